Source: an optimization exercise on an open RTL-to-GDS flow (aim: small area and a short achievable clock period). Production flows keep margins and buffers that such runs may drop. RTL that was checked went through simulation tests only; none was proved equivalent to the original. Order is by start time. A run may have started before the one above it ended, and the first run may already hold edits. The series may have gaps, and a smaller design here may also do less where the tests do not look. No functional check of the RTL was part of runs 8, 9, 14 to 16, 24 and 27. Power and IR drop assume default switching activity.

<file path="design/flow/config.mk">
export PLATFORM = sky130hd
export DESIGN_NAME = conv
export DESIGN_NICKNAME = conv
export VERILOG_FILES = /design/flow/design.v
export SDC_FILE = /design/flow/constraint.sdc
export NUM_CORES = 4
export LEC_CHECK = 0
export CAP_MARGIN = 20
export CORE_MARGIN = 2
export CORE_UTILIZATION = 40
export SLEW_MARGIN = 20
</file>
<file path="design/flow/constraint.sdc">
create_clock -name core_clock -period 11.0 [get_ports {clk}]
set_input_delay 2.2000 -clock core_clock [delete_from_list [all_inputs] [get_ports {clk}]]
set_output_delay 2.2000 -clock core_clock [all_outputs]
set_load 0.01 [all_outputs]
</file>
<file path="design/flow/design.v">
`timescale 1ns / 1ps
module conv (
input [4:0] stride,
input  conv_enable, 
output reg [18:0] address1 , address2, write_address,
output reg end_reach, full_conv_end, dot_sum_end,
input clk,
input reset,
input [9:0] w1 ,h1,w2,h2,
output reg [9:0] width, height
  );
reg [9:0] H1_index_outer , V1_index_outer ;
reg [5:0]	v1_index_inner , h1_index_inner ;
reg dot_sum_start ;
always @ (posedge clk) begin	 
		if (reset) begin
			H1_index_outer = 0;
			V1_index_outer = 0;
			v1_index_inner = 0;
			h1_index_inner = 0;
			address1 = 0;
			address2 = 0;
			write_address = 0;
			end_reach = 0;
			dot_sum_end = 0;
			dot_sum_start = 1;
			full_conv_end = 0;
			width = 0;
			height = 0;
		end
		else if (conv_enable) begin
				if (dot_sum_start) begin
						v1_index_inner = 0;
						h1_index_inner = 0;
						dot_sum_start = 0;
						dot_sum_end =0;
				end	
				if (!full_conv_end) begin
					address1 = address1 + 2'b01;
					h1_index_inner = h1_index_inner + 2'b01 ;
					if (h1_index_inner == w2) begin			 
						v1_index_inner = v1_index_inner + 1;
						h1_index_inner = 6'b0;								
						address1 = (v1_index_inner + V1_index_outer )* w1 + H1_index_outer;
					end	
					if (v1_index_inner == h2) begin			 
						H1_index_outer = H1_index_outer + stride;
						address1 = V1_index_outer * w1 + H1_index_outer ;
						dot_sum_start = 1;
						dot_sum_end =1;
						v1_index_inner = 6'b0;
					end
					if ((H1_index_outer + w2) > w1	) begin		 
						width = H1_index_outer;
						dot_sum_start = 1;
						V1_index_outer = V1_index_outer + stride;
						H1_index_outer = 10'b0000000000;
						address1 = V1_index_outer * w1;
					end
					if (address1 == h1*w1 ) 		full_conv_end = 1;		 
					if ((address1 + 1) == h1*w1 ) 		height = V1_index_outer + 1;
					address2 = v1_index_inner*w2 + h1_index_inner;
					if (dot_sum_start)	write_address	= write_address + 1;
				end
		end
    end
endmodule 
</file>
<file path="design/flow/run.sh">
#!/bin/bash
# synth_recipe.tcl (not shown) runs the flow's synth.tcl, then flattens the netlist and writes it again
# the make line also repeats each setting of config.mk as NAME=value (left out here)
make -C /OpenROAD-flow-scripts/flow DESIGN_CONFIG=/design/flow/config.mk WORK_HOME=/design/flow/orfs CLKGATE_MAP_FILE= SYNTH_SCRIPT=/design/flow/synth_recipe.tcl finish
</file>
==> summary.md, run 1 <==
| Metric | Value |
|---|---|
| Number of nets with antenna violations after routing | 0 |
| Sort of element at the start of the critical path | primary input |
| Number of rows created at floorplan | 90 |
| Sequential element share of the synthesized area | 9.13% |
| 1st-iter DRT viols | between 1,000 and 1,500 |
| Number of synthesized register bits | 110 |
| Maximum clock frequency | 95.7 MHz |
| Max-capacitance violation count | 0 |
| Number of enable-type register cells in the synthesized netlist | 0 |
| Setup TNS after final layout | 0 ns |
| Area growth syn-to-layout | 12.3% |
| Worst R2R Setup Slack | 0.70 ns |
| Signal arrival time at the worst endpoint | 10.72 ns |
| Number of hold-repair buffers added at the cts stage | 0 |
| Depth of the worst register-to-register path | between 40 and 50 |
| Max_slew headroom | around 35% |
| Number of cells produced by synthesis | 2,938 |
| Detailed-route vias per instance | 5.35 |
| Mapped Avg Cell Area | around 8.2 um2 |
| Delay contributed by the slowest stage of the critical path | 0.58 ns |
| Critical path fanouts, max | 10 |
| Leakage component of the power | 12.9 nW |
| Met3 GRT Util | 2.77% |
| CTS H-tree lvls | 3 |
| Grt total ovfl | 0 |
| Clock tree from TritonCTS | yes |
| Pin count of the biggest net entering global routing | 77 |
| Clock Sinks | 110 |
| Maximum VDD drop | 0.129 mV |
| Clock skew | 0.0184 ns |
| Combinational share of power | 75.5% |
| GRT met1 Usage | 32.2% |
| Unrepaired setup endpoints after global routing | no |
| Switch share | about 51% |
| Skew-Pair Late Insertion Delay | 0.41 ns |
| Routed length per placed instance | 19.2 um |
| Net switching power | approximately 1.7 mW |
| Count of final setup violators | 0 |
| Die width | 250 um |
| Async set-reset flop share out of synthesis | 0% |
| Num ports | between 100 and 150 |
| Worst min-delay path category | flop to flop |
| WL final | roughly 74,000 um |
| Post-CTS Repair Setup Buffers | 0 |
| Worst Path Class, Setup | primary input to flop |
| Library cells used by synthesis | 86 |
| Total via count in the routed design | between 20,000 and 25,000 |
| Cell internal power dissipation | around 1.6 mW |
| Port-buffer cells | 124 |
| Clock transition at the register clock pins on the worst setup and hold paths after CTS | 0.09 ns |
| Buffer levels on the longest clock path | 2 |
| Initial core utilization | 40.2% |
| Post-DP HPWL | 60,900 um |
| Most used flip-flop cell after synthesis | sky130_fd_sc_hd__dfxtp_1 |
| Cell with the most instances on the worst path | sky130_fd_sc_hd__fa_1 |
| Global-route wire length before repair | 119,000 um |
| Met2 Usage GRT | 42.1% |
| Number of hold-slack violations in the final timing report | 0 |
| Total instance count after detailed placement | 3,838 |
| Post-route fraction of the period consumed by the critical path | between 90% and 100% |
| Number of global-route vias before repair | 21,200 |
| Clock group share of total power | between 10% and 20% |
| Worst Setup End Kind | flop |
| Status | timing/DRC/antenna clean |
| Count of nets after finishing | 3,724 |
| DRC errors left | 0 |
| Antenna diode count | 0 |
| Required time of the critical path | 11.27 ns |
| Power density over cell area | 120 mW/mm2 |
| Number of max-slew violations in the final report | 0 |
| Final GP Congestion | 0.929 |
| Final min period | about 10 ns |
| Number of antenna violations at the first check in global routing | 3 |
| Number of iterations in the first detailed-routing pass | 5 |
| Share of post-route cells with drive strength above 1 | 5.96% |
| Gr usage total | 24.2% |
| Worst hold stages | 2 |
| Slowest cell on crit path | sky130_fd_sc_hd__fa_1 |
| Floorplan die area | a little over 0.06 mm2 |
| Die H | 250 um |
| Share of power burned in registers | about 14% |
| Number of buffers created by CTS | 9 |
| Global-route layer with the greatest usage | met2 |
| Buffer type at the clock tree root | sky130_fd_sc_hd__clkbuf_16 |
| Area of the mapped netlist | roughly 0.024 mm2 |
| Measured slew at the worst slew-check pin | 0.961 ns |
| Count of non-filler cells in the finished layout | 3,854 |
| Synthesis warning total | 1 |
| Core ar. | 0.0600 mm2 |
## cells by family (layout without fill, tap and decap cells)
family | after synthesis | in the layout | share of synthesized area [%]
AOI/OAI and AO/OA | 391 | 391 | 10.8
xor gates and xnor gates | 217 | 217 | 7.94
adders and majority gates | 609 | 609 | 41.3
buffers and inverters | 561 | 693 | 9.08
DFF | 110 | 110 | 9.13
muxes | 32 | 32 | 1.34
other | 1 | 3 | 0.0156
and+or+nand+nor | 1017 | 1017 | 20.4
## metrics by stage
stage / instance area, um2 / hold slack, ns / setup slack, ns / util (%) / power, mW
after CTS: 27000 / 0.465 / 0.441 / 45.0 / 3.25
after global routing: 27100 / 0.481 / 0.0766 / 45.1 / 3.57
after global placement: 26700 / 0.442 / 0.185 / 44.5 / 2.85
after floorplan: 24100 / 0.476 / 0.922 / - / 2.16
after detailed placement: 26700 / 0.444 / 0.0615 / 44.5 / 2.87
final: 27100 / 0.462 / 0.555 / 45.1 / 3.24
## routing by layer
metal  share of wire (%)  up-vias
li1                    -     9646
met1                  44    10300
met2                  49      545
met3                 4.8       77
met4                 2.0        0
met5                   0        -
## cell usage after synthesis, types with 16 or more instances
cell type,n,area [um2]
sky130_fd_sc_hd__a211oi_1,25,188
sky130_fd_sc_hd__a21o_1,28,210
sky130_fd_sc_hd__a21oi_1,129,646
sky130_fd_sc_hd__a22oi_1,18,135
sky130_fd_sc_hd__and2_1,239,1500
sky130_fd_sc_hd__and3_1,16,100
sky130_fd_sc_hd__clkbuf_1,100,375
sky130_fd_sc_hd__dfxtp_1,110,2200
sky130_fd_sc_hd__fa_1,313,6270
sky130_fd_sc_hd__ha_1,296,3700
sky130_fd_sc_hd__inv_1,437,1640
sky130_fd_sc_hd__mux2i_1,29,290
sky130_fd_sc_hd__nand2_1,358,1340
sky130_fd_sc_hd__nand2b_1,24,150
sky130_fd_sc_hd__nand3_1,41,205
sky130_fd_sc_hd__nand4_1,17,106
sky130_fd_sc_hd__nor2_1,210,788
sky130_fd_sc_hd__nor2b_1,19,119
sky130_fd_sc_hd__nor3_1,40,200
sky130_fd_sc_hd__o21a_1,16,120
sky130_fd_sc_hd__o21ai_0,56,280
sky130_fd_sc_hd__o21bai_1,28,210
sky130_fd_sc_hd__xnor2_1,137,1200
sky130_fd_sc_hd__xor2_1,79,692
## final cells by class
cell class              count  area [um2]
multi-input cells        2269       19800
flip-flops and latches    110        2200
clock buffers               9         225
well taps                 782         978
clock inverters             7        65.1
inverters                 437        1640
repair buffers            240        2160
fillers                  5922       32900
## power by group through the flow
stage,clock [mW],combinational (mW),sequential [mW]
finish,0.350,2.45,0.445
global placement,0,2.39,0.454
detailed placement,0,2.42,0.455
floorplan,0,1.71,0.450
global route,0.373,2.75,0.448
CTS,0.360,2.45,0.445
## worst max-delay path: cells and delay by family
family / cells / cell delay (ns)
adders and majority gates: 7 / 3.13
AOI/OAI and AO/OA: 10 / 1.99
and+or+nand+nor: 7 / 1.30
buffers and inverters: 4 / 0.96
xor gates and xnor gates: 3 / 0.63
muxes: 2 / 0.49
## path summary, 6_finish.rpt
check | startpoint | end
hold reg to reg | address2[9]$_SDFFE_PP0P_ | address2[9]$_SDFFE_PP0P_
setup / recovery | stride[1] | height[6]$_SDFFE_PP0P_
setup reg to reg | v1_index_inner[0]$_SDFFE_PP0P_ | height[6]$_SDFFE_PP0P_
hold / removal | address2[9]$_SDFFE_PP0P_ | address2[9]$_SDFFE_PP0P_
## cells in the final DEF (no fill, tap or decap), drive strengths merged, types with 110 or more instances in the layout
cell type,instances
buf,117
dfxtp,110
nor2,210
a21oi,130
nand2,360
fa,313
ha,296
and2,239
clkdlybuf4s50,123
xnor2,137
inv,440
## flip-flops by register name, summed over array words and instances (netlist names)
name and flops:
address1 19, write_address 19, v1_index_inner 6, address2 17, width 10, V1_index_outer 10, dot_sum_end 1, full_conv_end 1
dot_sum_start 1, height 10, h1_index_inner 6, H1_index_outer 10
## repair_timing
item                                   in CTS  in global routing
setup endpoints to repair                   0                 10
endpoints found under the hold margin       0                  0
gates resized for setup                     0                 10
==> inputs of run 2 (changes only) <==
==> design/flow/design.v (replaced) <==
`timescale 1ns / 1ps
module conv (
input [4:0] stride,
input  conv_enable,
output reg [18:0] address1 , address2, write_address,
output reg end_reach, full_conv_end, dot_sum_end,
input clk,
input reset,
input [9:0] w1 ,h1,w2,h2,
output reg [9:0] width, height
  );
reg [9:0]  H, V;            
reg [5:0]  vi, hi;          
reg [18:0] win_base;        
reg [18:0] nrb;             
wire        hi_wrap = ({4'b0, hi} + 10'd1) == w2;
wire [5:0]  vi1     = vi + 6'd1;
wire        win_end = hi_wrap && ({4'b0, vi1} == h2);
wire [9:0]  Hs      = H + {5'b0, stride};
wire        row_end = win_end && ((Hs + w2) > w1);
wire [5:0]  hi_n    = hi_wrap ? 6'd0 : hi + 6'd1;
wire [5:0]  vi_n    = hi_wrap ? (win_end ? 6'd0 : vi1) : vi;
wire [9:0]  H_n     = row_end ? 10'd0 : (win_end ? Hs : H);
wire [9:0]  V_n     = row_end ? V + {5'b0, stride} : V;
wire [18:0] wrap_val = address1 + {9'b0, w1 - w2 + 10'd1};
wire        cap     = hi_wrap && (H == 10'd0) && ({4'b0, vi1} == {5'b0, stride});
wire [18:0] nrb_cur = cap ? wrap_val : nrb;
wire [18:0] a1_n    = row_end ? nrb_cur :
                      win_end ? win_base + {14'b0, stride} :
                      hi_wrap ? wrap_val : address1 + 19'd1;
wire [9:0]  row_n   = V_n + {4'b0, vi_n};
wire        fce_n   = (row_n == h1) && (H_n == 10'd0) && (hi_n == 6'd0);
wire        hgt_n   = (row_n == h1 - 10'd1) && (H_n + {4'b0, hi_n} == w1 - 10'd1);
always @(posedge clk) begin
  if (reset) begin
    H <= 0; V <= 0; vi <= 0; hi <= 0;
    win_base <= 0; nrb <= 0;
    address1 <= 0; address2 <= 0; write_address <= 0;
    end_reach <= 0; dot_sum_end <= 0; full_conv_end <= 0;
    width <= 0; height <= 0;
  end else if (conv_enable) begin
    dot_sum_end <= 1'b0;
    if (!full_conv_end) begin
      hi <= hi_n; vi <= vi_n; H <= H_n; V <= V_n;
      nrb <= nrb_cur;
      address1 <= a1_n;
      if (win_end) win_base <= a1_n;
      address2 <= win_end ? 19'd0 : address2 + 19'd1;
      if (win_end) write_address <= write_address + 19'd1;
      dot_sum_end <= win_end;
      if (row_end) width <= Hs;
      if (fce_n) full_conv_end <= 1'b1;
      if (hgt_n) height <= V_n + 10'd1;
    end
  end
end
endmodule
==> run 2 against run 1 <==
Against the previous run: clock power is 73% higher; global-route usage is 0.49 points higher; routed wire length is 47% lower; sequential power is 26% higher; critical endpoint is now height[4]$_SDFFE_PP0P_; largest cell class unchanged; critical path type unchanged; highest routed layer unchanged.
==> summary.md, run 2 <==
| Metric | Value |
|---|---|
| Status | timing/DRC/antenna clean |
| Share of post-route cells with drive strength above 1 | 4.95% |
| Delay contributed by the slowest stage of the critical path | 0.64 ns |
| Maximum VDD drop | 0.0993 mV |
| Number of global-route vias before repair | 10,600 |
| Gr usage total | 24.7% |
| Max-capacitance violation count | 0 |
| DRC errors left | 0 |
| Xor/xnor cell area share of the yosys netlist | approximately 13% |
| Total via count in the routed design | 11,600 |
| Number of synthesized register bits | 149 |
| Antenna diode count | 0 |
| Number of nets with antenna violations after routing | 0 |
| Sort of element at the start of the critical path | primary input |
| Combinational family with the most area after synthesis | simple AND/OR/NAND/NOR gates |
| Clock Sinks | 149 |
| Port-buffer cells | 126 |
| Area of the mapped netlist | 0.0120 mm2 |
| Buffer levels on the longest clock path | 2 |
| Final min period | 10.10 ns |
| Number of cells produced by synthesis | 1,578 |
| Buffer type at the clock tree root | sky130_fd_sc_hd__clkbuf_16 |
| Worst min-delay path category | flop to flop |
| List of most frequent post-synthesis cells | sky130_fd_sc_hd__nand2_1 (170), sky130_fd_sc_hd__nor2_1 (163), sky130_fd_sc_hd__dfxtp_1 (149) |
| Library cells used by synthesis | 69 |
| Top area cells in the synthesized netlist | sky130_fd_sc_hd__dfxtp_1 (25%), sky130_fd_sc_hd__ha_1 (8.4%), sky130_fd_sc_hd__xnor2_1 (7.8%), sky130_fd_sc_hd__nand2_1 (5.3%), sky130_fd_sc_hd__a21oi_1 (5.3%) |
| Grt total ovfl | 0 |
| Die H | 177 um |
| Most used flip-flop cell after synthesis | sky130_fd_sc_hd__dfxtp_1 |
| Floorplan die area | between 0.03 and 0.04 mm2 |
| WL final | 38,900 um |
| Detailed-route vias per instance | about 5.6 |
| Synth area leader | sky130_fd_sc_hd__dfxtp_1 |
| Required time of the critical path | approximately 11 ns |
| Setup TNS after final layout | 0 ns |
| Maximum clock frequency | 99.0 MHz |
| Worst Path Class, Setup | primary input to flop |
| Routed length per placed instance | 18.8 um |
| Core ar. | 0.0296 mm2 |
| Mapped Avg Cell Area | roughly 7.6 um2 |
| Number of enable-type register cells in the synthesized netlist | 0 |
| Area growth syn-to-layout | 18.3% |
| Commonest non-fill, non-tap cells in the layout | sky130_fd_sc_hd__nand2_1 (170), sky130_fd_sc_hd__nor2_1 (161), sky130_fd_sc_hd__dfxtp_1 (149), sky130_fd_sc_hd__a21oi_1 (127), sky130_fd_sc_hd__clkdlybuf4s50_1 (125) |
| Power density over cell area | 109 mW/mm2 |
| Sequential element share of the synthesized area | about 25% |
| Clock transition at the register clock pins on the worst setup and hold paths after CTS | 0.07 ns |
| Global-route wire length before repair | roughly 60,000 um |
| Signal arrival time at the worst endpoint | ~10 ns |
| Post-DP HPWL | 28,800 um |
| Number of max-slew violations in the final report | 0 |
| Share of synthesized cell area in and, or, nand and nor gates | 23.7% |
| Cells resized by post-CTS repair | 0 |
| Adder-Cell Fraction of Synth Area | around a tenth |
| Post-route fraction of the period consumed by the critical path | around nine tenths |
| Mux share of post-synthesis cell area | 3.62% |
| Post-CTS Repair Setup Buffers | 0 |
| 1st-iter DRT viols | 837 |
| Count of final setup violators | 0 |
| CTS H-tree lvls | 4 |
| Clock skew | 0.0173 ns |
| Slowest cell on crit path | sky130_fd_sc_hd__clkdlybuf4s50_1 |
| Worst Setup End Kind | flop |
| Top cell type's share of synthesized area | 24.9% |
| Number of hold-slack violations in the final timing report | 0 |
| Measured slew at the worst slew-check pin | 0.915 ns |
| Most common cell after layout, fill and taps aside | sky130_fd_sc_hd__nand2_1 |
| Num ports | 128 |
| Number of iterations in the first detailed-routing pass | 6 |
| Number of rows created at floorplan | 63 |
| Number of antenna violations at the first check in global routing | 0 |
| Unrepaired setup endpoints after global routing | no |
| Synthesis warning total | 1 |
| Number of hold-repair buffers added at the cts stage | 0 |
| Pin count of the biggest net entering global routing | 70 |
| Minimum setup slack in the final design | 0.903 ns |
| Compound-Gate Fraction of Synth Area | between 10% and 20% |
| Most frequent cell after synthesis | sky130_fd_sc_hd__nand2_1 |
| Initial core utilization | 40.5% |
| Number of buffers created by CTS | 17 |
| Leakage component of the power | 5.48 nW |
| Pre-CTS worst setup slack | 0.585 ns |
| Max_slew headroom | 38.7% |
| Count of nets after finishing | 1,799 |
| Skew-Pair Late Insertion Delay | 0.45 ns |
| Async set-reset flop share out of synthesis | 0% |
| Die width | 177 um |
| Clock tree from TritonCTS | yes |
| Critical path fanouts, max | 15 |
| Final GP Congestion | 0.943 |
run 2: cell types whose count changed in the layout (fill, tap and decap cells not counted), moves of 29 or more:
cell                      before  now
sky130_fd_sc_hd__inv_1       437   78
sky130_fd_sc_hd__fa_1        313    8
sky130_fd_sc_hd__and2_1      238    9
sky130_fd_sc_hd__ha_1        296   80
sky130_fd_sc_hd__nand2_1     357  170
sky130_fd_sc_hd__buf_4       113   24
sky130_fd_sc_hd__nor2_1      208  161
sky130_fd_sc_hd__dfxtp_1     110  149
sky130_fd_sc_hd__xnor2_1     135  106
run 2: cell type report:
| cell class | instances | area, um2 |
|---|---|---|
| clock buffer | 19 | 443 |
| inverter | 79 | 297 |
| sequential | 149 | 2980 |
| clock inverter | 13 | 148 |
| multi-input combinational | 1267 | 8380 |
| tap | 390 | 488 |
| timing repair buffer | 149 | 1430 |
| fill | 2921 | 15400 |
run 2: cell families after synthesis:
kind of cell	Yosys count
and+or+nand+nor	592
adders and majority gates	89
muxes	40
other	1
AOI/OAI and AO/OA	366
xor gates and xnor gates	179
buffers and inverters	162
DFF	149
run 2: final timing paths:
path | from | endpoint | slack (ns) | cells past startpoint
worst max-delay path | stride[0] | height[4]$_SDFFE_PP0P_ | 0.90 | 37
worst min-delay path | nrb[4]$_SDFFE_PP0P_ | nrb[4]$_SDFFE_PP0P_ | 0.45 | 2
worst max register to register | H[0]$_SDFFE_PP0P_ | height[4]$_SDFFE_PP0P_ | 2.90 | 36
worst min register to register | nrb[4]$_SDFFE_PP0P_ | nrb[4]$_SDFFE_PP0P_ | 0.45 | 2
run 2: through the flow:
stage / power [mW] / area, um2 / hold slack (ns) / utilization, % / instances
after floorplan: 0.818 / 12000 / 0.429 / - / 1578
after global placement: 0.935 / 13600 / 0.437 / 45.9 / 2034
after detailed placement: 0.941 / 13600 / 0.444 / 45.9 / 2034
after CTS: 1.55 / 14200 / 0.453 / 47.9 / 2066
after global routing: 1.61 / 14200 / 0.473 / 47.9 / 2066
final: 1.54 / 14200 / 0.451 / 47.9 / 2066
run 2: critical path: cells and delay by family:
kind,cells,cell delay [ns]
AOI/OAI and AO/OA,15,2.60
buffers and inverters,6,1.42
xor gates and xnor gates,3,0.51
and+or+nand+nor,6,1.33
adders and majority gates,5,1.71
muxes,2,0.66
run 2: metal layers:
metal  wire length (um)  global-route usage (%)  vias up
met5                  0                       0        -
li1                   -                       -     5745
met1              17800                    33.8     5431
met4                754                    7.13        0
met3               2550                    3.80       54
met2              17800                    40.1      386
run 2: report_power, final:
| part | switching [mW] | total, mW | internal, mW |
|---|---|---|---|
| logic | 0.228 | 0.372 | 0.144 |
| registers | 0.0160 | 0.562 | 0.546 |
| clock network | 0.263 | 0.607 | 0.343 |
==> inputs of run 3 (changes only) <==
==> design/flow/design.v (replaced) <==
`timescale 1ns / 1ps
module conv (
input [4:0] stride,
input  conv_enable,
output reg [18:0] address1 , address2, write_address,
output reg end_reach, full_conv_end, dot_sum_end,
input clk,
input reset,
input [9:0] w1 ,h1,w2,h2,
output reg [9:0] width, height
  );
reg [4:0]  sR;
reg [9:0]  K;        
reg [9:0]  h1m1;     
reg [9:0]  h1ms;     
reg        w2is1;    
always @(posedge clk) begin
  sR    <= stride;
  K     <= w1 - w2 + 10'd1;
  h1m1  <= h1 - 10'd1;
  h1ms  <= h1 - {5'b0, stride};
  w2is1 <= (w2 == 10'd1);
end
reg [5:0]  hc;              
reg [5:0]  vc;              
reg [9:0]  H, V;            
reg        Hz;              
reg [9:0]  R;               
reg [18:0] win_base;        
reg [18:0] nrb;             
wire        step    = conv_enable && !full_conv_end;
wire        wrap    = (hc == 6'd1);
wire        win_end = wrap && (vc == 6'd1);
wire [9:0]  Hs      = H + {5'b0, sR};
wire [9:0]  VS      = V + {5'b0, sR};
wire [9:0]  R1      = R + 10'd1;
wire        LC      = ({1'b0, Hs} >= {1'b0, K});
wire        row_end = win_end && LC;
wire [18:0] wrap_val = address1 + {9'b0, K};
wire        cap     = wrap && Hz && (R1 == VS);
wire [18:0] a1_n    = row_end ? (cap ? wrap_val : nrb) :
                      win_end ? win_base + {14'b0, sR} :
                      wrap    ? wrap_val : address1 + 19'd1;
wire        Hlast   = (H + 10'd1 == K);
wire        fce_n   = (wrap && !win_end && Hz && (R == h1m1)) ||
                      (row_end && (V == h1ms));
wire        hgt_n   = (hc == 6'd2 && Hlast && R == h1m1) ||
                      (wrap && !win_end && w2is1 && Hlast && R1 == h1m1) ||
                      (win_end && !LC && w2is1 && (Hs + 10'd1 == K) && V == h1m1) ||
                      (row_end && w2is1 && K == 10'd1 && V + 10'd1 == h1ms);
wire [9:0]  hgt_v   = (row_end ? VS : V) + 10'd1;
always @(posedge clk) begin
  if (reset) begin
    hc <= w2[5:0]; vc <= h2[5:0];
    H <= 0; V <= 0; R <= 0; Hz <= 1'b1;
    win_base <= 0;
    address1 <= 0; address2 <= 0; write_address <= 0;
    end_reach <= 0; dot_sum_end <= 0; full_conv_end <= 0;
    width <= 0; height <= 0;
  end else if (conv_enable) begin
    dot_sum_end <= step && win_end;
    if (step) begin
      hc <= wrap ? w2[5:0] : hc - 6'd1;
      if (win_end) vc <= h2[5:0];
      else if (wrap) vc <= vc - 6'd1;
      if (row_end) begin
        H <= 0; Hz <= 1'b1; V <= VS; R <= VS;
      end else if (win_end) begin
        H <= Hs; Hz <= 1'b0; R <= V;
      end else if (wrap) begin
        R <= R1;
      end
      address1 <= a1_n;
      if (win_end) win_base <= a1_n;
      address2 <= win_end ? 19'd0 : address2 + 19'd1;
      if (win_end) write_address <= write_address + 19'd1;
      if (row_end) width <= Hs;
      if (fce_n) full_conv_end <= 1'b1;
      if (hgt_n) height <= hgt_v;
    end
  end
end
always @(posedge clk) begin
  if (cap) nrb <= wrap_val;
end
endmodule
==> run 3 against run 2 <==
Against the previous run: flip-flop and latch count grew 47; non-clock buffer count shrank 18; design area grew 5.7%; fmax grew 88%; utilization shrank 0.60 points; clock skew shrank 0.0033 ns; final cell count shrank 1.5%; power grew 16%; sequential share of layout area grew 6.0 points; synthesized area grew 7.6%; critical endpoint is now V[7]$_SDFFE_PP0P_.
==> summary.md, run 3 <==
| Metric | Value |
|---|---|
| Post-route worst hold slack | 0.449 ns |
| Area of the mapped netlist | 0.0129 mm2 |
| List of most frequent post-synthesis cells | sky130_fd_sc_hd__dfxtp_1 (184), sky130_fd_sc_hd__nand2_1 (150), sky130_fd_sc_hd__nor2_1 (148) |
| Final min period | 5.37 ns |
| Power after layout | 1.78 mW |
| Count of nets after finishing | approximately 1,700 |
| Detailed-route vias per instance | between 5 and 6 |
| Number of antenna violations at the first check in global routing | 0 |
| Status | timing/DRC/antenna clean |
| Count of final setup violators | 0 |
| DRC errors left | 0 |
| Setup TNS after final layout | 0 ns |
| Share of post-route cells with drive strength above 1 | 6.18% |
| Global-route layer with the greatest usage | met2 |
| Clock tree from TritonCTS | yes |
| Worst Setup End Kind | flop |
| Clock transition at the register clock pins on the worst setup and hold paths after CTS | 0.08 ns |
| Number of cells produced by synthesis | around 1,500 |
| Most used flip-flop cell after synthesis | sky130_fd_sc_hd__dfxtp_1 |
| Max-capacitance violation count | 0 |
| Number of max-slew violations in the final report | 0 |
| Total via count in the routed design | roughly 11,000 |
| Area growth syn-to-layout | 16.2% |
| Number of synthesized register bits | 196 |
| Sort of element at the start of the critical path | flop |
| GRT met1 Usage | 29.9% |
| Worst Path Class, Setup | flop to flop |
| Buffer levels on the longest clock path | 2 |
| Met3 GRT Util | 3.35% |
| Number of rows created at floorplan | 65 |
| Number of hold-slack violations in the final timing report | 0 |
| Worst min-delay path category | flop to flop |
| Number of enable-type register cells in the synthesized netlist | 12 |
| Maximum VDD drop | around 0.11 mV |
| Skew-Pair Late Insertion Delay | 0.45 ns |
| Signal arrival time at the worst endpoint | 5.75 ns |
| Unrepaired setup endpoints after global routing | no |
| FF/Latch Area | around 0.0040 mm2 |
| Cells resized by post-CTS repair | 0 |
| Library cells used by synthesis | 99 |
| Most common cell after layout, fill and taps aside | sky130_fd_sc_hd__dfxtp_1 |
| Async set-reset flop share out of synthesis | 0% |
| Maximum clock frequency | between 150 and 200 MHz |
| Antenna diode count | 0 |
| Top cell type's share of synthesized area | around 29% |
| Pin count of the biggest net entering global routing | 74 |
| Number of buffers created by CTS | 17 |
| Post-Route Utilization | 47.3% |
| Post-route fraction of the period consumed by the critical path | 48.8% |
| Post-CTS Repair Setup Buffers | 0 |
| Critical path fanouts, max | 23 |
| Max_slew headroom | 27.2% |
| Number of hold-repair buffers added at the cts stage | 0 |
| CTS H-tree lvls | 4 |
| Synth area leader | sky130_fd_sc_hd__dfxtp_1 |
| Multi-input logic area | 0.00828 mm2 |
| Clock skew | 0.0140 ns |
| Sequential element share of the synthesized area | 31.4% |
| Number of iterations in the first detailed-routing pass | 5 |
| Leakage component of the power | 5.75 nW |
| Number of global-route vias before repair | between 10,000 and 15,000 |
| Mapped Avg Cell Area | 8.34 um2 |
| Floorplan die area | 0.0337 mm2 |
| Most frequent cell after synthesis | sky130_fd_sc_hd__dfxtp_1 |
| Met2 Usage GRT | 37.4% |
| 1st-iter DRT viols | 863 |
| Post-DP HPWL | 27,500 um |
| Global-route wire length before repair | 59,000 um |
| Core ar. | between 0.03 and 0.04 mm2 |
| Number of nets with antenna violations after routing | 0 |
| Measured slew at the worst slew-check pin | 1.09 ns |
| Num ports | 128 |
| Final GP Congestion | 0.872 |
| Port-buffer cells | 122 |
| Die width | around 180 um |
| Required time of the critical path | approximately 11 ns |
| Initial core utilization | 40.7% |
| Gr usage total | 22.3% |
| WL final | 37,500 um |
| Commonest non-fill, non-tap cells in the layout | sky130_fd_sc_hd__dfxtp_1 (184), sky130_fd_sc_hd__nand2_1 (150), sky130_fd_sc_hd__nor2_1 (147), sky130_fd_sc_hd__clkdlybuf4s50_1 (121), sky130_fd_sc_hd__xnor2_1 (111) |
| Synthesis warning total | 1 |
| Die H | 183 um |
| Buffer type at the clock tree root | sky130_fd_sc_hd__clkbuf_16 |
| Routed length per placed instance | 18.4 um |
| Clock Sinks | 196 |
| Filler cell count | 3,010 |
| Top area cells in the synthesized netlist | sky130_fd_sc_hd__dfxtp_1 (29%), sky130_fd_sc_hd__xnor2_1 (7.5%), sky130_fd_sc_hd__xor2_1 (7.3%), sky130_fd_sc_hd__ha_1 (6.8%), sky130_fd_sc_hd__nand2_1 (4.4%) |
| Power density over cell area | between 100 and 150 mW/mm2 |
| Grt total ovfl | 0 |
-- run 3: cell count changes after synthesis, moves of 15 or more --
cell	delta
sky130_fd_sc_hd__a211oi_1	-19
sky130_fd_sc_hd__a21o_1	-15
sky130_fd_sc_hd__a21oi_1	-37
sky130_fd_sc_hd__clkbuf_1	-19
sky130_fd_sc_hd__dfxtp_1	+35
sky130_fd_sc_hd__inv_1	-17
sky130_fd_sc_hd__mux2i_1	-24
sky130_fd_sc_hd__nand2_1	-20
sky130_fd_sc_hd__nor2_1	-15
sky130_fd_sc_hd__nor3_1	-15
sky130_fd_sc_hd__o21ai_0	+16
sky130_fd_sc_hd__xor2_1	+37
-- run 3: metal layers --
metal / wire length, um / share of wire (%)
met1: 17500 / 47
met2: 17700 / 47
met3: 1610 / 4.3
met4: 653 / 1.7
met5: 0 / 0
-- run 3: power by group --
| part | leakage [nW] | switching, mW | internal, mW |
|---|---|---|---|
| Combinational | 3.82 | 0.166 | 0.128 |
| Clock | 0.310 | 0.323 | 0.370 |
| Sequential | 1.62 | 0.0487 | 0.748 |
| Total | 5.75 | 0.538 | 1.25 |
-- run 3: cell type report --
| class | count | share of cell area (%) |
|---|---|---|
| clock buffer | 17 | 2.84 |
| clock inverter | 15 | 1.38 |
| inverter | 61 | 1.53 |
| multi-input combinational | 1214 | 55.3 |
| sequential | 196 | 27.0 |
| tap | 402 | 3.36 |
| timing repair buffer | 131 | 8.59 |
-- run 3: cells by family after synthesis --
group | after synthesis | synth area share [%]
compound gates | 331 | 16.9
flops | 196 | 31.4
buf+inv | 136 | 4.52
fa+ha+maj | 76 | 7.73
mux | 17 | 1.45
xor+xnor | 224 | 15.8
simple gates | 565 | 22.2
other cells | 1 | 0.0291
-- run 3: worst paths after layout --
path                                startpoint                end  slack [ns]  cells past startpoint
worst min register to register  nrb[1]$_DFF_P_     nrb[1]$_DFF_P_        0.45                      2
worst max register to register   sR[1]$_DFF_P_  V[7]$_SDFFE_PP0P_        5.63                     14
worst max-delay path             sR[1]$_DFF_P_  V[7]$_SDFFE_PP0P_        5.63                     14
worst min-delay path            nrb[1]$_DFF_P_     nrb[1]$_DFF_P_        0.45                      2
-- run 3: through the flow --
step                      setup WS, ns  cells  area [um2]
final                             5.63   2036       15000
after global placement            5.71   2004       14300
after floorplan                   6.88   1546       12900
after detailed placement          5.71   2004       14300
after CTS                         5.70   2036       15000
after global routing              5.34   2036       15000
-- run 3: worst max-delay path, cell delays in order, from the launching register on --
cell and delay, ns:
sky130_fd_sc_hd__dfxtp_1 0.57, sky130_fd_sc_hd__inv_1 0.22, sky130_fd_sc_hd__fa_1 0.51, sky130_fd_sc_hd__nand2b_1 0.21, sky130_fd_sc_hd__a21oi_1 0.22, sky130_fd_sc_hd__o211ai_1 0.16
sky130_fd_sc_hd__xnor2_1 0.47, sky130_fd_sc_hd__ha_1 0.26, sky130_fd_sc_hd__o21ai_0 0.10, sky130_fd_sc_hd__o21ai_0 0.20, sky130_fd_sc_hd__a21oi_2 0.12, sky130_fd_sc_hd__nor2_1 0.71
sky130_fd_sc_hd__nand2_1 0.82, sky130_fd_sc_hd__or3_1 0.56, sky130_fd_sc_hd__a21oi_1 0.15
==> inputs of run 4 (changes only) <==
--- a/design/flow/config.mk
+++ b/design/flow/config.mk
@@ -5,7 +5,9 @@
 export SDC_FILE = /design/flow/constraint.sdc
 export NUM_CORES = 4
 export LEC_CHECK = 0
+export ABC_CLOCK_PERIOD_IN_PS = 2500
 export CAP_MARGIN = 20
 export CORE_MARGIN = 2
 export CORE_UTILIZATION = 40
+export SETUP_SLACK_MARGIN = 5
 export SLEW_MARGIN = 20
==> run 4 against run 3 <==
Against the previous run: clock-buffer cell count is the same; clock power is essentially flat; utilization is the same; register-to-register slack is essentially flat; setup slack is the same; routed wire length is the same; critical path depth is the same; combinational power is essentially flat; highest routed layer unchanged.
==> summary.md, run 4 <==
| Metric | Value |
|---|---|
| Most frequent cell after synthesis | sky130_fd_sc_hd__dfxtp_1 |
| Async set-reset flop share out of synthesis | 0% |
| Commonest non-fill, non-tap cells in the layout | sky130_fd_sc_hd__dfxtp_1 (184), sky130_fd_sc_hd__nand2_1 (150), sky130_fd_sc_hd__nor2_1 (147), sky130_fd_sc_hd__clkdlybuf4s50_1 (121), sky130_fd_sc_hd__xnor2_1 (111) |
| Final min period | ~5.4 ns |
| Count of nets after finishing | 1,745 |
| Global-route layer with the greatest usage | met2 |
| Final GP Congestion | around 0.87 |
| Pre-CTS worst setup slack | 5.71 ns |
| Required time of the critical path | 11.38 ns |
| Global-route wire length before repair | 59,000 um |
| 1st-iter DRT viols | 863 |
| Synthesis warning total | 1 |
| Post-route fraction of the period consumed by the critical path | about 49% |
| Signal arrival time at the worst endpoint | around 5.8 ns |
| Port-buffer cells | between 100 and 150 |
| Die H | 183 um |
| Routed length per placed instance | 18.4 um |
| List of most frequent post-synthesis cells | sky130_fd_sc_hd__dfxtp_1 (184), sky130_fd_sc_hd__nand2_1 (150), sky130_fd_sc_hd__nor2_1 (148) |
| Top cell type's share of synthesized area | 28.6% |
| Clock tree from TritonCTS | yes |
| Cells resized by post-CTS repair | 0 |
| Number of global-route vias before repair | 10,700 |
| Die width | 183 um |
| GRT met1 Usage | between 20% and 30% |
| Top area cells in the synthesized netlist | sky130_fd_sc_hd__dfxtp_1 (29%), sky130_fd_sc_hd__xnor2_1 (7.5%), sky130_fd_sc_hd__xor2_1 (7.3%), sky130_fd_sc_hd__ha_1 (6.8%), sky130_fd_sc_hd__nand2_1 (4.4%) |
| Post-CTS Repair Setup Buffers | 0 |
| Library cells used by synthesis | slightly below 100 |
| WL final | between 30,000 and 40,000 um |
| Clock skew | between 0.01 and 0.015 ns |
| Gr usage total | 22.3% |
| Setup TNS after final layout | 0 ns |
| FF/Latch Area | a little over 0.004 mm2 |
| Skew-Pair Late Insertion Delay | roughly 0.45 ns |
| Minimum setup slack in the final design | 5.63 ns |
| Maximum VDD drop | roughly 0.11 mV |
| Number of antenna violations at the first check in global routing | 0 |
| Area of the mapped netlist | 0.0129 mm2 |
| Buffer levels on the longest clock path | 2 |
| Met2 Usage GRT | between 30 and 40% |
| Measured slew at the worst slew-check pin | 1.09 ns |
| Worst Path Class, Setup | flop to flop |
| Clock transition at the register clock pins on the worst setup and hold paths after CTS | 0.08 ns |
| Number of hold-slack violations in the final timing report | 0 |
| Most used flip-flop cell after synthesis | sky130_fd_sc_hd__dfxtp_1 |
| CTS H-tree lvls | 4 |
| Worst min-delay path category | flop to flop |
| Maximum clock frequency | 186 MHz |
| Number of buffers created by CTS | 17 |
| Max_slew headroom | 27.2% |
| Core ar. | 0.0316 mm2 |
| Worst Setup End Kind | flop |
| Met3 GRT Util | 3.35% |
| Grt total ovfl | 0 |
| Synth area leader | sky130_fd_sc_hd__dfxtp_1 |
| Power density over cell area | 119 mW/mm2 |
| Number of max-slew violations in the final report | 0 |
| Pin count of the biggest net entering global routing | 74 |
| Mapped Avg Cell Area | between 8 and 9 um2 |
| Sequential element share of the synthesized area | 31.4% |
| Number of synthesized register bits | 196 |
| Area growth syn-to-layout | 16.2% |
| Filler cell count | 3,010 |
| Total via count in the routed design | 11,400 |
| Unrepaired setup endpoints after global routing | no |
| Critical path fanouts, max | 23 |
| Post-Route Utilization | 47.3% |
| Leakage component of the power | approximately 5.7 nW |
| Status | timing/DRC/antenna clean |
| Multi-input logic area | 0.00828 mm2 |
| Antenna diode count | 0 |
| Number of enable-type register cells in the synthesized netlist | 12 |
| Sort of element at the start of the critical path | flop |
| Detailed-route vias per instance | 5.57 |
| Number of hold-repair buffers added at the cts stage | 0 |
| Clock Sinks | 196 |
| Number of nets with antenna violations after routing | 0 |
| Floorplan die area | 0.0337 mm2 |
| Most common cell after layout, fill and taps aside | sky130_fd_sc_hd__dfxtp_1 |
| DRC errors left | 0 |
| Number of rows created at floorplan | between 60 and 70 |
| Count of final setup violators | 0 |
| Max-capacitance violation count | 0 |
| Initial core utilization | 40.7% |
| Share of post-route cells with drive strength above 1 | 6.18% |
| Num ports | between 100 and 150 |
| Buffer type at the clock tree root | sky130_fd_sc_hd__clkbuf_16 |
| Number of iterations in the first detailed-routing pass | 5 |
| Number of cells produced by synthesis | approximately 1,500 |
| Post-DP HPWL | 27,500 um |
-- run 4: cell counts after synthesis --
No cell type changed its count.
-- run 4: area by class of cell --
class                   count  share of cell area [%]
flip-flops and latches    196                    27.0
multi-input cells        1214                    55.3
well taps                 402                    3.36
clock inverters            15                    1.38
clock buffers              17                    2.84
inverters                  61                    1.53
repair buffers            131                    8.59
-- run 4: cells by family after synthesis --
family	after synthesis	share of synthesized area [%]
other	1	0.0291
multiplexers	17	1.45
flip-flops	196	31.4
AO/OA/AOI/OAI	331	16.9
AND/OR/NAND/NOR	565	22.2
adder cells (fa/ha/maj)	76	7.73
XOR/XNOR	224	15.8
buffers and inverters	136	4.52
-- run 4: power breakdown --
part           switching (mW)  internal, mW
clock network           0.323         0.370
logic                   0.166         0.128
registers              0.0487         0.748
total                   0.538          1.25
-- run 4: metrics by stage --
step	power [mW]	instance area (um2)	hold WS, ns	cells
detailed placement	1.10	14300	0.429	2004
finish	1.78	15000	0.449	2036
global route	1.86	15000	0.478	2036
floorplan	1.00	12900	0.410	1546
CTS	1.79	15000	0.449	2036
global placement	1.10	14300	0.420	2004
-- run 4: metal layers --
metal / share of wire (%) / wire, um / up-vias
met3: 4.3 / 1610 / 38
met2: 47 / 17700 / 299
met4: 1.7 / 653 / 0
met5: 0 / 0 / -
met1: 47 / 17500 / 5411
li1: - / - / 5602
-- run 4: critical path: stages (launching register included) --
cell and delay (ns):
sky130_fd_sc_hd__dfxtp_1 0.57, sky130_fd_sc_hd__inv_1 0.22, sky130_fd_sc_hd__fa_1 0.51, sky130_fd_sc_hd__nand2b_1 0.21
sky130_fd_sc_hd__a21oi_1 0.22, sky130_fd_sc_hd__o211ai_1 0.16, sky130_fd_sc_hd__xnor2_1 0.47, sky130_fd_sc_hd__ha_1 0.26
sky130_fd_sc_hd__o21ai_0 0.10, sky130_fd_sc_hd__o21ai_0 0.20, sky130_fd_sc_hd__a21oi_2 0.12, sky130_fd_sc_hd__nor2_1 0.71
sky130_fd_sc_hd__nand2_1 0.82, sky130_fd_sc_hd__or3_1 0.56, sky130_fd_sc_hd__a21oi_1 0.15
-- run 4: final timing paths --
check        depth (start not counted)           start                 to  slack [ns]
min                                  2  nrb[1]$_DFF_P_     nrb[1]$_DFF_P_        0.45
max reg2reg                         14   sR[1]$_DFF_P_  V[7]$_SDFFE_PP0P_        5.63
min reg2reg                          2  nrb[1]$_DFF_P_     nrb[1]$_DFF_P_        0.45
max                                 14   sR[1]$_DFF_P_  V[7]$_SDFFE_PP0P_        5.63
==> inputs of run 5 (changes only) <==
==> design/flow/design.v (replaced) <==
`timescale 1ns / 1ps
module conv (
input [4:0] stride,
input  conv_enable,
output reg [18:0] address1,
output [18:0] address2,
output reg [18:0] write_address,
output end_reach,
output reg full_conv_end, dot_sum_end,
input clk,
input reset,
input [9:0] w1 ,h1,w2,h2,
output reg [9:0] width, height
  );
reg [4:0]  sR;
reg [9:0]  K;         
reg        K1;        
reg        w2is1;     
reg [5:0]  h2m1;      
reg [6:0]  h2m1ms;    
reg [5:0]  CS;        
always @(posedge clk) begin
  sR     <= stride;
  K      <= w1 - w2 + 10'd1;
  K1     <= (w1 == w2);
  w2is1  <= (w2 == 10'd1);
  h2m1   <= h2[5:0] - 6'd1;
  h2m1ms <= {1'b0, h2[5:0]} - 7'd1 - {2'b0, stride};
  CS     <= h2[5:0] + 6'd1 - {1'b0, stride};
end
reg [5:0]  hc;              
reg [5:0]  vc;              
reg [9:0]  P;               
reg        Hz;              
reg        HL;              
reg [9:0]  RL;              
reg [9:0]  Vp1;             
reg [18:0] nxt_win;         
reg [18:0] nrb;             
reg [11:0] a2;              
assign end_reach = 1'b0;
assign address2 = {7'b0, a2};
wire        step    = conv_enable && !full_conv_end;
wire        wrap    = (hc == 6'd1);
wire        win_end = wrap && (vc == 6'd1);
wire        LC      = (P >= K);
wire        row_end = win_end && LC;
wire [18:0] wrap_val = address1 + {9'b0, K};
wire        cap     = wrap && Hz && (vc == CS);
wire [18:0] nrb_cur = cap ? wrap_val : nrb;
wire [18:0] a1_n    = row_end ? nrb_cur :
                      win_end ? nxt_win :
                      address1 + (wrap ? {9'b0, K} : 19'd1);
wire [9:0]  RL_d    = row_end ? {{3{h2m1ms[6]}}, h2m1ms} :
                      win_end ? {4'b0, h2m1} :
                      wrap    ? 10'h3ff : 10'd0;
wire [9:0]  RL_n    = RL + RL_d;
wire        Hz_n    = row_end || (Hz && !win_end);
wire        HL_n    = row_end ? K1 : win_end ? (P + 10'd1 == K) : HL;
wire        fce_n   = (RL_n == 10'd0) && wrap && Hz_n;
wire        hgt_n   = (RL_n == 10'd1) && HL_n && (wrap ? w2is1 : (hc == 6'd2));
wire [9:0]  Vp1_n   = row_end ? Vp1 + {5'b0, sR} : Vp1;
always @(posedge clk) begin
  if (reset) begin
    hc <= w2[5:0]; vc <= h2[5:0];
    P <= {5'b0, stride}; Hz <= 1'b1; HL <= (w1 == w2);
    RL <= h1; Vp1 <= 10'd1;
    nxt_win <= {14'b0, stride};
    address1 <= 0; a2 <= 0; write_address <= 0;
    dot_sum_end <= 0; full_conv_end <= 0;
    width <= 0; height <= 0;
  end else if (conv_enable) begin
    dot_sum_end <= step && win_end;
    if (step) begin
      hc <= wrap ? w2[5:0] : hc - 6'd1;
      if (win_end) vc <= h2[5:0];
      else if (wrap) vc <= vc - 6'd1;
      if (row_end) P <= {5'b0, sR};
      else if (win_end) P <= P + {5'b0, sR};
      Hz <= Hz_n; HL <= HL_n;
      RL <= RL_n; Vp1 <= Vp1_n;
      address1 <= a1_n;
      if (win_end) nxt_win <= a1_n + {14'b0, sR};
      a2 <= win_end ? 12'd0 : a2 + 12'd1;
      if (win_end) write_address <= write_address + 19'd1;
      if (row_end) width <= P;
      if (fce_n) full_conv_end <= 1'b1;
      if (hgt_n) height <= Vp1_n;
    end
  end
end
always @(posedge clk) begin
  if (cap) nrb <= wrap_val;
end
endmodule
==> design/flow/config.mk (replaced) <==
export PLATFORM = sky130hd
export DESIGN_NAME = conv
export DESIGN_NICKNAME = conv
export VERILOG_FILES = /design/flow/design.v
export SDC_FILE = /design/flow/constraint.sdc
export NUM_CORES = 4
export LEC_CHECK = 0
export CAP_MARGIN = 20
export CORE_MARGIN = 2
export CORE_UTILIZATION = 40
export SLEW_MARGIN = 20
==> run 5 against run 4 <==
Against the previous run: still clean; first-iteration DRC count shrank 14%; power shrank 1.4%; critical path depth grew 5; clock-buffer cell count grew 3; register-to-register slack lost 1.4 ns; clock power shrank 14%; hold slack gained 0.0046 ns; sequential power shrank 0.6%; sequential share of layout area grew 2.8 points; critical endpoint is now height[0]$_SDFFE_PP0P_; highest routed layer unchanged.
==> summary.md, run 5 <==
| Metric | Value |
|---|---|
| Status | timing/DRC/antenna clean |
| Worst hold stages | 2 |
| Commonest non-fill, non-tap cells in the layout | sky130_fd_sc_hd__dfxtp_1 (156), sky130_fd_sc_hd__nor2_1 (154), sky130_fd_sc_hd__nand2_1 (150), sky130_fd_sc_hd__clkdlybuf4s50_1 (114), sky130_fd_sc_hd__a21oi_1 (100) |
| Slowest cell on crit path | sky130_fd_sc_hd__nand4_1 |
| Detailed-route vias per instance | around 5.3 |
| Worst Setup End Kind | flop |
| Number of buffers created by CTS | 17 |
| DRC errors left | 0 |
| Max-capacitance violation count | 0 |
| Async set-reset flop share out of synthesis | 0% |
| Number of rows created at floorplan | 62 |
| Die H | 175 um |
| Cells resized by post-CTS repair | 0 |
| Post-CTS Repair Setup Buffers | 0 |
| Number of synthesized register bits | roughly 190 |
| Number of hold-repair buffers added at the cts stage | 0 |
| Floorplan die area | 0.0308 mm2 |
| Number of cells produced by synthesis | approximately 1,400 |
| Delay contributed by the slowest stage of the critical path | 0.86 ns |
| Final min period | 6.73 ns |
| Routed length per placed instance | roughly 16 um |
| Post-route worst hold slack | between 0.4 and 0.5 ns |
| Filler cell count | 2,825 |
| Top cell type's share of synthesized area | 26.5% |
| Post-DP HPWL | 23,100 um |
| Maximum clock frequency | 149 MHz |
| Cell with the most instances on the worst path | sky130_fd_sc_hd__a21oi_1 |
| Signal arrival time at the worst endpoint | 7.09 ns |
| Critical path fanouts, max | 22 |
| Synth area leader | sky130_fd_sc_hd__dfxtp_1 |
| Setup TNS after final layout | 0 ns |
| Die width | 175 um |
| Leakage component of the power | 5.46 nW |
| Skew-Pair Late Insertion Delay | between 0.4 and 0.5 ns |
| Cell-by-cell trace of the critical path | inv_1 > ha_1 > nand2b_1 > a211oi_1 > o211a_1 > buf_4 > mux2i_1 > a21oi_1 > ha_1 > a21o_1 > a21oi_1 > o21ai_0 > a2111oi_0 > o41ai_1 > or3_1 > a2111oi_0 > nand4_1 > or3_1 > a21oi_1 |
| Buffer type at the clock tree root | sky130_fd_sc_hd__clkbuf_16 |
| List of most frequent post-synthesis cells | sky130_fd_sc_hd__dfxtp_1 (156), sky130_fd_sc_hd__nor2_1 (155), sky130_fd_sc_hd__nand2_1 (150) |
| Port-buffer cells | 115 |
| Top area cells in the synthesized netlist | sky130_fd_sc_hd__dfxtp_1 (27%), sky130_fd_sc_hd__ha_1 (9.7%), sky130_fd_sc_hd__edfxtp_1 (8.4%), sky130_fd_sc_hd__nor2_1 (4.9%), sky130_fd_sc_hd__nand2_1 (4.8%) |
| Depth of the worst register-to-register path | 19 |
| Unrepaired setup endpoints after global routing | no |
| Number of nets with antenna violations after routing | 0 |
| Pin count of the biggest net entering global routing | 74 |
| Share of post-route cells with drive strength above 1 | under 10% |
| FF/Latch Area | between 0.004 and 0.005 mm2 |
| Multi-input logic area | 0.00709 mm2 |
| Post-route fraction of the period consumed by the critical path | 61.2% |
| Launch instance of the worst min-delay path | nrb[3]$_DFF_P_ |
| Count of final setup violators | 0 |
| Power density over cell area | 128 mW/mm2 |
| Library cells used by synthesis | 76 |
| Required time of the critical path | 11.36 ns |
| Synthesis warning total | 1 |
| Initial core utilization | ~41% |
| Number of max-slew violations in the final report | 0 |
| Measured slew at the worst slew-check pin | 0.975 ns |
| Final GP Congestion | between 0.8 and 0.9 |
| Count of nets after finishing | 1,636 |
| Number of iterations in the first detailed-routing pass | 5 |
| Area growth syn-to-layout | 17.2% |
| Number of hold-slack violations in the final timing report | 0 |
| Clock tree from TritonCTS | yes |
| Mapped Avg Cell Area | 8.42 um2 |
| Total via count in the routed design | 10,100 |
| Worst min-delay path category | flop to flop |
| Worst hold path endpoint | nrb[3]$_DFF_P_ |
| Launch instance of the worst register-to-register path | P[0]$_DFFE_PP_ |
| Grt total ovfl | 0 |
| Maximum VDD drop | around 0.071 mV |
| Clock transition at the register clock pins on the worst setup and hold paths after CTS | 0.07 ns |
| Number of antenna violations at the first check in global routing | 0 |
| Clock skew | 0.0125 ns |
| Most used flip-flop cell after synthesis | sky130_fd_sc_hd__dfxtp_1 |
| CTS H-tree lvls | 4 |
| Worst Path Class, Setup | flop to flop |
| WL final | slightly above 30,000 um |
| Sort of element at the start of the critical path | flop |
| Gr usage total | between 20 and 25% |
| 1st-iter DRT viols | 746 |
| Area of the mapped netlist | 0.0118 mm2 |
| Worst R2R Setup Slack | 4.27 ns |
| Clock Sinks | 189 |
| Number of global-route vias before repair | 9,780 |
| Buffer levels on the longest clock path | 2 |
| Most common cell after layout, fill and taps aside | sky130_fd_sc_hd__dfxtp_1 |
| Critical R2R Capture | height[0]$_SDFFE_PP0P_ |
| Num ports | approximately 130 |
| Most frequent cell after synthesis | sky130_fd_sc_hd__dfxtp_1 |
| Post-Route Utilization | 47.8% |
| Sequential element share of the synthesized area | 35.0% |
| Antenna diode count | 0 |
| Core ar. | between 0.02 and 0.03 mm2 |
| Max_slew headroom | 34.9% |
| Number of enable-type register cells in the synthesized netlist | 33 |
| Global-route wire length before repair | 50,500 um |
==> run 5: cell types whose count changed after synthesis, sizes merged, moves of 17 or more <==
cell    change
inv        +24
xnor2      -52
dfxtp      -28
o21ai      -17
xor2       -45
edfxtp     +21
ha         +21
nand3      -21
==> run 5: worst max-delay path: cells and delay by family (launching register included) <==
kind | cells | cell delay, ns
AO/OA/AOI/OAI | 10 | 2.89
multiplexers | 1 | 0.23
buffers and inverters | 2 | 0.41
flip-flops | 1 | 0.49
AND/OR/NAND/NOR | 4 | 2.03
adder cells (fa/ha/maj) | 2 | 0.59
==> run 5: worst max-delay path by stage <==
| stage | slack (ns) | startpoint | cells after the start | end |
|---|---|---|---|---|
| 2_1_floorplan | 5.59 | P[0]$_DFFE_PP_ | 21 | height[5]$_SDFFE_PP0P_ |
| 5_1_grt | 3.67 | P[0]$_DFFE_PP_ | 19 | height[0]$_SDFFE_PP0P_ |
| 3_3_place_gp | 4.31 | P[0]$_DFFE_PP_ | 19 | height[0]$_SDFFE_PP0P_ |
| 3_5_place_dp | 4.26 | P[0]$_DFFE_PP_ | 19 | height[0]$_SDFFE_PP0P_ |
| 6_report | 4.27 | P[0]$_DFFE_PP_ | 19 | height[0]$_SDFFE_PP0P_ |
| 4_1_cts | 4.18 | P[0]$_DFFE_PP_ | 19 | height[0]$_SDFFE_PP0P_ |
==> run 5: report_power, final <==
group	internal (mW)	leakage [nW]	switching, mW
logic	0.158	3.59	0.213
registers	0.752	1.60	0.0390
clock network	0.316	0.265	0.281
==> run 5: logic make-up after synthesis <==
kind of cell / count (synthesis) / share of synthesized area (%)
AND/OR/NAND/NOR: 497 / 20.0
buffers and inverters: 148 / 5.03
multiplexers: 25 / 2.25
flip-flops: 189 / 35.0
XOR/XNOR: 124 / 9.23
adder cells (fa/ha/maj): 102 / 11.6
AO/OA/AOI/OAI: 311 / 16.9
other: 1 / 0.0319
==> run 5: per-layer routing <==
metal	up-vias	GRT usage, %	routed length [um]
met5	-	0	0
met3	46	3.12	1280
met1	4782	27.5	14700
li1	5032	-	-
met4	0	6.23	643
met2	203	34.0	14300
==> run 5: final cells by class <==
cell class | instances | share of cell area, %
repair buffers | 126 | 8.93
multi-input cells | 1067 | 51.5
flip-flops and latches | 189 | 29.8
inverters | 85 | 2.31
clock buffers | 20 | 3.17
clock inverters | 11 | 0.799
well taps | 384 | 3.49
==> run 5: through the flow <==
stage	cells	total power, mW	cell area, um2	worst slack [ns]
after CTS	1882	1.77	13800	4.18
after detailed placement	1851	1.17	13200	4.26
after global placement	1851	1.17	13200	4.31
after global routing	1882	1.85	13800	3.67
final	1882	1.76	13800	4.27
after floorplan	1404	1.06	11800	5.59
==> inputs of run 6 (changes only) <==
--- a/design/flow/config.mk
+++ b/design/flow/config.mk
@@ -8,4 +8,5 @@
 export CAP_MARGIN = 20
 export CORE_MARGIN = 2
 export CORE_UTILIZATION = 40
+export SETUP_SLACK_MARGIN = 5
 export SLEW_MARGIN = 20
==> run 6 against run 5 <==
Against the previous run: sequential share of layout area shrank 0.087 points; fmax up 21%; routed wire length rose by 0.46%; non-clock buffer count rose by 3; utilization rose by 0.14 points; first-iteration DRC count down 8.3%; global-route usage is essentially flat; critical path type unchanged.
==> summary.md, run 6 <==
| Metric | Value |
|---|---|
| Maximum VDD drop | 0.0711 mV |
| Initial core utilization | between 40% and 50% |
| Final min period | 5.57 ns |
| Signal arrival time at the worst endpoint | 5.93 ns |
| DRC errors left | 0 |
| Number of buffers created by CTS | 17 |
| Area of the mapped netlist | 0.0118 mm2 |
| Most common cell after layout, fill and taps aside | sky130_fd_sc_hd__dfxtp_1 |
| Final GP Congestion | 0.861 |
| Die width | 175 um |
| Number of global-route vias before repair | 9,794 |
| Unrepaired setup endpoints after global routing | no |
| Top cell type's share of synthesized area | 26.5% |
| Buffer type at the clock tree root | sky130_fd_sc_hd__clkbuf_16 |
| Buffer levels on the longest clock path | 2 |
| Die H | 175 um |
| Delay contributed by the slowest stage of the critical path | between 0.6 and 0.7 ns |
| GRT met1 Usage | 27.4% |
| WL final | 31,100 um |
| Power after layout | 1.76 mW |
| Clock skew | 0.0132 ns |
| Share of post-route cells with drive strength above 1 | 5.26% |
| Grt total ovfl | 0 |
| Count of nets after finishing | 1,639 |
| Post-route fraction of the period consumed by the critical path | between 50% and 60% |
| Synthesis warning total | 1 |
| Post-DP HPWL | 23,100 um |
| Sequential element share of the synthesized area | 35.0% |
| Sort of element at the start of the critical path | flop |
| Clock transition at the register clock pins on the worst setup and hold paths after CTS | 0.08 ns |
| Num ports | 128 |
| Top area cells in the synthesized netlist | sky130_fd_sc_hd__dfxtp_1 (27%), sky130_fd_sc_hd__ha_1 (9.7%), sky130_fd_sc_hd__edfxtp_1 (8.4%), sky130_fd_sc_hd__nor2_1 (4.9%), sky130_fd_sc_hd__nand2_1 (4.8%) |
| Number of hold-repair buffers added at the cts stage | 0 |
| Launch instance of the worst register-to-register path | hc[2]$_DFFE_PP_ |
| Max_slew headroom | 34.4% |
| Timing endpoint of the critical path | nxt_win[18]$_SDFFE_PP0P_ |
| Worst Path Class, Setup | flop to flop |
| Floorplan die area | 0.0308 mm2 |
| Critical path fanouts, max | 16 |
| Measured slew at the worst slew-check pin | a little under 1 ns |
| Number of max-slew violations in the final report | 0 |
| Routed length per placed instance | approximately 16 um |
| Cell-by-cell trace of the critical path | or4_4 > or2_0 > buf_4 > nor2_1 > ha_1 > a21o_1 > a311oi_1 > o211ai_1 > a21oi_1 > mux2_2 > a211oi_1 > nand4b_1 > or3_4 > or4_1 > a31oi_1 |
| Async set-reset flop share out of synthesis | 0% |
| Maximum clock frequency | about 180 MHz |
| Area growth syn-to-layout | 17.5% |
| Number of antenna violations at the first check in global routing | 0 |
| Pin count of the biggest net entering global routing | 74 |
| Core ar. | 0.0289 mm2 |
| Mapped Avg Cell Area | 8.42 um2 |
| Most frequent cell after synthesis | sky130_fd_sc_hd__dfxtp_1 |
| Met3 GRT Util | 3.14% |
| Commonest non-fill, non-tap cells in the layout | sky130_fd_sc_hd__dfxtp_1 (156), sky130_fd_sc_hd__nor2_1 (154), sky130_fd_sc_hd__nand2_1 (150), sky130_fd_sc_hd__clkdlybuf4s50_1 (114), sky130_fd_sc_hd__a21oi_1 (100) |
| Worst min-delay path category | flop to flop |
| Worst Setup End Kind | flop |
| Skew-Pair Late Insertion Delay | 0.44 ns |
| Number of rows created at floorplan | 62 |
| Library cells used by synthesis | 76 |
| CTS H-tree lvls | 4 |
| Port-buffer cells | approximately 120 |
| Synth area leader | sky130_fd_sc_hd__dfxtp_1 |
| Number of enable-type register cells in the synthesized netlist | 33 |
| List of most frequent post-synthesis cells | sky130_fd_sc_hd__dfxtp_1 (156), sky130_fd_sc_hd__nor2_1 (155), sky130_fd_sc_hd__nand2_1 (150) |
| Global-route wire length before repair | ~51,000 um |
| Status | timing/DRC/antenna clean |
| Max-capacitance violation count | 0 |
| Leakage component of the power | 5.48 nW |
| Number of hold-slack violations in the final timing report | 0 |
| Clock Sinks | 189 |
| Number of iterations in the first detailed-routing pass | 7 |
| Power density over cell area | 128 mW/mm2 |
| Antenna diode count | 0 |
| Global-route layer with the greatest usage | met2 |
| Slowest cell on crit path | sky130_fd_sc_hd__or4_4 |
| Most used flip-flop cell after synthesis | sky130_fd_sc_hd__dfxtp_1 |
| Critical R2R Capture | nxt_win[18]$_SDFFE_PP0P_ |
| Number of synthesized register bits | 189 |
| Count of final setup violators | 0 |
| Worst R2R Setup Slack | 5.43 ns |
| Number of nets with antenna violations after routing | 0 |
| Gr usage total | 20.5% |
| Critical Path Start | hc[2]$_DFFE_PP_ |
| 1st-iter DRT viols | around 700 |
| Number of cells produced by synthesis | 1,397 |
| Detailed-route vias per instance | 5.35 |
| Total via count in the routed design | 10,100 |
| Setup TNS after final layout | 0 ns |
| Clock tree from TritonCTS | yes |
| Met2 Usage GRT | 34.1% |
| Required time of the critical path | 11.36 ns |
| Depth of the worst register-to-register path | 15 |
## run 6: worst min path at each step
stage | startpoint | endpoint | depth (start not counted)
2_1_floorplan | nrb[9]$_DFF_P_ | nrb[9]$_DFF_P_ | 2
3_3_place_gp | nrb[9]$_DFF_P_ | nrb[9]$_DFF_P_ | 2
3_5_place_dp | nrb[9]$_DFF_P_ | nrb[9]$_DFF_P_ | 2
4_1_cts | nrb[3]$_DFF_P_ | nrb[3]$_DFF_P_ | 2
5_1_grt | nxt_win[9]$_SDFFE_PP0P_ | nxt_win[9]$_SDFFE_PP0P_ | 2
6_report | nrb[9]$_DFF_P_ | nrb[9]$_DFF_P_ | 2
## run 6: cells by family (layout without fill, tap and decap cells)
family,Yosys count,in the layout,synth area share (%)
other cells,1,8,0.0319
mux,25,25,2.25
fa+ha+maj,102,102,11.6
buf+inv,148,245,5.03
xor+xnor,124,124,9.23
flops,189,189,35.0
compound gates,311,311,16.9
simple gates,497,497,20.0
## run 6: layout make-up
cell class                 count  area, um2
fill                        2819      15000
multi-input combinational   1067       7110
sequential                   189       4110
timing repair buffer         129       1250
tap                          384        480
clock buffer                  20        437
inverter                      85        319
clock inverter                11        110
## run 6: routing by layer
| layer | up-vias | share of wire (%) | wire (um) |
|---|---|---|---|
| met5 | - | 0 | 0 |
| met4 | 0 | 2.0 | 637 |
| met3 | 46 | 4.3 | 1330 |
| met2 | 221 | 46 | 14400 |
| met1 | 4782 | 47 | 14700 |
| li1 | 5041 | - | - |
## run 6: through the flow
step                      hold WS (ns)  worst slack [ns]  instance area [um2]  std cells  util (%)
after floorplan                  0.414              5.59                11800       1404         -
after global placement           0.428              4.31                13200       1851      45.9
after detailed placement         0.435              4.26                13200       1851      45.9
after CTS                        0.451              5.00                13800       1885      47.8
after global routing             0.471              5.03                13800       1885      47.9
final                            0.455              5.43                13800       1885      47.9
## run 6: worst max-delay path, delay by kind of cell (launching register included)
kind	cells	cell delay, ns
DFF	1	0.44
muxes	1	0.38
and+or+nand+nor	6	2.19
buffers and inverters	1	0.28
adders and majority gates	1	0.31
AOI/OAI and AO/OA	6	1.87
## run 6: power breakdown
part,switching (mW),internal (mW),total (mW),leakage [nW]
Sequential,0.0389,0.752,0.791,1.60
Combinational,0.215,0.159,0.374,3.61
Clock,0.283,0.316,0.599,0.265
## run 6: repair_timing
action,in CTS,in global routing
gates resized for setup,0,5
gates cloned,0,0
pin swaps,1,0
buffers inserted,3,0
setup endpoints to repair,10,10
==> inputs of run 7 (changes only) <==
==> design/flow/flow/run.sh (new file) <==
#!/bin/bash
set -euo pipefail
cd "$(dirname "$0")/.."
bash standard.sh SETUP_SLACK_MARGIN=8 finish > flow_make.log 2>&1
==> design/flow/standard.sh (new file) <==
#!/bin/bash
# synth_recipe.tcl (not shown) runs the flow's synth.tcl, then flattens the netlist and writes it again
# the make line also repeats each setting of config.mk as NAME=value (left out here)
make -C /OpenROAD-flow-scripts/flow DESIGN_CONFIG=/design/flow/config.mk WORK_HOME=/design/flow/orfs CLKGATE_MAP_FILE= SYNTH_SCRIPT=/design/flow/synth_recipe.tcl "${@:-finish}"
--- a/design/flow/config.mk
+++ b/design/flow/config.mk
@@ -8,5 +8,4 @@
 export CAP_MARGIN = 20
 export CORE_MARGIN = 2
 export CORE_UTILIZATION = 40
-export SETUP_SLACK_MARGIN = 5
 export SLEW_MARGIN = 20
removed: design/flow/run.sh
==> run 7 against run 6 <==
Against the previous run: hold slack got worse by 0.0012 ns; sequential power fell by 0.5%; routed wire length rose by 25%; critical path depth rose by 5; first-iteration DRC count rose by 21%; combinational power rose by 52%; clock skew barely moved; setup slack improved by 0.98 ns; final cell count rose by 13%; register-to-register slack improved by 0.98 ns; utilization rose by 14 points; design area rose by 29%; largest cell class unchanged.
==> summary.md, run 7 <==
| Metric | Value |
|---|---|
| Placement-stage cell area | 0.0139 mm2 |
| Delay contributed by the slowest stage of the critical path | 0.47 ns |
| Total via count in the routed design | roughly 11,000 |
| Share of post-route cells with drive strength above 1 | 42.1% |
| Buffer levels on the longest clock path | 2 |
| Initial core utilization | between 40% and 50% |
| Post-DP HPWL | between 20,000 and 25,000 um |
| Clock transition at the register clock pins on the worst setup and hold paths after CTS | 0.07 ns |
| Final GP Congestion | 0.849 |
| Antenna diode count | 0 |
| Synthesis warning total | 1 |
| Area growth syn-to-layout | 51.5% |
| Routed length on met3 | roughly 2100 um |
| Most used flip-flop cell after synthesis | sky130_fd_sc_hd__dfxtp_1 |
| Cell with the most instances on the worst path | sky130_fd_sc_hd__buf_4 |
| Number of nets with antenna violations after routing | 0 |
| Clock skew | ~0.013 ns |
| Signal arrival time at the worst endpoint | 4.95 ns |
| Largest delay share family, worst path | compound AO/OA/AOI/OAI gates |
| Clock tree from TritonCTS | yes |
| Minimum setup slack in the final design | 6.42 ns |
| Post-route fraction of the period consumed by the critical path | 41.7% |
| Top area cells in the synthesized netlist | sky130_fd_sc_hd__dfxtp_1 (27%), sky130_fd_sc_hd__ha_1 (9.7%), sky130_fd_sc_hd__edfxtp_1 (8.4%), sky130_fd_sc_hd__nor2_1 (4.9%), sky130_fd_sc_hd__nand2_1 (4.8%) |
| Number of cells produced by synthesis | 1,397 |
| WL final | around 39,000 um |
| Cell-by-cell trace of the critical path | ha_4 > buf_4 > a41o_1 > nand2_2 > o211ai_1 > buf_4 > buf_4 > nand2_1 > a31oi_1 > ha_1 > inv_1 > o21ai_2 > a2111oi_4 > o41ai_2 > or3_4 > a2111oi_4 > nand4_1 > buf_6 > or3_1 > a21oi_1 |
| Post-route worst hold slack | 0.454 ns |
| Highest signal layer in the routed design | met4 |
| Die H | 175 um |
| Top cell type's share of synthesized area | 26.5% |
| Number of rows created at floorplan | 62 |
| Routed metal-1 wire length | 17,000 um |
| DRC errors left | 0 |
| Floorplan die area | 0.0308 mm2 |
| Max_slew headroom | 46.9% |
| Critical path fanouts, max | 9 |
| Slowest cell on crit path | sky130_fd_sc_hd__edfxtp_1 |
| Pin count of the biggest net entering global routing | 44 |
| Pre-CTS worst setup slack | 5.36 ns |
| Commonest non-fill, non-tap cells in the layout | sky130_fd_sc_hd__buf_4 (193), sky130_fd_sc_hd__nand2_1 (139), sky130_fd_sc_hd__nor2_1 (130), sky130_fd_sc_hd__buf_6 (122) |
| Number of global-route vias before repair | 11,000 |
| Number of synthesized register bits | 189 |
| Routed length per placed instance | 18.3 um |
| Worst Setup End Kind | flop |
| Worst Path Class, Setup | flop to flop |
| Die width | 175 um |
| Number of buffers created by CTS | 17 |
| Number of antenna violations at the first check in global routing | 0 |
| Number of max-slew violations in the final report | 0 |
| Skew-Pair Late Insertion Delay | ~0.44 ns |
| Count of final setup violators | 0 |
| Maximum clock frequency | approximately 220 MHz |
| Sort of element at the start of the critical path | flop |
| Core ar. | 0.0289 mm2 |
| Grt total ovfl | 0 |
| Final min period | 4.58 ns |
| Num ports | about 130 |
| CTS H-tree lvls | 4 |
| Async set-reset flop share out of synthesis | 0% |
| Area of all placed cells without fillers | 0.0178 mm2 |
| Number of iterations in the first detailed-routing pass | 7 |
| Sequential element share of the synthesized area | 35.0% |
| Detailed-route vias per instance | 5.38 |
| Mapped Avg Cell Area | 8.42 um2 |
| Most common cell after layout, fill and taps aside | sky130_fd_sc_hd__buf_4 |
| Setup TNS after final layout | 0 ns |
| Port-buffer cells | 115 |
| Clock Sinks | 189 |
| Number of enable-type register cells in the synthesized netlist | 33 |
| List of most frequent post-synthesis cells | sky130_fd_sc_hd__dfxtp_1 (156), sky130_fd_sc_hd__nor2_1 (155), sky130_fd_sc_hd__nand2_1 (150) |
| Gr usage total | 24.5% |
| Measured slew at the worst slew-check pin | 0.788 ns |
| 1st-iter DRT viols | 830 |
| Number of hold-slack violations in the final timing report | 0 |
| Max-capacitance violation count | 0 |
| Required time of the critical path | 11.37 ns |
| Leakage component of the power | approximately 7.3 nW |
| Library cells used by synthesis | 76 |
| Global-route wire length before repair | 59,000 um |
| Met2 WL | 18,700 um |
| Power density over cell area | 111 mW/mm2 |
| Count of nets after finishing | 1,879 |
| Unrepaired setup endpoints after global routing | yes |
| Worst min-delay path category | flop to flop |
| Power after layout | 1.98 mW |
| Most frequent cell after synthesis | sky130_fd_sc_hd__dfxtp_1 |
| Area of the mapped netlist | between 0.01 and 0.015 mm2 |
| Buffer type at the clock tree root | sky130_fd_sc_hd__clkbuf_16 |
| Bufs and invs on worst path | 5 |
| Synth area leader | sky130_fd_sc_hd__dfxtp_1 |
| Status | timing/DRC/antenna clean |
| Maximum VDD drop | 0.105 mV |
-- run 7: worst paths after layout --
path / startpoint / endpoint / slack [ns] / cells past startpoint
max: P[3]$_DFFE_PP_ / height[0]$_SDFFE_PP0P_ / 6.42 / 20
min: nrb[9]$_DFF_P_ / nrb[9]$_DFF_P_ / 0.45 / 2
max reg2reg: P[3]$_DFFE_PP_ / height[0]$_SDFFE_PP0P_ / 6.42 / 20
min reg2reg: nrb[9]$_DFF_P_ / nrb[9]$_DFF_P_ / 0.45 / 2
-- run 7: final cells by class --
cell class,instances,area (um2)
inverters,85,377
multi-input cells,1069,8600
clock inverters,12,129
repair buffers,367,3500
well taps,384,480
fillers,2426,11000
flip-flops and latches,189,4290
clock buffers,20,437
-- run 7: logic make-up (layout without fill, tap and decap cells) --
kind of cell,Yosys count,after routing,synth area share (%)
mux,25,25,2.25
fa+ha+maj,102,102,11.6
buf+inv,148,484,5.03
xor+xnor,124,124,9.23
simple gates,497,499,20.0
other cells,1,8,0.0319
flops,189,189,35.0
compound gates,311,311,16.9
-- run 7: what timing repair did --
action,4_1_cts,5_1_grt
endpoints found under the setup margin,263,176
buffers inserted,184,55
resized for setup,762,103
gates cloned,4,1
hold buffers,0,0
pin swaps,101,80
-- run 7: report_power, final --
group          internal (mW)  total, mW  switching (mW)
combinational          0.274      0.570           0.296
sequential             0.750      0.787          0.0367
clock                  0.320      0.620           0.300
-- run 7: worst min-delay path, delay by kind of cell, from the launching register on --
family          cells  cell delay, ns
compound gates      1            0.06
flops               1            0.31
simple gates        1            0.05
-- run 7: through the flow --
step,utilization [%],cells
2_1_floorplan,-,1404
3_3_place_gp,48.2,1850
3_5_place_dp,48.2,1850
4_1_cts,58.8,2070
5_1_grt,61.8,2126
6_report,61.8,2126
-- run 7: routing by layer --
| layer | up-vias | track usage [%] |
|---|---|---|
| met4 | 0 | 8.68 |
| li1 | 5527 | - |
| met2 | 358 | 40.8 |
| met5 | - | 0 |
| met1 | 5478 | 31.7 |
| met3 | 71 | 4.72 |
==> inputs of run 8 (changes only) <==
==> design/flow/design.v (replaced) <==
`timescale 1ns / 1ps
module conv (
input [4:0] stride,
input  conv_enable,
output reg [18:0] address1,
output [18:0] address2,
output reg [18:0] write_address,
output end_reach,
output reg full_conv_end, dot_sum_end,
input clk,
input reset,
input [9:0] w1 ,h1,w2,h2,
output reg [9:0] width, height
  );
reg [4:0]  sR;
reg [9:0]  Km;        
reg        K1;        
reg        w2is1;     
reg        h2is1;     
reg        sis1;      
reg [5:0]  h2m1;      
reg [6:0]  h2m1ms;    
reg [6:0]  CS1;       
always @(posedge clk) begin
  sR     <= stride;
  Km     <= w1 - w2;
  K1     <= (w1 == w2);
  w2is1  <= (w2 == 10'd1);
  h2is1  <= (h2 == 10'd1);
  sis1   <= (stride == 5'd1);
  h2m1   <= h2[5:0] - 6'd1;
  h2m1ms <= {1'b0, h2[5:0]} - 7'd1 - {2'b0, stride};
  CS1    <= {1'b0, h2[5:0]} + 7'd2 - {2'b0, stride};
end
reg [5:0]  hc;              
reg        wrapF;           
reg [5:0]  vc;              
reg        vclF;            
reg        capF;            
reg [9:0]  P;               
reg        LC;              
reg        Hz;              
reg        HL;              
reg [9:0]  RL;              
reg [9:0]  Vp1;             
reg [18:0] win_base;        
reg [18:0] nrb;             
reg [11:0] a2;              
assign end_reach = 1'b0;
assign address2 = {7'b0, a2};
wire        go      = conv_enable && !full_conv_end;
wire        wrap    = wrapF;
wire        win_end = wrapF && vclF;
wire        row_end = win_end && LC;
wire        cap     = wrapF && Hz && capF;
wire [18:0] a1_inc  = address1 + 19'd1;
wire [18:0] a1_wv   = address1 + {9'b0, Km} + 19'd1;
wire [18:0] a1_bs   = win_base + {14'b0, sR};
wire [18:0] nrb_cur = cap ? a1_wv : nrb;
wire [18:0] a1_n    = row_end ? nrb_cur :
                      win_end ? a1_bs :
                      wrap    ? a1_wv : a1_inc;
wire [9:0]  P_s     = P + {5'b0, sR};
wire [9:0]  P_n     = row_end ? {5'b0, sR} : P_s;
wire [9:0]  RL_d    = row_end ? {{3{h2m1ms[6]}}, h2m1ms} :
                      win_end ? {4'b0, h2m1} :
                      wrap    ? 10'h3ff : 10'd0;
wire [9:0]  RL_n    = RL + RL_d;
wire        Hz_n    = row_end || (Hz && !win_end);
wire        HL_n    = row_end ? K1 : win_end ? (P == Km) : HL;
wire        fce_n   = (RL_n == 10'd0) && wrap && Hz_n;
wire        hgt_n   = (RL_n == 10'd1) && HL_n && (wrap ? w2is1 : (hc == 6'd2));
wire [9:0]  Vp1_n   = row_end ? Vp1 + {5'b0, sR} : Vp1;
always @(posedge clk) begin
  if (reset) begin
    hc <= w2[5:0]; wrapF <= (w2 == 10'd1);
    vc <= h2[5:0]; vclF <= (h2 == 10'd1);
    capF <= (stride == 5'd1);
    P <= {5'b0, stride};
    Hz <= 1'b1; HL <= (w1 == w2);
    RL <= h1; Vp1 <= 10'd1;
    win_base <= 0;
    address1 <= 0; a2 <= 0; write_address <= 0;
    dot_sum_end <= 0; full_conv_end <= 0;
    width <= 0; height <= 0;
  end else if (conv_enable) begin
    dot_sum_end <= go && win_end;
    if (go) begin
      hc <= wrap ? w2[5:0] : hc - 6'd1;
      wrapF <= wrap ? w2is1 : (hc == 6'd2);
      if (win_end) begin
        vc <= h2[5:0]; vclF <= h2is1; capF <= sis1;
      end else if (wrap) begin
        vc <= vc - 6'd1; vclF <= (vc == 6'd2); capF <= ({1'b0, vc} == CS1);
      end
      if (win_end) P <= P_n;
      Hz <= Hz_n; HL <= HL_n;
      RL <= RL_n; Vp1 <= Vp1_n;
      address1 <= a1_n;
      if (win_end) win_base <= a1_n;
      a2 <= win_end ? 12'd0 : a2 + 12'd1;
      if (win_end) write_address <= write_address + 19'd1;
      if (row_end) width <= P;
      if (fce_n) full_conv_end <= 1'b1;
      if (hgt_n) height <= Vp1_n;
    end
  end
end
always @(posedge clk) begin
  if (cap) nrb <= a1_wv;
end
wire LC_n = P_n > Km;
wire LC_h = P > Km;
always @(posedge clk) begin
  if (reset) LC <= (w1 == 10'd1);
  else LC <= (go && win_end) ? LC_n : LC_h;
end
endmodule
==> design/flow/flow/run.sh (replaced) <==
#!/bin/bash
set -euo pipefail
cd "$(dirname "$0")/.."
bash standard.sh SETUP_SLACK_MARGIN=7.8 finish > flow_make.log 2>&1
==> run 8 against run 7 <==
Against the previous run: still clean on timing, DRC and antenna; combinational power decreased by about 20%; final cell count down 6.5%; clock skew grew 0.0053 ns; hold slack lost 0.017 ns; design area is 15% lower; first-iteration DRC count shrank 5.1%; via count decreased by 6.1%; utilization fell by 9.0 points; sequential share of layout area is 4.8 points higher; setup slack gained 1.1 ns; largest cell class unchanged; largest power group unchanged.
==> summary.md, run 8 <==
| Metric | Value |
|---|---|
| Sequential element share of the synthesized area | 36.2% |
| Maximum VDD drop | 0.112 mV |
| Launch instance of the worst register-to-register path | wrapF$_DFFE_PP_ |
| CTS H-tree lvls | 4 |
| Worst Path Class, Setup | primary input to flop |
| Pre-CTS worst setup slack | about 5.8 ns |
| Minimum setup slack in the final design | around 7.5 ns |
| Share of post-route cells with drive strength above 1 | about a quarter |
| Die H | 175 um |
| Filler cell count | between 2,000 and 3,000 |
| Post-DP HPWL | 24,500 um |
| Worst min-delay path category | flop to flop |
| Gr usage total | 23.3% |
| Number of rows created at floorplan | 62 |
| Top cell type's share of synthesized area | 28.3% |
| Clock skew | between 0.015 and 0.02 ns |
| Maximum clock frequency | 284 MHz |
| Sort of element at the start of the critical path | primary input |
| Synth area leader | sky130_fd_sc_hd__dfxtp_1 |
| Worst hold stages | 2 |
| Number of hold-slack violations in the final timing report | 0 |
| Signal arrival time at the worst endpoint | 3.91 ns |
| DRC errors left | 0 |
| Number of buffers created by CTS | 17 |
| Leakage component of the power | 6.41 nW |
| Clock group share of total power | 32.5% |
| Number of synthesized register bits | ~200 |
| Num ports | 128 |
| Detailed-route vias per instance | 5.40 |
| Switch share | between 30% and 40% |
| Clock tree from TritonCTS | yes |
| Setup TNS after final layout | 0 ns |
| Placement-stage cell area | between 0.01 and 0.015 mm2 |
| Power after layout | between 1.5 and 2 mW |
| Initial core utilization | 40.8% |
| Number of enable-type register cells in the synthesized netlist | 31 |
| Net switching power | between 0.6 and 0.7 mW |
| Area of the mapped netlist | 0.0118 mm2 |
| Post-route fraction of the period consumed by the critical path | 32.0% |
| List of most frequent post-synthesis cells | sky130_fd_sc_hd__dfxtp_1 (166), sky130_fd_sc_hd__nand2_1 (166), sky130_fd_sc_hd__nor2_1 (139) |
| Critical R2R Capture | height[2]$_SDFFE_PP0P_ |
| Clock transition at the register clock pins on the worst setup and hold paths after CTS | approximately 0.07 ns |
| Routed length per placed instance | between 15 and 20 um |
| Launch instance of the worst min-delay path | nrb[11]$_DFF_P_ |
| Area of all placed cells without fillers | ~0.015 mm2 |
| Buffer type at the clock tree root | sky130_fd_sc_hd__clkbuf_16 |
| 1st-iter DRT viols | slightly below 800 |
| Worst Setup End Kind | flop |
| Worst hold path endpoint | nrb[11]$_DFF_P_ |
| Pin count of the biggest net entering global routing | 73 |
| Total via count in the routed design | 10,700 |
| Multi-input logic area | 0.00751 mm2 |
| Final GP Congestion | 0.871 |
| Combinational share of power | 23.9% |
| WL final | 36,000 um |
| Number of max-slew violations in the final report | 0 |
| Status | timing/DRC/antenna clean |
| Number of iterations in the first detailed-routing pass | 6 |
| Synthesis warning total | 1 |
| Max-capacitance violation count | 0 |
| Global-route wire length before repair | 56,400 um |
| Antenna diode count | 0 |
| Port-buffer cells | 119 |
| Library cells used by synthesis | 77 |
| Count of nets after finishing | about 1,700 |
| Mapped Avg Cell Area | 8.46 um2 |
| Number of global-route vias before repair | 10,300 |
| Required time of the critical path | 11.39 ns |
| Unrepaired setup endpoints after global routing | yes |
| Commonest non-fill, non-tap cells in the layout | sky130_fd_sc_hd__nand2_1 (162), sky130_fd_sc_hd__nor2_1 (128), sky130_fd_sc_hd__dfxtp_1 (105), sky130_fd_sc_hd__buf_4 (99), sky130_fd_sc_hd__a21oi_1 (89) |
| Most common cell after layout, fill and taps aside | sky130_fd_sc_hd__nand2_1 |
| Grt total ovfl | 0 |
| Critical path fanouts, max | 5 |
| Worst R2R Setup Slack | around 7.6 ns |
| Share of power burned in registers | 43.6% |
| Number of cells produced by synthesis | roughly 1,400 |
| Area growth syn-to-layout | 29.5% |
| Number of nets with antenna violations after routing | 0 |
| FF/Latch Area | 0.00439 mm2 |
| Cell internal power dissipation | between 1 and 1.5 mW |
| Number of hold-repair buffers added at the cts stage | 0 |
| Buffer levels on the longest clock path | 2 |
| Total instance count after detailed placement | 1,851 |
| Max_slew headroom | 53.0% |
| Power density over cell area | ~120 mW/mm2 |
| Post-route worst hold slack | 0.437 ns |
| Count of non-filler cells in the finished layout | 1,988 |
| Floorplan die area | 0.0308 mm2 |
| Measured slew at the worst slew-check pin | between 0.7 and 0.8 ns |
| Async set-reset flop share out of synthesis | 0% |
| Skew-Pair Late Insertion Delay | 0.45 ns |
| Final min period | 3.52 ns |
| Post-Route Utilization | 52.8% |
| Depth of the worst register-to-register path | 15 |
| Top area cells in the synthesized netlist | sky130_fd_sc_hd__dfxtp_1 (28%), sky130_fd_sc_hd__ha_1 (9.0%), sky130_fd_sc_hd__edfxtp_1 (7.9%), sky130_fd_sc_hd__nand2_1 (5.3%), sky130_fd_sc_hd__xor2_1 (4.8%) |
| Core ar. | slightly below 0.03 mm2 |
| Count of final setup violators | 0 |
| Die width | 175 um |
| Most used flip-flop cell after synthesis | sky130_fd_sc_hd__dfxtp_1 |
| Clock Sinks | 197 |
| Number of antenna violations at the first check in global routing | 0 |
-- run 8: cell types whose count changed in the layout (fill, tap and decap cells not counted), sizes merged, moves of 7 or more --
| cell | previous run | this run |
|---|---|---|
| dfxtp | 156 | 166 |
| buf | 345 | 198 |
| a211oi | 30 | 19 |
| mux2i | 16 | 23 |
| or3 | 22 | 13 |
| a32o | 0 | 9 |
| o21ai | 69 | 79 |
| nor2 | 158 | 140 |
| xnor2 | 62 | 53 |
| dlygate4sd2 | 3 | 10 |
| nand2 | 150 | 166 |
-- run 8: area by class of cell --
cell class | instances | area share, %
multi-input combinational | 1055 | 49.3
sequential | 197 | 28.8
timing repair buffer | 234 | 12.4
tap | 384 | 3.15
clock buffer | 19 | 2.84
inverter | 85 | 2.51
clock inverter | 13 | 0.862
timing repair inverter | 1 | 0.0575
-- run 8: how the worst max path moves through the flow --
stage / depth (start not counted) / from / to
2_1_floorplan: 8 / conv_enable / height[2]$_SDFFE_PP0P_
3_3_place_gp: 9 / conv_enable / height[2]$_SDFFE_PP0P_
3_5_place_dp: 9 / conv_enable / height[1]$_SDFFE_PP0P_
4_1_cts: 11 / conv_enable / height[2]$_SDFFE_PP0P_
5_1_grt: 11 / conv_enable / height[2]$_SDFFE_PP0P_
6_report: 11 / conv_enable / height[2]$_SDFFE_PP0P_
-- run 8: power by group through the flow --
stage	Combinational [mW]	Sequential, mW	Clock (mW)
finish	0.454	0.829	0.619
global route	0.502	0.836	0.658
CTS	0.428	0.829	0.630
detailed placement	0.390	0.856	0
global placement	0.382	0.855	0
floorplan	0.281	0.840	0
-- run 8: kinds of logic after synthesis --
kind of cell	synth area share (%)
and+or+nand+nor	19.3
AOI/OAI and AO/OA	17.2
DFF	36.2
buffers and inverters	5.00
xor gates and xnor gates	8.79
adders and majority gates	10.7
muxes	2.85
other	0.0319
-- run 8: metal layers --
layer | global-route usage [%] | wire [um]
met5 | 0 | 0
met4 | 7.58 | 822
met3 | 3.42 | 2270
met2 | 37.9 | 16800
met1 | 31.7 | 16100
-- run 8: timing repair --
| item | 4_1_cts | 5_1_grt |
|---|---|---|
| endpoints found under the setup margin | 229 | 97 |
| cloned | 4 | 1 |
| gates resized for setup | 520 | 83 |
| endpoints found under the hold margin | 0 | 0 |
| pin swaps | 33 | 41 |
| buffers inserted | 84 | 16 |
-- run 8: critical path, stage by stage --
cell and delay, ns:
sky130_fd_sc_hd__buf_8 0.08, sky130_fd_sc_hd__nor2b_4 0.16, sky130_fd_sc_hd__buf_12 0.12, sky130_fd_sc_hd__o2111ai_4 0.10, sky130_fd_sc_hd__a211oi_2 0.19, sky130_fd_sc_hd__o2111ai_2 0.18
sky130_fd_sc_hd__nor4_4 0.19, sky130_fd_sc_hd__buf_6 0.18, sky130_fd_sc_hd__buf_12 0.14, sky130_fd_sc_hd__mux2_4 0.30, sky130_fd_sc_hd__nor2_2 0.07
==> inputs of run 9 (changes only) <==
==> design/flow/run.sh (new file) <==
#!/bin/bash
# synth_recipe.tcl (not shown) runs the flow's synth.tcl, then flattens the netlist and writes it again
# the make line also repeats each setting of config.mk as NAME=value (left out here)
make -C /OpenROAD-flow-scripts/flow DESIGN_CONFIG=/design/flow/config.mk WORK_HOME=/design/flow/orfs CLKGATE_MAP_FILE= SYNTH_SCRIPT=/design/flow/synth_recipe.tcl finish
--- a/design/flow/config.mk
+++ b/design/flow/config.mk
@@ -8,4 +8,5 @@
 export CAP_MARGIN = 20
 export CORE_MARGIN = 2
 export CORE_UTILIZATION = 40
+export SETUP_SLACK_MARGIN = 5
 export SLEW_MARGIN = 20
removed: design/flow/flow/run.sh
removed: design/flow/standard.sh
==> run 9 against run 8 <==
Against the previous run: still clean on timing, DRC and antenna; register-to-register slack lost 0.69 ns; final cell count fell by 5.2%; combinational power is 16% lower; via count fell by 5.3%; die area did not move; fmax is 25% lower; power decreased by 3.2%; global-route usage decreased by 1.8 points; clock power hardly changed; setup slack lost 1.1 ns; synthesized area did not move; synthesized cell count is the same; critical path type unchanged; largest power group unchanged; highest routed layer unchanged.
==> summary.md, run 9 <==
| Metric | Value |
|---|---|
| Routed length per placed instance | roughly 18 um |
| Net switching power | 0.582 mW |
| Required time of the critical path | 11.38 ns |
| Combinational share of power | 20.8% |
| Global-route layer with the greatest usage | met2 |
| Global-route wire length before repair | 52,000 um |
| Clock skew | ~0.026 ns |
| List of most frequent post-synthesis cells | sky130_fd_sc_hd__dfxtp_1 (166), sky130_fd_sc_hd__nand2_1 (166), sky130_fd_sc_hd__nor2_1 (139) |
| Clock transition at the register clock pins on the worst setup and hold paths after CTS | about 0.080 ns |
| Port-buffer cells | 119 |
| Library cells used by synthesis | between 70 and 80 |
| Async set-reset flop share out of synthesis | 0% |
| Number of hold-slack violations in the final timing report | 0 |
| CTS H-tree lvls | 4 |
| Share of post-route cells with drive strength above 1 | 4.67% |
| 1st-iter DRT viols | 757 |
| Number of global-route vias before repair | 9,506 |
| Number of max-slew violations in the final report | 0 |
| WL final | 33,000 um |
| Clock Sinks | 197 |
| Number of antenna violations at the first check in global routing | 0 |
| Leakage component of the power | about 5.5 nW |
| Unrepaired setup endpoints after global routing | no |
| Synth area leader | sky130_fd_sc_hd__dfxtp_1 |
| Count of final setup violators | 0 |
| Worst Setup End Kind | flop |
| Count of nets after finishing | between 1,500 and 2,000 |
| Core ar. | just under 0.03 mm2 |
| Post-DP HPWL | 24,300 um |
| Max_slew headroom | 28.4% |
| Floorplan die area | 0.0308 mm2 |
| Skew-Pair Late Insertion Delay | about 0.45 ns |
| Number of cells produced by synthesis | 1,391 |
| Die width | 175 um |
| Number of nets with antenna violations after routing | 0 |
| Most used flip-flop cell after synthesis | sky130_fd_sc_hd__dfxtp_1 |
| Num ports | ~130 |
| Synthesis warning total | 1 |
| Number of hold-repair buffers added at the cts stage | 0 |
| Signal arrival time at the worst endpoint | 5.05 ns |
| Buffer type at the clock tree root | sky130_fd_sc_hd__clkbuf_16 |
| Total via count in the routed design | approximately 10,000 |
| Final GP Congestion | 0.884 |
| Setup TNS after final layout | 0 ns |
| Number of buffers created by CTS | 17 |
| Met3 GRT Util | 2.94% |
| Cells resized by post-CTS repair | 0 |
| Detailed-route vias per instance | 5.40 |
| Placement-stage cell area | around 0.013 mm2 |
| Top cell type's share of synthesized area | approximately 28% |
| Worst Path Class, Setup | primary input to flop |
| Number of rows created at floorplan | 62 |
| Antenna diode count | 0 |
| Maximum VDD drop | 0.111 mV |
| Clock group share of total power | 33.6% |
| Gr usage total | 21.5% |
| Buffer levels on the longest clock path | 2 |
| Final min period | 4.67 ns |
| Top area cells in the synthesized netlist | sky130_fd_sc_hd__dfxtp_1 (28%), sky130_fd_sc_hd__ha_1 (9.0%), sky130_fd_sc_hd__edfxtp_1 (7.9%), sky130_fd_sc_hd__nand2_1 (5.3%), sky130_fd_sc_hd__xor2_1 (4.8%) |
| Cell internal power dissipation | about 1.3 mW |
| Power density over cell area | between 100 and 150 mW/mm2 |
| Delay contributed by the slowest stage of the critical path | ~0.83 ns |
| Maximum clock frequency | 214 MHz |
| Number of synthesized register bits | 197 |
| Post-CTS Repair Setup Buffers | 0 |
| Critical path fanouts, max | 29 |
| Mapped Avg Cell Area | 8.46 um2 |
| Area of all placed cells without fillers | 0.0139 mm2 |
| Commonest non-fill, non-tap cells in the layout | sky130_fd_sc_hd__dfxtp_1 (166), sky130_fd_sc_hd__nand2_1 (166), sky130_fd_sc_hd__nor2_1 (139), sky130_fd_sc_hd__clkdlybuf4s50_1 (118), sky130_fd_sc_hd__a21oi_1 (97) |
| Filler cell count | between 2,000 and 3,000 |
| Die H | 175 um |
| Status | timing/DRC/antenna clean |
| Sort of element at the start of the critical path | primary input |
| Max-capacitance violation count | 0 |
| GRT met1 Usage | between 30% and 40% |
| Area growth syn-to-layout | 17.8% |
| DRC errors left | 0 |
| Worst min-delay path category | flop to flop |
| Number of enable-type register cells in the synthesized netlist | 31 |
| Sequential element share of the synthesized area | a little over a third |
| Measured slew at the worst slew-check pin | 1.07 ns |
| Pin count of the biggest net entering global routing | 67 |
| Met2 Usage GRT | 34.6% |
| Slowest cell on crit path | sky130_fd_sc_hd__nor4_4 |
| Clock tree from TritonCTS | yes |
| Post-route fraction of the period consumed by the critical path | 42.5% |
| Cell-by-cell trace of the critical path | clkdlybuf4s50_1 > nor2b_2 > buf_4 > o2111ai_1 > a211oi_1 > o2111ai_2 > nor4_4 > mux2_4 > nor2_2 |
| Number of iterations in the first detailed-routing pass | 6 |
| Initial core utilization | 40.8% |
| Share of power burned in registers | a little under half |
| Area of the mapped netlist | approximately 0.012 mm2 |
| Switch share | 31.6% |
| Grt total ovfl | 0 |
## run 9: path summary, 6_finish.rpt
path / startpoint / end / slack (ns) / depth (start not counted)
worst min-delay path: nrb[11]$_DFF_P_ / nrb[11]$_DFF_P_ / 0.44 / 2
worst max register to register: wrapF$_DFFE_PP_ / height[2]$_SDFFE_PP0P_ / 6.94 / 13
worst min register to register: nrb[11]$_DFF_P_ / nrb[11]$_DFF_P_ / 0.44 / 2
worst max-delay path: conv_enable / height[2]$_SDFFE_PP0P_ / 6.33 / 9
## run 9: area by class of cell
type	instances	area, um2	area share [%]
timing repair buffer	131	1280	9.23
tap	384	480	3.47
multi-input combinational	1055	6960	50.2
inverter	85	319	2.30
clock buffer	19	433	3.12
clock inverter	13	131	0.948
sequential	197	4250	30.7
## run 9: power by group through the flow
stage	clock network [mW]	registers, mW	logic [mW]
finish	0.618	0.841	0.383
global route	0.656	0.848	0.431
CTS	0.630	0.841	0.380
detailed placement	0	0.858	0.378
global placement	0	0.856	0.372
floorplan	0	0.840	0.271
## run 9: worst max-delay path, delay by kind of cell
kind	cells	cell delay, ns
buffers and inverters	2	0.85
muxes	1	0.36
AOI/OAI and AO/OA	3	0.58
and+or+nand+nor	3	1.04
## run 9: cell families (layout without fill, tap and decap cells)
group / count (synthesis) / in the layout / synth area share (%)
and+or+nand+nor: 488 / 488 / 19.3
AOI/OAI and AO/OA: 314 / 314 / 17.2
DFF: 197 / 197 / 36.2
buffers and inverters: 146 / 248 / 5.00
xor gates and xnor gates: 118 / 118 / 8.79
adders and majority gates: 95 / 95 / 10.7
muxes: 32 / 32 / 2.85
other: 1 / 8 / 0.0319
## run 9: metal layers
metal	wire, um	part of all wire (%)
met5	0	0
met1	15500	47
met3	1780	5.4
met2	15200	46
met4	503	1.5
## run 9: through the flow
step	hold slack (ns)	power [mW]	utilization [%]	instances	worst slack, ns
after floorplan	0.412	1.11	-	1398	7.10
after global placement	0.427	1.23	46.1	1852	5.85
after detailed placement	0.431	1.24	46.1	1852	5.83
after CTS	0.443	1.85	48.0	1884	6.30
after global routing	0.457	1.94	48.0	1884	6.12
final	0.442	1.84	48.0	1884	6.33
==> inputs of run 10 (changes only) <==
--- a/design/flow/design.v
+++ b/design/flow/design.v
@@ -18,8 +18,6 @@
 reg        w2is1;     
 reg        h2is1;     
 reg        sis1;      
-reg [5:0]  h2m1;      
-reg [6:0]  h2m1ms;    
 reg [6:0]  CS1;       
 always @(posedge clk) begin
   sR     <= stride;
@@ -28,8 +26,6 @@
   w2is1  <= (w2 == 10'd1);
   h2is1  <= (h2 == 10'd1);
   sis1   <= (stride == 5'd1);
-  h2m1   <= h2[5:0] - 6'd1;
-  h2m1ms <= {1'b0, h2[5:0]} - 7'd1 - {2'b0, stride};
   CS1    <= {1'b0, h2[5:0]} + 7'd2 - {2'b0, stride};
 end
 reg [5:0]  hc;              
@@ -42,6 +38,7 @@
 reg        Hz;              
 reg        HL;              
 reg [9:0]  RL;              
+reg [9:0]  VL;              
 reg [9:0]  Vp1;             
 reg [18:0] win_base;        
 reg [18:0] nrb;             
@@ -62,14 +59,19 @@
                       wrap    ? a1_wv : a1_inc;
 wire [9:0]  P_s     = P + {5'b0, sR};
 wire [9:0]  P_n     = row_end ? {5'b0, sR} : P_s;
-wire [9:0]  RL_d    = row_end ? {{3{h2m1ms[6]}}, h2m1ms} :
-                      win_end ? {4'b0, h2m1} :
-                      wrap    ? 10'h3ff : 10'd0;
-wire [9:0]  RL_n    = RL + RL_d;
+wire [9:0]  VLs     = VL - {5'b0, sR};
+wire [9:0]  RL_n    = row_end ? VLs :
+                      win_end ? VL :
+                      wrap    ? RL - 10'd1 : RL;
+wire        RL1     = (RL == 10'd1);
 wire        Hz_n    = row_end || (Hz && !win_end);
 wire        HL_n    = row_end ? K1 : win_end ? (P == Km) : HL;
-wire        fce_n   = (RL_n == 10'd0) && wrap && Hz_n;
-wire        hgt_n   = (RL_n == 10'd1) && HL_n && (wrap ? w2is1 : (hc == 6'd2));
+wire        fce_n   = (wrap && !win_end && Hz && RL1) ||
+                      (row_end && VL == {5'b0, sR});
+wire        hgt_n   = (!wrap && hc == 6'd2 && HL && RL1) ||
+                      (wrap && !win_end && w2is1 && HL && RL == 10'd2) ||
+                      (win_end && !LC && w2is1 && P == Km && VL == 10'd1) ||
+                      (row_end && w2is1 && K1 && VLs == 10'd1);
 wire [9:0]  Vp1_n   = row_end ? Vp1 + {5'b0, sR} : Vp1;
 always @(posedge clk) begin
   if (reset) begin
@@ -78,7 +80,7 @@
     capF <= (stride == 5'd1);
     P <= {5'b0, stride};
     Hz <= 1'b1; HL <= (w1 == w2);
-    RL <= h1; Vp1 <= 10'd1;
+    RL <= h1; VL <= h1; Vp1 <= 10'd1;
     win_base <= 0;
     address1 <= 0; a2 <= 0; write_address <= 0;
     dot_sum_end <= 0; full_conv_end <= 0;
@@ -96,6 +98,7 @@
       if (win_end) P <= P_n;
       Hz <= Hz_n; HL <= HL_n;
       RL <= RL_n; Vp1 <= Vp1_n;
+      if (row_end) VL <= VLs;
       address1 <= a1_n;
       if (win_end) win_base <= a1_n;
       a2 <= win_end ? 12'd0 : a2 + 12'd1;
==> design/flow/flow/run.sh (new file) <==
#!/bin/bash
set -euo pipefail
cd "$(dirname "$0")/.."
bash standard.sh SETUP_SLACK_MARGIN=7.8 finish > flow_make.log 2>&1
==> design/flow/standard.sh (new file) <==
#!/bin/bash
# synth_recipe.tcl (not shown) runs the flow's synth.tcl, then flattens the netlist and writes it again
# the make line also repeats each setting of config.mk as NAME=value (left out here)
make -C /OpenROAD-flow-scripts/flow DESIGN_CONFIG=/design/flow/config.mk WORK_HOME=/design/flow/orfs CLKGATE_MAP_FILE= SYNTH_SCRIPT=/design/flow/synth_recipe.tcl "${@:-finish}"
--- a/design/flow/config.mk
+++ b/design/flow/config.mk
@@ -8,5 +8,4 @@
 export CAP_MARGIN = 20
 export CORE_MARGIN = 2
 export CORE_UTILIZATION = 40
-export SETUP_SLACK_MARGIN = 5
 export SLEW_MARGIN = 20
removed: design/flow/run.sh
==> run 10 against run 9 <==
Against the previous run: still clean on timing, DRC and antenna; first-iteration DRC count fell by 2.1%; largest power group unchanged; combinational power rose by 14%; die area rose by 2.2%; critical endpoint is now height[1]$_SDFFE_PP0P_; utilization rose by 4.0 points; non-clock buffer count rose by 106; global-route usage rose by 1.9 points.
==> summary.md, run 10 <==
| Metric | Value |
|---|---|
| Detailed-route vias per instance | 5.54 |
| List of most frequent post-synthesis cells | sky130_fd_sc_hd__dfxtp_1 (153), sky130_fd_sc_hd__nand2_1 (151), sky130_fd_sc_hd__nor2_1 (139) |
| Number of hold-slack violations in the final timing report | 0 |
| Number of max-slew violations in the final report | 0 |
| Synthesis warning total | 1 |
| Delay contributed by the slowest stage of the critical path | 0.34 ns |
| Maximum VDD drop | 0.126 mV |
| Setup TNS after final layout | 0 ns |
| Die H | between 150 and 200 um |
| Port-buffer cells | 119 |
| Unrepaired setup endpoints after global routing | yes |
| Buffer levels on the longest clock path | 2 |
| Antenna diode count | 0 |
| Clock tree from TritonCTS | yes |
| Floorplan die area | 0.0315 mm2 |
| Slowest cell on crit path | sky130_fd_sc_hd__o41ai_4 |
| Number of rows created at floorplan | 63 |
| Critical path fanouts, max | 5 |
| Number of nets with antenna violations after routing | 0 |
| Post-route fraction of the period consumed by the critical path | 32.4% |
| Num ports | 128 |
| Cell-by-cell trace of the critical path | buf_8 > nor2b_4 > buf_12 > nand2_8 > nor4_4 > o221ai_2 > o41ai_4 > buf_6 > buf_12 > mux2i_1 > nor2_1 |
| Pin count of the biggest net entering global routing | 60 |
| Final min period | 3.56 ns |
| Power after layout | 1.89 mW |
| DRC errors left | 0 |
| Number of global-route vias before repair | 10,900 |
| Buffer type at the clock tree root | sky130_fd_sc_hd__clkbuf_16 |
| Most used flip-flop cell after synthesis | sky130_fd_sc_hd__dfxtp_1 |
| Met3 GRT Util | 3.04% |
| Most frequent cell after synthesis | sky130_fd_sc_hd__dfxtp_1 |
| Maximum clock frequency | around 280 MHz |
| Max_slew headroom | 37.9% |
| Total via count in the routed design | 11,200 |
| Share of post-route cells with drive strength above 1 | 25.2% |
| Clock Sinks | 194 |
| Number of buffers created by CTS | 17 |
| Top area cells in the synthesized netlist | sky130_fd_sc_hd__dfxtp_1 (25%), sky130_fd_sc_hd__edfxtp_1 (10%), sky130_fd_sc_hd__ha_1 (8.2%), sky130_fd_sc_hd__nand2_1 (4.7%), sky130_fd_sc_hd__xnor2_1 (4.4%) |
| Leakage component of the power | 6.39 nW |
| GRT met1 Usage | 29.5% |
| Number of hold-repair buffers added at the cts stage | 0 |
| Clock transition at the register clock pins on the worst setup and hold paths after CTS | about 0.080 ns |
| Synth area leader | sky130_fd_sc_hd__dfxtp_1 |
| Die width | 177 um |
| Required time of the critical path | 11.32 ns |
| Area growth syn-to-layout | 28.2% |
| Met2 Usage GRT | 40.1% |
| Count of final setup violators | 0 |
| Number of enable-type register cells in the synthesized netlist | between 40 and 50 |
| Async set-reset flop share out of synthesis | 0% |
| Cell with the most instances on the worst path | sky130_fd_sc_hd__buf_12 |
| Max-capacitance violation count | 0 |
| Library cells used by synthesis | 81 |
| Area of the mapped netlist | between 0.01 and 0.015 mm2 |
| Clock skew | 0.0210 ns |
| Number of cells produced by synthesis | 1,436 |
| Worst min-delay path category | flop to flop |
| Measured slew at the worst slew-check pin | a little over 0.9 ns |
| Global-route layer with the greatest usage | met2 |
| Routed length per placed instance | about 18 um |
| Initial core utilization | 40.6% |
| Worst Setup End Kind | flop |
| Mapped Avg Cell Area | ~8.4 um2 |
| Largest delay share family, worst path | buffers and inverters |
| Sort of element at the start of the critical path | primary input |
| Most common cell after layout, fill and taps aside | sky130_fd_sc_hd__nand2_1 |
| Count of nets after finishing | 1,759 |
| Skew-Pair Late Insertion Delay | 0.45 ns |
| Number of synthesized register bits | 194 |
| Sequential element share of the synthesized area | 35.7% |
| Commonest non-fill, non-tap cells in the layout | sky130_fd_sc_hd__nand2_1 (146), sky130_fd_sc_hd__nor2_1 (136), sky130_fd_sc_hd__buf_4 (104), sky130_fd_sc_hd__dfxtp_1 (91), sky130_fd_sc_hd__o21ai_0 (86) |
| Number of iterations in the first detailed-routing pass | 7 |
| 1st-iter DRT viols | 741 |
| CTS H-tree lvls | 4 |
| Status | timing/DRC/antenna clean |
| Core ar. | 0.0296 mm2 |
| Worst Path Class, Setup | primary input to flop |
| Filler cell count | ~2,800 |
| Top cell type's share of synthesized area | 25.5% |
| Grt total ovfl | 0 |
| WL final | ~37,000 um |
| Final GP Congestion | 0.892 |
| Post-DP HPWL | 25,000 um |
| Signal arrival time at the worst endpoint | 3.88 ns |
| Placement-stage cell area | 0.0138 mm2 |
| Area of all placed cells without fillers | 0.0154 mm2 |
| Bufs and invs on worst path | 4 |
| Global-route wire length before repair | 57,500 um |
| Number of antenna violations at the first check in global routing | 0 |
| Power density over cell area | 123 mW/mm2 |
| Gr usage total | 23.3% |
-- run 10: cell count changes after synthesis, sizes merged, moves of 10 or more --
| cell | before | now |
|---|---|---|
| edfxtp | 31 | 41 |
| clkbuf | 43 | 53 |
| nand4 | 16 | 26 |
| nand2 | 166 | 152 |
| nand3 | 41 | 53 |
| o21ai | 79 | 94 |
| dfxtp | 166 | 153 |
-- run 10: tightest hold or removal path: stages, from the launching register on --
cell	delay [ns]
sky130_fd_sc_hd__dfxtp_1	0.31
sky130_fd_sc_hd__nand2_1	0.05
sky130_fd_sc_hd__nand2_1	0.05
-- run 10: final timing paths --
check | slack (ns) | cells past startpoint | to | startpoint
hold / removal | 0.45 | 2 | nrb[14]$_DFF_P_ | nrb[14]$_DFF_P_
setup reg to reg | 7.84 | 11 | height[1]$_SDFFE_PP0P_ | wrapF$_DFFE_PP_
hold reg to reg | 0.45 | 2 | nrb[14]$_DFF_P_ | nrb[14]$_DFF_P_
setup / recovery | 7.44 | 11 | height[1]$_SDFFE_PP0P_ | conv_enable
-- run 10: stage by stage --
step	instances	hold slack (ns)	setup WS [ns]	util (%)
2_1_floorplan	1443	0.416	7.32	-
3_3_place_gp	1889	0.429	5.53	46.5
3_5_place_dp	1889	0.434	5.36	46.5
4_1_cts	2001	0.445	7.48	51.2
5_1_grt	2028	0.475	7.36	52.0
6_report	2028	0.452	7.44	52.0
-- run 10: cell type report --
class	instances	area [um2]	area share (%)
Multi-Input combinational cell	1094	7710	50.0
Sequential cell	194	4430	28.7
Timing Repair Buffer	237	1830	11.9
Tap cell	390	488	3.16
Clock buffer	18	450	2.92
Inverter	81	379	2.46
Clock inverter	14	133	0.860
-- run 10: cells by family after synthesis --
logic type | Yosys count | share of synthesized area (%)
compound gates | 340 | 18.2
xor+xnor | 118 | 8.59
fa+ha+maj | 86 | 9.38
buf+inv | 157 | 5.33
flops | 194 | 35.7
mux | 25 | 2.12
other cells | 1 | 0.0312
simple gates | 515 | 20.7
-- run 10: layer usage --
layer  vias to the layer above  share of wire [%]
met5                         -                  0
met4                         0                3.4
met3                        66                4.8
met2                       342                 48
met1                      5355                 44
li1                       5482                  -
-- run 10: repair_timing --
item	in CTS	in global routing
setup endpoints to repair	256	82
pin swaps	27	34
gates resized for setup	493	85
cloned	4	1
hold endpoints to repair	0	0
buffers inserted	76	26
-- run 10: report_power, final --
part | internal [mW] | leakage (nW) | switching (mW)
Sequential | 0.783 | 1.69 | 0.0401
Combinational | 0.190 | 4.42 | 0.248
Clock | 0.315 | 0.283 | 0.317
Total | 1.29 | 6.39 | 0.605
==> inputs of run 11 (changes only) <==
==> design/flow/flow/run.sh (replaced) <==
#!/bin/bash
set -euo pipefail
cd "$(dirname "$0")/.."
bash standard.sh SETUP_SLACK_MARGIN=8.2 finish > flow_make.log 2>&1
==> run 11 against run 10 <==
Against the previous run: global-route usage grew 2.0 points; utilization grew 7.7 points; clock skew shrank 0.0066 ns; sequential share of layout area shrank 3.5 points; sequential power is essentially flat; hold slack gained 0.0054 ns; synthesized cell count is the same; clock-buffer cell count is the same; non-clock buffer count grew 79; synthesized area is the same.
==> summary.md, run 11 <==
| Metric | Value |
|---|---|
| Most frequent cell after synthesis | sky130_fd_sc_hd__dfxtp_1 |
| Measured slew at the worst slew-check pin | around 0.95 ns |
| Synthesis warning total | 1 |
| Number of enable-type register cells in the synthesized netlist | 41 |
| Final min period | around 3.5 ns |
| Setup TNS after final layout | 0 ns |
| DRC errors left | 0 |
| Buffer type at the clock tree root | sky130_fd_sc_hd__clkbuf_16 |
| Post-route worst hold slack | 0.457 ns |
| Launch instance of the worst register-to-register path | wrapF$_DFFE_PP_ |
| Total via count in the routed design | between 10,000 and 15,000 |
| Grt total ovfl | 0 |
| Power density over cell area | 113 mW/mm2 |
| Required time of the critical path | 11.37 ns |
| Max-capacitance violation count | 0 |
| Power after layout | 2.00 mW |
| Library cells used by synthesis | 81 |
| Launch instance of the worst min-delay path | nrb[9]$_DFF_P_ |
| Count of final setup violators | 0 |
| Async set-reset flop share out of synthesis | 0% |
| Final GP Congestion | about 0.84 |
| Number of iterations in the first detailed-routing pass | 7 |
| Most common cell after layout, fill and taps aside | sky130_fd_sc_hd__buf_4 |
| Port-buffer cells | 119 |
| Placement-stage cell area | 0.0140 mm2 |
| Antenna diode count | 0 |
| Filler cell count | 2,530 |
| Detailed-route vias per instance | 5.64 |
| Mapped Avg Cell Area | 8.38 um2 |
| Initial core utilization | 40.6% |
| Commonest non-fill, non-tap cells in the layout | sky130_fd_sc_hd__buf_4 (126), sky130_fd_sc_hd__nor2_1 (122), sky130_fd_sc_hd__buf_6 (118), sky130_fd_sc_hd__nand2_1 (117), sky130_fd_sc_hd__dfxtp_1 (79) |
| 1st-iter DRT viols | between 800 and 900 |
| Synth area leader | sky130_fd_sc_hd__dfxtp_1 |
| CTS H-tree lvls | 4 |
| Die width | roughly 180 um |
| Number of buffers created by CTS | 17 |
| Buffer levels on the longest clock path | 2 |
| Maximum clock frequency | 282 MHz |
| Number of cells produced by synthesis | 1,436 |
| Number of synthesized register bits | 194 |
| Number of max-slew violations in the final report | 0 |
| Sequential element share of the synthesized area | 35.7% |
| Number of nets with antenna violations after routing | 0 |
| Number of rows created at floorplan | 63 |
| Number of hold-slack violations in the final timing report | 0 |
| Worst hold stages | 2 |
| Maximum VDD drop | 0.0982 mV |
| Critical R2R Capture | LC$_DFF_P_ |
| Clock skew | 0.0144 ns |
| Share of post-route cells with drive strength above 1 | a little over a third |
| Worst R2R Setup Slack | 7.96 ns |
| Core ar. | 0.0296 mm2 |
| Clock transition at the register clock pins on the worst setup and hold paths after CTS | 0.08 ns |
| List of most frequent post-synthesis cells | sky130_fd_sc_hd__dfxtp_1 (153), sky130_fd_sc_hd__nand2_1 (151), sky130_fd_sc_hd__nor2_1 (139) |
| Leakage component of the power | 7.16 nW |
| Max_slew headroom | 36.2% |
| Top cell type's share of synthesized area | 25.5% |
| Worst hold path endpoint | nrb[9]$_DFF_P_ |
| Floorplan die area | 0.0315 mm2 |
| Top area cells in the synthesized netlist | sky130_fd_sc_hd__dfxtp_1 (25%), sky130_fd_sc_hd__edfxtp_1 (10%), sky130_fd_sc_hd__ha_1 (8.2%), sky130_fd_sc_hd__nand2_1 (4.7%), sky130_fd_sc_hd__xnor2_1 (4.4%) |
| Post-route fraction of the period consumed by the critical path | 32.2% |
| Die H | between 150 and 200 um |
| Num ports | roughly 130 |
| Clock tree from TritonCTS | yes |
| Skew-Pair Late Insertion Delay | 0.45 ns |
| Worst Path Class, Setup | primary input to flop |
| Gr usage total | between 20% and 30% |
| Worst Setup End Kind | flop |
| Area of the mapped netlist | approximately 0.012 mm2 |
| Sort of element at the start of the critical path | primary input |
| Critical path fanouts, max | 5 |
| Area of all placed cells without fillers | ~0.018 mm2 |
| Count of nets after finishing | about 1,800 |
| Post-DP HPWL | 25,000 um |
| Most used flip-flop cell after synthesis | sky130_fd_sc_hd__dfxtp_1 |
| Number of antenna violations at the first check in global routing | 0 |
| Worst min-delay path category | flop to flop |
| Depth of the worst register-to-register path | 12 |
| Pin count of the biggest net entering global routing | between 80 and 90 |
| Unrepaired setup endpoints after global routing | yes |
| WL final | 40,800 um |
| Signal arrival time at the worst endpoint | 3.92 ns |
| Clock Sinks | 194 |
| Area growth syn-to-layout | 47.1% |
| Global-route wire length before repair | around 62,000 um |
| Number of global-route vias before repair | 11,500 |
| Status | timing/DRC/antenna clean |
| Routed length per placed instance | 19.3 um |
==> run 11: worst max path at each step <==
stage / startpoint / slack [ns] / to
after floorplan: conv_enable / 7.33 / height[0]$_SDFFE_PP0P_
after global placement: conv_enable / 5.93 / height[5]$_SDFFE_PP0P_
after detailed placement: conv_enable / 5.87 / height[6]$_SDFFE_PP0P_
after CTS: conv_enable / 7.60 / height[6]$_SDFFE_PP0P_
after global routing: conv_enable / 7.42 / write_address[16]$_SDFFE_PP0P_
final: conv_enable / 7.45 / write_address[16]$_SDFFE_PP0P_
==> run 11: area by class of cell <==
type	instances	area, um2	area share (%)
Multi-Input combinational cell	1096	8340	47.2
Sequential cell	194	4460	25.2
Timing Repair Buffer	316	3360	19.0
Tap cell	390	488	2.76
Clock buffer	18	450	2.55
Inverter	81	410	2.32
Clock inverter	14	165	0.934
Timing Repair inverter	1	16.3	0.0919
==> run 11: repair_timing <==
| item | CTS | global route |
|---|---|---|
| cloned | 11 | 4 |
| pin swaps | 104 | 76 |
| endpoints found under the setup margin | 267 | 235 |
| buffers inserted | 138 | 37 |
| hold endpoints to repair | 0 | 0 |
| hold buffers | 0 | 0 |
| gates resized for setup | 774 | 106 |
==> run 11: cells by family (layout without fill, tap and decap cells) <==
logic type	Yosys count	count (layout)	share of synthesized area, %
buffers and inverters	157	430	5.33
XOR/XNOR	118	118	8.59
multiplexers	25	25	2.12
flip-flops	194	194	35.7
adder cells (fa/ha/maj)	86	86	9.38
other	1	8	0.0312
AO/OA/AOI/OAI	340	340	18.2
AND/OR/NAND/NOR	515	519	20.7
==> run 11: metal layers <==
layer | GRT usage (%) | part of all wire, % | up-vias
met2 | 42.9 | 48 | 422
met5 | 0 | 0 | -
li1 | - | - | 5661
met3 | 3.83 | 5.7 | 93
met1 | 32.0 | 42 | 5717
met4 | 11.2 | 3.6 | 0
==> run 11: where the power goes <==
part           leakage (nW)  total [mW]  switching [mW]  internal, mW
clock                 0.297       0.667           0.310         0.356
combinational          5.16       0.510           0.277         0.233
sequential             1.70       0.822          0.0403         0.782
total                  7.16        2.00           0.628          1.37
==> run 11: stage by stage <==
step | instances | util, % | setup slack [ns]
after floorplan | 1443 | - | 7.33
after global placement | 1888 | 47.3 | 5.93
after detailed placement | 1888 | 47.3 | 5.87
after CTS | 2069 | 57.4 | 7.60
after global routing | 2110 | 59.7 | 7.42
final | 2110 | 59.7 | 7.45
==> run 11: critical path, cell delays in order <==
cell,delay (ns)
sky130_fd_sc_hd__buf_8,0.07
sky130_fd_sc_hd__buf_4,0.10
sky130_fd_sc_hd__buf_6,0.09
sky130_fd_sc_hd__buf_6,0.09
sky130_fd_sc_hd__and4b_2,0.28
sky130_fd_sc_hd__buf_12,0.11
sky130_fd_sc_hd__and3_4,0.17
sky130_fd_sc_hd__and2b_2,0.18
sky130_fd_sc_hd__nand3_4,0.09
sky130_fd_sc_hd__or3_4,0.40
sky130_fd_sc_hd__a21oi_2,0.14
==> inputs of run 12 (changes only) <==
==> design/flow/design.v (replaced) <==
`timescale 1ns / 1ps
module conv (
input [4:0] stride,
input  conv_enable,
output reg [18:0] address1,
output [18:0] address2,
output reg [18:0] write_address,
output end_reach,
output reg full_conv_end, dot_sum_end,
input clk,
input reset,
input [9:0] w1 ,h1,w2,h2,
output reg [9:0] width, height
  );
reg [4:0]  sR;
reg [9:0]  Km;        
reg        K1;        
reg        w2is1;     
reg        w2is2;     
reg        h2is1;     
reg        sis1;      
reg [6:0]  CS1;       
always @(posedge clk) begin
  sR     <= stride;
  Km     <= w1 - w2;
  K1     <= (w1 == w2);
  w2is1  <= (w2 == 10'd1);
  w2is2  <= (w2 == 10'd2);
  h2is1  <= (h2 == 10'd1);
  sis1   <= (stride == 5'd1);
  CS1    <= {1'b0, h2[5:0]} + 7'd2 - {2'b0, stride};
end
reg [5:0]  hc;              
reg        wrapF;           
reg [5:0]  vc;              
reg        vclF;            
reg        capF;            
reg [9:0]  P;               
reg        LC;              
reg        Hz;              
reg        HL;              
reg [9:0]  RL;              
reg [9:0]  VL;              
reg [9:0]  Vp1;             
reg [18:0] win_base;        
reg [18:0] nrb;             
reg [11:0] a2;              
reg        fceF;            
reg        hgtF;            
assign end_reach = 1'b0;
assign address2 = {7'b0, a2};
wire        go      = conv_enable && !full_conv_end;
wire        wrap    = wrapF;
wire        win_end = wrapF && vclF;
wire        row_end = win_end && LC;
wire        cap     = wrapF && Hz && capF;
wire [9:0]  s10     = {5'b0, sR};
wire [18:0] a1_inc  = address1 + 19'd1;
wire [18:0] a1_wv   = address1 + {9'b0, Km} + 19'd1;
wire [18:0] a1_bs   = win_base + {14'b0, sR};
wire [18:0] nrb_cur = cap ? a1_wv : nrb;
wire [18:0] a1_n    = row_end ? nrb_cur :
                      win_end ? a1_bs :
                      wrap    ? a1_wv : a1_inc;
wire [9:0]  P_s     = P + s10;
wire [9:0]  P_n     = row_end ? s10 : P_s;
wire        LC_n    = P_n > Km;
wire        LC_h    = P > Km;
wire [9:0]  VLs     = VL - s10;
wire [9:0]  RL_n    = row_end ? VLs :
                      win_end ? VL :
                      wrap    ? RL - 10'd1 : RL;
wire        Hz_n    = row_end || (Hz && !win_end);
wire        HL_n    = row_end ? K1 : win_end ? (P == Km) : HL;
wire [9:0]  Vp1_n   = row_end ? Vp1 + s10 : Vp1;
wire        wrapF_n = wrap ? w2is1 : (hc == 6'd2);
wire        vclF_n  = win_end ? h2is1 : wrap ? (vc == 6'd2) : vclF;
wire        LC_nx   = win_end ? LC_n : LC_h;
wire        hc2_n   = wrap ? w2is2 : (hc == 6'd3);
wire        RL1_n   = row_end ? (VLs == 10'd1) : win_end ? (VL == 10'd1) :
                      wrap ? (RL == 10'd2) : (RL == 10'd1);
wire        RL2_n   = row_end ? (VLs == 10'd2) : win_end ? (VL == 10'd2) :
                      wrap ? (RL == 10'd3) : (RL == 10'd2);
wire        VL1_n   = row_end ? (VLs == 10'd1) : (VL == 10'd1);
wire        VLS_n   = row_end ? (VLs == s10) : (VL == s10);
wire        VLs1_n  = row_end ? (VLs == s10 + 10'd1) : (VLs == 10'd1);
wire        PK_n    = row_end ? (s10 == Km) : win_end ? (P_s == Km) : (P == Km);
wire        fceF_n  = (wrapF_n && !vclF_n && Hz_n && RL1_n) ||
                      (wrapF_n && vclF_n && LC_nx && VLS_n);
wire        hgtF_n  = (!wrapF_n && hc2_n && HL_n && RL1_n) ||
                      (wrapF_n && !vclF_n && w2is1 && HL_n && RL2_n) ||
                      (wrapF_n && vclF_n && !LC_nx && w2is1 && PK_n && VL1_n) ||
                      (wrapF_n && vclF_n && LC_nx && w2is1 && K1 && VLs1_n);
always @(posedge clk) begin
  if (reset) begin
    hc <= w2[5:0]; wrapF <= (w2 == 10'd1);
    vc <= h2[5:0]; vclF <= (h2 == 10'd1);
    capF <= (stride == 5'd1);
    P <= {5'b0, stride};
    Hz <= 1'b1; HL <= (w1 == w2);
    RL <= h1; VL <= h1; Vp1 <= 10'd1;
    fceF <= (h1 == 10'd1) && (w1 == 10'd1);
    hgtF <= ((h1 == 10'd1) && (w1 == 10'd2)) || ((h1 == 10'd2) && (w1 == 10'd1));
    win_base <= 0;
    address1 <= 0; a2 <= 0; write_address <= 0;
    dot_sum_end <= 0; full_conv_end <= 0;
    width <= 0; height <= 0;
  end else if (conv_enable) begin
    dot_sum_end <= go && win_end;
    if (go) begin
      hc <= wrap ? w2[5:0] : hc - 6'd1;
      wrapF <= wrapF_n;
      if (win_end) begin
        vc <= h2[5:0]; vclF <= h2is1; capF <= sis1;
      end else if (wrap) begin
        vc <= vc - 6'd1; vclF <= (vc == 6'd2); capF <= ({1'b0, vc} == CS1);
      end
      if (win_end) P <= P_n;
      Hz <= Hz_n; HL <= HL_n;
      RL <= RL_n; Vp1 <= Vp1_n;
      if (row_end) VL <= VLs;
      fceF <= fceF_n; hgtF <= hgtF_n;
      address1 <= a1_n;
      if (win_end) win_base <= a1_n;
      a2 <= win_end ? 12'd0 : a2 + 12'd1;
      if (win_end) write_address <= write_address + 19'd1;
      if (row_end) width <= P;
      if (fceF) full_conv_end <= 1'b1;
      if (hgtF) height <= Vp1_n;
    end
  end
end
always @(posedge clk) begin
  if (cap) nrb <= a1_wv;
end
always @(posedge clk) begin
  if (reset) LC <= (w1 == 10'd1);
  else LC <= (go && win_end) ? LC_n : LC_h;
end
endmodule
==> design/flow/flow/run.sh (replaced) <==
#!/bin/bash
set -euo pipefail
cd "$(dirname "$0")/.."
bash standard.sh SETUP_SLACK_MARGIN=7.8 finish > flow_make.log 2>&1
==> run 12 against run 11 <==
Against the previous run: critical path type is now flop to flop; first-iteration DRC count is 2.3% lower; critical endpoint is now hgtF$_DFFE_PP_; synthesized cell count is 8.6% higher; synthesized area increased by 6.2%; utilization shrank 7.1 points; combinational power is 14% higher; die area grew 6.1%.
==> summary.md, run 12 <==
| Metric | Value |
|---|---|
| Number of antenna violations at the first check in global routing | 0 |
| Power density over cell area | 125 mW/mm2 |
| 1st-iter DRT viols | 875 |
| Global-route wire length before repair | 64,400 um |
| Number of rows created at floorplan | 65 |
| Post-route fraction of the period consumed by the critical path | a little under a third |
| Top cell type's share of synthesized area | 24.1% |
| Measured slew at the worst slew-check pin | slightly above 0.8 ns |
| Number of iterations in the first detailed-routing pass | 7 |
| Power after layout | 2.07 mW |
| Signal arrival time at the worst endpoint | 3.67 ns |
| Mapped Avg Cell Area | 8.19 um2 |
| Clock skew | 0.0144 ns |
| Max_slew headroom | 45.4% |
| CTS H-tree lvls | 4 |
| Library cells used by synthesis | just under 90 |
| Sort of element at the start of the critical path | flop |
| Number of hold-slack violations in the final timing report | 0 |
| Async set-reset flop share out of synthesis | 0% |
| Area of the mapped netlist | 0.0128 mm2 |
| Most used flip-flop cell after synthesis | sky130_fd_sc_hd__dfxtp_1 |
| Clock Sinks | 197 |
| Detailed-route vias per instance | 5.62 |
| Routed length per placed instance | 19.2 um |
| Pin count of the biggest net entering global routing | 92 |
| Die width | 183 um |
| Most common cell after layout, fill and taps aside | sky130_fd_sc_hd__nand2_1 |
| Critical path fanouts, max | 3 |
| WL final | 41,800 um |
| Count of nets after finishing | 1,903 |
| Final min period | 3.47 ns |
| List of most frequent post-synthesis cells | sky130_fd_sc_hd__nand2_1 (211), sky130_fd_sc_hd__dfxtp_1 (154), sky130_fd_sc_hd__nor2_1 (150) |
| Net switching power | about 0.7 mW |
| Setup TNS after final layout | 0 ns |
| Core ar. | 0.0315 mm2 |
| Skew-Pair Late Insertion Delay | around 0.45 ns |
| Number of enable-type register cells in the synthesized netlist | 43 |
| Initial core utilization | 40.6% |
| Commonest non-fill, non-tap cells in the layout | sky130_fd_sc_hd__nand2_1 (202), sky130_fd_sc_hd__nor2_1 (143), sky130_fd_sc_hd__buf_4 (121), sky130_fd_sc_hd__o21ai_0 (99), sky130_fd_sc_hd__a21oi_1 (91) |
| Critical Path Start | P[0]$_DFFE_PP_ |
| Grt total ovfl | 0 |
| Count of final setup violators | 0 |
| Number of nets with antenna violations after routing | 0 |
| Combinational share of power | 28.0% |
| Sequential element share of the synthesized area | 34.2% |
| Top area cells in the synthesized netlist | sky130_fd_sc_hd__dfxtp_1 (24%), sky130_fd_sc_hd__edfxtp_1 (10%), sky130_fd_sc_hd__ha_1 (8.0%), sky130_fd_sc_hd__nand2_1 (6.2%), sky130_fd_sc_hd__xnor2_1 (5.8%) |
| Number of max-slew violations in the final report | 0 |
| Switch share | 33.4% |
| Clock tree from TritonCTS | yes |
| Cell internal power dissipation | 1.38 mW |
| Synth area leader | sky130_fd_sc_hd__dfxtp_1 |
| Total via count in the routed design | 12,300 |
| Share of power burned in registers | 41.5% |
| Number of synthesized register bits | 197 |
| Worst Setup End Kind | flop |
| Share of post-route cells with drive strength above 1 | 27.5% |
| Clock group share of total power | 30.5% |
| Worst min-delay path category | flop to flop |
| Max-capacitance violation count | 0 |
| Launch instance of the worst register-to-register path | P[0]$_DFFE_PP_ |
| Required time of the critical path | 11.20 ns |
| Floorplan die area | 0.0334 mm2 |
| Gr usage total | 24.6% |
| Port-buffer cells | around 120 |
| Post-DP HPWL | 28,200 um |
| Status | timing/DRC/antenna clean |
| Maximum VDD drop | 0.117 mV |
| Num ports | 128 |
| Most frequent cell after synthesis | sky130_fd_sc_hd__nand2_1 |
| Clock transition at the register clock pins on the worst setup and hold paths after CTS | 0.08 ns |
| Antenna diode count | 0 |
| Unrepaired setup endpoints after global routing | yes |
| Number of cells produced by synthesis | 1,560 |
| Die H | 183 um |
| Launch instance of the worst min-delay path | nrb[14]$_DFF_P_ |
| Buffer levels on the longest clock path | 2 |
| Synthesis warning total | 1 |
| Worst Path Class, Setup | flop to flop |
| Final GP Congestion | 0.899 |
| Maximum clock frequency | 288 MHz |
| Area growth syn-to-layout | 29.5% |
| Buffer type at the clock tree root | sky130_fd_sc_hd__clkbuf_16 |
| Leakage component of the power | 6.68 nW |
| Number of global-route vias before repair | 11,800 |
| DRC errors left | 0 |
| Number of buffers created by CTS | 17 |
-- run 12: changes by cell type in the layout (fill, tap and decap cells not counted), sizes merged, moves of 9 or more --
cell,delta
buf,-69
nand2,+56
xnor2,+26
o21ai,+18
nand3,-14
nor2,+12
mux2i,-9
o22ai,+9
-- run 12: timing repair --
item                                    CTS  global route
hold endpoints to repair                  0             0
setup buffers                            89            28
gates cloned                              3             1
pin swaps                                48            53
gates resized for setup                 574            81
endpoints found under the setup margin  242            74
hold buffers                              0             0
-- run 12: cells by family (layout without fill, tap and decap cells) --
| logic type | count (synthesis) | in the layout | share of synthesized area, % |
|---|---|---|---|
| XOR/XNOR | 151 | 151 | 10.4 |
| other | 1 | 8 | 0.0294 |
| AND/OR/NAND/NOR | 573 | 574 | 21.1 |
| AO/OA/AOI/OAI | 371 | 371 | 18.4 |
| flip-flops | 197 | 197 | 34.2 |
| adder cells (fa/ha/maj) | 89 | 89 | 9.13 |
| buffers and inverters | 158 | 369 | 5.04 |
| multiplexers | 20 | 20 | 1.65 |
-- run 12: through the flow --
stage | instances | setup slack [ns] | hold WS (ns) | util [%] | cell area, um2
final | 2181 | 7.53 | 0.451 | 52.6 | 16500
after CTS | 2152 | 7.56 | 0.453 | 51.7 | 16300
after floorplan | 1567 | 7.54 | 0.414 | - | 13200
after global placement | 2028 | 6.39 | 0.423 | 46.4 | 14600
after detailed placement | 2028 | 6.34 | 0.439 | 46.4 | 14600
after global routing | 2181 | 7.41 | 0.471 | 52.6 | 16500
-- run 12: worst paths after layout --
path / to / slack (ns) / cells past startpoint
max: hgtF$_DFFE_PP_ / 7.53 / 13
min: nrb[14]$_DFF_P_ / 0.45 / 2
max reg2reg: hgtF$_DFFE_PP_ / 7.53 / 13
min reg2reg: nrb[14]$_DFF_P_ / 0.45 / 2
-- run 12: power by group through the flow --
stage	clock network (mW)	logic, mW	registers (mW)
2_1_floorplan	0	0.348	0.862
4_1_cts	0.639	0.546	0.860
5_1_grt	0.666	0.636	0.868
3_3_place_gp	0	0.468	0.888
3_5_place_dp	0	0.474	0.889
6_report	0.632	0.579	0.861
-- run 12: cell type report --
class / instances / area, um2
Tap cell: 402 / 503
Timing Repair Buffer: 253 / 1920
Sequential cell: 197 / 4530
Inverter: 83 / 390
Fill cell: 2919 / 14900
Timing Repair inverter: 1 / 8.76
Clock inverter: 15 / 144
Clock buffer: 17 / 425
Multi-Input combinational cell: 1213 / 8620
-- run 12: critical path, stage by stage, from the launching register on --
cell                       delay (ns)
sky130_fd_sc_hd__edfxtp_1        0.46
sky130_fd_sc_hd__ha_4            0.22
sky130_fd_sc_hd__fa_2            0.38
sky130_fd_sc_hd__a21oi_4         0.22
sky130_fd_sc_hd__o21bai_4        0.11
sky130_fd_sc_hd__xnor2_2         0.17
sky130_fd_sc_hd__a21oi_2         0.09
sky130_fd_sc_hd__ha_1            0.29
sky130_fd_sc_hd__nand4_1         0.15
sky130_fd_sc_hd__buf_4           0.18
sky130_fd_sc_hd__o311ai_4        0.37
sky130_fd_sc_hd__mux2i_2         0.16
sky130_fd_sc_hd__nor2b_1         0.19
sky130_fd_sc_hd__a311o_1         0.25
-- run 12: layer usage --
layer  GRT usage, %  part of all wire (%)  vias to the layer above  wire, um
li1               -                     -                     5915         -
met1           32.2                    44                     5799     18400
met2           41.7                    48                      461     19900
met3           3.67                   5.9                       84      2460
met4           7.94                   2.6                        0      1090
met5              0                     0                        -         0
==> inputs of run 13 (changes only) <==
==> design/flow/flow/run.sh (replaced) <==
#!/bin/bash
set -euo pipefail
cd "$(dirname "$0")/.."
bash standard.sh SETUP_SLACK_MARGIN=7.6 finish > flow_make.log 2>&1
==> run 13 against run 12 <==
Against the previous run: combinational power shrank 6.0%; synthesized cell count is the same; clock power grew 3.6%; non-clock buffer count shrank 71; die area is the same; utilization shrank 1.7 points; clock skew grew 0.0017 ns; via count shrank 2.4%; setup slack lost 0.016 ns; sequential power grew 0.8%; clock-buffer cell count grew 7; sequential share of layout area grew 0.39 points; critical endpoint unchanged; largest power group unchanged.
==> summary.md, run 13 <==
| Metric | Value |
|---|---|
| Sequential element share of the synthesized area | 34.2% |
| Signal arrival time at the worst endpoint | 3.69 ns |
| Die H | roughly 180 um |
| Async set-reset flop share out of synthesis | 0% |
| Gr usage total | 24.5% |
| 1st-iter DRT viols | 1,103 |
| Pin count of the biggest net entering global routing | 87 |
| Number of cells produced by synthesis | 1,560 |
| Number of enable-type register cells in the synthesized netlist | 43 |
| Share of post-route cells with drive strength above 1 | between 10% and 20% |
| Most frequent cell after synthesis | sky130_fd_sc_hd__nand2_1 |
| Post-DP HPWL | 27,900 um |
| CTS H-tree lvls | 4 |
| Synthesis warning total | 1 |
| Final min period | 3.49 ns |
| Die width | 183 um |
| Count of nets after finishing | 1,832 |
| Most common cell after layout, fill and taps aside | sky130_fd_sc_hd__nand2_1 |
| FF/Latch Area | 0.00445 mm2 |
| Area growth syn-to-layout | 25.4% |
| Floorplan die area | approximately 0.033 mm2 |
| Detailed-route vias per instance | between 5 and 6 |
| Number of global-route vias before repair | 11,600 |
| Sort of element at the start of the critical path | flop |
| List of most frequent post-synthesis cells | sky130_fd_sc_hd__nand2_1 (211), sky130_fd_sc_hd__dfxtp_1 (154), sky130_fd_sc_hd__nor2_1 (150) |
| Clock Sinks | 197 |
| Buffer levels on the longest clock path | 2 |
| Number of antenna violations at the first check in global routing | 0 |
| Most used flip-flop cell after synthesis | sky130_fd_sc_hd__dfxtp_1 |
| Clock tree from TritonCTS | yes |
| Worst Setup End Kind | flop |
| Worst min-delay path category | flop to flop |
| Number of hold-slack violations in the final timing report | 0 |
| Area of the mapped netlist | 0.0128 mm2 |
| Power density over cell area | around 130 mW/mm2 |
| Filler cell count | between 2,000 and 3,000 |
| Maximum VDD drop | 0.116 mV |
| Mapped Avg Cell Area | around 8.2 um2 |
| Top cell type's share of synthesized area | 24.1% |
| Status | timing/DRC/antenna clean |
| Antenna diode count | 0 |
| Number of buffers created by CTS | 17 |
| DRC errors left | 0 |
| Worst Path Class, Setup | flop to flop |
| Number of max-slew violations in the final report | 0 |
| Num ports | 128 |
| Number of rows created at floorplan | 65 |
| Count of final setup violators | 0 |
| Routed length per placed instance | 19.4 um |
| Port-buffer cells | 119 |
| Power after layout | 2.07 mW |
| Global-route wire length before repair | 63,800 um |
| Leakage component of the power | between 6 and 7 nW |
| Post-route worst hold slack | roughly 0.45 ns |
| Skew-Pair Late Insertion Delay | 0.46 ns |
| Number of synthesized register bits | 197 |
| Buffer type at the clock tree root | sky130_fd_sc_hd__clkbuf_16 |
| Max_slew headroom | 43.7% |
| Minimum setup slack in the final design | 7.51 ns |
| Final GP Congestion | 0.935 |
| Total via count in the routed design | about 12,000 |
| Clock transition at the register clock pins on the worst setup and hold paths after CTS | 0.07 ns |
| Library cells used by synthesis | 88 |
| Top area cells in the synthesized netlist | sky130_fd_sc_hd__dfxtp_1 (24%), sky130_fd_sc_hd__edfxtp_1 (10%), sky130_fd_sc_hd__ha_1 (8.0%), sky130_fd_sc_hd__nand2_1 (6.2%), sky130_fd_sc_hd__xnor2_1 (5.8%) |
| WL final | 40,900 um |
| Critical path fanouts, max | 3 |
| Pre-CTS worst setup slack | between 5 and 6 ns |
| Unrepaired setup endpoints after global routing | yes |
| Maximum clock frequency | 287 MHz |
| Number of iterations in the first detailed-routing pass | 7 |
| Number of nets with antenna violations after routing | 0 |
| Setup TNS after final layout | 0 ns |
| Measured slew at the worst slew-check pin | 0.844 ns |
| Required time of the critical path | 11.21 ns |
| Initial core utilization | around two fifths |
| Post-route fraction of the period consumed by the critical path | 31.7% |
| Synth area leader | sky130_fd_sc_hd__dfxtp_1 |
| Max-capacitance violation count | 0 |
| Core ar. | 0.0315 mm2 |
| Commonest non-fill, non-tap cells in the layout | sky130_fd_sc_hd__nand2_1 (206), sky130_fd_sc_hd__nor2_1 (146), sky130_fd_sc_hd__dfxtp_1 (118), sky130_fd_sc_hd__o21ai_0 (101), sky130_fd_sc_hd__a21oi_1 (91) |
| Multi-input logic area | between 0.008 and 0.009 mm2 |
| Grt total ovfl | 0 |
| Clock skew | roughly 0.016 ns |
[run 13: routing by layer]
layer,wire length [um],global-route usage (%)
met1,18100,32.4
met2,19400,41.4
met3,2420,3.37
met4,1040,7.87
met5,0,0
[run 13: power by group]
part | internal, mW | switching, mW | total (mW)
Sequential | 0.805 | 0.0624 | 0.868
Combinational | 0.239 | 0.305 | 0.544
Clock | 0.361 | 0.294 | 0.655
Total | 1.41 | 0.661 | 2.07
[run 13: kinds of logic (layout without fill, tap and decap cells)]
group | after synthesis | count (layout) | share of synthesized area, %
and+or+nand+nor | 573 | 574 | 21.1
DFF | 197 | 197 | 34.2
AOI/OAI and AO/OA | 371 | 371 | 18.4
adders and majority gates | 89 | 89 | 9.13
other | 1 | 8 | 0.0294
muxes | 20 | 20 | 1.65
buffers and inverters | 158 | 297 | 5.04
xor gates and xnor gates | 151 | 151 | 10.4
[run 13: cell type report]
cell class | instances | share of cell area, %
clock buffers | 24 | 3.08
repair inverters | 1 | 0.102
repair buffers | 182 | 10.3
inverters | 83 | 2.32
flip-flops and latches | 197 | 27.8
clock inverters | 7 | 0.586
well taps | 402 | 3.14
multi-input cells | 1213 | 52.7
[run 13: path summary, 6_finish.rpt]
check                        from  slack [ns]  depth (start not counted)              end
setup / recovery   P[0]$_DFFE_PP_        7.51                         15   hgtF$_DFFE_PP_
hold / removal    nrb[14]$_DFF_P_        0.45                          2  nrb[14]$_DFF_P_
setup reg to reg   P[0]$_DFFE_PP_        7.51                         15   hgtF$_DFFE_PP_
hold reg to reg   nrb[14]$_DFF_P_        0.45                          2  nrb[14]$_DFF_P_
[run 13: critical path, cell delays in order, from the launching register on]
cell,delay [ns]
sky130_fd_sc_hd__edfxtp_1,0.43
sky130_fd_sc_hd__ha_4,0.19
sky130_fd_sc_hd__buf_4,0.13
sky130_fd_sc_hd__a211oi_4,0.26
sky130_fd_sc_hd__buf_4,0.17
sky130_fd_sc_hd__buf_4,0.12
sky130_fd_sc_hd__nor2_1,0.06
sky130_fd_sc_hd__nor2_1,0.16
sky130_fd_sc_hd__o22ai_2,0.14
sky130_fd_sc_hd__ha_1,0.33
sky130_fd_sc_hd__nand4_1,0.17
sky130_fd_sc_hd__o2111ai_2,0.26
sky130_fd_sc_hd__o311ai_4,0.17
sky130_fd_sc_hd__mux2i_2,0.23
sky130_fd_sc_hd__nor4_1,0.10
sky130_fd_sc_hd__a311o_1,0.32
[run 13: timing repair]
action / in CTS / in global routing
gates resized for setup: 243 / 49
pin swaps: 36 / 21
setup buffers: 36 / 12
hold buffers: 0 / 0
gates cloned: 3 / 0
setup endpoints to repair: 204 / 35
[run 13: stage by stage]
step / area [um2] / std cells / util, %
finish: 16000 / 2109 / 50.9
global route: 16000 / 2109 / 50.9
CTS: 15800 / 2097 / 50.2
detailed placement: 14400 / 2027 / 45.7
global placement: 14400 / 2027 / 45.7
floorplan: 12900 / 1567 / -
==> inputs of run 14 (changes only) <==
--- a/design/flow/design.v
+++ b/design/flow/design.v
@@ -55,13 +55,13 @@
 wire        row_end = win_end && LC;
 wire        cap     = wrapF && Hz && capF;
 wire [9:0]  s10     = {5'b0, sR};
-wire [18:0] a1_inc  = address1 + 19'd1;
-wire [18:0] a1_wv   = address1 + {9'b0, Km} + 19'd1;
+wire [9:0]  a1_off  = wrap ? Km : 10'd0;
+wire [19:0] a1_sum  = {address1, 1'b1} + {9'b0, a1_off, 1'b1};
+wire [18:0] a1_adv  = a1_sum[19:1];
 wire [18:0] a1_bs   = win_base + {14'b0, sR};
-wire [18:0] nrb_cur = cap ? a1_wv : nrb;
+wire [18:0] nrb_cur = cap ? a1_adv : nrb;
 wire [18:0] a1_n    = row_end ? nrb_cur :
-                      win_end ? a1_bs :
-                      wrap    ? a1_wv : a1_inc;
+                      win_end ? a1_bs : a1_adv;
 wire [9:0]  P_s     = P + s10;
 wire [9:0]  P_n     = row_end ? s10 : P_s;
 wire        LC_n    = P_n > Km;
@@ -131,7 +131,7 @@
   end
 end
 always @(posedge clk) begin
-  if (cap) nrb <= a1_wv;
+  if (cap) nrb <= a1_adv;
 end
 always @(posedge clk) begin
   if (reset) LC <= (w1 == 10'd1);
==> design/flow/flow/run.sh (replaced) <==
#!/bin/bash
set -euo pipefail
cd "$(dirname "$0")/.."
bash standard.sh SETUP_SLACK_MARGIN=7.8 "BUFFER_PORTS_ARGS=-buffer_cell sky130_fd_sc_hd__buf_2" finish > flow_make.log 2>&1
==> run 14 against run 13 <==
Against the previous run: largest power group unchanged; final cell count fell by 3.4%; flip-flop and latch count unchanged; combinational power down 15%; clock power is 4.3% lower.
==> summary.md, run 14 <==
| Metric | Value |
|---|---|
| Die width | ~180 um |
| Required time of the critical path | between 10 and 15 ns |
| List of most frequent post-synthesis cells | sky130_fd_sc_hd__nand2_1 (171), sky130_fd_sc_hd__dfxtp_1 (154), sky130_fd_sc_hd__nor2_1 (135) |
| Critical path fanouts, max | 3 |
| Cell with the most instances on the worst path | sky130_fd_sc_hd__nand2_1 |
| Power after layout | just under 2 mW |
| Sequential element share of the synthesized area | 35.7% |
| Minimum setup slack in the final design | roughly 7.3 ns |
| Clock tree from TritonCTS | yes |
| Delay contributed by the slowest stage of the critical path | between 0.4 and 0.5 ns |
| Pin count of the biggest net entering global routing | 43 |
| Commonest non-fill, non-tap cells in the layout | sky130_fd_sc_hd__nand2_1 (165), sky130_fd_sc_hd__nor2_1 (127), sky130_fd_sc_hd__buf_2 (109), sky130_fd_sc_hd__dfxtp_1 (100), sky130_fd_sc_hd__a21oi_1 (95) |
| Gr usage total | 22.8% |
| Count of non-filler cells in the finished layout | 2,037 |
| Mapped Avg Cell Area | 8.36 um2 |
| Routed length per placed instance | 18.1 um |
| Max-capacitance violation count | 0 |
| Number of antenna violations at the first check in global routing | 0 |
| DRC errors left | 0 |
| Detailed-route vias per instance | 5.45 |
| Clock Sinks | 197 |
| Post-DP HPWL | ~25,000 um |
| Worst Setup End Kind | flop |
| Grt total ovfl | 0 |
| Signal arrival time at the worst endpoint | 3.95 ns |
| Number of hold-repair buffers added at the cts stage | 0 |
| Number of global-route vias before repair | around 10,000 |
| Final GP Congestion | 0.896 |
| Buffer levels on the longest clock path | 2 |
| Max_slew headroom | 31.4% |
| Die H | between 150 and 200 um |
| Filler cell count | just under 3,000 |
| Port-buffer cells | 119 |
| Area of the mapped netlist | ~0.012 mm2 |
| Most frequent cell after synthesis | sky130_fd_sc_hd__nand2_1 |
| Most used flip-flop cell after synthesis | sky130_fd_sc_hd__dfxtp_1 |
| Global-route layer with the greatest usage | met2 |
| Synthesis warning total | 1 |
| Bufs and invs on worst path | 1 |
| Number of nets with antenna violations after routing | 0 |
| Num ports | 128 |
| Final min period | 3.66 ns |
| Area growth syn-to-layout | 25.7% |
| Post-route fraction of the period consumed by the critical path | 33.3% |
| Antenna diode count | 0 |
| Met2 Usage GRT | 37.9% |
| Sort of element at the start of the critical path | flop |
| Initial core utilization | 40.3% |
| Pre-CTS worst setup slack | 6.36 ns |
| Clock skew | 0.0138 ns |
| Number of max-slew violations in the final report | 0 |
| Maximum clock frequency | 273 MHz |
| Power density over cell area | ~130 mW/mm2 |
| Count of nets after finishing | about 1,800 |
| Largest delay share family, worst path | simple AND/OR/NAND/NOR gates |
| Share of synthesized cell area in and, or, nand and nor gates | 19.6% |
| Number of synthesized register bits | 197 |
| Buffer type at the clock tree root | sky130_fd_sc_hd__clkbuf_16 |
| Top cell type's share of synthesized area | 25.2% |
| Number of buffers created by CTS | 17 |
| GRT met1 Usage | 30.7% |
| Number of rows created at floorplan | 64 |
| Clock transition at the register clock pins on the worst setup and hold paths after CTS | 0.07 ns |
| Top area cells in the synthesized netlist | sky130_fd_sc_hd__dfxtp_1 (25%), sky130_fd_sc_hd__edfxtp_1 (11%), sky130_fd_sc_hd__ha_1 (8.3%), sky130_fd_sc_hd__xnor2_1 (5.6%), sky130_fd_sc_hd__nand2_1 (5.2%) |
| Met3 GRT Util | 3.44% |
| Floorplan die area | 0.0320 mm2 |
| Setup TNS after final layout | 0 ns |
| Global-route wire length before repair | ~56,000 um |
| 1st-iter DRT viols | around 790 |
| Mux share of post-synthesis cell area | roughly 1.7% |
| Unrepaired setup endpoints after global routing | yes |
| Count of final setup violators | 0 |
| Worst Path Class, Setup | flop to flop |
| Status | timing/DRC/antenna clean |
| WL final | ~37,000 um |
| Xor/xnor cell area share of the yosys netlist | 10.7% |
| Adder-Cell Fraction of Synth Area | 9.43% |
| Synth area leader | sky130_fd_sc_hd__dfxtp_1 |
| Total via count in the routed design | 11,100 |
| Library cells used by synthesis | 75 |
| Most common cell after layout, fill and taps aside | sky130_fd_sc_hd__nand2_1 |
| Leakage component of the power | approximately 6.5 nW |
| Share of post-route cells with drive strength above 1 | 25.5% |
| CTS H-tree lvls | 4 |
| Number of iterations in the first detailed-routing pass | 5 |
| Total instance count after detailed placement | between 1,500 and 2,000 |
| Combinational family with the most area after synthesis | simple AND/OR/NAND/NOR gates |
| Worst min-delay path category | flop to flop |
| Number of cells produced by synthesis | 1,464 |
| Maximum VDD drop | between 0.1 and 0.15 mV |
| Measured slew at the worst slew-check pin | 1.03 ns |
| Cell-by-cell trace of the critical path | ha_4 > inv_2 > fa_2 > nor2b_4 > o221a_4 > o2111ai_4 > xnor2_1 > nor2_1 > ha_1 > nand2_1 > o21ai_4 > o32ai_2 > nor3_1 > a21oi_1 > or2_4 > nor4_4 > nand2_1 > a31oi_1 |
| Number of hold-slack violations in the final timing report | 0 |
| Core ar. | 0.0303 mm2 |
| Slowest cell on crit path | sky130_fd_sc_hd__edfxtp_1 |
| Skew-Pair Late Insertion Delay | 0.46 ns |
| Async set-reset flop share out of synthesis | 0% |
| Compound-Gate Fraction of Synth Area | 17.7% |
| Number of enable-type register cells in the synthesized netlist | 43 |
==> run 14: cell types whose count changed after synthesis, sizes merged, moves of 8 or more <==
cell / delta
a211oi: -8
a21o: +10
buf: -9
nand2: -40
nor2: -14
nor3: -13
o21ai: -17
o22ai: -9
==> run 14: routing by layer <==
metal	vias up	wire, um
met4	0	607
met2	333	17600
met5	-	0
li1	5455	-
met1	5271	16800
met3	42	1940
==> run 14: final timing paths <==
| check | cells past startpoint | to | startpoint | slack [ns] |
|---|---|---|---|---|
| setup reg to reg | 18 | hgtF$_DFFE_PP_ | P[0]$_DFFE_PP_ | 7.34 |
| hold reg to reg | 2 | width[9]$_SDFFE_PP0P_ | width[9]$_SDFFE_PP0P_ | 0.46 |
| setup / recovery | 18 | hgtF$_DFFE_PP_ | P[0]$_DFFE_PP_ | 7.34 |
| hold / removal | 2 | width[9]$_SDFFE_PP0P_ | width[9]$_SDFFE_PP0P_ | 0.46 |
==> run 14: layout make-up <==
type                       count  area [um2]  area share, %
multi-input combinational   1119        7970           51.8
tap                          396         495           3.22
clock buffer                  18         429           2.79
inverter                      88         400           2.60
timing repair buffer         205        1450           9.45
sequential                   197        4500           29.2
clock inverter                14         140          0.911
==> run 14: what timing repair did <==
action                     4_1_cts  5_1_grt
setup buffers                   42       34
pin swaps                       20       30
setup endpoints to repair      199       79
resized for setup              102       82
gates cloned                     4        0
==> run 14: report_power, final <==
group	internal, mW	total, mW	leakage [nW]	switching, mW
Clock	0.303	0.627	0.279	0.324
Combinational	0.206	0.464	4.47	0.258
Sequential	0.796	0.850	1.71	0.0532
Total	1.31	1.94	6.46	0.635
==> run 14: kinds of logic after synthesis <==
| family | count (synthesis) |
|---|---|
| and+or+nand+nor | 511 |
| other | 1 |
| buffers and inverters | 156 |
| AOI/OAI and AO/OA | 344 |
| xor gates and xnor gates | 147 |
| adders and majority gates | 88 |
| DFF | 197 |
| muxes | 20 |
==> run 14: metrics by stage <==
step,util [%],hold slack [ns],area [um2]
2_1_floorplan,-,0.419,12700
3_3_place_gp,44.5,0.434,13500
3_5_place_dp,44.5,0.440,13500
4_1_cts,48.7,0.460,14800
5_1_grt,50.7,0.485,15400
6_report,50.7,0.461,15400
==> run 14: tightest hold or removal path: stages, from the launching register on <==
cell and delay, ns:
sky130_fd_sc_hd__dfxtp_1 0.31, sky130_fd_sc_hd__nand2_1 0.05, sky130_fd_sc_hd__a21oi_1 0.05
==> inputs of run 15 (changes only) <==
--- a/design/flow/design.v
+++ b/design/flow/design.v
@@ -37,6 +37,8 @@
 reg        capF;            
 reg [9:0]  P;               
 reg        LC;              
+reg        LC2;             
+reg        LCs;             
 reg        Hz;              
 reg        HL;              
 reg [9:0]  RL;              
@@ -64,8 +66,14 @@
                       win_end ? a1_bs : a1_adv;
 wire [9:0]  P_s     = P + s10;
 wire [9:0]  P_n     = row_end ? s10 : P_s;
-wire        LC_n    = P_n > Km;
+wire        LC_n    = LC ? LCs : LC2;        
 wire        LC_h    = P > Km;
+wire [9:0]  s2      = {4'b0, sR, 1'b0};
+wire [9:0]  P_2s    = P + s2;
+wire        LC2_n   = LC ? (s2 > Km) : (P_2s > Km);
+wire        LC2_h   = P_s > Km;
+wire [9:0]  s1      = s10 + 10'd1;
+wire [9:0]  sp2     = s10 + 10'd2;
 wire [9:0]  VLs     = VL - s10;
 wire [9:0]  RL_n    = row_end ? VLs :
                       win_end ? VL :
@@ -77,14 +85,14 @@
 wire        vclF_n  = win_end ? h2is1 : wrap ? (vc == 6'd2) : vclF;
 wire        LC_nx   = win_end ? LC_n : LC_h;
 wire        hc2_n   = wrap ? w2is2 : (hc == 6'd3);
-wire        RL1_n   = row_end ? (VLs == 10'd1) : win_end ? (VL == 10'd1) :
+wire        RL1_n   = row_end ? (VL == s1) : win_end ? (VL == 10'd1) :
                       wrap ? (RL == 10'd2) : (RL == 10'd1);
-wire        RL2_n   = row_end ? (VLs == 10'd2) : win_end ? (VL == 10'd2) :
+wire        RL2_n   = row_end ? (VL == sp2) : win_end ? (VL == 10'd2) :
                       wrap ? (RL == 10'd3) : (RL == 10'd2);
-wire        VL1_n   = row_end ? (VLs == 10'd1) : (VL == 10'd1);
-wire        VLS_n   = row_end ? (VLs == s10) : (VL == s10);
-wire        VLs1_n  = row_end ? (VLs == s10 + 10'd1) : (VLs == 10'd1);
-wire        PK_n    = row_end ? (s10 == Km) : win_end ? (P_s == Km) : (P == Km);
+wire        VLS_n   = row_end ? (VL == s2) : (VL == s10);
+wire        VL1_n   = row_end ? (VL == 10'd2) : (VL == 10'd1);
+wire        VLs1_n  = row_end ? (VL == 10'd3) : (VL == 10'd2);
+wire        PK_n    = row_end ? (Km == 10'd1) : win_end ? (P + 10'd1 == Km) : (P == Km);
 wire        fceF_n  = (wrapF_n && !vclF_n && Hz_n && RL1_n) ||
                       (wrapF_n && vclF_n && LC_nx && VLS_n);
 wire        hgtF_n  = (!wrapF_n && hc2_n && HL_n && RL1_n) ||
@@ -134,7 +142,12 @@
   if (cap) nrb <= a1_adv;
 end
 always @(posedge clk) begin
-  if (reset) LC <= (w1 == 10'd1);
-  else LC <= (go && win_end) ? LC_n : LC_h;
+  if (reset) begin
+    LC <= (w1 == 10'd1); LC2 <= (w1 < 10'd3); LCs <= (w1 == 10'd1);
+  end else begin
+    LC <= (go && win_end) ? LC_n : LC_h;
+    LC2 <= (go && win_end) ? LC2_n : LC2_h;
+    LCs <= (s10 > Km);
+  end
 end
 endmodule
==> run 15 against run 14 <==
Against the previous run: largest cell class unchanged; via count increased by 8.1%; register-to-register slack improved by 0.28 ns; clock skew increased by 0.0020 ns; non-clock buffer count increased by 2; sequential share of layout area decreased by 0.78 points; critical path depth decreased by 1; global-route usage increased by 0.72 points; routed wire length increased by 8.8%; power increased by 6.3%.
==> summary.md, run 15 <==
| Metric | Value |
|---|---|
| Status | timing/DRC/antenna clean |
| Delay contributed by the slowest stage of the critical path | approximately 0.46 ns |
| Switch share | 33.5% |
| Clock Sinks | 199 |
| Top area cells in the synthesized netlist | sky130_fd_sc_hd__dfxtp_1 (24%), sky130_fd_sc_hd__ha_1 (10%), sky130_fd_sc_hd__edfxtp_1 (10%), sky130_fd_sc_hd__nand2_1 (5.2%), sky130_fd_sc_hd__xnor2_1 (4.9%) |
| Power density over cell area | 129 mW/mm2 |
| Number of rows created at floorplan | 65 |
| Antenna diode count | 0 |
| Sequential element share of the synthesized area | 34.2% |
| Global-route wire length before repair | 61,900 um |
| Largest delay share family, worst path | compound AO/OA/AOI/OAI gates |
| Synth area leader | sky130_fd_sc_hd__dfxtp_1 |
| Die width | approximately 180 um |
| Final min period | between 3 and 4 ns |
| 1st-iter DRT viols | around 890 |
| Most common cell after layout, fill and taps aside | sky130_fd_sc_hd__nand2_1 |
| Combinational share of power | around 26% |
| Post-route worst hold slack | between 0.4 and 0.5 ns |
| Number of hold-repair buffers added at the cts stage | 0 |
| Maximum clock frequency | 296 MHz |
| Final GP Congestion | 0.891 |
| Port-buffer cells | 119 |
| Async set-reset flop share out of synthesis | 0% |
| Post-route fraction of the period consumed by the critical path | 30.7% |
| Post-Route Utilization | 50.4% |
| Initial core utilization | between 40% and 50% |
| Number of global-route vias before repair | 11,400 |
| Detailed-route vias per instance | 5.64 |
| List of most frequent post-synthesis cells | sky130_fd_sc_hd__nand2_1 (179), sky130_fd_sc_hd__dfxtp_1 (156), sky130_fd_sc_hd__nor2_1 (142) |
| Number of iterations in the first detailed-routing pass | 5 |
| Worst min-delay path category | flop to flop |
| Buffer type at the clock tree root | sky130_fd_sc_hd__clkbuf_16 |
| Num ports | 128 |
| Worst Setup End Kind | flop |
| Clock tree from TritonCTS | yes |
| Setup TNS after final layout | 0 ns |
| Unrepaired setup endpoints after global routing | yes |
| Maximum VDD drop | approximately 0.11 mV |
| Number of nets with antenna violations after routing | 0 |
| Clock group share of total power | about a third |
| Share of post-route cells with drive strength above 1 | 23.5% |
| Number of synthesized register bits | 199 |
| Critical path fanouts, max | 7 |
| Gr usage total | a little under a quarter |
| CTS H-tree lvls | 4 |
| Net switching power | between 0.6 and 0.7 mW |
| Clock transition at the register clock pins on the worst setup and hold paths after CTS | 0.08 ns |
| Synthesis warning total | 1 |
| Number of buffers created by CTS | 17 |
| Total via count in the routed design | 12,000 |
| WL final | approximately 40,000 um |
| Number of hold-slack violations in the final timing report | 0 |
| Top cell type's share of synthesized area | 24.2% |
| Grt total ovfl | 0 |
| Placement-stage cell area | 0.0140 mm2 |
| Post-DP HPWL | 28,300 um |
| Bufs and invs on worst path | 3 |
| Leakage component of the power | roughly 6.7 nW |
| Pin count of the biggest net entering global routing | 43 |
| Library cells used by synthesis | 80 |
| Required time of the critical path | 11.32 ns |
| Max-capacitance violation count | 0 |
| Commonest non-fill, non-tap cells in the layout | sky130_fd_sc_hd__nand2_1 (172), sky130_fd_sc_hd__nor2_1 (133), sky130_fd_sc_hd__buf_2 (110), sky130_fd_sc_hd__dfxtp_1 (100), sky130_fd_sc_hd__a21oi_1 (93) |
| Total instance count after detailed placement | between 2,000 and 2,500 |
| Count of nets after finishing | around 1,900 |
| Area growth syn-to-layout | 23.6% |
| Share of power burned in registers | 42.3% |
| Sort of element at the start of the critical path | flop |
| Number of enable-type register cells in the synthesized netlist | 43 |
| Clock skew | 0.0159 ns |
| Filler cell count | around 3,000 |
| Area of all placed cells without fillers | 0.0160 mm2 |
| Skew-Pair Late Insertion Delay | 0.45 ns |
| Cell-by-cell trace of the critical path | buf_4 > inv_1 > fa_1 > inv_1 > a21oi_1 > o21ai_1 > and2_1 > o21ai_1 > nor2_1 > xor2_1 > ha_1 > nand4_1 > nor2_1 > a21oi_1 > o211ai_1 > a21oi_1 > o21ai_1 |
| Number of antenna violations at the first check in global routing | 2 |
| Signal arrival time at the worst endpoint | around 3.7 ns |
| DRC errors left | 0 |
| Slowest cell on crit path | sky130_fd_sc_hd__fa_1 |
| Worst Path Class, Setup | flop to flop |
| Most frequent cell after synthesis | sky130_fd_sc_hd__nand2_1 |
| Max_slew headroom | approximately 45% |
| Core ar. | 0.0316 mm2 |
| Cell internal power dissipation | 1.37 mW |
| Routed length per placed instance | 18.9 um |
| Die H | 184 um |
| Most used flip-flop cell after synthesis | sky130_fd_sc_hd__dfxtp_1 |
| Number of cells produced by synthesis | 1,554 |
| Buffer levels on the longest clock path | 2 |
| Count of final setup violators | 0 |
| Floorplan die area | 0.0337 mm2 |
| Measured slew at the worst slew-check pin | 0.832 ns |
| Mapped Avg Cell Area | between 8 and 9 um2 |
| Count of non-filler cells in the finished layout | 2,129 |
| Number of max-slew violations in the final report | 0 |
| Area of the mapped netlist | 0.0129 mm2 |
## run 15: final timing paths
check	from	end	slack [ns]	depth (start not counted)
worst max-delay path	P[1]$_DFFE_PP_	LC2$_DFF_P_	7.62	17
worst min-delay path	nrb[9]$_DFF_P_	nrb[9]$_DFF_P_	0.45	2
worst max register to register	P[1]$_DFFE_PP_	LC2$_DFF_P_	7.62	17
worst min register to register	nrb[9]$_DFF_P_	nrb[9]$_DFF_P_	0.45	2
## run 15: final cells by class
cell class | instances | area [um2] | share of cell area, %
multi-input combinational | 1200 | 8460 | 53.0
timing repair buffer | 207 | 1440 | 9.01
clock buffer | 18 | 429 | 2.69
clock inverter | 14 | 179 | 1.12
sequential | 199 | 4540 | 28.4
inverter | 89 | 412 | 2.58
tap | 402 | 503 | 3.15
## run 15: cells by family (layout without fill, tap and decap cells)
group,after synthesis,count (layout),share of synthesized area [%]
other,1,8,0.0291
AND/OR/NAND/NOR,556,556,20.4
multiplexers,16,16,1.26
flip-flops,199,199,34.2
adder cells (fa/ha/maj),115,115,11.6
AO/OA/AOI/OAI,360,360,17.6
buffers and inverters,162,328,5.00
XOR/XNOR,145,145,9.90
## run 15: layer usage
layer  share of wire [%]  GRT usage [%]
met1                  43           31.2
met2                  46           38.9
met3                 7.5           3.90
met4                 2.7           7.62
met5               0.052              0
## run 15: repair_timing
action / in CTS / in global routing
resized for setup: 114 / 83
pin swaps: 23 / 35
cloned: 1 / 0
buffers inserted: 42 / 38
setup endpoints to repair: 219 / 89
## run 15: metrics by stage
stage,setup slack [ns],power [mW]
5_1_grt,7.46,2.17
6_report,7.62,2.06
2_1_floorplan,7.47,1.22
3_5_place_dp,6.38,1.36
4_1_cts,7.67,2.04
3_3_place_gp,6.46,1.35
## run 15: power by group through the flow
| stage | registers (mW) | logic, mW | clock network [mW] |
|---|---|---|---|
| after floorplan | 0.868 | 0.350 | 0 |
| after global placement | 0.894 | 0.451 | 0 |
| after detailed placement | 0.895 | 0.460 | 0 |
| after CTS | 0.871 | 0.502 | 0.668 |
| after global routing | 0.878 | 0.592 | 0.696 |
| final | 0.871 | 0.532 | 0.659 |
## run 15: worst register-to-register path, cell delays in order, from the launching register on
cell and delay [ns]:
sky130_fd_sc_hd__edfxtp_1 0.43, sky130_fd_sc_hd__buf_4 0.20, sky130_fd_sc_hd__inv_1 0.07, sky130_fd_sc_hd__fa_1 0.46, sky130_fd_sc_hd__inv_1 0.07, sky130_fd_sc_hd__a21oi_1 0.06, sky130_fd_sc_hd__o21ai_1 0.17, sky130_fd_sc_hd__and2_1 0.18
sky130_fd_sc_hd__o21ai_1 0.14, sky130_fd_sc_hd__nor2_1 0.19, sky130_fd_sc_hd__xor2_1 0.22, sky130_fd_sc_hd__ha_1 0.27, sky130_fd_sc_hd__nand4_1 0.14, sky130_fd_sc_hd__nor2_1 0.09, sky130_fd_sc_hd__a21oi_1 0.17, sky130_fd_sc_hd__o211ai_1 0.12
sky130_fd_sc_hd__a21oi_1 0.17, sky130_fd_sc_hd__o21ai_1 0.11
==> inputs of run 16 (changes only) <==
==> design/flow/flow/run.sh (replaced) <==
#!/bin/bash
set -euo pipefail
cd "$(dirname "$0")/.."
bash standard.sh SETUP_SLACK_MARGIN=7.8 "BUFFER_PORTS_ARGS=-buffer_cell sky130_fd_sc_hd__buf_2" CORE_UTILIZATION=65 finish > flow_make.log 2>&1
==> run 16 against run 15 <==
Against the previous run: still clean on timing, DRC and antenna; sequential power is 0.6% higher; utilization is 30 points higher; via count is 2.7% higher; clock skew is 0.0034 ns lower; power hardly changed; synthesized area stayed put; hold slack better by 0.0068 ns; combinational power is 0.8% lower; critical path depth is 2 lower; design area is 2.2% lower; non-clock buffer count is 18 lower; fmax hardly changed; critical endpoint unchanged; highest routed layer is now met4.
==> summary.md, run 16 <==
| Metric | Value |
|---|---|
| Post-DP HPWL | 26,100 um |
| Worst hold path endpoint | nrb[5]$_DFF_P_ |
| Sort of element at the start of the critical path | flop |
| Cell with the most instances on the worst path | sky130_fd_sc_hd__inv_1 |
| Clock Sinks | slightly below 200 |
| Worst min-delay path category | flop to flop |
| Launch instance of the worst register-to-register path | P[1]$_DFFE_PP_ |
| Slowest cell on crit path | sky130_fd_sc_hd__edfxtp_1 |
| Worst R2R Setup Slack | 7.62 ns |
| Max-capacitance violation count | 0 |
| Met3 GRT Util | 5.63% |
| Gr usage total | approximately 35% |
| Number of rows created at floorplan | 51 |
| Library cells used by synthesis | 80 |
| Clock transition at the register clock pins on the worst setup and hold paths after CTS | 0.08 ns |
| Setup TNS after final layout | 0 ns |
| Count of final setup violators | 0 |
| Worst Path Class, Setup | flop to flop |
| Top area cells in the synthesized netlist | sky130_fd_sc_hd__dfxtp_1 (24%), sky130_fd_sc_hd__ha_1 (10%), sky130_fd_sc_hd__edfxtp_1 (10%), sky130_fd_sc_hd__nand2_1 (5.2%), sky130_fd_sc_hd__xnor2_1 (4.9%) |
| Measured slew at the worst slew-check pin | 0.773 ns |
| Worst Setup End Kind | flop |
| Clock skew | 0.0125 ns |
| CTS H-tree lvls | 4 |
| Number of enable-type register cells in the synthesized netlist | 43 |
| Floorplan die area | 0.0210 mm2 |
| Synthesis warning total | 1 |
| Number of buffers created by CTS | 17 |
| Cell-by-cell trace of the critical path | ha_2 > inv_1 > fa_2 > inv_1 > a21oi_1 > o21bai_2 > a21o_1 > nand4_1 > xnor2_1 > ha_1 > a2111o_1 > nor3_2 > o41ai_2 > a41oi_1 > o21ai_0 |
| Most frequent cell after synthesis | sky130_fd_sc_hd__nand2_1 |
| Detailed-route vias per instance | 6.24 |
| Die H | roughly 140 um |
| Global-route wire length before repair | between 50,000 and 60,000 um |
| 1st-iter DRT viols | 1,119 |
| Share of post-route cells with drive strength above 1 | ~22% |
| Port-buffer cells | 119 |
| Antenna diode count | 0 |
| Grt total ovfl | 0 |
| Commonest non-fill, non-tap cells in the layout | sky130_fd_sc_hd__nand2_1 (173), sky130_fd_sc_hd__nor2_1 (134), sky130_fd_sc_hd__dfxtp_1 (109), sky130_fd_sc_hd__buf_2 (108), sky130_fd_sc_hd__a21oi_1 (92) |
| GRT met1 Usage | 45.7% |
| Power density over cell area | 132 mW/mm2 |
| Critical R2R Capture | LC2$_DFF_P_ |
| Number of global-route vias before repair | 11,500 |
| Number of cells produced by synthesis | 1,554 |
| Signal arrival time at the worst endpoint | 3.71 ns |
| Synth area leader | sky130_fd_sc_hd__dfxtp_1 |
| Launch instance of the worst min-delay path | nrb[5]$_DFF_P_ |
| Most common cell after layout, fill and taps aside | sky130_fd_sc_hd__nand2_1 |
| Bufs and invs on worst path | 2 |
| Core ar. | 0.0195 mm2 |
| Status | timing/DRC/antenna clean |
| Clock tree from TritonCTS | yes |
| Async set-reset flop share out of synthesis | 0% |
| Delay contributed by the slowest stage of the critical path | 0.45 ns |
| Die width | between 100 and 150 um |
| Final GP Congestion | 0.936 |
| Buffer type at the clock tree root | sky130_fd_sc_hd__clkbuf_16 |
| Number of cells on the critical path | 15 |
| Sequential element share of the synthesized area | about a third |
| Area growth syn-to-layout | 20.9% |
| Count of nets after finishing | 1,859 |
| Maximum clock frequency | 296 MHz |
| DRC errors left | 0 |
| Initial core utilization | between 60 and 70% |
| Number of antenna violations at the first check in global routing | 0 |
| Number of hold-slack violations in the final timing report | 0 |
| Count of non-filler cells in the finished layout | 1,974 |
| Number of hold-repair buffers added at the cts stage | 0 |
| Area of the mapped netlist | 0.0129 mm2 |
| Pre-CTS worst setup slack | ~6.8 ns |
| Number of iterations in the first detailed-routing pass | 6 |
| Pin count of the biggest net entering global routing | 48 |
| Number of nets with antenna violations after routing | 0 |
| Minimum setup slack in the final design | 7.62 ns |
| Met2 Usage GRT | between 50% and 60% |
| Worst hold stages | 2 |
| Number of max-slew violations in the final report | 0 |
| Maximum VDD drop | 0.115 mV |
| Total instance count after detailed placement | 1,879 |
| Depth of the worst register-to-register path | 15 |
| Unrepaired setup endpoints after global routing | yes |
| Leakage component of the power | approximately 6.6 nW |
| Max_slew headroom | 48.4% |
| Post-route fraction of the period consumed by the critical path | 30.7% |
| Top cell type's share of synthesized area | 24.2% |
| Required time of the critical path | 11.33 ns |
| Final min period | 3.38 ns |
| Skew-Pair Late Insertion Delay | 0.45 ns |
| Buffer levels on the longest clock path | 2 |
| Power after layout | 2.06 mW |
| Number of synthesized register bits | 199 |
| Routed length per placed instance | 19.4 um |
| Largest delay share family, worst path | compound AO/OA/AOI/OAI gates |
| Global-route layer with the greatest usage | met2 |
| Total via count in the routed design | between 10,000 and 15,000 |
| Mapped Avg Cell Area | 8.30 um2 |
| Most used flip-flop cell after synthesis | sky130_fd_sc_hd__dfxtp_1 |
| List of most frequent post-synthesis cells | sky130_fd_sc_hd__nand2_1 (179), sky130_fd_sc_hd__dfxtp_1 (156), sky130_fd_sc_hd__nor2_1 (142) |
| WL final | 38,200 um |
| Critical path fanouts, max | 3 |
| Num ports | 128 |
## run 16: cell counts after synthesis
Identical to the previous run, type by type.
## run 16: worst min-delay path: stages (launching register included)
cell and delay (ns):
sky130_fd_sc_hd__dfxtp_1 0.31, sky130_fd_sc_hd__nand2_1 0.04, sky130_fd_sc_hd__o21ai_1 0.06
## run 16: layout make-up
| type | instances | area, um2 |
|---|---|---|
| well taps | 265 | 332 |
| repair buffers | 189 | 1280 |
| inverters | 89 | 424 |
| clock buffers | 17 | 425 |
| clock inverters | 15 | 204 |
| fillers | 1375 | 3850 |
| multi-input cells | 1200 | 8450 |
| flip-flops and latches | 199 | 4500 |
## run 16: metal layers
layer / vias to the layer above / wire length (um) / part of all wire, %
met4: 0 / 1590 / 4.2
met3: 119 / 3580 / 9.4
met1: 5805 / 15400 / 40
met5: - / 0 / 0
met2: 613 / 17700 / 46
li1: 5780 / - / -
## run 16: report_power, final
| part | total, mW | leakage, nW | switching (mW) | internal (mW) |
|---|---|---|---|---|
| Combinational | 0.528 | 4.55 | 0.299 | 0.229 |
| Clock | 0.658 | 0.302 | 0.344 | 0.315 |
| Sequential | 0.876 | 1.73 | 0.0646 | 0.811 |
## run 16: stage by stage
stage | util [%] | instance area [um2] | hold WS (ns)
after floorplan | - | 13200 | 0.417
after global placement | 71.2 | 13900 | 0.428
after detailed placement | 71.2 | 13900 | 0.443
after CTS | 77.1 | 15000 | 0.460
after global routing | 80.2 | 15600 | 0.476
final | 80.2 | 15600 | 0.461
## run 16: worst max-delay path by stage
| stage | startpoint | to | slack (ns) |
|---|---|---|---|
| 3_3_place_gp | reset | vc[3]$_DFFE_PP_ | 6.81 |
| 2_1_floorplan | w2[1] | Km[9]$_DFF_P_ | 7.47 |
| 4_1_cts | P[1]$_DFFE_PP_ | LC2$_DFF_P_ | 7.59 |
| 6_report | P[1]$_DFFE_PP_ | LC2$_DFF_P_ | 7.62 |
| 5_1_grt | P[1]$_DFFE_PP_ | LC2$_DFF_P_ | 7.44 |
| 3_5_place_dp | reset | vc[3]$_DFFE_PP_ | 6.81 |
## run 16: logic make-up (layout without fill, tap and decap cells)
family                     count (synthesis)  after routing  share of synthesized area, %
other                                      1              8                        0.0291
adders and majority gates                115            115                          11.6
AOI/OAI and AO/OA                        360            360                          17.6
DFF                                      199            199                          34.2
muxes                                     16             16                          1.26
buffers and inverters                    162            310                          5.00
and+or+nand+nor                          556            556                          20.4
xor gates and xnor gates                 145            145                          9.90
## run 16: repair_timing
action                                  in CTS  in global routing
cloned                                       1                  0
setup buffers                               32                 30
endpoints found under the setup margin     171                 94
pin swaps                                   25                 40
gates resized for setup                     85                 93
==> inputs of run 17 (changes only) <==
==> design/flow/design.v: back to that of run 10 <==
==> design/flow/flow/run.sh (replaced) <==
#!/bin/bash
set -euo pipefail
cd "$(dirname "$0")/.."
bash standard.sh SETUP_SLACK_MARGIN=7.8 "BUFFER_PORTS_ARGS=-buffer_cell sky130_fd_sc_hd__buf_2" finish > flow_make.log 2>&1
==> run 17 against run 16 <==
Against the previous run: still clean on timing, DRC and antenna; clock power fell by 2%; final cell count barely moved; flip-flop and latch count fell by 5; clock-buffer cell count rose by 1; sequential power fell by 6.3%; critical path type is now primary input to flop; critical endpoint is now height[6]$_SDFFE_PP0P_.
==> summary.md, run 17 <==
| Metric | Value |
|---|---|
| Top cell type's share of synthesized area | around 25% |
| Detailed-route vias per instance | between 5 and 6 |
| Total via count in the routed design | about 11,000 |
| Commonest non-fill, non-tap cells in the layout | sky130_fd_sc_hd__nand2_1 (147), sky130_fd_sc_hd__nor2_1 (135), sky130_fd_sc_hd__dfxtp_1 (109), sky130_fd_sc_hd__buf_2 (108), sky130_fd_sc_hd__o21ai_0 (87) |
| Count of final setup violators | 0 |
| List of most frequent post-synthesis cells | sky130_fd_sc_hd__dfxtp_1 (153), sky130_fd_sc_hd__nand2_1 (151), sky130_fd_sc_hd__nor2_1 (139) |
| Compound-Gate Fraction of Synth Area | 18.2% |
| Measured slew at the worst slew-check pin | 0.853 ns |
| Status | timing/DRC/antenna clean |
| Num ports | 128 |
| Area of the mapped netlist | 0.0120 mm2 |
| Number of antenna violations at the first check in global routing | 1 |
| Placement-stage cell area | 0.0132 mm2 |
| Routed length per placed instance | 18.4 um |
| Leakage component of the power | about 6.1 nW |
| Count of nets after finishing | 1,705 |
| Maximum clock frequency | 289 MHz |
| Area growth syn-to-layout | 21.7% |
| Clock tree from TritonCTS | yes |
| Adder-Cell Fraction of Synth Area | 9.38% |
| Number of global-route vias before repair | 10,700 |
| Max-capacitance violation count | 0 |
| Setup TNS after final layout | 0 ns |
| Buffer type at the clock tree root | sky130_fd_sc_hd__clkbuf_16 |
| Clock transition at the register clock pins on the worst setup and hold paths after CTS | ~0.080 ns |
| Combinational family with the most area after synthesis | simple AND/OR/NAND/NOR gates |
| Synth area leader | sky130_fd_sc_hd__dfxtp_1 |
| FF/Latch Area | between 0.004 and 0.005 mm2 |
| Most common cell after layout, fill and taps aside | sky130_fd_sc_hd__nand2_1 |
| Most used flip-flop cell after synthesis | sky130_fd_sc_hd__dfxtp_1 |
| Worst Path Class, Setup | primary input to flop |
| CTS H-tree lvls | 4 |
| Multi-input logic area | 0.00750 mm2 |
| Number of max-slew violations in the final report | 0 |
| Post-DP HPWL | between 20,000 and 25,000 um |
| DRC errors left | 0 |
| Number of nets with antenna violations after routing | 0 |
| Critical path fanouts, max | 5 |
| Number of rows created at floorplan | 63 |
| Die width | 177 um |
| Worst min-delay path category | flop to flop |
| Delay contributed by the slowest stage of the critical path | between 0.2 and 0.25 ns |
| Post-Route Utilization | about 50% |
| Number of synthesized register bits | 194 |
| Port-buffer cells | approximately 120 |
| Core ar. | 0.0296 mm2 |
| Synthesis warning total | 1 |
| Cell with the most instances on the worst path | sky130_fd_sc_hd__buf_12 |
| Die H | 177 um |
| Gr usage total | 23.2% |
| Signal arrival time at the worst endpoint | 3.79 ns |
| Clock skew | 0.0156 ns |
| Slowest cell on crit path | sky130_fd_sc_hd__o41ai_4 |
| Final min period | 3.46 ns |
| Sort of element at the start of the critical path | primary input |
| Filler cell count | 2,877 |
| Pin count of the biggest net entering global routing | 71 |
| Required time of the critical path | 11.33 ns |
| 1st-iter DRT viols | ~770 |
| Top area cells in the synthesized netlist | sky130_fd_sc_hd__dfxtp_1 (25%), sky130_fd_sc_hd__edfxtp_1 (10%), sky130_fd_sc_hd__ha_1 (8.2%), sky130_fd_sc_hd__nand2_1 (4.7%), sky130_fd_sc_hd__xnor2_1 (4.4%) |
| Library cells used by synthesis | between 80 and 90 |
| Global-route wire length before repair | 57,000 um |
| Mux share of post-synthesis cell area | about 2.1% |
| Power density over cell area | 128 mW/mm2 |
| Bufs and invs on worst path | 4 |
| Number of cells produced by synthesis | 1,436 |
| Clock Sinks | 194 |
| Buffer levels on the longest clock path | 2 |
| Cell-by-cell trace of the critical path | buf_8 > nor2b_4 > buf_12 > nand2_8 > nor4_4 > o221ai_2 > o41ai_4 > buf_6 > buf_12 > mux2i_1 > nor2_1 |
| Max_slew headroom | 43.1% |
| Largest delay share family, worst path | buffers and inverters |
| Worst Setup End Kind | flop |
| Async set-reset flop share out of synthesis | 0% |
| Mapped Avg Cell Area | 8.38 um2 |
| Power after layout | 1.88 mW |
| Unrepaired setup endpoints after global routing | yes |
| Skew-Pair Late Insertion Delay | 0.46 ns |
| Number of iterations in the first detailed-routing pass | 5 |
| Final GP Congestion | 0.901 |
| Area of all placed cells without fillers | 0.0146 mm2 |
| Floorplan die area | 0.0315 mm2 |
| Number of hold-slack violations in the final timing report | 0 |
| Xor/xnor cell area share of the yosys netlist | under 10% |
| Grt total ovfl | 0 |
| Initial core utilization | 40.6% |
| Maximum VDD drop | 0.106 mV |
| Share of post-route cells with drive strength above 1 | 21.0% |
| WL final | 36,300 um |
| Number of buffers created by CTS | 17 |
| Most frequent cell after synthesis | sky130_fd_sc_hd__dfxtp_1 |
| Post-route fraction of the period consumed by the critical path | 31.5% |
| Number of enable-type register cells in the synthesized netlist | 41 |
| Sequential element share of the synthesized area | 35.7% |
| Share of synthesized cell area in and, or, nand and nor gates | 20.7% |
-- run 17: changes by cell type after synthesis, moves of 8 or more --
cell | before | now
sky130_fd_sc_hd__a21oi_1 | 106 | 90
sky130_fd_sc_hd__xor2_1 | 72 | 58
sky130_fd_sc_hd__o21ai_0 | 82 | 93
sky130_fd_sc_hd__o211ai_1 | 7 | 15
sky130_fd_sc_hd__and2_1 | 16 | 6
sky130_fd_sc_hd__nand2_1 | 179 | 151
sky130_fd_sc_hd__nand3_1 | 44 | 53
sky130_fd_sc_hd__o21ai_1 | 28 | 1
sky130_fd_sc_hd__xnor2_1 | 72 | 60
sky130_fd_sc_hd__ha_1 | 107 | 79
-- run 17: path summary, 6_finish.rpt --
path / start / to / slack (ns) / cells past startpoint
min reg2reg: width[5]$_SDFFE_PP0P_ / width[5]$_SDFFE_PP0P_ / 0.46 / 2
min: width[5]$_SDFFE_PP0P_ / width[5]$_SDFFE_PP0P_ / 0.46 / 2
max: conv_enable / height[6]$_SDFFE_PP0P_ / 7.54 / 11
max reg2reg: P[0]$_DFFE_PP_ / LC$_DFF_P_ / 7.76 / 15
-- run 17: what timing repair did --
action | CTS | global route
resized for setup | 96 | 33
setup buffers | 32 | 15
endpoints found under the setup margin | 166 | 64
cloned | 4 | 1
hold buffers | 0 | 0
pin swaps | 9 | 20
-- run 17: cell type report --
cell class / instances / area share [%]
Multi-Input combinational cell: 1094 / 51.2
Sequential cell: 194 / 30.1
Timing Repair Buffer: 183 / 8.75
Tap cell: 390 / 3.33
Clock buffer: 18 / 2.93
Inverter: 81 / 2.47
Clock inverter: 14 / 1.17
Antenna cell: 1 / 0.0171
-- run 17: per-stage QoR --
step                      hold WS (ns)  cells  worst slack [ns]
after detailed placement         0.438   1890              5.86
after CTS                        0.454   1958              7.54
after floorplan                  0.416   1443              7.32
after global placement           0.429   1890              5.95
after global routing             0.477   1974              7.48
final                            0.455   1975              7.54
-- run 17: tightest hold or removal path: cells and delay by family (launching register included) --
kind	cells	cell delay [ns]
AO/OA/AOI/OAI	1	0.05
AND/OR/NAND/NOR	1	0.05
flip-flops	1	0.31
-- run 17: cells by family after synthesis --
logic type | count (synthesis)
AND/OR/NAND/NOR | 515
AO/OA/AOI/OAI | 340
flip-flops | 194
buffers and inverters | 157
XOR/XNOR | 118
adder cells (fa/ha/maj) | 86
multiplexers | 25
other | 1
-- run 17: power by group --
| group | internal (mW) | switching, mW |
|---|---|---|
| combinational | 0.170 | 0.239 |
| clock | 0.343 | 0.304 |
| sequential | 0.783 | 0.0387 |
| total | 1.30 | 0.581 |
-- run 17: routing by layer --
layer,global-route usage (%),vias to the layer above,routed length (um)
li1,-,5388,-
met5,0,-,0
met3,3.98,80,2070
met1,29.5,5270,15800
met4,8.91,0,1150
met2,39.1,332,17300
==> inputs of run 18 (changes only) <==
==> design/flow/flow/run.sh (replaced) <==
#!/bin/bash
set -euo pipefail
cd "$(dirname "$0")/.."
bash standard.sh SETUP_SLACK_MARGIN=7.8 "BUFFER_PORTS_ARGS=-buffer_cell sky130_fd_sc_hd__buf_2" CORE_UTILIZATION=65 finish > flow_make.log 2>&1
==> run 18 against run 17 <==
Against the previous run: still clean; design area rose by 0.88%; hold slack got worse by 0.0036 ns; clock power barely moved; combinational power rose by 5.1%; global-route usage rose by 12 points; utilization rose by 32 points; sequential power rose by 0.6%; fmax rose by 0.28%; final cell count fell by 7.2%; clock skew fell by 0.0025 ns; via count rose by 4.7%; largest power group unchanged.
==> summary.md, run 18 <==
| Metric | Value |
|---|---|
| Number of antenna violations at the first check in global routing | 0 |
| Share of power burned in registers | 43.4% |
| Post-route fraction of the period consumed by the critical path | 31.4% |
| Unrepaired setup endpoints after global routing | yes |
| Area of the mapped netlist | ~0.012 mm2 |
| Buffer type at the clock tree root | sky130_fd_sc_hd__clkbuf_16 |
| Count of final setup violators | 0 |
| Global-route wire length before repair | 54,600 um |
| Count of nets after finishing | 1,725 |
| Sequential element share of the synthesized area | about 36% |
| Clock tree from TritonCTS | yes |
| Detailed-route vias per instance | approximately 6.3 |
| Measured slew at the worst slew-check pin | approximately 0.77 ns |
| Setup TNS after final layout | 0 ns |
| Async set-reset flop share out of synthesis | 0% |
| WL final | 36,400 um |
| Buffer levels on the longest clock path | 2 |
| Sort of element at the start of the critical path | primary input |
| Total via count in the routed design | 11,600 |
| Most common cell after layout, fill and taps aside | sky130_fd_sc_hd__nand2_1 |
| Skew-Pair Late Insertion Delay | roughly 0.45 ns |
| Clock Sinks | 194 |
| Signal arrival time at the worst endpoint | 3.79 ns |
| Final GP Congestion | about 0.88 |
| Area of all placed cells without fillers | 0.0148 mm2 |
| Worst Setup End Kind | flop |
| Met3 GRT Util | 7.15% |
| Number of nets with antenna violations after routing | 0 |
| Maximum VDD drop | 0.112 mV |
| Most frequent cell after synthesis | sky130_fd_sc_hd__dfxtp_1 |
| Required time of the critical path | roughly 11 ns |
| Top cell type's share of synthesized area | 25.5% |
| Global-route layer with the greatest usage | met2 |
| Maximum clock frequency | 290 MHz |
| Power density over cell area | between 100 and 150 mW/mm2 |
| List of most frequent post-synthesis cells | sky130_fd_sc_hd__dfxtp_1 (153), sky130_fd_sc_hd__nand2_1 (151), sky130_fd_sc_hd__nor2_1 (139) |
| Pin count of the biggest net entering global routing | 67 |
| Clock transition at the register clock pins on the worst setup and hold paths after CTS | 0.08 ns |
| Cell with the most instances on the worst path | sky130_fd_sc_hd__buf_12 |
| GRT met1 Usage | 44.8% |
| Net switching power | 0.606 mW |
| Leakage component of the power | 6.21 nW |
| Num ports | 128 |
| Number of cells produced by synthesis | 1,436 |
| Number of hold-repair buffers added at the cts stage | 0 |
| Commonest non-fill, non-tap cells in the layout | sky130_fd_sc_hd__nand2_1 (143), sky130_fd_sc_hd__nor2_1 (134), sky130_fd_sc_hd__dfxtp_1 (112), sky130_fd_sc_hd__buf_2 (110), sky130_fd_sc_hd__o21ai_0 (85) |
| 1st-iter DRT viols | just over 1,000 |
| Met2 Usage GRT | 57.0% |
| Power after layout | 1.90 mW |
| Number of enable-type register cells in the synthesized netlist | 41 |
| Cell internal power dissipation | 1.29 mW |
| Core ar. | 0.0181 mm2 |
| Port-buffer cells | approximately 120 |
| Grt total ovfl | 0 |
| Critical path fanouts, max | 5 |
| Number of rows created at floorplan | 49 |
| Number of max-slew violations in the final report | 0 |
| Delay contributed by the slowest stage of the critical path | 0.24 ns |
| Post-DP HPWL | 23,200 um |
| Clock group share of total power | 34.0% |
| Die H | 140 um |
| Number of global-route vias before repair | ~11,000 |
| Area growth syn-to-layout | 22.8% |
| Floorplan die area | 0.0196 mm2 |
| Placement-stage cell area | 0.0130 mm2 |
| Post-route worst hold slack | 0.451 ns |
| Bufs and invs on worst path | 4 |
| Cell-by-cell trace of the critical path | buf_8 > nor2b_4 > buf_12 > nand2_8 > nor4_4 > o221ai_2 > o41ai_4 > buf_6 > buf_12 > mux2i_1 > nor2_1 |
| Synthesis warning total | 1 |
| Worst min-delay path category | flop to flop |
| Largest delay share family, worst path | buffers and inverters |
| Number of buffers created by CTS | 17 |
| Number of iterations in the first detailed-routing pass | 26 |
| Clock skew | 0.0131 ns |
| Mapped Avg Cell Area | 8.38 um2 |
| Die width | 140 um |
| Worst Path Class, Setup | primary input to flop |
| Filler cell count | 1,196 |
| Switch share | 31.9% |
| Final min period | 3.45 ns |
| Max_slew headroom | 48.8% |
| Gr usage total | 34.9% |
| Antenna diode count | 0 |
| Status | timing/DRC/antenna clean |
| Synth area leader | sky130_fd_sc_hd__dfxtp_1 |
| Initial core utilization | 66.5% |
| Share of post-route cells with drive strength above 1 | 23.3% |
| Routed length per placed instance | about 20 um |
| Most used flip-flop cell after synthesis | sky130_fd_sc_hd__dfxtp_1 |
| Number of hold-slack violations in the final timing report | 0 |
| Slowest cell on crit path | sky130_fd_sc_hd__o41ai_4 |
| CTS H-tree lvls | 4 |
| Max-capacitance violation count | 0 |
| Library cells used by synthesis | 81 |
| DRC errors left | 0 |
| Combinational share of power | 22.5% |
| Number of synthesized register bits | around 190 |
| Top area cells in the synthesized netlist | sky130_fd_sc_hd__dfxtp_1 (25%), sky130_fd_sc_hd__edfxtp_1 (10%), sky130_fd_sc_hd__ha_1 (8.2%), sky130_fd_sc_hd__nand2_1 (4.7%), sky130_fd_sc_hd__xnor2_1 (4.4%) |
==> run 18: cell type report <==
cell class                 instances  area (um2)  area share, %
sequential                       194        4390           29.7
clock inverter                    13         126          0.855
tap                              229         287           1.94
clock buffer                      19         475           3.22
inverter                          81         365           2.47
timing repair buffer             201        1480           10.0
multi-input combinational       1096        7640           51.7
==> run 18: path summary, 6_finish.rpt <==
check | end | cells after the start | slack, ns | from
setup / recovery | height[9]$_SDFFE_PP0P_ | 11 | 7.55 | conv_enable
hold / removal | nrb[13]$_DFF_P_ | 2 | 0.45 | nrb[13]$_DFF_P_
setup reg to reg | win_base[8]$_SDFFE_PP0P_ | 12 | 7.87 | address1[0]$_SDFFE_PP0P_
hold reg to reg | nrb[13]$_DFF_P_ | 2 | 0.45 | nrb[13]$_DFF_P_
==> run 18: cells by family (layout without fill, tap and decap cells) <==
| family | Yosys count | in the layout | share of synthesized area [%] |
|---|---|---|---|
| and+or+nand+nor | 515 | 519 | 20.7 |
| AOI/OAI and AO/OA | 340 | 340 | 18.2 |
| DFF | 194 | 194 | 35.7 |
| buffers and inverters | 157 | 314 | 5.33 |
| xor gates and xnor gates | 118 | 118 | 8.59 |
| adders and majority gates | 86 | 86 | 9.38 |
| muxes | 25 | 25 | 2.12 |
| other | 1 | 8 | 0.0312 |
==> run 18: per-stage QoR <==
| stage | instances | util (%) | setup slack [ns] |
|---|---|---|---|
| floorplan | 1443 | - | 7.32 |
| global placement | 1727 | 71.7 | 6.04 |
| detailed placement | 1727 | 71.7 | 5.95 |
| CTS | 1788 | 78.2 | 7.56 |
| global route | 1833 | 81.7 | 7.48 |
| finish | 1833 | 81.7 | 7.55 |
==> run 18: worst min-delay path, stage by stage (launching register included) <==
cell	delay [ns]
sky130_fd_sc_hd__dfxtp_1	0.32
sky130_fd_sc_hd__nand2_1	0.05
sky130_fd_sc_hd__nand2_1	0.04
==> run 18: power groups by stage <==
stage / clock network, mW / logic, mW / registers, mW
6_report: 0.646 / 0.429 / 0.826
5_1_grt: 0.674 / 0.469 / 0.832
4_1_cts: 0.647 / 0.392 / 0.826
3_5_place_dp: 0 / 0.369 / 0.845
3_3_place_gp: 0 / 0.359 / 0.844
2_1_floorplan: 0 / 0.282 / 0.832
==> run 18: timing repair <==
action	4_1_cts	5_1_grt
resized for setup	93	72
setup buffers	26	41
pin swaps	8	49
gates cloned	3	3
setup endpoints to repair	164	91
==> run 18: metal layers <==
layer | up-vias | part of all wire, % | wire length (um)
li1 | 5425 | - | -
met1 | 5410 | 39 | 14300
met2 | 621 | 47 | 17100
met3 | 137 | 9.0 | 3260
met4 | 0 | 4.6 | 1670
met5 | - | 0 | 0
==> inputs of run 19 (changes only) <==
--- a/design/flow/design.v
+++ b/design/flow/design.v
@@ -12,6 +12,8 @@
 input [9:0] w1 ,h1,w2,h2,
 output reg [9:0] width, height
   );
+wire [9:0] w2s = {4'b0, w2[5:0]};
+wire [9:0] h2s = {4'b0, h2[5:0]};
 reg [4:0]  sR;
 reg [9:0]  Km;        
 reg        K1;        
@@ -21,10 +23,10 @@
 reg [6:0]  CS1;       
 always @(posedge clk) begin
   sR     <= stride;
-  Km     <= w1 - w2;
-  K1     <= (w1 == w2);
-  w2is1  <= (w2 == 10'd1);
-  h2is1  <= (h2 == 10'd1);
+  Km     <= w1 - w2s;
+  K1     <= (w1 == w2s);
+  w2is1  <= (w2s == 10'd1);
+  h2is1  <= (h2s == 10'd1);
   sis1   <= (stride == 5'd1);
   CS1    <= {1'b0, h2[5:0]} + 7'd2 - {2'b0, stride};
 end
@@ -71,15 +73,15 @@
 wire        hgt_n   = (!wrap && hc == 6'd2 && HL && RL1) ||
                       (wrap && !win_end && w2is1 && HL && RL == 10'd2) ||
                       (win_end && !LC && w2is1 && P == Km && VL == 10'd1) ||
-                      (row_end && w2is1 && K1 && VLs == 10'd1);
+                      (row_end && w2is1 && K1 && VL == 10'd2);    
 wire [9:0]  Vp1_n   = row_end ? Vp1 + {5'b0, sR} : Vp1;
 always @(posedge clk) begin
   if (reset) begin
-    hc <= w2[5:0]; wrapF <= (w2 == 10'd1);
-    vc <= h2[5:0]; vclF <= (h2 == 10'd1);
+    hc <= w2[5:0]; wrapF <= (w2s == 10'd1);
+    vc <= h2[5:0]; vclF <= (h2s == 10'd1);
     capF <= (stride == 5'd1);
     P <= {5'b0, stride};
-    Hz <= 1'b1; HL <= (w1 == w2);
+    Hz <= 1'b1; HL <= (w1 == w2s);
     RL <= h1; VL <= h1; Vp1 <= 10'd1;
     win_base <= 0;
     address1 <= 0; a2 <= 0; write_address <= 0;
==> design/flow/flow/run.sh (replaced) <==
#!/bin/bash
set -euo pipefail
cd "$(dirname "$0")/.."
bash standard.sh SETUP_SLACK_MARGIN=7.8 "BUFFER_PORTS_ARGS=-buffer_cell sky130_fd_sc_hd__buf_2" finish > flow_make.log 2>&1
==> run 19 against run 18 <==
Against the previous run: utilization decreased by 32 points; still clean; hold slack got worse by 0.0066 ns; first-iteration DRC count decreased by 22%; largest cell class unchanged; clock power increased by 3%; clock-buffer cell count increased by 1; fmax increased by 4.6%; global-route usage decreased by 13 points.
==> summary.md, run 19 <==
| Metric | Value |
|---|---|
| Status | timing/DRC/antenna clean |
| Buffer levels on the longest clock path | 2 |
| Power density over cell area | about 130 mW/mm2 |
| Critical path fanouts, max | 2 |
| Most used flip-flop cell after synthesis | sky130_fd_sc_hd__dfxtp_1 |
| Number of max-slew violations in the final report | 0 |
| Sequential element share of the synthesized area | 36.8% |
| Setup TNS after final layout | 0 ns |
| Required time of the critical path | 11.38 ns |
| Commonest non-fill, non-tap cells in the layout | sky130_fd_sc_hd__nand2_1 (176), sky130_fd_sc_hd__nor2_1 (117), sky130_fd_sc_hd__dfxtp_1 (106), sky130_fd_sc_hd__buf_2 (99), sky130_fd_sc_hd__o21ai_0 (89) |
| Core ar. | about 0.029 mm2 |
| Post-DP HPWL | 22,600 um |
| 1st-iter DRT viols | 794 |
| Floorplan die area | around 0.03 mm2 |
| Depth of the worst register-to-register path | 10 |
| Worst R2R Setup Slack | 7.92 ns |
| Area of all placed cells without fillers | 0.0142 mm2 |
| CTS H-tree lvls | 4 |
| Mapped Avg Cell Area | 8.39 um2 |
| Launch instance of the worst min-delay path | nrb[10]$_DFF_P_ |
| Synth area leader | sky130_fd_sc_hd__dfxtp_1 |
| Sort of element at the start of the critical path | primary input |
| Number of cells produced by synthesis | around 1,400 |
| Clock transition at the register clock pins on the worst setup and hold paths after CTS | around 0.08 ns |
| Clock tree from TritonCTS | yes |
| Max-capacitance violation count | 0 |
| Die H | 175 um |
| Launch instance of the worst register-to-register path | address1[1]$_SDFFE_PP0P_ |
| Cell-by-cell trace of the critical path | buf_8 > inv_6 > ha_4 > nor2b_4 > o21ai_2 > buf_4 > buf_6 > buf_6 > buf_6 > buf_6 > buf_6 > buf_6 > nand2_4 > nor2_2 > nor2_1 |
| Maximum VDD drop | 0.0971 mV |
| Worst hold stages | 2 |
| Multi-input logic area | just over 0.007 mm2 |
| Bufs and invs on worst path | 9 |
| Clock Sinks | about 190 |
| Maximum clock frequency | ~300 MHz |
| Number of global-route vias before repair | ~9,900 |
| Count of non-filler cells in the finished layout | 1,918 |
| Measured slew at the worst slew-check pin | 1.02 ns |
| Number of synthesized register bits | 194 |
| Number of buffers created by CTS | 17 |
| Area of the mapped netlist | 0.0117 mm2 |
| Placement-stage cell area | between 0.01 and 0.015 mm2 |
| Most common cell after layout, fill and taps aside | sky130_fd_sc_hd__nand2_1 |
| Max_slew headroom | 31.5% |
| Grt total ovfl | 0 |
| Slowest cell on crit path | sky130_fd_sc_hd__ha_4 |
| Async set-reset flop share out of synthesis | 0% |
| Most frequent cell after synthesis | sky130_fd_sc_hd__nand2_1 |
| Synthesis warning total | 1 |
| Critical R2R Capture | win_base[15]$_SDFFE_PP0P_ |
| WL final | 33,600 um |
| Post-route fraction of the period consumed by the critical path | 30.0% |
| Top cell type's share of synthesized area | 26.2% |
| Worst Path Class, Setup | primary input to flop |
| Antenna diode count | 0 |
| Count of final setup violators | 0 |
| Unrepaired setup endpoints after global routing | yes |
| DRC errors left | 0 |
| Power after layout | 1.88 mW |
| Clock skew | 0.0143 ns |
| Cell with the most instances on the worst path | sky130_fd_sc_hd__buf_6 |
| Library cells used by synthesis | 83 |
| Num ports | 128 |
| Post-Route Utilization | about 49% |
| Gr usage total | a little over a fifth |
| FF/Latch Area | 0.00441 mm2 |
| Signal arrival time at the worst endpoint | ~3.7 ns |
| Initial core utilization | 40.7% |
| Number of antenna violations at the first check in global routing | 0 |
| Buffer type at the clock tree root | sky130_fd_sc_hd__clkbuf_16 |
| Top area cells in the synthesized netlist | sky130_fd_sc_hd__dfxtp_1 (26%), sky130_fd_sc_hd__edfxtp_1 (11%), sky130_fd_sc_hd__ha_1 (8.1%), sky130_fd_sc_hd__nand2_1 (5.9%), sky130_fd_sc_hd__xor2_1 (5.3%) |
| Routed length per placed instance | about 18 um |
| Count of nets after finishing | roughly 1,700 |
| Pin count of the biggest net entering global routing | a little over 80 |
| Total instance count after detailed placement | 1,829 |
| Worst Setup End Kind | flop |
| List of most frequent post-synthesis cells | sky130_fd_sc_hd__nand2_1 (183), sky130_fd_sc_hd__dfxtp_1 (153), sky130_fd_sc_hd__nor2_1 (123) |
| Filler cell count | 2,798 |
| Number of rows created at floorplan | 62 |
| Die width | 175 um |
| Delay contributed by the slowest stage of the critical path | about 0.25 ns |
| Worst min-delay path category | flop to flop |
| Skew-Pair Late Insertion Delay | roughly 0.45 ns |
| Share of post-route cells with drive strength above 1 | 22.4% |
| Number of iterations in the first detailed-routing pass | 6 |
| Port-buffer cells | about 110 |
| Detailed-route vias per instance | between 5 and 6 |
| Area growth syn-to-layout | 21.3% |
| Number of enable-type register cells in the synthesized netlist | 41 |
| Total via count in the routed design | 10,400 |
| Leakage component of the power | 5.80 nW |
| Worst hold path endpoint | nrb[10]$_DFF_P_ |
| Global-route wire length before repair | 52,800 um |
| Largest delay share family, worst path | buffers and inverters |
| Final min period | between 3 and 4 ns |
| Final GP Congestion | 0.854 |
| Number of hold-slack violations in the final timing report | 0 |
| Number of nets with antenna violations after routing | 0 |
==> run 19: logic make-up after synthesis <==
| group | Yosys count | share of synthesized area [%] |
|---|---|---|
| flops | 194 | 36.8 |
| other cells | 1 | 0.0321 |
| buf+inv | 147 | 5.17 |
| simple gates | 489 | 19.6 |
| xor+xnor | 126 | 9.45 |
| mux | 22 | 1.96 |
| fa+ha+maj | 83 | 9.35 |
| compound gates | 330 | 17.6 |
==> run 19: through the flow <==
step	hold slack [ns]	setup slack (ns)
finish	0.445	7.70
global route	0.476	7.61
CTS	0.446	7.69
detailed placement	0.427	6.44
global placement	0.419	6.48
floorplan	0.404	7.39
==> run 19: cell type report <==
type                    instances  area share, %
multi-input cells            1059           50.5
flip-flops and latches        194           31.2
repair buffers                178           8.39
clock buffers                  20           3.46
well taps                     384           3.39
inverters                      71           2.15
clock inverters                12          0.911
==> run 19: worst max-delay path by stage <==
stage           startpoint                             end  slack, ns  cells past startpoint
3_3_place_gp   conv_enable  write_address[16]$_SDFFE_PP0P_       6.48                      8
2_1_floorplan  conv_enable  write_address[16]$_SDFFE_PP0P_       7.39                      8
5_1_grt              w2[1]                   Km[9]$_DFF_P_       7.61                     11
3_5_place_dp   conv_enable  write_address[16]$_SDFFE_PP0P_       6.44                      8
6_report             w2[1]                   Km[3]$_DFF_P_       7.70                     15
4_1_cts              w1[1]                   Km[9]$_DFF_P_       7.69                     10
==> run 19: power breakdown <==
group	switching, mW	internal, mW	total (mW)
combinational	0.223	0.169	0.392
clock	0.309	0.355	0.663
sequential	0.0429	0.783	0.826
==> run 19: worst min-delay path: stages, from the launching register on <==
cell	delay (ns)
sky130_fd_sc_hd__dfxtp_1	0.32
sky130_fd_sc_hd__nand2_1	0.05
sky130_fd_sc_hd__nand2_1	0.05
==> run 19: metal layers <==
layer | share of wire [%] | routed length, um | up-vias | global-route usage [%]
li1 | - | - | 5133 | -
met1 | 45 | 15100 | 4980 | 27.8
met5 | 0 | 0 | - | 0
met3 | 4.5 | 1500 | 43 | 3.15
met4 | 2.8 | 932 | 0 | 7.88
met2 | 48 | 16100 | 275 | 37.2
==> run 19: repair_timing <==
action / 4_1_cts / 5_1_grt
cloned: 1 / 0
hold buffers: 0 / 0
setup endpoints to repair: 178 / 49
resized for setup: 89 / 60
pin swaps: 16 / 21
setup buffers: 33 / 23
==> inputs of run 20 (changes only) <==
==> design/flow/flow/run.sh (replaced) <==
#!/bin/bash
set -euo pipefail
cd "$(dirname "$0")/.."
bash standard.sh SETUP_SLACK_MARGIN=7.8 "BUFFER_PORTS_ARGS=-buffer_cell sky130_fd_sc_hd__buf_2" CTS_BUF_LIST=sky130_fd_sc_hd__clkbuf_8 finish > flow_make.log 2>&1
==> run 20 against run 19 <==
Against the previous run: synthesized cell count stayed put; highest routed layer unchanged; still clean on timing, DRC and antenna; clock power decreased by 21%; sequential share of layout area shrank 0.31 points; power down 7.8%; setup slack worse by 0.032 ns.
==> summary.md, run 20 <==
| Metric | Value |
|---|---|
| Status | timing/DRC/antenna clean |
| Post-route fraction of the period consumed by the critical path | 30.3% |
| Final GP Congestion | roughly 0.85 |
| Filler cell count | approximately 2,700 |
| Clock tree from TritonCTS | yes |
| Number of buffers created by CTS | 17 |
| Global-route wire length before repair | ~53,000 um |
| Slowest cell on crit path | sky130_fd_sc_hd__nor4_1 |
| Worst min-delay path category | flop to flop |
| Max-capacitance violation count | 0 |
| Critical path fanouts, max | 3 |
| Number of nets with antenna violations after routing | 0 |
| Synth area leader | sky130_fd_sc_hd__dfxtp_1 |
| Placement-stage cell area | 0.0127 mm2 |
| Required time of the critical path | around 11 ns |
| Synthesis warning total | 1 |
| Number of global-route vias before repair | 10,100 |
| Area growth syn-to-layout | 23.3% |
| Grt total ovfl | 0 |
| Top area cells in the synthesized netlist | sky130_fd_sc_hd__dfxtp_1 (26%), sky130_fd_sc_hd__edfxtp_1 (11%), sky130_fd_sc_hd__ha_1 (8.1%), sky130_fd_sc_hd__nand2_1 (5.9%), sky130_fd_sc_hd__xor2_1 (5.3%) |
| Most common cell after layout, fill and taps aside | sky130_fd_sc_hd__nand2_1 |
| Number of iterations in the first detailed-routing pass | 5 |
| Cell-by-cell trace of the critical path | buf_2 > or4_1 > nor4_1 > a211o_1 |
| Post-DP HPWL | between 20,000 and 25,000 um |
| Number of enable-type register cells in the synthesized netlist | 41 |
| Core ar. | approximately 0.029 mm2 |
| Power after layout | about 1.7 mW |
| Measured slew at the worst slew-check pin | just over 1 ns |
| Delay contributed by the slowest stage of the critical path | 0.70 ns |
| Area of the mapped netlist | approximately 0.012 mm2 |
| Total instance count after detailed placement | 1,829 |
| Floorplan die area | 0.0306 mm2 |
| Clock skew | 0.0239 ns |
| Largest delay share family, worst path | simple AND/OR/NAND/NOR gates |
| Minimum setup slack in the final design | 7.67 ns |
| Port-buffer cells | 111 |
| Commonest non-fill, non-tap cells in the layout | sky130_fd_sc_hd__nand2_1 (178), sky130_fd_sc_hd__nor2_1 (121), sky130_fd_sc_hd__o21ai_0 (92), sky130_fd_sc_hd__a21oi_1 (89), sky130_fd_sc_hd__buf_4 (83) |
| Final min period | 3.33 ns |
| Num ports | 128 |
| Power density over cell area | 121 mW/mm2 |
| Leakage component of the power | 5.84 nW |
| Bufs and invs on worst path | 1 |
| Worst Setup End Kind | flop |
| Buffer type at the clock tree root | sky130_fd_sc_hd__clkbuf_8 |
| Async set-reset flop share out of synthesis | 0% |
| Count of nets after finishing | approximately 1,700 |
| CTS H-tree lvls | 4 |
| Sort of element at the start of the critical path | primary input |
| Number of rows created at floorplan | 62 |
| DRC errors left | 0 |
| Maximum VDD drop | 0.0806 mV |
| Most frequent cell after synthesis | sky130_fd_sc_hd__nand2_1 |
| Signal arrival time at the worst endpoint | around 3.8 ns |
| WL final | 33,700 um |
| Die H | 175 um |
| Buffer levels on the longest clock path | 2 |
| Top cell type's share of synthesized area | 26.2% |
| Routed length per placed instance | 17.4 um |
| Pin count of the biggest net entering global routing | 83 |
| Share of post-route cells with drive strength above 1 | 23.8% |
| Worst Path Class, Setup | primary input to flop |
| Clock Sinks | 194 |
| Unrepaired setup endpoints after global routing | yes |
| Number of antenna violations at the first check in global routing | 0 |
| Setup TNS after final layout | 0 ns |
| Count of final setup violators | 0 |
| Skew-Pair Late Insertion Delay | 0.50 ns |
| Die width | 175 um |
| Pre-CTS worst setup slack | 6.44 ns |
| List of most frequent post-synthesis cells | sky130_fd_sc_hd__nand2_1 (183), sky130_fd_sc_hd__dfxtp_1 (153), sky130_fd_sc_hd__nor2_1 (123) |
| Maximum clock frequency | 300 MHz |
| Area of all placed cells without fillers | ~0.014 mm2 |
| Clock transition at the register clock pins on the worst setup and hold paths after CTS | approximately 0.12 ns |
| Antenna diode count | 0 |
| Initial core utilization | 40.7% |
| Most used flip-flop cell after synthesis | sky130_fd_sc_hd__dfxtp_1 |
| Detailed-route vias per instance | 5.46 |
| Sequential element share of the synthesized area | 36.8% |
| Number of synthesized register bits | ~190 |
| Mapped Avg Cell Area | 8.39 um2 |
| Number of cells produced by synthesis | around 1,400 |
| Number of hold-slack violations in the final timing report | 0 |
| Library cells used by synthesis | 83 |
| Gr usage total | 21.9% |
| Count of non-filler cells in the finished layout | between 1,500 and 2,000 |
| Max_slew headroom | 31.6% |
| 1st-iter DRT viols | 785 |
| Number of max-slew violations in the final report | 0 |
| Total via count in the routed design | 10,600 |
==> run 20: cell counts after synthesis <==
No cell type changed its count.
==> run 20: layout make-up <==
class,instances,area [um2],share of cell area (%)
multi-input cells,1059,7090,49.3
clock inverters,14,189,1.31
inverters,71,303,2.10
clock buffers,18,248,1.72
repair buffers,196,1640,11.4
flip-flops and latches,194,4440,30.9
well taps,384,480,3.34
==> run 20: metrics by stage <==
stage	hold slack, ns	utilization [%]
after global placement	0.419	44.2
after global routing	0.483	50.2
final	0.454	50.2
after detailed placement	0.427	44.2
after CTS	0.455	49.0
after floorplan	0.404	-
==> run 20: layer usage <==
metal | wire length (um) | GRT usage (%)
met1 | 15000 | 28.0
met2 | 16300 | 37.2
met3 | 1540 | 3.31
met4 | 915 | 8.19
met5 | 0 | 0
==> run 20: cell families after synthesis <==
group | after synthesis | share of synthesized area (%)
mux | 22 | 1.96
xor+xnor | 126 | 9.45
buf+inv | 147 | 5.17
fa+ha+maj | 83 | 9.35
compound gates | 330 | 17.6
simple gates | 489 | 19.6
flops | 194 | 36.8
other cells | 1 | 0.0321
==> run 20: timing repair <==
item | in CTS | in global routing
setup buffers | 60 | 14
cloned | 1 | 0
hold buffers | 0 | 0
endpoints found under the setup margin | 170 | 98
pin swaps | 7 | 13
hold endpoints to repair | 0 | 0
gates resized for setup | 153 | 50
==> run 20: path summary, 6_finish.rpt <==
path	start	endpoint	slack [ns]	depth (start not counted)
worst max register to register	sR[0]$_DFF_P_	LC$_DFF_P_	7.80	14
worst max-delay path	w1[8]	LC$_DFF_P_	7.67	4
worst min-delay path	nrb[10]$_DFF_P_	nrb[10]$_DFF_P_	0.45	2
worst min register to register	nrb[10]$_DFF_P_	nrb[10]$_DFF_P_	0.45	2
==> run 20: report_power, final <==
group	switching (mW)	internal (mW)	total, mW
logic	0.222	0.162	0.384
registers	0.0425	0.783	0.825
clock network	0.287	0.239	0.526
==> run 20: worst reg2reg max path: cells and delay by family (launching register included) <==
| family | cells | cell delay [ns] |
|---|---|---|
| AND/OR/NAND/NOR | 4 | 0.72 |
| adder cells (fa/ha/maj) | 2 | 0.60 |
| XOR/XNOR | 1 | 0.16 |
| AO/OA/AOI/OAI | 7 | 1.09 |
| flip-flops | 1 | 0.55 |
==> inputs of run 21 (changes only) <==
--- a/design/flow/design.v
+++ b/design/flow/design.v
@@ -21,9 +21,30 @@
 reg        h2is1;     
 reg        sis1;      
 reg [6:0]  CS1;       
+function [9:0] sub10;
+  input [9:0] a, b;
+  reg [10:0] g, p, q;
+  integer i, d;
+  begin
+    g[0] = 1'b1; p[0] = 1'b0;             
+    for (i = 0; i < 10; i = i + 1) begin
+      g[i+1] = a[i] & ~b[i];
+      p[i+1] = a[i] ^ ~b[i];
+    end
+    q = p;
+    for (d = 1; d < 11; d = d * 2)
+      for (i = 10; i >= 1; i = i - 1)
+        if (i >= d) begin
+          g[i] = g[i] | (p[i] & g[i-d]);
+          p[i] = p[i] & p[i-d];
+        end
+    for (i = 0; i < 10; i = i + 1)
+      sub10[i] = q[i+1] ^ g[i];
+  end
+endfunction
 always @(posedge clk) begin
   sR     <= stride;
-  Km     <= w1 - w2s;
+  Km     <= sub10(w1, w2s);
   K1     <= (w1 == w2s);
   w2is1  <= (w2s == 10'd1);
   h2is1  <= (h2s == 10'd1);
==> design/flow/flow/run.sh (replaced) <==
#!/bin/bash
set -euo pipefail
cd "$(dirname "$0")/.."
bash standard.sh SETUP_SLACK_MARGIN=7.8 "BUFFER_PORTS_ARGS=-buffer_cell sky130_fd_sc_hd__buf_2" finish > flow_make.log 2>&1
==> run 21 against run 20 <==
Against the previous run: clock skew is 0.0049 ns lower; final cell count decreased by 2.4%; register-to-register slack lost 0.02 ns; flip-flop and latch count unchanged; utilization shrank 1.3 points; synthesized cell count fell by 2.4%; design area down 2.8%; die area decreased by 0.49%; hold slack gained 0.0022 ns; critical path type unchanged; largest power group unchanged.
==> summary.md, run 21 <==
| Metric | Value |
|---|---|
| Clock transition at the register clock pins on the worst setup and hold paths after CTS | 0.07 ns |
| Unrepaired setup endpoints after global routing | yes |
| Buffer type at the clock tree root | sky130_fd_sc_hd__clkbuf_16 |
| Floorplan die area | 0.0304 mm2 |
| Die width | 174 um |
| Sequential element share of the synthesized area | 37.0% |
| Most common cell after layout, fill and taps aside | sky130_fd_sc_hd__nand2_1 |
| Share of post-route cells with drive strength above 1 | around 22% |
| Worst min-delay path category | flop to flop |
| Top cell type's share of synthesized area | 26.4% |
| Maximum clock frequency | 299 MHz |
| Clock skew | 0.0190 ns |
| Post-DP HPWL | between 20,000 and 25,000 um |
| Launch instance of the worst register-to-register path | wrapF$_DFFE_PP_ |
| Most used flip-flop cell after synthesis | sky130_fd_sc_hd__dfxtp_1 |
| Worst hold path endpoint | nrb[15]$_DFF_P_ |
| Status | timing/DRC/antenna clean |
| Final min period | around 3.3 ns |
| Setup TNS after final layout | 0 ns |
| Clock tree from TritonCTS | yes |
| Max-capacitance violation count | 0 |
| Num ports | about 130 |
| Synth area leader | sky130_fd_sc_hd__dfxtp_1 |
| Number of max-slew violations in the final report | 0 |
| Mapped Avg Cell Area | 8.55 um2 |
| Clock Sinks | between 150 and 200 |
| Compound-Gate Fraction of Synth Area | between 15 and 20% |
| Total via count in the routed design | 10,300 |
| Worst hold stages | 2 |
| Global-route layer with the greatest usage | met2 |
| Synthesis warning total | 1 |
| Detailed-route vias per instance | 5.44 |
| Library cells used by synthesis | 84 |
| Count of final setup violators | 0 |
| CTS H-tree lvls | 4 |
| Leakage component of the power | 5.76 nW |
| Routed length per placed instance | 18.2 um |
| GRT met1 Usage | 28.8% |
| List of most frequent post-synthesis cells | sky130_fd_sc_hd__dfxtp_1 (153), sky130_fd_sc_hd__nand2_1 (149), sky130_fd_sc_hd__nor2_1 (137) |
| Top area cells in the synthesized netlist | sky130_fd_sc_hd__dfxtp_1 (26%), sky130_fd_sc_hd__edfxtp_1 (11%), sky130_fd_sc_hd__ha_1 (8.3%), sky130_fd_sc_hd__xnor2_1 (5.5%), sky130_fd_sc_hd__nand2_1 (4.8%) |
| Filler cell count | 2,772 |
| DRC errors left | 0 |
| Most frequent cell after synthesis | sky130_fd_sc_hd__dfxtp_1 |
| Die H | 174 um |
| Number of global-route vias before repair | a little under 10,000 |
| Skew-Pair Late Insertion Delay | 0.44 ns |
| Required time of the critical path | 11.34 ns |
| Power density over cell area | 131 mW/mm2 |
| Signal arrival time at the worst endpoint | around 3.7 ns |
| Area growth syn-to-layout | 20.5% |
| Mux share of post-synthesis cell area | 2.21% |
| Minimum setup slack in the final design | 7.65 ns |
| Count of nets after finishing | around 1,600 |
| Post-route fraction of the period consumed by the critical path | 30.4% |
| Max_slew headroom | a little under half |
| Number of enable-type register cells in the synthesized netlist | 41 |
| Number of hold-slack violations in the final timing report | 0 |
| Number of rows created at floorplan | just over 60 |
| 1st-iter DRT viols | 783 |
| Number of nets with antenna violations after routing | 0 |
| Global-route wire length before repair | 54,000 um |
| Pre-CTS worst setup slack | 6.52 ns |
| Worst Setup End Kind | flop |
| Buffer levels on the longest clock path | 2 |
| Pin count of the biggest net entering global routing | 51 |
| Worst R2R Setup Slack | 7.78 ns |
| Initial core utilization | about two fifths |
| Number of antenna violations at the first check in global routing | 0 |
| Sort of element at the start of the critical path | primary input |
| Antenna diode count | 0 |
| WL final | 34,400 um |
| Core ar. | roughly 0.029 mm2 |
| Combinational family with the most area after synthesis | compound AO/OA/AOI/OAI gates |
| Adder-Cell Fraction of Synth Area | 9.33% |
| Port-buffer cells | 111 |
| Maximum VDD drop | approximately 0.090 mV |
| Depth of the worst register-to-register path | 15 |
| Number of iterations in the first detailed-routing pass | 5 |
| Met2 Usage GRT | 38.8% |
| Met3 GRT Util | 3.39% |
| Number of buffers created by CTS | 17 |
| Launch instance of the worst min-delay path | nrb[15]$_DFF_P_ |
| Grt total ovfl | 0 |
| Gr usage total | 22.5% |
| Area of the mapped netlist | 0.0116 mm2 |
| Final GP Congestion | 0.856 |
| Commonest non-fill, non-tap cells in the layout | sky130_fd_sc_hd__nand2_1 (142), sky130_fd_sc_hd__nor2_1 (132), sky130_fd_sc_hd__dfxtp_1 (110), sky130_fd_sc_hd__buf_2 (100), sky130_fd_sc_hd__o21ai_0 (82) |
| Measured slew at the worst slew-check pin | about 0.79 ns |
| Number of cells produced by synthesis | ~1,400 |
| Worst Path Class, Setup | primary input to flop |
| Number of synthesized register bits | 194 |
| Number of hold-repair buffers added at the cts stage | 0 |
| Critical path fanouts, max | 3 |
| Async set-reset flop share out of synthesis | 0% |
| Power after layout | ~1.8 mW |
| Critical R2R Capture | LC$_DFF_P_ |
| Xor/xnor cell area share of the yosys netlist | 10.0% |
| Share of synthesized cell area in and, or, nand and nor gates | between 10% and 20% |
## run 21: cell types whose count changed in the layout (fill, tap and decap cells not counted), moves of 13 or more
cell	delta
sky130_fd_sc_hd__buf_2	+57
sky130_fd_sc_hd__clkbuf_16	+17
sky130_fd_sc_hd__dfxtp_2	-31
sky130_fd_sc_hd__buf_6	-61
sky130_fd_sc_hd__dfxtp_1	+29
sky130_fd_sc_hd__a22o_1	+16
sky130_fd_sc_hd__nand2_1	-36
sky130_fd_sc_hd__nand4_1	+13
sky130_fd_sc_hd__xnor2_1	+17
sky130_fd_sc_hd__clkbuf_8	-18
sky130_fd_sc_hd__buf_4	-25
## run 21: what timing repair did
| action | CTS | global route |
|---|---|---|
| setup endpoints to repair | 187 | 75 |
| endpoints found under the hold margin | 0 | 0 |
| buffers inserted | 32 | 16 |
| pin swaps | 11 | 23 |
| resized for setup | 90 | 42 |
| cloned | 3 | 0 |
## run 21: logic make-up (layout without fill, tap and decap cells)
| kind of cell | after synthesis | count (layout) |
|---|---|---|
| multiplexers | 25 | 25 |
| flip-flops | 194 | 194 |
| XOR/XNOR | 133 | 133 |
| AO/OA/AOI/OAI | 321 | 321 |
| AND/OR/NAND/NOR | 453 | 456 |
| adder cells (fa/ha/maj) | 83 | 83 |
| other | 1 | 8 |
| buffers and inverters | 148 | 285 |
## run 21: worst max-delay path by stage
stage	from	end	cells past startpoint	slack [ns]
floorplan	w1[1]	Km[9]$_DFF_P_	8	7.48
global placement	reset	address1[16]$_SDFFE_PP0P_	6	6.52
detailed placement	reset	address1[16]$_SDFFE_PP0P_	6	6.52
CTS	wrapF$_DFFE_PP_	LC$_DFF_P_	15	7.69
global route	w2[1]	Km[6]$_DFF_P_	12	7.59
finish	w2[1]	Km[6]$_DFF_P_	12	7.65
## run 21: cell type report
type	instances	area (um2)	share of cell area [%]
Clock buffer	18	429	3.07
Tap cell	384	480	3.43
Inverter	82	358	2.56
Multi-Input combinational cell	1026	7020	50.2
Sequential cell	194	4410	31.5
Clock inverter	14	160	1.14
Timing Repair Buffer	171	1140	8.12
## run 21: metal layers
layer | vias to the layer above | wire (um)
met5 | - | 0
met4 | 0 | 802
met1 | 4868 | 15100
li1 | 5054 | -
met3 | 52 | 1730
met2 | 298 | 16800
## run 21: worst max-delay path: stages
cell	delay [ns]
sky130_fd_sc_hd__buf_8	0.10
sky130_fd_sc_hd__inv_4	0.05
sky130_fd_sc_hd__ha_4	0.19
sky130_fd_sc_hd__buf_6	0.12
sky130_fd_sc_hd__o21a_1	0.11
sky130_fd_sc_hd__o21a_1	0.20
sky130_fd_sc_hd__o21ai_1	0.14
sky130_fd_sc_hd__nand2_1	0.08
sky130_fd_sc_hd__a21o_1	0.19
sky130_fd_sc_hd__nand2_2	0.09
sky130_fd_sc_hd__nand2b_1	0.08
sky130_fd_sc_hd__xnor2_1	0.12
## run 21: report_power, final
part | internal (mW) | total (mW) | switching, mW
combinational | 0.165 | 0.384 | 0.219
clock | 0.324 | 0.629 | 0.305
sequential | 0.781 | 0.823 | 0.0421
## run 21: per-stage QoR
step	hold WS, ns	std cells	instance area [um2]	util (%)
3_5_place_dp	0.438	1806	12700	44.3
5_1_grt	0.474	1889	14000	48.9
4_1_cts	0.458	1873	13800	48.1
3_3_place_gp	0.431	1805	12700	44.3
6_report	0.456	1889	14000	48.9
2_1_floorplan	0.413	1365	11900	-
==> inputs of run 22 (changes only) <==
==> design/flow/flow/run.sh (replaced) <==
#!/bin/bash
set -euo pipefail
cd "$(dirname "$0")/.."
bash standard.sh SETUP_SLACK_MARGIN=7.95 "BUFFER_PORTS_ARGS=-buffer_cell sky130_fd_sc_hd__buf_2" finish > flow_make.log 2>&1
==> run 22 against run 21 <==
Against the previous run: via count grew 3.0%; sequential power barely moved; first-iteration DRC count grew 9.7%; clock-buffer cell count is 2 higher; global-route usage up 1.1 points; setup slack improved by 0.089 ns; critical path type is now flop to primary output; critical endpoint is now address1[2]; largest cell class unchanged; highest routed layer unchanged.
==> summary.md, run 22 <==
| Metric | Value |
|---|---|
| Synth area leader | sky130_fd_sc_hd__dfxtp_1 |
| Initial core utilization | between 40 and 50% |
| Core ar. | around 0.029 mm2 |
| Signal arrival time at the worst endpoint | 1.06 ns |
| Filler cell count | 2,637 |
| Status | timing/DRC/antenna clean |
| Gr usage total | around a quarter |
| Area of the mapped netlist | 0.0116 mm2 |
| Largest delay share family, worst path | flip-flops |
| Launch instance of the worst min-delay path | nrb[17]$_DFF_P_ |
| Worst Path Class, Setup | flop to primary output |
| Leakage component of the power | 6.23 nW |
| Power density over cell area | 123 mW/mm2 |
| Most frequent cell after synthesis | sky130_fd_sc_hd__dfxtp_1 |
| Slowest cell on crit path | sky130_fd_sc_hd__dfxtp_2 |
| Number of buffers created by CTS | 17 |
| Most used flip-flop cell after synthesis | sky130_fd_sc_hd__dfxtp_1 |
| Pin count of the biggest net entering global routing | 40 |
| Final GP Congestion | 0.891 |
| Library cells used by synthesis | 84 |
| Sequential element share of the synthesized area | 37.0% |
| Share of post-route cells with drive strength above 1 | between 20% and 30% |
| Bufs and invs on worst path | 1 |
| Post-route fraction of the period consumed by the critical path | 29.6% |
| Port-buffer cells | 111 |
| Grt total ovfl | 0 |
| Total instance count after detailed placement | 1,805 |
| Max_slew headroom | a little over two fifths |
| Critical path fanouts, max | 9 |
| Max-capacitance violation count | 0 |
| Clock Sinks | 194 |
| Number of iterations in the first detailed-routing pass | 5 |
| Mapped Avg Cell Area | around 8.6 um2 |
| Clock skew | roughly 0.013 ns |
| Area growth syn-to-layout | 31.1% |
| Post-DP HPWL | 23,800 um |
| Count of nets after finishing | between 1,500 and 2,000 |
| Skew-Pair Late Insertion Delay | 0.45 ns |
| Minimum setup slack in the final design | 7.74 ns |
| Final min period | between 3 and 4 ns |
| Routed length per placed instance | between 15 and 20 um |
| Number of nets with antenna violations after routing | 0 |
| Number of hold-slack violations in the final timing report | 0 |
| Top cell type's share of synthesized area | 26.4% |
| Commonest non-fill, non-tap cells in the layout | sky130_fd_sc_hd__nand2_1 (142), sky130_fd_sc_hd__nor2_1 (130), sky130_fd_sc_hd__buf_4 (103), sky130_fd_sc_hd__dfxtp_1 (79) |
| Setup TNS after final layout | 0 ns |
| Maximum clock frequency | roughly 310 MHz |
| Number of synthesized register bits | ~190 |
| Unrepaired setup endpoints after global routing | yes |
| Most common cell after layout, fill and taps aside | sky130_fd_sc_hd__nand2_1 |
| WL final | 35,800 um |
| Sort of element at the start of the critical path | flop |
| List of most frequent post-synthesis cells | sky130_fd_sc_hd__dfxtp_1 (153), sky130_fd_sc_hd__nand2_1 (149), sky130_fd_sc_hd__nor2_1 (137) |
| Number of max-slew violations in the final report | 0 |
| 1st-iter DRT viols | 859 |
| Buffer type at the clock tree root | sky130_fd_sc_hd__clkbuf_16 |
| Clock transition at the register clock pins on the worst setup and hold paths after CTS | 0.08 ns |
| DRC errors left | 0 |
| CTS H-tree lvls | 4 |
| Detailed-route vias per instance | 5.45 |
| Die H | 174 um |
| Cell-by-cell trace of the critical path | buf_2 |
| Synthesis warning total | 1 |
| Number of antenna violations at the first check in global routing | 0 |
| Maximum VDD drop | 0.105 mV |
| Worst min-delay path category | flop to flop |
| Number of enable-type register cells in the synthesized netlist | 41 |
| Floorplan die area | 0.0304 mm2 |
| Number of cells produced by synthesis | between 1,000 and 1,500 |
| Buffer levels on the longest clock path | 2 |
| Die width | 174 um |
| Worst Setup End Kind | primary output |
| Count of non-filler cells in the finished layout | 1,943 |
| Placement-stage cell area | 0.0128 mm2 |
| Launch instance of the worst register-to-register path | address1[0]$_SDFFE_PP0P_ |
| Area of all placed cells without fillers | 0.0152 mm2 |
| Critical Path Start | address1[2]$_SDFFE_PP0P_ |
| Number of rows created at floorplan | 62 |
| Number of global-route vias before repair | between 10,000 and 15,000 |
| Post-route worst hold slack | ~0.46 ns |
| Delay contributed by the slowest stage of the critical path | 0.45 ns |
| Num ports | about 130 |
| Global-route wire length before repair | 56,300 um |
| Measured slew at the worst slew-check pin | between 0.8 and 0.9 ns |
| Total via count in the routed design | 10,600 |
| Count of final setup violators | 0 |
| Required time of the critical path | a little under 9 ns |
| Clock tree from TritonCTS | yes |
| Pre-CTS worst setup slack | 6.54 ns |
| Top area cells in the synthesized netlist | sky130_fd_sc_hd__dfxtp_1 (26%), sky130_fd_sc_hd__edfxtp_1 (11%), sky130_fd_sc_hd__ha_1 (8.3%), sky130_fd_sc_hd__xnor2_1 (5.5%), sky130_fd_sc_hd__nand2_1 (4.8%) |
| Async set-reset flop share out of synthesis | 0% |
| Antenna diode count | 0 |
run 22: cell counts after synthesis:
No cell type changed its count.
run 22: kinds of logic after synthesis:
| group | after synthesis | share of synthesized area, % |
|---|---|---|
| mux | 25 | 2.21 |
| fa+ha+maj | 83 | 9.33 |
| simple gates | 453 | 18.1 |
| other cells | 1 | 0.0323 |
| buf+inv | 148 | 5.24 |
| xor+xnor | 133 | 10.0 |
| flops | 194 | 37.0 |
| compound gates | 321 | 18.1 |
run 22: layer usage:
metal	track usage, %	vias up	wire length [um]
met5	0	-	0
met4	9.10	0	1150
met3	4.09	68	2190
met2	39.5	341	17100
met1	30.1	5005	15400
li1	-	5168	-
run 22: through the flow:
step           total power, mW  util [%]
6_report                  1.87      53.2
5_1_grt                   1.96      53.2
4_1_cts                   1.87      52.2
3_5_place_dp              1.20      44.7
3_3_place_gp              1.19      44.7
2_1_floorplan             1.11         -
run 22: worst paths after layout:
kind | endpoint | slack (ns) | cells past startpoint
max | address1[2] | 7.74 | 1
min | nrb[17]$_DFF_P_ | 0.46 | 2
max reg2reg | address1[16]$_SDFFE_PP0P_ | 8.10 | 13
min reg2reg | nrb[17]$_DFF_P_ | 0.46 | 2
run 22: area by class of cell:
type,instances,area [um2],share of cell area (%)
Clock buffer,20,489,3.21
Tap cell,384,480,3.16
Clock inverter,12,110,0.723
Inverter,82,357,2.34
Sequential cell,194,4450,29.2
Timing Repair Buffer,225,2120,13.9
Multi-Input combinational cell,1026,7210,47.4
run 22: what timing repair did:
action | in CTS | in global routing
hold buffers | 0 | 0
setup buffers | 85 | 16
pin swaps | 29 | 23
setup endpoints to repair | 248 | 120
gates resized for setup | 222 | 42
gates cloned | 5 | 0
run 22: power breakdown:
group          leakage, nW  internal [mW]  switching (mW)  total [mW]
Combinational         4.24          0.182           0.230       0.412
Clock                0.297          0.332           0.310       0.642
Sequential            1.70          0.780          0.0398       0.820
Total                 6.23           1.29           0.580        1.87
==> inputs of run 23 (changes only) <==
==> design/flow/flow/run.sh (replaced) <==
#!/bin/bash
set -euo pipefail
cd "$(dirname "$0")/.."
bash standard.sh SETUP_SLACK_MARGIN=7.7 "BUFFER_PORTS_ARGS=-buffer_cell sky130_fd_sc_hd__buf_2" finish > flow_make.log 2>&1
==> run 23 against run 22 <==
Against the previous run: still clean; first-iteration DRC count decreased by 15%; clock-buffer cell count unchanged; synthesized area unchanged; utilization decreased by 5.4 points; hold slack improved by 0.00072 ns; power decreased by 2.6%; die area unchanged; critical path depth increased by 15; fmax decreased by 1.3%; highest routed layer unchanged.
==> summary.md, run 23 <==
| Metric | Value |
|---|---|
| Most common cell after layout, fill and taps aside | sky130_fd_sc_hd__nand2_1 |
| Number of cells produced by synthesis | 1,358 |
| Gr usage total | 22.4% |
| Clock tree from TritonCTS | yes |
| Sequential element share of the synthesized area | 37.0% |
| Delay contributed by the slowest stage of the critical path | roughly 0.36 ns |
| Signal arrival time at the worst endpoint | 3.66 ns |
| Worst Setup End Kind | flop |
| Clock skew | 0.0144 ns |
| Maximum VDD drop | 0.113 mV |
| Leakage component of the power | 5.61 nW |
| Power density over cell area | ~130 mW/mm2 |
| Number of iterations in the first detailed-routing pass | 5 |
| Setup TNS after final layout | 0 ns |
| Grt total ovfl | 0 |
| Worst min-delay path category | flop to flop |
| Clock Sinks | 194 |
| Synth area leader | sky130_fd_sc_hd__dfxtp_1 |
| Number of max-slew violations in the final report | 0 |
| Number of antenna violations at the first check in global routing | 0 |
| Pin count of the biggest net entering global routing | 56 |
| Global-route wire length before repair | 53,600 um |
| Initial core utilization | 40.6% |
| Skew-Pair Late Insertion Delay | 0.44 ns |
| Number of cells on the critical path | 16 |
| 1st-iter DRT viols | 730 |
| Largest delay share family, worst path | compound AO/OA/AOI/OAI gates |
| CTS H-tree lvls | 4 |
| Bufs and invs on worst path | 3 |
| Post-Route Utilization | a little under half |
| Worst hold stages | 2 |
| Number of nets with antenna violations after routing | 0 |
| Filler cell count | 2,762 |
| Worst Path Class, Setup | flop to flop |
| Buffer type at the clock tree root | sky130_fd_sc_hd__clkbuf_16 |
| Number of synthesized register bits | 194 |
| Detailed-route vias per instance | around 5.5 |
| Commonest non-fill, non-tap cells in the layout | sky130_fd_sc_hd__nand2_1 (145), sky130_fd_sc_hd__nor2_1 (132), sky130_fd_sc_hd__dfxtp_1 (131), sky130_fd_sc_hd__buf_2 (105), sky130_fd_sc_hd__o21ai_0 (83) |
| Count of nets after finishing | 1,604 |
| Launch instance of the worst min-delay path | nrb[13]$_DFF_P_ |
| Number of hold-slack violations in the final timing report | 0 |
| Max_slew headroom | 52.5% |
| Die width | roughly 170 um |
| Post-route fraction of the period consumed by the critical path | 30.0% |
| Mapped Avg Cell Area | 8.55 um2 |
| Max-capacitance violation count | 0 |
| WL final | 34,400 um |
| Maximum clock frequency | 303 MHz |
| Core ar. | ~0.029 mm2 |
| Num ports | 128 |
| Status | timing/DRC/antenna clean |
| Sort of element at the start of the critical path | flop |
| Async set-reset flop share out of synthesis | 0% |
| List of most frequent post-synthesis cells | sky130_fd_sc_hd__dfxtp_1 (153), sky130_fd_sc_hd__nand2_1 (149), sky130_fd_sc_hd__nor2_1 (137) |
| Post-DP HPWL | 24,200 um |
| Buffer levels on the longest clock path | 2 |
| Required time of the critical path | 11.36 ns |
| Number of global-route vias before repair | ~10,000 |
| Library cells used by synthesis | 84 |
| Number of enable-type register cells in the synthesized netlist | 41 |
| Number of buffers created by CTS | 17 |
| Critical path fanouts, max | 33 |
| Worst R2R Setup Slack | 7.70 ns |
| Die H | roughly 170 um |
| Most frequent cell after synthesis | sky130_fd_sc_hd__dfxtp_1 |
| Cell-by-cell trace of the critical path | buf_8 > clkinvlp_4 > nor2_2 > buf_4 > nand2_2 > nand2_1 > o21ai_2 > ha_1 > nor2b_1 > o21a_1 > o21a_1 > o211ai_1 > a21boi_0 > o21ai_0 > a211o_1 > o211ai_1 |
| Antenna diode count | 0 |
| Final GP Congestion | 0.838 |
| Final min period | 3.30 ns |
| Launch instance of the worst register-to-register path | wrapF$_DFFE_PP_ |
| Synthesis warning total | 1 |
| Unrepaired setup endpoints after global routing | yes |
| Routed length per placed instance | 18.4 um |
| Clock transition at the register clock pins on the worst setup and hold paths after CTS | 0.08 ns |
| Floorplan die area | slightly above 0.03 mm2 |
| Port-buffer cells | ~110 |
| Number of rows created at floorplan | 62 |
| Share of post-route cells with drive strength above 1 | between 10% and 20% |
| Total via count in the routed design | 10,300 |
| Most used flip-flop cell after synthesis | sky130_fd_sc_hd__dfxtp_1 |
| Slowest cell on crit path | sky130_fd_sc_hd__edfxtp_1 |
| Count of final setup violators | 0 |
| Depth of the worst register-to-register path | 16 |
| Worst hold path endpoint | nrb[13]$_DFF_P_ |
| Measured slew at the worst slew-check pin | 0.712 ns |
| Area of the mapped netlist | roughly 0.012 mm2 |
| Critical R2R Capture | LC$_DFF_P_ |
| DRC errors left | 0 |
| Area growth syn-to-layout | 17.7% |
| Top area cells in the synthesized netlist | sky130_fd_sc_hd__dfxtp_1 (26%), sky130_fd_sc_hd__edfxtp_1 (11%), sky130_fd_sc_hd__ha_1 (8.3%), sky130_fd_sc_hd__xnor2_1 (5.5%), sky130_fd_sc_hd__nand2_1 (4.8%) |
| Top cell type's share of synthesized area | around a quarter |
## run 23: cell counts after synthesis
No cell type changed its count.
## run 23: what timing repair did
item | in CTS | in global routing
endpoints found under the setup margin | 125 | 33
buffers inserted | 25 | 4
pin swaps | 12 | 9
resized for setup | 33 | 23
hold buffers | 0 | 0
cloned | 2 | 1
## run 23: worst max-delay path by stage
| stage | start | to | slack, ns |
|---|---|---|---|
| 3_3_place_gp | conv_enable | write_address[9]$_SDFFE_PP0P_ | 6.57 |
| 2_1_floorplan | w1[1] | Km[9]$_DFF_P_ | 7.48 |
| 6_report | wrapF$_DFFE_PP_ | LC$_DFF_P_ | 7.70 |
| 4_1_cts | conv_enable | LC$_DFF_P_ | 7.64 |
| 3_5_place_dp | conv_enable | write_address[9]$_SDFFE_PP0P_ | 6.57 |
| 5_1_grt | wrapF$_DFFE_PP_ | LC$_DFF_P_ | 7.60 |
## run 23: tightest hold or removal path: cells and delay by family, from the launching register on
family          cells  cell delay, ns
compound gates      1            0.06
flops               1            0.31
simple gates        1            0.05
## run 23: final cells by class
type	count	area, um2	area share, %
clock buffer	20	478	3.50
clock inverter	12	110	0.806
tap	384	480	3.52
inverter	82	345	2.53
multi-input combinational	1025	6970	51.0
timing repair buffer	153	958	7.01
sequential	194	4320	31.6
## run 23: metrics by stage
stage	hold WS, ns	total power [mW]	area, um2	worst slack [ns]	cells
6_report	0.457	1.83	13700	7.70	1870
5_1_grt	0.481	1.92	13700	7.60	1870
4_1_cts	0.457	1.83	13500	7.64	1865
3_5_place_dp	0.438	1.19	12700	6.57	1806
3_3_place_gp	0.431	1.18	12700	6.57	1806
2_1_floorplan	0.413	1.09	11900	7.48	1365
## run 23: metal layers
layer	up-vias	track usage [%]	part of all wire [%]
met5	-	0	0
met3	72	4.35	5.6
li1	5011	-	-
met2	297	37.2	47
met4	0	8.47	3.3
met1	4918	28.6	44
## run 23: logic make-up after synthesis
group / share of synthesized area, %
buffers and inverters: 5.24
flip-flops: 37.0
AND/OR/NAND/NOR: 18.1
other: 0.0323
multiplexers: 2.21
AO/OA/AOI/OAI: 18.1
adder cells (fa/ha/maj): 9.33
XOR/XNOR: 10.0
## run 23: where the power goes
group	internal, mW	total, mW	switching, mW
Sequential	0.785	0.829	0.0438
Combinational	0.156	0.371	0.215
Clock	0.325	0.625	0.300
==> inputs of run 24 (changes only) <==
--- a/design/flow/design.v
+++ b/design/flow/design.v
@@ -20,7 +20,7 @@
 reg        w2is1;     
 reg        h2is1;     
 reg        sis1;      
-reg [6:0]  CS1;       
+reg [5:0]  h2R;       
 function [9:0] sub10;
   input [9:0] a, b;
   reg [10:0] g, p, q;
@@ -49,7 +49,7 @@
   w2is1  <= (w2s == 10'd1);
   h2is1  <= (h2s == 10'd1);
   sis1   <= (stride == 5'd1);
-  CS1    <= {1'b0, h2[5:0]} + 7'd2 - {2'b0, stride};
+  h2R    <= h2[5:0];
 end
 reg [5:0]  hc;              
 reg        wrapF;           
@@ -60,7 +60,6 @@
 reg        LC;              
 reg        Hz;              
 reg        HL;              
-reg [9:0]  RL;              
 reg [9:0]  VL;              
 reg [9:0]  Vp1;             
 reg [18:0] win_base;        
@@ -83,16 +82,16 @@
 wire [9:0]  P_s     = P + {5'b0, sR};
 wire [9:0]  P_n     = row_end ? {5'b0, sR} : P_s;
 wire [9:0]  VLs     = VL - {5'b0, sR};
-wire [9:0]  RL_n    = row_end ? VLs :
-                      win_end ? VL :
-                      wrap    ? RL - 10'd1 : RL;
-wire        RL1     = (RL == 10'd1);
+wire [9:0]  VLvc    = VL + {4'b0, vc};
+wire [6:0]  h2p1    = {1'b0, h2R} + 7'd1;
+wire        RL1     = (VLvc == {3'b0, h2p1});
+wire        RL2     = (VLvc == {3'b0, h2p1} + 10'd1);
 wire        Hz_n    = row_end || (Hz && !win_end);
 wire        HL_n    = row_end ? K1 : win_end ? (P == Km) : HL;
 wire        fce_n   = (wrap && !win_end && Hz && RL1) ||
                       (row_end && VL == {5'b0, sR});
 wire        hgt_n   = (!wrap && hc == 6'd2 && HL && RL1) ||
-                      (wrap && !win_end && w2is1 && HL && RL == 10'd2) ||
+                      (wrap && !win_end && w2is1 && HL && RL2) ||
                       (win_end && !LC && w2is1 && P == Km && VL == 10'd1) ||
                       (row_end && w2is1 && K1 && VL == 10'd2);    
 wire [9:0]  Vp1_n   = row_end ? Vp1 + {5'b0, sR} : Vp1;
@@ -103,7 +102,7 @@
     capF <= (stride == 5'd1);
     P <= {5'b0, stride};
     Hz <= 1'b1; HL <= (w1 == w2s);
-    RL <= h1; VL <= h1; Vp1 <= 10'd1;
+    VL <= h1; Vp1 <= 10'd1;
     win_base <= 0;
     address1 <= 0; a2 <= 0; write_address <= 0;
     dot_sum_end <= 0; full_conv_end <= 0;
@@ -116,11 +115,11 @@
       if (win_end) begin
         vc <= h2[5:0]; vclF <= h2is1; capF <= sis1;
       end else if (wrap) begin
-        vc <= vc - 6'd1; vclF <= (vc == 6'd2); capF <= ({1'b0, vc} == CS1);
+        vc <= vc - 6'd1; vclF <= (vc == 6'd2); capF <= ({1'b0, vc} + {2'b0, sR} == h2p1 + 7'd1);
       end
       if (win_end) P <= P_n;
       Hz <= Hz_n; HL <= HL_n;
-      RL <= RL_n; Vp1 <= Vp1_n;
+      Vp1 <= Vp1_n;
       if (row_end) VL <= VLs;
       address1 <= a1_n;
       if (win_end) win_base <= a1_n;
==> design/flow/flow/run.sh (replaced) <==
#!/bin/bash
set -euo pipefail
cd "$(dirname "$0")/.."
bash standard.sh SETUP_SLACK_MARGIN=7.6 "BUFFER_PORTS_ARGS=-buffer_cell sky130_fd_sc_hd__buf_2" finish > flow_make.log 2>&1
==> run 24 against run 23 <==
Against the previous run: critical path depth decreased by 6; first-iteration DRC count is 7.7% lower; power is 0.16% higher; clock power down 1%; setup slack worse by 0.14 ns; synthesized area fell by 1.8%; fmax fell by 4.1%; clock skew increased by 0.0011 ns; sequential share of layout area is 1.8 points lower; design area down 2.3%; flip-flop and latch count decreased by 11; die area fell by 1.7%; largest cell class unchanged; largest power group unchanged; highest routed layer unchanged.
==> summary.md, run 24 <==
| Metric | Value |
|---|---|
| Status | timing/DRC/antenna clean |
| Max-capacitance violation count | 0 |
| Final GP Congestion | 0.926 |
| Most frequent cell after synthesis | sky130_fd_sc_hd__nand2_1 |
| Sort of element at the start of the critical path | primary input |
| Placement-stage cell area | approximately 0.012 mm2 |
| Count of nets after finishing | 1,585 |
| WL final | 32,800 um |
| Highest signal layer in the routed design | met4 |
| Top area cells in the synthesized netlist | sky130_fd_sc_hd__dfxtp_1 (27%), sky130_fd_sc_hd__ha_1 (8.6%), sky130_fd_sc_hd__edfxtp_1 (8.2%), sky130_fd_sc_hd__nand2_1 (5.5%), sky130_fd_sc_hd__xnor2_1 (5.5%) |
| Number of max-slew violations in the final report | 0 |
| Core ar. | 0.0279 mm2 |
| Number of nets with antenna violations after routing | 0 |
| Met2 WL | 14,600 um |
| Synth area leader | sky130_fd_sc_hd__dfxtp_1 |
| Gr usage total | 21.8% |
| Routed metal-1 wire length | 15,700 um |
| Power density over cell area | 137 mW/mm2 |
| Launch instance of the worst register-to-register path | P[1]$_DFFE_PP_ |
| Clock tree from TritonCTS | yes |
| Clock skew | 0.0155 ns |
| Detailed-route vias per instance | 5.47 |
| Initial core utilization | between 40 and 50% |
| Worst Setup End Kind | flop |
| Worst R2R Setup Slack | 7.58 ns |
| Synthesis warning total | 1 |
| Delay contributed by the slowest stage of the critical path | 0.32 ns |
| DRC errors left | 0 |
| Critical Path Start | w2[0] |
| Worst Path Class, Setup | primary input to flop |
| CTS H-tree lvls | 4 |
| Count of non-filler cells in the finished layout | 1,843 |
| Async set-reset flop share out of synthesis | 0% |
| Depth of the worst register-to-register path | 15 |
| Port-buffer cells | 111 |
| Minimum setup slack in the final design | 7.56 ns |
| Number of synthesized register bits | 183 |
| Bufs and invs on worst path | 1 |
| Most common cell after layout, fill and taps aside | sky130_fd_sc_hd__nand2_1 |
| Area growth syn-to-layout | 17.1% |
| Maximum clock frequency | between 200 and 300 MHz |
| Commonest non-fill, non-tap cells in the layout | sky130_fd_sc_hd__nand2_1 (159), sky130_fd_sc_hd__dfxtp_1 (140), sky130_fd_sc_hd__nor2_1 (108), sky130_fd_sc_hd__buf_2 (107), sky130_fd_sc_hd__o21ai_0 (79) |
| Number of hold-slack violations in the final timing report | 0 |
| Die H | 173 um |
| Buffer type at the clock tree root | sky130_fd_sc_hd__clkbuf_16 |
| Routed length on met3 | 1800 um |
| Area of all placed cells without fillers | 0.0134 mm2 |
| Routed length per placed instance | 17.8 um |
| Total instance count after detailed placement | 1,786 |
| Number of antenna violations at the first check in global routing | 0 |
| Required time of the critical path | 11.34 ns |
| Critical R2R Capture | LC$_DFF_P_ |
| Grt total ovfl | 0 |
| List of most frequent post-synthesis cells | sky130_fd_sc_hd__nand2_1 (166), sky130_fd_sc_hd__dfxtp_1 (152), sky130_fd_sc_hd__nor2_1 (113) |
| Final min period | 3.44 ns |
| Number of buffers created by CTS | 17 |
| Number of rows created at floorplan | 61 |
| Global-route wire length before repair | 52,500 um |
| Clock Sinks | 183 |
| Buffer levels on the longest clock path | 2 |
| Number of iterations in the first detailed-routing pass | 5 |
| Setup TNS after final layout | 0 ns |
| Die width | 173 um |
| Area of the mapped netlist | approximately 0.011 mm2 |
| Antenna diode count | 0 |
| Measured slew at the worst slew-check pin | 0.838 ns |
| Maximum VDD drop | slightly above 0.09 mV |
| 1st-iter DRT viols | 674 |
| Most used flip-flop cell after synthesis | sky130_fd_sc_hd__dfxtp_1 |
| Worst min-delay path category | flop to flop |
| Critical path fanouts, max | 3 |
| Sequential element share of the synthesized area | 34.8% |
| Max_slew headroom | 44.1% |
| Share of post-route cells with drive strength above 1 | 17.6% |
| Floorplan die area | around 0.030 mm2 |
| Number of cells produced by synthesis | 1,349 |
| Number of cells on the critical path | 10 |
| Post-route fraction of the period consumed by the critical path | 31.3% |
| Post-Route Utilization | 47.8% |
| Total via count in the routed design | 10,100 |
| Library cells used by synthesis | 83 |
| Skew-Pair Late Insertion Delay | 0.45 ns |
| Clock transition at the register clock pins on the worst setup and hold paths after CTS | 0.08 ns |
| Post-DP HPWL | 23,000 um |
| Cell-by-cell trace of the critical path | buf_6 > ha_4 > o21a_1 > o21ai_1 > nand2_1 > a21oi_2 > o21bai_1 > a21o_1 > or3_1 > xnor2_1 |
| Mapped Avg Cell Area | 8.46 um2 |
| Top cell type's share of synthesized area | 26.7% |
| Unrepaired setup endpoints after global routing | yes |
| Number of global-route vias before repair | just under 10,000 |
| Pre-CTS worst setup slack | 6.09 ns |
| Signal arrival time at the worst endpoint | 3.78 ns |
| Pin count of the biggest net entering global routing | approximately 90 |
| Number of enable-type register cells in the synthesized netlist | 31 |
| Timing endpoint of the critical path | Km[8]$_DFF_P_ |
| Slowest cell on crit path | sky130_fd_sc_hd__or3_1 |
| Largest delay share family, worst path | compound AO/OA/AOI/OAI gates |
| Leakage component of the power | 5.64 nW |
| Num ports | 128 |
| Count of final setup violators | 0 |
==> run 24: cell count changes in the layout (fill, tap and decap cells not counted), sizes merged, moves of 10 or more <==
cell    change
edfxtp     -10
nand2      +16
a21o       +15
nor2       -25
inv        -17
mux2i      -12
or3        +14
==> run 24: area by class of cell <==
cell class	count	area (um2)
Clock buffer	17	425
Inverter	64	259
Multi-Input combinational cell	1041	7130
Clock inverter	15	158
Tap cell	378	473
Timing Repair Buffer	145	922
Fill cell	2764	14600
Sequential cell	183	3990
==> run 24: how the worst min path moves through the flow <==
stage | startpoint | end | slack [ns] | cells after the start
final | width[0]$_SDFFE_PP0P_ | width[0]$_SDFFE_PP0P_ | 0.45 | 2
after global routing | width[9]$_SDFFE_PP0P_ | width[9]$_SDFFE_PP0P_ | 0.48 | 2
after CTS | nrb[11]$_DFF_P_ | nrb[11]$_DFF_P_ | 0.46 | 2
after detailed placement | nrb[1]$_DFF_P_ | nrb[1]$_DFF_P_ | 0.44 | 2
after global placement | nrb[11]$_DFF_P_ | nrb[11]$_DFF_P_ | 0.43 | 2
after floorplan | nrb[11]$_DFF_P_ | nrb[11]$_DFF_P_ | 0.42 | 2
==> run 24: worst register-to-register path: stages (launching register included) <==
cell                        delay [ns]
sky130_fd_sc_hd__edfxtp_1         0.42
sky130_fd_sc_hd__buf_4            0.17
sky130_fd_sc_hd__fa_1             0.45
sky130_fd_sc_hd__a21o_1           0.21
sky130_fd_sc_hd__a21oi_2          0.16
sky130_fd_sc_hd__nor2b_1          0.08
sky130_fd_sc_hd__o21ai_2          0.22
sky130_fd_sc_hd__xor2_1           0.16
sky130_fd_sc_hd__nor2_1           0.08
sky130_fd_sc_hd__ha_1             0.20
sky130_fd_sc_hd__a21o_1           0.17
sky130_fd_sc_hd__a21o_1           0.19
sky130_fd_sc_hd__a2111oi_2        0.37
sky130_fd_sc_hd__a311oi_1         0.11
sky130_fd_sc_hd__a221oi_1         0.22
sky130_fd_sc_hd__o21ai_1          0.10
==> run 24: stage by stage <==
stage | power, mW | hold WS, ns
after floorplan | 1.09 | 0.416
after global placement | 1.19 | 0.431
after detailed placement | 1.20 | 0.441
after CTS | 1.83 | 0.455
after global routing | 1.92 | 0.478
final | 1.83 | 0.452
==> run 24: routing by layer <==
metal / track usage, % / up-vias
met1: 30.2 / 4759
met3: 3.78 / 54
met5: 0 / -
met4: 6.67 / 0
li1: - / 4979
met2: 34.6 / 296
==> run 24: cell families after synthesis <==
kind of cell	Yosys count	synth area share [%]
DFF	183	34.8
adders and majority gates	85	9.78
other	1	0.0329
buffers and inverters	132	4.67
AOI/OAI and AO/OA	328	18.8
xor gates and xnor gates	135	10.6
and+or+nand+nor	465	19.1
muxes	20	2.15
==> run 24: report_power, final <==
part	switching (mW)	internal, mW	total [mW]
clock	0.314	0.304	0.618
combinational	0.243	0.183	0.426
sequential	0.0490	0.735	0.784
==> run 24: repair_timing <==
| action | CTS | global route |
|---|---|---|
| endpoints found under the hold margin | 0 | 0 |
| hold buffers | 0 | 0 |
| buffers inserted | 19 | 4 |
| setup endpoints to repair | 110 | 32 |
| pin swaps | 10 | 5 |
| gates resized for setup | 49 | 23 |
| gates cloned | 1 | 1 |
==> inputs of run 25 (changes only) <==
==> design/flow/design.v: back to that of run 21 <==
==> design/flow/flow/run.sh (replaced) <==
#!/bin/bash
set -euo pipefail
cd "$(dirname "$0")/.."
bash standard.sh SETUP_SLACK_MARGIN=7.3 "BUFFER_PORTS_ARGS=-buffer_cell sky130_fd_sc_hd__buf_2" finish > flow_make.log 2>&1
==> run 25 against run 24 <==
Against the previous run: clock-buffer cell count up 2; sequential power up 5.6%; highest routed layer unchanged; critical path type unchanged; routed wire length is 2.2% higher; global-route usage is 0.11 points higher.
==> summary.md, run 25 <==
| Metric | Value |
|---|---|
| Area of all placed cells without fillers | 0.0133 mm2 |
| Worst Path Class, Setup | primary input to flop |
| Pin count of the biggest net entering global routing | 60 |
| Buffer type at the clock tree root | sky130_fd_sc_hd__clkbuf_16 |
| Worst Setup End Kind | flop |
| Share of power burned in registers | about 46% |
| Required time of the critical path | between 10 and 15 ns |
| Area of the mapped netlist | 0.0116 mm2 |
| Filler cell count | ~2,800 |
| Pre-CTS worst setup slack | approximately 6.3 ns |
| Sequential element share of the synthesized area | 37.0% |
| Placement-stage cell area | 0.0125 mm2 |
| Number of nets with antenna violations after routing | 0 |
| Library cells used by synthesis | 84 |
| Sort of element at the start of the critical path | primary input |
| Measured slew at the worst slew-check pin | roughly 0.95 ns |
| Worst min-delay path category | flop to flop |
| 1st-iter DRT viols | 752 |
| Net switching power | 0.554 mW |
| Max-capacitance violation count | 0 |
| Number of hold-slack violations in the final timing report | 0 |
| Most frequent cell after synthesis | sky130_fd_sc_hd__dfxtp_1 |
| Grt total ovfl | 0 |
| FF/Latch Area | 0.00429 mm2 |
| Antenna diode count | 0 |
| Die H | 174 um |
| Synthesis warning total | 1 |
| Async set-reset flop share out of synthesis | 0% |
| Count of non-filler cells in the finished layout | 1,851 |
| Area growth syn-to-layout | 14.1% |
| Critical path fanouts, max | 27 |
| Floorplan die area | 0.0304 mm2 |
| Post-route worst hold slack | 0.455 ns |
| Post-DP HPWL | about 24,000 um |
| Clock tree from TritonCTS | yes |
| Clock transition at the register clock pins on the worst setup and hold paths after CTS | 0.07 ns |
| Power after layout | approximately 1.8 mW |
| Number of antenna violations at the first check in global routing | 0 |
| Top area cells in the synthesized netlist | sky130_fd_sc_hd__dfxtp_1 (26%), sky130_fd_sc_hd__edfxtp_1 (11%), sky130_fd_sc_hd__ha_1 (8.3%), sky130_fd_sc_hd__xnor2_1 (5.5%), sky130_fd_sc_hd__nand2_1 (4.8%) |
| DRC errors left | 0 |
| Total via count in the routed design | between 10,000 and 15,000 |
| Most common cell after layout, fill and taps aside | sky130_fd_sc_hd__dfxtp_1 |
| Maximum VDD drop | 0.0845 mV |
| Switch share | 30.4% |
| Total instance count after detailed placement | ~1,800 |
| Setup TNS after final layout | 0 ns |
| Routed length per placed instance | 18.1 um |
| Status | timing/DRC/antenna clean |
| Share of post-route cells with drive strength above 1 | 14.3% |
| Leakage component of the power | 5.49 nW |
| Number of global-route vias before repair | 9,690 |
| Count of nets after finishing | 1,585 |
| Power density over cell area | 137 mW/mm2 |
| Die width | 174 um |
| WL final | 33,600 um |
| Top cell type's share of synthesized area | 26.4% |
| Unrepaired setup endpoints after global routing | yes |
| Clock Sinks | 194 |
| Mapped Avg Cell Area | 8.55 um2 |
| Number of buffers created by CTS | 17 |
| Buffer levels on the longest clock path | 2 |
| Cell internal power dissipation | 1.27 mW |
| Number of iterations in the first detailed-routing pass | 6 |
| Num ports | 128 |
| Number of enable-type register cells in the synthesized netlist | 41 |
| Signal arrival time at the worst endpoint | 3.97 ns |
| Core ar. | 0.0286 mm2 |
| Most used flip-flop cell after synthesis | sky130_fd_sc_hd__dfxtp_1 |
| Synth area leader | sky130_fd_sc_hd__dfxtp_1 |
| Number of synthesized register bits | 194 |
| Post-route fraction of the period consumed by the critical path | 32.7% |
| Post-Route Utilization | 46.3% |
| Commonest non-fill, non-tap cells in the layout | sky130_fd_sc_hd__dfxtp_1 (153), sky130_fd_sc_hd__nand2_1 (148), sky130_fd_sc_hd__nor2_1 (132), sky130_fd_sc_hd__buf_2 (111), sky130_fd_sc_hd__o21ai_0 (85) |
| Number of hold-repair buffers added at the cts stage | 0 |
| Max_slew headroom | 36.8% |
| Initial core utilization | 40.6% |
| Final GP Congestion | 0.860 |
| Combinational share of power | 19.0% |
| Clock skew | 0.0136 ns |
| Global-route wire length before repair | 52,600 um |
| Detailed-route vias per instance | approximately 5.5 |
| Multi-input logic area | 0.00679 mm2 |
| Number of rows created at floorplan | between 60 and 70 |
| Port-buffer cells | 111 |
| Minimum setup slack in the final design | 7.40 ns |
| Number of cells produced by synthesis | 1,358 |
| Number of max-slew violations in the final report | 0 |
| Clock group share of total power | 35.5% |
| Count of final setup violators | 0 |
| Maximum clock frequency | 278 MHz |
| CTS H-tree lvls | 4 |
| Skew-Pair Late Insertion Delay | 0.44 ns |
| Gr usage total | 21.9% |
| Final min period | 3.60 ns |
| List of most frequent post-synthesis cells | sky130_fd_sc_hd__dfxtp_1 (153), sky130_fd_sc_hd__nand2_1 (149), sky130_fd_sc_hd__nor2_1 (137) |
## run 25: cell families (layout without fill, tap and decap cells)
logic type / count (synthesis) / in the layout / synth area share, %
AO/OA/AOI/OAI: 321 / 321 / 18.1
XOR/XNOR: 133 / 133 / 10.0
adder cells (fa/ha/maj): 83 / 83 / 9.33
buffers and inverters: 148 / 250 / 5.24
flip-flops: 194 / 194 / 37.0
multiplexers: 25 / 25 / 2.21
other: 1 / 8 / 0.0323
AND/OR/NAND/NOR: 453 / 453 / 18.1
## run 25: worst paths after layout
check                           depth (start not counted)  slack, ns       startpoint         endpoint
worst min-delay path                                    2       0.45  nrb[18]$_DFF_P_  nrb[18]$_DFF_P_
worst max register to register                         15       7.53  wrapF$_DFFE_PP_       LC$_DFF_P_
worst min register to register                          2       0.45  nrb[18]$_DFF_P_  nrb[18]$_DFF_P_
worst max-delay path                                    8       7.40      conv_enable       LC$_DFF_P_
## run 25: area by class of cell
type,count,share of cell area [%]
multi-input cells,1023,51.2
flip-flops and latches,194,32.4
repair buffers,136,5.82
well taps,384,3.63
clock buffers,19,3.50
inverters,82,2.36
clock inverters,13,1.05
## run 25: repair_timing
action,in CTS,in global routing
cloned,0,1
pin swaps,0,1
resized for setup,10,10
setup buffers,0,9
endpoints found under the setup margin,73,36
## run 25: power by group through the flow
stage                     clock, mW  combinational (mW)  sequential (mW)
after CTS                     0.658               0.341            0.830
final                         0.646               0.347            0.828
after floorplan                   0               0.256            0.830
after global routing          0.681               0.393            0.835
after detailed placement          0               0.338            0.846
after global placement            0               0.330            0.844
## run 25: routing by layer
layer,wire [um],vias up,part of all wire (%),track usage [%]
met5,0,-,0,0
met4,454,0,1.4,5.67
met3,2050,30,6.1,3.96
met2,15900,293,48,37.0
met1,15100,4839,45,28.8
li1,-,4973,-,-
## run 25: critical path: stages
cell and delay, ns:
sky130_fd_sc_hd__buf_2 0.10, sky130_fd_sc_hd__nor2b_2 0.12, sky130_fd_sc_hd__buf_4 0.35, sky130_fd_sc_hd__nand2_2 0.31
sky130_fd_sc_hd__nor2_4 0.34, sky130_fd_sc_hd__o21ai_0 0.15, sky130_fd_sc_hd__a211o_1 0.30, sky130_fd_sc_hd__o211ai_1 0.08
==> inputs of run 26 (changes only) <==
==> design/flow/flow/run.sh (replaced) <==
#!/bin/bash
set -euo pipefail
cd "$(dirname "$0")/.."
bash standard.sh SETUP_SLACK_MARGIN=7.6 "BUFFER_PORTS_ARGS=-buffer_cell sky130_fd_sc_hd__buf_2" finish > flow_make.log 2>&1
==> run 26 against run 25 <==
Against the previous run: hold slack barely moved; critical path depth rose by 1; routed wire length rose by 0.54%; fmax rose by 7.2%; non-clock buffer count rose by 10; register-to-register slack improved by 0.26 ns; combinational power rose by 5%; power fell by 1.7%; clock-buffer cell count did not move; largest cell class unchanged; largest power group unchanged.
==> summary.md, run 26 <==
| Metric | Value |
|---|---|
| Delay contributed by the slowest stage of the critical path | between 0.3 and 0.4 ns |
| Pre-CTS worst setup slack | 6.20 ns |
| Number of global-route vias before repair | 9,639 |
| Most used flip-flop cell after synthesis | sky130_fd_sc_hd__dfxtp_1 |
| Die width | 174 um |
| Global-route layer with the greatest usage | met2 |
| Top cell type's share of synthesized area | around a quarter |
| Measured slew at the worst slew-check pin | 0.857 ns |
| Final min period | 3.36 ns |
| Power after layout | 1.79 mW |
| GRT met1 Usage | 29.5% |
| Gr usage total | 22.1% |
| Sort of element at the start of the critical path | primary input |
| Signal arrival time at the worst endpoint | 3.72 ns |
| Post-route worst hold slack | 0.454 ns |
| Worst min-delay path category | flop to flop |
| Die H | 174 um |
| Post-Route Utilization | between 40% and 50% |
| Clock transition at the register clock pins on the worst setup and hold paths after CTS | 0.07 ns |
| Cell with the most instances on the worst path | sky130_fd_sc_hd__nor2_4 |
| Port-buffer cells | 111 |
| Async set-reset flop share out of synthesis | 0% |
| Total instance count after detailed placement | ~1,800 |
| Synth area leader | sky130_fd_sc_hd__dfxtp_1 |
| Global-route wire length before repair | 52,900 um |
| Commonest non-fill, non-tap cells in the layout | sky130_fd_sc_hd__dfxtp_1 (147), sky130_fd_sc_hd__nand2_1 (147), sky130_fd_sc_hd__nor2_1 (132), sky130_fd_sc_hd__buf_2 (109), sky130_fd_sc_hd__o21ai_0 (83) |
| Power density over cell area | 133 mW/mm2 |
| Clock tree from TritonCTS | yes |
| WL final | ~34,000 um |
| Number of rows created at floorplan | slightly above 60 |
| Share of post-route cells with drive strength above 1 | 16.9% |
| Number of nets with antenna violations after routing | 0 |
| Met2 Usage GRT | a little over a third |
| Core ar. | 0.0286 mm2 |
| Skew-Pair Late Insertion Delay | 0.44 ns |
| Met3 GRT Util | 3.46% |
| Max-capacitance violation count | 0 |
| Buffer type at the clock tree root | sky130_fd_sc_hd__clkbuf_16 |
| DRC errors left | 0 |
| Number of hold-repair buffers added at the cts stage | 0 |
| Final GP Congestion | just over 0.9 |
| Cell-by-cell trace of the critical path | buf_2 > nand2b_4 > nor2_4 > buf_12 > nand3_1 > nor2_4 > nand2_1 > or3_1 > a21oi_1 |
| 1st-iter DRT viols | 874 |
| Area of all placed cells without fillers | 0.0135 mm2 |
| Leakage component of the power | 5.53 nW |
| Number of buffers created by CTS | 17 |
| Setup TNS after final layout | 0 ns |
| Floorplan die area | between 0.03 and 0.04 mm2 |
| Required time of the critical path | about 11 ns |
| Count of nets after finishing | 1,597 |
| Max_slew headroom | a little over two fifths |
| Mapped Avg Cell Area | about 8.6 um2 |
| Total via count in the routed design | 10,200 |
| Num ports | 128 |
| Number of enable-type register cells in the synthesized netlist | 41 |
| Number of hold-slack violations in the final timing report | 0 |
| Count of final setup violators | 0 |
| Top area cells in the synthesized netlist | sky130_fd_sc_hd__dfxtp_1 (26%), sky130_fd_sc_hd__edfxtp_1 (11%), sky130_fd_sc_hd__ha_1 (8.3%), sky130_fd_sc_hd__xnor2_1 (5.5%), sky130_fd_sc_hd__nand2_1 (4.8%) |
| Status | timing/DRC/antenna clean |
| Number of cells produced by synthesis | around 1,400 |
| Critical path fanouts, max | 22 |
| Grt total ovfl | 0 |
| Synthesis warning total | 1 |
| Filler cell count | 2,806 |
| Sequential element share of the synthesized area | 37.0% |
| Placement-stage cell area | 0.0127 mm2 |
| Minimum setup slack in the final design | 7.64 ns |
| Number of iterations in the first detailed-routing pass | 5 |
| Count of non-filler cells in the finished layout | 1,863 |
| Maximum VDD drop | 0.112 mV |
| Clock Sinks | 194 |
| Maximum clock frequency | 298 MHz |
| Slowest cell on crit path | sky130_fd_sc_hd__or3_1 |
| Area of the mapped netlist | 0.0116 mm2 |
| Library cells used by synthesis | 84 |
| Unrepaired setup endpoints after global routing | yes |
| Multi-input logic area | 0.00694 mm2 |
| Worst Setup End Kind | flop |
| Detailed-route vias per instance | 5.48 |
| FF/Latch Area | 0.00430 mm2 |
| Clock skew | 0.0129 ns |
| Number of synthesized register bits | 194 |
| Buffer levels on the longest clock path | 2 |
| Most frequent cell after synthesis | sky130_fd_sc_hd__dfxtp_1 |
| CTS H-tree lvls | 4 |
| Post-route fraction of the period consumed by the critical path | 30.5% |
| Worst Path Class, Setup | primary input to flop |
| Number of max-slew violations in the final report | 0 |
| Antenna diode count | 0 |
| List of most frequent post-synthesis cells | sky130_fd_sc_hd__dfxtp_1 (153), sky130_fd_sc_hd__nand2_1 (149), sky130_fd_sc_hd__nor2_1 (137) |
| Initial core utilization | between 40% and 50% |
| Post-DP HPWL | around 24,000 um |
| Area growth syn-to-layout | 16.2% |
| Number of antenna violations at the first check in global routing | 0 |
| Pin count of the biggest net entering global routing | 70 |
| Routed length per placed instance | about 18 um |
[run 26: cell counts after synthesis]
No cell type changed its count.
[run 26: per-layer routing]
layer | part of all wire, % | vias to the layer above
li1 | - | 4989
met1 | 46 | 4834
met2 | 46 | 316
met3 | 5.2 | 64
met4 | 3.3 | 0
met5 | 0 | -
[run 26: kinds of logic after synthesis]
logic type	count (synthesis)	synth area share [%]
other	1	0.0323
flip-flops	194	37.0
AND/OR/NAND/NOR	453	18.1
adder cells (fa/ha/maj)	83	9.33
AO/OA/AOI/OAI	321	18.1
XOR/XNOR	133	10.0
multiplexers	25	2.21
buffers and inverters	148	5.24
[run 26: report_power, final]
part / total (mW) / internal (mW) / leakage (nW) / switching [mW]
clock: 0.600 / 0.301 / 0.272 / 0.299
sequential: 0.828 / 0.785 / 1.66 / 0.0435
combinational: 0.363 / 0.150 / 3.60 / 0.213
[run 26: final timing paths]
| path | start | endpoint | slack, ns | depth (start not counted) |
|---|---|---|---|---|
| max | conv_enable | write_address[18]$_SDFFE_PP0P_ | 7.64 | 9 |
| min | nrb[18]$_DFF_P_ | nrb[18]$_DFF_P_ | 0.45 | 2 |
| max reg2reg | vclF$_DFFE_PP_ | LC$_DFF_P_ | 7.79 | 16 |
| min reg2reg | nrb[18]$_DFF_P_ | nrb[18]$_DFF_P_ | 0.45 | 2 |
[run 26: cell type report]
cell class                      count  share of cell area, %
Clock buffer                       19                   3.28
Clock inverter                     13                  0.770
Inverter                           82                   2.52
Multi-Input combinational cell   1024                   51.4
Sequential cell                   194                   31.9
Tap cell                          384                   3.56
Timing Repair Buffer              146                   6.52
Timing Repair inverter              1                 0.0371
[run 26: timing repair]
| action | 4_1_cts | 5_1_grt |
|---|---|---|
| gates cloned | 2 | 0 |
| gates resized for setup | 23 | 12 |
| pin swaps | 1 | 9 |
| endpoints found under the setup margin | 134 | 27 |
| setup buffers | 8 | 11 |
[run 26: critical path, delay by kind of cell]
| kind | cells | cell delay (ns) |
|---|---|---|
| and+or+nand+nor | 6 | 1.02 |
| buffers and inverters | 2 | 0.36 |
| AOI/OAI and AO/OA | 1 | 0.14 |
==> inputs of run 27 (changes only) <==
==> design/flow/design.v: back to that of run 24 <==
==> design/flow/flow/run.sh (replaced) <==
#!/bin/bash
set -euo pipefail
cd "$(dirname "$0")/.."
bash standard.sh SETUP_SLACK_MARGIN=7.7 "BUFFER_PORTS_ARGS=-buffer_cell sky130_fd_sc_hd__buf_2" finish > flow_make.log 2>&1
==> run 27 against run 26 <==
Against the previous run: still clean on timing, DRC and antenna; sequential share of layout area down 2.6 points; routed wire length up 0.92%; combinational power up 22%; utilization up 1.9 points; power up 4.3%; hold slack worse by 0.012 ns; global-route usage up 0.17 points; synthesized cell count down 0.66%; final cell count down 0.43%; die area down 1.7%; critical path type unchanged; largest power group unchanged; highest routed layer unchanged.
==> summary.md, run 27 <==
| Metric | Value |
|---|---|
| Final min period | between 3 and 4 ns |
| Most frequent cell after synthesis | sky130_fd_sc_hd__nand2_1 |
| Launch instance of the worst min-delay path | nrb[11]$_DFF_P_ |
| Library cells used by synthesis | 83 |
| Power after layout | 1.87 mW |
| Die width | 173 um |
| Worst Path Class, Setup | primary input to flop |
| Number of iterations in the first detailed-routing pass | 5 |
| Count of non-filler cells in the finished layout | 1,855 |
| Sequential element share of the synthesized area | 34.8% |
| Detailed-route vias per instance | 5.49 |
| Maximum clock frequency | 290 MHz |
| Worst R2R Setup Slack | 7.62 ns |
| Number of max-slew violations in the final report | 0 |
| Number of rows created at floorplan | 61 |
| Critical R2R Capture | LC$_DFF_P_ |
| Commonest non-fill, non-tap cells in the layout | sky130_fd_sc_hd__nand2_1 (158), sky130_fd_sc_hd__dfxtp_1 (132), sky130_fd_sc_hd__nor2_1 (107), sky130_fd_sc_hd__buf_2 (106), sky130_fd_sc_hd__o21ai_0 (80) |
| Power density over cell area | 136 mW/mm2 |
| Top cell type's share of synthesized area | 26.7% |
| Buffer levels on the longest clock path | 2 |
| Port-buffer cells | 111 |
| CTS H-tree lvls | 4 |
| Max_slew headroom | 45.4% |
| Post-Route Utilization | 49.0% |
| Total via count in the routed design | roughly 10,000 |
| Area growth syn-to-layout | 20.0% |
| Most common cell after layout, fill and taps aside | sky130_fd_sc_hd__nand2_1 |
| Area of the mapped netlist | 0.0114 mm2 |
| Initial core utilization | 40.8% |
| Filler cell count | 2,708 |
| Global-route layer with the greatest usage | met2 |
| Depth of the worst register-to-register path | 15 |
| Launch instance of the worst register-to-register path | P[0]$_DFFE_PP_ |
| Count of nets after finishing | 1,597 |
| Maximum VDD drop | 0.100 mV |
| Total instance count after detailed placement | 1,787 |
| Pre-CTS worst setup slack | 5.98 ns |
| Final GP Congestion | about 0.9 |
| Minimum setup slack in the final design | 7.55 ns |
| Top area cells in the synthesized netlist | sky130_fd_sc_hd__dfxtp_1 (27%), sky130_fd_sc_hd__ha_1 (8.6%), sky130_fd_sc_hd__edfxtp_1 (8.2%), sky130_fd_sc_hd__nand2_1 (5.5%), sky130_fd_sc_hd__xnor2_1 (5.5%) |
| Worst hold path endpoint | nrb[11]$_DFF_P_ |
| Required time of the critical path | 11.34 ns |
| Most used flip-flop cell after synthesis | sky130_fd_sc_hd__dfxtp_1 |
| Pin count of the biggest net entering global routing | 46 |
| Post-route worst hold slack | 0.442 ns |
| Skew-Pair Late Insertion Delay | 0.44 ns |
| Synthesis warning total | 1 |
| Number of enable-type register cells in the synthesized netlist | 31 |
| Post-route fraction of the period consumed by the critical path | 31.4% |
| Core ar. | roughly 0.028 mm2 |
| Global-route wire length before repair | between 50,000 and 60,000 um |
| Critical path fanouts, max | 2 |
| Mapped Avg Cell Area | 8.46 um2 |
| Sort of element at the start of the critical path | primary input |
| Floorplan die area | 0.0299 mm2 |
| Post-DP HPWL | 23,200 um |
| List of most frequent post-synthesis cells | sky130_fd_sc_hd__nand2_1 (166), sky130_fd_sc_hd__dfxtp_1 (152), sky130_fd_sc_hd__nor2_1 (113) |
| Gr usage total | 22.3% |
| Number of synthesized register bits | 183 |
| Synth area leader | sky130_fd_sc_hd__dfxtp_1 |
| Measured slew at the worst slew-check pin | 0.799 ns |
| Worst Setup End Kind | flop |
| Signal arrival time at the worst endpoint | 3.79 ns |
| Unrepaired setup endpoints after global routing | yes |
| Grt total ovfl | 0 |
| Number of global-route vias before repair | 9,724 |
| Met2 Usage GRT | 35.2% |
| Async set-reset flop share out of synthesis | 0% |
| GRT met1 Usage | a little under a third |
| Clock Sinks | 183 |
| Clock transition at the register clock pins on the worst setup and hold paths after CTS | about 0.07 ns |
| Worst hold stages | 2 |
| Status | timing/DRC/antenna clean |
| Number of nets with antenna violations after routing | 0 |
| DRC errors left | 0 |
| Number of cells produced by synthesis | 1,349 |
| Routed length per placed instance | 18.4 um |
| Buffer type at the clock tree root | sky130_fd_sc_hd__clkbuf_16 |
| WL final | 34,100 um |
| Clock tree from TritonCTS | yes |
| Share of post-route cells with drive strength above 1 | 19.7% |
| Leakage component of the power | 5.79 nW |
| 1st-iter DRT viols | 912 |
| Setup TNS after final layout | 0 ns |
| Die H | approximately 170 um |
| Number of hold-slack violations in the final timing report | 0 |
| Number of buffers created by CTS | 17 |
| Placement-stage cell area | between 0.01 and 0.015 mm2 |
| Count of final setup violators | 0 |
| Number of antenna violations at the first check in global routing | 0 |
| Max-capacitance violation count | 0 |
| Area of all placed cells without fillers | 0.0137 mm2 |
| Num ports | approximately 130 |
| Worst min-delay path category | flop to flop |
| Antenna diode count | 0 |
| Met3 GRT Util | just over 4% |
| Clock skew | 0.0113 ns |
run 27: worst max-delay path, cell delays in order:
cell and delay [ns]:
sky130_fd_sc_hd__buf_8 0.10, sky130_fd_sc_hd__inv_6 0.05, sky130_fd_sc_hd__ha_4 0.19, sky130_fd_sc_hd__o21a_1 0.17, sky130_fd_sc_hd__o21ai_1 0.12, sky130_fd_sc_hd__nand2_1 0.07
sky130_fd_sc_hd__a21oi_2 0.13, sky130_fd_sc_hd__o21bai_1 0.07, sky130_fd_sc_hd__a21o_1 0.19, sky130_fd_sc_hd__or3_4 0.34, sky130_fd_sc_hd__xnor2_2 0.14
run 27: logic make-up after synthesis:
| logic type | synth area share [%] |
|---|---|
| simple gates | 19.1 |
| compound gates | 18.8 |
| flops | 34.8 |
| xor+xnor | 10.6 |
| buf+inv | 4.67 |
| fa+ha+maj | 9.78 |
| mux | 2.15 |
| other cells | 0.0329 |
run 27: metal layers:
metal / routed length [um] / vias to the layer above
met4: 529 / 0
li1: - / 5004
met5: 0 / -
met3: 1960 / 34
met1: 16400 / 4866
met2: 15200 / 286
run 27: final cells by class:
type                    count  area [um2]  area share, %
clock buffers              17         425           3.11
inverters                  64         265           1.94
repair buffers            156        1090           7.99
well taps                 378         473           3.45
multi-input cells        1042        7250           52.9
clock inverters            15         180           1.32
flip-flops and latches    183        4010           29.3
run 27: worst max path at each step:
stage                    end  startpoint  cells past startpoint  slack [ns]
2_1_floorplan  Km[8]$_DFF_P_       w2[0]                      9        7.27
3_3_place_gp      LC$_DFF_P_       reset                      9        5.99
3_5_place_dp      LC$_DFF_P_       reset                      9        5.98
4_1_cts        Km[8]$_DFF_P_       w1[0]                     11        7.51
5_1_grt        Km[8]$_DFF_P_       w1[0]                     11        7.46
6_report       Km[8]$_DFF_P_       w1[0]                     11        7.55
run 27: repair_timing:
item | CTS | global route
hold buffers | 0 | 0
setup buffers | 23 | 9
pin swaps | 18 | 15
cloned | 3 | 1
setup endpoints to repair | 145 | 65
resized for setup | 66 | 35
run 27: power breakdown:
part	internal [mW]	switching [mW]
registers	0.736	0.0484
logic	0.191	0.252
clock network	0.328	0.312
==> inputs of run 28 (changes only) <==
==> design/flow/design.v: back to that of run 21 <==
==> design/flow/flow/run.sh (replaced) <==
#!/bin/bash
set -euo pipefail
cd "$(dirname "$0")/.."
bash standard.sh SETUP_SLACK_MARGIN=7.6 "BUFFER_PORTS_ARGS=-buffer_cell sky130_fd_sc_hd__buf_2" CORE_UTILIZATION=50 finish > flow_make.log 2>&1
==> run 28 against run 27 <==
Against the previous run: sequential power is 5.6% higher; first-iteration DRC count is 31% lower; design area is 1.8% lower; power is 1.7% lower; routed wire length is 3.0% lower; combinational power is 18% lower; via count is 0.11% higher; global-route usage is 5.2 points higher; utilization is 10 points higher; setup slack better by 0.040 ns; largest power group unchanged.
==> summary.md, run 28 <==
| Metric | Value |
|---|---|
| Status | timing/DRC/antenna clean |
| Number of cells produced by synthesis | 1,358 |
| WL final | between 30,000 and 40,000 um |
| Skew-Pair Late Insertion Delay | 0.44 ns |
| Post-route worst hold slack | ~0.46 ns |
| Worst Setup End Kind | flop |
| Number of rows created at floorplan | 55 |
| Count of nets after finishing | 1,593 |
| Slowest cell on crit path | sky130_fd_sc_hd__a2111oi_1 |
| Number of hold-repair buffers added at the cts stage | 0 |
| Pre-CTS worst setup slack | 5.99 ns |
| Total via count in the routed design | between 10,000 and 15,000 |
| List of most frequent post-synthesis cells | sky130_fd_sc_hd__dfxtp_1 (153), sky130_fd_sc_hd__nand2_1 (149), sky130_fd_sc_hd__nor2_1 (137) |
| Most frequent cell after synthesis | sky130_fd_sc_hd__dfxtp_1 |
| Num ports | 128 |
| Synthesis warning total | 1 |
| Count of final setup violators | 0 |
| Cell-by-cell trace of the critical path | buf_4 > buf_16 > clkinvlp_4 > buf_8 > nand2_1 > a2111oi_1 > a31o_2 |
| Clock skew | 0.0167 ns |
| Number of antenna violations at the first check in global routing | 1 |
| Count of non-filler cells in the finished layout | 1,761 |
| Commonest non-fill, non-tap cells in the layout | sky130_fd_sc_hd__dfxtp_1 (150), sky130_fd_sc_hd__nand2_1 (148), sky130_fd_sc_hd__nor2_1 (131), sky130_fd_sc_hd__buf_2 (110), sky130_fd_sc_hd__o21ai_0 (82) |
| Critical Path Start | reset |
| Worst hold stages | 2 |
| Initial core utilization | 51.1% |
| Number of cells on the critical path | 7 |
| Number of buffers created by CTS | 17 |
| Number of max-slew violations in the final report | 0 |
| Launch instance of the worst register-to-register path | wrapF$_DFFE_PP_ |
| Launch instance of the worst min-delay path | nrb[18]$_DFF_P_ |
| Power density over cell area | 137 mW/mm2 |
| Global-route wire length before repair | about 52,000 um |
| Number of synthesized register bits | ~190 |
| Most common cell after layout, fill and taps aside | sky130_fd_sc_hd__dfxtp_1 |
| Total instance count after detailed placement | 1,708 |
| Unrepaired setup endpoints after global routing | yes |
| Delay contributed by the slowest stage of the critical path | 0.39 ns |
| Minimum setup slack in the final design | 7.59 ns |
| Sort of element at the start of the critical path | primary input |
| Critical path fanouts, max | 42 |
| Share of post-route cells with drive strength above 1 | between 15 and 20% |
| Number of global-route vias before repair | 9,581 |
| Die width | 156 um |
| Worst min-delay path category | flop to flop |
| Max-capacitance violation count | 0 |
| Area of the mapped netlist | 0.0116 mm2 |
| Number of hold-slack violations in the final timing report | 0 |
| Detailed-route vias per instance | slightly below 6 |
| Depth of the worst register-to-register path | 15 |
| 1st-iter DRT viols | 629 |
| Worst Path Class, Setup | primary input to flop |
| Number of enable-type register cells in the synthesized netlist | 41 |
| Setup TNS after final layout | 0 ns |
| Power after layout | 1.84 mW |
| Die H | 156 um |
| Pin count of the biggest net entering global routing | 43 |
| Leakage component of the power | 5.55 nW |
| Gr usage total | about 27% |
| Maximum clock frequency | 293 MHz |
| Area growth syn-to-layout | 15.8% |
| Buffer type at the clock tree root | sky130_fd_sc_hd__clkbuf_16 |
| Largest delay share family, worst path | buffers and inverters |
| Top cell type's share of synthesized area | 26.4% |
| Final min period | 3.41 ns |
| Critical R2R Capture | LC$_DFF_P_ |
| Signal arrival time at the worst endpoint | 3.80 ns |
| Filler cell count | ~2,100 |
| Grt total ovfl | 0 |
| Max_slew headroom | between 30% and 40% |
| Top area cells in the synthesized netlist | sky130_fd_sc_hd__dfxtp_1 (26%), sky130_fd_sc_hd__edfxtp_1 (11%), sky130_fd_sc_hd__ha_1 (8.3%), sky130_fd_sc_hd__xnor2_1 (5.5%), sky130_fd_sc_hd__nand2_1 (4.8%) |
| Clock transition at the register clock pins on the worst setup and hold paths after CTS | roughly 0.08 ns |
| Buffer levels on the longest clock path | 2 |
| DRC errors left | 0 |
| Library cells used by synthesis | 84 |
| Final GP Congestion | approximately 0.85 |
| Clock tree from TritonCTS | yes |
| Routed length per placed instance | 18.8 um |
| Core ar. | ~0.023 mm2 |
| Sequential element share of the synthesized area | 37.0% |
| Maximum VDD drop | between 0.08 and 0.09 mV |
| Worst R2R Setup Slack | roughly 7.7 ns |
| Timing endpoint of the critical path | address1[5]$_SDFFE_PP0P_ |
| Synth area leader | sky130_fd_sc_hd__dfxtp_1 |
| Measured slew at the worst slew-check pin | 1.02 ns |
| Bufs and invs on worst path | 4 |
| Most used flip-flop cell after synthesis | sky130_fd_sc_hd__dfxtp_1 |
| Port-buffer cells | around 110 |
| Post-DP HPWL | between 20,000 and 25,000 um |
| Floorplan die area | 0.0245 mm2 |
| Mapped Avg Cell Area | 8.55 um2 |
| Number of nets with antenna violations after routing | 0 |
| CTS H-tree lvls | 4 |
| Number of iterations in the first detailed-routing pass | 5 |
| Required time of the critical path | 11.39 ns |
| Clock Sinks | 194 |
| Post-route fraction of the period consumed by the critical path | 31.0% |
| Async set-reset flop share out of synthesis | 0% |
==> run 28: cell types whose count changed in the layout (fill, tap and decap cells not counted), moves of 10 or more <==
cell                       previous run  this run
sky130_fd_sc_hd__nor2_1             107       131
sky130_fd_sc_hd__dfxtp_1            132       150
sky130_fd_sc_hd__a21o_1              29        14
sky130_fd_sc_hd__inv_1               55        70
sky130_fd_sc_hd__dfxtp_2             16         3
sky130_fd_sc_hd__or3_1               17         4
sky130_fd_sc_hd__buf_4               36        24
sky130_fd_sc_hd__mux2i_1              8        20
sky130_fd_sc_hd__edfxtp_1            31        41
sky130_fd_sc_hd__nand2_1            158       148
==> run 28: power breakdown <==
part           total (mW)  internal [mW]  switching [mW]
sequential          0.828          0.785          0.0437
clock               0.643          0.311           0.332
combinational       0.366          0.153           0.213
total                1.84           1.25           0.588
==> run 28: metal layers <==
layer	GRT usage, %	share of wire (%)
met5	0	0
met2	44.7	47
met4	8.52	2.5
met3	4.35	5.9
met1	37.6	45
==> run 28: metrics by stage <==
| stage | utilization, % | area (um2) |
|---|---|---|
| 2_1_floorplan | - | 11800 |
| 5_1_grt | 59.2 | 13400 |
| 6_report | 59.2 | 13400 |
| 3_5_place_dp | 55.1 | 12500 |
| 3_3_place_gp | 55.1 | 12500 |
| 4_1_cts | 58.9 | 13400 |
==> run 28: repair_timing <==
action | 4_1_cts | 5_1_grt
resized for setup | 24 | 12
pin swaps | 2 | 5
hold endpoints to repair | 0 | 0
gates cloned | 3 | 0
setup buffers | 12 | 5
setup endpoints to repair | 135 | 16
==> run 28: how the worst min path moves through the flow <==
stage | endpoint | slack (ns)
after global routing | nrb[13]$_DFF_P_ | 0.49
after floorplan | nrb[10]$_DFF_P_ | 0.41
final | nrb[18]$_DFF_P_ | 0.46
after global placement | nrb[17]$_DFF_P_ | 0.43
after detailed placement | nrb[1]$_DFF_P_ | 0.44
after CTS | nrb[1]$_DFF_P_ | 0.46
==> run 28: cell families after synthesis <==
family / count (synthesis) / synth area share (%)
AOI/OAI and AO/OA: 321 / 18.1
xor gates and xnor gates: 133 / 10.0
adders and majority gates: 83 / 9.33
buffers and inverters: 148 / 5.24
DFF: 194 / 37.0
muxes: 25 / 2.21
other: 1 / 0.0323
and+or+nand+nor: 453 / 18.1
==> run 28: worst min-delay path: cells and delay by family, from the launching register on <==
| family | cells | cell delay (ns) |
|---|---|---|
| flip-flops | 1 | 0.31 |
| AO/OA/AOI/OAI | 1 | 0.06 |
| AND/OR/NAND/NOR | 1 | 0.05 |
==> run 28: cell type report <==
class / count / area, um2 / area share (%)
diodes: 1 / 2.50 / 0.0186
clock buffers: 17 / 425 / 3.16
clock inverters: 15 / 185 / 1.38
inverters: 82 / 344 / 2.56
multi-input cells: 1024 / 6940 / 51.6
flip-flops and latches: 194 / 4300 / 32.0
well taps: 285 / 357 / 2.65
repair buffers: 143 / 895 / 6.65
==> inputs of run 29 (changes only) <==
==> design/flow/flow/run.sh (replaced) <==
#!/bin/bash
set -euo pipefail
cd "$(dirname "$0")/.."
bash standard.sh SETUP_SLACK_MARGIN=7.6 "BUFFER_PORTS_ARGS=-buffer_cell sky130_fd_sc_hd__buf_2" TNS_END_PERCENT=10 finish > flow_make.log 2>&1
==> run 29 against run 28 <==
Against the previous run: final cell count grew 5.4%; non-clock buffer count shrank 3; first-iteration DRC count grew 30%; critical path depth is the same; fmax is essentially flat; clock-buffer cell count grew 1; hold slack lost 0.0093 ns; sequential power is essentially flat; setup slack gained 0.0027 ns; critical path type unchanged; largest power group unchanged.
==> summary.md, run 29 <==
| Metric | Value |
|---|---|
| Status | timing/DRC/antenna clean |
| Pin count of the biggest net entering global routing | 57 |
| Detailed-route vias per instance | 5.45 |
| Total via count in the routed design | 10,100 |
| Number of hold-slack violations in the final timing report | 0 |
| Maximum VDD drop | 0.0905 mV |
| Top cell type's share of synthesized area | a little over a quarter |
| Area of the mapped netlist | 0.0116 mm2 |
| Share of post-route cells with drive strength above 1 | 15.3% |
| Unrepaired setup endpoints after global routing | yes |
| Die width | 174 um |
| Area growth syn-to-layout | 15.1% |
| Number of hold-repair buffers added at the cts stage | 0 |
| Combinational family with the most area after synthesis | compound AO/OA/AOI/OAI gates |
| CTS H-tree lvls | 4 |
| Post-DP HPWL | around 24,000 um |
| Worst min-delay path category | flop to flop |
| 1st-iter DRT viols | 818 |
| Cell internal power dissipation | 1.27 mW |
| Floorplan die area | 0.0304 mm2 |
| Gr usage total | 21.9% |
| Num ports | ~130 |
| Signal arrival time at the worst endpoint | 3.80 ns |
| Most used flip-flop cell after synthesis | sky130_fd_sc_hd__dfxtp_1 |
| Number of nets with antenna violations after routing | 0 |
| Number of cells produced by synthesis | 1,358 |
| Met2 Usage GRT | between 30% and 40% |
| Count of non-filler cells in the finished layout | roughly 1,900 |
| Placement-stage cell area | around 0.013 mm2 |
| Core ar. | 0.0286 mm2 |
| Clock Sinks | a little under 200 |
| Die H | about 170 um |
| Number of buffers created by CTS | 17 |
| Setup TNS after final layout | 0 ns |
| Net switching power | 0.556 mW |
| Antenna diode count | 0 |
| Worst Path Class, Setup | primary input to flop |
| Worst Setup End Kind | flop |
| Number of enable-type register cells in the synthesized netlist | 41 |
| List of most frequent post-synthesis cells | sky130_fd_sc_hd__dfxtp_1 (153), sky130_fd_sc_hd__nand2_1 (149), sky130_fd_sc_hd__nor2_1 (137) |
| Critical path fanouts, max | 56 |
| Skew-Pair Late Insertion Delay | 0.45 ns |
| Area of all placed cells without fillers | 0.0134 mm2 |
| Clock skew | 0.0158 ns |
| Sequential element share of the synthesized area | 37.0% |
| Synth area leader | sky130_fd_sc_hd__dfxtp_1 |
| Async set-reset flop share out of synthesis | 0% |
| Sort of element at the start of the critical path | primary input |
| Adder-Cell Fraction of Synth Area | 9.33% |
| Global-route wire length before repair | 52,100 um |
| Number of iterations in the first detailed-routing pass | 6 |
| Share of power burned in registers | 45.3% |
| Number of synthesized register bits | 194 |
| Commonest non-fill, non-tap cells in the layout | sky130_fd_sc_hd__dfxtp_1 (152), sky130_fd_sc_hd__nand2_1 (146), sky130_fd_sc_hd__nor2_1 (132), sky130_fd_sc_hd__buf_2 (111), sky130_fd_sc_hd__o21ai_0 (83) |
| Clock group share of total power | around 36% |
| Leakage component of the power | 5.51 nW |
| Routed length per placed instance | 18.0 um |
| Grt total ovfl | 0 |
| Buffer type at the clock tree root | sky130_fd_sc_hd__clkbuf_16 |
| Count of final setup violators | 0 |
| Synthesis warning total | 1 |
| Number of global-route vias before repair | approximately 9,600 |
| Most frequent cell after synthesis | sky130_fd_sc_hd__dfxtp_1 |
| Power density over cell area | 137 mW/mm2 |
| Final min period | 3.41 ns |
| Post-Route Utilization | approximately 47% |
| Pre-CTS worst setup slack | 6.33 ns |
| WL final | 33,400 um |
| Number of antenna violations at the first check in global routing | 0 |
| Combinational share of power | 19.1% |
| Measured slew at the worst slew-check pin | roughly 0.80 ns |
| Number of rows created at floorplan | 62 |
| Number of max-slew violations in the final report | 0 |
| Required time of the critical path | roughly 11 ns |
| FF/Latch Area | between 0.004 and 0.005 mm2 |
| Mux share of post-synthesis cell area | 2.21% |
| Met3 GRT Util | under 10% |
| Count of nets after finishing | roughly 1,600 |
| GRT met1 Usage | 28.9% |
| Compound-Gate Fraction of Synth Area | between 10% and 20% |
| Xor/xnor cell area share of the yosys netlist | 10.0% |
| Library cells used by synthesis | 84 |
| Share of synthesized cell area in and, or, nand and nor gates | 18.1% |
| Global-route layer with the greatest usage | met2 |
| Final GP Congestion | 0.864 |
| DRC errors left | 0 |
| Mapped Avg Cell Area | 8.55 um2 |
| Top area cells in the synthesized netlist | sky130_fd_sc_hd__dfxtp_1 (26%), sky130_fd_sc_hd__edfxtp_1 (11%), sky130_fd_sc_hd__ha_1 (8.3%), sky130_fd_sc_hd__xnor2_1 (5.5%), sky130_fd_sc_hd__nand2_1 (4.8%) |
| Minimum setup slack in the final design | ~7.6 ns |
| Port-buffer cells | approximately 110 |
| Buffer levels on the longest clock path | 2 |
| Max_slew headroom | between 40% and 50% |
| Total instance count after detailed placement | 1,808 |
| Clock tree from TritonCTS | yes |
| Initial core utilization | roughly 41% |
| Filler cell count | roughly 2,800 |
| Max-capacitance violation count | 0 |
| Switch share | 30.4% |
| Multi-input logic area | just under 0.007 mm2 |
| Most common cell after layout, fill and taps aside | sky130_fd_sc_hd__dfxtp_1 |
| Clock transition at the register clock pins on the worst setup and hold paths after CTS | 0.08 ns |
| Maximum clock frequency | 293 MHz |
| Post-route fraction of the period consumed by the critical path | 31.0% |
==> run 29: cell counts after synthesis <==
Identical to the previous run, type by type.
==> run 29: routing by layer <==
metal | wire length (um) | share of wire, % | vias to the layer above
met5 | 0 | 0 | -
met4 | 1010 | 3.0 | 0
met3 | 2070 | 6.2 | 64
met2 | 15300 | 46 | 333
met1 | 14900 | 45 | 4739
li1 | - | - | 4976
==> run 29: worst max-delay path, stage by stage <==
cell and delay, ns:
sky130_fd_sc_hd__buf_6 0.18, sky130_fd_sc_hd__buf_12 0.24, sky130_fd_sc_hd__inv_1 0.12, sky130_fd_sc_hd__buf_12 0.25
sky130_fd_sc_hd__nand2_1 0.24, sky130_fd_sc_hd__a2111oi_1 0.39, sky130_fd_sc_hd__a31o_2 0.15
==> run 29: layout make-up <==
class	instances	area share, %
multi-input combinational	1024	51.3
sequential	194	32.1
clock buffer	18	3.21
clock inverter	14	1.28
tap	384	3.60
inverter	82	2.37
timing repair buffer	140	6.06
==> run 29: kinds of logic after synthesis <==
kind of cell             after synthesis
flip-flops                           194
multiplexers                          25
AO/OA/AOI/OAI                        321
other                                  1
XOR/XNOR                             133
buffers and inverters                148
adder cells (fa/ha/maj)               83
AND/OR/NAND/NOR                      453
==> run 29: what timing repair did <==
action	CTS	global route
setup endpoints to repair	123	43
buffers inserted	5	9
gates cloned	1	1
pin swaps	1	2
gates resized for setup	23	5
endpoints found under the hold margin	0	0
==> run 29: power by group through the flow <==
stage | Clock (mW) | Combinational, mW | Sequential (mW)
floorplan | 0 | 0.259 | 0.830
finish | 0.651 | 0.349 | 0.829
CTS | 0.661 | 0.347 | 0.829
global placement | 0 | 0.332 | 0.845
detailed placement | 0 | 0.339 | 0.846
global route | 0.689 | 0.393 | 0.835
==> run 29: per-stage QoR <==
step / power [mW] / hold slack, ns
detailed placement: 1.18 / 0.434
CTS: 1.84 / 0.454
floorplan: 1.09 / 0.413
global placement: 1.18 / 0.429
global route: 1.92 / 0.469
finish: 1.83 / 0.452
==> run 29: final timing paths <==
path	start	endpoint	slack [ns]	cells after the start
min reg2reg	nrb[13]$_DFF_P_	nrb[13]$_DFF_P_	0.45	2
max	reset	address1[5]$_SDFFE_PP0P_	7.59	7
max reg2reg	LC$_DFF_P_	LC$_DFF_P_	7.69	13
min	nrb[13]$_DFF_P_	nrb[13]$_DFF_P_	0.45	2
==> inputs of run 30 (changes only) <==
--- a/design/flow/design.v
+++ b/design/flow/design.v
@@ -73,13 +73,13 @@
 wire        win_end = wrapF && vclF;
 wire        row_end = win_end && LC;
 wire        cap     = wrapF && Hz && capF;
-wire [18:0] a1_inc  = address1 + 19'd1;
-wire [18:0] a1_wv   = address1 + {9'b0, Km} + 19'd1;
+wire [9:0]  a1_off  = wrap ? Km : 10'd0;
+wire [19:0] a1_sum  = {address1, 1'b1} + {9'b0, a1_off, 1'b1};
+wire [18:0] a1_adv  = a1_sum[19:1];
 wire [18:0] a1_bs   = win_base + {14'b0, sR};
-wire [18:0] nrb_cur = cap ? a1_wv : nrb;
+wire [18:0] nrb_cur = cap ? a1_adv : nrb;
 wire [18:0] a1_n    = row_end ? nrb_cur :
-                      win_end ? a1_bs :
-                      wrap    ? a1_wv : a1_inc;
+                      win_end ? a1_bs : a1_adv;
 wire [9:0]  P_s     = P + {5'b0, sR};
 wire [9:0]  P_n     = row_end ? {5'b0, sR} : P_s;
 wire [9:0]  VLs     = VL - {5'b0, sR};
@@ -133,7 +133,7 @@
   end
 end
 always @(posedge clk) begin
-  if (cap) nrb <= a1_wv;
+  if (cap) nrb <= a1_adv;
 end
 wire LC_n = P_n > Km;
 wire LC_h = P > Km;
==> design/flow/flow/run.sh (replaced) <==
#!/bin/bash
set -euo pipefail
cd "$(dirname "$0")/.."
bash standard.sh SETUP_SLACK_MARGIN=7.6 "BUFFER_PORTS_ARGS=-buffer_cell sky130_fd_sc_hd__buf_2" finish > flow_make.log 2>&1
==> run 30 against run 29 <==
Against the previous run: still clean on timing, DRC and antenna; sequential power is 1% lower; flip-flop and latch count unchanged; global-route usage is 0.077 points lower; utilization is 0.80 points higher; die area decreased by 2.7%; sequential share of layout area increased by 0.46 points; synthesized cell count fell by 3.6%; synthesized area shrank 2.7%; via count decreased by 2.6%; clock power barely moved; routed wire length decreased by 4.8%; combinational power fell by 13%; largest cell class unchanged; largest power group unchanged.
==> summary.md, run 30 <==
| Metric | Value |
|---|---|
| Floorplan die area | 0.0296 mm2 |
| Sort of element at the start of the critical path | primary input |
| Area of all placed cells without fillers | 0.0132 mm2 |
| Number of cells produced by synthesis | 1,309 |
| Max-capacitance violation count | 0 |
| Number of antenna violations at the first check in global routing | 0 |
| Clock skew | 0.0135 ns |
| Count of final setup violators | 0 |
| Port-buffer cells | 111 |
| Sequential element share of the synthesized area | 38.0% |
| Final min period | 3.35 ns |
| List of most frequent post-synthesis cells | sky130_fd_sc_hd__dfxtp_1 (153), sky130_fd_sc_hd__nand2_1 (138), sky130_fd_sc_hd__nor2_1 (125) |
| Async set-reset flop share out of synthesis | 0% |
| Unrepaired setup endpoints after global routing | no |
| Die H | 172 um |
| Status | timing/DRC/antenna clean |
| Pin count of the biggest net entering global routing | 57 |
| Share of post-route cells with drive strength above 1 | 16.5% |
| Post-route worst hold slack | 0.450 ns |
| Number of hold-repair buffers added at the cts stage | 0 |
| Worst min-delay path category | flop to flop |
| Detailed-route vias per instance | about 5.5 |
| Post-DP HPWL | 22,700 um |
| Initial core utilization | roughly two fifths |
| Mapped Avg Cell Area | roughly 8.6 um2 |
| Top area cells in the synthesized netlist | sky130_fd_sc_hd__dfxtp_1 (27%), sky130_fd_sc_hd__edfxtp_1 (11%), sky130_fd_sc_hd__ha_1 (8.4%), sky130_fd_sc_hd__xnor2_1 (4.7%), sky130_fd_sc_hd__nand2_1 (4.6%) |
| Skew-Pair Late Insertion Delay | 0.44 ns |
| Area of the mapped netlist | 0.0113 mm2 |
| Max_slew headroom | between 30% and 40% |
| Cell with the most instances on the worst path | sky130_fd_sc_hd__buf_4 |
| Final GP Congestion | 0.845 |
| Core ar. | around 0.028 mm2 |
| Number of buffers created by CTS | 17 |
| Worst Path Class, Setup | primary input to flop |
| Number of rows created at floorplan | 61 |
| Required time of the critical path | 11.33 ns |
| Clock transition at the register clock pins on the worst setup and hold paths after CTS | 0.07 ns |
| Slowest cell on crit path | sky130_fd_sc_hd__a31o_4 |
| Synth area leader | sky130_fd_sc_hd__dfxtp_1 |
| Top cell type's share of synthesized area | 27.1% |
| Gr usage total | a little over a fifth |
| Total via count in the routed design | between 9,000 and 10,000 |
| Power density over cell area | 134 mW/mm2 |
| Worst Setup End Kind | flop |
| Maximum clock frequency | 298 MHz |
| Leakage component of the power | 5.54 nW |
| Cell-by-cell trace of the critical path | buf_4 > inv_6 > ha_4 > nor2b_4 > o21ai_1 > nand2b_1 > a21o_1 > a31o_4 > buf_4 > xnor2_1 |
| Synthesis warning total | 1 |
| Clock Sinks | 194 |
| Buffer type at the clock tree root | sky130_fd_sc_hd__clkbuf_16 |
| WL final | 31,800 um |
| Number of max-slew violations in the final report | 0 |
| Signal arrival time at the worst endpoint | roughly 3.7 ns |
| Setup TNS after final layout | 0 ns |
| Grt total ovfl | 0 |
| Number of iterations in the first detailed-routing pass | 5 |
| Library cells used by synthesis | 77 |
| Die width | approximately 170 um |
| Most common cell after layout, fill and taps aside | sky130_fd_sc_hd__dfxtp_1 |
| Minimum setup slack in the final design | 7.65 ns |
| Global-route wire length before repair | around 50,000 um |
| Commonest non-fill, non-tap cells in the layout | sky130_fd_sc_hd__dfxtp_1 (148), sky130_fd_sc_hd__nand2_1 (135), sky130_fd_sc_hd__nor2_1 (121), sky130_fd_sc_hd__buf_2 (109), sky130_fd_sc_hd__o21ai_0 (85) |
| Power after layout | 1.77 mW |
| Delay contributed by the slowest stage of the critical path | around 0.26 ns |
| Measured slew at the worst slew-check pin | 0.926 ns |
| Most frequent cell after synthesis | sky130_fd_sc_hd__dfxtp_1 |
| Routed length per placed instance | roughly 18 um |
| Post-route fraction of the period consumed by the critical path | 30.5% |
| Antenna diode count | 0 |
| DRC errors left | 0 |
| Num ports | 128 |
| Area growth syn-to-layout | 16.8% |
| Critical path fanouts, max | 4 |
| Buffer levels on the longest clock path | 2 |
| 1st-iter DRT viols | 674 |
| CTS H-tree lvls | 4 |
| Most used flip-flop cell after synthesis | sky130_fd_sc_hd__dfxtp_1 |
| Maximum VDD drop | between 0.09 and 0.1 mV |
| Number of enable-type register cells in the synthesized netlist | 41 |
| Number of nets with antenna violations after routing | 0 |
| Number of hold-slack violations in the final timing report | 0 |
| Number of synthesized register bits | 194 |
| Clock tree from TritonCTS | yes |
| Number of global-route vias before repair | between 9,000 and 10,000 |
| Placement-stage cell area | around 0.012 mm2 |
| Largest delay share family, worst path | compound AO/OA/AOI/OAI gates |
| Count of nets after finishing | 1,544 |
| Pre-CTS worst setup slack | approximately 6 ns |
| Bufs and invs on worst path | 3 |
[run 30: changes by cell type in the layout (fill, tap and decap cells not counted), sizes merged, moves of 7 or more]
cell / previous run / this run
nor2b: 11 / 18
and2: 8 / 18
or3: 4 / 11
nand4: 34 / 23
nor2: 138 / 125
xnor2: 73 / 61
nand2: 150 / 138
and3: 16 / 8
xor2: 60 / 49
a21oi: 86 / 78
[run 30: per-stage QoR]
stage / cells / util [%]
floorplan: 1316 / -
global placement: 1755 / 44.3
detailed placement: 1755 / 44.3
CTS: 1799 / 47.1
global route: 1805 / 47.5
finish: 1805 / 47.5
[run 30: routing by layer]
layer / vias to the layer above / part of all wire, % / global-route usage (%)
li1: 4821 / - / -
met1: 4689 / 46 / 29.3
met2: 291 / 46 / 35.9
met3: 45 / 5.8 / 4.05
met4: 0 / 1.8 / 6.03
met5: - / 0 / 0
[run 30: what timing repair did]
action	in CTS	in global routing
gates cloned	1	0
buffers inserted	11	6
gates resized for setup	20	16
endpoints found under the setup margin	137	42
pin swaps	0	8
[run 30: path summary, 6_finish.rpt]
path	slack (ns)	to	cells past startpoint	start
setup / recovery	7.65	Km[7]$_DFF_P_	10	w2[1]
hold / removal	0.45	nrb[10]$_DFF_P_	2	nrb[10]$_DFF_P_
setup reg to reg	7.79	LC$_DFF_P_	15	sR[1]$_DFF_P_
hold reg to reg	0.45	nrb[10]$_DFF_P_	2	nrb[10]$_DFF_P_
[run 30: kinds of logic after synthesis]
logic type,count (synthesis),share of synthesized area [%]
compound gates,312,18.1
xor+xnor,110,8.53
fa+ha+maj,82,9.48
buf+inv,139,5.07
flops,194,38.0
mux,19,1.73
other cells,1,0.0332
simple gates,452,19.0
[run 30: area by class of cell]
| class | instances | area [um2] |
|---|---|---|
| Clock inverter | 14 | 164 |
| Fill cell | 2797 | 14600 |
| Clock buffer | 18 | 429 |
| Sequential cell | 194 | 4300 |
| Tap cell | 378 | 473 |
| Inverter | 78 | 328 |
| Multi-Input combinational cell | 984 | 6690 |
| Timing Repair Buffer | 139 | 807 |
[run 30: worst reg2reg max path: cells and delay by family (launching register included)]
| kind | cells | cell delay, ns |
|---|---|---|
| simple gates | 8 | 1.09 |
| flops | 1 | 0.45 |
| compound gates | 3 | 0.31 |
| buf+inv | 1 | 0.21 |
| fa+ha+maj | 2 | 0.82 |
| xor+xnor | 1 | 0.20 |
[run 30: power by group]
| part | switching, mW | internal, mW | total (mW) |
|---|---|---|---|
| clock network | 0.308 | 0.344 | 0.652 |
| logic | 0.173 | 0.129 | 0.302 |
| registers | 0.0411 | 0.779 | 0.820 |
| total | 0.522 | 1.25 | 1.77 |
==> inputs of run 31 (changes only) <==
--- a/design/flow/design.v
+++ b/design/flow/design.v
@@ -20,7 +20,7 @@
 reg        w2is1;     
 reg        h2is1;     
 reg        sis1;      
-reg [6:0]  CS1;       
+reg [5:0]  h2R;       
 function [9:0] sub10;
   input [9:0] a, b;
   reg [10:0] g, p, q;
@@ -49,7 +49,7 @@
   w2is1  <= (w2s == 10'd1);
   h2is1  <= (h2s == 10'd1);
   sis1   <= (stride == 5'd1);
-  CS1    <= {1'b0, h2[5:0]} + 7'd2 - {2'b0, stride};
+  h2R    <= h2[5:0];
 end
 reg [5:0]  hc;              
 reg        wrapF;           
@@ -60,7 +60,6 @@
 reg        LC;              
 reg        Hz;              
 reg        HL;              
-reg [9:0]  RL;              
 reg [9:0]  VL;              
 reg [9:0]  Vp1;             
 reg [18:0] win_base;        
@@ -83,16 +82,16 @@
 wire [9:0]  P_s     = P + {5'b0, sR};
 wire [9:0]  P_n     = row_end ? {5'b0, sR} : P_s;
 wire [9:0]  VLs     = VL - {5'b0, sR};
-wire [9:0]  RL_n    = row_end ? VLs :
-                      win_end ? VL :
-                      wrap    ? RL - 10'd1 : RL;
-wire        RL1     = (RL == 10'd1);
+wire [9:0]  VLvc    = VL + {4'b0, vc};
+wire [6:0]  h2p1    = {1'b0, h2R} + 7'd1;
+wire        RL1     = (VLvc == {3'b0, h2p1});
+wire        RL2     = (VLvc == {3'b0, h2p1} + 10'd1);
 wire        Hz_n    = row_end || (Hz && !win_end);
 wire        HL_n    = row_end ? K1 : win_end ? (P == Km) : HL;
 wire        fce_n   = (wrap && !win_end && Hz && RL1) ||
                       (row_end && VL == {5'b0, sR});
 wire        hgt_n   = (!wrap && hc == 6'd2 && HL && RL1) ||
-                      (wrap && !win_end && w2is1 && HL && RL == 10'd2) ||
+                      (wrap && !win_end && w2is1 && HL && RL2) ||
                       (win_end && !LC && w2is1 && P == Km && VL == 10'd1) ||
                       (row_end && w2is1 && K1 && VL == 10'd2);    
 wire [9:0]  Vp1_n   = row_end ? Vp1 + {5'b0, sR} : Vp1;
@@ -103,7 +102,7 @@
     capF <= (stride == 5'd1);
     P <= {5'b0, stride};
     Hz <= 1'b1; HL <= (w1 == w2s);
-    RL <= h1; VL <= h1; Vp1 <= 10'd1;
+    VL <= h1; Vp1 <= 10'd1;
     win_base <= 0;
     address1 <= 0; a2 <= 0; write_address <= 0;
     dot_sum_end <= 0; full_conv_end <= 0;
@@ -116,11 +115,11 @@
       if (win_end) begin
         vc <= h2[5:0]; vclF <= h2is1; capF <= sis1;
       end else if (wrap) begin
-        vc <= vc - 6'd1; vclF <= (vc == 6'd2); capF <= ({1'b0, vc} == CS1);
+        vc <= vc - 6'd1; vclF <= (vc == 6'd2); capF <= ({1'b0, vc} + {2'b0, sR} == h2p1 + 7'd1);
       end
       if (win_end) P <= P_n;
       Hz <= Hz_n; HL <= HL_n;
-      RL <= RL_n; Vp1 <= Vp1_n;
+      Vp1 <= Vp1_n;
       if (row_end) VL <= VLs;
       address1 <= a1_n;
       if (win_end) win_base <= a1_n;
==> run 31 against run 30 <==
Against the previous run: setup slack got worse by 0.017 ns; via count shrank 1.5%; critical path depth shrank 9; routed wire length shrank 2.5%; clock-buffer cell count is 1 lower; final cell count down 1.1%; fmax shrank 0.49%; sequential share of layout area down 2.2 points; global-route usage down 0.39 points; largest cell class unchanged.
==> summary.md, run 31 <==
| Metric | Value |
|---|---|
| Status | timing/DRC/antenna clean |
| Port-buffer cells | approximately 110 |
| Filler cell count | 2,619 |
| Clock Sinks | between 150 and 200 |
| WL final | 30,900 um |
| Core ar. | 0.0270 mm2 |
| Gr usage total | 21.4% |
| Share of post-route cells with drive strength above 1 | about 18% |
| Routed length per placed instance | 17.3 um |
| Antenna diode count | 0 |
| Most used flip-flop cell after synthesis | sky130_fd_sc_hd__dfxtp_1 |
| Sort of element at the start of the critical path | flop |
| Mapped Avg Cell Area | 8.43 um2 |
| Clock transition at the register clock pins on the worst setup and hold paths after CTS | 0.08 ns |
| Area growth syn-to-layout | 18.5% |
| Number of cells on the critical path | 1 |
| Detailed-route vias per instance | 5.43 |
| Number of rows created at floorplan | 60 |
| Synthesis warning total | 1 |
| Commonest non-fill, non-tap cells in the layout | sky130_fd_sc_hd__nand2_1 (174), sky130_fd_sc_hd__dfxtp_1 (149), sky130_fd_sc_hd__buf_2 (109), sky130_fd_sc_hd__nor2_1 (102), sky130_fd_sc_hd__o21ai_0 (89) |
| Clock skew | 0.0109 ns |
| Unrepaired setup endpoints after global routing | yes |
| Largest delay share family, worst path | flip-flops |
| Number of cells produced by synthesis | 1,310 |
| Launch instance of the worst register-to-register path | sR[2]$_DFF_P_ |
| Number of nets with antenna violations after routing | 0 |
| Worst Setup End Kind | primary output |
| Delay contributed by the slowest stage of the critical path | ~0.53 ns |
| Async set-reset flop share out of synthesis | 0% |
| Die H | 170 um |
| Number of iterations in the first detailed-routing pass | 5 |
| Number of synthesized register bits | 183 |
| Count of final setup violators | 0 |
| Number of max-slew violations in the final report | 0 |
| Max_slew headroom | 50.6% |
| Setup TNS after final layout | 0 ns |
| Number of antenna violations at the first check in global routing | 0 |
| Most common cell after layout, fill and taps aside | sky130_fd_sc_hd__nand2_1 |
| Floorplan die area | around 0.029 mm2 |
| Top cell type's share of synthesized area | 27.6% |
| Area of the mapped netlist | 0.0110 mm2 |
| Measured slew at the worst slew-check pin | about 0.73 ns |
| Final min period | 3.37 ns |
| Top area cells in the synthesized netlist | sky130_fd_sc_hd__dfxtp_1 (28%), sky130_fd_sc_hd__ha_1 (8.7%), sky130_fd_sc_hd__edfxtp_1 (8.4%), sky130_fd_sc_hd__nand2_1 (6.1%), sky130_fd_sc_hd__xnor2_1 (5.1%) |
| DRC errors left | 0 |
| Critical path fanouts, max | 6 |
| Num ports | around 130 |
| Number of enable-type register cells in the synthesized netlist | 31 |
| Pin count of the biggest net entering global routing | 53 |
| Sequential element share of the synthesized area | 36.0% |
| Max-capacitance violation count | 0 |
| Worst Path Class, Setup | flop to primary output |
| Post-DP HPWL | 22,200 um |
| Post-route fraction of the period consumed by the critical path | 30.6% |
| Buffer levels on the longest clock path | 2 |
| Depth of the worst register-to-register path | 16 |
| FF/Latch Area | 0.00398 mm2 |
| Synth area leader | sky130_fd_sc_hd__dfxtp_1 |
| CTS H-tree lvls | 4 |
| Leakage component of the power | 5.44 nW |
| Number of global-route vias before repair | 9,091 |
| Most frequent cell after synthesis | sky130_fd_sc_hd__nand2_1 |
| Library cells used by synthesis | 80 |
| Buffer type at the clock tree root | sky130_fd_sc_hd__clkbuf_16 |
| Die width | 170 um |
| Post-route worst hold slack | 0.447 ns |
| Number of hold-slack violations in the final timing report | 0 |
| Total via count in the routed design | 9,702 |
| List of most frequent post-synthesis cells | sky130_fd_sc_hd__nand2_1 (179), sky130_fd_sc_hd__dfxtp_1 (152), sky130_fd_sc_hd__nor2_1 (106) |
| Maximum VDD drop | 0.0788 mV |
| Power density over cell area | ~140 mW/mm2 |
| Signal arrival time at the worst endpoint | 1.17 ns |
| Power after layout | 1.81 mW |
| Maximum clock frequency | 297 MHz |
| Grt total ovfl | 0 |
| Global-route wire length before repair | 48,700 um |
| Worst min-delay path category | flop to flop |
| Skew-Pair Late Insertion Delay | 0.44 ns |
| Slowest cell on crit path | sky130_fd_sc_hd__dfxtp_1 |
| Number of hold-repair buffers added at the cts stage | 0 |
| Critical Path Start | full_conv_end$_SDFFE_PP0P_ |
| Bufs and invs on worst path | 1 |
| Number of buffers created by CTS | 17 |
| Initial core utilization | around 41% |
| Multi-input logic area | 0.00678 mm2 |
| Required time of the critical path | ~8.8 ns |
| Count of nets after finishing | ~1,600 |
| Final GP Congestion | 0.904 |
| Worst R2R Setup Slack | 7.74 ns |
| Clock tree from TritonCTS | yes |
| Cell-by-cell trace of the critical path | buf_2 |
| Timing endpoint of the critical path | full_conv_end |
| 1st-iter DRT viols | about 730 |
| Critical R2R Capture | LC$_DFF_P_ |
==> run 31: cell types whose count changed in the layout (fill, tap and decap cells not counted), moves of 8 or more <==
cell / delta
sky130_fd_sc_hd__nand2_1: +39
sky130_fd_sc_hd__mux2i_1: -12
sky130_fd_sc_hd__nor2_1: -19
sky130_fd_sc_hd__o21a_1: -8
sky130_fd_sc_hd__buf_4: +16
sky130_fd_sc_hd__edfxtp_1: -10
sky130_fd_sc_hd__a22o_1: -15
==> run 31: stage by stage <==
stage	std cells	utilization, %	instance area [um2]	worst slack, ns
2_1_floorplan	1317	-	11100	7.35
3_3_place_gp	1720	44.1	11900	6.27
3_5_place_dp	1720	44.1	11900	6.25
4_1_cts	1768	47.4	12800	7.61
5_1_grt	1786	48.4	13100	7.50
6_report	1786	48.4	13100	7.63
==> run 31: timing repair <==
item,CTS,global route
hold endpoints to repair,0,0
setup buffers,15,17
pin swaps,6,19
setup endpoints to repair,123,39
cloned,1,1
resized for setup,34,23
==> run 31: worst min path at each step <==
stage	from	endpoint	slack, ns	cells past startpoint
final	nrb[12]$_DFF_P_	nrb[12]$_DFF_P_	0.45	2
after CTS	nrb[12]$_DFF_P_	nrb[12]$_DFF_P_	0.45	2
after floorplan	nrb[12]$_DFF_P_	nrb[12]$_DFF_P_	0.42	2
after global placement	nrb[6]$_DFF_P_	nrb[6]$_DFF_P_	0.43	2
after detailed placement	nrb[12]$_DFF_P_	nrb[12]$_DFF_P_	0.43	2
after global routing	width[0]$_SDFFE_PP0P_	width[0]$_SDFFE_PP0P_	0.48	2
==> run 31: cell type report <==
cell class / instances / area share (%)
Inverter: 67 / 1.97
Tap cell: 341 / 3.26
Clock buffer: 17 / 3.25
Sequential cell: 183 / 30.5
Clock inverter: 15 / 1.43
Timing Repair Buffer: 158 / 7.82
Multi-Input combinational cell: 1005 / 51.8
==> run 31: logic make-up after synthesis <==
logic type,share of synthesized area [%]
AND/OR/NAND/NOR,20.3
AO/OA/AOI/OAI,18.4
flip-flops,36.0
buffers and inverters,4.91
XOR/XNOR,9.46
adder cells (fa/ha/maj),10.0
multiplexers,0.884
other,0.0340
==> run 31: tightest hold or removal path, stage by stage (launching register included) <==
cell and delay, ns:
sky130_fd_sc_hd__dfxtp_1 0.32, sky130_fd_sc_hd__nand2_1 0.05, sky130_fd_sc_hd__nand2_1 0.04
==> run 31: power by group <==
| group | switching [mW] | leakage (nW) | total (mW) | internal (mW) |
|---|---|---|---|---|
| Sequential | 0.0427 | 1.55 | 0.777 | 0.734 |
| Clock | 0.311 | 0.291 | 0.638 | 0.328 |
| Combinational | 0.222 | 3.59 | 0.397 | 0.175 |
| Total | 0.575 | 5.44 | 1.81 | 1.24 |
==> run 31: metal layers <==
layer,GRT usage [%],vias to the layer above,part of all wire (%)
met1,29.5,4566,47
met3,3.09,38,5.1
met2,34.7,242,46
met4,6.32,0,1.8
met5,0,-,0
li1,-,4856,-
==> inputs of run 32 (changes only) <==
==> design/flow/flow/run.sh (replaced) <==
#!/bin/bash
set -euo pipefail
cd "$(dirname "$0")/.."
bash standard.sh SETUP_SLACK_MARGIN=7.7 "BUFFER_PORTS_ARGS=-buffer_cell sky130_fd_sc_hd__buf_2" finish > flow_make.log 2>&1
==> run 32 against run 31 <==
Against the previous run: sequential share of layout area down 0.59 points; hold slack gained 0.0016 ns; clock power about the same; clock-buffer cell count up 3; routed wire length grew 3.2%; final cell count is 1.3% higher; critical path depth increased by 12; synthesized area stayed put; first-iteration DRC count fell by 14%; via count is 1.8% higher; critical endpoint is now height[3]$_SDFFE_PP0P_; highest routed layer unchanged.
==> summary.md, run 32 <==
| Metric | Value |
|---|---|
| Status | timing/DRC/antenna clean |
| Count of final setup violators | 0 |
| Required time of the critical path | 11.32 ns |
| Leakage component of the power | 5.60 nW |
| Number of global-route vias before repair | 9,271 |
| Most common cell after layout, fill and taps aside | sky130_fd_sc_hd__nand2_1 |
| Number of enable-type register cells in the synthesized netlist | 31 |
| Number of iterations in the first detailed-routing pass | 5 |
| Number of synthesized register bits | 183 |
| Share of power burned in registers | ~43% |
| Power after layout | 1.83 mW |
| Net switching power | 0.566 mW |
| Post-Route Utilization | between 40% and 50% |
| Power density over cell area | 137 mW/mm2 |
| Share of post-route cells with drive strength above 1 | between 20% and 30% |
| Pre-CTS worst setup slack | roughly 6.3 ns |
| Bufs and invs on worst path | 4 |
| Cell-by-cell trace of the critical path | ha_2 > inv_2 > fa_2 > nand2b_4 > o2bb2ai_4 > a211o_1 > or3b_4 > a2111oi_4 > o311a_4 > buf_12 > buf_8 > buf_6 > a311oi_1 |
| Area of all placed cells without fillers | roughly 0.013 mm2 |
| Post-route fraction of the period consumed by the critical path | 30.4% |
| Final min period | 3.34 ns |
| Detailed-route vias per instance | ~5.5 |
| Slowest cell on crit path | sky130_fd_sc_hd__a2111oi_4 |
| Die H | 170 um |
| Sequential element share of the synthesized area | 36.0% |
| Placement-stage cell area | 0.0119 mm2 |
| Floorplan die area | 0.0289 mm2 |
| Clock tree from TritonCTS | yes |
| Clock group share of total power | a little over a third |
| Unrepaired setup endpoints after global routing | yes |
| Switch share | 30.9% |
| Synthesis warning total | 1 |
| Area growth syn-to-layout | 21.0% |
| Async set-reset flop share out of synthesis | 0% |
| Largest delay share family, worst path | compound AO/OA/AOI/OAI gates |
| Minimum setup slack in the final design | 7.66 ns |
| Total via count in the routed design | just under 10,000 |
| Clock transition at the register clock pins on the worst setup and hold paths after CTS | about 0.08 ns |
| Area of the mapped netlist | 0.0110 mm2 |
| Critical path fanouts, max | 6 |
| Most used flip-flop cell after synthesis | sky130_fd_sc_hd__dfxtp_1 |
| Skew-Pair Late Insertion Delay | ~0.44 ns |
| Most frequent cell after synthesis | sky130_fd_sc_hd__nand2_1 |
| Count of non-filler cells in the finished layout | 1,809 |
| Cell internal power dissipation | 1.27 mW |
| Mapped Avg Cell Area | 8.43 um2 |
| Number of rows created at floorplan | 60 |
| Total instance count after detailed placement | ~1,700 |
| Measured slew at the worst slew-check pin | 0.767 ns |
| Antenna diode count | 0 |
| Met2 Usage GRT | 36.4% |
| Number of max-slew violations in the final report | 0 |
| Number of cells produced by synthesis | about 1,300 |
| Number of hold-slack violations in the final timing report | 0 |
| Maximum VDD drop | 0.113 mV |
| Synth area leader | sky130_fd_sc_hd__dfxtp_1 |
| Max-capacitance violation count | 0 |
| Sort of element at the start of the critical path | flop |
| GRT met1 Usage | 29.5% |
| Post-route worst hold slack | ~0.45 ns |
| Max_slew headroom | 48.8% |
| Initial core utilization | 40.9% |
| Post-DP HPWL | 22,300 um |
| Count of nets after finishing | 1,587 |
| Top cell type's share of synthesized area | roughly 28% |
| List of most frequent post-synthesis cells | sky130_fd_sc_hd__nand2_1 (179), sky130_fd_sc_hd__dfxtp_1 (152), sky130_fd_sc_hd__nor2_1 (106) |
| Clock skew | 0.0143 ns |
| Die width | 170 um |
| Buffer levels on the longest clock path | 2 |
| Gr usage total | 22.0% |
| WL final | between 30,000 and 40,000 um |
| Global-route wire length before repair | 49,900 um |
| Final GP Congestion | 0.865 |
| CTS H-tree lvls | 4 |
| Grt total ovfl | 0 |
| 1st-iter DRT viols | 629 |
| Commonest non-fill, non-tap cells in the layout | sky130_fd_sc_hd__nand2_1 (174), sky130_fd_sc_hd__dfxtp_1 (144), sky130_fd_sc_hd__buf_2 (106), sky130_fd_sc_hd__nor2_1 (94), sky130_fd_sc_hd__o21ai_0 (86) |
| Maximum clock frequency | 300 MHz |
| Pin count of the biggest net entering global routing | 40 |
| Core ar. | 0.0270 mm2 |
| Library cells used by synthesis | 80 |
| Routed length per placed instance | 17.7 um |
| Number of hold-repair buffers added at the cts stage | 0 |
| Number of nets with antenna violations after routing | 0 |
| Number of antenna violations at the first check in global routing | 0 |
| Num ports | ~130 |
| Worst Path Class, Setup | flop to flop |
| Top area cells in the synthesized netlist | sky130_fd_sc_hd__dfxtp_1 (28%), sky130_fd_sc_hd__ha_1 (8.7%), sky130_fd_sc_hd__edfxtp_1 (8.4%), sky130_fd_sc_hd__nand2_1 (6.1%), sky130_fd_sc_hd__xnor2_1 (5.1%) |
| Setup TNS after final layout | 0 ns |
| Port-buffer cells | 111 |
| DRC errors left | 0 |
| Worst Setup End Kind | flop |
| Met3 GRT Util | 3.23% |
| Number of buffers created by CTS | 17 |
| Delay contributed by the slowest stage of the critical path | approximately 0.45 ns |
| Clock Sinks | 183 |
| Combinational share of power | between 20 and 25% |
| Worst min-delay path category | flop to flop |
| Global-route layer with the greatest usage | met2 |
| Signal arrival time at the worst endpoint | 3.66 ns |
| Buffer type at the clock tree root | sky130_fd_sc_hd__clkbuf_16 |
## run 32: cell counts after synthesis
Identical to the previous run, type by type.
## run 32: power by group through the flow
stage / clock, mW / sequential (mW) / combinational (mW)
5_1_grt: 0.679 / 0.784 / 0.461
2_1_floorplan: 0 / 0.778 / 0.287
3_5_place_dp: 0 / 0.795 / 0.368
6_report: 0.640 / 0.778 / 0.414
3_3_place_gp: 0 / 0.794 / 0.360
4_1_cts: 0.652 / 0.777 / 0.398
## run 32: kinds of logic (layout without fill, tap and decap cells)
logic type / count (synthesis) / in the layout / share of synthesized area [%]
AOI/OAI and AO/OA: 315 / 315 / 18.4
xor gates and xnor gates: 116 / 116 / 9.46
adders and majority gates: 84 / 84 / 10.0
buffers and inverters: 129 / 280 / 4.91
DFF: 183 / 183 / 36.0
muxes: 9 / 9 / 0.884
other: 1 / 8 / 0.0340
and+or+nand+nor: 473 / 473 / 20.3
## run 32: what timing repair did
item / 4_1_cts / 5_1_grt
resized for setup: 53 / 46
setup buffers: 29 / 25
gates cloned: 2 / 1
endpoints found under the setup margin: 139 / 30
hold endpoints to repair: 0 / 0
pin swaps: 22 / 29
## run 32: layer usage
metal,share of wire (%),up-vias
li1,-,4903
met3,4.3,46
met4,2.2,0
met2,47,242
met1,46,4682
met5,0,-
## run 32: worst register-to-register path, stage by stage, from the launching register on
cell	delay, ns
sky130_fd_sc_hd__edfxtp_1	0.41
sky130_fd_sc_hd__ha_2	0.21
sky130_fd_sc_hd__inv_2	0.05
sky130_fd_sc_hd__fa_2	0.39
sky130_fd_sc_hd__nand2b_4	0.16
sky130_fd_sc_hd__o2bb2ai_4	0.15
sky130_fd_sc_hd__a211o_1	0.30
sky130_fd_sc_hd__or3b_4	0.43
sky130_fd_sc_hd__a2111oi_4	0.45
sky130_fd_sc_hd__o311a_4	0.29
sky130_fd_sc_hd__buf_12	0.13
sky130_fd_sc_hd__buf_8	0.11
sky130_fd_sc_hd__buf_6	0.09
sky130_fd_sc_hd__a311oi_1	0.06
## run 32: worst paths after layout
kind / from / to / slack [ns] / cells past startpoint
max: vc[0]$_DFFE_PP_ / height[3]$_SDFFE_PP0P_ / 7.66 / 13
min: nrb[13]$_DFF_P_ / nrb[13]$_DFF_P_ / 0.45 / 2
max reg2reg: vc[0]$_DFFE_PP_ / height[3]$_SDFFE_PP0P_ / 7.66 / 13
min reg2reg: nrb[13]$_DFF_P_ / nrb[13]$_DFF_P_ / 0.45 / 2
## run 32: cell type report
type                    count  area [um2]
clock buffers              20         478
clock inverters            12         129
flip-flops and latches    183        3990
repair buffers            181        1230
well taps                 341         427
fillers                  2616       13700
inverters                  67         264
multi-input cells        1005        6840
==> inputs of run 33 (changes only) <==
==> design/flow/flow/run.sh (replaced) <==
#!/bin/bash
set -euo pipefail
cd "$(dirname "$0")/.."
bash standard.sh SETUP_SLACK_MARGIN=7.45 "BUFFER_PORTS_ARGS=-buffer_cell sky130_fd_sc_hd__buf_2" finish > flow_make.log 2>&1
==> run 33 against run 32 <==
Against the previous run: synthesized cell count is the same; first-iteration DRC count shrank 2.2%; hold slack better by 0.0037 ns; synthesized area is the same; clock power down 5.0%; register-to-register slack hardly changed; sequential power is essentially flat; sequential share of layout area is 1.1 points higher; final cell count is 1.9% lower; highest routed layer unchanged.
==> summary.md, run 33 <==
| Metric | Value |
|---|---|
| Combinational share of power | 22.1% |
| Signal arrival time at the worst endpoint | around 3.8 ns |
| Multi-input logic area | between 0.006 and 0.007 mm2 |
| Number of cells produced by synthesis | 1,310 |
| Die width | 170 um |
| Max_slew headroom | 44.0% |
| Maximum VDD drop | 0.107 mV |
| Initial core utilization | 40.9% |
| Leakage component of the power | between 5 and 6 nW |
| Routed length per placed instance | 17.6 um |
| Port-buffer cells | roughly 110 |
| Number of rows created at floorplan | 60 |
| Filler cell count | approximately 2,600 |
| Post-route fraction of the period consumed by the critical path | 31.8% |
| Area growth syn-to-layout | 16.5% |
| Most used flip-flop cell after synthesis | sky130_fd_sc_hd__dfxtp_1 |
| Worst Setup End Kind | flop |
| CTS H-tree lvls | 4 |
| Number of hold-repair buffers added at the cts stage | 0 |
| Number of hold-slack violations in the final timing report | 0 |
| Area of the mapped netlist | 0.0110 mm2 |
| Number of global-route vias before repair | 9,242 |
| Num ports | 128 |
| Worst Path Class, Setup | primary input to flop |
| Pin count of the biggest net entering global routing | 52 |
| Share of post-route cells with drive strength above 1 | 16.7% |
| Number of synthesized register bits | roughly 180 |
| Antenna diode count | 0 |
| Final GP Congestion | 0.880 |
| Final min period | about 3.5 ns |
| Count of nets after finishing | 1,552 |
| Gr usage total | 21.6% |
| Die H | 170 um |
| Clock transition at the register clock pins on the worst setup and hold paths after CTS | approximately 0.08 ns |
| Buffer type at the clock tree root | sky130_fd_sc_hd__clkbuf_16 |
| Async set-reset flop share out of synthesis | 0% |
| Sequential element share of the synthesized area | between 30% and 40% |
| Synthesis warning total | 1 |
| Measured slew at the worst slew-check pin | 0.839 ns |
| Unrepaired setup endpoints after global routing | no |
| Library cells used by synthesis | 80 |
| FF/Latch Area | 0.00398 mm2 |
| Top cell type's share of synthesized area | between 20% and 30% |
| Sort of element at the start of the critical path | primary input |
| Most common cell after layout, fill and taps aside | sky130_fd_sc_hd__nand2_1 |
| Maximum clock frequency | 286 MHz |
| Number of max-slew violations in the final report | 0 |
| Switch share | 31.4% |
| Post-Route Utilization | 47.6% |
| Power density over cell area | 138 mW/mm2 |
| Clock group share of total power | 34.2% |
| Buffer levels on the longest clock path | 2 |
| Setup TNS after final layout | 0 ns |
| DRC errors left | 0 |
| Mapped Avg Cell Area | 8.43 um2 |
| Post-DP HPWL | 22,300 um |
| Total via count in the routed design | 9,685 |
| Top area cells in the synthesized netlist | sky130_fd_sc_hd__dfxtp_1 (28%), sky130_fd_sc_hd__ha_1 (8.7%), sky130_fd_sc_hd__edfxtp_1 (8.4%), sky130_fd_sc_hd__nand2_1 (6.1%), sky130_fd_sc_hd__xnor2_1 (5.1%) |
| Skew-Pair Late Insertion Delay | 0.44 ns |
| Required time of the critical path | 11.28 ns |
| Worst min-delay path category | flop to flop |
| Synth area leader | sky130_fd_sc_hd__dfxtp_1 |
| Number of buffers created by CTS | 17 |
| Status | timing/DRC/antenna clean |
| Clock Sinks | 183 |
| Clock tree from TritonCTS | yes |
| Detailed-route vias per instance | 5.46 |
| Core ar. | 0.0270 mm2 |
| Share of power burned in registers | 43.7% |
| Number of iterations in the first detailed-routing pass | 5 |
| Floorplan die area | 0.0289 mm2 |
| Cell internal power dissipation | 1.22 mW |
| Critical path fanouts, max | 4 |
| Most frequent cell after synthesis | sky130_fd_sc_hd__nand2_1 |
| Commonest non-fill, non-tap cells in the layout | sky130_fd_sc_hd__nand2_1 (175), sky130_fd_sc_hd__dfxtp_1 (149), sky130_fd_sc_hd__buf_2 (109), sky130_fd_sc_hd__nor2_1 (103), sky130_fd_sc_hd__o21ai_0 (88) |
| Max-capacitance violation count | 0 |
| Number of nets with antenna violations after routing | 0 |
| Number of antenna violations at the first check in global routing | 0 |
| List of most frequent post-synthesis cells | sky130_fd_sc_hd__nand2_1 (179), sky130_fd_sc_hd__dfxtp_1 (152), sky130_fd_sc_hd__nor2_1 (106) |
| Grt total ovfl | 0 |
| Count of final setup violators | 0 |
| Clock skew | ~0.015 ns |
| Global-route wire length before repair | 49,400 um |
| WL final | 31,100 um |
| Net switching power | 0.558 mW |
| Power after layout | 1.78 mW |
| 1st-iter DRT viols | 615 |
| Number of enable-type register cells in the synthesized netlist | 31 |
-- run 33: cell counts after synthesis --
No cell type changed its count.
-- run 33: area by class of cell --
cell class	instances	share of cell area (%)
Clock buffer	20	3.63
Sequential cell	183	31.0
Clock inverter	12	0.817
Multi-Input combinational cell	1005	52.2
Tap cell	341	3.32
Timing Repair Buffer	146	7.02
Inverter	67	2.01
-- run 33: stage by stage --
| stage | area [um2] | setup slack, ns | std cells | hold slack (ns) |
|---|---|---|---|---|
| after floorplan | 11100 | 7.35 | 1317 | 0.415 |
| after global placement | 11900 | 6.23 | 1720 | 0.430 |
| after detailed placement | 11900 | 6.24 | 1720 | 0.437 |
| after CTS | 12600 | 7.45 | 1760 | 0.451 |
| after global routing | 12900 | 7.45 | 1774 | 0.466 |
| final | 12900 | 7.50 | 1774 | 0.452 |
-- run 33: routing by layer --
layer  GRT usage (%)  up-vias  wire, um
li1                -     4830         -
met1            29.5     4582     15100
met2            35.3      234     14100
met3            3.37       39      1420
met4            6.28        0       595
met5               0        -         0
-- run 33: path summary, 6_finish.rpt --
path              startpoint                     end  slack [ns]  cells past startpoint
max                    w1[7]            HL$_DFFE_PP_        7.50                      5
min          nrb[12]$_DFF_P_         nrb[12]$_DFF_P_        0.45                      2
max reg2reg  vc[0]$_DFFE_PP_  height[5]$_SDFFE_PP0P_        7.67                     12
min reg2reg  nrb[12]$_DFF_P_         nrb[12]$_DFF_P_        0.45                      2
-- run 33: repair_timing --
action,4_1_cts,5_1_grt
cloned,0,2
pin swaps,4,14
buffers inserted,8,12
gates resized for setup,27,21
setup endpoints to repair,122,23
-- run 33: cell families after synthesis --
kind of cell | Yosys count | synth area share, %
multiplexers | 9 | 0.884
XOR/XNOR | 116 | 9.46
flip-flops | 183 | 36.0
buffers and inverters | 129 | 4.91
adder cells (fa/ha/maj) | 84 | 10.0
other | 1 | 0.0340
AND/OR/NAND/NOR | 473 | 20.3
AO/OA/AOI/OAI | 315 | 18.4
-- run 33: power groups by stage --
stage / clock, mW / combinational (mW) / sequential (mW)
after floorplan: 0 / 0.286 / 0.778
after global placement: 0 / 0.361 / 0.794
after detailed placement: 0 / 0.368 / 0.794
after CTS: 0.619 / 0.381 / 0.778
after global routing: 0.644 / 0.440 / 0.784
final: 0.608 / 0.393 / 0.778
-- run 33: critical path, cell delays in order --
cell	delay [ns]
sky130_fd_sc_hd__buf_2	0.13
sky130_fd_sc_hd__or4_1	0.56
sky130_fd_sc_hd__nor4_1	0.69
sky130_fd_sc_hd__nand2_1	0.10
sky130_fd_sc_hd__o21ai_0	0.09

## separate check: timing with driven ports
How much do the figures lean on ideal ports? The routed layouts below were timed once more, with nothing changed but the port constraints.
Step 1: set_driving_cell puts a clkbuf_16 on clk and a buf_2 on each other input, an assumption about the parent block.
Step 2 adds t to the input delays and takes it off the output delays; t is the mean of the earliest and latest rising clock arrival at the registers after step 1. Input paths then give back, and output paths get back, about the clock's delay inside the block.
Slacks: ideal ports / drivers / drivers and shift; pairs: ideal ports / drivers.
| run | shift t [ns] | setup slack, ns | worst hold slack (ns) | latest minus earliest clock arrival (ns) |
|---|---|---|---|---|
| run 1 | 0.456 | 0.555 / 0.570 / 0.114 | 0.462 / 0.462 / 0.462 | 0.018 / 0.018 |
| run 2 | 0.492 | 0.903 / 0.936 / 0.444 | 0.451 / 0.451 / 0.451 | 0.018 / 0.018 |
| run 3 | 0.496 | 5.632 / 5.632 / 5.632 | 0.449 / 0.449 / 0.449 | 0.014 / 0.014 |
| run 4 | 0.496 | 5.632 / 5.632 / 5.632 | 0.449 / 0.449 / 0.449 | 0.014 / 0.014 |
| run 5 | 0.478 | 4.268 / 4.268 / 4.268 | 0.454 / 0.454 / 0.454 | 0.013 / 0.013 |
| run 6 | 0.483 | 5.432 / 5.432 / 5.432 | 0.455 / 0.455 / 0.455 | 0.013 / 0.013 |
| run 7 | 0.485 | 6.416 / 6.416 / 6.416 | 0.454 / 0.454 / 0.454 | 0.013 / 0.013 |
| run 8 | 0.494 | 7.478 / 7.436 / 6.942 | 0.437 / 0.437 / 0.437 | 0.019 / 0.019 |
| run 9 | 0.491 | 6.329 / 6.353 / 5.862 | 0.442 / 0.442 / 0.442 | 0.027 / 0.027 |
| run 10 | 0.490 | 7.438 / 7.416 / 6.926 | 0.452 / 0.452 / 0.452 | 0.021 / 0.021 |
| run 11 | 0.491 | 7.453 / 7.438 / 6.947 | 0.457 / 0.457 / 0.457 | 0.014 / 0.014 |
| run 12 | 0.495 | 7.529 / 7.529 / 7.116 | 0.451 / 0.451 / 0.451 | 0.015 / 0.015 |
| run 13 | 0.500 | 7.513 / 7.513 / 7.097 | 0.449 / 0.449 / 0.449 | 0.018 / 0.018 |
| run 14 | 0.500 | 7.336 / 7.336 / 6.918 | 0.461 / 0.461 / 0.461 | 0.014 / 0.014 |
| run 15 | 0.493 | 7.619 / 7.619 / 7.217 | 0.454 / 0.454 / 0.454 | 0.020 / 0.020 |
| run 16 | 0.498 | 7.619 / 7.619 / 7.228 | 0.461 / 0.461 / 0.461 | 0.013 / 0.013 |
| run 17 | 0.500 | 7.540 / 7.532 / 7.032 | 0.455 / 0.455 / 0.455 | 0.015 / 0.015 |
| run 18 | 0.493 | 7.550 / 7.532 / 7.039 | 0.451 / 0.451 / 0.451 | 0.014 / 0.014 |
| run 19 | 0.493 | 7.701 / 7.699 / 7.206 | 0.445 / 0.445 / 0.445 | 0.015 / 0.014 |
| run 20 | 0.532 | 7.668 / 7.696 / 7.164 | 0.454 / 0.454 / 0.454 | 0.024 / 0.024 |
| run 21 | 0.481 | 7.654 / 7.663 / 7.182 | 0.456 / 0.456 / 0.456 | 0.022 / 0.022 |
| run 22 | 0.485 | 7.743 / 7.694 / 7.280 | 0.457 / 0.457 / 0.457 | 0.019 / 0.019 |
| run 23 | 0.475 | 7.700 / 7.693 / 7.267 | 0.457 / 0.457 / 0.457 | 0.015 / 0.015 |
| run 24 | 0.493 | 7.558 / 7.564 / 7.071 | 0.452 / 0.452 / 0.452 | 0.016 / 0.016 |
| run 25 | 0.488 | 7.400 / 7.400 / 6.920 | 0.455 / 0.455 / 0.455 | 0.013 / 0.014 |
| run 26 | 0.481 | 7.641 / 7.627 / 7.167 | 0.454 / 0.454 / 0.454 | 0.014 / 0.014 |
| run 27 | 0.486 | 7.548 / 7.550 / 7.064 | 0.442 / 0.442 / 0.442 | 0.012 / 0.012 |
| run 28 | 0.484 | 7.588 / 7.606 / 7.127 | 0.462 / 0.462 / 0.462 | 0.018 / 0.017 |
| run 29 | 0.490 | 7.590 / 7.571 / 7.120 | 0.452 / 0.452 / 0.452 | 0.017 / 0.018 |
| run 30 | 0.487 | 7.649 / 7.601 / 7.190 | 0.450 / 0.450 / 0.450 | 0.015 / 0.015 |
| run 31 | 0.484 | 7.633 / 7.586 / 7.198 | 0.447 / 0.447 / 0.447 | 0.011 / 0.012 |
| run 32 | 0.481 | 7.661 / 7.661 / 7.228 | 0.448 / 0.448 / 0.448 | 0.014 / 0.015 |
| run 33 | 0.482 | 7.501 / 7.524 / 7.042 | 0.452 / 0.452 / 0.452 | 0.016 / 0.015 |
After both steps setup and hold are still met in every run listed. The setup slack of run 8, which loses most, moves by -0.042 ns with the drivers and by -0.536 ns with both steps.
